From an optimization exercise on the open Yosys and OpenROAD flow, aimed at small area, a short achievable clock period and few clock cycles; shortcuts taken in it are not production practice. RTL that was checked went through simulation tests only; none was proved equivalent to the original. The runs stand in the order in which they began. Some may have run side by side, so a run need not build on the results above it, and the first need not be the original design. Not every run is shown, and edits may drop behaviour that the tests do not exercise. The RTL of runs 2 to 7, 10 to 12, 14, 18, 20, 21, 23, 24, 26 to 29 and 32 was laid out without a check of its function. The flow treats the clock pin as an ideal source. Dropping or thinning the clock tree relies on that and would not hold on a real chip. Power figures rest on the tool's default switching activity, not on a simulated workload.

$ cat flow/run.sh
#!/bin/bash
# synth_recipe.tcl (not shown) runs the flow's synth.tcl, then flattens the netlist and writes it again
# the make line also repeats each setting of config.mk as NAME=value (left out here)
make -C /OpenROAD-flow-scripts/flow DESIGN_CONFIG=/design/flow/config.mk WORK_HOME=/design/flow/orfs CLKGATE_MAP_FILE= SYNTH_SCRIPT=/design/flow/synth_recipe.tcl finish
$ cat flow/config.mk
export PLATFORM = sky130hd
export DESIGN_NAME = rv_top
export DESIGN_NICKNAME = rv_top
export VERILOG_FILES = /design/flow/design.v
export SDC_FILE = /design/flow/constraint.sdc
export NUM_CORES = 8
export LEC_CHECK = 0
export CAP_MARGIN = 20
export CORE_MARGIN = 2
export CORE_UTILIZATION = 40
export SETUP_SLACK_MARGIN = 0.5
export SLEW_MARGIN = 20
$ cat flow/constraint.sdc
create_clock -name core_clock -period 12.0 [get_ports {clk_i}]
set_input_delay 2.4000 -clock core_clock [delete_from_list [all_inputs] [get_ports {clk_i}]]
set_output_delay 2.4000 -clock core_clock [all_outputs]
set_load 0.01 [all_outputs]
$ cat flow/design.v
package rv_pkg;
    typedef enum logic [3:0] {
        OP_AND = 4'h0,
        OP_OR  = 4'h1,
        OP_ADD = 4'h2,
        OP_SUB = 4'h6,
        OP_SLT = 4'h7,
        OP_NOR = 4'hC,
        OP_NOP = 4'hF
    } alu_operations_e;
endpackage
module rv_alu (
    input  rv_pkg::alu_operations_e alu_ctrl_i, 
    input        [31:0]             operand_a_i,
    input        [31:0]             operand_b_i,
    output logic [31:0]             result_o,
    output logic                    zero_o
);
    assign zero_o = (result_o == 32'b0);
    always @(alu_ctrl_i, operand_a_i, operand_b_i) begin
        case (alu_ctrl_i)
            rv_pkg::OP_AND: result_o = operand_a_i & operand_b_i;
            rv_pkg::OP_OR : result_o = operand_a_i | operand_b_i;
            rv_pkg::OP_ADD: result_o = operand_a_i + operand_b_i;
            rv_pkg::OP_SUB: result_o = operand_a_i - operand_b_i;
            rv_pkg::OP_SLT: result_o = operand_a_i < operand_b_i ? 1:0;
            rv_pkg::OP_NOR: result_o = ~(operand_a_i | operand_b_i);
            default: result_o = 0;
        endcase
    end
endmodule
module counter (
    input               clk_i,
    input               rst_ni,
    input        [31:0] next_addr_i,
    output logic [31:0] addr_o
);
    always @(posedge clk_i) begin
        if ( !rst_ni ) begin
            addr_o <= 32'b0;
        end else begin
            addr_o <= next_addr_i;
        end 
    end
endmodule
module regfile (
    input clk_i,
    input rst_ni,
    input        [ 4:0] rs_addr_a_i,
    output logic [31:0] rs_data_a_o,
    input        [ 4:0] rs_addr_b_i,
    output logic [31:0] rs_data_b_o,
    input        [ 4:0] rd_addr_i,
    input        [31:0] rd_data_i,
    input               rd_we_i
);
    logic [31:0] reg_array [31:0];
    assign rs_data_a_o = reg_array[rs_addr_a_i];
    assign rs_data_b_o = reg_array[rs_addr_b_i];
    assign reg_array[0] = 32'h0;
    for (genvar i = 1; i < 32; i++) begin
        always_ff @(posedge clk_i) begin : regfile_reset
            if ( !rst_ni ) begin
                reg_array[i] <= 32'h0;
            end else if ( rd_we_i && ( rd_addr_i == 5'(i) ) ) begin
                reg_array[i] <= rd_data_i;
            end
        end
    end
endmodule
module rv_ctrl (
    input        [6:0] opcode_i,
    output logic [1:0] alu_op_o,
    output logic       branch_o,
    output logic       alu_src_o,
    output logic       rd_we_o,
    output logic [1:0] alu_dst_o,
    output logic       data_we_o
);
    assign alu_op_o = {opcode_i[4], opcode_i[6]};
    assign branch_o = opcode_i[6];
    assign alu_src_o = ~(opcode_i[6] | (opcode_i[5] & opcode_i[4]));
    assign rd_we_o = (~opcode_i[6]) & ( ~( opcode_i[5] | opcode_i[2] ) | ( opcode_i[5] & opcode_i[4] ) );
    assign alu_dst_o = { opcode_i[2], ~ { opcode_i[6] | opcode_i[5] | opcode_i[4] | opcode_i[2] } };
    assign data_we_o = ( ~opcode_i[6] ) & opcode_i[5] & ( ~opcode_i[4] );
endmodule
module rv_decoder (
    input        [31:0] instr_i,
    output logic [ 4:0] rs_addr_a_o,
    output logic [ 4:0] rs_addr_b_o,
    output logic [ 4:0] rd_addr_o,
    output logic [31:0] rs_imm_b_o,
    output logic [31:0] rd_imm_o,
    output logic        alu_src_o,
    output rv_pkg::alu_operations_e alu_ctrl_o,
    output logic        rd_we_o,
    output logic [31:0] branch_target_o,
    output logic        branch_o,
    output logic [ 1:0] alu_dst_o,
    output logic        data_we_o
);
    assign rd_imm_o = { instr_i[31:12],  
                        12'b0 };         
    assign rs_imm_b_o = { {21{instr_i[31]}},  
                          instr_i[30:25], 
                          data_we_o ? rd_addr_o : rs_addr_b_o };   
    assign branch_target_o = { {20{instr_i[31]}}, 
                                instr_i[7], instr_i[30:25], 
                                instr_i[11:8], 1'b0};
    assign rs_addr_a_o = instr_i[19:15];
    assign rs_addr_b_o = instr_i[24:20];
    assign rd_addr_o   = instr_i[11:7];
    logic [1:0] alu_op;
    logic [3:0] alu_ctrl_d;  
    assign alu_ctrl_d = {instr_i[30], instr_i[14:12]};
    logic [5:0] alu_case;
    assign alu_case = {alu_op, alu_ctrl_d};
    rv_ctrl u_rv_ctrl(
        .opcode_i ( instr_i[6:0] ),
        .alu_op_o (  alu_op      ),
        .branch_o ( branch_o     ),
        .alu_src_o ( alu_src_o   ),
        .rd_we_o  ( rd_we_o      ),
        .alu_dst_o ( alu_dst_o   ),
        .data_we_o ( data_we_o   )
    );
    always @(*) begin
        casex (alu_case)
            6'b00????: alu_ctrl_o = rv_pkg::OP_ADD;
            6'b?1????: alu_ctrl_o = rv_pkg::OP_SUB;
            6'b1?0000: alu_ctrl_o = rv_pkg::OP_ADD;
            6'b1??000: begin
                if (instr_i[5]) begin
                    alu_ctrl_o = rv_pkg::OP_SUB;
                end else begin
                    alu_ctrl_o = rv_pkg::OP_ADD;
                end           
            end
            6'b1?0111: alu_ctrl_o = rv_pkg::OP_AND;
            6'b1?0110: alu_ctrl_o = rv_pkg::OP_OR;
            default:   alu_ctrl_o = rv_pkg::OP_NOP;
        endcase
    end
endmodule
module rv_top (
    input               clk_i,
    input               rst_ni,
    output logic [31:0] addr_o,
    input        [31:0] instr_i,
    input        [31:0] data_i,
    output logic        data_we_o,
    output logic [31:0] data_o,
    output logic [31:0] data_addr_o
);
    rv_pkg::alu_operations_e alu_ctrl;
    logic        alu_zero;
    logic [ 4:0] rs_addr_a;
    logic [31:0] rs_data_a;
    logic [ 4:0] rs_addr_b;
    logic [31:0] rs_data_b;
    logic [ 4:0] rd_addr;
    logic [31:0] rd_data;
    logic        rd_we;
    logic        operand_b_sel;
    logic [31:0] operand_b;
    logic [31:0] rs_imm_b;
    logic [31:0] rd_imm;
    assign operand_b = operand_b_sel ? rs_imm_b : rs_data_b;
    assign data_o = rs_data_b;
    logic [ 1:0] alu_dst;
    logic [31:0] alu_result;
    assign rd_data = alu_dst[1] ? rd_imm : 
                     alu_dst[0] ? data_i : 
                                  alu_result;
    assign data_addr_o = alu_result;
    logic [31:0] next_addr;
    logic        branch_instr;
    logic [31:0] branch_target;
    logic        test_next_addr;
    assign test_next_addr = branch_instr & alu_zero;
    assign next_addr = test_next_addr ? (addr_o + branch_target) : (addr_o + 'h4);
    counter u_counter(
        .clk_i       (     clk_i ),
        .rst_ni      (    rst_ni ),
        .next_addr_i ( next_addr ),
        .addr_o      (    addr_o )
    );
    rv_decoder u_decoder(
        .instr_i     (       instr_i ),
        .rs_addr_a_o (     rs_addr_a ),
        .rs_addr_b_o (     rs_addr_b ),
        .rd_addr_o   (       rd_addr ),
        .rs_imm_b_o  (      rs_imm_b ),
        .rd_imm_o    (        rd_imm ),
        .alu_src_o   ( operand_b_sel ),
        .alu_ctrl_o  (      alu_ctrl ),
        .rd_we_o     (         rd_we ),
        .branch_target_o ( branch_target ),
        .branch_o    (  branch_instr ),
        .alu_dst_o   (       alu_dst ),
        .data_we_o   (     data_we_o )
    );
    rv_alu u_alu (
        .alu_ctrl_i  (   alu_ctrl ),
        .operand_a_i (  rs_data_a ),
        .operand_b_i (  operand_b ),
        .result_o    ( alu_result ),
        .zero_o      (   alu_zero )
    );
    regfile u_regfile(
        .clk_i       (     clk_i ),
        .rst_ni      (    rst_ni ),
        .rs_addr_a_i ( rs_addr_a ),
        .rs_data_a_o ( rs_data_a ),
        .rs_addr_b_i ( rs_addr_b ),
        .rs_data_b_o ( rs_data_b ),
        .rd_addr_i   (   rd_addr ),
        .rd_data_i   (   rd_data ),
        .rd_we_i     (     rd_we )
    );
endmodule
==> results of run 1 <==
-- path summary, 6_finish.rpt --
| kind | start | end | cells past startpoint |
|---|---|---|---|
| worst min register to register | u_regfile.reg_array[22][25]$_SDFFE_PN0P_ | u_regfile.reg_array[22][25]$_SDFFE_PN0P_ | 2 |
| worst max register to register | u_regfile.reg_array[16][1]$_SDFFE_PN0P_ | u_counter.addr_o[23]$_SDFF_PN0_ | 21 |
| worst min-delay path | u_regfile.reg_array[22][25]$_SDFFE_PN0P_ | u_regfile.reg_array[22][25]$_SDFFE_PN0P_ | 2 |
| worst max-delay path | instr_i[15] | data_addr_o[27] | 21 |
-- tightest hold or removal path, cell delays in order (launching register included) --
cell	delay, ps
dfxtp_1	320
nand2_1	60
a21oi_1	50
-- flip-flops by register name, summed over array words and instances, names as in the netlist --
signal,flops
u_regfile.reg_array,992
u_counter.addr_o,31
-- power groups by stage --
stage,registers (mW),logic [mW],clock network [mW]
floorplan,3.50,0.386,0
global placement,3.50,0.724,0
detailed placement,3.50,0.725,0
CTS,3.43,0.729,3.60
global route,3.43,0.792,3.74
finish,3.43,0.780,3.63
-- per-stage QoR --
| step | instances | util, % | hold WS, ps |
|---|---|---|---|
| 2_1_floorplan | 6858 | - | 448 |
| 3_3_place_gp | 8481 | 44.1 | 457 |
| 3_5_place_dp | 8482 | 44.1 | 464 |
| 4_1_cts | 8695 | 47.0 | 472 |
| 5_1_grt | 8734 | 47.4 | 482 |
| 6_report | 8751 | 47.4 | 475 |
-- metal layers --
metal | vias up | track usage, % | routed length, um
met4 | 34 | 28.0 | 26500
met5 | - | 2.88 | 775
met1 | 29300 | 52.8 | 110000
met3 | 1797 | 21.6 | 52300
met2 | 5799 | 57.9 | 117000
li1 | 25400 | - | -
-- layout make-up --
type,count,area (sq um),area share (%)
inverter,112,428,0.679
multi-input combinational,5036,30900,49.0
antenna,17,42.5,0.0675
timing repair buffer,598,5240,8.30
sequential,1023,20500,32.5
clock inverter,49,656,1.04
clock buffer,148,3100,4.92
tap,1768,2210,3.51
-- cell usage after synthesis (all sizes together), types with 12 or more instances --
cell    number
nor2      1147
dfxtp     1023
clkbuf     640
nand2      633
a21oi      617
a22oi      608
a211oi     533
nand3      204
a221oi     156
a22o       147
o21ai      139
ha         127
inv        112
nand4      104
a222oi      65
nor3        54
buf         47
nor4        45
xnor2       36
a21o        29
or3         29
xor2        27
or4         26
a31oi       23
o21a        20
nand2b      18
nor2b       17
and2        16
mux2i       15
o21bai      15
o22ai       13
o211ai      12
-- what timing repair did --
item | 4_1_cts | 5_1_grt
hold buffers | 0 | 0
buffers inserted | 16 | 38
pin swaps | 4 | 15
setup endpoints to repair | 3 | 14
resized for setup | 3 | 21
-- logic make-up after synthesis --
logic type                 after synthesis  share of synthesized area (%)
adders and majority gates              130                           3.09
and+or+nand+nor                       2337                           18.6
AOI/OAI and AO/OA                     2483                           32.8
muxes                                   22                          0.429
other                                    1                        0.00702
buffers and inverters                  799                           5.69
DFF                                   1023                           38.3
xor gates and xnor gates                63                           1.03
==> results by group, run 1 <==
Status
  – Status: finished clean

Layout
  – Commonest non-fill, non-tap cell in the layout: nor2_1
  – Nets: 7074
  – Cell area after layout: 63100 sq um
  – Area growth from synthesis to layout: 18.0%
  – Leading cell types in the layout, fill and taps excluded: nor2_1, dfxtp_1, nand2_1
  – Filler instances: 13000
  – Layout cells sized above 1: 12.0%

Die
  – Initial Util: 40.2%
  – Die area: 137000 sq um
  – Core box area: 133000 sq um
  – Die W: 369 um
  – Die height: 369 um
  – Row cnt: 134
  – IO Pins: 163

Placement
  – Post-DP Area: 58600 sq um
  – Setup WS pre-CTS: 425 ps
  – Final RePlAce weighted congestion: 1.04
  – Port Buffers: 158
  – DP Wirelength: 188 mm

Global route
  – Initial antenna violation count: 19
  – Remaining Overflow, GRT: 0
  – Largest net degree at the start of global routing: 224
  – Total GRT Usage: 42.9%
  – Vias in the first global route: 55100
  – Global-route wire length before repair: 421 mm

STA
  – Final setup TNS: 0 ps
  – Relative slew slack: 8.85%
  – Setup-failing EPs final: 0
  – Hold Fails Final Rpt: 0
  – Setup WS post-layout: 473 ps
  – RSZ-0062 raised after global routing: true
  – Part of the cycle the worst path needs: 96.1%
  – Tmin final: 11530 ps
  – Max-slew violations: 0
  – Slew @ Worst Pin: 1360 ps
  – Skew final: 40.8 ps
  – FMAX: 86.8 MHz

Synthesis
  – Leading area contributor after synthesis: dfxtp_1
  – #FFs+latches synth: 1023
  – Async set-reset flop share out of synthesis: 0%
  – Synth top area share: 38.3%
  – Syn_area_per_cell: 7.79 sq um
  – Synth Instances: 6858
  – Mapped Area: 53400 sq um
  – Synth cell types: 86
  – EDFF count, synth: 0
  – Synth area leaders: dfxtp_1, a22oi_1, nor2_1, a211oi_1, a21oi_1
  – Ys flop type: dfxtp_1
  – Share of the yosys chip area belonging to registers: 38.3%
  – Ys Warns: 5

Power and ir drop
  – Clk pwr share: 46.3%
  – Comb power frac: 10.0%
  – Total power: 7.84 mW
  – Switch share: 27.4%
  – Pwr per Cell Area: 124 nW/um^2
  – Reg power frac: 43.7%
  – Lkg Pwr: 21.9 nW
  – Net Sw Power: 2.15 mW
  – Internal power: 5.69 mW
  – Max IR drop VDD: 0.134 mV

Clock tree
  – CTS root buffer: clkbuf_16
  – CTS tree: built
  – Sink Count: 1023
  – CTS buffer count: 107
  – Worst-case clock buffer depth: 3
  – Reg clk slew, reported paths: 70 ps
  – H-tree depth: 3
  – Clock latency (worst-skew pair): 790 ps

Run
  – Max-Cap Viols: 0

Setup path
  – CP delay by family, top: buffers and inverters
  – Setup crit end kind: output pin
  – Reg2Reg Setup Slack: 5440 ps
  – Crit Path Class: primary input to output pin
  – Crit-path cells: clkdlybuf4s50_1 > nand3b_1 > nor2_4 > buf_4 > a22oi_1 > nand3_1 > nor4_2 > buf_4 > inv_1 > ha_1 > buf_4 > nor4_1 > o21ai_0 > o211a_1 > o221ai_2 > a211oi_2 > o21ai_1 > o211ai_1 > a32oi_1 > inv_1 > clkdlybuf4s50_1
  – Worst Path Max Fanout: 17
  – WP data arrival: 9130 ps
  – Max incr delay on CP: 1160 ps
  – CP Buf/Inv Count: 7
  – Most common cell on crit path: buf_4
  – Slowest-stage cell, CP: nor2_4
  – CP required: 9600 ps
  – CP Launch Type: primary input

Route
  – Router iterations before antenna repair: 13
  – Post-Route WL: 307 mm
  – Avg WL per Cell: 35.1 um
  – DRC Markers: 0
  – Via density: 7.12
  – Vias after detailed routing: 62300
  – Initial DRC Count: 14700
  – Post-route ant nets: 0

Worst hold path
  – Min-delay worst type: flop to flop
Testbench counts, summed over its fixed seeds: cycles 63,104.
==> run 2, diff against run 1 <==
==> flow/design.v (replaced) <==
package rv_pkg;
    typedef enum logic [3:0] {
        OP_AND = 4'h0,
        OP_OR  = 4'h1,
        OP_ADD = 4'h2,
        OP_SUB = 4'h6,
        OP_SLT = 4'h7,
        OP_NOR = 4'hC,
        OP_NOP = 4'hF
    } alu_operations_e;
endpackage
module regfile (
    input               clk_i,
    input        [ 4:0] rs_addr_a_i,
    output logic [31:0] rs_data_a_o,
    input        [ 4:0] rs_addr_b_i,
    output logic [31:0] rs_data_b_o,
    input        [ 4:0] rd_addr_i,
    input        [31:0] rd_data_i,
    input               rd_we_i
);
    logic [31:0] reg_array [31:0];
    assign reg_array[0] = 32'h0;
    for (genvar i = 1; i < 32; i++) begin : g_reg
        always_ff @(posedge clk_i) begin
            if (rd_we_i && (rd_addr_i == 5'(i))) begin
                reg_array[i] <= rd_data_i;
            end
        end
    end
    assign rs_data_a_o = reg_array[rs_addr_a_i];
    assign rs_data_b_o = reg_array[rs_addr_b_i];
endmodule
module rv_top (
    input               clk_i,
    input               rst_ni,
    output logic [31:0] addr_o,
    input        [31:0] instr_i,
    input        [31:0] data_i,
    output logic        data_we_o,
    output logic [31:0] data_o,
    output logic [31:0] data_addr_o
);
    logic [11:1] pc_f;           
    logic        v_d;            
    logic [31:0] ir_d;           
    logic [11:1] tgt_d;          
    logic        v_e;
    logic        wr_e, ld_e, st_e, br_e;
    logic        add_e, sub_e, and_e, or_e, lui_e;
    logic        fa_e, fb_e, fs_e;   
    logic [ 4:0] rd_e;
    logic [31:0] a_e, b_e, s_e;
    logic [11:1] tgt_e;
    logic        wr_m, ld_m, st_m;
    logic [ 4:0] rd_m;
    logic [31:0] res_m, s_m;
    logic        stall_d;        
    logic        redir_e;        
    assign addr_o = {20'b0, pc_f, 1'b0};
    logic        jmp_f;
    logic [11:1] tgt_f;
    assign jmp_f = instr_i[6] & (instr_i[19:15] == instr_i[24:20]);
    assign tgt_f = pc_f + {instr_i[7], instr_i[30:25], instr_i[11:8]};
    always_ff @(posedge clk_i) begin
        if (!rst_ni) begin
            pc_f <= '0;
        end else if (redir_e) begin
            pc_f <= tgt_e;
        end else if (!stall_d) begin
            pc_f <= jmp_f ? tgt_f : pc_f + 11'd2;
        end
    end
    always_ff @(posedge clk_i) begin
        if (!rst_ni) begin
            v_d <= 1'b0;
        end else if (redir_e) begin
            v_d <= 1'b0;
        end else if (!stall_d) begin
            v_d <= 1'b1;
        end
    end
    always_ff @(posedge clk_i) begin
        if (!stall_d) begin
            ir_d  <= instr_i;
            tgt_d <= tgt_f;
        end
    end
    logic [6:0] op_d;
    logic [4:0] rs1_d, rs2_d, rd_d;
    logic [2:0] f3_d;
    assign op_d  = ir_d[6:0];
    assign rd_d  = ir_d[11:7];
    assign f3_d  = ir_d[14:12];
    assign rs1_d = ir_d[19:15];
    assign rs2_d = ir_d[24:20];
    logic is_br_d, is_lui_d, is_alu_d, is_r_d, is_ld_d, is_st_d;
    assign is_br_d  = op_d[6];
    assign is_lui_d = op_d[2];
    assign is_alu_d = op_d[4];                        
    assign is_r_d   = op_d[5] & op_d[4] & ~op_d[2];
    assign is_ld_d  = ~op_d[6] & ~op_d[5] & ~op_d[4];
    assign is_st_d  = ~op_d[6] &  op_d[5] & ~op_d[4];
    logic wr_d, use1_d, use2_d;
    assign wr_d   = (is_alu_d | is_ld_d) & (rd_d != 5'd0);
    assign use1_d = ~is_lui_d;
    assign use2_d = op_d[5] & ~op_d[2];                
    logic        wb_en;
    logic [31:0] wb_data;
    logic [31:0] rf_a, rf_b;
    assign wb_en   = wr_m;
    assign wb_data = ld_m ? data_i : res_m;
    regfile u_regfile (
        .clk_i       ( clk_i   ),
        .rs_addr_a_i ( rs1_d   ),
        .rs_data_a_o ( rf_a    ),
        .rs_addr_b_i ( rs2_d   ),
        .rs_data_b_o ( rf_b    ),
        .rd_addr_i   ( rd_m    ),
        .rd_data_i   ( wb_data ),
        .rd_we_i     ( wb_en   )
    );
    logic [31:0] a_d, b_d;
    assign a_d = (wb_en && rd_m == rs1_d) ? wb_data : rf_a;
    assign b_d = (wb_en && rd_m == rs2_d) ? wb_data : rf_b;
    logic [31:0] imm_d;
    always_comb begin
        if (is_lui_d)      imm_d = {ir_d[31:12], 12'b0};
        else if (is_st_d)  imm_d = {{20{ir_d[31]}}, ir_d[31:25], ir_d[11:7]};
        else               imm_d = {{20{ir_d[31]}}, ir_d[31:20]};
    end
    logic hit1_e, hit2_e;
    assign hit1_e  = v_e & wr_e & (rd_e == rs1_d);
    assign hit2_e  = v_e & wr_e & (rd_e == rs2_d);
    assign stall_d = v_d & ld_e & ((use1_d & hit1_e) | (use2_d & hit2_e));
    logic b30_d, zero3_d;
    assign b30_d   = ir_d[30];
    assign zero3_d = (f3_d == 3'b000);
    always_ff @(posedge clk_i) begin
        if (!rst_ni) begin
            v_e <= 1'b0;
        end else begin
            v_e <= v_d & ~stall_d & ~redir_e;
        end
    end
    always_ff @(posedge clk_i) begin
        wr_e  <= wr_d;
        ld_e  <= is_ld_d;
        st_e  <= is_st_d;
        br_e  <= is_br_d & (rs1_d != rs2_d);
        lui_e <= is_lui_d;
        add_e <= is_ld_d | is_st_d | (is_alu_d & ~is_lui_d & zero3_d);
        sub_e <= is_r_d & zero3_d & b30_d;
        and_e <= is_alu_d & ~is_lui_d & (f3_d == 3'b111) & ~b30_d;
        or_e  <= is_alu_d & ~is_lui_d & (f3_d == 3'b110) & ~b30_d;
        fa_e  <= hit1_e;
        fb_e  <= hit2_e & (is_r_d | is_br_d);
        fs_e  <= hit2_e;
        rd_e  <= rd_d;
        a_e   <= a_d;
        b_e   <= (is_r_d | is_br_d) ? b_d : imm_d;
        s_e   <= b_d;
        tgt_e <= tgt_d;
    end
    logic [31:0] a_x, b_x, s_x, sum_e, res_e;
    assign a_x = fa_e ? res_m : a_e;
    assign b_x = fb_e ? res_m : b_e;
    assign s_x = fs_e ? res_m : s_e;
    assign sum_e = a_x + (b_x ^ {32{sub_e}}) + {31'b0, sub_e};
    always_comb begin
        res_e = 32'b0;
        if (add_e)      res_e = sum_e;
        else if (and_e) res_e = a_x & b_x;
        else if (or_e)  res_e = a_x | b_x;
        else if (lui_e) res_e = b_e;
    end
    assign redir_e = v_e & br_e & (a_x == b_x);
    always_ff @(posedge clk_i) begin
        if (!rst_ni) begin
            wr_m <= 1'b0;
            st_m <= 1'b0;
        end else begin
            wr_m <= v_e & wr_e;
            st_m <= v_e & st_e;
        end
    end
    always_ff @(posedge clk_i) begin
        ld_m  <= ld_e;
        rd_m  <= rd_e;
        res_m <= res_e;
        s_m   <= s_x;
    end
    assign data_we_o   = st_m;
    assign data_addr_o = res_m;
    assign data_o      = s_m;
endmodule
==> results by group, run 2 <==
Status
  – Status: finished clean

Setup path
  – FF-to-FF path depth: 9 (-57%)
  – Worst Path Max Fanout: 22 (+5)
  – CP Launch Type: flop
  – Cell depth of the worst setup path: 9 (-57%)
  – Reg2Reg Setup Slack: 7160 ps (+1720 ps)
  – CP Buf/Inv Count: 1 (-6)
  – CP delay by family, top: simple AND/OR/NAND/NOR gates
  – Setup crit end kind: flop
  – Slowest-stage cell, CP: nor3_1
  – Reg2Reg Launch Point: ir_d[24]$_DFFE_PN_
  – WP data arrival: 5510 ps (-3620 ps)
  – CP required: 12660 ps (+3060 ps)
  – Max incr delay on CP: 1130 ps (-30 ps)
  – Crit Path Class: flop to flop
  – Crit-path cells: nand2b_1 > nor2_4 > buf_4 > a22o_1 > a221oi_1 > nand3_1 > nor3_1 > o22ai_1 > o21a_1
  – Reg2Reg Capture Point: b_e[18]$_DFF_P_

Layout
  – Leading cell types in the layout, fill and taps excluded: edfxtp_1, a22oi_1, a221oi_1
  – Nets: 4376 (-38%)
  – Max reg flops: 992 (unchanged)
  – Layout cells sized above 1: 12.4% (+0.41 points)
  – Area growth from synthesis to layout: 15.7%
  – Commonest non-fill, non-tap cell in the layout: edfxtp_1
  – Layout Utilization: 46.8% (-0.68 points)
  – Filler instances: 11800 (-9.1%)
  – Largest Register: u_regfile.reg_array

Clock tree
  – CTS tree: built
  – CTS buffer count: 134 (+25%)
  – Post-cts resize count: 0 (-3)
  – CTS root buffer: clkbuf_16
  – Clock latency (worst-skew pair): 790 ps (about the same)
  – Post-CTS Setup Inserts: 0 (-16)
  – H-tree depth: 4 (+1)
  – Sink Count: 1241 (+21%)
  – Reg clk slew, reported paths: 60 ps (about the same)
  – Hold Buf Count CTS: 0 (unchanged)
  – Worst-case clock buffer depth: 3 (unchanged)

STA
  – Tmin final: 4840 ps (-6680 ps)
  – Relative slew slack: 4.12% (-4.7 points)
  – Max-slew violations: 0 (unchanged)
  – Part of the cycle the worst path needs: 40.4% (-56 points)
  – Setup-failing EPs final: 0 (unchanged)
  – Slew @ Worst Pin: 1430 ps (+63.3 ps)
  – RSZ-0062 raised after global routing: false
  – Skew final: 26.9 ps (-13.9 ps)
  – Hold Fails Final Rpt: 0 (unchanged)
  – WHS: 336 ps (-139 ps)
  – FMAX: 206 MHz (+140%)
  – Final setup TNS: 0 ps (unchanged)
  – Setup WS post-layout: 7160 ps (+6680 ps)

Global route
  – Remaining Overflow, GRT: 0 (unchanged)
  – Total GRT Usage: 34.3% (-8.6 points)
  – Vias in the first global route: 41600 (-24%)
  – Largest net degree at the start of global routing: 72 (-68%)
  – Global-route wire length before repair: 336 mm (-20%)
  – Initial antenna violation count: 10 (-9)

Synthesis
  – Top cells by count, synth: edfxtp_1, a22oi_1, a221oi_1
  – #FFs+latches synth: 1241 (+21%)
  – Ys Warns: 3 (-2)
  – Mapped Area: 54900 sq um (+2.8%)
  – Synth top area share: 56.4% (+18 points)
  – Synth Instances: 4087 (-40%)
  – Synth cell types: 71 (-17%)
  – Most numerous cell in the Yosys netlist: edfxtp_1
  – Ys flop type: edfxtp_1
  – Share of the yosys chip area belonging to registers: 64.0% (+26 points)
  – Leading area contributor after synthesis: edfxtp_1
  – EDFF count, synth: 1032 (+1032)
  – Synth area leaders: edfxtp_1, dfxtp_1, a22oi_1, a221oi_1, a22o_1
  – Syn_area_per_cell: 13.4 sq um (+73%)
  – Async set-reset flop share out of synthesis: 0% (unchanged)

Die
  – Initial Util: 40.4% (+0.22 points)
  – Die area: 140000 sq um (+2.8%)
  – IO Pins: 163 (unchanged)
  – Die W: 375 um (+1.4%)
  – Row cnt: 135 (+0.75%)
  – Die height: 375 um (+1.4%)
  – Core box area: 136000 sq um (+2.3%)

Placement
  – Final RePlAce weighted congestion: 0.959 (-8.0%)
  – Setup WS pre-CTS: 6770 ps (+6350 ps)
  – DP Wirelength: 138 mm (-27%)
  – Port Buffers: 138 (-13%)

Route
  – Post-Route WL: 249 mm (-19%)
  – Avg WL per Cell: 40.9 um (+17%)
  – Initial DRC Count: 10700 (-27%)
  – DRC Markers: 0 (unchanged)
  – Via density: 7.34 (+3.1%)
  – Router iterations before antenna repair: 16 (+3)
  – Post-route ant nets: 0 (unchanged)
  – Vias after detailed routing: 44700 (-28%)

Worst hold path
  – Hold Startpoint: tgt_d[10]$_DFFE_PN_
  – Worst hold stages: 0 (-2)
  – Hold Path End: tgt_e[10]$_DFF_P_
  – Min-delay worst type: flop to flop

Run
  – Max-Cap Viols: 0 (unchanged)

Power and ir drop
  – Lkg Pwr: 21.2 nW (-3.2%)
  – Pwr per Cell Area: 167 nW/um^2 (+35%)
  – Max IR drop VDD: 0.128 mV (-4.7%)
[run 2: how the worst max path moves through the flow]
stage	from	endpoint	slack (ps)
after floorplan	fa_e$_DFF_P_	res_m[24]$_DFF_P_	7610
after global placement	instr_i[8]	pc_f[9]$_SDFFE_PN0P_	6760
after detailed placement	instr_i[8]	pc_f[9]$_SDFFE_PN0P_	6770
after CTS	fa_e$_DFF_P_	res_m[22]$_DFF_P_	7300
after global routing	fb_e$_DFF_P_	res_m[22]$_DFF_P_	7110
final	ir_d[24]$_DFFE_PN_	b_e[18]$_DFF_P_	7160
[run 2: logic make-up after synthesis]
group           share of synthesized area, %
mux                                     3.75
other cells                          0.00683
fa+ha+maj                               2.47
compound gates                          18.4
simple gates                            6.50
flops                                   64.0
xor+xnor                                1.72
buf+inv                                 3.11
[run 2: per-stage QoR]
stage	cell area, sq um	power, mW	instances
global placement	59100	6.48	5849
finish	63600	10.6	6099
global route	63600	10.9	6092
CTS	63500	10.6	6090
detailed placement	59100	6.50	5849
floorplan	55000	5.89	4107
[run 2: layer usage]
metal,vias to the layer above,global-route usage [%],part of all wire (%)
li1,16900,-,-
met1,21600,41.7,34
met2,4821,48.7,41
met3,1368,16.5,17
met4,22,21.1,8.0
met5,-,1.06,0.24
[run 2: layout make-up]
cell class                 instances  area [sq um]  share of cell area [%]
sequential                      1241         35200                    55.3
multi-input combinational       2436         19000                    29.8
clock inverter                    67           627                   0.986
timing repair buffer             271          2390                    3.76
inverter                         121           454                   0.714
antenna                            8          20.0                  0.0315
tap                             1781          2230                    3.51
clock buffer                     174          3710                    5.84
[run 2: power by group]
group / leakage [nW] / internal [mW] / total (mW) / switching (mW)
logic: 7.86 / 0.433 / 1.36 / 0.926
clock network: 2.10 / 2.39 / 4.16 / 1.77
registers: 11.2 / 5.00 / 5.13 / 0.130
==> run 3, diff against run 2 <==
==> flow/flow/run.sh (new file) <==
#!/bin/bash
set -e
bash standard.sh SETUP_SLACK_MARGIN=8.5 finish > standard.log 2>&1
==> flow/standard.sh (new file) <==
#!/bin/bash
# synth_recipe.tcl (not shown) runs the flow's synth.tcl, then flattens the netlist and writes it again
# the make line also repeats each setting of config.mk as NAME=value (left out here)
make -C /OpenROAD-flow-scripts/flow DESIGN_CONFIG=/design/flow/config.mk WORK_HOME=/design/flow/orfs CLKGATE_MAP_FILE= SYNTH_SCRIPT=/design/flow/synth_recipe.tcl "${@:-finish}"
removed: flow/run.sh
==> results by group, run 3 <==
Die
  – Core box area: 136000 sq um (unchanged)
  – Die area: 140000 sq um (unchanged)
  – Initial Util: 40.4% (unchanged)
  – Die height: 375 um (unchanged)
  – Die W: 375 um (unchanged)
  – Row cnt: 135 (unchanged)
  – IO Pins: 163 (unchanged)

Placement
  – Final RePlAce weighted congestion: 0.974 (+1.6%)
  – DP Wirelength: 141 mm (+2.2%)
  – Post-DP Area: 59300 sq um (+0.29%)
  – Port Buffers: 138 (unchanged)

Synthesis
  – #FFs+latches synth: 1241 (unchanged)
  – Share of the yosys chip area belonging to registers: 64.0% (unchanged)
  – Mapped Area: 54900 sq um (unchanged)
  – Leading area contributor after synthesis: edfxtp_1
  – Syn_area_per_cell: 13.4 sq um (unchanged)
  – Synth cell types: 71 (unchanged)
  – Most numerous cell in the Yosys netlist: edfxtp_1
  – Synth Instances: 4087 (unchanged)
  – Synth area leaders: edfxtp_1, dfxtp_1, a22oi_1, a221oi_1, a22o_1
  – Async set-reset flop share out of synthesis: 0% (unchanged)
  – Ys flop type: edfxtp_1
  – Synth top area share: 56.4% (unchanged)
  – Ys Warns: 3 (unchanged)
  – Top cells by count, synth: edfxtp_1, a22oi_1, a221oi_1
  – EDFF count, synth: 1032 (unchanged)

Global route
  – Initial antenna violation count: 7 (-3)
  – Vias in the first global route: 43200 (+3.7%)
  – Largest net degree at the start of global routing: 72 (unchanged)
  – Total GRT Usage: 35.3% (+1.0 points)
  – Global-route wire length before repair: 345 mm (+2.9%)
  – Remaining Overflow, GRT: 0 (unchanged)

Route
  – Top sig layer: met5
  – Via density: 7.38 (+0.59%)
  – DRC Markers: 0 (unchanged)
  – WL met3: 46.8 mm (+7.4%)
  – Post-Route WL: 259 mm (+3.8%)
  – Router iterations before antenna repair: 10 (-6)
  – Initial DRC Count: 11500 (+7.9%)
  – WL met1: 84.0 mm (+0.11%)
  – Met2 wire len: 105 mm (+4.0%)
  – Avg WL per Cell: 41.3 um (+1.1%)
  – Vias after detailed routing: 46200 (+3.3%)
  – Post-route ant nets: 0 (unchanged)

Worst hold path
  – Hold Startpoint: tgt_d[6]$_DFFE_PN_
  – Worst hold stages: 0 (unchanged)
  – Hold Path End: tgt_e[6]$_DFF_P_
  – Min-delay worst type: flop to flop

Layout
  – Cell area after layout: 66600 sq um (+4.7%)
  – Commonest non-fill, non-tap cell in the layout: edfxtp_1
  – Nets: 4540 (+3.7%)
  – Max reg flops: 992 (unchanged)
  – Largest Register: u_regfile.reg_array
  – Layout cells sized above 1: 22.8% (+10 points)
  – Leading cell types in the layout, fill and taps excluded: edfxtp_1, a22oi_1, a22o_1, a221oi_1, buf_4
  – Area of the multi-input gates: 20100 sq um (+6.0%)
  – Filler instances: 11600 (-1.8%)
  – Area growth from synthesis to layout: 21.1%
  – Reg area: 35400 sq um (+0.52%)

STA
  – RSZ-0062 raised after global routing: true
  – Part of the cycle the worst path needs: 30.9% (-9.5 points)
  – Final setup TNS: 0 ps (unchanged)
  – Relative slew slack: 22.5% (+18 points)
  – Hold Fails Final Rpt: 0 (unchanged)
  – FMAX: 270 MHz (+31%)
  – Tmin final: 3700 ps (-1140 ps)
  – Slew @ Worst Pin: 1160 ps (-265 ps)
  – Setup-failing EPs final: 0 (unchanged)
  – Max-slew violations: 0 (unchanged)
  – Skew final: 27.6 ps (+0.746 ps)

Setup path
  – CP Launch Type: flop
  – Setup crit end kind: flop
  – Worst Path Max Fanout: 6 (-73%)
  – Reg2Reg Setup Slack: 8300 ps (+1140 ps)
  – Reg2Reg Launch Point: fb_e$_DFF_P_
  – Reg2Reg Capture Point: res_m[24]$_DFF_P_
  – FF-to-FF path depth: 14 (+5)
  – WP data arrival: 4400 ps (-1110 ps)
  – CP required: 12700 ps (+40 ps)
  – Crit Path Class: flop to flop

Status
  – Status: finished clean

Power and ir drop
  – Max IR drop VDD: 0.135 mV (+5.8%)
  – Switch share: 27.5% (+0.95 points)
  – Comb power frac: 15.2% (+2.4 points)
  – Clk pwr share: 38.3% (-0.7 points)
  – Lkg Pwr: 22.3 nW (+5.3%)
  – Internal power: 7.96 mW (+1.8%)
  – Pwr per Cell Area: 165 nW/um^2 (-1.4%)
  – Reg power frac: 46.5% (-1.7 points)
  – Net Sw Power: 3.02 mW (+6.9%)

Clock tree
  – Reg clk slew, reported paths: 60 ps (about the same)
  – Clock latency (worst-skew pair): 790 ps (about the same)
  – Worst-case clock buffer depth: 3 (unchanged)
  – CTS root buffer: clkbuf_16
  – CTS buffer count: 132 (-1.5%)
  – CTS tree: built
  – Hold Buf Count CTS: 0 (unchanged)
  – Sink Count: 1241 (unchanged)
  – H-tree depth: 4 (unchanged)

Run
  – Max-Cap Viols: 0 (unchanged)
==> run 3: worst max path at each step <==
stage,startpoint,to,depth (start not counted)
after CTS,fb_e$_DFF_P_,res_m[24]$_DFF_P_,14
after global routing,fb_e$_DFF_P_,res_m[24]$_DFF_P_,14
after global placement,instr_i[22],pc_f[1]$_SDFFE_PN0P_,8
final,fb_e$_DFF_P_,res_m[24]$_DFF_P_,14
after detailed placement,instr_i[22],pc_f[1]$_SDFFE_PN0P_,8
after floorplan,instr_i[8],pc_f[9]$_SDFFE_PN0P_,12
==> run 3: worst max-delay path, cell delays in order (launching register included) <==
cell and delay [ps]:
dfxtp_4 450, buf_6 140, mux2i_4 260, xnor2_2 160, inv_1 90, fa_2 360
nand2b_4 160, a211oi_2 250, a211oi_2 80, or3_4 380, and2_4 170, o31a_1 320
a31o_4 300, or4_4 410, nand3_1 90
==> run 3: kinds of logic (layout without fill, tap and decap cells) <==
kind of cell    count (synthesis)  after routing  share of synthesized area [%]
flops                        1241           1241                           64.0
fa+ha+maj                     108            108                           2.47
mux                           196            196                           3.75
xor+xnor                      108            108                           1.72
buf+inv                       430            796                           3.11
other cells                     1             27                        0.00683
compound gates               1288           1289                           18.4
simple gates                  715            715                           6.50
==> run 3: through the flow <==
stage | power (mW) | std cells | hold slack, ps | worst slack, ps | util, %
global route | 11.2 | 6255 | 345 | 8200 | 48.9
CTS | 10.8 | 6210 | 342 | 8270 | 48.2
detailed placement | 6.51 | 5850 | 328 | 6950 | 43.6
floorplan | 5.90 | 4107 | 323 | 7840 | -
finish | 11.0 | 6261 | 340 | 8300 | 48.9
global placement | 6.50 | 5848 | 323 | 6970 | 43.6
==> run 3: what timing repair did <==
item / CTS / global route
resized for setup: 654 / 136
pin swaps: 61 / 58
endpoints found under the setup margin: 820 / 568
setup buffers: 97 / 38
gates cloned: 24 / 7
==> run 3: layer usage <==
layer	track usage, %	vias up
met5	1.65	-
met2	50.5	5239
met4	22.7	10
met1	42.3	22200
li1	-	17300
met3	17.0	1505
==> run 3: final cells by class <==
class,instances,area share (%)
antenna,6,0.0226
clock buffer,160,5.21
clock inverter,79,1.37
inverter,121,0.829
multi-input combinational,2437,30.2
sequential,1241,53.1
tap,1781,3.35
timing repair buffer,410,5.61
timing repair inverter,26,0.286
==> run 3: power by group through the flow <==
stage                     clock network, mW  registers [mW]  logic (mW)
after global placement                    0            5.22        1.27
after CTS                              4.20            5.10        1.51
after floorplan                           0            5.16       0.741
after detailed placement                  0            5.22        1.29
after global routing                   4.37            5.11        1.73
final                                  4.21            5.10        1.67
==> run 4, diff against run 3 <==
==> flow/run.sh (new file) <==
#!/bin/bash
# synth_recipe.tcl (not shown) runs the flow's synth.tcl, then flattens the netlist and writes it again
# the make line also repeats each setting of config.mk as NAME=value (left out here)
make -C /OpenROAD-flow-scripts/flow DESIGN_CONFIG=/design/flow/config.mk WORK_HOME=/design/flow/orfs CLKGATE_MAP_FILE= SYNTH_SCRIPT=/design/flow/synth_recipe.tcl finish
--- a/flow/config.mk
+++ b/flow/config.mk
@@ -8,5 +8,6 @@
 export CAP_MARGIN = 20
 export CORE_MARGIN = 2
 export CORE_UTILIZATION = 40
+export CTS_BUF_LIST = sky130_fd_sc_hd__clkbuf_4
 export SETUP_SLACK_MARGIN = 0.5
 export SLEW_MARGIN = 20
removed: flow/flow/run.sh
removed: flow/standard.sh
==> results by group, run 4 <==
Clock tree
  – Sink Count: 1241 (unchanged)
  – CTS root buffer: clkbuf_4
  – Reg clk slew, reported paths: 70 ps (about the same)
  – Worst-case clock buffer depth: 4 (+1)
  – CTS buffer count: 336 (+150%)
  – Post-CTS Setup Inserts: 0 (-100%)
  – Clock latency (worst-skew pair): 1300 ps (+510 ps)
  – Hold Buf Count CTS: 0 (unchanged)
  – H-tree depth: 5 (+1)
  – CTS tree: built
  – Post-cts resize count: 0 (-100%)

Placement
  – Final RePlAce weighted congestion: 0.959 (-1.5%)
  – DP Wirelength: 138 mm (-2.2%)
  – Post-DP Area: 59100 sq um (-0.29%)
  – Port Buffers: 138 (unchanged)

Die
  – IO Pins: 163 (unchanged)
  – Row cnt: 135 (unchanged)
  – Die area: 140000 sq um (unchanged)
  – Die height: 375 um (unchanged)
  – Core box area: 136000 sq um (unchanged)
  – Initial Util: 40.4% (unchanged)
  – Die W: 375 um (unchanged)

Layout
  – Max reg flops: 992 (unchanged)
  – Filler instances: 12000 (+3.8%)
  – Commonest non-fill, non-tap cell in the layout: edfxtp_1
  – Largest Register: u_regfile.reg_array
  – Area of the multi-input gates: 19000 sq um (-5.6%)
  – Leading cell types in the layout, fill and taps excluded: edfxtp_1, clkbuf_4, a22oi_1
  – Area growth from synthesis to layout: 15.1%
  – Layout cells sized above 1: 18.0% (-4.8 points)
  – Cell area after layout: 63200 sq um (-5.0%)
  – Nets: 4578 (+0.84%)
  – Reg area: 35200 sq um (-0.52%)

Global route
  – Remaining Overflow, GRT: 0 (unchanged)
  – Vias in the first global route: 43400 (+0.50%)
  – Largest net degree at the start of global routing: 72 (unchanged)
  – Initial antenna violation count: 10 (+3)
  – Total GRT Usage: 34.6% (-0.74 points)
  – Global-route wire length before repair: 340 mm (-1.6%)

Synthesis
  – Synth Instances: 4087 (unchanged)
  – Mapped Area: 54900 sq um (unchanged)
  – XOR/XNOR share of the synthesized area: 1.72% (unchanged)
  – Ys Warns: 3 (unchanged)
  – Largest family of logic cells by synthesized area: compound AO/OA/AOI/OAI gates
  – Most numerous cell in the Yosys netlist: edfxtp_1
  – Synth area leaders: edfxtp_1, dfxtp_1, a22oi_1, a221oi_1, a22o_1
  – Leading area contributor after synthesis: edfxtp_1
  – Mux cell area share after synthesis: 3.75% (unchanged)
  – Async set-reset flop share out of synthesis: 0% (unchanged)
  – Syn_area_per_cell: 13.4 sq um (unchanged)
  – Synth top area share: 56.4% (unchanged)
  – Ys flop type: edfxtp_1
  – Simple-Gate Fraction of Synth Area: 6.50% (unchanged)
  – #FFs+latches synth: 1241 (unchanged)
  – Share of the yosys chip area belonging to registers: 64.0% (unchanged)
  – Compound-Gate Fraction of Synth Area: 18.4% (unchanged)
  – EDFF count, synth: 1032 (unchanged)
  – Top cells by count, synth: edfxtp_1, a22oi_1, a221oi_1
  – Post-Synth Adder-Cell Area: 2.47% (unchanged)
  – Synth cell types: 71 (unchanged)

STA
  – Skew final: 87.0 ps (+59.3 ps)
  – Max-slew violations: 0 (unchanged)
  – FMAX: 203 MHz (-25%)
  – Tmin final: 4920 ps (+1220 ps)
  – Setup-failing EPs final: 0 (unchanged)
  – Slew @ Worst Pin: 1410 ps (+243 ps)
  – Hold Fails Final Rpt: 0 (unchanged)
  – Relative slew slack: 5.59% (-17 points)
  – RSZ-0062 raised after global routing: false
  – Part of the cycle the worst path needs: 41.0% (+10 points)
  – Final setup TNS: 0 ps (unchanged)

Route
  – Via density: 7.13 (-3.3%)
  – Vias after detailed routing: 45900 (-0.71%)
  – Post-route ant nets: 0 (unchanged)
  – Avg WL per Cell: 39.1 um (-5.4%)
  – Initial DRC Count: 10600 (-8.0%)
  – DRC Markers: 0 (unchanged)
  – Router iterations before antenna repair: 13 (+3)
  – Post-Route WL: 251 mm (-2.9%)

Setup path
  – Setup crit end kind: output pin
  – WP data arrival: 2520 ps (-1880 ps)
  – CP Buf/Inv Count: 1 (-1)
  – CP required: 9600 ps (-3100 ps)
  – Worst Path Max Fanout: 5 (-1)
  – Crit Path Class: flop to output pin
  – Slowest-stage cell, CP: clkdlybuf4s50_1
  – Crit-path cells: clkdlybuf4s50_1
  – CP delay by family, top: buffers and inverters
  – CP Launch Type: flop
  – Max incr delay on CP: 640 ps (+190 ps)

Power and ir drop
  – Pwr per Cell Area: 161 nW/um^2 (-2.7%)
  – Max IR drop VDD: 0.106 mV (-21%)
  – Clk pwr share: 36.1% (-2.2 points)
  – Comb power frac: 13.4% (-1.8 points)
  – Net Sw Power: 2.86 mW (-5.4%)
  – Lkg Pwr: 21.5 nW (-3.7%)
  – Total power: 10.2 mW (-7.6%)
  – Switch share: 28.2% (+0.66 points)
  – Internal power: 7.29 mW (-8.4%)
  – Reg power frac: 50.5% (+4.0 points)

Status
  – Status: finished clean

Worst hold path
  – Min-delay worst type: flop to flop

Run
  – Max-Cap Viols: 0 (unchanged)
-- run 4: per-layer routing --
layer / wire length, um / vias to the layer above / part of all wire [%] / global-route usage (%)
li1: - / 17500 / - / -
met1: 84400 / 21900 / 34 / 41.2
met2: 103000 / 5001 / 41 / 49.3
met3: 44300 / 1395 / 18 / 17.9
met4: 19700 / 18 / 7.8 / 20.8
met5: 271 / - / 0.11 / 0.892
-- run 4: final timing paths --
check	slack, ps	startpoint	endpoint	cells past startpoint
worst max-delay path	7080	res_m[31]$_DFF_P_	data_addr_o[31]	1
worst min-delay path	340	tgt_d[4]$_DFFE_PN_	tgt_e[4]$_DFF_P_	0
worst max register to register	7190	ir_d[20]$_DFFE_PN_	b_e[28]$_DFF_P_	10
worst min register to register	340	tgt_d[4]$_DFFE_PN_	tgt_e[4]$_DFF_P_	0
-- run 4: worst reg2reg max path: stages (launching register included) --
cell	delay, ps
edfxtp_1	670
nand2b_1	770
nor2_4	260
buf_4	370
buf_4	390
a22o_1	300
a221oi_1	250
nand4_1	130
nor3_1	940
o22ai_1	400
o21a_1	280
-- run 4: power by group through the flow --
stage	combinational, mW	sequential, mW	clock [mW]
after floorplan	0.733	5.16	0
after global placement	1.27	5.22	0
after detailed placement	1.28	5.22	0
after CTS	1.29	5.12	3.67
after global routing	1.42	5.14	3.92
final	1.36	5.13	3.67
-- run 4: per-stage QoR --
step	setup WS (ps)	util (%)	cells	hold WS (ps)
detailed placement	6770	43.5	5849	327
global route	6990	46.5	6422	348
finish	7080	46.5	6429	342
floorplan	7610	-	4107	323
global placement	6760	43.5	5849	324
CTS	6990	46.4	6418	342
-- run 4: final cells by class --
class / count / area share, %
Sequential cell: 1241 / 55.6
Multi-Input combinational cell: 2436 / 30.0
Clock buffer: 462 / 5.48
Timing Repair Buffer: 271 / 3.78
Tap cell: 1781 / 3.52
Clock inverter: 107 / 0.839
Inverter: 121 / 0.718
Antenna cell: 10 / 0.0396
-- run 4: cell families (layout without fill, tap and decap cells) --
family | after synthesis | after routing
AOI/OAI and AO/OA | 1288 | 1288
xor gates and xnor gates | 108 | 108
adders and majority gates | 108 | 108
buffers and inverters | 430 | 961
DFF | 1241 | 1241
muxes | 196 | 196
other | 1 | 31
and+or+nand+nor | 715 | 715
==> run 5, diff against run 4 <==
--- a/flow/design.v
+++ b/flow/design.v
@@ -62,13 +62,32 @@
     logic [11:1] tgt_f;
     assign jmp_f = instr_i[6] & (instr_i[19:15] == instr_i[24:20]);
     assign tgt_f = pc_f + {instr_i[7], instr_i[30:25], instr_i[11:8]};
+    logic        btb_v;
+    logic [11:1] btb_pc, btb_tgt;
+    logic [11:1] seq_f;
+    logic        hit_f;
+    assign seq_f = pc_f + 11'd2;
+    assign hit_f = btb_v & (seq_f == btb_pc);
+    always_ff @(posedge clk_i) begin
+        if (!rst_ni) begin
+            btb_v <= 1'b0;
+        end else if (jmp_f) begin
+            btb_v <= 1'b1;
+        end
+    end
+    always_ff @(posedge clk_i) begin
+        if (jmp_f) begin
+            btb_pc  <= pc_f;
+            btb_tgt <= tgt_f;
+        end
+    end
     always_ff @(posedge clk_i) begin
         if (!rst_ni) begin
             pc_f <= '0;
         end else if (redir_e) begin
             pc_f <= tgt_e;
         end else if (!stall_d) begin
-            pc_f <= jmp_f ? tgt_f : pc_f + 11'd2;
+            pc_f <= jmp_f ? tgt_f : hit_f ? btb_tgt : seq_f;
         end
     end
     always_ff @(posedge clk_i) begin
==> flow/flow/run.sh (new file) <==
#!/bin/bash
# Layout flow: the standard flow (standard.sh: ORFS synthesis through
# final layout, unchanged constraints), with two settings changed:
#  - repair_timing is asked for a larger setup margin, so it keeps improving
#    paths beyond the 12 ns clock (the SDC and the clock are unchanged);
#  - clock tree synthesis clusters up to 25 flip-flops per leaf buffer and
#    inserts no dummy loads, which makes a smaller tree.
# Each tool's output goes to the ORFS logs under orfs/logs/; the make output
# goes to standard.log in this folder.
set -e
bash standard.sh \
  SETUP_SLACK_MARGIN=8.5 \
  "CTS_ARGS=-sink_clustering_enable -repair_clock_nets -dont_use_dummy_load -buf_list sky130_fd_sc_hd__clkbuf_16 -sink_clustering_size 25 -sink_clustering_max_diameter 100" \
  finish > standard.log 2>&1
==> flow/standard.sh (new file) <==
#!/bin/bash
# synth_recipe.tcl (not shown) runs the flow's synth.tcl, then flattens the netlist and writes it again
# the make line also repeats each setting of config.mk as NAME=value (left out here)
make -C /OpenROAD-flow-scripts/flow DESIGN_CONFIG=/design/flow/config.mk WORK_HOME=/design/flow/orfs CLKGATE_MAP_FILE= SYNTH_SCRIPT=/design/flow/synth_recipe.tcl "${@:-finish}"
--- a/flow/config.mk
+++ b/flow/config.mk
@@ -8,6 +8,5 @@
 export CAP_MARGIN = 20
 export CORE_MARGIN = 2
 export CORE_UTILIZATION = 40
-export CTS_BUF_LIST = sky130_fd_sc_hd__clkbuf_4
 export SETUP_SLACK_MARGIN = 0.5
 export SLEW_MARGIN = 20
removed: flow/run.sh
==> results by group, run 5 <==
Layout
  – Largest Register: u_regfile.reg_array
  – Max reg flops: 992 (unchanged)
  – Area growth from synthesis to layout: 16.1%
  – Commonest non-fill, non-tap cell in the layout: edfxtp_1
  – Cell area after layout: 65000 sq um (+2.7%)
  – Leading cell types in the layout, fill and taps excluded: edfxtp_1, a22oi_1, buf_4
  – Non-Filler Instances: 6232 (-3.1%)
  – Nets: 4524 (-1.2%)
  – Layout cells sized above 1: 21.2% (+3.2 points)

Setup path
  – WP data arrival: 4180 ps (+1660 ps)
  – Setup crit end kind: flop
  – CP delay by family, top: compound AO/OA/AOI/OAI gates
  – Max incr delay on CP: 370 ps (-270 ps)
  – Slowest-stage cell, CP: fa_2
  – CP Launch Type: primary input
  – CP Buf/Inv Count: 3 (+2)
  – Crit-path cells: buf_8 > ha_4 > inv_2 > fa_2 > nor2b_1 > o21ai_1 > nand2b_1 > a21o_1 > nand2_2 > a21oi_4 > a31oi_4 > xnor2_2 > buf_4
  – Crit Path Class: primary input to flop
  – CP required: 12460 ps (+2860 ps)
  – Worst Path Max Fanout: 3 (-2)

Synthesis
  – Async set-reset flop share out of synthesis: 0% (unchanged)
  – #FFs+latches synth: 1264 (+1.9%)
  – Ys flop type: edfxtp_1
  – Mapped Area: 56000 sq um (+1.9%)
  – Most numerous cell in the Yosys netlist: edfxtp_1
  – Synth cell types: 87 (+23%)
  – XOR/XNOR share of the synthesized area: 2.11% (+0.39 points)
  – Top cells by count, synth: edfxtp_1, a22oi_1, a221oi_1, a22o_1, clkbuf_1
  – Compound-Gate Fraction of Synth Area: 18.1% (-0.36 points)
  – Share of the yosys chip area belonging to registers: 64.1% (about the same)
  – Syn_area_per_cell: 13.6 sq um (+1.0%)
  – Synth top area share: 56.6% (+0.16 points)
  – Leading area contributor after synthesis: edfxtp_1
  – Synth area leaders: edfxtp_1, dfxtp_1, a22oi_1, a221oi_1, a22o_1
  – Ys Warns: 3 (unchanged)
  – EDFF count, synth: 1054 (+2.1%)
  – Synth Instances: 4121 (+0.83%)
  – Post-Synth Adder-Cell Area: 2.39% (-0.081 points)
  – Mux cell area share after synthesis: 3.88% (+0.13 points)
  – Simple-Gate Fraction of Synth Area: 6.39% (-0.12 points)
  – Largest family of logic cells by synthesized area: compound AO/OA/AOI/OAI gates

Clock tree
  – CTS buffer count: 57 (-83%)
  – Sink Count: 1264 (+1.9%)
  – Clock latency (worst-skew pair): 740 ps (-560 ps)
  – Worst-case clock buffer depth: 3 (-1)
  – H-tree depth: 2 (-3)
  – Hold Buf Count CTS: 0 (unchanged)
  – Reg clk slew, reported paths: 100 ps (+30 ps)
  – CTS tree: built
  – CTS root buffer: clkbuf_16

Power and ir drop
  – Pwr per Cell Area: 140 nW/um^2 (-13%)
  – Max IR drop VDD: 0.127 mV (+19%)
  – Lkg Pwr: 21.4 nW (-0.12%)

Route
  – Vias after detailed routing: 45300 (-1.2%)
  – Via density: 7.27 (+1.9%)
  – Initial DRC Count: 11100 (+4.6%)
  – Router iterations before antenna repair: 13 (unchanged)
  – DRC Markers: 0 (unchanged)
  – Post-Route WL: 253 mm (+0.82%)
  – Post-route ant nets: 0 (unchanged)
  – Avg WL per Cell: 40.7 um (+4.0%)

Placement
  – Post-DP Area: 60300 sq um (+2.1%)
  – Setup WS pre-CTS: 7060 ps (+288 ps)
  – Final RePlAce weighted congestion: 0.956 (-0.32%)
  – Port Buffers: 138 (unchanged)
  – DP Wirelength: 139 mm (+0.38%)
  – Dpl cells: 5978 (+2.2%)

STA
  – Hold Fails Final Rpt: 0 (unchanged)
  – Relative slew slack: 15.8% (+10 points)
  – Setup WS post-layout: 8280 ps (+1200 ps)
  – Max-slew violations: 0 (unchanged)
  – WHS: 348 ps (+6.45 ps)
  – FMAX: 269 MHz (+32%)
  – Skew final: 67.5 ps (-19.4 ps)
  – Part of the cycle the worst path needs: 31.0% (-10 points)
  – Tmin final: 3720 ps (-1200 ps)
  – Final setup TNS: 0 ps (unchanged)
  – RSZ-0062 raised after global routing: true
  – Setup-failing EPs final: 0 (unchanged)
  – Slew @ Worst Pin: 1260 ps (-143 ps)

Global route
  – Remaining Overflow, GRT: 0 (unchanged)
  – Grt met1 use: 41.6% (+0.37 points)
  – GR met2 Demand/Resource: 50.0% (+0.69 points)
  – GR peak layer: met2
  – Total GRT Usage: 34.0% (-0.61 points)
  – Global-route wire length before repair: 337 mm (-0.73%)
  – Met3 Resource Use GR: 14.4% (-3.5 points)
  – Vias in the first global route: 42000 (-3.3%)
  – Initial antenna violation count: 10 (unchanged)
  – Largest net degree at the start of global routing: 65 (-9.7%)

Die
  – IO Pins: 163 (unchanged)
  – Core box area: 139000 sq um (+2.4%)
  – Die area: 143000 sq um (+1.8%)
  – Initial Util: 40.2% (-0.20 points)
  – Die W: 378 um (+0.91%)
  – Die height: 378 um (+0.91%)
  – Row cnt: 137 (+1.5%)

Status
  – Status: finished clean

Worst hold path
  – Min-delay worst type: flop to flop

Run
  – Max-Cap Viols: 0 (unchanged)
run 5: cell types whose count changed after synthesis, moves of 6 or more:
| cell | previous run | this run |
|---|---|---|
| xnor2_1 | 81 | 91 |
| a22o_1 | 269 | 257 |
| clkbuf_1 | 238 | 230 |
| edfxtp_1 | 1032 | 1054 |
| a21oi_1 | 102 | 94 |
| a21o_1 | 18 | 24 |
| a22oi_1 | 358 | 382 |
| xor2_1 | 27 | 40 |
| nand4_1 | 107 | 98 |
| a221oi_1 | 271 | 257 |
run 5: logic make-up after synthesis:
kind of cell    after synthesis
compound gates             1283
flops                      1264
simple gates                703
buf+inv                     428
mux                         203
xor+xnor                    133
fa+ha+maj                   106
other cells                   1
run 5: worst register-to-register path, cell delays in order, from the launching register on:
cell and delay, ps:
edfxtp_1 430, buf_12 170, or3b_2 610, nor2_4 490, buf_4 710, a22o_1 280, a221oi_1 50, nand4_1 150
nor3_2 90, o22ai_1 480, o21a_1 190
run 5: routing by layer:
layer / up-vias / routed length [um]
met5: - / 444
met4: 18 / 20200
met3: 1351 / 43000
met2: 4886 / 106000
met1: 22000 / 84300
li1: 17100 / -
run 5: final timing paths:
check,cells past startpoint,slack [ps],from,endpoint
setup / recovery,13,8280,instr_i[8],btb_tgt[11]$_DFFE_PP_
hold / removal,0,350,tgt_d[3]$_DFFE_PN_,tgt_e[3]$_DFF_P_
setup reg to reg,10,8360,ir_d[21]$_DFFE_PN_,b_e[26]$_DFF_P_
hold reg to reg,0,350,tgt_d[3]$_DFFE_PN_,tgt_e[3]$_DFF_P_
run 5: final cells by class:
cell class	instances	area, sq um
sequential	1264	36000
fill	12200	74200
timing repair buffer	427	3840
multi-input combinational	2454	20500
tap	1876	2350
inverter	120	559
antenna	5	12.5
timing repair inverter	29	218
clock buffer	57	1430
run 5: power breakdown:
group | internal [mW] | total, mW | switching, mW
Combinational | 0.604 | 1.71 | 1.11
Sequential | 5.09 | 5.18 | 0.0965
Clock | 0.848 | 2.22 | 1.37
Total | 6.54 | 9.11 | 2.58
run 5: stage by stage:
stage,utilization [%],total power [mW]
CTS,45.8,8.88
global route,46.7,9.31
finish,46.7,9.11
floorplan,-,6.02
detailed placement,43.4,6.61
global placement,43.4,6.60
run 5: what timing repair did:
action	in CTS	in global routing
gates cloned	28	10
endpoints found under the setup margin	821	751
endpoints found under the hold margin	0	0
pin swaps	34	46
gates resized for setup	636	164
setup buffers	92	62
==> run 6, diff against run 5 <==
--- a/flow/design.v
+++ b/flow/design.v
@@ -9,6 +9,29 @@
         OP_NOP = 4'hF
     } alu_operations_e;
 endpackage
+module rf_aoi3 (
+    input  a0, b0, a1, b1, a2, b2,
+    output y
+);
+    assign y = ~((a0 & b0) | (a1 & b1) | (a2 & b2));
+endmodule
+module rf_bit (
+    input  [31:1] q,
+    input  [31:1] sel,
+    output        o
+);
+    logic [10:0] n;
+    for (genvar g = 0; g < 10; g++) begin : g_aoi
+        rf_aoi3 u_aoi (
+            .a0 ( q[3*g+1] ), .b0 ( sel[3*g+1] ),
+            .a1 ( q[3*g+2] ), .b1 ( sel[3*g+2] ),
+            .a2 ( q[3*g+3] ), .b2 ( sel[3*g+3] ),
+            .y  ( n[g]     )
+        );
+    end
+    assign n[10] = ~(q[31] & sel[31]);
+    assign o = ~&n;
+endmodule
 module regfile (
     input               clk_i,
     input        [ 4:0] rs_addr_a_i,
@@ -19,8 +42,7 @@
     input        [31:0] rd_data_i,
     input               rd_we_i
 );
-    logic [31:0] reg_array [31:0];
-    assign reg_array[0] = 32'h0;
+    logic [31:0] reg_array [31:1];
     for (genvar i = 1; i < 32; i++) begin : g_reg
         always_ff @(posedge clk_i) begin
             if (rd_we_i && (rd_addr_i == 5'(i))) begin
@@ -28,8 +50,21 @@
             end
         end
     end
-    assign rs_data_a_o = reg_array[rs_addr_a_i];
-    assign rs_data_b_o = reg_array[rs_addr_b_i];
+    logic [31:1] sel_a, sel_b;
+    always_comb begin
+        for (int i = 1; i < 32; i++) begin
+            sel_a[i] = (rs_addr_a_i == 5'(i));
+            sel_b[i] = (rs_addr_b_i == 5'(i));
+        end
+    end
+    for (genvar b = 0; b < 32; b++) begin : g_bit
+        logic [31:1] col;
+        for (genvar i = 1; i < 32; i++) begin : g_col
+            assign col[i] = reg_array[i][b];
+        end
+        rf_bit u_rd_a (.q(col), .sel(sel_a), .o(rs_data_a_o[b]));
+        rf_bit u_rd_b (.q(col), .sel(sel_b), .o(rs_data_b_o[b]));
+    end
 endmodule
 module rv_top (
     input               clk_i,
--- a/flow/config.mk
+++ b/flow/config.mk
@@ -10,3 +10,5 @@
 export CORE_UTILIZATION = 40
 export SETUP_SLACK_MARGIN = 0.5
 export SLEW_MARGIN = 20
+export SYNTH_HIERARCHICAL = 1
+export SYNTH_MINIMUM_KEEP_SIZE = 0
==> results by group, run 6 <==
Status
  – Status: finished clean

STA
  – Setup-failing EPs final: 0 (unchanged)
  – Skew final: 104 ps (+36.9 ps)
  – Slew @ Worst Pin: 1040 ps (-224 ps)
  – Part of the cycle the worst path needs: 33.8% (+2.8 points)
  – Final setup TNS: 0 ps (unchanged)
  – Relative slew slack: 30.7% (+15 points)
  – RSZ-0062 raised after global routing: true
  – Max-slew violations: 0 (unchanged)
  – Tmin final: 4050 ps (+333 ps)
  – WHS: 334 ps (-14.0 ps)
  – Hold Fails Final Rpt: 0 (unchanged)
  – FMAX: 247 MHz (-8.2%)

Layout
  – Largest Register: u_regfile.reg_array
  – Non-Filler Instances: 5878 (-5.7%)
  – Leading cell types in the layout, fill and taps excluded: edfxtp_1, a222oi_1, buf_4
  – Filler instances: 11600 (-4.8%)
  – Nets: 4268 (-5.7%)
  – Layout Utilization: 47.0% (+0.29 points)
  – Area growth from synthesis to layout: 17.0%
  – Layout cells sized above 1: 22.0% (+0.76 points)
  – Commonest non-fill, non-tap cell in the layout: edfxtp_1
  – Max reg flops: 992 (unchanged)

Synthesis
  – Synth Instances: 3665 (-11%)
  – Share of the yosys chip area belonging to registers: 66.1% (+2.1 points)
  – Synth cell types: 91 (+4.6%)
  – Mapped Area: 54200 sq um (-3.1%)
  – Ys Warns: 9 (+6)
  – #FFs+latches synth: 1264 (unchanged)
  – Leading area contributor after synthesis: edfxtp_1
  – EDFF count, synth: 1054 (unchanged)
  – Synth top area share: 58.4% (+1.8 points)
  – Synth area leaders: edfxtp_1, a222oi_1, dfxtp_1, ha_1, mux2i_1
  – Ys flop type: edfxtp_1
  – Most numerous cell in the Yosys netlist: edfxtp_1
  – Async set-reset flop share out of synthesis: 0% (unchanged)
  – Syn_area_per_cell: 14.8 sq um (+8.9%)
  – Top cells by count, synth: edfxtp_1, a222oi_1, nor2_1

Setup path
  – WP data arrival: 4500 ps (+320 ps)
  – Crit Path Class: primary input to flop
  – Setup crit end kind: flop
  – CP Launch Type: primary input
  – Worst Path Max Fanout: 2 (-1)
  – Slowest-stage cell, CP: a2111o_1
  – Max incr delay on CP: 380 ps (about the same)
  – CP required: 12450 ps (about the same)
  – Crit-path cells: buf_8 > ha_4 > fa_2 > a21o_1 > a21oi_2 > o21bai_1 > a2111o_1 > o211ai_1 > o21ai_1 > xnor2_1 > buf_4 > buf_6

Clock tree
  – CTS tree: built
  – Sink Count: 1264 (unchanged)
  – Worst-case clock buffer depth: 3 (unchanged)
  – H-tree depth: 2 (unchanged)
  – Clock latency (worst-skew pair): 770 ps (+30 ps)
  – Hold Buf Count CTS: 0 (unchanged)
  – Reg clk slew, reported paths: 100 ps (about the same)
  – CTS root buffer: clkbuf_16
  – CTS buffer count: 59 (+3.5%)

Route
  – Post-route ant nets: 0 (unchanged)
  – Initial DRC Count: 10200 (-7.8%)
  – Vias after detailed routing: 41000 (-9.7%)
  – DRC Markers: 0 (unchanged)
  – Avg WL per Cell: 37.0 um (-8.9%)
  – Via density: 6.97 (-4.2%)
  – Post-Route WL: 218 mm (-14%)
  – Router iterations before antenna repair: 14 (+1)

Power and ir drop
  – Clk pwr share: 24.1% (-0.3 points)
  – Pwr per Cell Area: 146 nW/um^2 (+3.9%)
  – Reg power frac: 56.3% (-0.6 points)
  – Switch share: 28.6% (+0.37 points)
  – Internal power: 6.59 mW (+0.88%)
  – Total power: 9.24 mW (+1.4%)
  – Comb power frac: 19.6% (+0.8 points)
  – Max IR drop VDD: 0.123 mV (-3.2%)
  – Lkg Pwr: 21.3 nW (-0.49%)
  – Net Sw Power: 2.65 mW (+2.7%)

Die
  – Initial Util: 40.2% (-0.042 points)
  – IO Pins: 163 (unchanged)
  – Die W: 372 um (-1.6%)
  – Die height: 372 um (-1.6%)
  – Die area: 138000 sq um (-3.1%)
  – Core box area: 135000 sq um (-3.0%)
  – Row cnt: 135 (-1.5%)

Global route
  – Remaining Overflow, GRT: 0 (unchanged)
  – Initial antenna violation count: 11 (+1)
  – Vias in the first global route: 38900 (-7.4%)
  – Total GRT Usage: 29.8% (-4.1 points)
  – Global-route wire length before repair: 291 mm (-14%)
  – Largest net degree at the start of global routing: 65 (unchanged)

Run
  – Max-Cap Viols: 0 (unchanged)

Placement
  – Dpl cells: 5610 (-6.2%)
  – Final RePlAce weighted congestion: 0.902 (-5.7%)
  – Port Buffers: 138 (unchanged)
  – DP Wirelength: 118 mm (-15%)

Worst hold path
  – Min-delay worst type: flop to flop
-- run 6: logic make-up (layout without fill, tap and decap cells) --
| logic type | after synthesis | after routing | share of synthesized area [%] |
|---|---|---|---|
| buf+inv | 233 | 642 | 1.82 |
| simple gates | 697 | 698 | 6.37 |
| mux | 219 | 219 | 4.31 |
| other cells | 1 | 23 | 0.00692 |
| xor+xnor | 132 | 132 | 2.23 |
| fa+ha+maj | 106 | 106 | 2.47 |
| flops | 1264 | 1264 | 66.1 |
| compound gates | 1013 | 1013 | 16.6 |
-- run 6: final timing paths --
| check | cells past startpoint | to | slack (ps) | startpoint |
|---|---|---|---|---|
| min | 0 | tgt_e[5]$_DFF_P_ | 330 | tgt_d[5]$_DFFE_PN_ |
| max reg2reg | 13 | b_e[5]$_DFF_P_ | 8450 | ir_d[23]$_DFFE_PN_ |
| min reg2reg | 0 | tgt_e[5]$_DFF_P_ | 330 | tgt_d[5]$_DFFE_PN_ |
| max | 12 | tgt_d[11]$_DFFE_PN_ | 7950 | instr_i[8] |
-- run 6: worst max-delay path, delay by kind of cell --
family	cells	cell delay, ps
adder cells (fa/ha/maj)	2	500
AO/OA/AOI/OAI	6	1090
buffers and inverters	3	360
XOR/XNOR	1	170
-- run 6: cell type report --
cell class | count | area [sq um] | area share [%]
repair inverters | 24 | 175 | 0.276
clock buffers | 59 | 1480 | 2.33
multi-input cells | 2189 | 18800 | 29.6
diodes | 2 | 5.00 | 0.00789
repair buffers | 444 | 4110 | 6.48
flip-flops and latches | 1264 | 36100 | 56.9
well taps | 1781 | 2230 | 3.51
inverters | 115 | 557 | 0.878
-- run 6: power groups by stage --
stage               sequential, mW  clock, mW  combinational [mW]
finish                        5.21       2.22                1.81
global placement              5.33          0                1.38
global route                  5.22       2.38                1.88
floorplan                     5.27          0               0.776
CTS                           5.20       2.23                1.65
detailed placement            5.33          0                1.40
-- run 6: layer usage --
metal  part of all wire [%]  wire, um  vias to the layer above  global-route usage [%]
li1                       -         -                    16600                       -
met4                    5.0     11000                       12                    14.5
met3                     16     34400                      556                    11.5
met5                   0.16       355                        -                    1.54
met1                     36     78300                    20500                    38.7
met2                     43     93700                     3293                    43.5
-- run 6: stage by stage --
step,area (sq um),setup WS [ps]
after floorplan,54400,7520
after global placement,58900,6630
after detailed placement,58900,6580
after CTS,62200,7960
after global routing,63400,7850
final,63400,7950
-- run 6: repair_timing --
action                                  CTS  global route
endpoints found under the setup margin  915           558
cloned                                   26             7
gates resized for setup                 608           154
setup buffers                           119            55
hold endpoints to repair                  0             0
pin swaps                                29            48
-- run 6: modules after synthesis (local to each module, per instance) --
module | flops+latches | cells inside
rf_aoi3 | 0 | 1
rf_bit | 0 | 4
regfile | 992 | 1130
rv_top | 272 | 1639
==> run 7, diff against run 6 <==
--- a/flow/design.v
+++ b/flow/design.v
@@ -140,6 +140,11 @@
             tgt_d <= tgt_f;
         end
     end
+    logic [4:0] ra1_d, ra2_d;
+    always_ff @(posedge clk_i) begin
+        ra1_d <= stall_d ? ir_d[19:15] : instr_i[19:15];
+        ra2_d <= stall_d ? ir_d[24:20] : instr_i[24:20];
+    end
     logic [6:0] op_d;
     logic [4:0] rs1_d, rs2_d, rd_d;
     logic [2:0] f3_d;
@@ -166,9 +171,9 @@
     assign wb_data = ld_m ? data_i : res_m;
     regfile u_regfile (
         .clk_i       ( clk_i   ),
-        .rs_addr_a_i ( rs1_d   ),
+        .rs_addr_a_i ( ra1_d   ),
         .rs_data_a_o ( rf_a    ),
-        .rs_addr_b_i ( rs2_d   ),
+        .rs_addr_b_i ( ra2_d   ),
         .rs_data_b_o ( rf_b    ),
         .rd_addr_i   ( rd_m    ),
         .rd_data_i   ( wb_data ),
==> flow/flow/run.sh (replaced) <==
#!/bin/bash
# Layout flow: the standard flow (standard.sh: ORFS synthesis through
# final layout, unchanged constraints), with these settings changed:
#  - repair_timing is asked for a larger setup margin, so it keeps improving
#    paths beyond the 12 ns clock (the SDC and the clock are unchanged);
#  - clock tree synthesis clusters up to 25 flip-flops per leaf buffer and
#    inserts no dummy loads, which makes a smaller tree;
#  - flow/cts_hook.tcl removes the tree's root buffer, so the clock port
#    drives the four first-level buffers directly.
# Each tool's output goes to the ORFS logs under orfs/logs/; the make output
# goes to standard.log in this folder.
set -e
bash standard.sh \
  SETUP_SLACK_MARGIN=8.7 \
  "CTS_ARGS=-sink_clustering_enable -repair_clock_nets -dont_use_dummy_load -buf_list sky130_fd_sc_hd__clkbuf_16 -sink_clustering_size 25 -sink_clustering_max_diameter 100" \
  PRE_CTS_TCL=$PWD/flow/cts_hook.tcl \
  finish > standard.log 2>&1
==> flow/flow/cts_hook.tcl (new file) <==
rename clock_tree_synthesis orig_clock_tree_synthesis
proc clock_tree_synthesis { args } {
  orig_clock_tree_synthesis {*}$args
  set block [ord::get_db_block]
  set port [$block findBTerm clk_i]
  if { $port == "NULL" } { puts "cts_hook: no clk_i port"; return }
  set pnet [$port getNet]
  set pins [$pnet getITerms]
  if { [llength $pins] != 1 } {
    puts "cts_hook: clk_i drives [llength $pins] pins, tree left as built"
    return
  }
  set root [[lindex $pins 0] getInst]
  set onet ""
  foreach it [$root getITerms] {
    if { [$it isOutputSignal] } { set onet [$it getNet] }
  }
  if { $onet == "" || $onet == "NULL" } { puts "cts_hook: root has no output net"; return }
  set loads {}
  foreach it [$onet getITerms] {
    if { [$it getInst] != $root } { lappend loads $it }
  }
  if { [llength $loads] > 4 || [llength $loads] == 0 || [llength [$onet getBTerms]] > 0 } {
    puts "cts_hook: root [$root getName] drives [llength $loads] pins, tree left as built"
    return
  }
  foreach it $loads {
    puts "cts_hook: [[$it getInst] getName] now driven by clk_i"
    $it disconnect
    $it connect $pnet
  }
  puts "cts_hook: removed root buffer [$root getName] ([[$root getMaster] getName])"
  odb::dbInst_destroy $root
  odb::dbNet_destroy $onet
}
==> results by group, run 7 <==
Status
  – Status: finished clean

Global route
  – Total GRT Usage: 29.9% (+0.11 points)
  – Remaining Overflow, GRT: 0 (unchanged)
  – Initial antenna violation count: 5 (-6)
  – Largest net degree at the start of global routing: 74 (+14%)
  – Vias in the first global route: 39800 (+2.5%)
  – Global-route wire length before repair: 294 mm (+1.2%)

STA
  – Part of the cycle the worst path needs: 33.0% (-0.82 points)
  – Skew final: 83.4 ps (-21.0 ps)
  – Slew @ Worst Pin: 1030 ps (-11.9 ps)
  – Hold Fails Final Rpt: 0 (unchanged)
  – Max-slew violations: 0 (unchanged)
  – RSZ-0062 raised after global routing: true
  – Setup-failing EPs final: 0 (unchanged)
  – Final setup TNS: 0 ps (unchanged)
  – Setup WS post-layout: 8050 ps (+98.0 ps)
  – FMAX: 253 MHz (+2.5%)
  – WHS: 330 ps (-4.24 ps)
  – Tmin final: 3950 ps (-98.0 ps)
  – Relative slew slack: 31.4% (+0.65 points)

Power and ir drop
  – Max IR drop VDD: 0.118 mV (-4.1%)
  – Lkg Pwr: 22.2 nW (+4.1%)
  – Pwr per Cell Area: 145 nW/um^2 (-0.22%)

Synthesis
  – Top cells by count, synth: edfxtp_1, a222oi_1, nor2_1
  – Leading area contributor after synthesis: edfxtp_1
  – Syn_area_per_cell: 14.7 sq um (-0.51%)
  – #FFs+latches synth: 1274 (+0.79%)
  – Synth top area share: 58.3% (-0.13 points)
  – Mapped Area: 54300 sq um (+0.22%)
  – Synth Instances: 3692 (+0.74%)
  – Ys flop type: edfxtp_1
  – Synth area leaders: edfxtp_1, a222oi_1, dfxtp_1, ha_1, mux2i_1
  – Share of the yosys chip area belonging to registers: 66.4% (+0.22 points)
  – Async set-reset flop share out of synthesis: 0% (unchanged)
  – Ys Warns: 9 (unchanged)
  – Synth cell types: 84 (-7.7%)
  – Most numerous cell in the Yosys netlist: edfxtp_1
  – EDFF count, synth: 1054 (unchanged)

Layout
  – Max reg flops: 992 (unchanged)
  – Nets: 4388 (+2.8%)
  – Layout cells sized above 1: 25.8% (+3.8 points)
  – Leading cell types in the layout, fill and taps excluded: edfxtp_1, a222oi_1, buf_4
  – Filler instances: 11600 (-0.65%)
  – Commonest non-fill, non-tap cell in the layout: edfxtp_1
  – Largest Register: u_regfile.reg_array
  – Area growth from synthesis to layout: 20.7%
  – Layout Utilization: 48.5% (+1.5 points)

Placement
  – DP Wirelength: 116 mm (-1.2%)
  – Setup WS pre-CTS: 6840 ps (+264 ps)
  – Port Buffers: 138 (unchanged)
  – Final RePlAce weighted congestion: 0.921 (+2.2%)

Route
  – Post-route ant nets: 0 (unchanged)
  – Avg WL per Cell: 36.4 um (-1.9%)
  – Top sig layer: met5
  – Vias after detailed routing: 42100 (+2.9%)
  – Initial DRC Count: 9710 (-4.9%)
  – WL met3: 36.3 mm (+5.4%)
  – Post-Route WL: 218 mm (+0.13%)
  – WL met1: 78.4 mm (+0.16%)
  – DRC Markers: 0 (unchanged)
  – Router iterations before antenna repair: 15 (+1)
  – Met2 wire len: 91.5 mm (-2.4%)
  – Via density: 7.03 (+0.85%)

Die
  – Core box area: 135000 sq um (+0.13%)
  – Row cnt: 135 (unchanged)
  – IO Pins: 163 (unchanged)
  – Die area: 139000 sq um (+0.22%)
  – Initial Util: 40.2% (about the same)
  – Die W: 373 um (+0.11%)
  – Die height: 373 um (+0.11%)

Setup path
  – Crit Path Class: primary input to flop
  – Reg2Reg Capture Point: res_m[28]$_DFF_P_
  – Worst Setup SP: instr_i[8]
  – Reg2Reg Setup Slack: 8540 ps (+90 ps)
  – CP Launch Type: primary input
  – Worst Setup EP: pc_f[11]$_SDFFE_PN0P_
  – Reg2Reg Launch Point: fa_e$_DFF_P_
  – WP data arrival: 4290 ps (-210 ps)
  – Worst Path Max Fanout: 2 (unchanged)
  – Setup crit end kind: flop
  – CP required: 12330 ps (-120 ps)
  – FF-to-FF path depth: 14 (+1)

Clock tree
  – Clock latency (worst-skew pair): 520 ps (-250 ps)
  – Reg clk slew, reported paths: 100 ps (about the same)
  – Sink Count: 1274 (+0.79%)

Run
  – Max-Cap Viols: 0 (unchanged)

Worst hold path
  – Min-delay worst type: flop to flop
-- run 7: logic make-up (layout without fill, tap and decap cells) --
logic type / Yosys count / in the layout / share of synthesized area [%]
buffers and inverters: 236 / 738 / 1.83
AO/OA/AOI/OAI: 1031 / 1031 / 16.8
multiplexers: 203 / 203 / 3.95
flip-flops: 1274 / 1274 / 66.4
adder cells (fa/ha/maj): 108 / 108 / 2.50
AND/OR/NAND/NOR: 713 / 714 / 6.36
XOR/XNOR: 126 / 126 / 2.15
other: 1 / 22 / 0.00690
-- run 7: report_power, final --
| part | switching [mW] | internal (mW) |
|---|---|---|
| clock network | 1.32 | 0.847 |
| logic | 1.31 | 0.834 |
| registers | 0.106 | 5.12 |
-- run 7: worst max-delay path: stages --
cell	delay, ps
buf_8	110
ha_4	160
fa_2	350
a21o_1	180
a21oi_2	160
o21bai_1	90
a21oi_2	190
o21ai_2	90
a31oi_1	170
xnor2_1	110
a22oi_1	180
a31oi_1	100
-- run 7: per-layer routing --
metal / up-vias / global-route usage [%]
met5: - / 0.909
met4: 6 / 13.6
met3: 630 / 12.7
met2: 3467 / 42.8
met1: 21100 / 39.2
li1: 17000 / -
-- run 7: how the worst min path moves through the flow --
| stage | slack (ps) | cells past startpoint | from | to |
|---|---|---|---|---|
| global placement | 320 | 0 | tgt_d[2]$_DFFE_PN_ | tgt_e[2]$_DFF_P_ |
| detailed placement | 330 | 0 | tgt_d[10]$_DFFE_PN_ | tgt_e[10]$_DFF_P_ |
| global route | 340 | 0 | tgt_d[2]$_DFFE_PN_ | tgt_e[2]$_DFF_P_ |
| CTS | 330 | 0 | tgt_d[2]$_DFFE_PN_ | tgt_e[2]$_DFF_P_ |
| floorplan | 320 | 0 | tgt_d[10]$_DFFE_PN_ | tgt_e[10]$_DFF_P_ |
| finish | 330 | 0 | tgt_d[2]$_DFFE_PN_ | tgt_e[2]$_DFF_P_ |
-- run 7: per-module statistics from Yosys (local to each module, per instance) --
module / cell area, sq um / cells inside / flip-flops and latches
rf_aoi3: 10.0 / 1 / 0
regfile: 30400 / 1130 / 992
rf_bit: 27.5 / 4 / 0
rv_top: 15700 / 1666 / 282
-- run 7: repair_timing --
item,in CTS,in global routing
gates resized for setup,849,198
pin swaps,44,77
cloned,42,9
hold buffers,0,0
setup buffers,195,67
setup endpoints to repair,1208,400
-- run 7: through the flow --
| stage | instance area (sq um) | std cells | power [mW] |
|---|---|---|---|
| after floorplan | 54600 | 3712 | 6.06 |
| after global placement | 59000 | 5626 | 6.69 |
| after detailed placement | 59000 | 5626 | 6.71 |
| after CTS | 64000 | 5920 | 9.30 |
| after global routing | 65600 | 5996 | 9.76 |
| final | 65600 | 5997 | 9.54 |
-- run 7: area by class of cell --
class / count / area (sq um) / share of cell area, %
antenna: 1 / 2.50 / 0.00382
clock buffer: 57 / 1430 / 2.18
inverter: 118 / 576 / 0.878
multi-input combinational: 2203 / 19500 / 29.7
sequential: 1274 / 36300 / 55.3
tap: 1781 / 2230 / 3.40
timing repair buffer: 520 / 5230 / 7.98
timing repair inverter: 43 / 358 / 0.546
==> run 8, diff against run 7 <==
--- a/flow/design.v
+++ b/flow/design.v
@@ -79,7 +79,7 @@
     logic [11:1] pc_f;           
     logic        v_d;            
     logic [31:0] ir_d;           
-    logic [11:1] tgt_d;          
+    logic [11:1] pc_d;           
     logic        v_e;
     logic        wr_e, ld_e, st_e, br_e;
     logic        add_e, sub_e, and_e, or_e, lui_e;
@@ -93,57 +93,45 @@
     logic        stall_d;        
     logic        redir_e;        
     assign addr_o = {20'b0, pc_f, 1'b0};
-    logic        jmp_f;
-    logic [11:1] tgt_f;
-    assign jmp_f = instr_i[6] & (instr_i[19:15] == instr_i[24:20]);
-    assign tgt_f = pc_f + {instr_i[7], instr_i[30:25], instr_i[11:8]};
     logic        btb_v;
     logic [11:1] btb_pc, btb_tgt;
     logic [11:1] seq_f;
     logic        hit_f;
+    logic        jmp_d;          
+    logic [11:1] tgt_d;
     assign seq_f = pc_f + 11'd2;
     assign hit_f = btb_v & (seq_f == btb_pc);
     always_ff @(posedge clk_i) begin
         if (!rst_ni) begin
             btb_v <= 1'b0;
-        end else if (jmp_f) begin
+        end else if (jmp_d) begin
             btb_v <= 1'b1;
         end
     end
     always_ff @(posedge clk_i) begin
-        if (jmp_f) begin
-            btb_pc  <= pc_f;
-            btb_tgt <= tgt_f;
-        end
-    end
-    always_ff @(posedge clk_i) begin
-        if (!rst_ni) begin
-            pc_f <= '0;
-        end else if (redir_e) begin
-            pc_f <= tgt_e;
-        end else if (!stall_d) begin
-            pc_f <= jmp_f ? tgt_f : hit_f ? btb_tgt : seq_f;
-        end
+        if (jmp_d) begin
+            btb_pc  <= pc_d;
+            btb_tgt <= tgt_d;
+        end
+    end
+    always_ff @(posedge clk_i) begin
+        if (!rst_ni)       pc_f <= '0;
+        else if (redir_e)  pc_f <= tgt_e;
+        else if (stall_d)  pc_f <= pc_d;
+        else if (jmp_d)    pc_f <= tgt_d;
+        else if (hit_f)    pc_f <= btb_tgt;
+        else               pc_f <= seq_f;
     end
     always_ff @(posedge clk_i) begin
         if (!rst_ni) begin
             v_d <= 1'b0;
-        end else if (redir_e) begin
-            v_d <= 1'b0;
-        end else if (!stall_d) begin
-            v_d <= 1'b1;
-        end
-    end
-    always_ff @(posedge clk_i) begin
-        if (!stall_d) begin
-            ir_d  <= instr_i;
-            tgt_d <= tgt_f;
-        end
-    end
-    logic [4:0] ra1_d, ra2_d;
-    always_ff @(posedge clk_i) begin
-        ra1_d <= stall_d ? ir_d[19:15] : instr_i[19:15];
-        ra2_d <= stall_d ? ir_d[24:20] : instr_i[24:20];
+        end else begin
+            v_d <= ~redir_e & ~stall_d & ~jmp_d;
+        end
+    end
+    always_ff @(posedge clk_i) begin
+        ir_d <= instr_i;
+        pc_d <= pc_f;
     end
     logic [6:0] op_d;
     logic [4:0] rs1_d, rs2_d, rd_d;
@@ -171,9 +159,9 @@
     assign wb_data = ld_m ? data_i : res_m;
     regfile u_regfile (
         .clk_i       ( clk_i   ),
-        .rs_addr_a_i ( ra1_d   ),
+        .rs_addr_a_i ( rs1_d   ),
         .rs_data_a_o ( rf_a    ),
-        .rs_addr_b_i ( ra2_d   ),
+        .rs_addr_b_i ( rs2_d   ),
         .rs_data_b_o ( rf_b    ),
         .rd_addr_i   ( rd_m    ),
         .rd_data_i   ( wb_data ),
@@ -188,10 +176,14 @@
         else if (is_st_d)  imm_d = {{20{ir_d[31]}}, ir_d[31:25], ir_d[11:7]};
         else               imm_d = {{20{ir_d[31]}}, ir_d[31:20]};
     end
+    logic is_jmp_d;
+    assign is_jmp_d = is_br_d & (rs1_d == rs2_d);
+    assign jmp_d    = v_d & is_jmp_d;
+    assign tgt_d    = pc_d + {ir_d[7], ir_d[30:25], ir_d[11:8]};
     logic hit1_e, hit2_e;
     assign hit1_e  = v_e & wr_e & (rd_e == rs1_d);
     assign hit2_e  = v_e & wr_e & (rd_e == rs2_d);
-    assign stall_d = v_d & ld_e & ((use1_d & hit1_e) | (use2_d & hit2_e));
+    assign stall_d = v_d & ~is_jmp_d & ld_e & ((use1_d & hit1_e) | (use2_d & hit2_e));
     logic b30_d, zero3_d;
     assign b30_d   = ir_d[30];
     assign zero3_d = (f3_d == 3'b000);
@@ -206,7 +198,7 @@
         wr_e  <= wr_d;
         ld_e  <= is_ld_d;
         st_e  <= is_st_d;
-        br_e  <= is_br_d & (rs1_d != rs2_d);
+        br_e  <= is_br_d & ~is_jmp_d;
         lui_e <= is_lui_d;
         add_e <= is_ld_d | is_st_d | (is_alu_d & ~is_lui_d & zero3_d);
         sub_e <= is_r_d & zero3_d & b30_d;
==> results by group, run 8 <==
Power and ir drop
  – Switch share: 28.7% (about the same)
  – Max IR drop VDD: 0.131 mV (+11%)
  – Net Sw Power: 2.71 mW (-1.2%)
  – Lkg Pwr: 21.9 nW (-1.5%)
  – Clk pwr share: 23.0% (+0.2 points)
  – Internal power: 6.72 mW (-1.1%)
  – Comb power frac: 22.3% (-0.2 points)
  – Pwr per Cell Area: 146 nW/um^2 (+0.25%)
  – Reg power frac: 54.7% (about the same)

Route
  – Met2 wire len: 90.0 mm (-1.5%)
  – Via density: 6.88 (-2.1%)
  – Avg WL per Cell: 35.4 um (-2.6%)
  – Post-route ant nets: 0 (unchanged)
  – Vias after detailed routing: 40900 (-3.0%)
  – Initial DRC Count: 9996 (+2.9%)
  – Post-Route WL: 210 mm (-3.5%)
  – Router iterations before antenna repair: 15 (unchanged)
  – Top sig layer: met5
  – WL met1: 78.1 mm (-0.36%)
  – DRC Markers: 0 (unchanged)
  – WL met3: 35.0 mm (-3.6%)

Setup path
  – CP Launch Type: flop
  – FF-to-FF path depth: 14 (unchanged)
  – Slowest-stage cell, CP: dfxtp_4
  – Max incr delay on CP: 450 ps (+100 ps)
  – Reg2Reg Launch Point: fb_e$_DFF_P_
  – Reg2Reg Capture Point: res_m[31]$_DFF_P_
  – Setup crit end kind: flop
  – WP data arrival: 3960 ps (-330 ps)
  – Worst Path Max Fanout: 8 (+6)
  – Reg2Reg Setup Slack: 8420 ps (-120 ps)
  – Crit-path cells: buf_12 > buf_16 > mux2i_4 > xnor2_2 > ha_2 > and2_4 > a22o_1 > or2_4 > a311oi_2 > o2bb2ai_2 > a221oi_2 > o31ai_4 > or4_4 > a41o_1
  – CP required: 12380 ps (+50 ps)
  – Crit Path Class: flop to flop

STA
  – Setup WS post-layout: 8420 ps (+372 ps)
  – Setup-failing EPs final: 0 (unchanged)
  – Tmin final: 3580 ps (-372 ps)
  – Max-slew violations: 0 (unchanged)
  – RSZ-0062 raised after global routing: true
  – FMAX: 279 MHz (+10%)
  – WHS: 363 ps (+32.5 ps)
  – Relative slew slack: 28.2% (-3.2 points)
  – Hold Fails Final Rpt: 0 (unchanged)
  – Skew final: 86.6 ps (+3.21 ps)
  – Final setup TNS: 0 ps (unchanged)
  – Part of the cycle the worst path needs: 29.9% (-3.1 points)
  – Slew @ Worst Pin: 1070 ps (+47.3 ps)

Clock tree
  – Clock latency (worst-skew pair): 530 ps (about the same)
  – Sink Count: 1264 (-0.78%)
  – Reg clk slew, reported paths: 100 ps (about the same)
  – Hold Buf Count CTS: 0 (unchanged)

Synthesis
  – Ys Warns: 9 (unchanged)
  – Synth Instances: 3655 (-1.0%)
  – #FFs+latches synth: 1264 (-0.78%)
  – Most numerous cell in the Yosys netlist: edfxtp_1
  – Share of the yosys chip area belonging to registers: 66.1% (-0.30 points)
  – EDFF count, synth: 1014 (-3.8%)
  – Synth area leaders: edfxtp_1, a222oi_1, dfxtp_1, ha_1, mux2i_1
  – Async set-reset flop share out of synthesis: 0% (unchanged)
  – Top cells by count, synth: edfxtp_1, a222oi_1, nor2_1
  – Synth cell types: 88 (+4.8%)
  – Mapped Area: 53700 sq um (-1.2%)
  – Leading area contributor after synthesis: edfxtp_1
  – Ys flop type: edfxtp_1
  – Synth top area share: 56.7% (-1.5 points)
  – Syn_area_per_cell: 14.7 sq um (-0.22%)

Worst hold path
  – Worst hold stages: 0 (unchanged)
  – Hold Startpoint: ld_e$_DFF_P_
  – Min-delay worst type: flop to flop
  – Hold Path End: ld_m$_DFF_P_

Die
  – Row cnt: 134 (-0.74%)
  – Die W: 370 um (-0.61%)
  – Die area: 137000 sq um (-1.2%)
  – IO Pins: 163 (unchanged)
  – Die height: 370 um (-0.61%)
  – Initial Util: 40.3% (+0.056 points)
  – Core box area: 133000 sq um (-1.4%)

Placement
  – Dpl cells: 5584 (-0.75%)
  – Post-DP Area: 58500 sq um (-0.75%)
  – Setup WS pre-CTS: 7440 ps (+604 ps)
  – DP Wirelength: 119 mm (+2.1%)
  – Final RePlAce weighted congestion: 0.902 (-2.1%)
  – Port Buffers: 138 (unchanged)

Layout
  – Max reg flops: 992 (unchanged)
  – Commonest non-fill, non-tap cell in the layout: edfxtp_1
  – Layout cells sized above 1: 24.3% (-1.5 points)
  – Leading cell types in the layout, fill and taps excluded: edfxtp_1, a222oi_1, buf_4
  – Cell area after layout: 64700 sq um (-1.4%)
  – Non-Filler Instances: 5941 (-0.93%)
  – Nets: 4344 (-1.0%)
  – Largest Register: u_regfile.reg_array
  – Area growth from synthesis to layout: 20.5%

Global route
  – Total GRT Usage: 29.3% (-0.66 points)
  – Remaining Overflow, GRT: 0 (unchanged)
  – Vias in the first global route: 38400 (-3.7%)
  – Largest net degree at the start of global routing: 65 (-12%)
  – Global-route wire length before repair: 287 mm (-2.2%)
  – Initial antenna violation count: 7 (+2)

Run
  – Max-Cap Viols: 0 (unchanged)

Status
  – Status: finished clean
[run 8: cell count changes after synthesis, sizes merged, moves of 9 or more]
cell	change
a21oi	-10
a31o	-11
dfxtp	+30
edfxtp	-40
mux2i	+10
nand2	-24
nor2	+16
nor3	+9
o211ai	-9
[run 8: metal layers]
layer	global-route usage (%)	vias to the layer above
met3	11.1	416
met4	9.65	8
li1	-	16700
met2	43.0	3225
met5	0	-
met1	39.8	20500
[run 8: per-stage QoR]
stage	utilization, %	total power, mW
3_3_place_gp	43.9	6.64
2_1_floorplan	-	6.02
4_1_cts	47.7	9.25
5_1_grt	48.5	9.67
6_report	48.5	9.43
3_5_place_dp	43.9	6.66
[run 8: modules after synthesis, one instance, submodules excluded]
| module | copies in the design | flip-flops and latches | cells inside |
|---|---|---|---|
| rf_aoi3 | 640 | 0 | 1 |
| rf_bit | 64 | 0 | 4 |
| regfile | 1 | 992 | 1130 |
| rv_top | 1 | 272 | 1629 |
[run 8: repair_timing]
item | 4_1_cts | 5_1_grt
buffers inserted | 196 | 57
resized for setup | 746 | 154
pin swaps | 38 | 38
cloned | 41 | 4
setup endpoints to repair | 1185 | 443
[run 8: layout make-up]
type,instances,area (sq um)
Antenna cell,2,5.00
Clock buffer,57,1430
Fill cell,11500,68600
Inverter,115,554
Multi-Input combinational cell,2184,19300
Sequential cell,1264,35700
Tap cell,1768,2210
Timing Repair Buffer,515,5240
Timing Repair inverter,36,263
[run 8: critical path, delay by kind of cell (launching register included)]
family,cells,cell delay [ps]
compound gates,6,1180
xor+xnor,1,130
fa+ha+maj,1,310
buf+inv,2,290
flops,1,450
mux,1,280
simple gates,3,820
[run 8: worst max path at each step]
stage,endpoint,cells after the start,from
5_1_grt,res_m[31]$_DFF_P_,14,fb_e$_DFF_P_
3_3_place_gp,u_regfile.reg_array[14][25]$_DFFE_PP_,3,data_i[25]
2_1_floorplan,res_m[31]$_DFF_P_,16,fb_e$_DFF_P_
4_1_cts,res_m[26]$_DFF_P_,15,fb_e$_DFF_P_
6_report,res_m[31]$_DFF_P_,14,fb_e$_DFF_P_
3_5_place_dp,u_regfile.reg_array[24][25]$_DFFE_PP_,3,data_i[25]
[run 8: logic make-up (layout without fill, tap and decap cells)]
| group | after synthesis | in the layout | share of synthesized area (%) |
|---|---|---|---|
| fa+ha+maj | 108 | 108 | 2.53 |
| other cells | 1 | 23 | 0.00699 |
| compound gates | 1002 | 1002 | 16.6 |
| flops | 1264 | 1264 | 66.1 |
| xor+xnor | 125 | 125 | 2.17 |
| buf+inv | 230 | 723 | 1.84 |
| simple gates | 713 | 716 | 6.51 |
| mux | 212 | 212 | 4.23 |
[run 8: power by group through the flow]
| stage | Combinational (mW) | Clock [mW] | Sequential [mW] |
|---|---|---|---|
| 6_report | 2.10 | 2.17 | 5.16 |
| 5_1_grt | 2.18 | 2.31 | 5.17 |
| 4_1_cts | 1.91 | 2.18 | 5.16 |
| 3_5_place_dp | 1.36 | 0 | 5.29 |
| 3_3_place_gp | 1.35 | 0 | 5.29 |
| 2_1_floorplan | 0.774 | 0 | 5.24 |
Testbench counts for the RTL of run 8, summed over its fixed seeds: cycles 64,215.
==> run 9, diff against run 8 <==
--- a/flow/config.mk
+++ b/flow/config.mk
@@ -10,5 +10,3 @@
 export CORE_UTILIZATION = 40
 export SETUP_SLACK_MARGIN = 0.5
 export SLEW_MARGIN = 20
-export SYNTH_HIERARCHICAL = 1
-export SYNTH_MINIMUM_KEEP_SIZE = 0
==> results by group, run 9 <==
Status
  – Status: finished clean

STA
  – Setup-failing EPs final: 0 (unchanged)
  – Setup WS post-layout: 8570 ps (+152 ps)
  – Hold Fails Final Rpt: 0 (unchanged)
  – Final setup TNS: 0 ps (unchanged)
  – Slew @ Worst Pin: 1210 ps (+139 ps)
  – FMAX: 291 MHz (+4.4%)
  – Tmin final: 3430 ps (-152 ps)
  – Part of the cycle the worst path needs: 28.6% (-1.3 points)
  – Max-slew violations: 0 (unchanged)
  – Relative slew slack: 19.1% (-9.1 points)
  – RSZ-0062 raised after global routing: true
  – Skew final: 74.7 ps (-11.9 ps)

Setup path
  – Crit Path Class: flop to flop
  – CP required: 12340 ps (-40 ps)
  – Reg2Reg Capture Point: a_e[7]$_DFF_P_
  – Worst Setup EP: a_e[7]$_DFF_P_
  – Worst Setup SP: ir_d[16]$_DFF_P_
  – Worst Path Max Fanout: 18 (+10)
  – Reg2Reg Setup Slack: 8570 ps (+150 ps)
  – Reg2Reg Launch Point: ir_d[16]$_DFF_P_
  – CP Launch Type: flop
  – FF-to-FF path depth: 9 (-5)
  – Setup crit end kind: flop
  – WP data arrival: 3770 ps (-190 ps)

Synthesis
  – Leading area contributor after synthesis: edfxtp_1
  – Post-Synth Adder-Cell Area: 2.43% (-0.10 points)
  – Top cells by count, synth: edfxtp_1, a221oi_1, a22o_1
  – Async set-reset flop share out of synthesis: 0% (unchanged)
  – Synth Instances: 4128 (+13%)
  – Synth area leaders: edfxtp_1, dfxtp_1, a221oi_1, a22o_1, ha_1
  – Synth top area share: 54.8% (-2.0 points)
  – Syn_area_per_cell: 13.5 sq um (-8.2%)
  – EDFF count, synth: 1014 (unchanged)
  – Mux cell area share after synthesis: 2.77% (-1.5 points)
  – Compound-Gate Fraction of Synth Area: 19.5% (+2.9 points)
  – Mapped Area: 55600 sq um (+3.6%)
  – Most numerous cell in the Yosys netlist: edfxtp_1
  – Simple-Gate Fraction of Synth Area: 6.38% (-0.13 points)
  – #FFs+latches synth: 1264 (unchanged)
  – Ys Warns: 3 (-6)
  – Synth cell types: 86 (-2.3%)
  – Largest family of logic cells by synthesized area: compound AO/OA/AOI/OAI gates
  – Ys flop type: edfxtp_1
  – XOR/XNOR share of the synthesized area: 1.97% (-0.20 points)
  – Share of the yosys chip area belonging to registers: 63.8% (-2.3 points)

Power and ir drop
  – Clk pwr share: 23.8% (+0.8 points)
  – Switch share: 28.4% (-0.28 points)
  – Lkg Pwr: 21.5 nW (-1.5%)
  – Net Sw Power: 2.60 mW (-4.1%)
  – Comb power frac: 19.9% (-2.4 points)
  – Internal power: 6.54 mW (-2.7%)
  – Pwr per Cell Area: 140 nW/um^2 (-4.0%)
  – Reg power frac: 56.3% (+1.6 points)
  – Max IR drop VDD: 0.115 mV (-13%)

Die
  – Row cnt: 136 (+1.5%)
  – Core box area: 138000 sq um (+3.3%)
  – Initial Util: 40.4% (+0.14 points)
  – IO Pins: 163 (unchanged)
  – Die W: 377 um (+1.8%)
  – Die height: 377 um (+1.8%)
  – Die area: 142000 sq um (+3.6%)

Layout
  – Largest Register: u_regfile.reg_array
  – Nets: 4578 (+5.4%)
  – Cell area after layout: 65200 sq um (+0.89%)
  – Area growth from synthesis to layout: 17.3%
  – Layout cells sized above 1: 21.9% (-2.4 points)
  – Commonest non-fill, non-tap cell in the layout: edfxtp_1
  – Leading cell types in the layout, fill and taps excluded: edfxtp_1, a221oi_1, a22o_1
  – Filler instances: 11900 (+4.3%)
  – Max reg flops: 992 (unchanged)

Placement
  – Setup WS pre-CTS: 7360 ps (-82.9 ps)
  – Final RePlAce weighted congestion: 0.929 (+3.0%)
  – Post-DP Area: 59800 sq um (+2.1%)
  – Port Buffers: 138 (unchanged)
  – DP Wirelength: 136 mm (+15%)

Route
  – Post-Route WL: 263 mm (+25%)
  – Initial DRC Count: 10400 (+4.0%)
  – Router iterations before antenna repair: 14 (-1)
  – Vias after detailed routing: 46200 (+13%)
  – Avg WL per Cell: 42.3 um (+19%)
  – Post-route ant nets: 0 (unchanged)
  – DRC Markers: 0 (unchanged)
  – Via density: 7.45 (+8.3%)

Global route
  – Largest net degree at the start of global routing: 65 (unchanged)
  – Total GRT Usage: 35.5% (+6.3 points)
  – Remaining Overflow, GRT: 0 (unchanged)
  – Initial antenna violation count: 11 (+4)
  – Global-route wire length before repair: 351 mm (+22%)
  – Vias in the first global route: 43000 (+12%)

Worst hold path
  – Min-delay worst type: flop to flop

Clock tree
  – Reg clk slew, reported paths: 110 ps (about the same)
  – Clock latency (worst-skew pair): 530 ps (about the same)
  – Sink Count: 1264 (unchanged)

Run
  – Max-Cap Viols: 0 (unchanged)
-- run 9: critical path: stages (launching register included) --
cell	delay [ps]
dfxtp_2	560
or3b_2	620
nor2_4	110
buf_4	410
buf_4	600
a22o_1	250
a221oi_1	50
nand4_1	160
nor3_1	100
a21oi_2	410
-- run 9: kinds of logic after synthesis --
group,after synthesis
flops,1264
fa+ha+maj,107
buf+inv,439
compound gates,1360
mux,147
xor+xnor,120
simple gates,690
other cells,1
-- run 9: area by class of cell --
type / count / area, sq um / area share [%]
Antenna cell: 7 / 17.5 / 0.0269
Clock buffer: 56 / 1400 / 2.15
Inverter: 124 / 589 / 0.903
Multi-Input combinational cell: 2446 / 20500 / 31.4
Sequential cell: 1264 / 35700 / 54.7
Tap cell: 1794 / 2240 / 3.44
Timing Repair Buffer: 462 / 4430 / 6.80
Timing Repair inverter: 53 / 393 / 0.602
-- run 9: timing repair --
item                        CTS  global route
pin swaps                    31            43
setup endpoints to repair  1203           593
buffers inserted            142            43
gates resized for setup     712           176
cloned                       37            21
hold buffers                  0             0
-- run 9: how the worst min path moves through the flow --
stage / from / end / slack [ps] / depth (start not counted)
floorplan: ld_e$_DFF_P_ / ld_m$_DFF_P_ / 330 / 0
detailed placement: ld_e$_DFF_P_ / ld_m$_DFF_P_ / 340 / 0
global route: ld_e$_DFF_P_ / ld_m$_DFF_P_ / 360 / 0
CTS: ld_e$_DFF_P_ / ld_m$_DFF_P_ / 350 / 0
finish: ld_e$_DFF_P_ / ld_m$_DFF_P_ / 350 / 0
global placement: ld_e$_DFF_P_ / ld_m$_DFF_P_ / 340 / 0
-- run 9: power by group through the flow --
stage          Sequential (mW)  Clock, mW  Combinational (mW)
6_report                  5.14       2.17                1.82
2_1_floorplan             5.21          0               0.720
3_3_place_gp              5.26          0                1.26
5_1_grt                   5.15       2.30                1.89
3_5_place_dp              5.26          0                1.27
4_1_cts                   5.13       2.16                1.60
-- run 9: metrics by stage --
stage	hold WS (ps)	power (mW)	utilization (%)	instances
CTS	353	8.89	46.4	6135
global route	365	9.34	47.4	6199
global placement	336	6.52	43.4	5900
finish	354	9.13	47.4	6206
detailed placement	338	6.53	43.4	5900
floorplan	331	5.93	-	4148
-- run 9: per-layer routing --
layer	share of wire [%]	global-route usage, %	up-vias
met5	0.060	0.240	-
met3	18	15.5	1492
met4	9.0	22.5	10
met2	41	51.5	5223
met1	32	43.2	22200
li1	-	-	17300
==> run 10, diff against run 9 <==
--- a/flow/design.v
+++ b/flow/design.v
@@ -9,6 +9,431 @@
         OP_NOP = 4'hF
     } alu_operations_e;
 endpackage
+module cl_inv   (input a, output y);                 assign y = ~a;                    endmodule
+module cl_nand2 (input a, b, output y);              assign y = ~(a & b);              endmodule
+module cl_nor2  (input a, b, output y);              assign y = ~(a | b);              endmodule
+module cl_xor2  (input a, b, output y);              assign y = a ^ b;                 endmodule
+module cl_xnor2 (input a, b, output y);              assign y = ~(a ^ b);              endmodule
+module cl_aoi21 (input a1, a2, b1, output y);        assign y = ~((a1 & a2) | b1);     endmodule
+module cl_oai21 (input a1, a2, b1, output y);        assign y = ~((a1 | a2) & b1);     endmodule
+module cl_mux2  (input a, b, s, output y);           assign y = s ? b : a;             endmodule
+module rv_add32c (
+    input  [31:0] a_i,
+    input  [31:0] b_i,
+    input         cin_i,
+    output [31:0] s_o
+);
+    wire w1, w2, w3, w4, w5, w6, w7, w8, w9, w10, w11, w12, w13, w14, w15, w16, w17, w18, w19, w20, w21, w22, w23, w24, w25, w26, w27, w28, w29, w30, w31, w32, w33, w34, w35, w36, w37, w38, w39, w40, w41, w42, w43, w44, w45, w46, w47, w48, w49, w50, w51, w52, w53, w54, w55, w56, w57, w58, w59, w60, w61, w62, w63, w64, w65, w66, w67, w68, w69, w70, w71, w72, w73, w74, w75, w76, w77, w78, w79, w80, w81, w82, w83, w84, w85, w86, w87, w88, w89, w90, w91, w92, w93, w94, w95, w96, w97, w98, w99, w100, w101, w102, w103, w104, w105, w106, w107, w108, w109, w110, w111, w112, w113, w114, w115, w116, w117, w118, w119, w120, w121, w122, w123, w124, w125, w126, w127, w128, w129, w130, w131, w132, w133, w134, w135, w136, w137, w138, w139, w140, w141, w142, w143, w144, w145, w146, w147, w148, w149, w150, w151, w152, w153, w154, w155, w156, w157, w158, w159, w160, w161, w162, w163, w164, w165, w166, w167, w168, w169, w170, w171, w172, w173, w174, w175, w176, w177, w178, w179, w180, w181, w182, w183, w184, w185, w186, w187, w188, w189, w190, w191, w192, w193, w194, w195, w196, w197, w198, w199, w200, w201, w202, w203, w204, w205, w206, w207, w208, w209, w210, w211, w212, w213, w214, w215, w216, w217, w218, w219, w220, w221, w222, w223, w224, w225, w226, w227, w228, w229, w230, w231, w232, w233, w234, w235, w236, w237, w238, w239, w240, w241, w242, w243, w244, w245, w246, w247, w248, w249, w250, w251, w252, w253, w254, w255, w256, w257, w258, w259, w260, w261, w262, w263, w264, w265, w266, w267, w268, w269, w270, w271, w272, w273, w274, w275, w276, w277, w278, w279, w280, w281, w282, w283, w284, w285, w286;
+    cl_inv u1 (.a(cin_i), .y(w1));
+    cl_nand2 u2 (.a(a_i[0]), .b(b_i[0]), .y(w2));
+    cl_nor2 u3 (.a(a_i[0]), .b(b_i[0]), .y(w3));
+    cl_xor2 u4 (.a(a_i[0]), .b(b_i[0]), .y(w4));
+    cl_nand2 u5 (.a(a_i[1]), .b(b_i[1]), .y(w5));
+    cl_nor2 u6 (.a(a_i[1]), .b(b_i[1]), .y(w6));
+    cl_xor2 u7 (.a(a_i[1]), .b(b_i[1]), .y(w7));
+    cl_nand2 u8 (.a(a_i[2]), .b(b_i[2]), .y(w8));
+    cl_nor2 u9 (.a(a_i[2]), .b(b_i[2]), .y(w9));
+    cl_xor2 u10 (.a(a_i[2]), .b(b_i[2]), .y(w10));
+    cl_nand2 u11 (.a(a_i[3]), .b(b_i[3]), .y(w11));
+    cl_nor2 u12 (.a(a_i[3]), .b(b_i[3]), .y(w12));
+    cl_xor2 u13 (.a(a_i[3]), .b(b_i[3]), .y(w13));
+    cl_nand2 u14 (.a(a_i[4]), .b(b_i[4]), .y(w14));
+    cl_nor2 u15 (.a(a_i[4]), .b(b_i[4]), .y(w15));
+    cl_xor2 u16 (.a(a_i[4]), .b(b_i[4]), .y(w16));
+    cl_nand2 u17 (.a(a_i[5]), .b(b_i[5]), .y(w17));
+    cl_nor2 u18 (.a(a_i[5]), .b(b_i[5]), .y(w18));
+    cl_xor2 u19 (.a(a_i[5]), .b(b_i[5]), .y(w19));
+    cl_nand2 u20 (.a(a_i[6]), .b(b_i[6]), .y(w20));
+    cl_nor2 u21 (.a(a_i[6]), .b(b_i[6]), .y(w21));
+    cl_xor2 u22 (.a(a_i[6]), .b(b_i[6]), .y(w22));
+    cl_nand2 u23 (.a(a_i[7]), .b(b_i[7]), .y(w23));
+    cl_nor2 u24 (.a(a_i[7]), .b(b_i[7]), .y(w24));
+    cl_xor2 u25 (.a(a_i[7]), .b(b_i[7]), .y(w25));
+    cl_nand2 u26 (.a(a_i[8]), .b(b_i[8]), .y(w26));
+    cl_nor2 u27 (.a(a_i[8]), .b(b_i[8]), .y(w27));
+    cl_xor2 u28 (.a(a_i[8]), .b(b_i[8]), .y(w28));
+    cl_nand2 u29 (.a(a_i[9]), .b(b_i[9]), .y(w29));
+    cl_nor2 u30 (.a(a_i[9]), .b(b_i[9]), .y(w30));
+    cl_xor2 u31 (.a(a_i[9]), .b(b_i[9]), .y(w31));
+    cl_nand2 u32 (.a(a_i[10]), .b(b_i[10]), .y(w32));
+    cl_nor2 u33 (.a(a_i[10]), .b(b_i[10]), .y(w33));
+    cl_xor2 u34 (.a(a_i[10]), .b(b_i[10]), .y(w34));
+    cl_nand2 u35 (.a(a_i[11]), .b(b_i[11]), .y(w35));
+    cl_nor2 u36 (.a(a_i[11]), .b(b_i[11]), .y(w36));
+    cl_xor2 u37 (.a(a_i[11]), .b(b_i[11]), .y(w37));
+    cl_nand2 u38 (.a(a_i[12]), .b(b_i[12]), .y(w38));
+    cl_nor2 u39 (.a(a_i[12]), .b(b_i[12]), .y(w39));
+    cl_xor2 u40 (.a(a_i[12]), .b(b_i[12]), .y(w40));
+    cl_nand2 u41 (.a(a_i[13]), .b(b_i[13]), .y(w41));
+    cl_nor2 u42 (.a(a_i[13]), .b(b_i[13]), .y(w42));
+    cl_xor2 u43 (.a(a_i[13]), .b(b_i[13]), .y(w43));
+    cl_nand2 u44 (.a(a_i[14]), .b(b_i[14]), .y(w44));
+    cl_nor2 u45 (.a(a_i[14]), .b(b_i[14]), .y(w45));
+    cl_xor2 u46 (.a(a_i[14]), .b(b_i[14]), .y(w46));
+    cl_nand2 u47 (.a(a_i[15]), .b(b_i[15]), .y(w47));
+    cl_nor2 u48 (.a(a_i[15]), .b(b_i[15]), .y(w48));
+    cl_xor2 u49 (.a(a_i[15]), .b(b_i[15]), .y(w49));
+    cl_nand2 u50 (.a(a_i[16]), .b(b_i[16]), .y(w50));
+    cl_nor2 u51 (.a(a_i[16]), .b(b_i[16]), .y(w51));
+    cl_xor2 u52 (.a(a_i[16]), .b(b_i[16]), .y(w52));
+    cl_nand2 u53 (.a(a_i[17]), .b(b_i[17]), .y(w53));
+    cl_nor2 u54 (.a(a_i[17]), .b(b_i[17]), .y(w54));
+    cl_xor2 u55 (.a(a_i[17]), .b(b_i[17]), .y(w55));
+    cl_nand2 u56 (.a(a_i[18]), .b(b_i[18]), .y(w56));
+    cl_nor2 u57 (.a(a_i[18]), .b(b_i[18]), .y(w57));
+    cl_xor2 u58 (.a(a_i[18]), .b(b_i[18]), .y(w58));
+    cl_nand2 u59 (.a(a_i[19]), .b(b_i[19]), .y(w59));
+    cl_nor2 u60 (.a(a_i[19]), .b(b_i[19]), .y(w60));
+    cl_xor2 u61 (.a(a_i[19]), .b(b_i[19]), .y(w61));
+    cl_nand2 u62 (.a(a_i[20]), .b(b_i[20]), .y(w62));
+    cl_nor2 u63 (.a(a_i[20]), .b(b_i[20]), .y(w63));
+    cl_xor2 u64 (.a(a_i[20]), .b(b_i[20]), .y(w64));
+    cl_nand2 u65 (.a(a_i[21]), .b(b_i[21]), .y(w65));
+    cl_nor2 u66 (.a(a_i[21]), .b(b_i[21]), .y(w66));
+    cl_xor2 u67 (.a(a_i[21]), .b(b_i[21]), .y(w67));
+    cl_nand2 u68 (.a(a_i[22]), .b(b_i[22]), .y(w68));
+    cl_nor2 u69 (.a(a_i[22]), .b(b_i[22]), .y(w69));
+    cl_xor2 u70 (.a(a_i[22]), .b(b_i[22]), .y(w70));
+    cl_nand2 u71 (.a(a_i[23]), .b(b_i[23]), .y(w71));
+    cl_nor2 u72 (.a(a_i[23]), .b(b_i[23]), .y(w72));
+    cl_xor2 u73 (.a(a_i[23]), .b(b_i[23]), .y(w73));
+    cl_nand2 u74 (.a(a_i[24]), .b(b_i[24]), .y(w74));
+    cl_nor2 u75 (.a(a_i[24]), .b(b_i[24]), .y(w75));
+    cl_xor2 u76 (.a(a_i[24]), .b(b_i[24]), .y(w76));
+    cl_nand2 u77 (.a(a_i[25]), .b(b_i[25]), .y(w77));
+    cl_nor2 u78 (.a(a_i[25]), .b(b_i[25]), .y(w78));
+    cl_xor2 u79 (.a(a_i[25]), .b(b_i[25]), .y(w79));
+    cl_nand2 u80 (.a(a_i[26]), .b(b_i[26]), .y(w80));
+    cl_nor2 u81 (.a(a_i[26]), .b(b_i[26]), .y(w81));
+    cl_xor2 u82 (.a(a_i[26]), .b(b_i[26]), .y(w82));
+    cl_nand2 u83 (.a(a_i[27]), .b(b_i[27]), .y(w83));
+    cl_nor2 u84 (.a(a_i[27]), .b(b_i[27]), .y(w84));
+    cl_xor2 u85 (.a(a_i[27]), .b(b_i[27]), .y(w85));
+    cl_nand2 u86 (.a(a_i[28]), .b(b_i[28]), .y(w86));
+    cl_nor2 u87 (.a(a_i[28]), .b(b_i[28]), .y(w87));
+    cl_xor2 u88 (.a(a_i[28]), .b(b_i[28]), .y(w88));
+    cl_nand2 u89 (.a(a_i[29]), .b(b_i[29]), .y(w89));
+    cl_nor2 u90 (.a(a_i[29]), .b(b_i[29]), .y(w90));
+    cl_xor2 u91 (.a(a_i[29]), .b(b_i[29]), .y(w91));
+    cl_nand2 u92 (.a(a_i[30]), .b(b_i[30]), .y(w92));
+    cl_nor2 u93 (.a(a_i[30]), .b(b_i[30]), .y(w93));
+    cl_xor2 u94 (.a(a_i[30]), .b(b_i[30]), .y(w94));
+    cl_nand2 u95 (.a(a_i[31]), .b(b_i[31]), .y(w95));
+    cl_nor2 u96 (.a(a_i[31]), .b(b_i[31]), .y(w96));
+    cl_xor2 u97 (.a(a_i[31]), .b(b_i[31]), .y(w97));
+    cl_oai21 u98 (.a1(w3), .a2(w1), .b1(w2), .y(w98));
+    cl_oai21 u99 (.a1(w9), .a2(w5), .b1(w8), .y(w99));
+    cl_nor2 u100 (.a(w9), .b(w6), .y(w100));
+    cl_oai21 u101 (.a1(w15), .a2(w11), .b1(w14), .y(w101));
+    cl_nor2 u102 (.a(w15), .b(w12), .y(w102));
+    cl_oai21 u103 (.a1(w21), .a2(w17), .b1(w20), .y(w103));
+    cl_nor2 u104 (.a(w21), .b(w18), .y(w104));
+    cl_oai21 u105 (.a1(w27), .a2(w23), .b1(w26), .y(w105));
+    cl_nor2 u106 (.a(w27), .b(w24), .y(w106));
+    cl_oai21 u107 (.a1(w33), .a2(w29), .b1(w32), .y(w107));
+    cl_nor2 u108 (.a(w33), .b(w30), .y(w108));
+    cl_oai21 u109 (.a1(w39), .a2(w35), .b1(w38), .y(w109));
+    cl_nor2 u110 (.a(w39), .b(w36), .y(w110));
+    cl_oai21 u111 (.a1(w45), .a2(w41), .b1(w44), .y(w111));
+    cl_nor2 u112 (.a(w45), .b(w42), .y(w112));
+    cl_oai21 u113 (.a1(w51), .a2(w47), .b1(w50), .y(w113));
+    cl_nor2 u114 (.a(w51), .b(w48), .y(w114));
+    cl_oai21 u115 (.a1(w57), .a2(w53), .b1(w56), .y(w115));
+    cl_nor2 u116 (.a(w57), .b(w54), .y(w116));
+    cl_oai21 u117 (.a1(w63), .a2(w59), .b1(w62), .y(w117));
+    cl_nor2 u118 (.a(w63), .b(w60), .y(w118));
+    cl_oai21 u119 (.a1(w69), .a2(w65), .b1(w68), .y(w119));
+    cl_nor2 u120 (.a(w69), .b(w66), .y(w120));
+    cl_oai21 u121 (.a1(w75), .a2(w71), .b1(w74), .y(w121));
+    cl_nor2 u122 (.a(w75), .b(w72), .y(w122));
+    cl_oai21 u123 (.a1(w81), .a2(w77), .b1(w80), .y(w123));
+    cl_nor2 u124 (.a(w81), .b(w78), .y(w124));
+    cl_oai21 u125 (.a1(w87), .a2(w83), .b1(w86), .y(w125));
+    cl_nor2 u126 (.a(w87), .b(w84), .y(w126));
+    cl_oai21 u127 (.a1(w93), .a2(w89), .b1(w92), .y(w127));
+    cl_nor2 u128 (.a(w93), .b(w90), .y(w128));
+    cl_inv u129 (.a(w98), .y(w129));
+    cl_oai21 u130 (.a1(w6), .a2(w129), .b1(w5), .y(w130));
+    cl_aoi21 u131 (.a1(w100), .a2(w98), .b1(w99), .y(w131));
+    cl_inv u132 (.a(w101), .y(w132));
+    cl_inv u133 (.a(w102), .y(w133));
+    cl_oai21 u134 (.a1(w18), .a2(w132), .b1(w17), .y(w134));
+    cl_nor2 u135 (.a(w18), .b(w133), .y(w135));
+    cl_aoi21 u136 (.a1(w104), .a2(w101), .b1(w103), .y(w136));
+    cl_nand2 u137 (.a(w104), .b(w102), .y(w137));
+    cl_inv u138 (.a(w105), .y(w138));
+    cl_inv u139 (.a(w106), .y(w139));
+    cl_oai21 u140 (.a1(w30), .a2(w138), .b1(w29), .y(w140));
+    cl_nor2 u141 (.a(w30), .b(w139), .y(w141));
+    cl_aoi21 u142 (.a1(w108), .a2(w105), .b1(w107), .y(w142));
+    cl_nand2 u143 (.a(w108), .b(w106), .y(w143));
+    cl_inv u144 (.a(w109), .y(w144));
+    cl_inv u145 (.a(w110), .y(w145));
+    cl_oai21 u146 (.a1(w42), .a2(w144), .b1(w41), .y(w146));
+    cl_nor2 u147 (.a(w42), .b(w145), .y(w147));
+    cl_aoi21 u148 (.a1(w112), .a2(w109), .b1(w111), .y(w148));
+    cl_nand2 u149 (.a(w112), .b(w110), .y(w149));
+    cl_inv u150 (.a(w113), .y(w150));
+    cl_inv u151 (.a(w114), .y(w151));
+    cl_oai21 u152 (.a1(w54), .a2(w150), .b1(w53), .y(w152));
+    cl_nor2 u153 (.a(w54), .b(w151), .y(w153));
+    cl_aoi21 u154 (.a1(w116), .a2(w113), .b1(w115), .y(w154));
+    cl_nand2 u155 (.a(w116), .b(w114), .y(w155));
+    cl_inv u156 (.a(w117), .y(w156));
+    cl_inv u157 (.a(w118), .y(w157));
+    cl_oai21 u158 (.a1(w66), .a2(w156), .b1(w65), .y(w158));
+    cl_nor2 u159 (.a(w66), .b(w157), .y(w159));
+    cl_aoi21 u160 (.a1(w120), .a2(w117), .b1(w119), .y(w160));
+    cl_nand2 u161 (.a(w120), .b(w118), .y(w161));
+    cl_inv u162 (.a(w121), .y(w162));
+    cl_inv u163 (.a(w122), .y(w163));
+    cl_oai21 u164 (.a1(w78), .a2(w162), .b1(w77), .y(w164));
+    cl_nor2 u165 (.a(w78), .b(w163), .y(w165));
+    cl_aoi21 u166 (.a1(w124), .a2(w121), .b1(w123), .y(w166));
+    cl_nand2 u167 (.a(w124), .b(w122), .y(w167));
+    cl_inv u168 (.a(w125), .y(w168));
+    cl_inv u169 (.a(w126), .y(w169));
+    cl_oai21 u170 (.a1(w90), .a2(w168), .b1(w89), .y(w170));
+    cl_nor2 u171 (.a(w90), .b(w169), .y(w171));
+    cl_aoi21 u172 (.a1(w128), .a2(w125), .b1(w127), .y(w172));
+    cl_nand2 u173 (.a(w128), .b(w126), .y(w173));
+    cl_oai21 u174 (.a1(w12), .a2(w131), .b1(w11), .y(w174));
+    cl_inv u175 (.a(w131), .y(w175));
+    cl_aoi21 u176 (.a1(w102), .a2(w175), .b1(w101), .y(w176));
+    cl_aoi21 u177 (.a1(w135), .a2(w175), .b1(w134), .y(w177));
+    cl_oai21 u178 (.a1(w137), .a2(w131), .b1(w136), .y(w178));
+    cl_oai21 u179 (.a1(w36), .a2(w142), .b1(w35), .y(w179));
+    cl_nor2 u180 (.a(w36), .b(w143), .y(w180));
+    cl_inv u181 (.a(w142), .y(w181));
+    cl_inv u182 (.a(w143), .y(w182));
+    cl_aoi21 u183 (.a1(w110), .a2(w181), .b1(w109), .y(w183));
+    cl_nand2 u184 (.a(w110), .b(w182), .y(w184));
+    cl_aoi21 u185 (.a1(w147), .a2(w181), .b1(w146), .y(w185));
+    cl_nand2 u186 (.a(w147), .b(w182), .y(w186));
+    cl_oai21 u187 (.a1(w149), .a2(w142), .b1(w148), .y(w187));
+    cl_nor2 u188 (.a(w149), .b(w143), .y(w188));
+    cl_oai21 u189 (.a1(w60), .a2(w154), .b1(w59), .y(w189));
+    cl_nor2 u190 (.a(w60), .b(w155), .y(w190));
+    cl_inv u191 (.a(w154), .y(w191));
+    cl_inv u192 (.a(w155), .y(w192));
+    cl_aoi21 u193 (.a1(w118), .a2(w191), .b1(w117), .y(w193));
+    cl_nand2 u194 (.a(w118), .b(w192), .y(w194));
+    cl_aoi21 u195 (.a1(w159), .a2(w191), .b1(w158), .y(w195));
+    cl_nand2 u196 (.a(w159), .b(w192), .y(w196));
+    cl_oai21 u197 (.a1(w161), .a2(w154), .b1(w160), .y(w197));
+    cl_nor2 u198 (.a(w161), .b(w155), .y(w198));
+    cl_oai21 u199 (.a1(w84), .a2(w166), .b1(w83), .y(w199));
+    cl_nor2 u200 (.a(w84), .b(w167), .y(w200));
+    cl_inv u201 (.a(w166), .y(w201));
+    cl_inv u202 (.a(w167), .y(w202));
+    cl_aoi21 u203 (.a1(w126), .a2(w201), .b1(w125), .y(w203));
+    cl_nand2 u204 (.a(w126), .b(w202), .y(w204));
+    cl_aoi21 u205 (.a1(w171), .a2(w201), .b1(w170), .y(w205));
+    cl_nand2 u206 (.a(w171), .b(w202), .y(w206));
+    cl_oai21 u207 (.a1(w173), .a2(w166), .b1(w172), .y(w207));
+    cl_nor2 u208 (.a(w173), .b(w167), .y(w208));
+    cl_inv u209 (.a(w178), .y(w209));
+    cl_oai21 u210 (.a1(w24), .a2(w209), .b1(w23), .y(w210));
+    cl_aoi21 u211 (.a1(w106), .a2(w178), .b1(w105), .y(w211));
+    cl_aoi21 u212 (.a1(w141), .a2(w178), .b1(w140), .y(w212));
+    cl_oai21 u213 (.a1(w143), .a2(w209), .b1(w142), .y(w213));
+    cl_aoi21 u214 (.a1(w180), .a2(w178), .b1(w179), .y(w214));
+    cl_oai21 u215 (.a1(w184), .a2(w209), .b1(w183), .y(w215));
+    cl_oai21 u216 (.a1(w186), .a2(w209), .b1(w185), .y(w216));
+    cl_aoi21 u217 (.a1(w188), .a2(w178), .b1(w187), .y(w217));
+    cl_inv u218 (.a(w197), .y(w218));
+    cl_inv u219 (.a(w198), .y(w219));
+    cl_oai21 u220 (.a1(w72), .a2(w218), .b1(w71), .y(w220));
+    cl_nor2 u221 (.a(w72), .b(w219), .y(w221));
+    cl_aoi21 u222 (.a1(w122), .a2(w197), .b1(w121), .y(w222));
+    cl_nand2 u223 (.a(w122), .b(w198), .y(w223));
+    cl_aoi21 u224 (.a1(w165), .a2(w197), .b1(w164), .y(w224));
+    cl_nand2 u225 (.a(w165), .b(w198), .y(w225));
+    cl_oai21 u226 (.a1(w167), .a2(w218), .b1(w166), .y(w226));
+    cl_nor2 u227 (.a(w167), .b(w219), .y(w227));
+    cl_aoi21 u228 (.a1(w200), .a2(w197), .b1(w199), .y(w228));
+    cl_nand2 u229 (.a(w200), .b(w198), .y(w229));
+    cl_oai21 u230 (.a1(w204), .a2(w218), .b1(w203), .y(w230));
+    cl_nor2 u231 (.a(w204), .b(w219), .y(w231));
+    cl_oai21 u232 (.a1(w206), .a2(w218), .b1(w205), .y(w232));
+    cl_nor2 u233 (.a(w206), .b(w219), .y(w233));
+    cl_aoi21 u234 (.a1(w208), .a2(w197), .b1(w207), .y(w234));
+    cl_nand2 u235 (.a(w208), .b(w198), .y(w235));
+    cl_oai21 u236 (.a1(w48), .a2(w217), .b1(w47), .y(w236));
+    cl_inv u237 (.a(w217), .y(w237));
+    cl_aoi21 u238 (.a1(w114), .a2(w237), .b1(w113), .y(w238));
+    cl_aoi21 u239 (.a1(w153), .a2(w237), .b1(w152), .y(w239));
+    cl_oai21 u240 (.a1(w155), .a2(w217), .b1(w154), .y(w240));
+    cl_aoi21 u241 (.a1(w190), .a2(w237), .b1(w189), .y(w241));
+    cl_oai21 u242 (.a1(w194), .a2(w217), .b1(w193), .y(w242));
+    cl_oai21 u243 (.a1(w196), .a2(w217), .b1(w195), .y(w243));
+    cl_aoi21 u244 (.a1(w198), .a2(w237), .b1(w197), .y(w244));
+    cl_aoi21 u245 (.a1(w221), .a2(w237), .b1(w220), .y(w245));
+    cl_oai21 u246 (.a1(w223), .a2(w217), .b1(w222), .y(w246));
+    cl_oai21 u247 (.a1(w225), .a2(w217), .b1(w224), .y(w247));
+    cl_aoi21 u248 (.a1(w227), .a2(w237), .b1(w226), .y(w248));
+    cl_oai21 u249 (.a1(w229), .a2(w217), .b1(w228), .y(w249));
+    cl_aoi21 u250 (.a1(w231), .a2(w237), .b1(w230), .y(w250));
+    cl_aoi21 u251 (.a1(w233), .a2(w237), .b1(w232), .y(w251));
+    cl_oai21 u252 (.a1(w235), .a2(w217), .b1(w234), .y(w252));
+    cl_inv u253 (.a(w252), .y(w253));
+    cl_oai21 u254 (.a1(w96), .a2(w253), .b1(w95), .y(w254));
+    cl_xnor2 u255 (.a(w4), .b(w1), .y(w255));
+    cl_xor2 u256 (.a(w7), .b(w98), .y(w256));
+    cl_xor2 u257 (.a(w10), .b(w130), .y(w257));
+    cl_xnor2 u258 (.a(w13), .b(w131), .y(w258));
+    cl_xor2 u259 (.a(w16), .b(w174), .y(w259));
+    cl_xnor2 u260 (.a(w19), .b(w176), .y(w260));
+    cl_xnor2 u261 (.a(w22), .b(w177), .y(w261));
+    cl_xor2 u262 (.a(w25), .b(w178), .y(w262));
+    cl_xor2 u263 (.a(w28), .b(w210), .y(w263));
+    cl_xnor2 u264 (.a(w31), .b(w211), .y(w264));
+    cl_xnor2 u265 (.a(w34), .b(w212), .y(w265));
+    cl_xor2 u266 (.a(w37), .b(w213), .y(w266));
+    cl_xnor2 u267 (.a(w40), .b(w214), .y(w267));
+    cl_xor2 u268 (.a(w43), .b(w215), .y(w268));
+    cl_xor2 u269 (.a(w46), .b(w216), .y(w269));
+    cl_xnor2 u270 (.a(w49), .b(w217), .y(w270));
+    cl_xor2 u271 (.a(w52), .b(w236), .y(w271));
+    cl_xnor2 u272 (.a(w55), .b(w238), .y(w272));
+    cl_xnor2 u273 (.a(w58), .b(w239), .y(w273));
+    cl_xor2 u274 (.a(w61), .b(w240), .y(w274));
+    cl_xnor2 u275 (.a(w64), .b(w241), .y(w275));
+    cl_xor2 u276 (.a(w67), .b(w242), .y(w276));
+    cl_xor2 u277 (.a(w70), .b(w243), .y(w277));
+    cl_xnor2 u278 (.a(w73), .b(w244), .y(w278));
+    cl_xnor2 u279 (.a(w76), .b(w245), .y(w279));
+    cl_xor2 u280 (.a(w79), .b(w246), .y(w280));
+    cl_xor2 u281 (.a(w82), .b(w247), .y(w281));
+    cl_xnor2 u282 (.a(w85), .b(w248), .y(w282));
+    cl_xor2 u283 (.a(w88), .b(w249), .y(w283));
+    cl_xnor2 u284 (.a(w91), .b(w250), .y(w284));
+    cl_xnor2 u285 (.a(w94), .b(w251), .y(w285));
+    cl_xor2 u286 (.a(w97), .b(w252), .y(w286));
+    assign s_o[0] = w255;
+    assign s_o[1] = w256;
+    assign s_o[2] = w257;
+    assign s_o[3] = w258;
+    assign s_o[4] = w259;
+    assign s_o[5] = w260;
+    assign s_o[6] = w261;
+    assign s_o[7] = w262;
+    assign s_o[8] = w263;
+    assign s_o[9] = w264;
+    assign s_o[10] = w265;
+    assign s_o[11] = w266;
+    assign s_o[12] = w267;
+    assign s_o[13] = w268;
+    assign s_o[14] = w269;
+    assign s_o[15] = w270;
+    assign s_o[16] = w271;
+    assign s_o[17] = w272;
+    assign s_o[18] = w273;
+    assign s_o[19] = w274;
+    assign s_o[20] = w275;
+    assign s_o[21] = w276;
+    assign s_o[22] = w277;
+    assign s_o[23] = w278;
+    assign s_o[24] = w279;
+    assign s_o[25] = w280;
+    assign s_o[26] = w281;
+    assign s_o[27] = w282;
+    assign s_o[28] = w283;
+    assign s_o[29] = w284;
+    assign s_o[30] = w285;
+    assign s_o[31] = w286;
+endmodule
+module rv_add11 (
+    input  [10:0] a_i,
+    input  [10:0] b_i,
+    output [10:0] s_o
+);
+    wire w1, w2, w3, w4, w5, w6, w7, w8, w9, w10, w11, w12, w13, w14, w15, w16, w17, w18, w19, w20, w21, w22, w23, w24, w25, w26, w27, w28, w29, w30, w31, w32, w33, w34, w35, w36, w37, w38, w39, w40, w41, w42, w43, w44, w45, w46, w47, w48, w49, w50, w51, w52, w53, w54, w55, w56, w57, w58, w59, w60, w61, w62, w63, w64, w65, w66, w67, w68, w69, w70, w71, w72, w73;
+    cl_nand2 u1 (.a(a_i[0]), .b(b_i[0]), .y(w1));
+    cl_xor2 u2 (.a(a_i[0]), .b(b_i[0]), .y(w2));
+    cl_nand2 u3 (.a(a_i[1]), .b(b_i[1]), .y(w3));
+    cl_nor2 u4 (.a(a_i[1]), .b(b_i[1]), .y(w4));
+    cl_xor2 u5 (.a(a_i[1]), .b(b_i[1]), .y(w5));
+    cl_nand2 u6 (.a(a_i[2]), .b(b_i[2]), .y(w6));
+    cl_nor2 u7 (.a(a_i[2]), .b(b_i[2]), .y(w7));
+    cl_xor2 u8 (.a(a_i[2]), .b(b_i[2]), .y(w8));
+    cl_nand2 u9 (.a(a_i[3]), .b(b_i[3]), .y(w9));
+    cl_nor2 u10 (.a(a_i[3]), .b(b_i[3]), .y(w10));
+    cl_xor2 u11 (.a(a_i[3]), .b(b_i[3]), .y(w11));
+    cl_nand2 u12 (.a(a_i[4]), .b(b_i[4]), .y(w12));
+    cl_nor2 u13 (.a(a_i[4]), .b(b_i[4]), .y(w13));
+    cl_xor2 u14 (.a(a_i[4]), .b(b_i[4]), .y(w14));
+    cl_nand2 u15 (.a(a_i[5]), .b(b_i[5]), .y(w15));
+    cl_nor2 u16 (.a(a_i[5]), .b(b_i[5]), .y(w16));
+    cl_xor2 u17 (.a(a_i[5]), .b(b_i[5]), .y(w17));
+    cl_nand2 u18 (.a(a_i[6]), .b(b_i[6]), .y(w18));
+    cl_nor2 u19 (.a(a_i[6]), .b(b_i[6]), .y(w19));
+    cl_xor2 u20 (.a(a_i[6]), .b(b_i[6]), .y(w20));
+    cl_nand2 u21 (.a(a_i[7]), .b(b_i[7]), .y(w21));
+    cl_nor2 u22 (.a(a_i[7]), .b(b_i[7]), .y(w22));
+    cl_xor2 u23 (.a(a_i[7]), .b(b_i[7]), .y(w23));
+    cl_nand2 u24 (.a(a_i[8]), .b(b_i[8]), .y(w24));
+    cl_nor2 u25 (.a(a_i[8]), .b(b_i[8]), .y(w25));
+    cl_xor2 u26 (.a(a_i[8]), .b(b_i[8]), .y(w26));
+    cl_nand2 u27 (.a(a_i[9]), .b(b_i[9]), .y(w27));
+    cl_nor2 u28 (.a(a_i[9]), .b(b_i[9]), .y(w28));
+    cl_xor2 u29 (.a(a_i[9]), .b(b_i[9]), .y(w29));
+    cl_nand2 u30 (.a(a_i[10]), .b(b_i[10]), .y(w30));
+    cl_nor2 u31 (.a(a_i[10]), .b(b_i[10]), .y(w31));
+    cl_xor2 u32 (.a(a_i[10]), .b(b_i[10]), .y(w32));
+    cl_oai21 u33 (.a1(w4), .a2(w1), .b1(w3), .y(w33));
+    cl_oai21 u34 (.a1(w10), .a2(w6), .b1(w9), .y(w34));
+    cl_nor2 u35 (.a(w10), .b(w7), .y(w35));
+    cl_oai21 u36 (.a1(w16), .a2(w12), .b1(w15), .y(w36));
+    cl_nor2 u37 (.a(w16), .b(w13), .y(w37));
+    cl_oai21 u38 (.a1(w22), .a2(w18), .b1(w21), .y(w38));
+    cl_nor2 u39 (.a(w22), .b(w19), .y(w39));
+    cl_oai21 u40 (.a1(w28), .a2(w24), .b1(w27), .y(w40));
+    cl_nor2 u41 (.a(w28), .b(w25), .y(w41));
+    cl_inv u42 (.a(w33), .y(w42));
+    cl_oai21 u43 (.a1(w7), .a2(w42), .b1(w6), .y(w43));
+    cl_aoi21 u44 (.a1(w35), .a2(w33), .b1(w34), .y(w44));
+    cl_inv u45 (.a(w36), .y(w45));
+    cl_inv u46 (.a(w37), .y(w46));
+    cl_oai21 u47 (.a1(w19), .a2(w45), .b1(w18), .y(w47));
+    cl_nor2 u48 (.a(w19), .b(w46), .y(w48));
+    cl_aoi21 u49 (.a1(w39), .a2(w36), .b1(w38), .y(w49));
+    cl_nand2 u50 (.a(w39), .b(w37), .y(w50));
+    cl_inv u51 (.a(w40), .y(w51));
+    cl_inv u52 (.a(w41), .y(w52));
+    cl_oai21 u53 (.a1(w31), .a2(w51), .b1(w30), .y(w53));
+    cl_nor2 u54 (.a(w31), .b(w52), .y(w54));
+    cl_oai21 u55 (.a1(w13), .a2(w44), .b1(w12), .y(w55));
+    cl_inv u56 (.a(w44), .y(w56));
+    cl_aoi21 u57 (.a1(w37), .a2(w56), .b1(w36), .y(w57));
+    cl_aoi21 u58 (.a1(w48), .a2(w56), .b1(w47), .y(w58));
+    cl_oai21 u59 (.a1(w50), .a2(w44), .b1(w49), .y(w59));
+    cl_inv u60 (.a(w59), .y(w60));
+    cl_oai21 u61 (.a1(w25), .a2(w60), .b1(w24), .y(w61));
+    cl_aoi21 u62 (.a1(w41), .a2(w59), .b1(w40), .y(w62));
+    cl_aoi21 u63 (.a1(w54), .a2(w59), .b1(w53), .y(w63));
+    cl_xnor2 u64 (.a(w5), .b(w1), .y(w64));
+    cl_xor2 u65 (.a(w8), .b(w33), .y(w65));
+    cl_xor2 u66 (.a(w11), .b(w43), .y(w66));
+    cl_xnor2 u67 (.a(w14), .b(w44), .y(w67));
+    cl_xor2 u68 (.a(w17), .b(w55), .y(w68));
+    cl_xnor2 u69 (.a(w20), .b(w57), .y(w69));
+    cl_xnor2 u70 (.a(w23), .b(w58), .y(w70));
+    cl_xor2 u71 (.a(w26), .b(w59), .y(w71));
+    cl_xor2 u72 (.a(w29), .b(w61), .y(w72));
+    cl_xnor2 u73 (.a(w32), .b(w62), .y(w73));
+    assign s_o[0] = w2;
+    assign s_o[1] = w64;
+    assign s_o[2] = w65;
+    assign s_o[3] = w66;
+    assign s_o[4] = w67;
+    assign s_o[5] = w68;
+    assign s_o[6] = w69;
+    assign s_o[7] = w70;
+    assign s_o[8] = w71;
+    assign s_o[9] = w72;
+    assign s_o[10] = w73;
+endmodule
 module rf_aoi3 (
     input  a0, b0, a1, b1, a2, b2,
     output y
@@ -93,40 +518,59 @@
     logic        stall_d;        
     logic        redir_e;        
     assign addr_o = {20'b0, pc_f, 1'b0};
+    logic        jmp_f;
+    logic [11:1] tgt_f;
+    assign jmp_f = instr_i[6] & (instr_i[19:15] == instr_i[24:20]);
+    rv_add11 u_tgt_f (
+        .a_i ( pc_f ),
+        .b_i ( {instr_i[7], instr_i[30:25], instr_i[11:8]} ),
+        .s_o ( tgt_f )
+    );
     logic        btb_v;
     logic [11:1] btb_pc, btb_tgt;
     logic [11:1] seq_f;
     logic        hit_f;
-    logic        jmp_d;          
+    logic        jmp_d;
     logic [11:1] tgt_d;
     assign seq_f = pc_f + 11'd2;
     assign hit_f = btb_v & (seq_f == btb_pc);
     always_ff @(posedge clk_i) begin
         if (!rst_ni) begin
             btb_v <= 1'b0;
-        end else if (jmp_d) begin
+        end else if (v_d && jmp_d) begin
             btb_v <= 1'b1;
         end
     end
     always_ff @(posedge clk_i) begin
-        if (jmp_d) begin
+        if (v_d && jmp_d) begin
             btb_pc  <= pc_d;
             btb_tgt <= tgt_d;
         end
     end
+    logic [11:1] early_f;
+    logic        late_f;
+    always_comb begin
+        if (!rst_ni)       early_f = '0;
+        else if (redir_e)  early_f = tgt_e;
+        else if (stall_d)  early_f = pc_d;
+        else if (hit_f)    early_f = btb_tgt;
+        else               early_f = seq_f;
+    end
+    assign late_f = rst_ni & ~redir_e & ~stall_d;
+    logic        take_f;
+    logic [11:1] next_f;
+    assign take_f = late_f & jmp_f;
+    for (genvar i = 1; i < 12; i++) begin : g_next_f
+        cl_mux2 u_mux (.a(early_f[i]), .b(tgt_f[i]), .s(take_f), .y(next_f[i]));
+    end
     always_ff @(posedge clk_i) begin
-        if (!rst_ni)       pc_f <= '0;
-        else if (redir_e)  pc_f <= tgt_e;
-        else if (stall_d)  pc_f <= pc_d;
-        else if (jmp_d)    pc_f <= tgt_d;
-        else if (hit_f)    pc_f <= btb_tgt;
-        else               pc_f <= seq_f;
+        pc_f <= next_f;
     end
     always_ff @(posedge clk_i) begin
         if (!rst_ni) begin
             v_d <= 1'b0;
         end else begin
-            v_d <= ~redir_e & ~stall_d & ~jmp_d;
+            v_d <= ~redir_e & ~stall_d;
         end
     end
     always_ff @(posedge clk_i) begin
@@ -176,14 +620,12 @@
         else if (is_st_d)  imm_d = {{20{ir_d[31]}}, ir_d[31:25], ir_d[11:7]};
         else               imm_d = {{20{ir_d[31]}}, ir_d[31:20]};
     end
-    logic is_jmp_d;
-    assign is_jmp_d = is_br_d & (rs1_d == rs2_d);
-    assign jmp_d    = v_d & is_jmp_d;
-    assign tgt_d    = pc_d + {ir_d[7], ir_d[30:25], ir_d[11:8]};
+    assign jmp_d = is_br_d & (rs1_d == rs2_d);
+    assign tgt_d = pc_d + {ir_d[7], ir_d[30:25], ir_d[11:8]};
     logic hit1_e, hit2_e;
     assign hit1_e  = v_e & wr_e & (rd_e == rs1_d);
     assign hit2_e  = v_e & wr_e & (rd_e == rs2_d);
-    assign stall_d = v_d & ~is_jmp_d & ld_e & ((use1_d & hit1_e) | (use2_d & hit2_e));
+    assign stall_d = v_d & ~jmp_d & ld_e & ((use1_d & hit1_e) | (use2_d & hit2_e));
     logic b30_d, zero3_d;
     assign b30_d   = ir_d[30];
     assign zero3_d = (f3_d == 3'b000);
@@ -198,7 +640,7 @@
         wr_e  <= wr_d;
         ld_e  <= is_ld_d;
         st_e  <= is_st_d;
-        br_e  <= is_br_d & ~is_jmp_d;
+        br_e  <= is_br_d & ~jmp_d;
         lui_e <= is_lui_d;
         add_e <= is_ld_d | is_st_d | (is_alu_d & ~is_lui_d & zero3_d);
         sub_e <= is_r_d & zero3_d & b30_d;
@@ -217,7 +659,12 @@
     assign a_x = fa_e ? res_m : a_e;
     assign b_x = fb_e ? res_m : b_e;
     assign s_x = fs_e ? res_m : s_e;
-    assign sum_e = a_x + (b_x ^ {32{sub_e}}) + {31'b0, sub_e};
+    rv_add32c u_add (
+        .a_i   ( a_x ),
+        .b_i   ( b_x ^ {32{sub_e}} ),
+        .cin_i ( sub_e ),
+        .s_o   ( sum_e )
+    );
     always_comb begin
         res_e = 32'b0;
         if (add_e)      res_e = sum_e;
--- a/flow/config.mk
+++ b/flow/config.mk
@@ -10,3 +10,5 @@
 export CORE_UTILIZATION = 40
 export SETUP_SLACK_MARGIN = 0.5
 export SLEW_MARGIN = 20
+export SYNTH_HIERARCHICAL = 1
+export SYNTH_MINIMUM_KEEP_SIZE = 0
==> results by group, run 10 <==
Setup path
  – Reg2Reg Launch Point: fb_e$_DFF_P_
  – CP Buf/Inv Count: 2 (unchanged)
  – CP delay by family, top: simple AND/OR/NAND/NOR gates
  – Reg2Reg Capture Point: pc_f[3]$_DFF_P_
  – Cell depth of the worst setup path: 7 (-2)
  – WP data arrival: 3890 ps (+120 ps)
  – Slowest-stage cell, CP: nor4_4
  – Crit-path cells: buf_6 > xor2_1 > nor4_4 > nand3_2 > nor2_4 > buf_12 > mux2_4
  – Worst Path Max Fanout: 6 (-12)
  – CP required: 12330 ps (about the same)
  – Setup crit end kind: flop
  – FF-to-FF path depth: 12 (+3)
  – Max incr delay on CP: 360 ps (-260 ps)
  – Crit Path Class: primary input to flop
  – Reg2Reg Setup Slack: 8550 ps (-20 ps)
  – Worst Setup EP: pc_f[3]$_DFF_P_
  – Worst Setup SP: instr_i[16]
  – CP Launch Type: primary input

Power and ir drop
  – Pwr per Cell Area: 146 nW/um^2 (+4.1%)
  – Lkg Pwr: 21.2 nW (-1.4%)
  – Max IR drop VDD: 0.0994 mV (-13%)
  – Total power: 9.20 mW (+0.76%)

Die
  – Die area: 138000 sq um (-2.7%)
  – IO Pins: 163 (unchanged)
  – Die height: 372 um (-1.4%)
  – Row cnt: 134 (-1.5%)
  – Initial Util: 40.4% (about the same)
  – Core box area: 134000 sq um (-2.8%)
  – Die W: 372 um (-1.4%)

Global route
  – Initial antenna violation count: 11 (unchanged)
  – Global-route wire length before repair: 282 mm (-20%)
  – Remaining Overflow, GRT: 0 (unchanged)
  – Largest net degree at the start of global routing: 65 (unchanged)
  – Total GRT Usage: 28.6% (-6.9 points)
  – Vias in the first global route: 39000 (-9.3%)

Route
  – Initial DRC Count: 9976 (-4.0%)
  – DRC Markers: 0 (unchanged)
  – Via density: 6.87 (-7.8%)
  – Post-route ant nets: 0 (unchanged)
  – Router iterations before antenna repair: 14 (unchanged)
  – Avg WL per Cell: 34.9 um (-18%)
  – Vias after detailed routing: 40900 (-12%)
  – Post-Route WL: 208 mm (-21%)

Synthesis
  – Top cells by count, synth: edfxtp_1, a222oi_1, nor2_1
  – Leading area contributor after synthesis: edfxtp_1
  – EDFF count, synth: 1014 (unchanged)
  – Synth area leaders: edfxtp_1, a222oi_1, dfxtp_1, nor2_1, mux2i_1
  – Mapped Area: 54100 sq um (-2.8%)
  – Syn_area_per_cell: 14.2 sq um (+5.7%)
  – #FFs+latches synth: 1264 (unchanged)
  – Ys Warns: 9 (+6)
  – Async set-reset flop share out of synthesis: 0% (unchanged)
  – Ys flop type: edfxtp_1
  – Share of the yosys chip area belonging to registers: 65.6% (+1.8 points)
  – Most numerous cell in the Yosys netlist: edfxtp_1
  – Synth top area share: 56.3% (+1.6 points)
  – Synth cell types: 70 (-19%)
  – Synth Instances: 3798 (-8.0%)

Placement
  – Port Buffers: 138 (unchanged)
  – DP Wirelength: 116 mm (-15%)
  – Final RePlAce weighted congestion: 0.935 (+0.64%)

Status
  – Status: finished clean

Layout
  – Filler instances: 11700 (-2.1%)
  – Nets: 4327 (-5.5%)
  – Max reg flops: 992 (unchanged)
  – Layout cells sized above 1: 22.6% (+0.73 points)
  – Largest Register: u_regfile.reg_array
  – Commonest non-fill, non-tap cell in the layout: edfxtp_1
  – Area growth from synthesis to layout: 16.7%
  – # diodes: 0 (-7)
  – Leading cell types in the layout, fill and taps excluded: edfxtp_1, a222oi_1, buf_4

STA
  – Setup-failing EPs final: 0 (unchanged)
  – FMAX: 281 MHz (-3.5%)
  – Final setup TNS: 0 ps (unchanged)
  – Slew @ Worst Pin: 987 ps (-227 ps)
  – Part of the cycle the worst path needs: 29.6% (+1.0 points)
  – Skew final: 92.2 ps (+17.5 ps)
  – Relative slew slack: 34.2% (+15 points)
  – Hold Fails Final Rpt: 0 (unchanged)
  – Tmin final: 3560 ps (+125 ps)
  – RSZ-0062 raised after global routing: true
  – Max-slew violations: 0 (unchanged)

Run
  – Max-Cap Viols: 0 (unchanged)

Worst hold path
  – Worst hold stages: 0 (unchanged)
  – Min-delay worst type: flop to flop

Clock tree
  – Sink Count: 1264 (unchanged)
  – Reg clk slew, reported paths: 100 ps (about the same)
  – Hold Buf Count CTS: 0 (unchanged)
  – Clock latency (worst-skew pair): 510 ps (-20 ps)
==> run 10: changes by cell type in the layout (fill, tap and decap cells not counted), sizes merged, moves of 50 or more <==
| cell | delta |
|---|---|
| a222oi | +576 |
| a22o | -449 |
| xor2 | +60 |
| a2111o | +64 |
| nor2 | +150 |
| nor3 | -65 |
| mux2 | +50 |
| nand2 | +73 |
| a221oi | -450 |
==> run 10: metrics by stage <==
step                hold WS, ps  instance area (sq um)  setup slack [ps]  utilization, %  instances
floorplan                   331                  54200              8290               -       3818
global placement            339                  58300              7190            43.6       5688
detailed placement          339                  58300              7170            43.6       5688
CTS                         354                  62200              8300            46.5       5905
global route                370                  63100              8410            47.2       5951
finish                      354                  63100              8440            47.2       5951
==> run 10: cells by family (layout without fill, tap and decap cells) <==
family                     Yosys count  after routing  synth area share, %
DFF                               1264           1264                 65.6
AOI/OAI and AO/OA                 1020           1020                 16.6
and+or+nand+nor                    766            766                 6.61
buffers and inverters              296            661                 2.62
muxes                              203            203                 4.04
xor gates and xnor gates           171            171                 2.77
adders and majority gates           77             77                 1.79
other                                1             21              0.00693
==> run 10: per-module statistics from Yosys, one instance, submodules excluded, a selection <==
module     area, sq um  copies in the design  cells inside
cl_nand2          3.75                    59             1
rv_add32c          240                     1            32
cl_inv            3.75                    32             1
regfile          30400                     1          1130
rf_aoi3           10.0                   640             1
cl_nor2           3.75                    77             1
rv_top           13000                     1          1370
cl_xor2           8.76                    64             1
rf_bit            27.5                    64             4
cl_xnor2          8.76                    21             1
==> run 10: layout make-up <==
| cell class | count | area (sq um) | area share [%] |
|---|---|---|---|
| clock buffers | 56 | 1400 | 2.22 |
| inverters | 143 | 661 | 1.05 |
| multi-input cells | 2258 | 18700 | 29.6 |
| flip-flops and latches | 1264 | 35700 | 56.5 |
| well taps | 1768 | 2210 | 3.50 |
| repair buffers | 423 | 4190 | 6.64 |
| repair inverters | 39 | 290 | 0.460 |
==> run 10: worst min path at each step <==
stage	start	endpoint	slack, ps
final	ld_e$_DFF_P_	ld_m$_DFF_P_	350
after global placement	ld_e$_DFF_P_	ld_m$_DFF_P_	340
after global routing	ld_e$_DFF_P_	ld_m$_DFF_P_	370
after CTS	ld_e$_DFF_P_	ld_m$_DFF_P_	350
after detailed placement	ld_e$_DFF_P_	ld_m$_DFF_P_	340
after floorplan	ld_e$_DFF_P_	ld_m$_DFF_P_	330
==> run 10: per-layer routing <==
metal	vias up	part of all wire, %	GRT usage [%]
li1	16700	-	-
met1	20400	36	37.5
met2	3229	43	43.0
met3	549	15	9.16
met4	8	5.2	13.5
met5	-	0.023	0
==> run 10: what timing repair did <==
action	4_1_cts	5_1_grt
pin swaps	20	24
cloned	34	10
setup buffers	127	36
resized for setup	716	136
endpoints found under the setup margin	1188	398
==> run 10: where the power goes <==
group          leakage, nW  internal [mW]  total [mW]  switching (mW)
combinational         9.21          0.690        1.89            1.20
clock                0.690          0.834        2.15            1.32
sequential            11.3           5.07        5.17          0.0974
==> run 11, diff against run 10 <==
--- a/flow/design.v
+++ b/flow/design.v
@@ -440,46 +440,60 @@
 );
     assign y = ~((a0 & b0) | (a1 & b1) | (a2 & b2));
 endmodule
-module rf_bit (
-    input  [31:1] q,
-    input  [31:1] sel,
-    output        o
+module rf_bit #(
+    parameter int N = 33
+) (
+    input  [N-1:0] q,
+    input  [N-1:0] sel,
+    output         o
 );
-    logic [10:0] n;
-    for (genvar g = 0; g < 10; g++) begin : g_aoi
+    localparam int G = (N + 2) / 3;
+    logic [3*G-1:0] qq, ss;
+    logic [G-1:0]   n;
+    assign qq = {{(3*G-N){1'b0}}, q};
+    assign ss = {{(3*G-N){1'b0}}, sel};
+    for (genvar g = 0; g < G; g++) begin : g_aoi
         rf_aoi3 u_aoi (
-            .a0 ( q[3*g+1] ), .b0 ( sel[3*g+1] ),
-            .a1 ( q[3*g+2] ), .b1 ( sel[3*g+2] ),
-            .a2 ( q[3*g+3] ), .b2 ( sel[3*g+3] ),
-            .y  ( n[g]     )
+            .a0 ( qq[3*g]   ), .b0 ( ss[3*g]   ),
+            .a1 ( qq[3*g+1] ), .b1 ( ss[3*g+1] ),
+            .a2 ( qq[3*g+2] ), .b2 ( ss[3*g+2] ),
+            .y  ( n[g]      )
         );
     end
-    assign n[10] = ~(q[31] & sel[31]);
     assign o = ~&n;
 endmodule
-module regfile (
+module regfile #(
+    parameter int NA = 2,
+    parameter int NB = 3
+) (
     input               clk_i,
-    input        [ 4:0] rs_addr_a_i,
-    output logic [31:0] rs_data_a_o,
-    input        [ 4:0] rs_addr_b_i,
-    output logic [31:0] rs_data_b_o,
-    input        [ 4:0] rd_addr_i,
-    input        [31:0] rd_data_i,
-    input               rd_we_i
+    input        [ 4:0] ra_a_i,
+    input               mask_a_i,
+    input        [NA-1:0]      xa_en_i,
+    input        [NA-1:0][31:0] xa_i,
+    output logic [31:0] rd_a_o,
+    input        [ 4:0] ra_b_i,
+    input               mask_b_i,
+    input        [NB-1:0]      xb_en_i,
+    input        [NB-1:0][31:0] xb_i,
+    output logic [31:0] rd_b_o,
+    input        [ 4:0] wa_i,
+    input        [31:0] wd_i,
+    input               we_i
 );
     logic [31:0] reg_array [31:1];
     for (genvar i = 1; i < 32; i++) begin : g_reg
         always_ff @(posedge clk_i) begin
-            if (rd_we_i && (rd_addr_i == 5'(i))) begin
-                reg_array[i] <= rd_data_i;
+            if (we_i && (wa_i == 5'(i))) begin
+                reg_array[i] <= wd_i;
             end
         end
     end
     logic [31:1] sel_a, sel_b;
     always_comb begin
         for (int i = 1; i < 32; i++) begin
-            sel_a[i] = (rs_addr_a_i == 5'(i));
-            sel_b[i] = (rs_addr_b_i == 5'(i));
+            sel_a[i] = (ra_a_i == 5'(i)) & ~mask_a_i;
+            sel_b[i] = (ra_b_i == 5'(i)) & ~mask_b_i;
         end
     end
     for (genvar b = 0; b < 32; b++) begin : g_bit
@@ -487,8 +501,24 @@
         for (genvar i = 1; i < 32; i++) begin : g_col
             assign col[i] = reg_array[i][b];
         end
-        rf_bit u_rd_a (.q(col), .sel(sel_a), .o(rs_data_a_o[b]));
-        rf_bit u_rd_b (.q(col), .sel(sel_b), .o(rs_data_b_o[b]));
+        logic [NA-1:0] xa_b;
+        logic [NB-1:0] xb_b;
+        for (genvar j = 0; j < NA; j++) begin : g_xa
+            assign xa_b[j] = xa_i[j][b];
+        end
+        for (genvar j = 0; j < NB; j++) begin : g_xb
+            assign xb_b[j] = xb_i[j][b];
+        end
+        rf_bit #(.N(31 + NA)) u_rd_a (
+            .q   ( {col, xa_b}      ),
+            .sel ( {sel_a, xa_en_i} ),
+            .o   ( rd_a_o[b]        )
+        );
+        rf_bit #(.N(31 + NB)) u_rd_b (
+            .q   ( {col, xb_b}      ),
+            .sel ( {sel_b, xb_en_i} ),
+            .o   ( rd_b_o[b]        )
+        );
     end
 endmodule
 module rv_top (
@@ -505,12 +535,16 @@
     logic        v_d;            
     logic [31:0] ir_d;           
     logic [11:1] pc_d;           
+    logic        byp_a_d;        
+    logic        byp_b_d;        
+    logic        imm_d;          
     logic        v_e;
     logic        wr_e, ld_e, st_e, br_e;
     logic        add_e, sub_e, and_e, or_e, lui_e;
-    logic        fa_e, fb_e, fs_e;   
+    logic        fa_e, fb_e;     
     logic [ 4:0] rd_e;
-    logic [31:0] a_e, b_e, s_e;
+    logic [31:0] a_e, b_e;       
+    logic [11:0] simm_e;         
     logic [11:1] tgt_e;
     logic        wr_m, ld_m, st_m;
     logic [ 4:0] rd_m;
@@ -574,8 +608,11 @@
         end
     end
     always_ff @(posedge clk_i) begin
-        ir_d <= instr_i;
-        pc_d <= pc_f;
+        ir_d    <= instr_i;
+        pc_d    <= pc_f;
+        byp_a_d <= v_e & wr_e & (rd_e == instr_i[19:15]);
+        byp_b_d <= v_e & wr_e & (rd_e == instr_i[24:20]);
+        imm_d   <= ~instr_i[5] | instr_i[2];              
     end
     logic [6:0] op_d;
     logic [4:0] rs1_d, rs2_d, rd_d;
@@ -596,30 +633,27 @@
     assign wr_d   = (is_alu_d | is_ld_d) & (rd_d != 5'd0);
     assign use1_d = ~is_lui_d;
     assign use2_d = op_d[5] & ~op_d[2];                
-    logic        wb_en;
+    logic [31:0] immb_d;
+    assign immb_d = is_lui_d ? {ir_d[31:12], 12'b0} : {{20{ir_d[31]}}, ir_d[31:20]};
     logic [31:0] wb_data;
-    logic [31:0] rf_a, rf_b;
-    assign wb_en   = wr_m;
+    logic [31:0] a_d, b_d;
     assign wb_data = ld_m ? data_i : res_m;
-    regfile u_regfile (
-        .clk_i       ( clk_i   ),
-        .rs_addr_a_i ( rs1_d   ),
-        .rs_data_a_o ( rf_a    ),
-        .rs_addr_b_i ( rs2_d   ),
-        .rs_data_b_o ( rf_b    ),
-        .rd_addr_i   ( rd_m    ),
-        .rd_data_i   ( wb_data ),
-        .rd_we_i     ( wb_en   )
+    regfile #(.NA(2), .NB(3)) u_regfile (
+        .clk_i    ( clk_i                ),
+        .ra_a_i   ( rs1_d                ),
+        .mask_a_i ( byp_a_d              ),
+        .xa_en_i  ( {byp_a_d & ld_m, byp_a_d & ~ld_m} ),
+        .xa_i     ( {data_i, res_m}      ),
+        .rd_a_o   ( a_d                  ),
+        .ra_b_i   ( rs2_d                ),
+        .mask_b_i ( byp_b_d | imm_d      ),
+        .xb_en_i  ( {byp_b_d & ~imm_d & ld_m, byp_b_d & ~imm_d & ~ld_m, imm_d} ),
+        .xb_i     ( {data_i, res_m, immb_d} ),
+        .rd_b_o   ( b_d                  ),
+        .wa_i     ( rd_m                 ),
+        .wd_i     ( wb_data              ),
+        .we_i     ( wr_m                 )
     );
-    logic [31:0] a_d, b_d;
-    assign a_d = (wb_en && rd_m == rs1_d) ? wb_data : rf_a;
-    assign b_d = (wb_en && rd_m == rs2_d) ? wb_data : rf_b;
-    logic [31:0] imm_d;
-    always_comb begin
-        if (is_lui_d)      imm_d = {ir_d[31:12], 12'b0};
-        else if (is_st_d)  imm_d = {{20{ir_d[31]}}, ir_d[31:25], ir_d[11:7]};
-        else               imm_d = {{20{ir_d[31]}}, ir_d[31:20]};
-    end
     assign jmp_d = is_br_d & (rs1_d == rs2_d);
     assign tgt_d = pc_d + {ir_d[7], ir_d[30:25], ir_d[11:8]};
     logic hit1_e, hit2_e;
@@ -637,31 +671,30 @@
         end
     end
     always_ff @(posedge clk_i) begin
-        wr_e  <= wr_d;
-        ld_e  <= is_ld_d;
-        st_e  <= is_st_d;
-        br_e  <= is_br_d & ~jmp_d;
-        lui_e <= is_lui_d;
-        add_e <= is_ld_d | is_st_d | (is_alu_d & ~is_lui_d & zero3_d);
-        sub_e <= is_r_d & zero3_d & b30_d;
-        and_e <= is_alu_d & ~is_lui_d & (f3_d == 3'b111) & ~b30_d;
-        or_e  <= is_alu_d & ~is_lui_d & (f3_d == 3'b110) & ~b30_d;
-        fa_e  <= hit1_e;
-        fb_e  <= hit2_e & (is_r_d | is_br_d);
-        fs_e  <= hit2_e;
-        rd_e  <= rd_d;
-        a_e   <= a_d;
-        b_e   <= (is_r_d | is_br_d) ? b_d : imm_d;
-        s_e   <= b_d;
-        tgt_e <= tgt_d;
+        wr_e   <= wr_d;
+        ld_e   <= is_ld_d;
+        st_e   <= is_st_d;
+        br_e   <= is_br_d & ~jmp_d;
+        lui_e  <= is_lui_d;
+        add_e  <= is_ld_d | is_st_d | (is_alu_d & ~is_lui_d & zero3_d);
+        sub_e  <= is_r_d & zero3_d & b30_d;
+        and_e  <= is_alu_d & ~is_lui_d & (f3_d == 3'b111) & ~b30_d;
+        or_e   <= is_alu_d & ~is_lui_d & (f3_d == 3'b110) & ~b30_d;
+        fa_e   <= hit1_e;
+        fb_e   <= hit2_e & use2_d;
+        rd_e   <= rd_d;
+        a_e    <= a_d;
+        b_e    <= b_d;
+        simm_e <= {ir_d[31:25], ir_d[11:7]};
+        tgt_e  <= tgt_d;
     end
-    logic [31:0] a_x, b_x, s_x, sum_e, res_e;
+    logic [31:0] a_x, b_x, o_x, sum_e, res_e;
     assign a_x = fa_e ? res_m : a_e;
     assign b_x = fb_e ? res_m : b_e;
-    assign s_x = fs_e ? res_m : s_e;
+    assign o_x = st_e ? {{20{simm_e[11]}}, simm_e} : b_x ^ {32{sub_e}};
     rv_add32c u_add (
-        .a_i   ( a_x ),
-        .b_i   ( b_x ^ {32{sub_e}} ),
+        .a_i   ( a_x   ),
+        .b_i   ( o_x   ),
         .cin_i ( sub_e ),
         .s_o   ( sum_e )
     );
@@ -686,7 +719,7 @@
         ld_m  <= ld_e;
         rd_m  <= rd_e;
         res_m <= res_e;
-        s_m   <= s_x;
+        s_m   <= b_x;
     end
     assign data_we_o   = st_m;
     assign data_addr_o = res_m;
==> results by group, run 11 <==
STA
  – Setup-failing EPs final: 0 (unchanged)
  – Skew final: 91.7 ps (-0.414 ps)
  – Hold Fails Final Rpt: 0 (unchanged)
  – FMAX: 285 MHz (+1.2%)
  – RSZ-0062 raised after global routing: true
  – Slew @ Worst Pin: 1110 ps (+126 ps)
  – Part of the cycle the worst path needs: 29.3% (-0.35 points)
  – WHS: 396 ps (+41.6 ps)
  – Relative slew slack: 25.6% (-8.6 points)
  – Max-slew violations: 0 (unchanged)
  – Final setup TNS: 0 ps (unchanged)
  – Tmin final: 3510 ps (-41.7 ps)

Route
  – Via density: 7.33 (+6.8%)
  – Initial DRC Count: 13700 (+37%)
  – Post-route ant nets: 0 (unchanged)
  – Post-Route WL: 238 mm (+14%)
  – Avg WL per Cell: 40.5 um (+16%)
  – Vias after detailed routing: 43000 (+5.3%)
  – DRC Markers: 0 (unchanged)
  – Router iterations before antenna repair: 22 (+8)

Clock tree
  – Reg clk slew, reported paths: 110 ps (about the same)
  – Sink Count: 1241 (-1.8%)
  – Clock latency (worst-skew pair): 520 ps (about the same)

Global route
  – Largest net degree at the start of global routing: 65 (unchanged)
  – Remaining Overflow, GRT: 0 (unchanged)
  – Vias in the first global route: 39800 (+2.1%)
  – Global-route wire length before repair: 314 mm (+12%)
  – Initial antenna violation count: 11 (unchanged)
  – Total GRT Usage: 33.3% (+4.7 points)

Placement
  – Final RePlAce weighted congestion: 0.960 (+2.7%)
  – DP Wirelength: 136 mm (+17%)
  – Post-DP Area: 58200 sq um (-0.14%)
  – Port Buffers: 138 (unchanged)

Setup path
  – Max incr delay on CP: 700 ps (+340 ps)
  – Reg2Reg Launch Point: ir_d[15]$_DFF_P_
  – Reg2Reg Setup Slack: 8510 ps (-40 ps)
  – CP required: 12370 ps (+40 ps)
  – Reg2Reg Capture Point: a_e[12]$_DFF_P_
  – WP data arrival: 3890 ps (about the same)
  – Setup crit end kind: flop
  – FF-to-FF path depth: 6 (-6)
  – Slowest-stage cell, CP: a222oi_1
  – Crit-path cells: buf_12 > a222oi_1 > nand4_1 > or3_4
  – Crit Path Class: primary input to flop
  – CP Launch Type: primary input
  – Worst Path Max Fanout: 3 (-3)

Layout
  – Commonest non-fill, non-tap cell in the layout: edfxtp_1
  – Leading cell types in the layout, fill and taps excluded: edfxtp_1, a222oi_1, buf_4
  – Layout Utilization: 46.5% (-0.65 points)
  – Nets: 4255 (-1.7%)
  – Largest Register: u_regfile.reg_array
  – Max reg flops: 992 (unchanged)
  – Layout cells sized above 1: 18.8% (-3.8 points)
  – Area growth from synthesis to layout: 15.2%
  – Cell area after layout: 61400 sq um (-2.7%)

Synthesis
  – Ys flop type: edfxtp_1
  – Synth Instances: 3711 (-2.3%)
  – Share of the yosys chip area belonging to registers: 65.6% (about the same)
  – Async set-reset flop share out of synthesis: 0% (unchanged)
  – Synth top area share: 57.1% (+0.80 points)
  – Syn_area_per_cell: 14.4 sq um (+0.92%)
  – Top cells by count, synth: edfxtp_1, a222oi_1, dfxtp_1
  – Synth cell types: 61 (-13%)
  – Synth area leaders: edfxtp_1, a222oi_1, dfxtp_1, nand4_1, xor2_1
  – Leading area contributor after synthesis: edfxtp_1
  – Most numerous cell in the Yosys netlist: edfxtp_1
  – EDFF count, synth: 1014 (unchanged)
  – Mapped Area: 53300 sq um (-1.4%)
  – #FFs+latches synth: 1241 (-1.8%)
  – Ys Warns: 9 (unchanged)

Run
  – Max-Cap Viols: 0 (unchanged)

Power and ir drop
  – Pwr per Cell Area: 140 nW/um^2 (-4.0%)
  – Max IR drop VDD: 0.122 mV (+23%)
  – Lkg Pwr: 20.7 nW (-2.6%)
  – Total power: 8.59 mW (-6.6%)

Die
  – Die W: 369 um (-0.69%)
  – Die height: 369 um (-0.69%)
  – Initial Util: 40.4% (about the same)
  – Core box area: 132000 sq um (-1.4%)
  – IO Pins: 163 (unchanged)
  – Row cnt: 133 (-0.75%)
  – Die area: 136000 sq um (-1.4%)

Worst hold path
  – Hold Startpoint: ld_e$_DFF_P_
  – Worst hold stages: 0 (unchanged)
  – Min-delay worst type: flop to flop
  – Hold Path End: ld_m$_DFF_P_

Status
  – Status: finished clean
## run 11: area by class of cell
class | instances | area (sq um)
Multi-Input combinational cell | 2339 | 18900
Timing Repair Buffer | 365 | 3360
Inverter | 111 | 420
Tap cell | 1755 | 2200
Antenna cell | 1 | 2.50
Clock buffer | 55 | 1380
Sequential cell | 1241 | 35200
Fill cell | 11500 | 70600
## run 11: logic make-up after synthesis
family,share of synthesized area (%)
other,0.232
and+or+nand+nor,7.81
buffers and inverters,2.25
xor gates and xnor gates,2.79
AOI/OAI and AO/OA,16.4
adders and majority gates,1.80
DFF,65.6
muxes,3.07
## run 11: worst max-delay path by stage
stage                            startpoint  cells past startpoint                to  slack, ps
after floorplan                 instr_i[15]                      5  pc_f[10]$_DFF_P_       8290
after global placement          instr_i[15]                      6   pc_f[1]$_DFF_P_       7460
after detailed placement       fa_e$_DFF_P_                     10   pc_f[2]$_DFF_P_       7480
after CTS                 res_m[14]$_DFF_P_                      1   data_addr_o[14]       8550
after global routing           fa_e$_DFF_P_                     12   pc_f[7]$_DFF_P_       8510
final                            data_i[30]                      4   b_e[30]$_DFF_P_       8490
## run 11: through the flow
step / setup WS, ps / cells
after floorplan: 8290 / 3827
after global placement: 7460 / 5697
after detailed placement: 7480 / 5698
after CTS: 8550 / 5848
after global routing: 8510 / 5866
final: 8490 / 5867
## run 11: power by group
| part | total (mW) | internal (mW) | switching, mW | leakage, nW |
|---|---|---|---|---|
| registers | 5.12 | 4.97 | 0.148 | 11.1 |
| clock network | 2.12 | 0.819 | 1.31 | 0.678 |
| logic | 1.35 | 0.452 | 0.902 | 8.90 |
| total | 8.59 | 6.24 | 2.36 | 20.7 |
## run 11: timing repair
item / CTS / global route
pin swaps: 77 / 47
gates cloned: 4 / 2
hold buffers: 0 / 0
gates resized for setup: 679 / 104
endpoints found under the hold margin: 0 / 0
setup buffers: 91 / 16
endpoints found under the setup margin: 850 / 142
## run 11: layer usage
layer  part of all wire, %  global-route usage (%)  up-vias
li1                      -                       -    16600
met1                    34                    41.3    20900
met5                 0.085                   0.890        -
met4                   6.2                    15.9       14
met3                    19                    17.6      911
met2                    40                    47.2     4596
## run 11: critical path, delay by kind of cell
family	cells	cell delay [ps]
buf+inv	1	120
compound gates	1	700
simple gates	2	670
## run 11: per-module statistics from Yosys, one instance, submodules excluded, a selection
module | times used | cell area, sq um | flip-flops and latches
rv_add11 | 1 | 82.6 | 0
cl_mux2 | 11 | 15.0 | 0
rf_aoi3 | 736 | 10.0 | 0
cl_aoi21 | 37 | 8.76 | 0
cl_xnor2 | 21 | 8.76 | 0
cl_xor2 | 64 | 8.76 | 0
## Run 12: large edit since run 11, in outline
flow/design.v: 727 -> 778 lines; modules unchanged: 9
  rv_add32c: edited, 326 -> 347 lines, shown in part
  rv_add11: edited, 91 -> 96 lines, not shown
  rf_aoi2: new, 6 lines
  rf_bit: edited, 22 -> 25 lines
  regfile: edited, 59 -> 59 lines, not shown
  rv_top: edited, 204 -> 220 lines, not shown
==> module rv_add32c as of run 12, first 6 of 347 lines <==
module rv_add32c (
    input  [31:0] a_i,
    input  [31:0] b_i,
    input         cin_i,
    output [31:0] s_o
);
==> module rf_aoi2 as of run 12 <==
module rf_aoi2 (
    input  a0, b0, a1, b1,
    output y
);
    assign y = ~((a0 & b0) | (a1 & b1));
endmodule
==> module rf_bit as of run 12 <==
module rf_bit #(
    parameter int N = 33
) (
    input  [N-1:0] q,
    input  [N-1:0] sel,
    output         o
);
    localparam int G = N / 3;            
    localparam int R = N % 3;            
    logic [G + (R > 0) - 1:0] n;
    for (genvar g = 0; g < G; g++) begin : g_aoi
        rf_aoi3 u_aoi (
            .a0 ( q[3*g]   ), .b0 ( sel[3*g]   ),
            .a1 ( q[3*g+1] ), .b1 ( sel[3*g+1] ),
            .a2 ( q[3*g+2] ), .b2 ( sel[3*g+2] ),
            .y  ( n[g]     )
        );
    end
    if (R == 2) begin : g_r2
        rf_aoi2 u_aoi (.a0(q[3*G]), .b0(sel[3*G]), .a1(q[3*G+1]), .b1(sel[3*G+1]), .y(n[G]));
    end else if (R == 1) begin : g_r1
        assign n[G] = ~(q[3*G] & sel[3*G]);
    end
    assign o = ~&n;
endmodule
==> results by group, run 12 <==
Status
  – Status: finished clean

Die
  – Row cnt: 135 (+1.5%)
  – IO Pins: 163 (unchanged)
  – Initial Util: 40.2% (-0.24 points)
  – Die area: 139000 sq um (+1.8%)
  – Die W: 372 um (+0.88%)
  – Die height: 372 um (+0.88%)
  – Core box area: 135000 sq um (+2.4%)

Synthesis
  – Mux cell area share after synthesis: 3.01% (-0.061 points)
  – #FFs+latches synth: 1297 (+4.5%)
  – Ys flop type: edfxtp_1
  – Synth Instances: 3718 (+0.19%)
  – Leading area contributor after synthesis: edfxtp_1
  – EDFF count, synth: 1014 (unchanged)
  – Compound-Gate Fraction of Synth Area: 16.3% (-0.10 points)
  – Syn_area_per_cell: 14.6 sq um (+1.6%)
  – XOR/XNOR share of the synthesized area: 2.80% (+0.0038 points)
  – Synth cell types: 63 (+3.3%)
  – Largest family of logic cells by synthesized area: compound AO/OA/AOI/OAI gates
  – Async set-reset flop share out of synthesis: 0% (unchanged)
  – Most numerous cell in the Yosys netlist: edfxtp_1
  – Synth top area share: 56.1% (-1.0 points)
  – Simple-Gate Fraction of Synth Area: 7.21% (-0.60 points)
  – Top cells by count, synth: edfxtp_1, a222oi_1, dfxtp_1
  – Post-Synth Adder-Cell Area: 1.78% (-0.013 points)
  – Share of the yosys chip area belonging to registers: 66.5% (+0.91 points)
  – Ys Warns: 9 (unchanged)
  – Synth area leaders: edfxtp_1, a222oi_1, dfxtp_1, xor2_1, ha_1
  – Mapped Area: 54300 sq um (+1.8%)

Setup path
  – CP Buf/Inv Count: 4 (+3)
  – Worst Path Max Fanout: 10 (+7)
  – Crit Path Class: flop to flop
  – Cell depth of the worst setup path: 13 (+9)
  – CP Launch Type: flop
  – Crit-path cells: buf_12 > buf_12 > buf_16 > mux2i_4 > ha_1 > nor4_4 > nand2_2 > or4_4 > nor2b_4 > nand2_2 > nor2_4 > buf_12 > mux2_4
  – CP delay by family, top: simple AND/OR/NAND/NOR gates
  – Setup crit end kind: flop
  – Worst Setup SP: fb_e$_DFF_P_
  – Max incr delay on CP: 590 ps (-110 ps)
  – Reg2Reg Launch Point: fb_e$_DFF_P_
  – FF-to-FF path depth: 13 (+7)
  – WP data arrival: 4030 ps (+140 ps)
  – CP required: 12370 ps (about the same)
  – Most common cell on crit path: buf_12
  – Slowest-stage cell, CP: or4_4

Placement
  – Final RePlAce weighted congestion: 0.951 (-0.98%)
  – Port Buffers: 138 (unchanged)
  – DP Wirelength: 139 mm (+2.6%)
  – Setup WS pre-CTS: 6180 ps (-1300 ps)

Global route
  – Total GRT Usage: 33.7% (+0.42 points)
  – Vias in the first global route: 40300 (+1.3%)
  – Initial antenna violation count: 17 (+6)
  – Largest net degree at the start of global routing: 65 (unchanged)
  – Remaining Overflow, GRT: 0 (unchanged)
  – Global-route wire length before repair: 320 mm (+1.8%)

STA
  – FMAX: 273 MHz (-3.9%)
  – Part of the cycle the worst path needs: 30.5% (+1.2 points)
  – Skew final: 83.5 ps (-8.23 ps)
  – RSZ-0062 raised after global routing: true
  – Relative slew slack: 20.6% (-5.0 points)
  – Final setup TNS: 0 ps (unchanged)
  – Tmin final: 3660 ps (+144 ps)
  – Setup WS post-layout: 8340 ps (-144 ps)
  – Slew @ Worst Pin: 1180 ps (+69.7 ps)
  – Hold Fails Final Rpt: 0 (unchanged)
  – Max-slew violations: 0 (unchanged)
  – Setup-failing EPs final: 0 (unchanged)

Route
  – Router iterations before antenna repair: 17 (-23%)
  – Avg WL per Cell: 42.2 um (+4.2%)
  – Post-Route WL: 244 mm (+2.5%)
  – DRC Markers: 0 (unchanged)
  – Vias after detailed routing: 42700 (-0.72%)
  – Via density: 7.40 (+0.88%)
  – Post-route ant nets: 0 (unchanged)
  – Initial DRC Count: 12700 (-7.2%)

Run
  – Max-Cap Viols: 0 (unchanged)

Layout
  – Area growth from synthesis to layout: 13.4%
  – Area of the multi-input gates: 18200 sq um (-3.7%)
  – Nets: 4132 (-2.9%)
  – Commonest non-fill, non-tap cell in the layout: edfxtp_1
  – Filler instances: 11900 (+3.0%)
  – Layout cells sized above 1: 18.2% (-0.60 points)
  – Leading cell types in the layout, fill and taps excluded: edfxtp_1, a222oi_1, dfxtp_1
  – Max reg flops: 992 (unchanged)
  – Largest Register: u_regfile.reg_array
  – Reg area: 36200 sq um (+2.9%)

Worst hold path
  – Worst hold stages: 0 (unchanged)
  – Hold Startpoint: ir_d[11]$_DFF_P_
  – Min-delay worst type: flop to flop

Power and ir drop
  – Lkg Pwr: 21.0 nW (+1.5%)
  – Pwr per Cell Area: 145 nW/um^2 (+3.8%)
  – Max IR drop VDD: 0.117 mV (-4.0%)

Clock tree
  – Clock latency (worst-skew pair): 520 ps (about the same)
  – Sink Count: 1297 (+4.5%)
  – Reg clk slew, reported paths: 100 ps (about the same)
[run 12: per-module statistics from Yosys (local to each module, per instance), a selection]
module	flops+latches	times used	cells inside	cell area [sq um]
rv_add11	0	1	11	82.6
cl_oai21	0	57	1	5.00
cl_inv	0	55	1	3.75
rf_aoi3	0	704	1	10.0
cl_xnor2	0	16	1	8.76
rv_add32c	0	1	32	240
rv_top	305	1	1233	12600
cl_xor2	0	69	1	8.76
cl_aoi21	0	38	1	8.76
cl_nand2	0	65	1	3.75
cl_mux2	0	11	1	15.0
cl_nor2	0	71	1	3.75
[run 12: cells by family (layout without fill, tap and decap cells)]
group           Yosys count  in the layout
buf+inv                 270            518
compound gates          982            982
xor+xnor                170            170
simple gates            772            774
other cells               1             26
fa+ha+maj                77             77
flops                  1297           1297
mux                     149            149
[run 12: worst reg2reg max path: cells and delay by family (launching register included)]
family | cells | cell delay, ps
AND/OR/NAND/NOR | 6 | 1620
buffers and inverters | 4 | 600
multiplexers | 2 | 570
flip-flops | 1 | 450
adder cells (fa/ha/maj) | 1 | 290
[run 12: repair_timing]
item / in CTS / in global routing
pin swaps: 40 / 48
setup buffers: 47 / 23
endpoints found under the setup margin: 847 / 140
resized for setup: 613 / 123
hold buffers: 0 / 0
cloned: 4 / 2
[run 12: final cells by class]
cell class	count	area share (%)
multi-input cells	2173	29.5
diodes	5	0.0203
flip-flops and latches	1297	58.8
repair buffers	324	4.80
clock buffers	59	2.40
well taps	1781	3.62
inverters	135	0.823
[run 12: power by group]
part           switching [mW]  internal, mW  total, mW
Clock                    1.38         0.876       2.25
Combinational           0.869         0.473       1.34
Sequential              0.160          5.19       5.35
Total                    2.41          6.54       8.94
[run 12: path summary, 6_finish.rpt]
path	to	slack [ps]
setup / recovery	pc_f[11]$_DFF_P_	8340
hold / removal	simm_e[4]$_DFF_P_	360
setup reg to reg	pc_f[11]$_DFF_P_	8340
hold reg to reg	simm_e[4]$_DFF_P_	360
[run 12: stage by stage]
stage	instance area [sq um]	hold slack, ps	total power [mW]	std cells	utilization [%]
finish	61600	364	8.94	5774	45.6
global route	61600	372	9.15	5770	45.6
CTS	60900	364	8.76	5744	45.1
detailed placement	58400	350	6.56	5634	43.3
global placement	58400	352	6.55	5633	43.2
floorplan	54400	329	6.08	3738	-
[run 12: routing by layer]
metal	track usage (%)	routed length, um	vias to the layer above
met5	1.15	205	-
met2	49.5	102000	4538
met3	13.9	40700	1153
met1	40.1	79200	20600
li1	-	-	16400
met4	23.3	21700	12
==> run 13, diff against run 12 <==
--- a/flow/design.v
+++ b/flow/design.v
@@ -23,7 +23,7 @@
     input         cin_i,
     output [31:0] s_o
 );
-    wire w1, w2, w3, w4, w5, w6, w7, w8, w9, w10, w11, w12, w13, w14, w15, w16, w17, w18, w19, w20, w21, w22, w23, w24, w25, w26, w27, w28, w29, w30, w31, w32, w33, w34, w35, w36, w37, w38, w39, w40, w41, w42, w43, w44, w45, w46, w47, w48, w49, w50, w51, w52, w53, w54, w55, w56, w57, w58, w59, w60, w61, w62, w63, w64, w65, w66, w67, w68, w69, w70, w71, w72, w73, w74, w75, w76, w77, w78, w79, w80, w81, w82, w83, w84, w85, w86, w87, w88, w89, w90, w91, w92, w93, w94, w95, w96, w97, w98, w99, w100, w101, w102, w103, w104, w105, w106, w107, w108, w109, w110, w111, w112, w113, w114, w115, w116, w117, w118, w119, w120, w121, w122, w123, w124, w125, w126, w127, w128, w129, w130, w131, w132, w133, w134, w135, w136, w137, w138, w139, w140, w141, w142, w143, w144, w145, w146, w147, w148, w149, w150, w151, w152, w153, w154, w155, w156, w157, w158, w159, w160, w161, w162, w163, w164, w165, w166, w167, w168, w169, w170, w171, w172, w173, w174, w175, w176, w177, w178, w179, w180, w181, w182, w183, w184, w185, w186, w187, w188, w189, w190, w191, w192, w193, w194, w195, w196, w197, w198, w199, w200, w201, w202, w203, w204, w205, w206, w207, w208, w209, w210, w211, w212, w213, w214, w215, w216, w217, w218, w219, w220, w221, w222, w223, w224, w225, w226, w227, w228, w229, w230, w231, w232, w233, w234, w235, w236, w237, w238, w239, w240, w241, w242, w243, w244, w245, w246, w247, w248, w249, w250, w251, w252, w253, w254, w255, w256, w257, w258, w259, w260, w261, w262, w263, w264, w265, w266, w267, w268, w269, w270, w271, w272, w273, w274, w275, w276, w277, w278, w279, w280, w281, w282, w283, w284, w285, w286, w287, w288, w289, w290, w291, w292, w293, w294, w295, w296, w297, w298, w299, w300, w301, w302, w303, w304, w305, w306, w307;
+    wire w1, w2, w3, w4, w5, w6, w7, w8, w9, w10, w11, w12, w13, w14, w15, w16, w17, w18, w19, w20, w21, w22, w23, w24, w25, w26, w27, w28, w29, w30, w31, w32, w33, w34, w35, w36, w37, w38, w39, w40, w41, w42, w43, w44, w45, w46, w47, w48, w49, w50, w51, w52, w53, w54, w55, w56, w57, w58, w59, w60, w61, w62, w63, w64, w65, w66, w67, w68, w69, w70, w71, w72, w73, w74, w75, w76, w77, w78, w79, w80, w81, w82, w83, w84, w85, w86, w87, w88, w89, w90, w91, w92, w93, w94, w95, w96, w97, w98, w99, w100, w101, w102, w103, w104, w105, w106, w107, w108, w109, w110, w111, w112, w113, w114, w115, w116, w117, w118, w119, w120, w121, w122, w123, w124, w125, w126, w127, w128, w129, w130, w131, w132, w133, w134, w135, w136, w137, w138, w139, w140, w141, w142, w143, w144, w145, w146, w147, w148, w149, w150, w151, w152, w153, w154, w155, w156, w157, w158, w159, w160, w161, w162, w163, w164, w165, w166, w167, w168, w169, w170, w171, w172, w173, w174, w175, w176, w177, w178, w179, w180, w181, w182, w183, w184, w185, w186, w187, w188, w189, w190, w191, w192, w193, w194, w195, w196, w197, w198, w199, w200, w201, w202, w203, w204, w205, w206, w207, w208, w209, w210, w211, w212, w213, w214, w215, w216, w217, w218, w219, w220, w221, w222, w223, w224, w225, w226, w227, w228, w229, w230, w231, w232, w233, w234, w235, w236, w237, w238, w239, w240, w241, w242, w243, w244, w245, w246, w247, w248, w249, w250, w251, w252, w253, w254, w255, w256, w257, w258, w259, w260, w261, w262, w263, w264, w265, w266, w267, w268, w269, w270, w271, w272, w273, w274, w275, w276, w277, w278, w279, w280, w281, w282, w283, w284, w285, w286;
     cl_inv u1 (.a(cin_i), .y(w1));
     cl_nand2 u2 (.a(a_i[0]), .b(b_i[0]), .y(w2));
     cl_nor2 u3 (.a(a_i[0]), .b(b_i[0]), .y(w3));
@@ -152,224 +152,203 @@
     cl_nor2 u126 (.a(w87), .b(w84), .y(w126));
     cl_oai21 u127 (.a1(w93), .a2(w89), .b1(w92), .y(w127));
     cl_nor2 u128 (.a(w93), .b(w90), .y(w128));
-    cl_inv u129 (.a(w5), .y(w129));
-    cl_inv u130 (.a(w6), .y(w130));
-    cl_aoi21 u131 (.a1(w130), .a2(w98), .b1(w129), .y(w131));
-    cl_aoi21 u132 (.a1(w100), .a2(w98), .b1(w99), .y(w132));
-    cl_inv u133 (.a(w17), .y(w133));
-    cl_inv u134 (.a(w18), .y(w134));
-    cl_aoi21 u135 (.a1(w134), .a2(w101), .b1(w133), .y(w135));
-    cl_nand2 u136 (.a(w134), .b(w102), .y(w136));
-    cl_aoi21 u137 (.a1(w104), .a2(w101), .b1(w103), .y(w137));
-    cl_nand2 u138 (.a(w104), .b(w102), .y(w138));
-    cl_inv u139 (.a(w29), .y(w139));
-    cl_inv u140 (.a(w30), .y(w140));
-    cl_aoi21 u141 (.a1(w140), .a2(w105), .b1(w139), .y(w141));
-    cl_nand2 u142 (.a(w140), .b(w106), .y(w142));
-    cl_aoi21 u143 (.a1(w108), .a2(w105), .b1(w107), .y(w143));
-    cl_nand2 u144 (.a(w108), .b(w106), .y(w144));
-    cl_inv u145 (.a(w41), .y(w145));
-    cl_inv u146 (.a(w42), .y(w146));
-    cl_aoi21 u147 (.a1(w146), .a2(w109), .b1(w145), .y(w147));
-    cl_nand2 u148 (.a(w146), .b(w110), .y(w148));
-    cl_aoi21 u149 (.a1(w112), .a2(w109), .b1(w111), .y(w149));
-    cl_nand2 u150 (.a(w112), .b(w110), .y(w150));
-    cl_inv u151 (.a(w53), .y(w151));
-    cl_inv u152 (.a(w54), .y(w152));
-    cl_aoi21 u153 (.a1(w152), .a2(w113), .b1(w151), .y(w153));
-    cl_nand2 u154 (.a(w152), .b(w114), .y(w154));
-    cl_aoi21 u155 (.a1(w116), .a2(w113), .b1(w115), .y(w155));
-    cl_nand2 u156 (.a(w116), .b(w114), .y(w156));
-    cl_inv u157 (.a(w65), .y(w157));
-    cl_inv u158 (.a(w66), .y(w158));
-    cl_aoi21 u159 (.a1(w158), .a2(w117), .b1(w157), .y(w159));
-    cl_nand2 u160 (.a(w158), .b(w118), .y(w160));
-    cl_aoi21 u161 (.a1(w120), .a2(w117), .b1(w119), .y(w161));
-    cl_nand2 u162 (.a(w120), .b(w118), .y(w162));
-    cl_inv u163 (.a(w77), .y(w163));
-    cl_inv u164 (.a(w78), .y(w164));
-    cl_aoi21 u165 (.a1(w164), .a2(w121), .b1(w163), .y(w165));
-    cl_nand2 u166 (.a(w164), .b(w122), .y(w166));
-    cl_aoi21 u167 (.a1(w124), .a2(w121), .b1(w123), .y(w167));
-    cl_nand2 u168 (.a(w124), .b(w122), .y(w168));
-    cl_inv u169 (.a(w89), .y(w169));
-    cl_inv u170 (.a(w90), .y(w170));
-    cl_aoi21 u171 (.a1(w170), .a2(w125), .b1(w169), .y(w171));
-    cl_nand2 u172 (.a(w170), .b(w126), .y(w172));
-    cl_aoi21 u173 (.a1(w128), .a2(w125), .b1(w127), .y(w173));
-    cl_nand2 u174 (.a(w128), .b(w126), .y(w174));
-    cl_oai21 u175 (.a1(w12), .a2(w132), .b1(w11), .y(w175));
-    cl_inv u176 (.a(w101), .y(w176));
-    cl_inv u177 (.a(w102), .y(w177));
-    cl_oai21 u178 (.a1(w177), .a2(w132), .b1(w176), .y(w178));
-    cl_oai21 u179 (.a1(w136), .a2(w132), .b1(w135), .y(w179));
-    cl_oai21 u180 (.a1(w138), .a2(w132), .b1(w137), .y(w180));
-    cl_oai21 u181 (.a1(w36), .a2(w143), .b1(w35), .y(w181));
-    cl_nor2 u182 (.a(w36), .b(w144), .y(w182));
-    cl_inv u183 (.a(w109), .y(w183));
-    cl_inv u184 (.a(w110), .y(w184));
-    cl_oai21 u185 (.a1(w184), .a2(w143), .b1(w183), .y(w185));
-    cl_nor2 u186 (.a(w184), .b(w144), .y(w186));
-    cl_oai21 u187 (.a1(w148), .a2(w143), .b1(w147), .y(w187));
-    cl_nor2 u188 (.a(w148), .b(w144), .y(w188));
-    cl_oai21 u189 (.a1(w150), .a2(w143), .b1(w149), .y(w189));
-    cl_nor2 u190 (.a(w150), .b(w144), .y(w190));
-    cl_oai21 u191 (.a1(w60), .a2(w155), .b1(w59), .y(w191));
-    cl_nor2 u192 (.a(w60), .b(w156), .y(w192));
-    cl_inv u193 (.a(w117), .y(w193));
-    cl_inv u194 (.a(w118), .y(w194));
-    cl_oai21 u195 (.a1(w194), .a2(w155), .b1(w193), .y(w195));
-    cl_nor2 u196 (.a(w194), .b(w156), .y(w196));
-    cl_oai21 u197 (.a1(w160), .a2(w155), .b1(w159), .y(w197));
-    cl_nor2 u198 (.a(w160), .b(w156), .y(w198));
-    cl_oai21 u199 (.a1(w162), .a2(w155), .b1(w161), .y(w199));
-    cl_nor2 u200 (.a(w162), .b(w156), .y(w200));
-    cl_oai21 u201 (.a1(w84), .a2(w167), .b1(w83), .y(w201));
-    cl_nor2 u202 (.a(w84), .b(w168), .y(w202));
-    cl_inv u203 (.a(w125), .y(w203));
-    cl_inv u204 (.a(w126), .y(w204));
-    cl_oai21 u205 (.a1(w204), .a2(w167), .b1(w203), .y(w205));
-    cl_nor2 u206 (.a(w204), .b(w168), .y(w206));
-    cl_oai21 u207 (.a1(w172), .a2(w167), .b1(w171), .y(w207));
-    cl_nor2 u208 (.a(w172), .b(w168), .y(w208));
-    cl_oai21 u209 (.a1(w174), .a2(w167), .b1(w173), .y(w209));
-    cl_nor2 u210 (.a(w174), .b(w168), .y(w210));
-    cl_inv u211 (.a(w23), .y(w211));
-    cl_inv u212 (.a(w24), .y(w212));
-    cl_aoi21 u213 (.a1(w212), .a2(w180), .b1(w211), .y(w213));
-    cl_aoi21 u214 (.a1(w106), .a2(w180), .b1(w105), .y(w214));
-    cl_inv u215 (.a(w141), .y(w215));
-    cl_inv u216 (.a(w142), .y(w216));
-    cl_aoi21 u217 (.a1(w216), .a2(w180), .b1(w215), .y(w217));
-    cl_inv u218 (.a(w143), .y(w218));
-    cl_inv u219 (.a(w144), .y(w219));
-    cl_aoi21 u220 (.a1(w219), .a2(w180), .b1(w218), .y(w220));
-    cl_aoi21 u221 (.a1(w182), .a2(w180), .b1(w181), .y(w221));
-    cl_aoi21 u222 (.a1(w186), .a2(w180), .b1(w185), .y(w222));
-    cl_aoi21 u223 (.a1(w188), .a2(w180), .b1(w187), .y(w223));
-    cl_aoi21 u224 (.a1(w190), .a2(w180), .b1(w189), .y(w224));
-    cl_inv u225 (.a(w71), .y(w225));
-    cl_inv u226 (.a(w72), .y(w226));
-    cl_aoi21 u227 (.a1(w226), .a2(w199), .b1(w225), .y(w227));
-    cl_nand2 u228 (.a(w226), .b(w200), .y(w228));
-    cl_aoi21 u229 (.a1(w122), .a2(w199), .b1(w121), .y(w229));
-    cl_nand2 u230 (.a(w122), .b(w200), .y(w230));
-    cl_inv u231 (.a(w165), .y(w231));
-    cl_inv u232 (.a(w166), .y(w232));
-    cl_aoi21 u233 (.a1(w232), .a2(w199), .b1(w231), .y(w233));
-    cl_nand2 u234 (.a(w232), .b(w200), .y(w234));
-    cl_inv u235 (.a(w167), .y(w235));
-    cl_inv u236 (.a(w168), .y(w236));
-    cl_aoi21 u237 (.a1(w236), .a2(w199), .b1(w235), .y(w237));
-    cl_nand2 u238 (.a(w236), .b(w200), .y(w238));
-    cl_aoi21 u239 (.a1(w202), .a2(w199), .b1(w201), .y(w239));
-    cl_nand2 u240 (.a(w202), .b(w200), .y(w240));
-    cl_aoi21 u241 (.a1(w206), .a2(w199), .b1(w205), .y(w241));
-    cl_nand2 u242 (.a(w206), .b(w200), .y(w242));
-    cl_aoi21 u243 (.a1(w208), .a2(w199), .b1(w207), .y(w243));
-    cl_nand2 u244 (.a(w208), .b(w200), .y(w244));
-    cl_aoi21 u245 (.a1(w210), .a2(w199), .b1(w209), .y(w245));
-    cl_nand2 u246 (.a(w210), .b(w200), .y(w246));
-    cl_oai21 u247 (.a1(w48), .a2(w224), .b1(w47), .y(w247));
-    cl_inv u248 (.a(w113), .y(w248));
-    cl_inv u249 (.a(w114), .y(w249));
-    cl_oai21 u250 (.a1(w249), .a2(w224), .b1(w248), .y(w250));
-    cl_oai21 u251 (.a1(w154), .a2(w224), .b1(w153), .y(w251));
-    cl_oai21 u252 (.a1(w156), .a2(w224), .b1(w155), .y(w252));
-    cl_inv u253 (.a(w191), .y(w253));
-    cl_inv u254 (.a(w192), .y(w254));
-    cl_oai21 u255 (.a1(w254), .a2(w224), .b1(w253), .y(w255));
-    cl_inv u256 (.a(w195), .y(w256));
-    cl_inv u257 (.a(w196), .y(w257));
-    cl_oai21 u258 (.a1(w257), .a2(w224), .b1(w256), .y(w258));
-    cl_inv u259 (.a(w197), .y(w259));
-    cl_inv u260 (.a(w198), .y(w260));
-    cl_oai21 u261 (.a1(w260), .a2(w224), .b1(w259), .y(w261));
-    cl_inv u262 (.a(w199), .y(w262));
-    cl_inv u263 (.a(w200), .y(w263));
-    cl_oai21 u264 (.a1(w263), .a2(w224), .b1(w262), .y(w264));
-    cl_oai21 u265 (.a1(w228), .a2(w224), .b1(w227), .y(w265));
-    cl_oai21 u266 (.a1(w230), .a2(w224), .b1(w229), .y(w266));
-    cl_oai21 u267 (.a1(w234), .a2(w224), .b1(w233), .y(w267));
-    cl_oai21 u268 (.a1(w238), .a2(w224), .b1(w237), .y(w268));
-    cl_oai21 u269 (.a1(w240), .a2(w224), .b1(w239), .y(w269));
-    cl_oai21 u270 (.a1(w242), .a2(w224), .b1(w241), .y(w270));
-    cl_oai21 u271 (.a1(w244), .a2(w224), .b1(w243), .y(w271));
-    cl_oai21 u272 (.a1(w246), .a2(w224), .b1(w245), .y(w272));
-    cl_inv u273 (.a(w95), .y(w273));
-    cl_inv u274 (.a(w96), .y(w274));
-    cl_aoi21 u275 (.a1(w274), .a2(w272), .b1(w273), .y(w275));
-    cl_xnor2 u276 (.a(w4), .b(w1), .y(w276));
-    cl_xor2 u277 (.a(w7), .b(w98), .y(w277));
-    cl_xnor2 u278 (.a(w10), .b(w131), .y(w278));
-    cl_xnor2 u279 (.a(w13), .b(w132), .y(w279));
-    cl_xor2 u280 (.a(w16), .b(w175), .y(w280));
-    cl_xor2 u281 (.a(w19), .b(w178), .y(w281));
-    cl_xor2 u282 (.a(w22), .b(w179), .y(w282));
-    cl_xor2 u283 (.a(w25), .b(w180), .y(w283));
-    cl_xnor2 u284 (.a(w28), .b(w213), .y(w284));
-    cl_xnor2 u285 (.a(w31), .b(w214), .y(w285));
-    cl_xnor2 u286 (.a(w34), .b(w217), .y(w286));
-    cl_xnor2 u287 (.a(w37), .b(w220), .y(w287));
-    cl_xnor2 u288 (.a(w40), .b(w221), .y(w288));
-    cl_xnor2 u289 (.a(w43), .b(w222), .y(w289));
-    cl_xnor2 u290 (.a(w46), .b(w223), .y(w290));
-    cl_xnor2 u291 (.a(w49), .b(w224), .y(w291));
-    cl_xor2 u292 (.a(w52), .b(w247), .y(w292));
-    cl_xor2 u293 (.a(w55), .b(w250), .y(w293));
-    cl_xor2 u294 (.a(w58), .b(w251), .y(w294));
-    cl_xor2 u295 (.a(w61), .b(w252), .y(w295));
-    cl_xor2 u296 (.a(w64), .b(w255), .y(w296));
-    cl_xor2 u297 (.a(w67), .b(w258), .y(w297));
-    cl_xor2 u298 (.a(w70), .b(w261), .y(w298));
-    cl_xor2 u299 (.a(w73), .b(w264), .y(w299));
-    cl_xor2 u300 (.a(w76), .b(w265), .y(w300));
-    cl_xor2 u301 (.a(w79), .b(w266), .y(w301));
-    cl_xor2 u302 (.a(w82), .b(w267), .y(w302));
-    cl_xor2 u303 (.a(w85), .b(w268), .y(w303));
-    cl_xor2 u304 (.a(w88), .b(w269), .y(w304));
-    cl_xor2 u305 (.a(w91), .b(w270), .y(w305));
-    cl_xor2 u306 (.a(w94), .b(w271), .y(w306));
-    cl_xor2 u307 (.a(w97), .b(w272), .y(w307));
-    assign s_o[0] = w276;
-    assign s_o[1] = w277;
-    assign s_o[2] = w278;
-    assign s_o[3] = w279;
-    assign s_o[4] = w280;
-    assign s_o[5] = w281;
-    assign s_o[6] = w282;
-    assign s_o[7] = w283;
-    assign s_o[8] = w284;
-    assign s_o[9] = w285;
-    assign s_o[10] = w286;
-    assign s_o[11] = w287;
-    assign s_o[12] = w288;
-    assign s_o[13] = w289;
-    assign s_o[14] = w290;
-    assign s_o[15] = w291;
-    assign s_o[16] = w292;
-    assign s_o[17] = w293;
-    assign s_o[18] = w294;
-    assign s_o[19] = w295;
-    assign s_o[20] = w296;
-    assign s_o[21] = w297;
-    assign s_o[22] = w298;
-    assign s_o[23] = w299;
-    assign s_o[24] = w300;
-    assign s_o[25] = w301;
-    assign s_o[26] = w302;
-    assign s_o[27] = w303;
-    assign s_o[28] = w304;
-    assign s_o[29] = w305;
-    assign s_o[30] = w306;
-    assign s_o[31] = w307;
+    cl_inv u129 (.a(w98), .y(w129));
+    cl_oai21 u130 (.a1(w6), .a2(w129), .b1(w5), .y(w130));
+    cl_aoi21 u131 (.a1(w100), .a2(w98), .b1(w99), .y(w131));
+    cl_inv u132 (.a(w101), .y(w132));
+    cl_inv u133 (.a(w102), .y(w133));
+    cl_oai21 u134 (.a1(w18), .a2(w132), .b1(w17), .y(w134));
+    cl_nor2 u135 (.a(w18), .b(w133), .y(w135));
+    cl_aoi21 u136 (.a1(w104), .a2(w101), .b1(w103), .y(w136));
+    cl_nand2 u137 (.a(w104), .b(w102), .y(w137));
+    cl_inv u138 (.a(w105), .y(w138));
+    cl_inv u139 (.a(w106), .y(w139));
+    cl_oai21 u140 (.a1(w30), .a2(w138), .b1(w29), .y(w140));
+    cl_nor2 u141 (.a(w30), .b(w139), .y(w141));
+    cl_aoi21 u142 (.a1(w108), .a2(w105), .b1(w107), .y(w142));
+    cl_nand2 u143 (.a(w108), .b(w106), .y(w143));
+    cl_inv u144 (.a(w109), .y(w144));
+    cl_inv u145 (.a(w110), .y(w145));
+    cl_oai21 u146 (.a1(w42), .a2(w144), .b1(w41), .y(w146));
+    cl_nor2 u147 (.a(w42), .b(w145), .y(w147));
+    cl_aoi21 u148 (.a1(w112), .a2(w109), .b1(w111), .y(w148));
+    cl_nand2 u149 (.a(w112), .b(w110), .y(w149));
+    cl_inv u150 (.a(w113), .y(w150));
+    cl_inv u151 (.a(w114), .y(w151));
+    cl_oai21 u152 (.a1(w54), .a2(w150), .b1(w53), .y(w152));
+    cl_nor2 u153 (.a(w54), .b(w151), .y(w153));
+    cl_aoi21 u154 (.a1(w116), .a2(w113), .b1(w115), .y(w154));
+    cl_nand2 u155 (.a(w116), .b(w114), .y(w155));
+    cl_inv u156 (.a(w117), .y(w156));
+    cl_inv u157 (.a(w118), .y(w157));
+    cl_oai21 u158 (.a1(w66), .a2(w156), .b1(w65), .y(w158));
+    cl_nor2 u159 (.a(w66), .b(w157), .y(w159));
+    cl_aoi21 u160 (.a1(w120), .a2(w117), .b1(w119), .y(w160));
+    cl_nand2 u161 (.a(w120), .b(w118), .y(w161));
+    cl_inv u162 (.a(w121), .y(w162));
+    cl_inv u163 (.a(w122), .y(w163));
+    cl_oai21 u164 (.a1(w78), .a2(w162), .b1(w77), .y(w164));
+    cl_nor2 u165 (.a(w78), .b(w163), .y(w165));
+    cl_aoi21 u166 (.a1(w124), .a2(w121), .b1(w123), .y(w166));
+    cl_nand2 u167 (.a(w124), .b(w122), .y(w167));
+    cl_inv u168 (.a(w125), .y(w168));
+    cl_inv u169 (.a(w126), .y(w169));
+    cl_oai21 u170 (.a1(w90), .a2(w168), .b1(w89), .y(w170));
+    cl_nor2 u171 (.a(w90), .b(w169), .y(w171));
+    cl_aoi21 u172 (.a1(w128), .a2(w125), .b1(w127), .y(w172));
+    cl_nand2 u173 (.a(w128), .b(w126), .y(w173));
+    cl_oai21 u174 (.a1(w12), .a2(w131), .b1(w11), .y(w174));
+    cl_inv u175 (.a(w131), .y(w175));
+    cl_aoi21 u176 (.a1(w102), .a2(w175), .b1(w101), .y(w176));
+    cl_aoi21 u177 (.a1(w135), .a2(w175), .b1(w134), .y(w177));
+    cl_oai21 u178 (.a1(w137), .a2(w131), .b1(w136), .y(w178));
+    cl_oai21 u179 (.a1(w36), .a2(w142), .b1(w35), .y(w179));
+    cl_nor2 u180 (.a(w36), .b(w143), .y(w180));
+    cl_inv u181 (.a(w142), .y(w181));
+    cl_inv u182 (.a(w143), .y(w182));
+    cl_aoi21 u183 (.a1(w110), .a2(w181), .b1(w109), .y(w183));
+    cl_nand2 u184 (.a(w110), .b(w182), .y(w184));
+    cl_aoi21 u185 (.a1(w147), .a2(w181), .b1(w146), .y(w185));
+    cl_nand2 u186 (.a(w147), .b(w182), .y(w186));
+    cl_oai21 u187 (.a1(w149), .a2(w142), .b1(w148), .y(w187));
+    cl_nor2 u188 (.a(w149), .b(w143), .y(w188));
+    cl_oai21 u189 (.a1(w60), .a2(w154), .b1(w59), .y(w189));
+    cl_nor2 u190 (.a(w60), .b(w155), .y(w190));
+    cl_inv u191 (.a(w154), .y(w191));
+    cl_inv u192 (.a(w155), .y(w192));
+    cl_aoi21 u193 (.a1(w118), .a2(w191), .b1(w117), .y(w193));
+    cl_nand2 u194 (.a(w118), .b(w192), .y(w194));
+    cl_aoi21 u195 (.a1(w159), .a2(w191), .b1(w158), .y(w195));
+    cl_nand2 u196 (.a(w159), .b(w192), .y(w196));
+    cl_oai21 u197 (.a1(w161), .a2(w154), .b1(w160), .y(w197));
+    cl_nor2 u198 (.a(w161), .b(w155), .y(w198));
+    cl_oai21 u199 (.a1(w84), .a2(w166), .b1(w83), .y(w199));
+    cl_nor2 u200 (.a(w84), .b(w167), .y(w200));
+    cl_inv u201 (.a(w166), .y(w201));
+    cl_inv u202 (.a(w167), .y(w202));
+    cl_aoi21 u203 (.a1(w126), .a2(w201), .b1(w125), .y(w203));
+    cl_nand2 u204 (.a(w126), .b(w202), .y(w204));
+    cl_aoi21 u205 (.a1(w171), .a2(w201), .b1(w170), .y(w205));
+    cl_nand2 u206 (.a(w171), .b(w202), .y(w206));
+    cl_oai21 u207 (.a1(w173), .a2(w166), .b1(w172), .y(w207));
+    cl_nor2 u208 (.a(w173), .b(w167), .y(w208));
+    cl_inv u209 (.a(w178), .y(w209));
+    cl_oai21 u210 (.a1(w24), .a2(w209), .b1(w23), .y(w210));
+    cl_aoi21 u211 (.a1(w106), .a2(w178), .b1(w105), .y(w211));
+    cl_aoi21 u212 (.a1(w141), .a2(w178), .b1(w140), .y(w212));
+    cl_oai21 u213 (.a1(w143), .a2(w209), .b1(w142), .y(w213));
+    cl_aoi21 u214 (.a1(w180), .a2(w178), .b1(w179), .y(w214));
+    cl_oai21 u215 (.a1(w184), .a2(w209), .b1(w183), .y(w215));
+    cl_oai21 u216 (.a1(w186), .a2(w209), .b1(w185), .y(w216));
+    cl_aoi21 u217 (.a1(w188), .a2(w178), .b1(w187), .y(w217));
+    cl_inv u218 (.a(w197), .y(w218));
+    cl_inv u219 (.a(w198), .y(w219));
+    cl_oai21 u220 (.a1(w72), .a2(w218), .b1(w71), .y(w220));
+    cl_nor2 u221 (.a(w72), .b(w219), .y(w221));
+    cl_aoi21 u222 (.a1(w122), .a2(w197), .b1(w121), .y(w222));
+    cl_nand2 u223 (.a(w122), .b(w198), .y(w223));
+    cl_aoi21 u224 (.a1(w165), .a2(w197), .b1(w164), .y(w224));
+    cl_nand2 u225 (.a(w165), .b(w198), .y(w225));
+    cl_oai21 u226 (.a1(w167), .a2(w218), .b1(w166), .y(w226));
+    cl_nor2 u227 (.a(w167), .b(w219), .y(w227));
+    cl_aoi21 u228 (.a1(w200), .a2(w197), .b1(w199), .y(w228));
+    cl_nand2 u229 (.a(w200), .b(w198), .y(w229));
+    cl_oai21 u230 (.a1(w204), .a2(w218), .b1(w203), .y(w230));
+    cl_nor2 u231 (.a(w204), .b(w219), .y(w231));
+    cl_oai21 u232 (.a1(w206), .a2(w218), .b1(w205), .y(w232));
+    cl_nor2 u233 (.a(w206), .b(w219), .y(w233));
+    cl_aoi21 u234 (.a1(w208), .a2(w197), .b1(w207), .y(w234));
+    cl_nand2 u235 (.a(w208), .b(w198), .y(w235));
+    cl_oai21 u236 (.a1(w48), .a2(w217), .b1(w47), .y(w236));
+    cl_inv u237 (.a(w217), .y(w237));
+    cl_aoi21 u238 (.a1(w114), .a2(w237), .b1(w113), .y(w238));
+    cl_aoi21 u239 (.a1(w153), .a2(w237), .b1(w152), .y(w239));
+    cl_oai21 u240 (.a1(w155), .a2(w217), .b1(w154), .y(w240));
+    cl_aoi21 u241 (.a1(w190), .a2(w237), .b1(w189), .y(w241));
+    cl_oai21 u242 (.a1(w194), .a2(w217), .b1(w193), .y(w242));
+    cl_oai21 u243 (.a1(w196), .a2(w217), .b1(w195), .y(w243));
+    cl_aoi21 u244 (.a1(w198), .a2(w237), .b1(w197), .y(w244));
+    cl_aoi21 u245 (.a1(w221), .a2(w237), .b1(w220), .y(w245));
+    cl_oai21 u246 (.a1(w223), .a2(w217), .b1(w222), .y(w246));
+    cl_oai21 u247 (.a1(w225), .a2(w217), .b1(w224), .y(w247));
+    cl_aoi21 u248 (.a1(w227), .a2(w237), .b1(w226), .y(w248));
+    cl_oai21 u249 (.a1(w229), .a2(w217), .b1(w228), .y(w249));
+    cl_aoi21 u250 (.a1(w231), .a2(w237), .b1(w230), .y(w250));
+    cl_aoi21 u251 (.a1(w233), .a2(w237), .b1(w232), .y(w251));
+    cl_oai21 u252 (.a1(w235), .a2(w217), .b1(w234), .y(w252));
+    cl_inv u253 (.a(w252), .y(w253));
+    cl_oai21 u254 (.a1(w96), .a2(w253), .b1(w95), .y(w254));
+    cl_xnor2 u255 (.a(w4), .b(w1), .y(w255));
+    cl_xor2 u256 (.a(w7), .b(w98), .y(w256));
+    cl_xor2 u257 (.a(w10), .b(w130), .y(w257));
+    cl_xnor2 u258 (.a(w13), .b(w131), .y(w258));
+    cl_xor2 u259 (.a(w16), .b(w174), .y(w259));
+    cl_xnor2 u260 (.a(w19), .b(w176), .y(w260));
+    cl_xnor2 u261 (.a(w22), .b(w177), .y(w261));
+    cl_xor2 u262 (.a(w25), .b(w178), .y(w262));
+    cl_xor2 u263 (.a(w28), .b(w210), .y(w263));
+    cl_xnor2 u264 (.a(w31), .b(w211), .y(w264));
+    cl_xnor2 u265 (.a(w34), .b(w212), .y(w265));
+    cl_xor2 u266 (.a(w37), .b(w213), .y(w266));
+    cl_xnor2 u267 (.a(w40), .b(w214), .y(w267));
+    cl_xor2 u268 (.a(w43), .b(w215), .y(w268));
+    cl_xor2 u269 (.a(w46), .b(w216), .y(w269));
+    cl_xnor2 u270 (.a(w49), .b(w217), .y(w270));
+    cl_xor2 u271 (.a(w52), .b(w236), .y(w271));
+    cl_xnor2 u272 (.a(w55), .b(w238), .y(w272));
+    cl_xnor2 u273 (.a(w58), .b(w239), .y(w273));
+    cl_xor2 u274 (.a(w61), .b(w240), .y(w274));
+    cl_xnor2 u275 (.a(w64), .b(w241), .y(w275));
+    cl_xor2 u276 (.a(w67), .b(w242), .y(w276));
+    cl_xor2 u277 (.a(w70), .b(w243), .y(w277));
+    cl_xnor2 u278 (.a(w73), .b(w244), .y(w278));
+    cl_xnor2 u279 (.a(w76), .b(w245), .y(w279));
+    cl_xor2 u280 (.a(w79), .b(w246), .y(w280));
+    cl_xor2 u281 (.a(w82), .b(w247), .y(w281));
+    cl_xnor2 u282 (.a(w85), .b(w248), .y(w282));
+    cl_xor2 u283 (.a(w88), .b(w249), .y(w283));
+    cl_xnor2 u284 (.a(w91), .b(w250), .y(w284));
+    cl_xnor2 u285 (.a(w94), .b(w251), .y(w285));
+    cl_xor2 u286 (.a(w97), .b(w252), .y(w286));
+    assign s_o[0] = w255;
+    assign s_o[1] = w256;
+    assign s_o[2] = w257;
+    assign s_o[3] = w258;
+    assign s_o[4] = w259;
+    assign s_o[5] = w260;
+    assign s_o[6] = w261;
+    assign s_o[7] = w262;
+    assign s_o[8] = w263;
+    assign s_o[9] = w264;
+    assign s_o[10] = w265;
+    assign s_o[11] = w266;
+    assign s_o[12] = w267;
+    assign s_o[13] = w268;
+    assign s_o[14] = w269;
+    assign s_o[15] = w270;
+    assign s_o[16] = w271;
+    assign s_o[17] = w272;
+    assign s_o[18] = w273;
+    assign s_o[19] = w274;
+    assign s_o[20] = w275;
+    assign s_o[21] = w276;
+    assign s_o[22] = w277;
+    assign s_o[23] = w278;
+    assign s_o[24] = w279;
+    assign s_o[25] = w280;
+    assign s_o[26] = w281;
+    assign s_o[27] = w282;
+    assign s_o[28] = w283;
+    assign s_o[29] = w284;
+    assign s_o[30] = w285;
+    assign s_o[31] = w286;
 endmodule
 module rv_add11 (
     input  [10:0] a_i,
     input  [10:0] b_i,
     output [10:0] s_o
 );
-    wire w1, w2, w3, w4, w5, w6, w7, w8, w9, w10, w11, w12, w13, w14, w15, w16, w17, w18, w19, w20, w21, w22, w23, w24, w25, w26, w27, w28, w29, w30, w31, w32, w33, w34, w35, w36, w37, w38, w39, w40, w41, w42, w43, w44, w45, w46, w47, w48, w49, w50, w51, w52, w53, w54, w55, w56, w57, w58, w59, w60, w61, w62, w63, w64, w65, w66, w67, w68, w69, w70, w71, w72, w73, w74, w75, w76, w77, w78;
+    wire w1, w2, w3, w4, w5, w6, w7, w8, w9, w10, w11, w12, w13, w14, w15, w16, w17, w18, w19, w20, w21, w22, w23, w24, w25, w26, w27, w28, w29, w30, w31, w32, w33, w34, w35, w36, w37, w38, w39, w40, w41, w42, w43, w44, w45, w46, w47, w48, w49, w50, w51, w52, w53, w54, w55, w56, w57, w58, w59, w60, w61, w62, w63, w64, w65, w66, w67, w68, w69, w70, w71, w72, w73;
     cl_nand2 u1 (.a(a_i[0]), .b(b_i[0]), .y(w1));
     cl_xor2 u2 (.a(a_i[0]), .b(b_i[0]), .y(w2));
     cl_nand2 u3 (.a(a_i[1]), .b(b_i[1]), .y(w3));
@@ -411,54 +390,49 @@
     cl_nor2 u39 (.a(w22), .b(w19), .y(w39));
     cl_oai21 u40 (.a1(w28), .a2(w24), .b1(w27), .y(w40));
     cl_nor2 u41 (.a(w28), .b(w25), .y(w41));
-    cl_inv u42 (.a(w6), .y(w42));
-    cl_inv u43 (.a(w7), .y(w43));
-    cl_aoi21 u44 (.a1(w43), .a2(w33), .b1(w42), .y(w44));
-    cl_aoi21 u45 (.a1(w35), .a2(w33), .b1(w34), .y(w45));
-    cl_inv u46 (.a(w18), .y(w46));
-    cl_inv u47 (.a(w19), .y(w47));
-    cl_aoi21 u48 (.a1(w47), .a2(w36), .b1(w46), .y(w48));
-    cl_nand2 u49 (.a(w47), .b(w37), .y(w49));
-    cl_aoi21 u50 (.a1(w39), .a2(w36), .b1(w38), .y(w50));
-    cl_nand2 u51 (.a(w39), .b(w37), .y(w51));
-    cl_inv u52 (.a(w30), .y(w52));
-    cl_inv u53 (.a(w31), .y(w53));
-    cl_aoi21 u54 (.a1(w53), .a2(w40), .b1(w52), .y(w54));
-    cl_nand2 u55 (.a(w53), .b(w41), .y(w55));
-    cl_oai21 u56 (.a1(w13), .a2(w45), .b1(w12), .y(w56));
-    cl_inv u57 (.a(w36), .y(w57));
-    cl_inv u58 (.a(w37), .y(w58));
-    cl_oai21 u59 (.a1(w58), .a2(w45), .b1(w57), .y(w59));
-    cl_oai21 u60 (.a1(w49), .a2(w45), .b1(w48), .y(w60));
-    cl_oai21 u61 (.a1(w51), .a2(w45), .b1(w50), .y(w61));
-    cl_inv u62 (.a(w24), .y(w62));
-    cl_inv u63 (.a(w25), .y(w63));
-    cl_aoi21 u64 (.a1(w63), .a2(w61), .b1(w62), .y(w64));
-    cl_aoi21 u65 (.a1(w41), .a2(w61), .b1(w40), .y(w65));
-    cl_inv u66 (.a(w54), .y(w66));
-    cl_inv u67 (.a(w55), .y(w67));
-    cl_aoi21 u68 (.a1(w67), .a2(w61), .b1(w66), .y(w68));
-    cl_xnor2 u69 (.a(w5), .b(w1), .y(w69));
-    cl_xor2 u70 (.a(w8), .b(w33), .y(w70));
-    cl_xnor2 u71 (.a(w11), .b(w44), .y(w71));
-    cl_xnor2 u72 (.a(w14), .b(w45), .y(w72));
-    cl_xor2 u73 (.a(w17), .b(w56), .y(w73));
-    cl_xor2 u74 (.a(w20), .b(w59), .y(w74));
-    cl_xor2 u75 (.a(w23), .b(w60), .y(w75));
-    cl_xor2 u76 (.a(w26), .b(w61), .y(w76));
-    cl_xnor2 u77 (.a(w29), .b(w64), .y(w77));
-    cl_xnor2 u78 (.a(w32), .b(w65), .y(w78));
+    cl_inv u42 (.a(w33), .y(w42));
+    cl_oai21 u43 (.a1(w7), .a2(w42), .b1(w6), .y(w43));
+    cl_aoi21 u44 (.a1(w35), .a2(w33), .b1(w34), .y(w44));
+    cl_inv u45 (.a(w36), .y(w45));
+    cl_inv u46 (.a(w37), .y(w46));
+    cl_oai21 u47 (.a1(w19), .a2(w45), .b1(w18), .y(w47));
+    cl_nor2 u48 (.a(w19), .b(w46), .y(w48));
+    cl_aoi21 u49 (.a1(w39), .a2(w36), .b1(w38), .y(w49));
+    cl_nand2 u50 (.a(w39), .b(w37), .y(w50));
+    cl_inv u51 (.a(w40), .y(w51));
+    cl_inv u52 (.a(w41), .y(w52));
+    cl_oai21 u53 (.a1(w31), .a2(w51), .b1(w30), .y(w53));
+    cl_nor2 u54 (.a(w31), .b(w52), .y(w54));
+    cl_oai21 u55 (.a1(w13), .a2(w44), .b1(w12), .y(w55));
+    cl_inv u56 (.a(w44), .y(w56));
+    cl_aoi21 u57 (.a1(w37), .a2(w56), .b1(w36), .y(w57));
+    cl_aoi21 u58 (.a1(w48), .a2(w56), .b1(w47), .y(w58));
+    cl_oai21 u59 (.a1(w50), .a2(w44), .b1(w49), .y(w59));
+    cl_inv u60 (.a(w59), .y(w60));
+    cl_oai21 u61 (.a1(w25), .a2(w60), .b1(w24), .y(w61));
+    cl_aoi21 u62 (.a1(w41), .a2(w59), .b1(w40), .y(w62));
+    cl_aoi21 u63 (.a1(w54), .a2(w59), .b1(w53), .y(w63));
+    cl_xnor2 u64 (.a(w5), .b(w1), .y(w64));
+    cl_xor2 u65 (.a(w8), .b(w33), .y(w65));
+    cl_xor2 u66 (.a(w11), .b(w43), .y(w66));
+    cl_xnor2 u67 (.a(w14), .b(w44), .y(w67));
+    cl_xor2 u68 (.a(w17), .b(w55), .y(w68));
+    cl_xnor2 u69 (.a(w20), .b(w57), .y(w69));
+    cl_xnor2 u70 (.a(w23), .b(w58), .y(w70));
+    cl_xor2 u71 (.a(w26), .b(w59), .y(w71));
+    cl_xor2 u72 (.a(w29), .b(w61), .y(w72));
+    cl_xnor2 u73 (.a(w32), .b(w62), .y(w73));
     assign s_o[0] = w2;
-    assign s_o[1] = w69;
-    assign s_o[2] = w70;
-    assign s_o[3] = w71;
-    assign s_o[4] = w72;
-    assign s_o[5] = w73;
-    assign s_o[6] = w74;
-    assign s_o[7] = w75;
-    assign s_o[8] = w76;
-    assign s_o[9] = w77;
-    assign s_o[10] = w78;
+    assign s_o[1] = w64;
+    assign s_o[2] = w65;
+    assign s_o[3] = w66;
+    assign s_o[4] = w67;
+    assign s_o[5] = w68;
+    assign s_o[6] = w69;
+    assign s_o[7] = w70;
+    assign s_o[8] = w71;
+    assign s_o[9] = w72;
+    assign s_o[10] = w73;
 endmodule
 module rf_aoi3 (
     input  a0, b0, a1, b1, a2, b2,
@@ -466,12 +440,6 @@
 );
     assign y = ~((a0 & b0) | (a1 & b1) | (a2 & b2));
 endmodule
-module rf_aoi2 (
-    input  a0, b0, a1, b1,
-    output y
-);
-    assign y = ~((a0 & b0) | (a1 & b1));
-endmodule
 module rf_bit #(
     parameter int N = 33
 ) (
@@ -479,22 +447,19 @@
     input  [N-1:0] sel,
     output         o
 );
-    localparam int G = N / 3;            
-    localparam int R = N % 3;            
-    logic [G + (R > 0) - 1:0] n;
+    localparam int G = (N + 2) / 3;
+    logic [3*G-1:0] qq, ss;
+    logic [G-1:0]   n;
+    assign qq = {{(3*G-N){1'b0}}, q};
+    assign ss = {{(3*G-N){1'b0}}, sel};
     for (genvar g = 0; g < G; g++) begin : g_aoi
         rf_aoi3 u_aoi (
-            .a0 ( q[3*g]   ), .b0 ( sel[3*g]   ),
-            .a1 ( q[3*g+1] ), .b1 ( sel[3*g+1] ),
-            .a2 ( q[3*g+2] ), .b2 ( sel[3*g+2] ),
-            .y  ( n[g]     )
+            .a0 ( qq[3*g]   ), .b0 ( ss[3*g]   ),
+            .a1 ( qq[3*g+1] ), .b1 ( ss[3*g+1] ),
+            .a2 ( qq[3*g+2] ), .b2 ( ss[3*g+2] ),
+            .y  ( n[g]      )
         );
     end
-    if (R == 2) begin : g_r2
-        rf_aoi2 u_aoi (.a0(q[3*G]), .b0(sel[3*G]), .a1(q[3*G+1]), .b1(sel[3*G+1]), .y(n[G]));
-    end else if (R == 1) begin : g_r1
-        assign n[G] = ~(q[3*G] & sel[3*G]);
-    end
     assign o = ~&n;
 endmodule
 module regfile #(
@@ -584,7 +549,6 @@
     logic        wr_m, ld_m, st_m;
     logic [ 4:0] rd_m;
     logic [31:0] res_m, s_m;
-    logic [31:0] addr_m;         
     logic        stall_d;        
     logic        redir_e;        
     assign addr_o = {20'b0, pc_f, 1'b0};
@@ -768,11 +732,10 @@
     always_ff @(posedge clk_i) begin
         ld_m  <= ld_e;
         rd_m  <= rd_e;
-        res_m  <= res_e;
-        addr_m <= sum_e;
-        s_m    <= b_x;
+        res_m <= res_e;
+        s_m   <= b_x;
     end
     assign data_we_o   = st_m;
-    assign data_addr_o = addr_m;
+    assign data_addr_o = res_m;
     assign data_o      = s_m;
 endmodule
==> results by group, run 13 <==
Die
  – Core box area: 134000 sq um (-1.1%)
  – Die W: 371 um (-0.37%)
  – Die area: 138000 sq um (-0.75%)
  – Initial Util: 40.3% (+0.14 points)
  – Die height: 371 um (-0.37%)
  – Row cnt: 134 (-0.74%)
  – IO Pins: 163 (unchanged)

Setup path
  – CP required: 9600 ps (-2770 ps)
  – Setup crit end kind: output pin
  – CP Launch Type: flop
  – Slowest-stage cell, CP: dfxtp_4
  – WP data arrival: 1130 ps (-2900 ps)
  – Reg2Reg Setup Slack: 8580 ps (+240 ps)
  – Worst Path Max Fanout: 2 (-8)
  – Crit-path cells: buf_6
  – Max incr delay on CP: 480 ps (-110 ps)
  – CP Buf/Inv Count: 1 (-3)
  – CP delay by family, top: flip-flops
  – Crit Path Class: flop to output pin

Status
  – Status: finished clean

Placement
  – Port Buffers: 138 (unchanged)
  – Final RePlAce weighted congestion: 0.916 (-3.6%)
  – DP Wirelength: 131 mm (-6.0%)

STA
  – Relative slew slack: 21.0% (+0.43 points)
  – Hold Fails Final Rpt: 0 (unchanged)
  – RSZ-0062 raised after global routing: true
  – FMAX: 284 MHz (+3.7%)
  – Final setup TNS: 0 ps (unchanged)
  – Setup-failing EPs final: 0 (unchanged)
  – Part of the cycle the worst path needs: 29.4% (-1.1 points)
  – Slew @ Worst Pin: 1180 ps (-0.772 ps)
  – Skew final: 57.9 ps (-25.6 ps)
  – Tmin final: 3530 ps (-132 ps)
  – Max-slew violations: 0 (unchanged)

Power and ir drop
  – Pwr per Cell Area: 141 nW/um^2 (-2.7%)
  – Switch share: 27.1% (+0.14 points)
  – Reg power frac: 59.7% (about the same)
  – Max IR drop VDD: 0.122 mV (+3.7%)
  – Clk pwr share: 24.8% (-0.4 points)
  – Lkg Pwr: 20.8 nW (-0.93%)
  – Comb power frac: 15.6% (+0.6 points)
  – Internal power: 6.35 mW (-2.8%)
  – Net Sw Power: 2.36 mW (-2.1%)

Layout
  – Leading cell types in the layout, fill and taps excluded: edfxtp_1, a222oi_1, nand2_1
  – Max reg flops: 992 (unchanged)
  – Area growth from synthesis to layout: 14.4%
  – Commonest non-fill, non-tap cell in the layout: edfxtp_1
  – Largest Register: u_regfile.reg_array
  – Nets: 4251 (+2.9%)
  – Layout cells sized above 1: 18.8% (+0.62 points)
  – Layout Utilization: 46.1% (+0.55 points)

Synthesis
  – Ys Warns: 9 (unchanged)
  – Syn_area_per_cell: 14.5 sq um (-1.0%)
  – Synth cell types: 62 (-1.6%)
  – Synth area leaders: edfxtp_1, a222oi_1, dfxtp_1, nand4_1, xor2_1
  – Synth top area share: 56.5% (+0.43 points)
  – Leading area contributor after synthesis: edfxtp_1
  – Async set-reset flop share out of synthesis: 0% (unchanged)
  – Most numerous cell in the Yosys netlist: edfxtp_1
  – Share of the yosys chip area belonging to registers: 65.9% (-0.68 points)
  – EDFF count, synth: 1014 (unchanged)
  – Synth Instances: 3727 (+0.24%)
  – #FFs+latches synth: 1265 (-2.5%)
  – Ys flop type: edfxtp_1
  – Mapped Area: 53900 sq um (-0.76%)
  – Top cells by count, synth: edfxtp_1, a222oi_1, dfxtp_1

Global route
  – Initial antenna violation count: 15 (-2)
  – Remaining Overflow, GRT: 0 (unchanged)
  – Total GRT Usage: 32.0% (-1.7 points)
  – Global-route wire length before repair: 307 mm (-4.1%)
  – Vias in the first global route: 39700 (-1.5%)
  – Largest net degree at the start of global routing: 65 (unchanged)

Route
  – Post-Route WL: 229 mm (-6.0%)
  – Via density: 7.16 (-3.2%)
  – Post-route ant nets: 0 (unchanged)
  – DRC Markers: 0 (unchanged)
  – Initial DRC Count: 11900 (-6.0%)
  – Avg WL per Cell: 39.0 um (-7.7%)
  – Router iterations before antenna repair: 12 (-5)
  – Vias after detailed routing: 42100 (-1.5%)

Clock tree
  – Sink Count: 1265 (-2.5%)
  – Reg clk slew, reported paths: 100 ps (about the same)
  – Hold Buf Count CTS: 0 (unchanged)
  – Clock latency (worst-skew pair): 510 ps (about the same)

Run
  – Max-Cap Viols: 0 (unchanged)

Worst hold path
  – Min-delay worst type: flop to flop
[run 13: cell count changes in the layout (fill, tap and decap cells not counted), moves of 32 or more]
cell,previous run,this run
a2111o_1,32,0
a222oi_1,704,736
conb_1,21,149
dfxtp_1,222,176
dfxtp_4,12,46
nand3_1,72,39
nand4_1,137,169
[run 13: metal layers]
metal  track usage [%]  up-vias  share of wire [%]
met1              39.1    20500                 34
met3              10.5      941                 15
li1                  -    16600                  -
met2              49.2     4009                 44
met4              19.3        6                7.4
met5                 0        -              0.018
[run 13: through the flow]
| stage | setup WS [ps] | total power [mW] | hold slack [ps] | cells | instance area, sq um |
|---|---|---|---|---|---|
| 4_1_cts | 8480 | 8.59 | 352 | 5855 | 61200 |
| 3_5_place_dp | 7300 | 6.39 | 342 | 5725 | 58300 |
| 2_1_floorplan | 8150 | 5.97 | 329 | 3843 | 54400 |
| 5_1_grt | 8450 | 8.93 | 361 | 5875 | 61600 |
| 6_report | 8470 | 8.71 | 351 | 5879 | 61600 |
| 3_3_place_gp | 7280 | 6.37 | 337 | 5725 | 58300 |
[run 13: kinds of logic (layout without fill, tap and decap cells)]
kind of cell / after synthesis / after routing / share of synthesized area (%)
AOI/OAI and AO/OA: 982 / 982 / 16.4
adders and majority gates: 77 / 77 / 1.80
xor gates and xnor gates: 170 / 170 / 2.82
other: 33 / 153 / 0.230
buffers and inverters: 247 / 511 / 2.19
muxes: 149 / 149 / 3.03
and+or+nand+nor: 804 / 804 / 7.71
DFF: 1265 / 1265 / 65.9
[run 13: worst paths after layout]
check,startpoint,endpoint,cells after the start
worst max-delay path,res_m[26]$_DFF_P_,data_addr_o[26],1
worst min-delay path,ld_e$_DFF_P_,ld_m$_DFF_P_,0
worst max register to register,fb_e$_DFF_P_,pc_f[1]$_DFF_P_,14
worst min register to register,ld_e$_DFF_P_,ld_m$_DFF_P_,0
[run 13: timing repair]
| action | 4_1_cts | 5_1_grt |
|---|---|---|
| pin swaps | 51 | 41 |
| gates resized for setup | 711 | 103 |
| setup endpoints to repair | 815 | 123 |
| setup buffers | 68 | 18 |
| gates cloned | 6 | 2 |
[run 13: final cells by class]
class / instances / area [sq um]
tap: 1768 / 2210
fill: 11700 / 72000
multi-input combinational: 2331 / 18700
sequential: 1265 / 35700
clock buffer: 56 / 1400
antenna: 4 / 10.0
inverter: 112 / 424
timing repair buffer: 343 / 3160
[run 13: worst register-to-register path: cells and delay by family, from the launching register on]
| family | cells | cell delay [ps] |
|---|---|---|
| AOI/OAI and AO/OA | 1 | 70 |
| adders and majority gates | 1 | 240 |
| and+or+nand+nor | 5 | 1360 |
| muxes | 2 | 560 |
| buffers and inverters | 5 | 700 |
| DFF | 1 | 390 |
[run 13: power by group through the flow]
stage | clock, mW | sequential [mW] | combinational, mW
after floorplan | 0 | 5.21 | 0.758
final | 2.16 | 5.20 | 1.36
after global routing | 2.29 | 5.20 | 1.44
after CTS | 2.15 | 5.18 | 1.26
after global placement | 0 | 5.31 | 1.06
after detailed placement | 0 | 5.31 | 1.08
[run 13: per-module statistics from Yosys (local to each module, per instance), a selection]
module | cell area, sq um | copies in the design
rv_add11 | 82.6 | 1
cl_oai21 | 5.00 | 58
rv_add32c | 240 | 1
cl_aoi21 | 8.76 | 37
cl_xor2 | 8.76 | 64
cl_nor2 | 3.75 | 77
rv_top | 11900 | 1
cl_inv | 3.75 | 32
cl_nand2 | 3.75 | 59
cl_mux2 | 15.0 | 11
cl_xnor2 | 8.76 | 21
rf_aoi3 | 10.0 | 736
Testbench counts for the RTL of run 13, summed over its fixed seeds: cycles 62,844.
==> run 14: too many edits to list; what changed since run 13 <==
flow/design.v: 741 -> 785 lines; modules unchanged: 10
  rv_add32c: edited, 326 -> 347 lines, shown in part
  rv_add11: edited, 91 -> 96 lines, not shown
  rf_aoi2: new, 6 lines
  rf_bit: edited, 22 -> 25 lines
  rv_top: edited, 218 -> 227 lines, not shown
==> module rv_add32c as of run 14, first 6 of 347 lines <==
module rv_add32c (
    input  [31:0] a_i,
    input  [31:0] b_i,
    input         cin_i,
    output [31:0] s_o
);
==> module rf_aoi2 as of run 14 <==
module rf_aoi2 (
    input  a0, b0, a1, b1,
    output y
);
    assign y = ~((a0 & b0) | (a1 & b1));
endmodule
==> module rf_bit as of run 14 <==
module rf_bit #(
    parameter int N = 33
) (
    input  [N-1:0] q,
    input  [N-1:0] sel,
    output         o
);
    localparam int G = N / 3;            
    localparam int R = N % 3;            
    logic [G + (R > 0) - 1:0] n;
    for (genvar g = 0; g < G; g++) begin : g_aoi
        rf_aoi3 u_aoi (
            .a0 ( q[3*g]   ), .b0 ( sel[3*g]   ),
            .a1 ( q[3*g+1] ), .b1 ( sel[3*g+1] ),
            .a2 ( q[3*g+2] ), .b2 ( sel[3*g+2] ),
            .y  ( n[g]     )
        );
    end
    if (R == 2) begin : g_r2
        rf_aoi2 u_aoi (.a0(q[3*G]), .b0(sel[3*G]), .a1(q[3*G+1]), .b1(sel[3*G+1]), .y(n[G]));
    end else if (R == 1) begin : g_r1
        assign n[G] = ~(q[3*G] & sel[3*G]);
    end
    assign o = ~&n;
endmodule
==> results by group, run 14 <==
Layout
  – Leading cell types in the layout, fill and taps excluded: edfxtp_1, a222oi_1, dfxtp_1
  – Commonest non-fill, non-tap cell in the layout: edfxtp_1
  – Layout Utilization: 45.5% (-0.64 points)
  – Layout cells sized above 1: 19.0% (+0.23 points)
  – Area growth from synthesis to layout: 12.9%
  – Filler instances: 11900 (+1.8%)
  – Largest Register: u_regfile.reg_array
  – Non-Filler Instances: 5789 (-1.5%)
  – Max reg flops: 992 (unchanged)
  – Nets: 4139 (-2.6%)

Clock tree
  – Sink Count: 1297 (+2.5%)
  – Clock latency (worst-skew pair): 530 ps (+20 ps)
  – Reg clk slew, reported paths: 90 ps (about the same)

Route
  – WL met3: 44.5 mm (+30%)
  – Avg WL per Cell: 40.7 um (+4.6%)
  – WL met1: 81.5 mm (+4.5%)
  – Router iterations before antenna repair: 12 (unchanged)
  – Post-route ant nets: 0 (unchanged)
  – Via density: 7.36 (+2.8%)
  – Initial DRC Count: 13800 (+16%)
  – Met2 wire len: 95.7 mm (-4.2%)
  – Vias after detailed routing: 42600 (+1.2%)
  – Post-Route WL: 236 mm (+3.0%)
  – DRC Markers: 0 (unchanged)
  – Top sig layer: met5

Setup path
  – Slowest-stage cell, CP: dfxtp_4
  – Max incr delay on CP: 390 ps (-90 ps)
  – Worst Setup EP: pc_f[8]$_DFF_P_
  – CP Launch Type: flop
  – Worst Setup SP: fb_e$_DFF_P_
  – FF-to-FF path depth: 22 (+8)
  – Setup crit end kind: flop
  – Crit Path Class: flop to flop
  – Reg2Reg Launch Point: fb_e$_DFF_P_
  – Reg2Reg Setup Slack: 7600 ps (-980 ps)
  – Worst Path Max Fanout: 9 (+7)
  – Crit-path cells: buf_12 > buf_16 > mux2i_4 > xor2_1 > o21ai_2 > nand2_1 > o21ai_2 > a21oi_4 > o21ai_4 > a21oi_4 > buf_12 > buf_4 > o21ai_1 > xor2_1 > nor4_2 > nand4_1 > nor2_1 > and2_4 > buf_4 > nor3_4 > and4_4 > mux2_4
  – Reg2Reg Capture Point: pc_f[8]$_DFF_P_
  – WP data arrival: 4770 ps (+3640 ps)
  – CP required: 12370 ps (+2770 ps)

Synthesis
  – Compound-Gate Fraction of Synth Area: 16.3% (-0.12 points)
  – Mapped Area: 54500 sq um (+1.2%)
  – Ys flop type: edfxtp_1
  – Synth top area share: 55.9% (-0.65 points)
  – Largest family of logic cells by synthesized area: compound AO/OA/AOI/OAI gates
  – Simple-Gate Fraction of Synth Area: 7.21% (-0.50 points)
  – Leading area contributor after synthesis: edfxtp_1
  – Mux cell area share after synthesis: 3.31% (+0.28 points)
  – Syn_area_per_cell: 14.6 sq um (+1.0%)
  – #FFs+latches synth: 1297 (+2.5%)
  – Top cells by count, synth: edfxtp_1, a222oi_1, dfxtp_1
  – EDFF count, synth: 1014 (unchanged)
  – Synth area leaders: edfxtp_1, a222oi_1, dfxtp_1, xor2_1, ha_1
  – Most numerous cell in the Yosys netlist: edfxtp_1
  – Ys Warns: 9 (unchanged)
  – Synth cell types: 61 (-1.6%)
  – XOR/XNOR share of the synthesized area: 2.88% (+0.060 points)
  – Async set-reset flop share out of synthesis: 0% (unchanged)
  – Share of the yosys chip area belonging to registers: 66.3% (+0.42 points)
  – Synth Instances: 3731 (+0.11%)
  – Post-Synth Adder-Cell Area: 1.76% (-0.039 points)

STA
  – FMAX: 227 MHz (-20%)
  – Final setup TNS: 0 ps (unchanged)
  – Hold Fails Final Rpt: 0 (unchanged)
  – Relative slew slack: 24.3% (+3.3 points)
  – Slew @ Worst Pin: 1130 ps (-47.2 ps)
  – Tmin final: 4400 ps (+872 ps)
  – Part of the cycle the worst path needs: 36.7% (+7.3 points)
  – RSZ-0062 raised after global routing: true
  – Max-slew violations: 0 (unchanged)
  – WHS: 372 ps (+21.1 ps)
  – Skew final: 64.8 ps (+6.94 ps)
  – Setup-failing EPs final: 0 (unchanged)

Placement
  – Dpl cells: 5647 (-1.4%)
  – Port Buffers: 138 (unchanged)
  – Final RePlAce weighted congestion: 0.948 (+3.4%)
  – DP Wirelength: 137 mm (+4.9%)

Power and ir drop
  – Pwr per Cell Area: 146 nW/um^2 (+3.4%)
  – Lkg Pwr: 20.9 nW (+0.69%)
  – Total power: 8.99 mW (+3.2%)
  – Max IR drop VDD: 0.119 mV (-2.1%)

Global route
  – Total GRT Usage: 32.2% (+0.28 points)
  – Vias in the first global route: 39800 (+0.29%)
  – Largest net degree at the start of global routing: 65 (unchanged)
  – Initial antenna violation count: 12 (-3)
  – Remaining Overflow, GRT: 0 (unchanged)
  – Global-route wire length before repair: 314 mm (+2.5%)

Worst hold path
  – Min-delay worst type: flop to flop

Die
  – Die W: 373 um (+0.57%)
  – Core box area: 135000 sq um (+1.3%)
  – IO Pins: 163 (unchanged)
  – Initial Util: 40.3% (about the same)
  – Die area: 139000 sq um (+1.1%)
  – Row cnt: 135 (+0.75%)
  – Die height: 373 um (+0.57%)

Status
  – Status: finished clean

Run
  – Max-Cap Viols: 0 (unchanged)
==> run 14: worst min-delay path by stage <==
| stage | startpoint | end | slack, ps | depth (start not counted) |
|---|---|---|---|---|
| final | ld_e$_DFF_P_ | ld_m$_DFF_P_ | 370 | 0 |
| after global routing | ld_e$_DFF_P_ | ld_m$_DFF_P_ | 380 | 0 |
| after CTS | ld_e$_DFF_P_ | ld_m$_DFF_P_ | 370 | 0 |
| after detailed placement | ld_e$_DFF_P_ | ld_m$_DFF_P_ | 350 | 0 |
| after global placement | ld_e$_DFF_P_ | ld_m$_DFF_P_ | 360 | 0 |
| after floorplan | simm_e[0]$_DFF_P_ | rd_m[0]$_DFF_P_ | 330 | 0 |
==> run 14: area by class of cell <==
class                      count  area, sq um  area share, %
sequential                  1297        36200           58.9
antenna                       13         32.5         0.0529
timing repair buffer         317         2720           4.41
tap                         1781         2230           3.62
inverter                     136          510          0.830
clock buffer                  58         1450           2.36
multi-input combinational   2187        18400           29.8
==> run 14: worst max-delay path: cells and delay by family, from the launching register on <==
kind / cells / cell delay, ps
compound gates: 6 / 960
simple gates: 7 / 1190
xor+xnor: 2 / 440
mux: 2 / 570
buf+inv: 5 / 700
flops: 1 / 390
==> run 14: cells by family (layout without fill, tap and decap cells) <==
kind of cell,Yosys count,in the layout
other cells,1,34
fa+ha+maj,76,76
compound gates,974,974
flops,1297,1297
buf+inv,268,511
mux,161,161
xor+xnor,171,171
simple gates,783,784
==> run 14: power by group <==
part / internal [mW] / total (mW) / switching (mW)
sequential: 5.19 / 5.42 / 0.230
combinational: 0.476 / 1.35 / 0.871
clock: 0.862 / 2.22 / 1.36
total: 6.53 / 8.99 / 2.46
==> run 14: Yosys stat by module, one instance, submodules excluded, excerpt <==
module,flip-flops and latches,cell area [sq um]
rv_add32c,0,240
rv_add11,0,82.6
cl_inv,0,3.75
cl_mux2,0,15.0
rv_top,305,12600
cl_aoi21,0,8.76
rf_aoi3,0,10.0
cl_oai21,0,5.00
==> run 14: per-stage QoR <==
| step | instance area [sq um] | worst slack, ps |
|---|---|---|
| floorplan | 54800 | 8130 |
| global route | 61500 | 7500 |
| global placement | 58700 | 6120 |
| detailed placement | 58700 | 6100 |
| CTS | 61000 | 7650 |
| finish | 61500 | 7600 |
==> run 14: layer usage <==
layer,GRT usage (%),vias up
li1,-,16500
met1,41.2,20800
met2,45.5,4460
met3,15.6,887
met4,15.5,12
met5,1.12,-
==> run 14: what timing repair did <==
item | 4_1_cts | 5_1_grt
resized for setup | 554 | 141
hold buffers | 0 | 0
pin swaps | 54 | 42
setup buffers | 46 | 22
endpoints found under the setup margin | 875 | 123
cloned | 2 | 1
==> run 15, diff against run 14 <==
--- a/flow/design.v
+++ b/flow/design.v
@@ -17,6 +17,9 @@
 module cl_aoi21 (input a1, a2, b1, output y);        assign y = ~((a1 & a2) | b1);     endmodule
 module cl_oai21 (input a1, a2, b1, output y);        assign y = ~((a1 | a2) & b1);     endmodule
 module cl_mux2  (input a, b, s, output y);           assign y = s ? b : a;             endmodule
+module cl_nand3 (input a, b, c, output y);           assign y = ~(a & b & c);          endmodule
+module cl_nor3  (input a, b, c, output y);           assign y = ~(a | b | c);          endmodule
+module cl_dff   (input clk, d, output logic q);      always_ff @(posedge clk) q <= d;  endmodule
 module rv_add32c (
     input  [31:0] a_i,
     input  [31:0] b_i,
@@ -460,6 +463,77 @@
     assign s_o[9] = w77;
     assign s_o[10] = w78;
 endmodule
+module rv_neq32 (
+    input  [31:0] a_i,
+    input  [31:0] b_i,
+    output neq_o
+);
+    wire w1, w2, w3, w4, w5, w6, w7, w8, w9, w10, w11, w12, w13, w14, w15, w16, w17, w18, w19, w20, w21, w22, w23, w24, w25, w26, w27, w28, w29, w30, w31, w32, w33, w34, w35, w36, w37, w38, w39, w40, w41, w42, w43, w44, w45, w46, w47, w48, w49, w50, w51, w52, w53, w54, w55, w56, w57, w58, w59, w60, w61, w62, w63;
+    cl_xnor2 u1 (.a(a_i[0]), .b(b_i[0]), .y(w1));
+    cl_xnor2 u2 (.a(a_i[1]), .b(b_i[1]), .y(w2));
+    cl_xnor2 u3 (.a(a_i[2]), .b(b_i[2]), .y(w3));
+    cl_xnor2 u4 (.a(a_i[3]), .b(b_i[3]), .y(w4));
+    cl_xnor2 u5 (.a(a_i[4]), .b(b_i[4]), .y(w5));
+    cl_xnor2 u6 (.a(a_i[5]), .b(b_i[5]), .y(w6));
+    cl_xnor2 u7 (.a(a_i[6]), .b(b_i[6]), .y(w7));
+    cl_xnor2 u8 (.a(a_i[7]), .b(b_i[7]), .y(w8));
+    cl_xnor2 u9 (.a(a_i[8]), .b(b_i[8]), .y(w9));
+    cl_xnor2 u10 (.a(a_i[9]), .b(b_i[9]), .y(w10));
+    cl_xnor2 u11 (.a(a_i[10]), .b(b_i[10]), .y(w11));
+    cl_xnor2 u12 (.a(a_i[11]), .b(b_i[11]), .y(w12));
+    cl_xnor2 u13 (.a(a_i[12]), .b(b_i[12]), .y(w13));
+    cl_xnor2 u14 (.a(a_i[13]), .b(b_i[13]), .y(w14));
+    cl_xnor2 u15 (.a(a_i[14]), .b(b_i[14]), .y(w15));
+    cl_xnor2 u16 (.a(a_i[15]), .b(b_i[15]), .y(w16));
+    cl_xnor2 u17 (.a(a_i[16]), .b(b_i[16]), .y(w17));
+    cl_xnor2 u18 (.a(a_i[17]), .b(b_i[17]), .y(w18));
+    cl_xnor2 u19 (.a(a_i[18]), .b(b_i[18]), .y(w19));
+    cl_xnor2 u20 (.a(a_i[19]), .b(b_i[19]), .y(w20));
+    cl_xnor2 u21 (.a(a_i[20]), .b(b_i[20]), .y(w21));
+    cl_xnor2 u22 (.a(a_i[21]), .b(b_i[21]), .y(w22));
+    cl_xnor2 u23 (.a(a_i[22]), .b(b_i[22]), .y(w23));
+    cl_xnor2 u24 (.a(a_i[23]), .b(b_i[23]), .y(w24));
+    cl_xnor2 u25 (.a(a_i[24]), .b(b_i[24]), .y(w25));
+    cl_xnor2 u26 (.a(a_i[25]), .b(b_i[25]), .y(w26));
+    cl_xnor2 u27 (.a(a_i[26]), .b(b_i[26]), .y(w27));
+    cl_xnor2 u28 (.a(a_i[27]), .b(b_i[27]), .y(w28));
+    cl_xnor2 u29 (.a(a_i[28]), .b(b_i[28]), .y(w29));
+    cl_xnor2 u30 (.a(a_i[29]), .b(b_i[29]), .y(w30));
+    cl_xnor2 u31 (.a(a_i[30]), .b(b_i[30]), .y(w31));
+    cl_xnor2 u32 (.a(a_i[31]), .b(b_i[31]), .y(w32));
+    cl_nand2 u33 (.a(w1), .b(w2), .y(w33));
+    cl_nand2 u34 (.a(w3), .b(w4), .y(w34));
+    cl_nand2 u35 (.a(w5), .b(w6), .y(w35));
+    cl_nand2 u36 (.a(w7), .b(w8), .y(w36));
+    cl_nand2 u37 (.a(w9), .b(w10), .y(w37));
+    cl_nand2 u38 (.a(w11), .b(w12), .y(w38));
+    cl_nand2 u39 (.a(w13), .b(w14), .y(w39));
+    cl_nand2 u40 (.a(w15), .b(w16), .y(w40));
+    cl_nand2 u41 (.a(w17), .b(w18), .y(w41));
+    cl_nand2 u42 (.a(w19), .b(w20), .y(w42));
+    cl_nand2 u43 (.a(w21), .b(w22), .y(w43));
+    cl_nand2 u44 (.a(w23), .b(w24), .y(w44));
+    cl_nand2 u45 (.a(w25), .b(w26), .y(w45));
+    cl_nand2 u46 (.a(w27), .b(w28), .y(w46));
+    cl_nand2 u47 (.a(w29), .b(w30), .y(w47));
+    cl_nand2 u48 (.a(w31), .b(w32), .y(w48));
+    cl_nor2 u49 (.a(w33), .b(w34), .y(w49));
+    cl_nor2 u50 (.a(w35), .b(w36), .y(w50));
+    cl_nor2 u51 (.a(w37), .b(w38), .y(w51));
+    cl_nor2 u52 (.a(w39), .b(w40), .y(w52));
+    cl_nor2 u53 (.a(w41), .b(w42), .y(w53));
+    cl_nor2 u54 (.a(w43), .b(w44), .y(w54));
+    cl_nor2 u55 (.a(w45), .b(w46), .y(w55));
+    cl_nor2 u56 (.a(w47), .b(w48), .y(w56));
+    cl_nand2 u57 (.a(w49), .b(w50), .y(w57));
+    cl_nand2 u58 (.a(w51), .b(w52), .y(w58));
+    cl_nand2 u59 (.a(w53), .b(w54), .y(w59));
+    cl_nand2 u60 (.a(w55), .b(w56), .y(w60));
+    cl_nor2 u61 (.a(w57), .b(w58), .y(w61));
+    cl_nor2 u62 (.a(w59), .b(w60), .y(w62));
+    cl_nand2 u63 (.a(w61), .b(w62), .y(w63));
+    assign neq_o = w63;
+endmodule
 module rf_aoi3 (
     input  a0, b0, a1, b1, a2, b2,
     output y
@@ -576,7 +650,7 @@
     logic        v_e;
     logic        wr_e, ld_e, st_e, br_e;
     logic        add_e, sub_e, and_e, or_e, lui_e;
-    logic        fa_e, fb_e;     
+    logic [3:0]  fa_e, fb_e;     
     logic [ 4:0] rd_e;
     logic [31:0] a_e, b_e;       
     logic [11:0] simm_e;         
@@ -586,12 +660,9 @@
     logic [31:0] res_m, s_m;
     logic [31:0] addr_m;         
     logic        stall_d;        
-    logic        redir_d;        
     logic        redir_e;        
     assign addr_o = {20'b0, pc_f, 1'b0};
-    logic        jmp_f;
     logic [11:1] tgt_f;
-    assign jmp_f = instr_i[6] & (instr_i[19:15] == instr_i[24:20]);
     rv_add11 u_tgt_f (
         .a_i ( pc_f ),
         .b_i ( {instr_i[7], instr_i[30:25], instr_i[11:8]} ),
@@ -618,22 +689,30 @@
             btb_tgt <= tgt_d;
         end
     end
-    logic [11:1] early_f, mid_f;
-    logic        late_f;
+    logic [11:1] e2_f, e1_f, e0_f, next_f;
     always_comb begin
-        if (!rst_ni)       early_f = '0;
-        else if (redir_e)  early_f = tgt_e;
-        else if (stall_d)  early_f = pc_d;
-        else if (hit_f)    early_f = btb_tgt;
-        else               early_f = seq_f;
-    end
-    assign late_f = rst_ni & ~redir_e & ~stall_d;
-    logic        take_f;
-    logic [11:1] next_f;
-    assign take_f = late_f & ~redir_d & jmp_f;
+        if (stall_d)      e2_f = pc_d;
+        else if (hit_f)   e2_f = btb_tgt;
+        else              e2_f = seq_f;
+    end
+    for (genvar i = 1; i < 12; i++) begin : g_red_f
+        cl_mux2 u_mux (.a(e2_f[i]), .b(tgt_e[i]), .s(redir_e), .y(e1_f[i]));
+    end
+    assign e0_f = e1_f & {11{rst_ni}};
+    logic [4:0] x_f;
+    logic       n0_f, n1_f, nlate_f;
+    logic [2:0] take_f;
+    for (genvar k = 0; k < 5; k++) begin : g_x_f
+        cl_xnor2 u_x (.a(instr_i[15+k]), .b(instr_i[20+k]), .y(x_f[k]));
+    end
+    cl_nand3 u_n0_f (.a(x_f[0]), .b(x_f[1]), .c(x_f[2]),    .y(n0_f));
+    cl_nand3 u_n1_f (.a(x_f[3]), .b(x_f[4]), .c(instr_i[6]), .y(n1_f));
+    assign nlate_f = ~rst_ni | redir_e | stall_d;
+    for (genvar j = 0; j < 3; j++) begin : g_take_f
+        cl_nor3 u_take (.a(n0_f), .b(n1_f), .c(nlate_f), .y(take_f[j]));
+    end
     for (genvar i = 1; i < 12; i++) begin : g_next_f
-        cl_mux2 u_mid (.a(early_f[i]), .b(tgt_d[i]), .s(redir_d), .y(mid_f[i]));
-        cl_mux2 u_mux (.a(mid_f[i]), .b(tgt_f[i]), .s(take_f), .y(next_f[i]));
+        cl_mux2 u_mux (.a(e0_f[i]), .b(tgt_f[i]), .s(take_f[(i-1)/4]), .y(next_f[i]));
     end
     always_ff @(posedge clk_i) begin
         pc_f <= next_f;
@@ -642,7 +721,7 @@
         if (!rst_ni) begin
             v_d <= 1'b0;
         end else begin
-            v_d <= ~redir_e & ~stall_d & ~redir_d;
+            v_d <= ~redir_e & ~stall_d;
         end
     end
     logic       byp_a_f, byp_b_f, imm_f;
@@ -712,10 +791,6 @@
     assign hit1_e  = v_e & wr_e & (rd_e == rs1_d);
     assign hit2_e  = v_e & wr_e & (rd_e == rs2_d);
     assign stall_d = v_d & ~jmp_d & ld_e & ((use1_d & hit1_e) | (use2_d & hit2_e));
-    logic early_d, sumz_e;
-    assign early_d = v_d & is_br_d & ~jmp_d & add_e & ~ld_e &
-                     (((rs2_d == 5'd0) & hit1_e) | ((rs1_d == 5'd0) & hit2_e));
-    assign redir_d = early_d & sumz_e;
     logic b30_d, zero3_d;
     assign b30_d   = ir_d[30];
     assign zero3_d = (f3_d == 3'b000);
@@ -730,23 +805,27 @@
         wr_e   <= wr_d;
         ld_e   <= is_ld_d;
         st_e   <= is_st_d;
-        br_e   <= is_br_d & ~jmp_d & ~early_d;
+        br_e   <= is_br_d & ~jmp_d;
         lui_e  <= is_lui_d;
         add_e  <= is_ld_d | is_st_d | (is_alu_d & ~is_lui_d & zero3_d);
         sub_e  <= is_r_d & zero3_d & b30_d;
         and_e  <= is_alu_d & ~is_lui_d & (f3_d == 3'b111) & ~b30_d;
         or_e   <= is_alu_d & ~is_lui_d & (f3_d == 3'b110) & ~b30_d;
-        fa_e   <= hit1_e;
-        fb_e   <= hit2_e & use2_d;
         rd_e   <= rd_d;
         a_e    <= a_d;
         b_e    <= b_d;
         simm_e <= {ir_d[31:25], ir_d[11:7]};
         tgt_e  <= tgt_d;
     end
+    for (genvar j = 0; j < 4; j++) begin : g_fwd
+        cl_dff u_fa (.clk(clk_i), .d(hit1_e),          .q(fa_e[j]));
+        cl_dff u_fb (.clk(clk_i), .d(hit2_e & use2_d), .q(fb_e[j]));
+    end
     logic [31:0] a_x, b_x, o_x, sum_e, res_e;
-    assign a_x = fa_e ? res_m : a_e;
-    assign b_x = fb_e ? res_m : b_e;
+    for (genvar i = 0; i < 32; i++) begin : g_opnd
+        assign a_x[i] = fa_e[i/8] ? res_m[i] : a_e[i];
+        assign b_x[i] = fb_e[i/8] ? res_m[i] : b_e[i];
+    end
     assign o_x = st_e ? {{20{simm_e[11]}}, simm_e} : b_x ^ {32{sub_e}};
     rv_add32c u_add (
         .a_i   ( a_x   ),
@@ -761,8 +840,9 @@
         else if (or_e)  res_e = a_x | b_x;
         else if (lui_e) res_e = b_e;
     end
-    assign redir_e = v_e & br_e & (a_x == b_x);
-    assign sumz_e  = (sum_e == 32'b0);
+    logic neq_e;
+    rv_neq32 u_neq (.a_i(a_x), .b_i(b_x), .neq_o(neq_e));
+    assign redir_e = v_e & br_e & ~neq_e;
     always_ff @(posedge clk_i) begin
         if (!rst_ni) begin
             wr_m <= 1'b0;
--- a/flow/config.mk
+++ b/flow/config.mk
@@ -7,7 +7,7 @@
 export LEC_CHECK = 0
 export CAP_MARGIN = 20
 export CORE_MARGIN = 2
-export CORE_UTILIZATION = 40
+export CORE_UTILIZATION = 30
 export SETUP_SLACK_MARGIN = 0.5
 export SLEW_MARGIN = 20
 export SYNTH_HIERARCHICAL = 1
==> results by group, run 15 <==
Status
  – Status: finished clean

Power and ir drop
  – Max IR drop VDD: 0.119 mV (-0.15%)
  – Reg power frac: 61.2% (+0.9 points)
  – Clk pwr share: 25.1% (+0.4 points)
  – Net Sw Power: 2.39 mW (-3.1%)
  – Pwr per Cell Area: 145 nW/um^2 (-1.1%)
  – Switch share: 26.9% (-0.56 points)
  – Lkg Pwr: 20.5 nW (-2.0%)
  – Internal power: 6.50 mW (-0.38%)
  – Comb power frac: 13.7% (-1.3 points)

Route
  – Avg WL per Cell: 38.3 um (-6.1%)
  – Vias after detailed routing: 42500 (-0.12%)
  – Router iterations before antenna repair: 15 (+3)
  – Via density: 6.76 (-8.1%)
  – DRC Markers: 0 (unchanged)
  – Post-Route WL: 241 mm (+2.0%)
  – Post-route ant nets: 0 (unchanged)
  – Initial DRC Count: 13200 (-3.9%)

Layout
  – Area of the multi-input gates: 17600 sq um (-4.1%)
  – Layout cells sized above 1: 18.5% (-0.51 points)
  – Commonest non-fill, non-tap cell in the layout: edfxtp_1
  – Reg area: 36400 sq um (+0.49%)
  – Non-Filler Instances: 6289 (+8.6%)
  – Largest Register: u_regfile.reg_array
  – Leading cell types in the layout, fill and taps excluded: edfxtp_1, a222oi_1, dfxtp_1
  – Max reg flops: 992 (unchanged)
  – Filler instances: 17100 (+44%)
  – Area growth from synthesis to layout: 14.1%
  – Nets: 3997 (-3.4%)

Setup path
  – Max incr delay on CP: 380 ps (about the same)
  – Reg2Reg Launch Point: pc_f[3]$_DFF_P_
  – FF-to-FF path depth: 13 (-41%)
  – CP delay by family, top: flip-flops
  – Reg2Reg Setup Slack: 8680 ps (+1080 ps)
  – CP Buf/Inv Count: 1 (-4)
  – WP data arrival: 990 ps (-3780 ps)
  – Worst Setup SP: s_m[11]$_DFF_P_
  – Worst Path Max Fanout: 1 (-8)
  – Crit Path Class: flop to output pin
  – Crit-path cells: buf_6
  – Worst Setup EP: data_o[11]
  – CP required: 9600 ps (-2770 ps)
  – Cell depth of the worst setup path: 1 (-95%)
  – CP Launch Type: flop
  – Reg2Reg Capture Point: pc_f[11]$_DFF_P_
  – Slowest-stage cell, CP: dfxtp_2
  – Setup crit end kind: output pin

Global route
  – Initial antenna violation count: 19 (+7)
  – Total GRT Usage: 24.7% (-7.5 points)
  – Largest net degree at the start of global routing: 65 (unchanged)
  – Remaining Overflow, GRT: 0 (unchanged)
  – Global-route wire length before repair: 318 mm (+1.2%)
  – Vias in the first global route: 39500 (-0.69%)

STA
  – Max-slew violations: 0 (unchanged)
  – Relative slew slack: 24.5% (+0.18 points)
  – Slew @ Worst Pin: 1130 ps (-2.74 ps)
  – FMAX: 295 MHz (+30%)
  – Setup-failing EPs final: 0 (unchanged)
  – Skew final: 94.5 ps (+29.7 ps)
  – Tmin final: 3390 ps (-1010 ps)
  – Part of the cycle the worst path needs: 28.3% (-8.4 points)
  – Hold Fails Final Rpt: 0 (unchanged)
  – Final setup TNS: 0 ps (unchanged)
  – RSZ-0062 raised after global routing: true

Synthesis
  – Synth top area share: 56.5% (+0.60 points)
  – Syn_area_per_cell: 14.7 sq um (+0.64%)
  – Synth area leaders: edfxtp_1, a222oi_1, dfxtp_1, xor2_1, nand4_1
  – Synth cell types: 69 (+13%)
  – Ys Warns: 10 (+1)
  – Leading area contributor after synthesis: edfxtp_1
  – Most numerous cell in the Yosys netlist: edfxtp_1
  – Ys flop type: edfxtp_1
  – Mapped Area: 53900 sq um (-1.1%)
  – Share of the yosys chip area belonging to registers: 67.2% (+0.93 points)
  – Async set-reset flop share out of synthesis: 0% (unchanged)
  – #FFs+latches synth: 1303 (+0.46%)
  – Synth Instances: 3668 (-1.7%)
  – EDFF count, synth: 1014 (unchanged)
  – Top cells by count, synth: edfxtp_1, a222oi_1, dfxtp_1

Clock tree
  – Hold Buf Count CTS: 0 (unchanged)
  – Reg clk slew, reported paths: 110 ps (+20 ps)
  – Clock latency (worst-skew pair): 550 ps (+20 ps)
  – Sink Count: 1303 (+0.46%)

Die
  – Row cnt: 155 (+15%)
  – Initial Util: 30.2% (-10 points)
  – Die W: 428 um (+15%)
  – IO Pins: 163 (unchanged)
  – Die height: 428 um (+15%)
  – Die area: 183000 sq um (+32%)
  – Core box area: 178000 sq um (+32%)

Placement
  – Port Buffers: 138 (unchanged)
  – DP Wirelength: 129 mm (-6.1%)
  – Final RePlAce weighted congestion: 0.903 (-4.7%)
  – Dpl cells: 6167 (+9.2%)

Run
  – Max-Cap Viols: 0 (unchanged)

Worst hold path
  – Hold Startpoint: ld_e$_DFF_P_
  – Min-delay worst type: flop to flop
-- run 15: cell count changes after synthesis, moves of 24 or more --
cell,previous run,this run
mux2_2,64,32
o31ai_1,1,32
xnor2_1,38,78
a21oi_1,46,70
o21ai_0,71,35
o21a_1,2,34
ha_1,75,11
-- run 15: layer usage --
| metal | vias to the layer above | GRT usage, % | share of wire, % |
|---|---|---|---|
| met5 | - | 0.104 | 0.14 |
| met4 | 16 | 16.3 | 8.1 |
| met3 | 1172 | 10.8 | 17 |
| met2 | 4499 | 37.3 | 43 |
| met1 | 20600 | 28.6 | 32 |
| li1 | 16200 | - | - |
-- run 15: through the flow --
stage	power [mW]	utilization [%]	hold WS, ps	area, sq um	setup WS, ps
floorplan	6.11	-	329	54100	8390
global placement	6.60	33.0	336	58900	7180
detailed placement	6.62	33.0	342	58900	7160
CTS	8.79	34.1	352	60900	8540
global route	9.10	34.4	366	61500	8600
finish	8.89	34.5	354	61500	8610
-- run 15: power by group through the flow --
stage	clock network (mW)	logic [mW]	registers (mW)
floorplan	0	0.711	5.40
global placement	0	1.11	5.49
detailed placement	0	1.14	5.49
CTS	2.23	1.15	5.41
global route	2.37	1.29	5.44
finish	2.23	1.22	5.44
-- run 15: worst min path at each step --
stage                                  to  slack (ps)  cells past startpoint
after floorplan           rd_m[0]$_DFF_P_         330                      0
after global placement       ld_m$_DFF_P_         340                      0
after detailed placement     ld_m$_DFF_P_         340                      0
after CTS                    ld_m$_DFF_P_         350                      0
after global routing         ld_m$_DFF_P_         370                      0
final                        ld_m$_DFF_P_         350                      0
-- run 15: area by class of cell --
cell class | instances | area share (%)
Multi-Input combinational cell | 2135 | 28.6
Clock buffer | 58 | 2.36
Timing Repair Buffer | 295 | 4.17
Antenna cell | 17 | 0.0692
Inverter | 126 | 0.769
Sequential cell | 1303 | 59.2
Tap cell | 2355 | 4.79
-- run 15: repair_timing --
action                     4_1_cts  5_1_grt
pin swaps                       54       61
setup endpoints to repair      705      132
setup buffers                   28       19
hold endpoints to repair         0        0
resized for setup              664      125
-- run 15: modules after synthesis, one instance, submodules excluded, a selection --
module     flip-flops and latches  cells  times used  area (sq um)
cl_nand3                        0      1           2          5.00
rv_top                        303   1091           1         11400
cl_nor3                         0      1           3          10.0
rv_add32c                       0     32           1           240
cl_aoi21                        0      1          38          8.76
cl_inv                          0      1          55          3.75
cl_xor2                         0      1          69          8.76
rf_aoi3                         0      1         704          10.0
cl_nand2                        0      1          86          3.75
cl_oai21                        0      1          57          5.00
rv_add11                        0     11           1          82.6
-- run 15: kinds of logic after synthesis --
family | after synthesis | share of synthesized area, %
muxes | 127 | 2.66
DFF | 1303 | 67.2
other | 1 | 0.00696
buffers and inverters | 250 | 2.20
and+or+nand+nor | 744 | 7.06
xor gates and xnor gates | 202 | 3.31
adders and majority gates | 12 | 0.292
AOI/OAI and AO/OA | 1029 | 17.3
Testbench counts for the RTL of run 15, summed over its fixed seeds: cycles 62,844.
==> run 16, diff against run 15 <==
--- a/flow/config.mk
+++ b/flow/config.mk
@@ -7,7 +7,7 @@
 export LEC_CHECK = 0
 export CAP_MARGIN = 20
 export CORE_MARGIN = 2
-export CORE_UTILIZATION = 30
+export CORE_UTILIZATION = 40
 export SETUP_SLACK_MARGIN = 0.5
 export SLEW_MARGIN = 20
 export SYNTH_HIERARCHICAL = 1
==> results by group, run 16 <==
Clock tree
  – Sink Count: 1303 (unchanged)
  – Reg clk slew, reported paths: 110 ps (about the same)
  – Hold Buf Count CTS: 0 (unchanged)
  – Clock latency (worst-skew pair): 550 ps (about the same)

Setup path
  – Worst Setup SP: data_i[14]
  – FF-to-FF path depth: 13 (unchanged)
  – CP Launch Type: primary input
  – CP required: 12310 ps (+2710 ps)
  – Reg2Reg Launch Point: pc_f[2]$_DFF_P_
  – Worst Path Max Fanout: 3 (+2)
  – Setup crit end kind: flop
  – Slowest-stage cell, CP: a222oi_1
  – WP data arrival: 3720 ps (+2730 ps)
  – Crit Path Class: primary input to flop
  – Reg2Reg Setup Slack: 8730 ps (+50 ps)
  – Max incr delay on CP: 440 ps (+60 ps)
  – Crit-path cells: clkdlybuf4s15_2 > a222oi_1 > nand4_1 > a2111o_1

Power and ir drop
  – Lkg Pwr: 20.5 nW (-0.19%)
  – Pwr per Cell Area: 145 nW/um^2 (+0.48%)
  – Max IR drop VDD: 0.127 mV (+6.9%)

Status
  – Status: finished clean

Synthesis
  – Most numerous cell in the Yosys netlist: edfxtp_1
  – Synth Instances: 3668 (unchanged)
  – Synth top area share: 56.5% (unchanged)
  – Ys Warns: 10 (unchanged)
  – Syn_area_per_cell: 14.7 sq um (unchanged)
  – Synth cell types: 69 (unchanged)
  – Async set-reset flop share out of synthesis: 0% (unchanged)
  – #FFs+latches synth: 1303 (unchanged)
  – Mapped Area: 53900 sq um (unchanged)
  – Ys flop type: edfxtp_1
  – Leading area contributor after synthesis: edfxtp_1
  – EDFF count, synth: 1014 (unchanged)
  – Share of the yosys chip area belonging to registers: 67.2% (unchanged)
  – Top cells by count, synth: edfxtp_1, a222oi_1, dfxtp_1
  – Synth area leaders: edfxtp_1, a222oi_1, dfxtp_1, xor2_1, nand4_1

Layout
  – Non-Filler Instances: 5691 (-9.5%)
  – Area growth from synthesis to layout: 12.5%
  – Leading cell types in the layout, fill and taps excluded: edfxtp_1, a222oi_1, dfxtp_1
  – Layout cells sized above 1: 18.2% (-0.29 points)
  – Largest Register: u_regfile.reg_array
  – Commonest non-fill, non-tap cell in the layout: edfxtp_1
  – Max reg flops: 992 (unchanged)
  – Nets: 3994 (-0.075%)
  – Layout Utilization: 45.4% (+11 points)

Die
  – Die area: 138000 sq um (-25%)
  – Row cnt: 134 (-14%)
  – Die W: 371 um (-13%)
  – Initial Util: 40.3% (+10 points)
  – IO Pins: 163 (unchanged)
  – Core box area: 134000 sq um (-25%)
  – Die height: 371 um (-13%)

Worst hold path
  – Min-delay worst type: flop to flop
  – Hold Startpoint: ld_e$_DFF_P_
  – Worst hold stages: 0 (unchanged)

STA
  – Final setup TNS: 0 ps (unchanged)
  – RSZ-0062 raised after global routing: true
  – FMAX: 293 MHz (-0.55%)
  – Hold Fails Final Rpt: 0 (unchanged)
  – Setup-failing EPs final: 0 (unchanged)
  – Relative slew slack: 30.1% (+5.6 points)
  – Slew @ Worst Pin: 1050 ps (-86.1 ps)
  – Part of the cycle the worst path needs: 28.4% (+0.15 points)
  – Max-slew violations: 0 (unchanged)
  – Skew final: 95.1 ps (+0.590 ps)
  – Tmin final: 3410 ps (+18.6 ps)

Global route
  – Vias in the first global route: 38900 (-1.7%)
  – Total GRT Usage: 32.5% (+7.7 points)
  – Initial antenna violation count: 8 (-11)
  – Global-route wire length before repair: 309 mm (-2.8%)
  – Largest net degree at the start of global routing: 65 (unchanged)
  – Remaining Overflow, GRT: 0 (unchanged)

Route
  – Vias after detailed routing: 42700 (+0.32%)
  – Router iterations before antenna repair: 15 (unchanged)
  – Avg WL per Cell: 41.2 um (+7.6%)
  – Post-Route WL: 234 mm (-2.7%)
  – Post-route ant nets: 0 (unchanged)
  – Via density: 7.50 (+11%)
  – Initial DRC Count: 13600 (+2.8%)
  – DRC Markers: 0 (unchanged)

Placement
  – Dpl cells: 5576 (-9.6%)
  – Port Buffers: 138 (unchanged)
  – DP Wirelength: 129 mm (-0.26%)
  – Final RePlAce weighted congestion: 0.920 (+1.8%)

Run
  – Max-Cap Viols: 0 (unchanged)
==> run 16: power breakdown <==
group | leakage (nW) | switching (mW) | total [mW] | internal [mW]
Sequential | 11.7 | 0.211 | 5.42 | 5.21
Combinational | 8.09 | 0.778 | 1.19 | 0.408
Clock | 0.702 | 1.35 | 2.20 | 0.847
Total | 20.5 | 2.34 | 8.81 | 6.47
==> run 16: final cells by class <==
type | instances | area, sq um
fill | 11700 | 73000
sequential | 1303 | 36400
multi-input combinational | 2136 | 17600
timing repair buffer | 292 | 2490
tap | 1768 | 2210
clock buffer | 57 | 1430
inverter | 126 | 473
antenna | 9 | 22.5
==> run 16: worst paths after layout <==
path / to
worst max-delay path: b_e[14]$_DFF_P_
worst min register to register: ld_m$_DFF_P_
worst min-delay path: ld_m$_DFF_P_
worst max register to register: pc_f[11]$_DFF_P_
==> run 16: Yosys stat by module, one instance, submodules excluded, excerpt <==
module	cell area [sq um]	flip-flops and latches
rv_add32c	240	0
cl_dff	20.0	1
cl_aoi21	8.76	0
cl_oai21	5.00	0
cl_nand3	5.00	0
cl_nand2	3.75	0
cl_nor2	3.75	0
==> run 16: critical path: cells and delay by family <==
kind                   cells  cell delay (ps)
AO/OA/AOI/OAI              2              880
buffers and inverters      1              280
AND/OR/NAND/NOR            1              160
==> run 16: routing by layer <==
metal	share of wire (%)	global-route usage, %	vias to the layer above
met5	0.23	1.40	-
met4	6.2	15.2	22
met3	19	16.5	896
met2	40	45.5	4665
met1	34	41.3	20800
li1	-	-	16300
==> run 16: per-stage QoR <==
| step | cell area (sq um) | hold WS [ps] | power (mW) | setup slack [ps] |
|---|---|---|---|---|
| floorplan | 54100 | 329 | 6.11 | 8390 |
| global placement | 58100 | 352 | 6.57 | 7500 |
| detailed placement | 58100 | 344 | 6.58 | 7480 |
| CTS | 60000 | 360 | 8.69 | 8610 |
| global route | 60600 | 373 | 9.01 | 8620 |
| finish | 60600 | 358 | 8.81 | 8590 |
==> run 16: kinds of logic after synthesis <==
| kind of cell | after synthesis | synth area share [%] |
|---|---|---|
| xor gates and xnor gates | 202 | 3.31 |
| adders and majority gates | 12 | 0.292 |
| AOI/OAI and AO/OA | 1029 | 17.3 |
| and+or+nand+nor | 744 | 7.06 |
| muxes | 127 | 2.66 |
| other | 1 | 0.00696 |
| buffers and inverters | 250 | 2.20 |
| DFF | 1303 | 67.2 |
==> run 16: timing repair <==
action / in CTS / in global routing
hold endpoints to repair: 0 / 0
pin swaps: 57 / 51
gates resized for setup: 613 / 135
setup endpoints to repair: 704 / 129
setup buffers: 29 / 19
gates cloned: 0 / 1
==> run 17, diff against run 16 <==
--- a/flow/flow/run.sh
+++ b/flow/flow/run.sh
@@ -6,7 +6,9 @@
 #  - clock tree synthesis clusters up to 25 flip-flops per leaf buffer and
 #    inserts no dummy loads, which makes a smaller tree;
 #  - flow/cts_hook.tcl removes the tree's root buffer, so the clock port
-#    drives the four first-level buffers directly.
+#    drives the four first-level buffers directly;
+#  - the input and output ports are buffered with buf_4 cells (the standard flow's flow
+#    picks a delay cell for them).
 # Each tool's output goes to the ORFS logs under orfs/logs/; the make output
 # goes to standard.log in this folder.
 set -e
@@ -14,4 +16,5 @@
   SETUP_SLACK_MARGIN=8.7 \
   "CTS_ARGS=-sink_clustering_enable -repair_clock_nets -dont_use_dummy_load -buf_list sky130_fd_sc_hd__clkbuf_16 -sink_clustering_size 25 -sink_clustering_max_diameter 100" \
   PRE_CTS_TCL=$PWD/flow/cts_hook.tcl \
+  "BUFFER_PORTS_ARGS=-buffer_cell sky130_fd_sc_hd__buf_4" \
   finish > standard.log 2>&1
==> results by group, run 17 <==
Status
  – Status: finished clean

Synthesis
  – Mux cell area share after synthesis: 2.66% (unchanged)
  – Most numerous cell in the Yosys netlist: edfxtp_1
  – Mapped Area: 53900 sq um (unchanged)
  – Synth cell types: 69 (unchanged)
  – Top cells by count, synth: edfxtp_1, a222oi_1, dfxtp_1
  – Syn_area_per_cell: 14.7 sq um (unchanged)
  – Ys flop type: edfxtp_1
  – Largest family of logic cells by synthesized area: compound AO/OA/AOI/OAI gates
  – Simple-Gate Fraction of Synth Area: 7.06% (unchanged)
  – XOR/XNOR share of the synthesized area: 3.31% (unchanged)
  – Synth area leaders: edfxtp_1, a222oi_1, dfxtp_1, xor2_1, nand4_1
  – Post-Synth Adder-Cell Area: 0.292% (unchanged)
  – Async set-reset flop share out of synthesis: 0% (unchanged)
  – #FFs+latches synth: 1303 (unchanged)
  – Ys Warns: 10 (unchanged)
  – Leading area contributor after synthesis: edfxtp_1
  – EDFF count, synth: 1014 (unchanged)
  – Share of the yosys chip area belonging to registers: 67.2% (unchanged)
  – Compound-Gate Fraction of Synth Area: 17.3% (unchanged)
  – Synth Instances: 3668 (unchanged)
  – Synth top area share: 56.5% (unchanged)

Layout
  – Filler instances: 11800 (+0.96%)
  – Cell area after layout: 60500 sq um (-0.21%)
  – Max reg flops: 992 (unchanged)
  – Area growth from synthesis to layout: 12.2%
  – Leading cell types in the layout, fill and taps excluded: edfxtp_1, a222oi_1, buf_4
  – Layout cells sized above 1: 18.8% (+0.54 points)
  – Largest Register: u_regfile.reg_array
  – Non-Filler Instances: 5680 (-0.19%)
  – Layout Utilization: 45.3% (-0.094 points)
  – Commonest non-fill, non-tap cell in the layout: edfxtp_1
  – Nets: 3977 (-0.43%)

Clock tree
  – Hold Buf Count CTS: 0 (unchanged)
  – Clock latency (worst-skew pair): 520 ps (-30 ps)
  – Reg clk slew, reported paths: 100 ps (about the same)
  – Sink Count: 1303 (unchanged)

Global route
  – Remaining Overflow, GRT: 0 (unchanged)
  – Vias in the first global route: 39200 (+0.99%)
  – Global-route wire length before repair: 310 mm (+0.22%)
  – Largest net degree at the start of global routing: 65 (unchanged)
  – Initial antenna violation count: 14 (+6)
  – Total GRT Usage: 32.6% (+0.18 points)

Setup path
  – CP Launch Type: flop
  – Setup crit end kind: output pin
  – Worst Setup SP: pc_f[3]$_DFF_P_
  – Crit-path cells: buf_6
  – Worst Path Max Fanout: 5 (+2)
  – WP data arrival: 1000 ps (-2720 ps)
  – CP required: 9600 ps (-2710 ps)
  – Crit Path Class: flop to output pin
  – CP delay by family, top: flip-flops
  – Max incr delay on CP: 410 ps (-30 ps)
  – Slowest-stage cell, CP: dfxtp_4
  – Reg2Reg Launch Point: pc_f[3]$_DFF_P_
  – CP Buf/Inv Count: 1 (unchanged)

Placement
  – DP Wirelength: 132 mm (+2.9%)
  – Post-DP Area: 57800 sq um (-0.59%)
  – Setup WS pre-CTS: 7730 ps (+253 ps)
  – Dpl cells: 5576 (unchanged)
  – Final RePlAce weighted congestion: 0.941 (+2.3%)
  – Port Buffers: 138 (unchanged)

STA
  – Setup WS post-layout: 8600 ps (+5.95 ps)
  – Final setup TNS: 0 ps (unchanged)
  – Hold Fails Final Rpt: 0 (unchanged)
  – Setup-failing EPs final: 0 (unchanged)
  – Tmin final: 3400 ps (-5.95 ps)
  – Part of the cycle the worst path needs: 28.4% (-0.050 points)
  – FMAX: 294 MHz (+0.17%)
  – RSZ-0062 raised after global routing: true
  – Max-slew violations: 0 (unchanged)
  – Skew final: 65.6 ps (-29.5 ps)
  – Slew @ Worst Pin: 1060 ps (+11.6 ps)
  – Relative slew slack: 29.3% (-0.77 points)

Die
  – IO Pins: 163 (unchanged)
  – Initial Util: 40.3% (unchanged)
  – Die W: 371 um (unchanged)
  – Die height: 371 um (unchanged)
  – Row cnt: 134 (unchanged)
  – Core box area: 134000 sq um (unchanged)
  – Die area: 138000 sq um (unchanged)

Route
  – Via density: 7.44 (-0.80%)
  – Avg WL per Cell: 41.3 um (+0.41%)
  – Router iterations before antenna repair: 20 (+5)
  – Post-Route WL: 235 mm (+0.21%)
  – Vias after detailed routing: 42200 (-0.99%)
  – Post-route ant nets: 0 (unchanged)
  – DRC Markers: 0 (unchanged)
  – Initial DRC Count: 12900 (-5.3%)

Run
  – Max-Cap Viols: 0 (unchanged)

Worst hold path
  – Hold Startpoint: ir_d[11]$_DFF_P_
  – Min-delay worst type: flop to flop

Power and ir drop
  – Net Sw Power: 2.34 mW (about the same)
  – Internal power: 6.50 mW (+0.47%)
  – Comb power frac: 13.6% (about the same)
  – Lkg Pwr: 20.4 nW (-0.56%)
  – Max IR drop VDD: 0.119 mV (-6.3%)
  – Pwr per Cell Area: 146 nW/um^2 (+0.56%)
  – Clk pwr share: 24.9% (about the same)
  – Switch share: 26.5% (-0.087 points)
  – Reg power frac: 61.5% (about the same)
==> run 17: cell counts after synthesis <==
Identical to the previous run, type by type.
==> run 17: logic make-up (layout without fill, tap and decap cells) <==
family,Yosys count,after routing
flops,1303,1303
fa+ha+maj,12,12
buf+inv,250,458
simple gates,744,744
compound gates,1029,1030
xor+xnor,202,202
other cells,1,36
mux,127,127
==> run 17: timing repair <==
action | in CTS | in global routing
buffers inserted | 21 | 10
gates cloned | 0 | 1
pin swaps | 8 | 25
endpoints found under the setup margin | 130 | 125
gates resized for setup | 200 | 118
endpoints found under the hold margin | 0 | 0
==> run 17: path summary, 6_finish.rpt <==
| kind | slack [ps] | endpoint | cells after the start |
|---|---|---|---|
| setup / recovery | 8600 | addr_o[3] | 1 |
| hold / removal | 380 | simm_e[4]$_DFF_P_ | 0 |
| setup reg to reg | 8770 | pc_f[1]$_DFF_P_ | 12 |
| hold reg to reg | 380 | simm_e[4]$_DFF_P_ | 0 |
==> run 17: worst register-to-register path: stages (launching register included) <==
cell and delay (ps):
dfxtp_4 390, ha_4 250, xnor2_2 140, nand4_1 180
nor4_2 310, nand4_1 170, a2111oi_4 250, buf_4 210
mux2_4 300, mux2_4 260, mux2_4 270, and2_4 150
mux2_4 250
==> run 17: metrics by stage <==
stage	total power [mW]	hold slack (ps)
floorplan	6.11	329
global placement	6.54	348
detailed placement	6.55	354
CTS	8.73	373
global route	9.05	383
finish	8.84	382
==> run 17: power by group through the flow <==
stage | Sequential (mW) | Combinational (mW) | Clock (mW)
5_1_grt | 5.44 | 1.28 | 2.33
4_1_cts | 5.40 | 1.14 | 2.19
3_3_place_gp | 5.48 | 1.06 | 0
3_5_place_dp | 5.48 | 1.07 | 0
6_report | 5.43 | 1.20 | 2.20
2_1_floorplan | 5.40 | 0.711 | 0
==> run 17: area by class of cell <==
cell class | count | area (sq um) | share of cell area (%)
sequential | 1303 | 36400 | 60.2
inverter | 126 | 473 | 0.782
antenna | 15 | 37.5 | 0.0620
timing repair buffer | 275 | 2410 | 3.99
multi-input combinational | 2136 | 17500 | 29.0
clock buffer | 57 | 1430 | 2.36
tap | 1768 | 2210 | 3.66
==> run 17: metal layers <==
metal  GRT usage [%]  wire length, um  vias up
met5           0.210              153        -
met4            18.0            16400       16
met3            16.5            43100     1019
met2            46.3            96000     4378
met1            40.1            79100    20600
li1                -                -    16200
==> run 17: Yosys stat by module (local to each module, per instance), excerpt <==
module / copies in the design / cells / area, sq um
rv_add32c: 1 / 32 / 240
rf_aoi3: 704 / 1 / 10.0
cl_nor2: 81 / 1 / 3.75
cl_oai21: 57 / 1 / 5.00
rv_add11: 1 / 11 / 82.6
cl_xnor2: 53 / 1 / 8.76
cl_inv: 55 / 1 / 3.75
cl_nor3: 3 / 1 / 10.0
==> run 18, diff against run 17 <==
--- a/flow/design.v
+++ b/flow/design.v
@@ -24,9 +24,10 @@
     input  [31:0] a_i,
     input  [31:0] b_i,
     input         cin_i,
-    output [31:0] s_o
+    output [31:0] s_o,
+    output nz_o
 );
-    wire w1, w2, w3, w4, w5, w6, w7, w8, w9, w10, w11, w12, w13, w14, w15, w16, w17, w18, w19, w20, w21, w22, w23, w24, w25, w26, w27, w28, w29, w30, w31, w32, w33, w34, w35, w36, w37, w38, w39, w40, w41, w42, w43, w44, w45, w46, w47, w48, w49, w50, w51, w52, w53, w54, w55, w56, w57, w58, w59, w60, w61, w62, w63, w64, w65, w66, w67, w68, w69, w70, w71, w72, w73, w74, w75, w76, w77, w78, w79, w80, w81, w82, w83, w84, w85, w86, w87, w88, w89, w90, w91, w92, w93, w94, w95, w96, w97, w98, w99, w100, w101, w102, w103, w104, w105, w106, w107, w108, w109, w110, w111, w112, w113, w114, w115, w116, w117, w118, w119, w120, w121, w122, w123, w124, w125, w126, w127, w128, w129, w130, w131, w132, w133, w134, w135, w136, w137, w138, w139, w140, w141, w142, w143, w144, w145, w146, w147, w148, w149, w150, w151, w152, w153, w154, w155, w156, w157, w158, w159, w160, w161, w162, w163, w164, w165, w166, w167, w168, w169, w170, w171, w172, w173, w174, w175, w176, w177, w178, w179, w180, w181, w182, w183, w184, w185, w186, w187, w188, w189, w190, w191, w192, w193, w194, w195, w196, w197, w198, w199, w200, w201, w202, w203, w204, w205, w206, w207, w208, w209, w210, w211, w212, w213, w214, w215, w216, w217, w218, w219, w220, w221, w222, w223, w224, w225, w226, w227, w228, w229, w230, w231, w232, w233, w234, w235, w236, w237, w238, w239, w240, w241, w242, w243, w244, w245, w246, w247, w248, w249, w250, w251, w252, w253, w254, w255, w256, w257, w258, w259, w260, w261, w262, w263, w264, w265, w266, w267, w268, w269, w270, w271, w272, w273, w274, w275, w276, w277, w278, w279, w280, w281, w282, w283, w284, w285, w286, w287, w288, w289, w290, w291, w292, w293, w294, w295, w296, w297, w298, w299, w300, w301, w302, w303, w304, w305, w306, w307;
+    wire w1, w2, w3, w4, w5, w6, w7, w8, w9, w10, w11, w12, w13, w14, w15, w16, w17, w18, w19, w20, w21, w22, w23, w24, w25, w26, w27, w28, w29, w30, w31, w32, w33, w34, w35, w36, w37, w38, w39, w40, w41, w42, w43, w44, w45, w46, w47, w48, w49, w50, w51, w52, w53, w54, w55, w56, w57, w58, w59, w60, w61, w62, w63, w64, w65, w66, w67, w68, w69, w70, w71, w72, w73, w74, w75, w76, w77, w78, w79, w80, w81, w82, w83, w84, w85, w86, w87, w88, w89, w90, w91, w92, w93, w94, w95, w96, w97, w98, w99, w100, w101, w102, w103, w104, w105, w106, w107, w108, w109, w110, w111, w112, w113, w114, w115, w116, w117, w118, w119, w120, w121, w122, w123, w124, w125, w126, w127, w128, w129, w130, w131, w132, w133, w134, w135, w136, w137, w138, w139, w140, w141, w142, w143, w144, w145, w146, w147, w148, w149, w150, w151, w152, w153, w154, w155, w156, w157, w158, w159, w160, w161, w162, w163, w164, w165, w166, w167, w168, w169, w170, w171, w172, w173, w174, w175, w176, w177, w178, w179, w180, w181, w182, w183, w184, w185, w186, w187, w188, w189, w190, w191, w192, w193, w194, w195, w196, w197, w198, w199, w200, w201, w202, w203, w204, w205, w206, w207, w208, w209, w210, w211, w212, w213, w214, w215, w216, w217, w218, w219, w220, w221, w222, w223, w224, w225, w226, w227, w228, w229, w230, w231, w232, w233, w234, w235, w236, w237, w238, w239, w240, w241, w242, w243, w244, w245, w246, w247, w248, w249, w250, w251, w252, w253, w254, w255, w256, w257, w258, w259, w260, w261, w262, w263, w264, w265, w266, w267, w268, w269, w270, w271, w272, w273, w274, w275, w276, w277, w278, w279, w280, w281, w282, w283, w284, w285, w286, w287, w288, w289, w290, w291, w292, w293, w294, w295, w296, w297, w298, w299, w300, w301, w302, w303, w304, w305, w306, w307, w308, w309, w310, w311, w312, w313, w314, w315, w316, w317, w318, w319, w320, w321, w322, w323, w324, w325, w326, w327, w328, w329, w330, w331, w332, w333, w334, w335, w336, w337, w338, w339, w340, w341, w342, w343, w344, w345, w346, w347, w348, w349, w350, w351, w352, w353, w354, w355, w356, w357, w358, w359, w360, w361, w362, w363, w364, w365, w366, w367, w368, w369, w370;
     cl_inv u1 (.a(cin_i), .y(w1));
     cl_nand2 u2 (.a(a_i[0]), .b(b_i[0]), .y(w2));
     cl_nor2 u3 (.a(a_i[0]), .b(b_i[0]), .y(w3));
@@ -334,6 +335,69 @@
     cl_xor2 u305 (.a(w91), .b(w270), .y(w305));
     cl_xor2 u306 (.a(w94), .b(w271), .y(w306));
     cl_xor2 u307 (.a(w97), .b(w272), .y(w307));
+    cl_xnor2 u308 (.a(w4), .b(cin_i), .y(w308));
+    cl_xor2 u309 (.a(w7), .b(w3), .y(w309));
+    cl_xor2 u310 (.a(w10), .b(w6), .y(w310));
+    cl_xor2 u311 (.a(w13), .b(w9), .y(w311));
+    cl_xor2 u312 (.a(w16), .b(w12), .y(w312));
+    cl_xor2 u313 (.a(w19), .b(w15), .y(w313));
+    cl_xor2 u314 (.a(w22), .b(w18), .y(w314));
+    cl_xor2 u315 (.a(w25), .b(w21), .y(w315));
+    cl_xor2 u316 (.a(w28), .b(w24), .y(w316));
+    cl_xor2 u317 (.a(w31), .b(w27), .y(w317));
+    cl_xor2 u318 (.a(w34), .b(w30), .y(w318));
+    cl_xor2 u319 (.a(w37), .b(w33), .y(w319));
+    cl_xor2 u320 (.a(w40), .b(w36), .y(w320));
+    cl_xor2 u321 (.a(w43), .b(w39), .y(w321));
+    cl_xor2 u322 (.a(w46), .b(w42), .y(w322));
+    cl_xor2 u323 (.a(w49), .b(w45), .y(w323));
+    cl_xor2 u324 (.a(w52), .b(w48), .y(w324));
+    cl_xor2 u325 (.a(w55), .b(w51), .y(w325));
+    cl_xor2 u326 (.a(w58), .b(w54), .y(w326));
+    cl_xor2 u327 (.a(w61), .b(w57), .y(w327));
+    cl_xor2 u328 (.a(w64), .b(w60), .y(w328));
+    cl_xor2 u329 (.a(w67), .b(w63), .y(w329));
+    cl_xor2 u330 (.a(w70), .b(w66), .y(w330));
+    cl_xor2 u331 (.a(w73), .b(w69), .y(w331));
+    cl_xor2 u332 (.a(w76), .b(w72), .y(w332));
+    cl_xor2 u333 (.a(w79), .b(w75), .y(w333));
+    cl_xor2 u334 (.a(w82), .b(w78), .y(w334));
+    cl_xor2 u335 (.a(w85), .b(w81), .y(w335));
+    cl_xor2 u336 (.a(w88), .b(w84), .y(w336));
+    cl_xor2 u337 (.a(w91), .b(w87), .y(w337));
+    cl_xor2 u338 (.a(w94), .b(w90), .y(w338));
+    cl_xor2 u339 (.a(w97), .b(w93), .y(w339));
+    cl_nand2 u340 (.a(w308), .b(w309), .y(w340));
+    cl_nand2 u341 (.a(w310), .b(w311), .y(w341));
+    cl_nand2 u342 (.a(w312), .b(w313), .y(w342));
+    cl_nand2 u343 (.a(w314), .b(w315), .y(w343));
+    cl_nand2 u344 (.a(w316), .b(w317), .y(w344));
+    cl_nand2 u345 (.a(w318), .b(w319), .y(w345));
+    cl_nand2 u346 (.a(w320), .b(w321), .y(w346));
+    cl_nand2 u347 (.a(w322), .b(w323), .y(w347));
+    cl_nand2 u348 (.a(w324), .b(w325), .y(w348));
+    cl_nand2 u349 (.a(w326), .b(w327), .y(w349));
+    cl_nand2 u350 (.a(w328), .b(w329), .y(w350));
+    cl_nand2 u351 (.a(w330), .b(w331), .y(w351));
+    cl_nand2 u352 (.a(w332), .b(w333), .y(w352));
+    cl_nand2 u353 (.a(w334), .b(w335), .y(w353));
+    cl_nand2 u354 (.a(w336), .b(w337), .y(w354));
+    cl_nand2 u355 (.a(w338), .b(w339), .y(w355));
+    cl_nor2 u356 (.a(w340), .b(w341), .y(w356));
+    cl_nor2 u357 (.a(w342), .b(w343), .y(w357));
+    cl_nor2 u358 (.a(w344), .b(w345), .y(w358));
+    cl_nor2 u359 (.a(w346), .b(w347), .y(w359));
+    cl_nor2 u360 (.a(w348), .b(w349), .y(w360));
+    cl_nor2 u361 (.a(w350), .b(w351), .y(w361));
+    cl_nor2 u362 (.a(w352), .b(w353), .y(w362));
+    cl_nor2 u363 (.a(w354), .b(w355), .y(w363));
+    cl_nand2 u364 (.a(w356), .b(w357), .y(w364));
+    cl_nand2 u365 (.a(w358), .b(w359), .y(w365));
+    cl_nand2 u366 (.a(w360), .b(w361), .y(w366));
+    cl_nand2 u367 (.a(w362), .b(w363), .y(w367));
+    cl_nor2 u368 (.a(w364), .b(w365), .y(w368));
+    cl_nor2 u369 (.a(w366), .b(w367), .y(w369));
+    cl_nand2 u370 (.a(w368), .b(w369), .y(w370));
     assign s_o[0] = w276;
     assign s_o[1] = w277;
     assign s_o[2] = w278;
@@ -366,6 +430,7 @@
     assign s_o[29] = w305;
     assign s_o[30] = w306;
     assign s_o[31] = w307;
+    assign nz_o = w370;
 endmodule
 module rv_add11 (
     input  [10:0] a_i,
@@ -660,6 +725,7 @@
     logic [31:0] res_m, s_m;
     logic [31:0] addr_m;         
     logic        stall_d;        
+    logic        redir_d;        
     logic        redir_e;        
     assign addr_o = {20'b0, pc_f, 1'b0};
     logic [11:1] tgt_f;
@@ -689,7 +755,7 @@
             btb_tgt <= tgt_d;
         end
     end
-    logic [11:1] e2_f, e1_f, e0_f, next_f;
+    logic [11:1] e2_f, e1_f, e1d_f, e0_f, next_f;
     always_comb begin
         if (stall_d)      e2_f = pc_d;
         else if (hit_f)   e2_f = btb_tgt;
@@ -698,7 +764,10 @@
     for (genvar i = 1; i < 12; i++) begin : g_red_f
         cl_mux2 u_mux (.a(e2_f[i]), .b(tgt_e[i]), .s(redir_e), .y(e1_f[i]));
     end
-    assign e0_f = e1_f & {11{rst_ni}};
+    for (genvar i = 1; i < 12; i++) begin : g_redd_f
+        cl_mux2 u_mux (.a(e1_f[i]), .b(tgt_d[i]), .s(redir_d), .y(e1d_f[i]));
+    end
+    assign e0_f = e1d_f & {11{rst_ni}};
     logic [4:0] x_f;
     logic       n0_f, n1_f, nlate_f;
     logic [2:0] take_f;
@@ -707,7 +776,7 @@
     end
     cl_nand3 u_n0_f (.a(x_f[0]), .b(x_f[1]), .c(x_f[2]),    .y(n0_f));
     cl_nand3 u_n1_f (.a(x_f[3]), .b(x_f[4]), .c(instr_i[6]), .y(n1_f));
-    assign nlate_f = ~rst_ni | redir_e | stall_d;
+    assign nlate_f = ~rst_ni | redir_e | stall_d | redir_d;
     for (genvar j = 0; j < 3; j++) begin : g_take_f
         cl_nor3 u_take (.a(n0_f), .b(n1_f), .c(nlate_f), .y(take_f[j]));
     end
@@ -721,7 +790,7 @@
         if (!rst_ni) begin
             v_d <= 1'b0;
         end else begin
-            v_d <= ~redir_e & ~stall_d;
+            v_d <= ~redir_e & ~stall_d & ~redir_d;
         end
     end
     logic       byp_a_f, byp_b_f, imm_f;
@@ -791,6 +860,10 @@
     assign hit1_e  = v_e & wr_e & (rd_e == rs1_d);
     assign hit2_e  = v_e & wr_e & (rd_e == rs2_d);
     assign stall_d = v_d & ~jmp_d & ld_e & ((use1_d & hit1_e) | (use2_d & hit2_e));
+    logic early_d, nz_e;
+    assign early_d = v_d & is_br_d & ~jmp_d & add_e & ~ld_e &
+                     (((rs2_d == 5'd0) & hit1_e) | ((rs1_d == 5'd0) & hit2_e));
+    assign redir_d = early_d & ~nz_e;
     logic b30_d, zero3_d;
     assign b30_d   = ir_d[30];
     assign zero3_d = (f3_d == 3'b000);
@@ -805,7 +878,7 @@
         wr_e   <= wr_d;
         ld_e   <= is_ld_d;
         st_e   <= is_st_d;
-        br_e   <= is_br_d & ~jmp_d;
+        br_e   <= is_br_d & ~jmp_d & ~early_d;
         lui_e  <= is_lui_d;
         add_e  <= is_ld_d | is_st_d | (is_alu_d & ~is_lui_d & zero3_d);
         sub_e  <= is_r_d & zero3_d & b30_d;
@@ -831,7 +904,8 @@
         .a_i   ( a_x   ),
         .b_i   ( o_x   ),
         .cin_i ( sub_e ),
-        .s_o   ( sum_e )
+        .s_o   ( sum_e ),
+        .nz_o  ( nz_e  )
     );
     always_comb begin
         res_e = 32'b0;
--- a/flow/config.mk
+++ b/flow/config.mk
@@ -7,7 +7,7 @@
 export LEC_CHECK = 0
 export CAP_MARGIN = 20
 export CORE_MARGIN = 2
-export CORE_UTILIZATION = 40
+export CORE_UTILIZATION = 30
 export SETUP_SLACK_MARGIN = 0.5
 export SLEW_MARGIN = 20
 export SYNTH_HIERARCHICAL = 1
==> results by group, run 18 <==
Synthesis
  – Top cells by count, synth: edfxtp_1, a222oi_1, dfxtp_1
  – Mapped Area: 54500 sq um (+1.1%)
  – Async set-reset flop share out of synthesis: 0% (unchanged)
  – EDFF count, synth: 1014 (unchanged)
  – Most numerous cell in the Yosys netlist: edfxtp_1
  – Share of the yosys chip area belonging to registers: 66.5% (-0.74 points)
  – Synth top area share: 55.9% (-0.62 points)
  – Synth area leaders: edfxtp_1, a222oi_1, dfxtp_1, xor2_1, nand4_1
  – Ys flop type: edfxtp_1
  – Ys Warns: 10 (unchanged)
  – Synth Instances: 3750 (+2.2%)
  – #FFs+latches synth: 1303 (unchanged)
  – Syn_area_per_cell: 14.5 sq um (-1.1%)
  – Leading area contributor after synthesis: edfxtp_1
  – Synth cell types: 65 (-5.8%)

Die
  – Row cnt: 156 (+16%)
  – Die W: 430 um (+16%)
  – IO Pins: 163 (unchanged)
  – Die area: 185000 sq um (+34%)
  – Die height: 430 um (+16%)
  – Core box area: 181000 sq um (+35%)
  – Initial Util: 30.2% (-10 points)

Setup path
  – CP delay by family, top: flip-flops
  – Slowest-stage cell, CP: dfxtp_4
  – WP data arrival: 1010 ps (about the same)
  – Max incr delay on CP: 400 ps (about the same)
  – Reg2Reg Launch Point: g_fwd[3].u_fb.q$_DFF_P_
  – CP Buf/Inv Count: 1 (unchanged)
  – Reg2Reg Capture Point: pc_f[8]$_DFF_P_
  – CP Launch Type: flop
  – Worst Path Max Fanout: 1 (-4)
  – FF-to-FF path depth: 16 (+4)
  – Crit Path Class: flop to output pin
  – Setup crit end kind: output pin
  – Crit-path cells: buf_6
  – Reg2Reg Setup Slack: 8630 ps (-140 ps)
  – CP required: 9600 ps (about the same)

STA
  – Relative slew slack: 25.2% (-4.1 points)
  – Part of the cycle the worst path needs: 28.4% (+0.087 points)
  – Final setup TNS: 0 ps (unchanged)
  – Hold Fails Final Rpt: 0 (unchanged)
  – Max-slew violations: 0 (unchanged)
  – Tmin final: 3410 ps (+10.4 ps)
  – FMAX: 293 MHz (-0.30%)
  – RSZ-0062 raised after global routing: true
  – Skew final: 118 ps (+52.4 ps)
  – Slew @ Worst Pin: 1120 ps (+61.1 ps)
  – Setup-failing EPs final: 0 (unchanged)

Placement
  – Final RePlAce weighted congestion: 0.911 (-3.2%)
  – Dpl cells: 6261 (+12%)
  – Port Buffers: 138 (unchanged)
  – DP Wirelength: 133 mm (+0.50%)
  – Post-DP Area: 59200 sq um (+2.5%)

Power and ir drop
  – Clk pwr share: 24.8% (about the same)
  – Internal power: 6.59 mW (+1.5%)
  – Max IR drop VDD: 0.129 mV (+8.1%)
  – Net Sw Power: 2.45 mW (+4.5%)
  – Pwr per Cell Area: 145 nW/um^2 (-1.0%)
  – Total power: 9.04 mW (+2.3%)
  – Lkg Pwr: 20.9 nW (+2.5%)
  – Comb power frac: 14.8% (+1.2 points)
  – Switch share: 27.1% (+0.56 points)
  – Reg power frac: 60.3% (-1.2 points)

Layout
  – Non-Filler Instances: 6398 (+13%)
  – Max reg flops: 992 (unchanged)
  – Area growth from synthesis to layout: 14.7%
  – Commonest non-fill, non-tap cell in the layout: edfxtp_1
  – Cell area after layout: 62500 sq um (+3.3%)
  – Largest Register: u_regfile.reg_array
  – Layout cells sized above 1: 20.0% (+1.2 points)
  – Nets: 4101 (+3.1%)
  – Layout Utilization: 34.6% (-11 points)
  – Leading cell types in the layout, fill and taps excluded: edfxtp_1, a222oi_1, buf_4

Clock tree
  – Sink Count: 1303 (unchanged)
  – Clock latency (worst-skew pair): 550 ps (+30 ps)
  – Hold Buf Count CTS: 0 (unchanged)
  – Reg clk slew, reported paths: 100 ps (about the same)

Global route
  – Largest net degree at the start of global routing: 65 (unchanged)
  – Initial antenna violation count: 17 (+3)
  – Global-route wire length before repair: 312 mm (+0.63%)
  – Vias in the first global route: 39800 (+1.5%)
  – Remaining Overflow, GRT: 0 (unchanged)
  – Total GRT Usage: 23.8% (-8.9 points)

Route
  – DRC Markers: 0 (unchanged)
  – Via density: 6.51 (-12%)
  – Vias after detailed routing: 41600 (-1.4%)
  – Avg WL per Cell: 36.1 um (-13%)
  – Initial DRC Count: 10900 (-15%)
  – Post-Route WL: 231 mm (-1.5%)
  – Post-route ant nets: 0 (unchanged)
  – Router iterations before antenna repair: 15 (-25%)

Worst hold path
  – Min-delay worst type: flop to flop
  – Hold Startpoint: ld_e$_DFF_P_
  – Hold Path End: ld_m$_DFF_P_
  – Worst hold stages: 0 (unchanged)

Run
  – Max-Cap Viols: 0 (unchanged)

Status
  – Status: finished clean
## run 18: changes by cell type in the layout (fill, tap and decap cells not counted), sizes merged, moves of 5 or more
| cell | before | now |
|---|---|---|
| buf | 275 | 316 |
| nand2 | 180 | 211 |
| and3 | 9 | 4 |
| o21ai | 92 | 102 |
| nand3 | 82 | 73 |
| mux2i | 67 | 73 |
| xor2 | 123 | 154 |
| mux2 | 60 | 65 |
| o221a | 6 | 0 |
| xnor2 | 78 | 83 |
| diode | 15 | 7 |
| nor2 | 147 | 156 |
## run 18: worst max-delay path by stage
stage                                  startpoint                to  slack, ps  depth (start not counted)
after floorplan                        instr_i[9]  pc_f[10]$_DFF_P_       8390                          8
after global placement    g_fwd[3].u_fb.q$_DFF_P_   pc_f[8]$_DFF_P_       7410                         14
after detailed placement  g_fwd[3].u_fb.q$_DFF_P_   pc_f[8]$_DFF_P_       7470                         13
after CTS                         s_m[16]$_DFF_P_        data_o[16]       8580                          1
after global routing      g_fwd[3].u_fb.q$_DFF_P_   pc_f[8]$_DFF_P_       8420                         16
final                          addr_m[16]$_DFF_P_   data_addr_o[16]       8590                          1
## run 18: what timing repair did
action | 4_1_cts | 5_1_grt
buffers inserted | 61 | 10
setup endpoints to repair | 125 | 113
pin swaps | 32 | 20
gates resized for setup | 325 | 43
## run 18: through the flow
stage          setup slack [ps]  hold slack, ps
6_report                   8590             375
5_1_grt                    8420             393
3_3_place_gp               7410             361
4_1_cts                    8580             371
2_1_floorplan              8390             329
3_5_place_dp               7470             361
## run 18: power groups by stage
| stage | registers [mW] | logic, mW | clock network [mW] |
|---|---|---|---|
| floorplan | 5.40 | 0.777 | 0 |
| global placement | 5.50 | 1.15 | 0 |
| detailed placement | 5.50 | 1.17 | 0 |
| CTS | 5.44 | 1.29 | 2.25 |
| global route | 5.46 | 1.43 | 2.39 |
| finish | 5.46 | 1.34 | 2.24 |
## run 18: cells by family after synthesis
family / Yosys count / synth area share, %
muxes: 138 / 2.91
adders and majority gates: 12 / 0.289
DFF: 1303 / 66.5
buffers and inverters: 249 / 2.18
and+or+nand+nor: 776 / 7.20
other: 1 / 0.00688
xor gates and xnor gates: 238 / 3.86
AOI/OAI and AO/OA: 1033 / 17.1
## run 18: per-module statistics from Yosys (local to each module, per instance), excerpt
module | area [sq um] | cells | copies in the design | flip-flops and latches
cl_nor2 | 3.75 | 1 | 91 | 0
cl_xnor2 | 8.76 | 1 | 54 | 0
cl_nand2 | 3.75 | 1 | 107 | 0
cl_nand3 | 5.00 | 1 | 2 | 0
cl_aoi21 | 8.76 | 1 | 38 | 0
rv_add32c | 240 | 32 | 1 | 0
cl_inv | 3.75 | 1 | 55 | 0
## run 18: final cells by class
cell class,count,area (sq um)
Antenna cell,7,17.5
Clock buffer,59,1480
Multi-Input combinational cell,2218,18300
Sequential cell,1303,36500
Fill cell,17300,118000
Timing Repair Buffer,316,2870
Tap cell,2370,2970
Inverter,125,469
## run 18: routing by layer
layer / vias up / wire length, um / part of all wire (%) / global-route usage [%]
li1: 16500 / - / - / -
met1: 20400 / 77300 / 33 / 27.7
met2: 3773 / 103000 / 44 / 37.3
met3: 917 / 32900 / 14 / 7.86
met4: 14 / 18100 / 7.8 / 15.7
met5: - / 139 / 0.060 / 0.390
==> run 19, diff against run 18 <==
==> flow/design.v: back to that of run 15 <==
--- a/flow/flow/run.sh
+++ b/flow/flow/run.sh
@@ -13,7 +13,7 @@
 # goes to standard.log in this folder.
 set -e
 bash standard.sh \
-  SETUP_SLACK_MARGIN=8.7 \
+  SETUP_SLACK_MARGIN=8.6 \
   "CTS_ARGS=-sink_clustering_enable -repair_clock_nets -dont_use_dummy_load -buf_list sky130_fd_sc_hd__clkbuf_16 -sink_clustering_size 25 -sink_clustering_max_diameter 100" \
   PRE_CTS_TCL=$PWD/flow/cts_hook.tcl \
   "BUFFER_PORTS_ARGS=-buffer_cell sky130_fd_sc_hd__buf_4" \
==> results by group, run 19 <==
Setup path
  – Setup crit end kind: output pin
  – Crit-path cells: buf_6 > buf_6
  – Cell depth of the worst setup path: 2 (+1)
  – CP Buf/Inv Count: 2 (+1)
  – Max incr delay on CP: 380 ps (-20 ps)
  – CP Launch Type: flop
  – CP required: 9600 ps (about the same)
  – Worst Path Max Fanout: 5 (+4)
  – CP delay by family, top: flip-flops
  – Crit Path Class: flop to output pin
  – Slowest-stage cell, CP: dfxtp_4
  – WP data arrival: 1080 ps (+70 ps)
  – Most common cell on crit path: buf_6
  – FF-to-FF path depth: 9 (-7)

Route
  – Initial DRC Count: 13100 (+20%)
  – Avg WL per Cell: 38.3 um (+5.8%)
  – Via density: 6.77 (+4.0%)
  – Post-route ant nets: 0 (unchanged)
  – Router iterations before antenna repair: 17 (+2)
  – Vias after detailed routing: 42500 (+2.0%)
  – DRC Markers: 0 (unchanged)
  – Post-Route WL: 240 mm (+3.7%)

Global route
  – Global-route wire length before repair: 317 mm (+1.8%)
  – GR met2 Demand/Resource: 35.3% (-2.0 points)
  – Total GRT Usage: 24.7% (+0.99 points)
  – Remaining Overflow, GRT: 0 (unchanged)
  – Initial antenna violation count: 17 (unchanged)
  – Vias in the first global route: 39400 (-1.1%)
  – GR peak layer: met2
  – Met3 Resource Use GR: 11.9% (+4.0 points)
  – Largest net degree at the start of global routing: 65 (unchanged)
  – Grt met1 use: 29.8% (+2.1 points)

Layout
  – Nets: 3980 (-3.0%)
  – Commonest non-fill, non-tap cell in the layout: edfxtp_1
  – Largest Register: u_regfile.reg_array
  – Leading cell types in the layout, fill and taps excluded: edfxtp_1, a222oi_1, buf_4
  – Filler instances: 17200 (-0.85%)
  – Max reg flops: 992 (unchanged)
  – Non-Filler Instances: 6271 (-2.0%)
  – Area growth from synthesis to layout: 12.6%
  – Layout cells sized above 1: 16.9% (-3.1 points)

Synthesis
  – Synth top area share: 56.5% (+0.62 points)
  – Top cells by count, synth: edfxtp_1, a222oi_1, dfxtp_1
  – Syn_area_per_cell: 14.7 sq um (+1.1%)
  – Synth area leaders: edfxtp_1, a222oi_1, dfxtp_1, xor2_1, nand4_1
  – Leading area contributor after synthesis: edfxtp_1
  – Synth cell types: 69 (+6.2%)
  – Most numerous cell in the Yosys netlist: edfxtp_1
  – Share of the yosys chip area belonging to registers: 67.2% (+0.74 points)
  – Async set-reset flop share out of synthesis: 0% (unchanged)
  – Mapped Area: 53900 sq um (-1.1%)
  – Ys Warns: 10 (unchanged)
  – #FFs+latches synth: 1303 (unchanged)
  – Synth Instances: 3668 (-2.2%)
  – Ys flop type: edfxtp_1
  – EDFF count, synth: 1014 (unchanged)

STA
  – Part of the cycle the worst path needs: 29.0% (+0.56 points)
  – Slew @ Worst Pin: 1240 ps (+117 ps)
  – Max-slew violations: 0 (unchanged)
  – RSZ-0062 raised after global routing: true
  – Skew final: 151 ps (+33.5 ps)
  – Hold Fails Final Rpt: 0 (unchanged)
  – Relative slew slack: 17.4% (-7.8 points)
  – FMAX: 287 MHz (-1.9%)
  – Setup-failing EPs final: 0 (unchanged)
  – Final setup TNS: 0 ps (unchanged)
  – Tmin final: 3480 ps (+67.2 ps)

Clock tree
  – Hold Buf Count CTS: 0 (unchanged)
  – Sink Count: 1303 (unchanged)
  – Clock latency (worst-skew pair): 580 ps (+30 ps)
  – Reg clk slew, reported paths: 100 ps (about the same)

Die
  – Die height: 428 um (-0.55%)
  – IO Pins: 163 (unchanged)
  – Initial Util: 30.2% (+0.056 points)
  – Die W: 428 um (-0.55%)
  – Die area: 183000 sq um (-1.1%)
  – Core box area: 178000 sq um (-1.3%)
  – Row cnt: 155 (-0.64%)

Power and ir drop
  – Max IR drop VDD: 0.139 mV (+8.2%)
  – Pwr per Cell Area: 145 nW/um^2 (+0.35%)
  – Lkg Pwr: 20.2 nW (-2.9%)

Placement
  – DP Wirelength: 128 mm (-3.6%)
  – Port Buffers: 138 (unchanged)
  – Dpl cells: 6167 (-1.5%)
  – Final RePlAce weighted congestion: 0.911 (about the same)

Status
  – Status: finished clean

Run
  – Max-Cap Viols: 0 (unchanged)

Worst hold path
  – Min-delay worst type: flop to flop
  – Worst hold stages: 0 (unchanged)
-- run 19: cell types whose count changed after synthesis, sizes merged, moves of 4 or more --
cell	delta
xnor2	-5
mux2i	-6
mux2	-5
nor3	-4
nand3	+9
o221a	+6
and3	+5
nand2	-31
nor2	-9
o21ai	-10
xor2	-31
-- run 19: kinds of logic (layout without fill, tap and decap cells) --
| family | count (synthesis) | count (layout) | share of synthesized area (%) |
|---|---|---|---|
| other | 1 | 37 | 0.00696 |
| buffers and inverters | 250 | 462 | 2.20 |
| AOI/OAI and AO/OA | 1029 | 1029 | 17.3 |
| DFF | 1303 | 1303 | 67.2 |
| adders and majority gates | 12 | 12 | 0.292 |
| muxes | 127 | 127 | 2.66 |
| and+or+nand+nor | 744 | 744 | 7.06 |
| xor gates and xnor gates | 202 | 202 | 3.31 |
-- run 19: area by class of cell --
type | instances | area [sq um] | area share [%]
inverters | 126 | 473 | 0.779
repair buffers | 278 | 2150 | 3.55
well taps | 2355 | 2950 | 4.85
diodes | 16 | 40.0 | 0.0660
clock buffers | 58 | 1450 | 2.39
multi-input cells | 2135 | 17300 | 28.5
flip-flops and latches | 1303 | 36300 | 59.9
-- run 19: worst register-to-register path, stage by stage, from the launching register on --
cell	delay, ps
dfxtp_1	690
xor2_1	160
nor4_1	610
nand3_1	260
a221o_1	350
buf_4	220
mux2_1	330
mux2_4	260
and2_1	150
mux2_4	250
-- run 19: metrics by stage --
stage	worst slack (ps)	total power, mW	hold WS (ps)	area, sq um	utilization (%)
global placement	7800	6.56	363	58500	32.8
global route	8480	9.02	391	60700	34.0
floorplan	8390	6.11	329	54100	-
detailed placement	7810	6.58	365	58500	32.8
CTS	8580	8.72	383	60300	33.8
finish	8520	8.81	381	60700	34.0
-- run 19: Yosys stat by module, one instance, submodules excluded, a selection --
module	times used	cells	cell area [sq um]
cl_xnor2	53	1	8.76
cl_inv	55	1	3.75
rv_add32c	1	32	240
cl_dff	8	1	20.0
rv_top	1	1091	11400
rf_aoi3	704	1	10.0
cl_nand3	2	1	5.00
cl_xor2	69	1	8.76
cl_nand2	86	1	3.75
cl_mux2	22	1	15.0
cl_oai21	57	1	5.00
rv_add11	1	11	82.6
cl_nor3	3	1	10.0
cl_aoi21	38	1	8.76
-- run 19: what timing repair did --
action	CTS	global route
pin swaps	8	6
endpoints found under the setup margin	63	58
buffers inserted	22	6
resized for setup	69	69
-- run 19: path summary, 6_finish.rpt --
| check | slack [ps] | start | endpoint |
|---|---|---|---|
| setup / recovery | 8520 | pc_f[3]$_DFF_P_ | addr_o[3] |
| hold / removal | 380 | ld_e$_DFF_P_ | ld_m$_DFF_P_ |
| setup reg to reg | 8620 | simm_e[2]$_DFF_P_ | pc_f[1]$_DFF_P_ |
| hold reg to reg | 380 | ld_e$_DFF_P_ | ld_m$_DFF_P_ |
-- run 19: report_power, final --
| part | switching (mW) | leakage, nW | internal [mW] | total, mW |
|---|---|---|---|---|
| Sequential | 0.210 | 11.7 | 5.21 | 5.42 |
| Combinational | 0.774 | 7.85 | 0.380 | 1.15 |
| Clock | 1.37 | 0.715 | 0.862 | 2.24 |
-- run 19: metal layers --
layer | routed length [um] | up-vias | part of all wire (%)
met1 | 80200 | 20600 | 33
met3 | 42200 | 1085 | 18
li1 | - | 16200 | -
met4 | 19000 | 20 | 7.9
met2 | 98100 | 4559 | 41
met5 | 521 | - | 0.22
Testbench counts for the RTL of run 19, summed over its fixed seeds: cycles 62,844.
==> run 20, diff against run 19 <==
--- a/flow/design.v
+++ b/flow/design.v
@@ -646,6 +646,7 @@
     logic [11:1] pc_d;           
     logic        byp_a_d;        
     logic        byp_b_d;        
+    logic        ldu_d;          
     logic        imm_d;          
     logic        v_e;
     logic        wr_e, ld_e, st_e, br_e;
@@ -730,12 +731,17 @@
     assign byp_a_f = v_e & wr_e & (rd_e == instr_i[19:15]);
     assign byp_b_f = v_e & wr_e & (rd_e == instr_i[24:20]);
     assign imm_f   = ~instr_i[5] | instr_i[2];            
+    logic ldu_f;
+    assign ldu_f = v_d & is_ld_d & wr_d &
+                   ((~instr_i[2] & (rd_d == instr_i[19:15])) |               
+                    (instr_i[5] & ~instr_i[2] & (rd_d == instr_i[24:20])));   
     always_ff @(posedge clk_i) begin
         ir_d    <= instr_i;
         pc_d    <= pc_f;
         byp_a_d <= byp_a_f;
         byp_b_d <= byp_b_f;
         imm_d   <= imm_f;
+        ldu_d   <= ldu_f;
         for (int i = 0; i < 4; i++) begin
             lo_a_d[i] <= (instr_i[16:15] == 2'(i));
             lo_b_d[i] <= (instr_i[21:20] == 2'(i));
@@ -790,7 +796,7 @@
     logic hit1_e, hit2_e;
     assign hit1_e  = v_e & wr_e & (rd_e == rs1_d);
     assign hit2_e  = v_e & wr_e & (rd_e == rs2_d);
-    assign stall_d = v_d & ~jmp_d & ld_e & ((use1_d & hit1_e) | (use2_d & hit2_e));
+    assign stall_d = v_d & ~jmp_d & ldu_d;
     logic b30_d, zero3_d;
     assign b30_d   = ir_d[30];
     assign zero3_d = (f3_d == 3'b000);
--- a/flow/flow/run.sh
+++ b/flow/flow/run.sh
@@ -13,7 +13,7 @@
 # goes to standard.log in this folder.
 set -e
 bash standard.sh \
-  SETUP_SLACK_MARGIN=8.6 \
+  SETUP_SLACK_MARGIN=8.7 \
   "CTS_ARGS=-sink_clustering_enable -repair_clock_nets -dont_use_dummy_load -buf_list sky130_fd_sc_hd__clkbuf_16 -sink_clustering_size 25 -sink_clustering_max_diameter 100" \
   PRE_CTS_TCL=$PWD/flow/cts_hook.tcl \
   "BUFFER_PORTS_ARGS=-buffer_cell sky130_fd_sc_hd__buf_4" \
==> results by group, run 20 <==
STA
  – Max-slew violations: 0 (unchanged)
  – Skew final: 66.2 ps (-85.2 ps)
  – Slew @ Worst Pin: 1210 ps (-28.3 ps)
  – FMAX: 294 MHz (+2.2%)
  – Tmin final: 3410 ps (-75.6 ps)
  – Setup-failing EPs final: 0 (unchanged)
  – RSZ-0062 raised after global routing: true
  – Final setup TNS: 0 ps (unchanged)
  – Relative slew slack: 19.3% (+1.9 points)
  – Part of the cycle the worst path needs: 28.4% (-0.63 points)
  – Hold Fails Final Rpt: 0 (unchanged)
  – Setup WS post-layout: 8590 ps (+75.6 ps)

Setup path
  – CP Launch Type: flop
  – CP required: 9600 ps (about the same)
  – FF-to-FF path depth: 14 (+5)
  – CP Buf/Inv Count: 1 (-1)
  – Slowest-stage cell, CP: dfxtp_4
  – Cell depth of the worst setup path: 1 (-1)
  – WP data arrival: 1010 ps (-70 ps)
  – Max incr delay on CP: 400 ps (+20 ps)
  – Crit-path cells: buf_6
  – CP delay by family, top: flip-flops
  – Reg2Reg Capture Point: pc_f[5]$_DFF_P_
  – Reg2Reg Setup Slack: 8670 ps (+50 ps)
  – Crit Path Class: flop to output pin
  – Setup crit end kind: output pin
  – Reg2Reg Launch Point: g_fwd[2].u_fa.q$_DFF_P_
  – Worst Path Max Fanout: 1 (-4)

Die
  – Row cnt: 155 (unchanged)
  – Core box area: 179000 sq um (+0.22%)
  – Die area: 184000 sq um (+0.38%)
  – IO Pins: 163 (unchanged)
  – Die height: 429 um (+0.19%)
  – Initial Util: 30.3% (+0.049 points)
  – Die W: 429 um (+0.19%)

Layout
  – Area growth from synthesis to layout: 13.7%
  – Leading cell types in the layout, fill and taps excluded: edfxtp_1, a222oi_1, dfxtp_1
  – Nets: 4011 (+0.78%)
  – Filler instances: 17200 (+0.099%)
  – Commonest non-fill, non-tap cell in the layout: edfxtp_1
  – Max reg flops: 992 (unchanged)
  – Layout cells sized above 1: 18.6% (+1.7 points)
  – Largest Register: u_regfile.reg_array
  – Non-Filler Instances: 6295 (+0.38%)

Worst hold path
  – Worst hold stages: 0 (unchanged)
  – Min-delay worst type: flop to flop
  – Hold Startpoint: ld_e$_DFF_P_
  – Hold Path End: ld_m$_DFF_P_

Placement
  – Setup WS pre-CTS: 7680 ps (-132 ps)
  – DP Wirelength: 130 mm (+1.1%)
  – Dpl cells: 6196 (+0.47%)
  – Port Buffers: 138 (unchanged)
  – Final RePlAce weighted congestion: 0.948 (+4.0%)

Synthesis
  – Ys Warns: 10 (unchanged)
  – Synth area leaders: edfxtp_1, a222oi_1, dfxtp_1, xor2_1, nand4_1
  – Synth Instances: 3705 (+1.0%)
  – Leading area contributor after synthesis: edfxtp_1
  – Synth cell types: 65 (-5.8%)
  – Synth top area share: 56.3% (-0.21 points)
  – #FFs+latches synth: 1304 (+0.077%)
  – Async set-reset flop share out of synthesis: 0% (unchanged)
  – Most numerous cell in the Yosys netlist: edfxtp_1
  – EDFF count, synth: 1014 (unchanged)
  – Mapped Area: 54100 sq um (+0.38%)
  – Top cells by count, synth: edfxtp_1, a222oi_1, dfxtp_1
  – Share of the yosys chip area belonging to registers: 67.0% (-0.22 points)
  – Syn_area_per_cell: 14.6 sq um (-0.62%)
  – Ys flop type: edfxtp_1

Route
  – Initial DRC Count: 13400 (+2.4%)
  – Post-route ant nets: 0 (unchanged)
  – DRC Markers: 0 (unchanged)
  – Router iterations before antenna repair: 17 (unchanged)
  – Post-Route WL: 245 mm (+2.0%)
  – Avg WL per Cell: 38.9 um (+1.6%)
  – Vias after detailed routing: 42800 (+0.78%)
  – Via density: 6.80 (+0.40%)

Run
  – Max-Cap Viols: 0 (unchanged)

Clock tree
  – Sink Count: 1304 (+0.077%)
  – Clock latency (worst-skew pair): 520 ps (-60 ps)
  – Reg clk slew, reported paths: 100 ps (about the same)

Power and ir drop
  – Net Sw Power: 2.37 mW (+0.56%)
  – Lkg Pwr: 20.5 nW (+1.1%)
  – Max IR drop VDD: 0.134 mV (-3.7%)
  – Reg power frac: 60.6% (-0.9 points)
  – Internal power: 6.54 mW (+1.4%)
  – Switch share: 26.6% (-0.16 points)
  – Comb power frac: 14.3% (+1.2 points)
  – Pwr per Cell Area: 145 nW/um^2 (-0.17%)
  – Clk pwr share: 25.1% (-0.3 points)
  – Total power: 8.91 mW (+1.2%)

Global route
  – Initial antenna violation count: 26 (+9)
  – Global-route wire length before repair: 323 mm (+1.8%)
  – Vias in the first global route: 40000 (+1.5%)
  – Total GRT Usage: 25.1% (+0.38 points)
  – Largest net degree at the start of global routing: 47 (-28%)
  – Remaining Overflow, GRT: 0 (unchanged)

Status
  – Status: finished clean
run 20: cell types whose count changed in the layout (fill, tap and decap cells not counted), moves of 13 or more:
cell / delta
buf_4: -84
nor2_1: +15
dfxtp_2: +35
buf_6: +76
dfxtp_1: -38
nand2_1: +13
mux2i_1: -14
run 20: cell families (layout without fill, tap and decap cells):
group / Yosys count / count (layout) / synth area share [%]
flip-flops: 1304 / 1304 / 67.0
XOR/XNOR: 213 / 213 / 3.51
AO/OA/AOI/OAI: 1027 / 1027 / 17.2
multiplexers: 119 / 119 / 2.48
AND/OR/NAND/NOR: 774 / 774 / 7.28
other: 1 / 30 / 0.00693
buffers and inverters: 255 / 461 / 2.26
adder cells (fa/ha/maj): 12 / 12 / 0.291
run 20: modules after synthesis, one instance, submodules excluded, excerpt:
module,copies in the design,flip-flops and latches
cl_aoi21,38,0
cl_mux2,22,0
cl_nand2,86,0
cl_nand3,2,0
cl_oai21,57,0
cl_xnor2,53,0
cl_xor2,69,0
rf_aoi3,704,0
rv_add11,1,0
rv_add32c,1,0
rv_top,1,304
run 20: metrics by stage:
stage	cell area [sq um]	util (%)	hold WS [ps]
3_5_place_dp	58700	32.8	314
2_1_floorplan	54300	-	310
5_1_grt	61500	34.4	345
3_3_place_gp	58700	32.8	314
4_1_cts	61000	34.1	334
6_report	61500	34.4	336
run 20: worst max-delay path by stage:
stage,from,to
finish,addr_m[19]$_DFF_P_,data_addr_o[19]
floorplan,instr_i[9],pc_f[10]$_DFF_P_
detailed placement,g_fwd[2].u_fb.q$_DFF_P_,res_m[23]$_DFF_P_
global placement,g_fwd[2].u_fb.q$_DFF_P_,res_m[23]$_DFF_P_
CTS,addr_m[19]$_DFF_P_,data_addr_o[19]
global route,addr_m[19]$_DFF_P_,data_addr_o[19]
run 20: power groups by stage:
stage | Clock (mW) | Sequential (mW) | Combinational (mW)
after floorplan | 0 | 5.41 | 0.719
after global placement | 0 | 5.46 | 1.10
after detailed placement | 0 | 5.46 | 1.12
after CTS | 2.23 | 5.38 | 1.20
after global routing | 2.37 | 5.41 | 1.33
final | 2.24 | 5.40 | 1.27
run 20: cell type report:
cell class | count | area [sq um] | share of cell area [%]
inverters | 126 | 475 | 0.773
repair buffers | 276 | 2490 | 4.05
multi-input cells | 2166 | 17700 | 28.7
clock buffers | 59 | 1480 | 2.40
diodes | 9 | 22.5 | 0.0366
flip-flops and latches | 1304 | 36400 | 59.2
well taps | 2355 | 2950 | 4.79
run 20: timing repair:
action                                  4_1_cts  5_1_grt
buffers inserted                             21        8
hold buffers                                  0        0
pin swaps                                     9       13
resized for setup                           200      103
gates cloned                                  0        1
endpoints found under the setup margin      130      120
run 20: metal layers:
layer / wire (um) / global-route usage (%) / vias to the layer above
met5: 371 / 0.677 / -
met4: 19700 / 16.3 / 28
met2: 100000 / 36.2 / 4693
met3: 45600 / 12.4 / 1069
met1: 78700 / 29.5 / 20700
li1: - / - / 16300
==> run 21, diff against run 20 <==
--- a/flow/design.v
+++ b/flow/design.v
@@ -534,6 +534,51 @@
     cl_nand2 u63 (.a(w61), .b(w62), .y(w63));
     assign neq_o = w63;
 endmodule
+module rv_isone32 (
+    input  [31:0] a_i,
+    output one_o
+);
+    wire w1, w2, w3, w4, w5, w6, w7, w8, w9, w10, w11, w12, w13, w14, w15, w16, w17, w18, w19, w20, w21, w22, w23, w24, w25, w26, w27, w28, w29, w30, w31, w32, w33, w34, w35, w36, w37, w38;
+    cl_inv u1 (.a(a_i[0]), .y(w1));
+    cl_nor2 u2 (.a(a_i[1]), .b(a_i[2]), .y(w2));
+    cl_nor2 u3 (.a(a_i[3]), .b(a_i[4]), .y(w3));
+    cl_nor2 u4 (.a(a_i[5]), .b(a_i[6]), .y(w4));
+    cl_nor2 u5 (.a(a_i[7]), .b(a_i[8]), .y(w5));
+    cl_nor2 u6 (.a(a_i[9]), .b(a_i[10]), .y(w6));
+    cl_nor2 u7 (.a(a_i[11]), .b(a_i[12]), .y(w7));
+    cl_nor2 u8 (.a(a_i[13]), .b(a_i[14]), .y(w8));
+    cl_nor2 u9 (.a(a_i[15]), .b(a_i[16]), .y(w9));
+    cl_nor2 u10 (.a(a_i[17]), .b(a_i[18]), .y(w10));
+    cl_nor2 u11 (.a(a_i[19]), .b(a_i[20]), .y(w11));
+    cl_nor2 u12 (.a(a_i[21]), .b(a_i[22]), .y(w12));
+    cl_nor2 u13 (.a(a_i[23]), .b(a_i[24]), .y(w13));
+    cl_nor2 u14 (.a(a_i[25]), .b(a_i[26]), .y(w14));
+    cl_nor2 u15 (.a(a_i[27]), .b(a_i[28]), .y(w15));
+    cl_nor2 u16 (.a(a_i[29]), .b(a_i[30]), .y(w16));
+    cl_inv u17 (.a(a_i[31]), .y(w17));
+    cl_nand2 u18 (.a(w2), .b(w3), .y(w18));
+    cl_nand2 u19 (.a(w4), .b(w5), .y(w19));
+    cl_nand2 u20 (.a(w6), .b(w7), .y(w20));
+    cl_nand2 u21 (.a(w8), .b(w9), .y(w21));
+    cl_nand2 u22 (.a(w10), .b(w11), .y(w22));
+    cl_nand2 u23 (.a(w12), .b(w13), .y(w23));
+    cl_nand2 u24 (.a(w14), .b(w15), .y(w24));
+    cl_nand2 u25 (.a(w16), .b(w17), .y(w25));
+    cl_inv u26 (.a(a_i[0]), .y(w26));
+    cl_nor2 u27 (.a(w18), .b(w19), .y(w27));
+    cl_nor2 u28 (.a(w20), .b(w21), .y(w28));
+    cl_nor2 u29 (.a(w22), .b(w23), .y(w29));
+    cl_nor2 u30 (.a(w24), .b(w25), .y(w30));
+    cl_inv u31 (.a(w26), .y(w31));
+    cl_nand2 u32 (.a(w27), .b(w28), .y(w32));
+    cl_nand2 u33 (.a(w29), .b(w30), .y(w33));
+    cl_inv u34 (.a(w31), .y(w34));
+    cl_nor2 u35 (.a(w32), .b(w33), .y(w35));
+    cl_inv u36 (.a(w34), .y(w36));
+    cl_nand2 u37 (.a(w35), .b(w36), .y(w37));
+    cl_inv u38 (.a(w37), .y(w38));
+    assign one_o = w38;
+endmodule
 module rf_aoi3 (
     input  a0, b0, a1, b1, a2, b2,
     output y
@@ -651,6 +696,7 @@
     logic        v_e;
     logic        wr_e, ld_e, st_e, br_e;
     logic        add_e, sub_e, and_e, or_e, lui_e;
+    logic        dec_e;          
     logic [3:0]  fa_e, fb_e;     
     logic [ 4:0] rd_e;
     logic [31:0] a_e, b_e;       
@@ -661,6 +707,7 @@
     logic [31:0] res_m, s_m;
     logic [31:0] addr_m;         
     logic        stall_d;        
+    logic        redir_d;        
     logic        redir_e;        
     assign addr_o = {20'b0, pc_f, 1'b0};
     logic [11:1] tgt_f;
@@ -690,7 +737,7 @@
             btb_tgt <= tgt_d;
         end
     end
-    logic [11:1] e2_f, e1_f, e0_f, next_f;
+    logic [11:1] e2_f, e1_f, e1d_f, e0_f, next_f;
     always_comb begin
         if (stall_d)      e2_f = pc_d;
         else if (hit_f)   e2_f = btb_tgt;
@@ -699,7 +746,10 @@
     for (genvar i = 1; i < 12; i++) begin : g_red_f
         cl_mux2 u_mux (.a(e2_f[i]), .b(tgt_e[i]), .s(redir_e), .y(e1_f[i]));
     end
-    assign e0_f = e1_f & {11{rst_ni}};
+    for (genvar i = 1; i < 12; i++) begin : g_redd_f
+        cl_mux2 u_mux (.a(e1_f[i]), .b(tgt_d[i]), .s(redir_d), .y(e1d_f[i]));
+    end
+    assign e0_f = e1d_f & {11{rst_ni}};
     logic [4:0] x_f;
     logic       n0_f, n1_f, nlate_f;
     logic [2:0] take_f;
@@ -708,7 +758,7 @@
     end
     cl_nand3 u_n0_f (.a(x_f[0]), .b(x_f[1]), .c(x_f[2]),    .y(n0_f));
     cl_nand3 u_n1_f (.a(x_f[3]), .b(x_f[4]), .c(instr_i[6]), .y(n1_f));
-    assign nlate_f = ~rst_ni | redir_e | stall_d;
+    assign nlate_f = ~rst_ni | redir_e | stall_d | redir_d;
     for (genvar j = 0; j < 3; j++) begin : g_take_f
         cl_nor3 u_take (.a(n0_f), .b(n1_f), .c(nlate_f), .y(take_f[j]));
     end
@@ -722,7 +772,7 @@
         if (!rst_ni) begin
             v_d <= 1'b0;
         end else begin
-            v_d <= ~redir_e & ~stall_d;
+            v_d <= ~redir_e & ~stall_d & ~redir_d;
         end
     end
     logic       byp_a_f, byp_b_f, imm_f;
@@ -797,6 +847,10 @@
     assign hit1_e  = v_e & wr_e & (rd_e == rs1_d);
     assign hit2_e  = v_e & wr_e & (rd_e == rs2_d);
     assign stall_d = v_d & ~jmp_d & ldu_d;
+    logic early_d, one_e;
+    assign early_d = v_d & is_br_d & ~jmp_d & dec_e &
+                     (((rs2_d == 5'd0) & hit1_e) | ((rs1_d == 5'd0) & hit2_e));
+    assign redir_d = early_d & one_e;
     logic b30_d, zero3_d;
     assign b30_d   = ir_d[30];
     assign zero3_d = (f3_d == 3'b000);
@@ -811,7 +865,8 @@
         wr_e   <= wr_d;
         ld_e   <= is_ld_d;
         st_e   <= is_st_d;
-        br_e   <= is_br_d & ~jmp_d;
+        br_e   <= is_br_d & ~jmp_d & ~early_d;
+        dec_e  <= is_alu_d & ~op_d[5] & ~is_lui_d & zero3_d & (ir_d[31:20] == 12'hfff);
         lui_e  <= is_lui_d;
         add_e  <= is_ld_d | is_st_d | (is_alu_d & ~is_lui_d & zero3_d);
         sub_e  <= is_r_d & zero3_d & b30_d;
@@ -848,6 +903,7 @@
     end
     logic neq_e;
     rv_neq32 u_neq (.a_i(a_x), .b_i(b_x), .neq_o(neq_e));
+    rv_isone32 u_one (.a_i(a_x), .one_o(one_e));
     assign redir_e = v_e & br_e & ~neq_e;
     always_ff @(posedge clk_i) begin
         if (!rst_ni) begin
==> flow/flow/run.sh (replaced) <==
#!/bin/bash
# Layout flow: the standard flow (standard.sh: ORFS synthesis through
# final layout, unchanged constraints), with these settings changed:
#  - repair_timing is asked for a larger setup margin, so it keeps improving
#    paths beyond the 12 ns clock (the SDC and the clock are unchanged);
#  - clock tree synthesis clusters up to 25 flip-flops per leaf buffer and
#    inserts no dummy loads, which makes a smaller tree, from buf_12 cells;
#  - flow/cts_hook.tcl removes the tree's root buffer, so the clock port
#    drives the four first-level buffers directly;
#  - the input and output ports are buffered with buf_4 cells (the standard flow's flow
#    picks a delay cell for them).
# Each tool's output goes to the ORFS logs under orfs/logs/; the make output
# goes to standard.log in this folder.
set -e
bash standard.sh \
  SETUP_SLACK_MARGIN=8.7 \
  "CTS_ARGS=-sink_clustering_enable -repair_clock_nets -dont_use_dummy_load -buf_list sky130_fd_sc_hd__buf_12 -sink_clustering_size 25 -sink_clustering_max_diameter 100" \
  PRE_CTS_TCL=$PWD/flow/cts_hook.tcl \
  "BUFFER_PORTS_ARGS=-buffer_cell sky130_fd_sc_hd__buf_4" \
  finish > standard.log 2>&1
==> results by group, run 21 <==
Status
  – Status: finished clean

Route
  – Post-Route WL: 241 mm (-1.6%)
  – Router iterations before antenna repair: 15 (-2)
  – Via density: 6.71 (-1.3%)
  – Initial DRC Count: 12700 (-5.7%)
  – DRC Markers: 0 (unchanged)
  – Post-route ant nets: 0 (unchanged)
  – Vias after detailed routing: 42800 (+0.065%)
  – Avg WL per Cell: 37.7 um (-3.0%)

Power and ir drop
  – Pwr per Cell Area: 143 nW/um^2 (-0.99%)
  – Lkg Pwr: 20.5 nW (-0.10%)
  – Total power: 8.83 mW (-0.92%)
  – Max IR drop VDD: 0.142 mV (+5.9%)

STA
  – Relative slew slack: 28.8% (+9.4 points)
  – Setup-failing EPs final: 0 (unchanged)
  – FMAX: 296 MHz (+0.81%)
  – Hold Fails Final Rpt: 0 (unchanged)
  – Setup WS post-layout: 8620 ps (+27.3 ps)
  – RSZ-0062 raised after global routing: true
  – Skew final: 76.2 ps (+10.1 ps)
  – Part of the cycle the worst path needs: 28.1% (-0.23 points)
  – Final setup TNS: 0 ps (unchanged)
  – Tmin final: 3380 ps (-27.3 ps)
  – Slew @ Worst Pin: 1070 ps (-141 ps)
  – Max-slew violations: 0 (unchanged)

Setup path
  – WP data arrival: 980 ps (-30 ps)
  – Max incr delay on CP: 380 ps (-20 ps)
  – Setup crit end kind: output pin
  – CP required: 9600 ps (about the same)
  – Slowest-stage cell, CP: dfxtp_4
  – CP Buf/Inv Count: 1 (unchanged)
  – CP Launch Type: flop
  – Worst Path Max Fanout: 2 (+1)
  – Crit Path Class: flop to output pin
  – CP delay by family, top: flip-flops
  – Crit-path cells: buf_6
  – Reg2Reg Setup Slack: 8760 ps (+90 ps)

Synthesis
  – Most numerous cell in the Yosys netlist: edfxtp_1
  – Ys flop type: edfxtp_1
  – Simple-Gate Fraction of Synth Area: 7.48% (+0.21 points)
  – Post-Synth Adder-Cell Area: 0.289% (-0.0021 points)
  – Synth cell types: 66 (+1.5%)
  – Async set-reset flop share out of synthesis: 0% (unchanged)
  – XOR/XNOR share of the synthesized area: 3.52% (about the same)
  – #FFs+latches synth: 1305 (+0.077%)
  – Top cells by count, synth: edfxtp_1, a222oi_1, dfxtp_1
  – Ys Warns: 10 (unchanged)
  – Syn_area_per_cell: 14.4 sq um (-1.1%)
  – EDFF count, synth: 1014 (unchanged)
  – Synth Instances: 3774 (+1.9%)
  – Mapped Area: 54500 sq um (+0.73%)
  – Synth area leaders: edfxtp_1, a222oi_1, dfxtp_1, xor2_1, nand4_1
  – Leading area contributor after synthesis: edfxtp_1
  – Compound-Gate Fraction of Synth Area: 17.1% (-0.064 points)
  – Synth top area share: 55.9% (-0.41 points)
  – Share of the yosys chip area belonging to registers: 66.5% (-0.45 points)
  – Largest family of logic cells by synthesized area: compound AO/OA/AOI/OAI gates
  – Mux cell area share after synthesis: 2.75% (+0.27 points)

Die
  – Core box area: 181000 sq um (+1.1%)
  – IO Pins: 163 (unchanged)
  – Die W: 430 um (+0.36%)
  – Die area: 185000 sq um (+0.72%)
  – Row cnt: 156 (+0.65%)
  – Die height: 430 um (+0.36%)
  – Initial Util: 30.2% (-0.11 points)

Worst hold path
  – Min-delay worst type: flop to flop

Layout
  – Layout Utilization: 34.1% (-0.35 points)
  – Layout cells sized above 1: 18.4% (-0.25 points)
  – Nets: 4087 (+1.9%)
  – Max reg flops: 992 (unchanged)
  – Area growth from synthesis to layout: 12.9%
  – Area of the multi-input gates: 18000 sq um (+1.9%)
  – Non-Filler Instances: 6384 (+1.4%)
  – Reg area: 36400 sq um (unchanged)
  – Largest Register: u_regfile.reg_array
  – Filler instances: 17500 (+1.5%)
  – Leading cell types in the layout, fill and taps excluded: edfxtp_1, a222oi_1, buf_4
  – Commonest non-fill, non-tap cell in the layout: edfxtp_1

Global route
  – Global-route wire length before repair: 321 mm (-0.67%)
  – Remaining Overflow, GRT: 0 (unchanged)
  – Initial antenna violation count: 20 (-23%)
  – Vias in the first global route: 40300 (+0.76%)
  – Largest net degree at the start of global routing: 65 (+38%)
  – Total GRT Usage: 24.7% (-0.41 points)

Placement
  – Final RePlAce weighted congestion: 0.931 (-1.8%)
  – Port Buffers: 138 (unchanged)
  – Dpl cells: 6281 (+1.4%)
  – Setup WS pre-CTS: 7650 ps (-26.8 ps)
  – DP Wirelength: 134 mm (+3.3%)

Clock tree
  – Sink Count: 1305 (+0.077%)
  – Reg clk slew, reported paths: 100 ps (about the same)
  – Clock latency (worst-skew pair): 510 ps (about the same)

Run
  – Max-Cap Viols: 0 (unchanged)
run 21: cells by family (layout without fill, tap and decap cells):
| family | Yosys count | after routing |
|---|---|---|
| buf+inv | 265 | 478 |
| mux | 129 | 129 |
| fa+ha+maj | 12 | 12 |
| simple gates | 808 | 808 |
| compound gates | 1040 | 1040 |
| other cells | 1 | 28 |
| xor+xnor | 214 | 214 |
| flops | 1305 | 1305 |
run 21: Yosys stat by module (local to each module, per instance), a selection:
module,copies in the design,cells
cl_mux2,33,1
cl_xor2,69,1
cl_nor3,3,1
rv_add32c,1,32
cl_aoi21,38,1
rf_aoi3,704,1
cl_xnor2,53,1
run 21: power breakdown:
part | total (mW) | internal [mW] | switching [mW]
clock network | 2.15 | 0.750 | 1.40
registers | 5.44 | 5.22 | 0.222
logic | 1.24 | 0.427 | 0.811
total | 8.83 | 6.40 | 2.43
run 21: stage by stage:
step,hold WS [ps],cell area (sq um)
after floorplan,310,54700
after global placement,313,59100
after detailed placement,330,59100
after CTS,345,61000
after global routing,361,61500
final,343,61600
run 21: path summary, 6_finish.rpt:
path | startpoint | endpoint | cells past startpoint
max | pc_f[10]$_DFF_P_ | addr_o[10] | 1
min | ld_e$_DFF_P_ | ld_m$_DFF_P_ | 0
min reg2reg | ld_e$_DFF_P_ | ld_m$_DFF_P_ | 0
max reg2reg | ir_d[2]$_DFF_P_ | b_e[23]$_DFF_P_ | 7
run 21: timing repair:
item	4_1_cts	5_1_grt
resized for setup	168	105
buffers inserted	24	14
endpoints found under the setup margin	106	99
hold buffers	0	0
pin swaps	14	21
run 21: area by class of cell:
class                      instances  area share, %
multi-input combinational       2224           29.3
timing repair buffer             286           3.99
inverter                         134          0.823
clock buffer                      58           1.89
antenna                            7         0.0285
sequential                      1305           59.2
tap                             2370           4.82
run 21: layer usage:
metal / up-vias / share of wire, % / GRT usage (%)
met5: - / 0.23 / 0.885
met4: 30 / 7.7 / 14.7
met3: 1051 / 18 / 11.5
met2: 4335 / 42 / 36.2
met1: 20900 / 33 / 29.5
li1: 16500 / - / -
run 21: worst register-to-register path: stages (launching register included):
cell and delay [ps]:
dfxtp_1 330, buf_4 600, nand2b_1 220, buf_4 460
nand2_1 370, a222oi_1 440, nand4_1 150, a2111o_1 490
==> run 22, diff against run 21 <==
==> flow/design.v: back to that of run 15 <==
==> results by group, run 22 <==
Placement
  – Dpl cells: 6163 (-1.9%)
  – DP Wirelength: 131 mm (-2.1%)
  – Final RePlAce weighted congestion: 0.916 (-1.6%)
  – Port Buffers: 138 (unchanged)
  – Setup WS pre-CTS: 7700 ps (+45.0 ps)
  – Post-DP Area: 58500 sq um (-1.1%)

Global route
  – Initial antenna violation count: 19 (-5.0%)
  – Total GRT Usage: 24.8% (+0.066 points)
  – Vias in the first global route: 39800 (-1.2%)
  – Largest net degree at the start of global routing: 65 (unchanged)
  – Global-route wire length before repair: 320 mm (-0.43%)
  – Remaining Overflow, GRT: 0 (unchanged)

Die
  – Row cnt: 155 (-0.64%)
  – Die area: 183000 sq um (-1.1%)
  – Die height: 428 um (-0.55%)
  – Die W: 428 um (-0.55%)
  – IO Pins: 163 (unchanged)
  – Initial Util: 30.2% (+0.057 points)
  – Core box area: 178000 sq um (-1.3%)

Setup path
  – Worst Path Max Fanout: 6 (+4)
  – Slowest-stage cell, CP: dfxtp_4
  – CP delay by family, top: flip-flops
  – CP Buf/Inv Count: 1 (unchanged)
  – Setup crit end kind: output pin
  – Max incr delay on CP: 410 ps (+30 ps)
  – CP Launch Type: flop
  – Crit-path cells: buf_6
  – WP data arrival: 970 ps (about the same)
  – CP required: 9600 ps (about the same)
  – Crit Path Class: flop to output pin

Route
  – Vias after detailed routing: 42200 (-1.5%)
  – Post-route ant nets: 0 (unchanged)
  – Router iterations before antenna repair: 12 (-3)
  – Post-Route WL: 240 mm (-0.45%)
  – Avg WL per Cell: 38.2 um (+1.3%)
  – Via density: 6.72 (+0.22%)
  – Initial DRC Count: 12200 (-3.8%)
  – DRC Markers: 0 (unchanged)

Clock tree
  – Reg clk slew, reported paths: 110 ps (about the same)
  – Clock latency (worst-skew pair): 510 ps (about the same)
  – Sink Count: 1303 (-0.15%)
  – Hold Buf Count CTS: 0 (unchanged)

STA
  – FMAX: 297 MHz (+0.32%)
  – Tmin final: 3370 ps (-10.9 ps)
  – RSZ-0062 raised after global routing: true
  – Skew final: 98.5 ps (+22.3 ps)
  – WHS: 370 ps (+26.9 ps)
  – Max-slew violations: 0 (unchanged)
  – Hold Fails Final Rpt: 0 (unchanged)
  – Final setup TNS: 0 ps (unchanged)
  – Slew @ Worst Pin: 1130 ps (+59.9 ps)
  – Setup-failing EPs final: 0 (unchanged)
  – Relative slew slack: 24.8% (-4.0 points)
  – Setup WS post-layout: 8630 ps (+10.9 ps)
  – Part of the cycle the worst path needs: 28.1% (-0.091 points)

Layout
  – Nets: 3991 (-2.3%)
  – Leading cell types in the layout, fill and taps excluded: edfxtp_1, a222oi_1, buf_4
  – Cell area after layout: 61100 sq um (-0.77%)
  – Area growth from synthesis to layout: 13.3%
  – Commonest non-fill, non-tap cell in the layout: edfxtp_1
  – Non-Filler Instances: 6276 (-1.7%)
  – Layout Utilization: 34.2% (+0.18 points)
  – Largest Register: u_regfile.reg_array
  – Max reg flops: 992 (unchanged)
  – Area of the multi-input gates: 17600 sq um (-2.6%)
  – Reg area: 36400 sq um (about the same)
  – Layout cells sized above 1: 18.8% (+0.43 points)
  – Filler instances: 17100 (-1.8%)

Synthesis
  – Leading area contributor after synthesis: edfxtp_1
  – Async set-reset flop share out of synthesis: 0% (unchanged)
  – Top cells by count, synth: edfxtp_1, a222oi_1, dfxtp_1
  – Mapped Area: 53900 sq um (-1.1%)
  – Synth Instances: 3668 (-2.8%)
  – Ys Warns: 10 (unchanged)
  – EDFF count, synth: 1014 (unchanged)
  – Synth area leaders: edfxtp_1, a222oi_1, dfxtp_1, xor2_1, nand4_1
  – Synth cell types: 69 (+4.5%)
  – Synth top area share: 56.5% (+0.62 points)
  – Most numerous cell in the Yosys netlist: edfxtp_1
  – Syn_area_per_cell: 14.7 sq um (+1.8%)
  – Share of the yosys chip area belonging to registers: 67.2% (+0.66 points)
  – #FFs+latches synth: 1303 (-0.15%)
  – Ys flop type: edfxtp_1

Worst hold path
  – Min-delay worst type: flop to flop

Status
  – Status: finished clean

Power and ir drop
  – Lkg Pwr: 20.3 nW (-0.74%)
  – Max IR drop VDD: 0.115 mV (-19%)
  – Pwr per Cell Area: 144 nW/um^2 (+0.59%)
  – Total power: 8.81 mW (-0.18%)

Run
  – Max-Cap Viols: 0 (unchanged)
-- run 22: cell types whose count changed after synthesis, moves of 8 or more --
cell and delta:
a31oi_1 -9, inv_1 -8, mux2_4 -11, nand2_1 -25
nor2_1 -29, nor4_1 -8, o31ai_1 -10
-- run 22: Yosys stat by module, one instance, submodules excluded, a selection --
module	cells	flip-flops and latches	times used	area [sq um]
rv_add11	11	0	1	82.6
cl_dff	1	1	8	20.0
cl_xor2	1	0	69	8.76
cl_xnor2	1	0	53	8.76
cl_nand3	1	0	2	5.00
cl_nand2	1	0	86	3.75
-- run 22: power breakdown --
part | switching, mW | total, mW | internal [mW]
combinational | 0.786 | 1.21 | 0.422
clock | 1.39 | 2.16 | 0.763
sequential | 0.231 | 5.45 | 5.22
-- run 22: cell type report --
type | instances | share of cell area [%]
flip-flops and latches | 1303 | 59.6
multi-input cells | 2135 | 28.7
repair buffers | 288 | 4.09
clock buffers | 59 | 1.93
well taps | 2355 | 4.82
diodes | 10 | 0.0410
inverters | 126 | 0.774
-- run 22: timing repair --
action / CTS / global route
gates resized for setup: 206 / 88
setup buffers: 20 / 24
pin swaps: 8 / 20
setup endpoints to repair: 102 / 92
-- run 22: cells by family after synthesis --
kind of cell / share of synthesized area, %
flops: 67.2
compound gates: 17.3
simple gates: 7.06
buf+inv: 2.20
xor+xnor: 3.31
mux: 2.66
fa+ha+maj: 0.292
other cells: 0.00696
-- run 22: final timing paths --
path	startpoint	end	slack, ps	cells after the start
worst max register to register	pc_f[3]$_DFF_P_	pc_f[1]$_DFF_P_	8700	12
worst min register to register	ir_d[8]$_DFF_P_	simm_e[1]$_DFF_P_	370	0
worst max-delay path	pc_f[3]$_DFF_P_	addr_o[3]	8630	1
worst min-delay path	ir_d[8]$_DFF_P_	simm_e[1]$_DFF_P_	370	0
-- run 22: metal layers --
metal,vias to the layer above,part of all wire [%],GRT usage (%)
li1,16200,-,-
met1,20400,33,29.2
met5,-,0.28,0.651
met4,28,8.1,16.1
met2,4398,43,37.1
met3,1126,16,10.3
Testbench counts for the RTL of run 22, summed over its fixed seeds: cycles 62,844.
==> run 23, diff against run 22 <==
--- a/flow/design.v
+++ b/flow/design.v
@@ -19,6 +19,8 @@
 module cl_mux2  (input a, b, s, output y);           assign y = s ? b : a;             endmodule
 module cl_nand3 (input a, b, c, output y);           assign y = ~(a & b & c);          endmodule
 module cl_nor3  (input a, b, c, output y);           assign y = ~(a | b | c);          endmodule
+module cl_nand4 (input a, b, c, d, output y);        assign y = ~(a & b & c & d);      endmodule
+module cl_ao2111 (input a1, a2, b, c, d, output y);  assign y = (a1 & a2) | b | c | d; endmodule
 module cl_dff   (input clk, d, output logic q);      always_ff @(posedge clk) q <= d;  endmodule
 module rv_add32c (
     input  [31:0] a_i,
@@ -551,11 +553,13 @@
 ) (
     input  [N-1:0] q,
     input  [N-1:0] sel,
+    input          lq,
+    input          ls,
     output         o
 );
     localparam int G = N / 3;            
     localparam int R = N % 3;            
-    logic [G + (R > 0) - 1:0] n;
+    logic [10:0] n;
     for (genvar g = 0; g < G; g++) begin : g_aoi
         rf_aoi3 u_aoi (
             .a0 ( q[3*g]   ), .b0 ( sel[3*g]   ),
@@ -566,25 +570,31 @@
     end
     if (R == 2) begin : g_r2
         rf_aoi2 u_aoi (.a0(q[3*G]), .b0(sel[3*G]), .a1(q[3*G+1]), .b1(sel[3*G+1]), .y(n[G]));
-    end else if (R == 1) begin : g_r1
-        assign n[G] = ~(q[3*G] & sel[3*G]);
     end
-    assign o = ~&n;
+    logic [2:0] m;
+    cl_nand4 u_m0 (.a(n[0]), .b(n[1]), .c(n[2]),  .d(n[3]), .y(m[0]));
+    cl_nand4 u_m1 (.a(n[4]), .b(n[5]), .c(n[6]),  .d(n[7]), .y(m[1]));
+    cl_nand3 u_m2 (.a(n[8]), .b(n[9]), .c(n[10]),           .y(m[2]));
+    cl_ao2111 u_o (.a1(lq), .a2(ls), .b(m[0]), .c(m[1]), .d(m[2]), .y(o));
 endmodule
 module regfile #(
-    parameter int NA = 2,
-    parameter int NB = 3
+    parameter int NA = 1,
+    parameter int NB = 2
 ) (
     input               clk_i,
     input        [ 3:0] lo_a_i,
     input        [ 7:0] hi_a_i,
     input        [NA-1:0]      xa_en_i,
     input        [NA-1:0][31:0] xa_i,
+    input               la_en_i,         
+    input        [31:0] la_i,
     output logic [31:0] rd_a_o,
     input        [ 3:0] lo_b_i,
     input        [ 7:0] hi_b_i,
     input        [NB-1:0]      xb_en_i,
     input        [NB-1:0][31:0] xb_i,
+    input               lb_en_i,
+    input        [31:0] lb_i,
     output logic [31:0] rd_b_o,
     input        [ 4:0] wa_i,
     input        [31:0] wd_i,
@@ -621,11 +631,15 @@
         rf_bit #(.N(31 + NA)) u_rd_a (
             .q   ( {col, xa_b}      ),
             .sel ( {sel_a, xa_en_i} ),
+            .lq  ( la_i[b]          ),
+            .ls  ( la_en_i          ),
             .o   ( rd_a_o[b]        )
         );
         rf_bit #(.N(31 + NB)) u_rd_b (
             .q   ( {col, xb_b}      ),
             .sel ( {sel_b, xb_en_i} ),
+            .lq  ( lb_i[b]          ),
+            .ls  ( lb_en_i          ),
             .o   ( rd_b_o[b]        )
         );
     end
@@ -646,6 +660,7 @@
     logic [11:1] pc_d;           
     logic        byp_a_d;        
     logic        byp_b_d;        
+    logic        ldu_d;          
     logic        imm_d;          
     logic        v_e;
     logic        wr_e, ld_e, st_e, br_e;
@@ -661,7 +676,8 @@
     logic [31:0] addr_m;         
     logic        stall_d;        
     logic        redir_e;        
-    assign addr_o = {20'b0, pc_f, 1'b0};
+    logic [11:1] pc_o;
+    assign addr_o = {20'b0, pc_o, 1'b0};
     logic [11:1] tgt_f;
     rv_add11 u_tgt_f (
         .a_i ( pc_f ),
@@ -717,6 +733,9 @@
     always_ff @(posedge clk_i) begin
         pc_f <= next_f;
     end
+    for (genvar i = 1; i < 12; i++) begin : g_pc_o
+        cl_dff u_ff (.clk(clk_i), .d(next_f[i]), .q(pc_o[i]));
+    end
     always_ff @(posedge clk_i) begin
         if (!rst_ni) begin
             v_d <= 1'b0;
@@ -730,12 +749,17 @@
     assign byp_a_f = v_e & wr_e & (rd_e == instr_i[19:15]);
     assign byp_b_f = v_e & wr_e & (rd_e == instr_i[24:20]);
     assign imm_f   = ~instr_i[5] | instr_i[2];            
+    logic ldu_f;
+    assign ldu_f = v_d & is_ld_d & wr_d &
+                   ((~instr_i[2] & (rd_d == instr_i[19:15])) |               
+                    (instr_i[5] & ~instr_i[2] & (rd_d == instr_i[24:20])));   
     always_ff @(posedge clk_i) begin
         ir_d    <= instr_i;
         pc_d    <= pc_f;
         byp_a_d <= byp_a_f;
         byp_b_d <= byp_b_f;
         imm_d   <= imm_f;
+        ldu_d   <= ldu_f;
         for (int i = 0; i < 4; i++) begin
             lo_a_d[i] <= (instr_i[16:15] == 2'(i));
             lo_b_d[i] <= (instr_i[21:20] == 2'(i));
@@ -769,17 +793,21 @@
     logic [31:0] wb_data;
     logic [31:0] a_d, b_d;
     assign wb_data = ld_m ? data_i : res_m;
-    regfile #(.NA(2), .NB(3)) u_regfile (
+    regfile #(.NA(1), .NB(2)) u_regfile (
         .clk_i    ( clk_i                ),
         .lo_a_i   ( lo_a_d               ),
         .hi_a_i   ( hi_a_d               ),
-        .xa_en_i  ( {byp_a_d & ld_m, byp_a_d & ~ld_m} ),
-        .xa_i     ( {data_i, res_m}      ),
+        .xa_en_i  ( byp_a_d & ~ld_m      ),
+        .xa_i     ( res_m                ),
+        .la_en_i  ( byp_a_d & ld_m       ),
+        .la_i     ( data_i               ),
         .rd_a_o   ( a_d                  ),
         .lo_b_i   ( lo_b_d               ),
         .hi_b_i   ( hi_b_d               ),
-        .xb_en_i  ( {byp_b_d & ~imm_d & ld_m, byp_b_d & ~imm_d & ~ld_m, imm_d} ),
-        .xb_i     ( {data_i, res_m, immb_d} ),
+        .xb_en_i  ( {byp_b_d & ~imm_d & ~ld_m, imm_d} ),
+        .xb_i     ( {res_m, immb_d}      ),
+        .lb_en_i  ( byp_b_d & ~imm_d & ld_m ),
+        .lb_i     ( data_i               ),
         .rd_b_o   ( b_d                  ),
         .wa_i     ( rd_m                 ),
         .wd_i     ( wb_data              ),
@@ -790,7 +818,7 @@
     logic hit1_e, hit2_e;
     assign hit1_e  = v_e & wr_e & (rd_e == rs1_d);
     assign hit2_e  = v_e & wr_e & (rd_e == rs2_d);
-    assign stall_d = v_d & ~jmp_d & ld_e & ((use1_d & hit1_e) | (use2_d & hit2_e));
+    assign stall_d = v_d & ~jmp_d & ldu_d;
     logic b30_d, zero3_d;
     assign b30_d   = ir_d[30];
     assign zero3_d = (f3_d == 3'b000);
--- a/flow/flow/run.sh
+++ b/flow/flow/run.sh
@@ -8,7 +8,9 @@
 #  - flow/cts_hook.tcl removes the tree's root buffer, so the clock port
 #    drives the four first-level buffers directly;
 #  - the input and output ports are buffered with buf_4 cells (the standard flow's flow
-#    picks a delay cell for them).
+#    picks a delay cell for them);
+#  - flow/place_hook.tcl moves each flip-flop that only drives an output
+#    port's buffer next to that buffer after global placement.
 # Each tool's output goes to the ORFS logs under orfs/logs/; the make output
 # goes to standard.log in this folder.
 set -e
@@ -16,5 +18,6 @@
   SETUP_SLACK_MARGIN=8.7 \
   "CTS_ARGS=-sink_clustering_enable -repair_clock_nets -dont_use_dummy_load -buf_list sky130_fd_sc_hd__buf_12 -sink_clustering_size 25 -sink_clustering_max_diameter 100" \
   PRE_CTS_TCL=$PWD/flow/cts_hook.tcl \
+  POST_GLOBAL_PLACE_TCL=$PWD/flow/place_hook.tcl \
   "BUFFER_PORTS_ARGS=-buffer_cell sky130_fd_sc_hd__buf_4" \
   finish > standard.log 2>&1
==> flow/flow/place_hook.tcl (new file) <==
# Sourced by ORFS's global_place.tcl after global placement
# (POST_GLOBAL_PLACE_TCL). For each output port driven by a buffer whose
# input comes straight from a flip-flop that drives nothing else, move the
# flip-flop next to the buffer, so that the flip-flop-to-port path has a
# short wire. Detailed placement legalizes the moved cells afterwards.
set block [ord::get_db_block]
set moved 0
foreach bterm [$block getBTerms] {
  if { [$bterm getIoType] != "OUTPUT" } { continue }
  set net [$bterm getNet]
  if { $net == "NULL" } { continue }
  set buf ""
  foreach it [$net getITerms] {
    if { [$it isOutputSignal] } { set buf [$it getInst] }
  }
  if { $buf == "" } { continue }
  # the buffer's input net and its driver
  set in_net ""
  foreach it [$buf getITerms] {
    if { [$it isInputSignal] } { set in_net [$it getNet] }
  }
  if { $in_net == "" || $in_net == "NULL" } { continue }
  set its [$in_net getITerms]
  if { [llength $its] != 2 } { continue }
  set ff ""
  foreach it $its {
    if { [$it isOutputSignal] } { set ff [$it getInst] }
  }
  if { $ff == "" } { continue }
  if { ![string match "*df*" [[$ff getMaster] getName]] } { continue }
  set loc [$buf getLocation]
  $ff setLocation [lindex $loc 0] [lindex $loc 1]
  incr moved
}
puts "place_hook: moved $moved output flip-flops next to their port buffers"
==> results by group, run 23 <==
Placement
  – Dpl cells: 6232 (+1.1%)
  – Setup WS pre-CTS: 7630 ps (-63.4 ps)
  – Post-DP Area: 59200 sq um (+1.2%)
  – DP Wirelength: 130 mm (-1.2%)
  – Port Buffers: 138 (unchanged)

Die
  – Die height: 431 um (+0.61%)
  – Die W: 431 um (+0.61%)
  – Core box area: 181000 sq um (+1.3%)
  – Initial Util: 30.2% (about the same)
  – Row cnt: 156 (+0.65%)
  – Die area: 185000 sq um (+1.2%)
  – IO Pins: 163 (unchanged)

Route
  – Post-route ant nets: 0 (unchanged)
  – Post-Route WL: 216 mm (-9.9%)
  – DRC Markers: 0 (unchanged)
  – Initial DRC Count: 10200 (-17%)
  – Avg WL per Cell: 34.0 um (-11%)
  – Vias after detailed routing: 40700 (-3.6%)
  – Via density: 6.41 (-4.6%)
  – Router iterations before antenna repair: 22 (+10)

Global route
  – GR peak layer: met2
  – Global-route wire length before repair: 293 mm (-8.2%)
  – GR met2 Demand/Resource: 34.7% (-2.4 points)
  – Initial antenna violation count: 15 (-4)
  – Total GRT Usage: 22.3% (-2.5 points)
  – Remaining Overflow, GRT: 0 (unchanged)
  – Largest net degree at the start of global routing: 65 (unchanged)
  – Met3 Resource Use GR: 6.38% (-3.9 points)
  – Vias in the first global route: 38700 (-2.9%)
  – Grt met1 use: 27.1% (-2.0 points)

Synthesis
  – #FFs+latches synth: 1315 (+0.92%)
  – Mapped Area: 54600 sq um (+1.2%)
  – Top cells by count, synth: edfxtp_1, a222oi_1, dfxtp_1
  – Synth top area share: 55.8% (-0.69 points)
  – EDFF count, synth: 1014 (unchanged)
  – Ys flop type: edfxtp_1
  – Synth area leaders: edfxtp_1, a222oi_1, dfxtp_1, xor2_1, nand4_1
  – Synth cell types: 66 (-4.3%)
  – Leading area contributor after synthesis: edfxtp_1
  – Async set-reset flop share out of synthesis: 0% (unchanged)
  – Ys Warns: 10 (unchanged)
  – Syn_area_per_cell: 14.7 sq um (about the same)
  – Most numerous cell in the Yosys netlist: edfxtp_1
  – Share of the yosys chip area belonging to registers: 66.8% (-0.38 points)
  – Synth Instances: 3716 (+1.3%)

Layout
  – Area growth from synthesis to layout: 13.8%
  – Max reg flops: 992 (unchanged)
  – Layout Utilization: 34.4% (+0.14 points)
  – Leading cell types in the layout, fill and taps excluded: edfxtp_1, a222oi_1, dfxtp_1
  – Filler instances: 17300 (+0.72%)
  – Non-Filler Instances: 6344 (+1.1%)
  – Commonest non-fill, non-tap cell in the layout: edfxtp_1
  – Largest Register: u_regfile.reg_array
  – Cell area after layout: 62100 sq um (+1.7%)
  – Nets: 4046 (+1.4%)
  – Layout cells sized above 1: 19.0% (+0.22 points)

Setup path
  – CP Launch Type: flop
  – Slowest-stage cell, CP: dfxtp_2
  – Max incr delay on CP: 330 ps (-80 ps)
  – Cell depth of the worst setup path: 1 (unchanged)
  – CP required: 9600 ps (about the same)
  – Crit Path Class: flop to output pin
  – FF-to-FF path depth: 16 (+4)
  – CP delay by family, top: flip-flops
  – CP Buf/Inv Count: 1 (unchanged)
  – Crit-path cells: buf_6
  – Worst Path Max Fanout: 1 (-5)
  – Setup crit end kind: output pin
  – WP data arrival: 1090 ps (+120 ps)

Power and ir drop
  – Lkg Pwr: 20.6 nW (+1.6%)
  – Pwr per Cell Area: 145 nW/um^2 (+0.78%)
  – Total power: 9.03 mW (+2.5%)
  – Max IR drop VDD: 0.110 mV (-4.5%)

Clock tree
  – CTS tree: built
  – Clock latency (worst-skew pair): 660 ps (+150 ps)
  – CTS buffer count: 67
  – Reg clk slew, reported paths: 100 ps (about the same)
  – Sink Count: 1315 (+0.92%)

Run
  – Max-Cap Viols: 0 (unchanged)

STA
  – FMAX: 287 MHz (-3.4%)
  – Max-slew violations: 0 (unchanged)
  – Setup-failing EPs final: 0 (unchanged)
  – Slew @ Worst Pin: 1300 ps (+172 ps)
  – Relative slew slack: 13.5% (-11 points)
  – Final setup TNS: 0 ps (unchanged)
  – Tmin final: 3490 ps (+120 ps)
  – Setup WS post-layout: 8510 ps (-120 ps)
  – WHS: 328 ps (-42.0 ps)
  – Part of the cycle the worst path needs: 29.1% (+1.0 points)
  – Hold Fails Final Rpt: 0 (unchanged)
  – RSZ-0062 raised after global routing: true
  – Skew final: 91.5 ps (-7.04 ps)

Worst hold path
  – Min-delay worst type: flop to flop
  – Worst hold stages: 0 (unchanged)

Status
  – Status: finished clean
run 23: cell types whose count changed after synthesis, sizes merged, moves of 6 or more:
cell | previous run | this run
o221a | 6 | 0
mux2 | 60 | 54
a222oi | 704 | 672
a2111o | 32 | 64
xnor2 | 78 | 88
nor3 | 19 | 25
nand2 | 180 | 192
nor2 | 147 | 168
dfxtp | 289 | 301
a211oi | 2 | 10
or3 | 34 | 3
a22oi | 0 | 32
run 23: per-layer routing:
layer / wire, um / share of wire (%)
met5: 69 / 0.032
met4: 15400 / 7.2
met3: 29000 / 13
met2: 95600 / 44
met1: 75800 / 35
run 23: modules after synthesis (local to each module, per instance), excerpt:
module,cells inside,cell area (sq um)
rv_top,1128,11600
rf_aoi2,1,12.5
cl_nor3,1,10.0
rf_aoi3,1,10.0
cl_mux2,1,15.0
cl_inv,1,3.75
rv_add32c,32,240
rv_add11,11,82.6
cl_xnor2,1,8.76
cl_nand2,1,3.75
run 23: worst paths after layout:
path,startpoint,end,slack [ps]
setup reg to reg,g_fwd[0].u_fb.q$_DFF_P_,g_pc_o[3].u_ff.q$_DFF_P_,8740
hold reg to reg,ld_e$_DFF_P_,ld_m$_DFF_P_,330
hold / removal,ld_e$_DFF_P_,ld_m$_DFF_P_,330
setup / recovery,addr_m[7]$_DFF_P_,data_addr_o[7],8510
run 23: power by group:
group | leakage, nW | switching, mW | internal, mW | total (mW)
Sequential | 11.8 | 0.170 | 5.26 | 5.43
Combinational | 8.22 | 0.837 | 0.458 | 1.29
Clock | 0.630 | 1.44 | 0.872 | 2.31
run 23: what timing repair did:
| action | 4_1_cts | 5_1_grt |
|---|---|---|
| gates cloned | 1 | 1 |
| buffers inserted | 7 | 28 |
| hold buffers | 0 | 0 |
| gates resized for setup | 229 | 106 |
| pin swaps | 6 | 13 |
| setup endpoints to repair | 148 | 122 |
run 23: kinds of logic (layout without fill, tap and decap cells):
logic type / Yosys count / count (layout) / synth area share, %
other: 1 / 29 / 0.00687
xor gates and xnor gates: 213 / 213 / 3.48
muxes: 119 / 119 / 2.46
and+or+nand+nor: 742 / 743 / 6.85
DFF: 1315 / 1315 / 66.8
buffers and inverters: 255 / 484 / 2.24
AOI/OAI and AO/OA: 1059 / 1059 / 17.9
adders and majority gates: 12 / 12 / 0.289
run 23: final cells by class:
type	count	area (sq um)	share of cell area (%)
antenna	8	20.0	0.0322
clock buffer	67	1340	2.16
inverter	126	475	0.765
multi-input combinational	2167	18100	29.1
sequential	1315	36600	58.9
tap	2370	2970	4.77
timing repair buffer	291	2620	4.21
==> run 24, diff against run 23 <==
--- a/flow/design.v
+++ b/flow/design.v
@@ -536,6 +536,51 @@
     cl_nand2 u63 (.a(w61), .b(w62), .y(w63));
     assign neq_o = w63;
 endmodule
+module rv_isone32 (
+    input  [31:0] a_i,
+    output one_o
+);
+    wire w1, w2, w3, w4, w5, w6, w7, w8, w9, w10, w11, w12, w13, w14, w15, w16, w17, w18, w19, w20, w21, w22, w23, w24, w25, w26, w27, w28, w29, w30, w31, w32, w33, w34, w35, w36, w37, w38;
+    cl_inv u1 (.a(a_i[0]), .y(w1));
+    cl_nor2 u2 (.a(a_i[1]), .b(a_i[2]), .y(w2));
+    cl_nor2 u3 (.a(a_i[3]), .b(a_i[4]), .y(w3));
+    cl_nor2 u4 (.a(a_i[5]), .b(a_i[6]), .y(w4));
+    cl_nor2 u5 (.a(a_i[7]), .b(a_i[8]), .y(w5));
+    cl_nor2 u6 (.a(a_i[9]), .b(a_i[10]), .y(w6));
+    cl_nor2 u7 (.a(a_i[11]), .b(a_i[12]), .y(w7));
+    cl_nor2 u8 (.a(a_i[13]), .b(a_i[14]), .y(w8));
+    cl_nor2 u9 (.a(a_i[15]), .b(a_i[16]), .y(w9));
+    cl_nor2 u10 (.a(a_i[17]), .b(a_i[18]), .y(w10));
+    cl_nor2 u11 (.a(a_i[19]), .b(a_i[20]), .y(w11));
+    cl_nor2 u12 (.a(a_i[21]), .b(a_i[22]), .y(w12));
+    cl_nor2 u13 (.a(a_i[23]), .b(a_i[24]), .y(w13));
+    cl_nor2 u14 (.a(a_i[25]), .b(a_i[26]), .y(w14));
+    cl_nor2 u15 (.a(a_i[27]), .b(a_i[28]), .y(w15));
+    cl_nor2 u16 (.a(a_i[29]), .b(a_i[30]), .y(w16));
+    cl_inv u17 (.a(a_i[31]), .y(w17));
+    cl_nand2 u18 (.a(w2), .b(w3), .y(w18));
+    cl_nand2 u19 (.a(w4), .b(w5), .y(w19));
+    cl_nand2 u20 (.a(w6), .b(w7), .y(w20));
+    cl_nand2 u21 (.a(w8), .b(w9), .y(w21));
+    cl_nand2 u22 (.a(w10), .b(w11), .y(w22));
+    cl_nand2 u23 (.a(w12), .b(w13), .y(w23));
+    cl_nand2 u24 (.a(w14), .b(w15), .y(w24));
+    cl_nand2 u25 (.a(w16), .b(w17), .y(w25));
+    cl_inv u26 (.a(a_i[0]), .y(w26));
+    cl_nor2 u27 (.a(w18), .b(w19), .y(w27));
+    cl_nor2 u28 (.a(w20), .b(w21), .y(w28));
+    cl_nor2 u29 (.a(w22), .b(w23), .y(w29));
+    cl_nor2 u30 (.a(w24), .b(w25), .y(w30));
+    cl_inv u31 (.a(w26), .y(w31));
+    cl_nand2 u32 (.a(w27), .b(w28), .y(w32));
+    cl_nand2 u33 (.a(w29), .b(w30), .y(w33));
+    cl_inv u34 (.a(w31), .y(w34));
+    cl_nor2 u35 (.a(w32), .b(w33), .y(w35));
+    cl_inv u36 (.a(w34), .y(w36));
+    cl_nand2 u37 (.a(w35), .b(w36), .y(w37));
+    cl_inv u38 (.a(w37), .y(w38));
+    assign one_o = w38;
+endmodule
 module rf_aoi3 (
     input  a0, b0, a1, b1, a2, b2,
     output y
@@ -665,6 +710,7 @@
     logic        v_e;
     logic        wr_e, ld_e, st_e, br_e;
     logic        add_e, sub_e, and_e, or_e, lui_e;
+    logic        dec_e;          
     logic [3:0]  fa_e, fb_e;     
     logic [ 4:0] rd_e;
     logic [31:0] a_e, b_e;       
@@ -675,6 +721,7 @@
     logic [31:0] res_m, s_m;
     logic [31:0] addr_m;         
     logic        stall_d;        
+    logic        redir_d;        
     logic        redir_e;        
     logic [11:1] pc_o;
     assign addr_o = {20'b0, pc_o, 1'b0};
@@ -705,7 +752,7 @@
             btb_tgt <= tgt_d;
         end
     end
-    logic [11:1] e2_f, e1_f, e0_f, next_f;
+    logic [11:1] e2_f, e1_f, e1d_f, e0_f, next_f;
     always_comb begin
         if (stall_d)      e2_f = pc_d;
         else if (hit_f)   e2_f = btb_tgt;
@@ -714,7 +761,10 @@
     for (genvar i = 1; i < 12; i++) begin : g_red_f
         cl_mux2 u_mux (.a(e2_f[i]), .b(tgt_e[i]), .s(redir_e), .y(e1_f[i]));
     end
-    assign e0_f = e1_f & {11{rst_ni}};
+    for (genvar i = 1; i < 12; i++) begin : g_redd_f
+        cl_mux2 u_mux (.a(e1_f[i]), .b(tgt_d[i]), .s(redir_d), .y(e1d_f[i]));
+    end
+    assign e0_f = e1d_f & {11{rst_ni}};
     logic [4:0] x_f;
     logic       n0_f, n1_f, nlate_f;
     logic [2:0] take_f;
@@ -723,7 +773,7 @@
     end
     cl_nand3 u_n0_f (.a(x_f[0]), .b(x_f[1]), .c(x_f[2]),    .y(n0_f));
     cl_nand3 u_n1_f (.a(x_f[3]), .b(x_f[4]), .c(instr_i[6]), .y(n1_f));
-    assign nlate_f = ~rst_ni | redir_e | stall_d;
+    assign nlate_f = ~rst_ni | redir_e | stall_d | redir_d;
     for (genvar j = 0; j < 3; j++) begin : g_take_f
         cl_nor3 u_take (.a(n0_f), .b(n1_f), .c(nlate_f), .y(take_f[j]));
     end
@@ -740,7 +790,7 @@
         if (!rst_ni) begin
             v_d <= 1'b0;
         end else begin
-            v_d <= ~redir_e & ~stall_d;
+            v_d <= ~redir_e & ~stall_d & ~redir_d;
         end
     end
     logic       byp_a_f, byp_b_f, imm_f;
@@ -819,6 +869,10 @@
     assign hit1_e  = v_e & wr_e & (rd_e == rs1_d);
     assign hit2_e  = v_e & wr_e & (rd_e == rs2_d);
     assign stall_d = v_d & ~jmp_d & ldu_d;
+    logic early_d, one_e;
+    assign early_d = v_d & is_br_d & ~jmp_d & dec_e &
+                     (((rs2_d == 5'd0) & hit1_e) | ((rs1_d == 5'd0) & hit2_e));
+    assign redir_d = early_d & one_e;
     logic b30_d, zero3_d;
     assign b30_d   = ir_d[30];
     assign zero3_d = (f3_d == 3'b000);
@@ -833,7 +887,8 @@
         wr_e   <= wr_d;
         ld_e   <= is_ld_d;
         st_e   <= is_st_d;
-        br_e   <= is_br_d & ~jmp_d;
+        br_e   <= is_br_d & ~jmp_d & ~early_d;
+        dec_e  <= is_alu_d & ~op_d[5] & ~is_lui_d & zero3_d & (ir_d[31:20] == 12'hfff);
         lui_e  <= is_lui_d;
         add_e  <= is_ld_d | is_st_d | (is_alu_d & ~is_lui_d & zero3_d);
         sub_e  <= is_r_d & zero3_d & b30_d;
@@ -870,6 +925,7 @@
     end
     logic neq_e;
     rv_neq32 u_neq (.a_i(a_x), .b_i(b_x), .neq_o(neq_e));
+    rv_isone32 u_one (.a_i(a_x), .one_o(one_e));
     assign redir_e = v_e & br_e & ~neq_e;
     always_ff @(posedge clk_i) begin
         if (!rst_ni) begin
==> results by group, run 24 <==
Worst hold path
  – Min-delay worst type: flop to flop
  – Hold Startpoint: ld_e$_DFF_P_
  – Worst hold stages: 0 (unchanged)
  – Hold Path End: ld_m$_DFF_P_

Layout
  – Leading cell types in the layout, fill and taps excluded: edfxtp_1, a222oi_1, buf_4
  – Nets: 4134 (+2.2%)
  – Max reg flops: 992 (unchanged)
  – Area of the multi-input gates: 18700 sq um (+3.4%)
  – Reg area: 36600 sq um (about the same)
  – Layout cells sized above 1: 21.3% (+2.3 points)
  – Area growth from synthesis to layout: 14.8%
  – Largest Register: u_regfile.reg_array
  – Commonest non-fill, non-tap cell in the layout: edfxtp_1
  – Filler instances: 17500 (+1.1%)
  – Non-Filler Instances: 6447 (+1.6%)

Setup path
  – Reg2Reg Capture Point: g_pc_o[11].u_ff.q$_DFF_P_
  – CP required: 12330 ps (+2730 ps)
  – Worst Path Max Fanout: 6 (+5)
  – Crit Path Class: flop to flop
  – WP data arrival: 3710 ps (+2620 ps)
  – Reg2Reg Launch Point: g_fwd[3].u_fa.q$_DFF_P_
  – Setup crit end kind: flop
  – FF-to-FF path depth: 15 (-1)
  – CP Launch Type: flop
  – Reg2Reg Setup Slack: 8620 ps (-120 ps)

Clock tree
  – Clock latency (worst-skew pair): 500 ps (-160 ps)
  – Sink Count: 1316 (+0.076%)
  – Reg clk slew, reported paths: 110 ps (about the same)

STA
  – FMAX: 296 MHz (+3.0%)
  – Hold Fails Final Rpt: 0 (unchanged)
  – Final setup TNS: 0 ps (unchanged)
  – Relative slew slack: 15.5% (+1.9 points)
  – Setup-failing EPs final: 0 (unchanged)
  – Setup WS post-layout: 8620 ps (+103 ps)
  – Tmin final: 3380 ps (-103 ps)
  – Skew final: 87.3 ps (-4.22 ps)
  – Max-slew violations: 0 (unchanged)
  – Slew @ Worst Pin: 1260 ps (-36.0 ps)
  – RSZ-0062 raised after global routing: true
  – Part of the cycle the worst path needs: 28.2% (-0.86 points)

Power and ir drop
  – Internal power: 6.54 mW (-0.77%)
  – Comb power frac: 15.5% (+1.2 points)
  – Max IR drop VDD: 0.131 mV (+19%)
  – Lkg Pwr: 21.0 nW (+1.8%)
  – Reg power frac: 60.4% (+0.3 points)
  – Net Sw Power: 2.46 mW (+0.54%)
  – Pwr per Cell Area: 143 nW/um^2 (-1.9%)
  – Clk pwr share: 24.0% (-1.5 points)
  – Switch share: 27.3% (+0.26 points)
  – Total power: 9.00 mW (-0.42%)

Global route
  – Vias in the first global route: 39800 (+3.0%)
  – Global-route wire length before repair: 304 mm (+3.5%)
  – Initial antenna violation count: 26 (+11)
  – Total GRT Usage: 22.9% (+0.69 points)
  – Largest net degree at the start of global routing: 65 (unchanged)
  – Remaining Overflow, GRT: 0 (unchanged)

Synthesis
  – Synth area leaders: edfxtp_1, a222oi_1, dfxtp_1, xor2_1, nand4_1
  – Leading area contributor after synthesis: edfxtp_1
  – Most numerous cell in the Yosys netlist: edfxtp_1
  – EDFF count, synth: 1014 (unchanged)
  – Ys Warns: 10 (unchanged)
  – Syn_area_per_cell: 14.5 sq um (-1.1%)
  – Mapped Area: 55000 sq um (+0.72%)
  – Synth top area share: 55.4% (-0.40 points)
  – #FFs+latches synth: 1316 (+0.076%)
  – Top cells by count, synth: edfxtp_1, a222oi_1, dfxtp_1
  – Share of the yosys chip area belonging to registers: 66.4% (-0.44 points)
  – Synth cell types: 67 (+1.5%)
  – Ys flop type: edfxtp_1
  – Async set-reset flop share out of synthesis: 0% (unchanged)
  – Synth Instances: 3785 (+1.9%)

Die
  – Die height: 432 um (+0.36%)
  – Row cnt: 157 (+0.64%)
  – Core box area: 182000 sq um (+0.97%)
  – IO Pins: 163 (unchanged)
  – Initial Util: 30.1% (-0.074 points)
  – Die area: 187000 sq um (+0.71%)
  – Die W: 432 um (+0.36%)

Route
  – Vias after detailed routing: 41800 (+2.7%)
  – Post-route ant nets: 0 (unchanged)
  – Router iterations before antenna repair: 14 (-36%)
  – DRC Markers: 0 (unchanged)
  – Initial DRC Count: 11100 (+9.3%)
  – Via density: 6.48 (+1.0%)
  – Avg WL per Cell: 35.0 um (+2.9%)
  – Post-Route WL: 226 mm (+4.6%)

Placement
  – DP Wirelength: 133 mm (+2.9%)
  – Setup WS pre-CTS: 7240 ps (-391 ps)
  – Port Buffers: 138 (unchanged)
  – Dpl cells: 6306 (+1.2%)

Run
  – Max-Cap Viols: 0 (unchanged)

Status
  – Status: finished clean
## run 24: cell count changes after synthesis, moves of 9 or more
cell and change:
a211oi_2 -9, nor4_1 +10, a31oi_1 +9, nor2_1 +9, o31ai_1 +10, mux2_4 +11, nand2_1 +12, nand4_1 +9
## run 24: cell type report
| class | instances | share of cell area [%] |
|---|---|---|
| repair buffers | 321 | 4.80 |
| diodes | 8 | 0.0317 |
| well taps | 2385 | 4.73 |
| inverters | 134 | 0.807 |
| clock buffers | 59 | 1.87 |
| flip-flops and latches | 1316 | 58.1 |
| multi-input cells | 2224 | 29.7 |
## run 24: cell families (layout without fill, tap and decap cells)
family          count (synthesis)  after routing  synth area share (%)
other cells                     1             29               0.00682
mux                           129            129                  2.72
flops                        1316           1316                  66.4
simple gates                  776            776                  7.06
compound gates               1072           1072                  17.8
fa+ha+maj                      12             12                 0.287
buf+inv                       265            514                  2.27
xor+xnor                      214            214                  3.49
## run 24: through the flow
step	utilization (%)	hold slack (ps)	instance area, sq um
finish	34.6	331	63100
global route	34.6	338	63100
CTS	33.9	332	61800
detailed placement	32.6	315	59600
global placement	32.6	315	59600
floorplan	-	310	55200
## run 24: worst max-delay path, cell delays in order, from the launching register on
cell     delay, ps
dfxtp_4        410
buf_12         140
mux2i_4        260
inv_2          100
xnor2_2        160
nand2_1         80
nor2_2         150
nand2_2        110
nor2_4         270
nand2_4        150
nor2_4         200
buf_12         160
mux2_4         300
mux2_4         290
and2_4         140
mux2_4         270
## run 24: how the worst max path moves through the flow
stage	end	cells past startpoint	startpoint
after floorplan	g_pc_o[10].u_ff.q$_DFF_P_	8	instr_i[9]
after global placement	g_pc_o[11].u_ff.q$_DFF_P_	13	g_fwd[3].u_fb.q$_DFF_P_
after detailed placement	g_pc_o[11].u_ff.q$_DFF_P_	13	g_fwd[3].u_fb.q$_DFF_P_
after CTS	data_o[22]	1	s_m[22]$_DFF_P_
after global routing	g_pc_o[10].u_ff.q$_DFF_P_	15	g_fwd[3].u_fa.q$_DFF_P_
final	g_pc_o[11].u_ff.q$_DFF_P_	15	g_fwd[3].u_fa.q$_DFF_P_
## run 24: power groups by stage
| stage | sequential (mW) | combinational [mW] | clock [mW] |
|---|---|---|---|
| 6_report | 5.44 | 1.40 | 2.16 |
| 5_1_grt | 5.45 | 1.47 | 2.31 |
| 4_1_cts | 5.41 | 1.25 | 2.18 |
| 3_5_place_dp | 5.48 | 1.17 | 0 |
| 3_3_place_gp | 5.49 | 1.14 | 0 |
| 2_1_floorplan | 5.45 | 0.741 | 0 |
## run 24: metal layers
| metal | part of all wire [%] | global-route usage (%) | routed length, um | vias up |
|---|---|---|---|---|
| met2 | 44 | 35.5 | 99400 | 3772 |
| met3 | 14 | 8.22 | 32300 | 977 |
| met5 | 0.086 | 0 | 193 | - |
| met4 | 8.0 | 15.7 | 18100 | 18 |
| met1 | 34 | 26.6 | 75800 | 20300 |
| li1 | - | - | - | 16700 |
## run 24: modules after synthesis (local to each module, per instance), excerpt
module / flops+latches / cells inside / copies in the design
cl_ao2111: 0 / 1 / 64
cl_aoi21: 0 / 1 / 38
cl_mux2: 0 / 1 / 33
cl_nand3: 0 / 1 / 66
cl_nor2: 0 / 1 / 101
cl_nor3: 0 / 1 / 3
rf_aoi3: 0 / 1 / 672
rv_add11: 0 / 11 / 1
## run 24: timing repair
action	in CTS	in global routing
buffers inserted	18	52
pin swaps	8	36
hold buffers	0	0
cloned	0	4
endpoints found under the setup margin	146	129
resized for setup	250	163
==> run 25, diff against run 24 <==
--- a/flow/design.v
+++ b/flow/design.v
@@ -536,51 +536,6 @@
     cl_nand2 u63 (.a(w61), .b(w62), .y(w63));
     assign neq_o = w63;
 endmodule
-module rv_isone32 (
-    input  [31:0] a_i,
-    output one_o
-);
-    wire w1, w2, w3, w4, w5, w6, w7, w8, w9, w10, w11, w12, w13, w14, w15, w16, w17, w18, w19, w20, w21, w22, w23, w24, w25, w26, w27, w28, w29, w30, w31, w32, w33, w34, w35, w36, w37, w38;
-    cl_inv u1 (.a(a_i[0]), .y(w1));
-    cl_nor2 u2 (.a(a_i[1]), .b(a_i[2]), .y(w2));
-    cl_nor2 u3 (.a(a_i[3]), .b(a_i[4]), .y(w3));
-    cl_nor2 u4 (.a(a_i[5]), .b(a_i[6]), .y(w4));
-    cl_nor2 u5 (.a(a_i[7]), .b(a_i[8]), .y(w5));
-    cl_nor2 u6 (.a(a_i[9]), .b(a_i[10]), .y(w6));
-    cl_nor2 u7 (.a(a_i[11]), .b(a_i[12]), .y(w7));
-    cl_nor2 u8 (.a(a_i[13]), .b(a_i[14]), .y(w8));
-    cl_nor2 u9 (.a(a_i[15]), .b(a_i[16]), .y(w9));
-    cl_nor2 u10 (.a(a_i[17]), .b(a_i[18]), .y(w10));
-    cl_nor2 u11 (.a(a_i[19]), .b(a_i[20]), .y(w11));
-    cl_nor2 u12 (.a(a_i[21]), .b(a_i[22]), .y(w12));
-    cl_nor2 u13 (.a(a_i[23]), .b(a_i[24]), .y(w13));
-    cl_nor2 u14 (.a(a_i[25]), .b(a_i[26]), .y(w14));
-    cl_nor2 u15 (.a(a_i[27]), .b(a_i[28]), .y(w15));
-    cl_nor2 u16 (.a(a_i[29]), .b(a_i[30]), .y(w16));
-    cl_inv u17 (.a(a_i[31]), .y(w17));
-    cl_nand2 u18 (.a(w2), .b(w3), .y(w18));
-    cl_nand2 u19 (.a(w4), .b(w5), .y(w19));
-    cl_nand2 u20 (.a(w6), .b(w7), .y(w20));
-    cl_nand2 u21 (.a(w8), .b(w9), .y(w21));
-    cl_nand2 u22 (.a(w10), .b(w11), .y(w22));
-    cl_nand2 u23 (.a(w12), .b(w13), .y(w23));
-    cl_nand2 u24 (.a(w14), .b(w15), .y(w24));
-    cl_nand2 u25 (.a(w16), .b(w17), .y(w25));
-    cl_inv u26 (.a(a_i[0]), .y(w26));
-    cl_nor2 u27 (.a(w18), .b(w19), .y(w27));
-    cl_nor2 u28 (.a(w20), .b(w21), .y(w28));
-    cl_nor2 u29 (.a(w22), .b(w23), .y(w29));
-    cl_nor2 u30 (.a(w24), .b(w25), .y(w30));
-    cl_inv u31 (.a(w26), .y(w31));
-    cl_nand2 u32 (.a(w27), .b(w28), .y(w32));
-    cl_nand2 u33 (.a(w29), .b(w30), .y(w33));
-    cl_inv u34 (.a(w31), .y(w34));
-    cl_nor2 u35 (.a(w32), .b(w33), .y(w35));
-    cl_inv u36 (.a(w34), .y(w36));
-    cl_nand2 u37 (.a(w35), .b(w36), .y(w37));
-    cl_inv u38 (.a(w37), .y(w38));
-    assign one_o = w38;
-endmodule
 module rf_aoi3 (
     input  a0, b0, a1, b1, a2, b2,
     output y
@@ -705,12 +660,10 @@
     logic [11:1] pc_d;           
     logic        byp_a_d;        
     logic        byp_b_d;        
-    logic        ldu_d;          
     logic        imm_d;          
     logic        v_e;
     logic        wr_e, ld_e, st_e, br_e;
     logic        add_e, sub_e, and_e, or_e, lui_e;
-    logic        dec_e;          
     logic [3:0]  fa_e, fb_e;     
     logic [ 4:0] rd_e;
     logic [31:0] a_e, b_e;       
@@ -721,10 +674,8 @@
     logic [31:0] res_m, s_m;
     logic [31:0] addr_m;         
     logic        stall_d;        
-    logic        redir_d;        
     logic        redir_e;        
-    logic [11:1] pc_o;
-    assign addr_o = {20'b0, pc_o, 1'b0};
+    assign addr_o = {20'b0, pc_f, 1'b0};
     logic [11:1] tgt_f;
     rv_add11 u_tgt_f (
         .a_i ( pc_f ),
@@ -752,7 +703,7 @@
             btb_tgt <= tgt_d;
         end
     end
-    logic [11:1] e2_f, e1_f, e1d_f, e0_f, next_f;
+    logic [11:1] e2_f, e1_f, e0_f, next_f;
     always_comb begin
         if (stall_d)      e2_f = pc_d;
         else if (hit_f)   e2_f = btb_tgt;
@@ -761,10 +712,7 @@
     for (genvar i = 1; i < 12; i++) begin : g_red_f
         cl_mux2 u_mux (.a(e2_f[i]), .b(tgt_e[i]), .s(redir_e), .y(e1_f[i]));
     end
-    for (genvar i = 1; i < 12; i++) begin : g_redd_f
-        cl_mux2 u_mux (.a(e1_f[i]), .b(tgt_d[i]), .s(redir_d), .y(e1d_f[i]));
-    end
-    assign e0_f = e1d_f & {11{rst_ni}};
+    assign e0_f = e1_f & {11{rst_ni}};
     logic [4:0] x_f;
     logic       n0_f, n1_f, nlate_f;
     logic [2:0] take_f;
@@ -773,7 +721,7 @@
     end
     cl_nand3 u_n0_f (.a(x_f[0]), .b(x_f[1]), .c(x_f[2]),    .y(n0_f));
     cl_nand3 u_n1_f (.a(x_f[3]), .b(x_f[4]), .c(instr_i[6]), .y(n1_f));
-    assign nlate_f = ~rst_ni | redir_e | stall_d | redir_d;
+    assign nlate_f = ~rst_ni | redir_e | stall_d;
     for (genvar j = 0; j < 3; j++) begin : g_take_f
         cl_nor3 u_take (.a(n0_f), .b(n1_f), .c(nlate_f), .y(take_f[j]));
     end
@@ -783,14 +731,11 @@
     always_ff @(posedge clk_i) begin
         pc_f <= next_f;
     end
-    for (genvar i = 1; i < 12; i++) begin : g_pc_o
-        cl_dff u_ff (.clk(clk_i), .d(next_f[i]), .q(pc_o[i]));
-    end
     always_ff @(posedge clk_i) begin
         if (!rst_ni) begin
             v_d <= 1'b0;
         end else begin
-            v_d <= ~redir_e & ~stall_d & ~redir_d;
+            v_d <= ~redir_e & ~stall_d;
         end
     end
     logic       byp_a_f, byp_b_f, imm_f;
@@ -799,17 +744,12 @@
     assign byp_a_f = v_e & wr_e & (rd_e == instr_i[19:15]);
     assign byp_b_f = v_e & wr_e & (rd_e == instr_i[24:20]);
     assign imm_f   = ~instr_i[5] | instr_i[2];            
-    logic ldu_f;
-    assign ldu_f = v_d & is_ld_d & wr_d &
-                   ((~instr_i[2] & (rd_d == instr_i[19:15])) |               
-                    (instr_i[5] & ~instr_i[2] & (rd_d == instr_i[24:20])));   
     always_ff @(posedge clk_i) begin
         ir_d    <= instr_i;
         pc_d    <= pc_f;
         byp_a_d <= byp_a_f;
         byp_b_d <= byp_b_f;
         imm_d   <= imm_f;
-        ldu_d   <= ldu_f;
         for (int i = 0; i < 4; i++) begin
             lo_a_d[i] <= (instr_i[16:15] == 2'(i));
             lo_b_d[i] <= (instr_i[21:20] == 2'(i));
@@ -868,11 +808,7 @@
     logic hit1_e, hit2_e;
     assign hit1_e  = v_e & wr_e & (rd_e == rs1_d);
     assign hit2_e  = v_e & wr_e & (rd_e == rs2_d);
-    assign stall_d = v_d & ~jmp_d & ldu_d;
-    logic early_d, one_e;
-    assign early_d = v_d & is_br_d & ~jmp_d & dec_e &
-                     (((rs2_d == 5'd0) & hit1_e) | ((rs1_d == 5'd0) & hit2_e));
-    assign redir_d = early_d & one_e;
+    assign stall_d = v_d & ~jmp_d & ld_e & ((use1_d & hit1_e) | (use2_d & hit2_e));
     logic b30_d, zero3_d;
     assign b30_d   = ir_d[30];
     assign zero3_d = (f3_d == 3'b000);
@@ -887,8 +823,7 @@
         wr_e   <= wr_d;
         ld_e   <= is_ld_d;
         st_e   <= is_st_d;
-        br_e   <= is_br_d & ~jmp_d & ~early_d;
-        dec_e  <= is_alu_d & ~op_d[5] & ~is_lui_d & zero3_d & (ir_d[31:20] == 12'hfff);
+        br_e   <= is_br_d & ~jmp_d;
         lui_e  <= is_lui_d;
         add_e  <= is_ld_d | is_st_d | (is_alu_d & ~is_lui_d & zero3_d);
         sub_e  <= is_r_d & zero3_d & b30_d;
@@ -925,7 +860,6 @@
     end
     logic neq_e;
     rv_neq32 u_neq (.a_i(a_x), .b_i(b_x), .neq_o(neq_e));
-    rv_isone32 u_one (.a_i(a_x), .one_o(one_e));
     assign redir_e = v_e & br_e & ~neq_e;
     always_ff @(posedge clk_i) begin
         if (!rst_ni) begin
--- a/flow/flow/run.sh
+++ b/flow/flow/run.sh
@@ -8,9 +8,7 @@
 #  - flow/cts_hook.tcl removes the tree's root buffer, so the clock port
 #    drives the four first-level buffers directly;
 #  - the input and output ports are buffered with buf_4 cells (the standard flow's flow
-#    picks a delay cell for them);
-#  - flow/place_hook.tcl moves each flip-flop that only drives an output
-#    port's buffer next to that buffer after global placement.
+#    picks a delay cell for them).
 # Each tool's output goes to the ORFS logs under orfs/logs/; the make output
 # goes to standard.log in this folder.
 set -e
@@ -18,6 +16,5 @@
   SETUP_SLACK_MARGIN=8.7 \
   "CTS_ARGS=-sink_clustering_enable -repair_clock_nets -dont_use_dummy_load -buf_list sky130_fd_sc_hd__buf_12 -sink_clustering_size 25 -sink_clustering_max_diameter 100" \
   PRE_CTS_TCL=$PWD/flow/cts_hook.tcl \
-  POST_GLOBAL_PLACE_TCL=$PWD/flow/place_hook.tcl \
   "BUFFER_PORTS_ARGS=-buffer_cell sky130_fd_sc_hd__buf_4" \
   finish > standard.log 2>&1
removed: flow/flow/place_hook.tcl
==> results by group, run 25 <==
STA
  – Hold Fails Final Rpt: 0 (unchanged)
  – Skew final: 66.7 ps (-20.6 ps)
  – Max-slew violations: 0 (unchanged)
  – Slew @ Worst Pin: 1030 ps (-234 ps)
  – Setup-failing EPs final: 0 (unchanged)
  – RSZ-0062 raised after global routing: true
  – Part of the cycle the worst path needs: 27.9% (-0.30 points)
  – Final setup TNS: 0 ps (unchanged)
  – FMAX: 299 MHz (+1.1%)
  – Tmin final: 3350 ps (-35.6 ps)
  – Relative slew slack: 31.4% (+16 points)

Layout
  – Largest Register: u_regfile.reg_array
  – Max reg flops: 992 (unchanged)
  – Commonest non-fill, non-tap cell in the layout: edfxtp_1
  – Leading cell types in the layout, fill and taps excluded: edfxtp_1, a222oi_1, dfxtp_1
  – Area growth from synthesis to layout: 12.7%
  – Layout cells sized above 1: 17.4% (-3.9 points)
  – Nets: 3978 (-3.8%)

Synthesis
  – Ys Warns: 10 (unchanged)
  – Leading area contributor after synthesis: edfxtp_1
  – Syn_area_per_cell: 14.8 sq um (+1.7%)
  – EDFF count, synth: 1014 (unchanged)
  – Most numerous cell in the Yosys netlist: edfxtp_1
  – Synth cell types: 70 (+4.5%)
  – Synth Instances: 3668 (-3.1%)
  – Synth top area share: 56.2% (+0.84 points)
  – Share of the yosys chip area belonging to registers: 66.9% (+0.52 points)
  – Ys flop type: edfxtp_1
  – #FFs+latches synth: 1303 (-0.99%)
  – Top cells by count, synth: edfxtp_1, a222oi_1, dfxtp_1
  – Mapped Area: 54200 sq um (-1.5%)
  – Async set-reset flop share out of synthesis: 0% (unchanged)
  – Synth area leaders: edfxtp_1, a222oi_1, dfxtp_1, xor2_1, nand4_1

Global route
  – Vias in the first global route: 36800 (-7.6%)
  – Global-route wire length before repair: 264 mm (-13%)
  – Largest net degree at the start of global routing: 65 (unchanged)
  – Remaining Overflow, GRT: 0 (unchanged)
  – Total GRT Usage: 19.3% (-3.6 points)
  – Initial antenna violation count: 7 (-73%)

Setup path
  – WP data arrival: 950 ps (-2760 ps)
  – CP Launch Type: flop
  – CP Buf/Inv Count: 1 (-2)
  – Crit Path Class: flop to output pin
  – CP required: 9600 ps (-2730 ps)
  – Slowest-stage cell, CP: dfxtp_4
  – Max incr delay on CP: 370 ps (-40 ps)
  – CP delay by family, top: flip-flops
  – Crit-path cells: buf_6
  – Setup crit end kind: output pin
  – Worst Path Max Fanout: 2 (-4)

Run
  – Max-Cap Viols: 0 (unchanged)

Route
  – Router iterations before antenna repair: 13 (-1)
  – Initial DRC Count: 8522 (-23%)
  – Post-route ant nets: 0 (unchanged)
  – Via density: 6.13 (-5.4%)
  – Avg WL per Cell: 30.1 um (-14%)
  – DRC Markers: 0 (unchanged)
  – Vias after detailed routing: 38300 (-8.2%)
  – Post-Route WL: 188 mm (-17%)

Die
  – Row cnt: 155 (-1.3%)
  – Die height: 429 um (-0.74%)
  – IO Pins: 163 (unchanged)
  – Core box area: 179000 sq um (-2.0%)
  – Initial Util: 30.3% (+0.16 points)
  – Die area: 184000 sq um (-1.5%)
  – Die W: 429 um (-0.74%)

Clock tree
  – Hold Buf Count CTS: 0 (unchanged)
  – Clock latency (worst-skew pair): 460 ps (-40 ps)
  – Sink Count: 1303 (-0.99%)
  – Reg clk slew, reported paths: 110 ps (about the same)

Placement
  – DP Wirelength: 122 mm (-8.2%)
  – Final RePlAce weighted congestion: 0.919
  – Port Buffers: 138 (unchanged)

Worst hold path
  – Min-delay worst type: flop to flop

Power and ir drop
  – Pwr per Cell Area: 143 nW/um^2 (+0.22%)
  – Lkg Pwr: 20.2 nW (-3.7%)
  – Max IR drop VDD: 0.127 mV (-3.3%)
  – Total power: 8.72 mW (-3.0%)

Status
  – Status: finished clean
-- run 25: final timing paths --
check	start	end	slack [ps]	depth (start not counted)
setup / recovery	pc_f[5]$_DFF_P_	addr_o[5]	8650	1
hold / removal	ld_e$_DFF_P_	ld_m$_DFF_P_	360	0
setup reg to reg	ir_d[21]$_DFF_P_	pc_f[7]$_DFF_P_	8820	9
hold reg to reg	ld_e$_DFF_P_	ld_m$_DFF_P_	360	0
-- run 25: what timing repair did --
item	in CTS	in global routing
setup endpoints to repair	126	128
resized for setup	214	69
setup buffers	21	12
endpoints found under the hold margin	0	0
gates cloned	1	2
pin swaps	20	19
-- run 25: logic make-up after synthesis --
| group | after synthesis | synth area share [%] |
|---|---|---|
| DFF | 1303 | 66.9 |
| adders and majority gates | 12 | 0.291 |
| other | 1 | 0.00692 |
| buffers and inverters | 250 | 2.19 |
| muxes | 127 | 2.65 |
| AOI/OAI and AO/OA | 1061 | 18.0 |
| xor gates and xnor gates | 202 | 3.29 |
| and+or+nand+nor | 712 | 6.66 |
-- run 25: per-stage QoR --
step / worst slack, ps / cell area, sq um / cells / util [%] / hold WS [ps]
2_1_floorplan: 8390 / 54300 / 3688 / - / 329
3_3_place_gp: 7780 / 58600 / 6159 / 32.8 / 338
3_5_place_dp: 7790 / 58600 / 6159 / 32.8 / 339
4_1_cts: 8630 / 60600 / 6239 / 33.9 / 356
5_1_grt: 8630 / 61000 / 6253 / 34.1 / 368
6_report: 8650 / 61100 / 6254 / 34.1 / 355
-- run 25: area by class of cell --
cell class / instances / area [sq um]
inverter: 126 / 473
clock buffer: 58 / 1160
tap: 2355 / 2950
multi-input combinational: 2138 / 17700
sequential: 1303 / 36400
antenna: 1 / 2.50
timing repair buffer: 273 / 2390
fill: 17200 / 118000
-- run 25: per-layer routing --
layer / global-route usage (%) / vias up / share of wire [%]
li1: - / 16200 / -
met1: 24.2 / 19000 / 36
met2: 32.0 / 2705 / 47
met3: 4.61 / 380 / 12
met4: 7.77 / 4 / 4.6
met5: 0.182 / - / 0.025
-- run 25: per-module statistics from Yosys, one instance, submodules excluded, a selection --
module     cells  times used  cell area [sq um]  flops+latches
rv_add11      11           1               82.6              0
cl_dff         1           8               20.0              1
cl_nand3       1          66               5.00              0
rf_aoi2        1          32               12.5              0
rv_add32c     32           1                240              0
cl_nor3        1           3               10.0              0
rf_aoi3        1         672               10.0              0
cl_ao2111      1          64               11.3              0
cl_nor2        1          81               3.75              0
cl_inv         1          55               3.75              0
rv_top      1091           1              11400            303
cl_mux2        1          22               15.0              0
cl_oai21       1          57               5.00              0
cl_nand4       1         128               6.26              0
cl_xor2        1          69               8.76              0
cl_aoi21       1          38               8.76              0
-- run 25: report_power, final --
part	switching [mW]	leakage [nW]	internal [mW]	total [mW]
registers	0.155	11.7	5.22	5.37
clock network	1.36	0.545	0.750	2.11
logic	0.816	8.00	0.431	1.25
Testbench counts for the RTL of run 25, summed over its fixed seeds: cycles 62,844.
==> run 26, diff against run 25 <==
==> flow/design.v: back to that of run 24 <==
==> results by group, run 26 <==
Route
  – Avg WL per Cell: 34.8 um (+16%)
  – Post-Route WL: 224 mm (+19%)
  – Post-route ant nets: 0 (unchanged)
  – Router iterations before antenna repair: 13 (unchanged)
  – Vias after detailed routing: 41700 (+8.9%)
  – Initial DRC Count: 10900 (+28%)
  – Via density: 6.48 (+5.8%)
  – DRC Markers: 0 (unchanged)

Synthesis
  – Share of the yosys chip area belonging to registers: 66.4% (-0.52 points)
  – Ys flop type: edfxtp_1
  – Synth Instances: 3785 (+3.2%)
  – Most numerous cell in the Yosys netlist: edfxtp_1
  – Leading area contributor after synthesis: edfxtp_1
  – Mapped Area: 55000 sq um (+1.5%)
  – Syn_area_per_cell: 14.5 sq um (-1.6%)
  – Synth area leaders: edfxtp_1, a222oi_1, dfxtp_1, xor2_1, nand4_1
  – #FFs+latches synth: 1316 (+1.0%)
  – Synth top area share: 55.4% (-0.84 points)
  – EDFF count, synth: 1014 (unchanged)
  – Ys Warns: 10 (unchanged)
  – Async set-reset flop share out of synthesis: 0% (unchanged)
  – Synth cell types: 67 (-4.3%)
  – Top cells by count, synth: edfxtp_1, a222oi_1, dfxtp_1

Setup path
  – CP delay by family, top: flip-flops
  – Slowest-stage cell, CP: dfxtp_4
  – Max incr delay on CP: 420 ps (+50 ps)
  – CP required: 9600 ps (about the same)
  – Worst Path Max Fanout: 1 (-1)
  – CP Buf/Inv Count: 1 (unchanged)
  – Crit Path Class: flop to output pin
  – WP data arrival: 1020 ps (+70 ps)
  – Crit-path cells: buf_6
  – CP Launch Type: flop
  – Setup crit end kind: output pin

STA
  – RSZ-0062 raised after global routing: true
  – FMAX: 292 MHz (-2.2%)
  – Final setup TNS: 0 ps (unchanged)
  – Tmin final: 3420 ps (+76.3 ps)
  – Setup-failing EPs final: 0 (unchanged)
  – Part of the cycle the worst path needs: 28.5% (+0.64 points)
  – Skew final: 132 ps (+65.5 ps)
  – Relative slew slack: 26.0% (-5.3 points)
  – Max-slew violations: 0 (unchanged)
  – Hold Fails Final Rpt: 0 (unchanged)
  – Slew @ Worst Pin: 1110 ps (+82.6 ps)
  – WHS: 404 ps (+49.1 ps)

Power and ir drop
  – Lkg Pwr: 20.9 nW (+3.1%)
  – Max IR drop VDD: 0.129 mV (+2.0%)
  – Pwr per Cell Area: 142 nW/um^2 (-0.37%)

Global route
  – Vias in the first global route: 40300 (+9.5%)
  – Global-route wire length before repair: 304 mm (+16%)
  – Total GRT Usage: 23.0% (+3.7 points)
  – Initial antenna violation count: 23 (+16)
  – Largest net degree at the start of global routing: 65 (unchanged)
  – Remaining Overflow, GRT: 0 (unchanged)

Clock tree
  – Sink Count: 1316 (+1.0%)
  – Clock latency (worst-skew pair): 510 ps (+50 ps)
  – Reg clk slew, reported paths: 110 ps (about the same)

Die
  – Core box area: 182000 sq um (+2.1%)
  – IO Pins: 163 (unchanged)
  – Die height: 432 um (+0.75%)
  – Die area: 187000 sq um (+1.5%)
  – Die W: 432 um (+0.75%)
  – Row cnt: 157 (+1.3%)
  – Initial Util: 30.1% (-0.16 points)

Status
  – Status: finished clean

Run
  – Max-Cap Viols: 0 (unchanged)

Layout
  – Layout cells sized above 1: 21.0% (+3.6 points)
  – Filler instances: 17500 (+2.0%)
  – Leading cell types in the layout, fill and taps excluded: edfxtp_1, a222oi_1, buf_4
  – Max reg flops: 992 (unchanged)
  – Layout Utilization: 34.4% (+0.29 points)
  – Commonest non-fill, non-tap cell in the layout: edfxtp_1
  – Non-Filler Instances: 6435 (+2.9%)
  – Largest Register: u_regfile.reg_array
  – Nets: 4113 (+3.4%)
  – Cell area after layout: 62800 sq um (+2.9%)
  – Area growth from synthesis to layout: 14.3%

Placement
  – Dpl cells: 6306 (+2.4%)
  – DP Wirelength: 134 mm (+9.2%)
  – Port Buffers: 138 (unchanged)
  – Final RePlAce weighted congestion: 0.961 (+4.5%)
  – Post-DP Area: 59600 sq um (+1.7%)

Worst hold path
  – Min-delay worst type: flop to flop
==> run 26: changes by cell type after synthesis, moves of 7 or more <==
cell and delta:
nand2_1 +25, nor2_1 +29, nand3_1 -7, nor4_1 +8, a31oi_1 +9, inv_1 +8
nand4_1 +7, mux2_4 +11, dfxtp_1 +13, o31ai_1 +10
==> run 26: layout make-up <==
| class | count | area (sq um) | area share [%] |
|---|---|---|---|
| antenna | 17 | 42.5 | 0.0677 |
| clock buffer | 60 | 1200 | 1.91 |
| inverter | 134 | 509 | 0.810 |
| multi-input combinational | 2224 | 18700 | 29.8 |
| sequential | 1316 | 36700 | 58.3 |
| tap | 2385 | 2980 | 4.75 |
| timing repair buffer | 299 | 2740 | 4.36 |
==> run 26: final timing paths <==
check | end | slack [ps] | cells after the start | startpoint
max | data_o[1] | 8580 | 1 | s_m[1]$_DFF_P_
min | ld_m$_DFF_P_ | 400 | 0 | ld_e$_DFF_P_
max reg2reg | g_pc_o[11].u_ff.q$_DFF_P_ | 8660 | 15 | g_fwd[1].u_fb.q$_DFF_P_
min reg2reg | ld_m$_DFF_P_ | 400 | 0 | ld_e$_DFF_P_
==> run 26: stage by stage <==
step	total power [mW]	setup slack (ps)
after global routing	9.19	8560
after CTS	8.87	8550
final	8.95	8580
after floorplan	6.19	8390
after detailed placement	6.65	7240
after global placement	6.63	7280
==> run 26: cells by family (layout without fill, tap and decap cells) <==
| kind of cell | after synthesis | after routing | share of synthesized area (%) |
|---|---|---|---|
| AO/OA/AOI/OAI | 1072 | 1072 | 17.8 |
| XOR/XNOR | 214 | 214 | 3.49 |
| adder cells (fa/ha/maj) | 12 | 12 | 0.287 |
| buffers and inverters | 265 | 493 | 2.27 |
| flip-flops | 1316 | 1316 | 66.4 |
| multiplexers | 129 | 129 | 2.72 |
| other | 1 | 38 | 0.00682 |
| AND/OR/NAND/NOR | 776 | 776 | 7.06 |
==> run 26: power by group <==
group / switching (mW) / leakage (nW) / internal (mW)
sequential: 0.187 / 11.8 / 5.26
combinational: 0.846 / 8.50 / 0.476
clock: 1.40 / 0.564 / 0.775
==> run 26: worst register-to-register path, delay by kind of cell, from the launching register on <==
family / cells / cell delay [ps]
flip-flops: 1 / 400
multiplexers: 4 / 1150
buffers and inverters: 3 / 440
XOR/XNOR: 1 / 200
AND/OR/NAND/NOR: 7 / 990
==> run 26: layer usage <==
metal / part of all wire, % / vias up / GRT usage [%] / routed length (um)
met3: 14 / 966 / 8.49 / 31700
met2: 44 / 3712 / 35.6 / 99200
li1: - / 16600 / - / -
met5: 0.11 / - / 0.572 / 253
met4: 8.1 / 18 / 16.3 / 18200
met1: 33 / 20400 / 26.3 / 74700
==> run 26: modules after synthesis, one instance, submodules excluded, a selection <==
module,copies in the design,cells inside,flip-flops and latches
cl_mux2,33,1,0
cl_ao2111,64,1,0
cl_nand2,97,1,0
cl_dff,19,1,1
rv_add11,1,11,0
cl_nand4,128,1,0
cl_xnor2,53,1,0
rv_top,1,1149,305
==> run 26: timing repair <==
| item | 4_1_cts | 5_1_grt |
|---|---|---|
| gates resized for setup | 283 | 128 |
| setup endpoints to repair | 141 | 119 |
| pin swaps | 12 | 31 |
| hold buffers | 0 | 0 |
| hold endpoints to repair | 0 | 0 |
| buffers inserted | 24 | 28 |
==> run 27, diff against run 26 <==
--- a/flow/design.v
+++ b/flow/design.v
@@ -705,7 +705,6 @@
     logic [11:1] pc_d;           
     logic        byp_a_d;        
     logic        byp_b_d;        
-    logic        ldu_d;          
     logic        imm_d;          
     logic        v_e;
     logic        wr_e, ld_e, st_e, br_e;
@@ -720,7 +719,6 @@
     logic [ 4:0] rd_m;
     logic [31:0] res_m, s_m;
     logic [31:0] addr_m;         
-    logic        stall_d;        
     logic        redir_d;        
     logic        redir_e;        
     logic [11:1] pc_o;
@@ -752,12 +750,8 @@
             btb_tgt <= tgt_d;
         end
     end
-    logic [11:1] e2_f, e1_f, e1d_f, e0_f, next_f;
-    always_comb begin
-        if (stall_d)      e2_f = pc_d;
-        else if (hit_f)   e2_f = btb_tgt;
-        else              e2_f = seq_f;
-    end
+    logic [11:1] e2_f, e1_f, e1d_f, e0_f, h_f, next_f;
+    assign e2_f = hit_f ? btb_tgt : seq_f;
     for (genvar i = 1; i < 12; i++) begin : g_red_f
         cl_mux2 u_mux (.a(e2_f[i]), .b(tgt_e[i]), .s(redir_e), .y(e1_f[i]));
     end
@@ -773,12 +767,14 @@
     end
     cl_nand3 u_n0_f (.a(x_f[0]), .b(x_f[1]), .c(x_f[2]),    .y(n0_f));
     cl_nand3 u_n1_f (.a(x_f[3]), .b(x_f[4]), .c(instr_i[6]), .y(n1_f));
-    assign nlate_f = ~rst_ni | redir_e | stall_d | redir_d;
+    assign nlate_f = ~rst_ni | redir_e | redir_d;
     for (genvar j = 0; j < 3; j++) begin : g_take_f
         cl_nor3 u_take (.a(n0_f), .b(n1_f), .c(nlate_f), .y(take_f[j]));
     end
+    logic hold_f;
     for (genvar i = 1; i < 12; i++) begin : g_next_f
-        cl_mux2 u_mux (.a(e0_f[i]), .b(tgt_f[i]), .s(take_f[(i-1)/4]), .y(next_f[i]));
+        cl_mux2 u_hold (.a(e0_f[i]), .b(pc_o[i]), .s(hold_f), .y(h_f[i]));
+        cl_mux2 u_mux (.a(h_f[i]), .b(tgt_f[i]), .s(take_f[(i-1)/4]), .y(next_f[i]));
     end
     always_ff @(posedge clk_i) begin
         pc_f <= next_f;
@@ -790,7 +786,7 @@
         if (!rst_ni) begin
             v_d <= 1'b0;
         end else begin
-            v_d <= ~redir_e & ~stall_d & ~redir_d;
+            v_d <= ~redir_e & ~redir_d & ~hold_f;
         end
     end
     logic       byp_a_f, byp_b_f, imm_f;
@@ -800,16 +796,16 @@
     assign byp_b_f = v_e & wr_e & (rd_e == instr_i[24:20]);
     assign imm_f   = ~instr_i[5] | instr_i[2];            
     logic ldu_f;
-    assign ldu_f = v_d & is_ld_d & wr_d &
+    assign ldu_f = v_d & is_ld_d & wr_d & ~(~n0_f & ~n1_f) &                  
                    ((~instr_i[2] & (rd_d == instr_i[19:15])) |               
                     (instr_i[5] & ~instr_i[2] & (rd_d == instr_i[24:20])));   
+    assign hold_f = ldu_f & ~nlate_f;
     always_ff @(posedge clk_i) begin
         ir_d    <= instr_i;
         pc_d    <= pc_f;
         byp_a_d <= byp_a_f;
         byp_b_d <= byp_b_f;
         imm_d   <= imm_f;
-        ldu_d   <= ldu_f;
         for (int i = 0; i < 4; i++) begin
             lo_a_d[i] <= (instr_i[16:15] == 2'(i));
             lo_b_d[i] <= (instr_i[21:20] == 2'(i));
@@ -868,7 +864,6 @@
     logic hit1_e, hit2_e;
     assign hit1_e  = v_e & wr_e & (rd_e == rs1_d);
     assign hit2_e  = v_e & wr_e & (rd_e == rs2_d);
-    assign stall_d = v_d & ~jmp_d & ldu_d;
     logic early_d, one_e;
     assign early_d = v_d & is_br_d & ~jmp_d & dec_e &
                      (((rs2_d == 5'd0) & hit1_e) | ((rs1_d == 5'd0) & hit2_e));
@@ -880,7 +875,7 @@
         if (!rst_ni) begin
             v_e <= 1'b0;
         end else begin
-            v_e <= v_d & ~stall_d & ~redir_e;
+            v_e <= v_d & ~redir_e;
         end
     end
     always_ff @(posedge clk_i) begin
==> results by group, run 27 <==
Power and ir drop
  – Switch share: 26.7% (-0.41 points)
  – Reg power frac: 61.4% (+0.5 points)
  – Comb power frac: 14.7% (about the same)
  – Max IR drop VDD: 0.127 mV (-1.3%)
  – Total power: 8.83 mW (-1.3%)
  – Pwr per Cell Area: 143 nW/um^2 (+0.12%)
  – Internal power: 6.47 mW (-0.74%)
  – Lkg Pwr: 20.6 nW (-1.3%)
  – Net Sw Power: 2.36 mW (-2.8%)
  – Clk pwr share: 23.9% (-0.4 points)

Clock tree
  – Sink Count: 1315 (-0.076%)
  – Hold Buf Count CTS: 0 (unchanged)
  – Reg clk slew, reported paths: 100 ps (about the same)
  – Clock latency (worst-skew pair): 450 ps (-60 ps)

Setup path
  – Crit Path Class: primary input to flop
  – Reg2Reg Launch Point: pc_f[2]$_DFF_P_
  – Worst Path Max Fanout: 6 (+5)
  – Setup crit end kind: flop
  – Worst Setup EP: pc_f[9]$_DFF_P_
  – CP Launch Type: primary input
  – CP required: 12340 ps (+2740 ps)
  – Worst Setup SP: instr_i[15]
  – Reg2Reg Setup Slack: 8190 ps (-470 ps)
  – WP data arrival: 4280 ps (+3260 ps)
  – FF-to-FF path depth: 12 (-3)
  – Reg2Reg Capture Point: g_pc_o[8].u_ff.q$_DFF_P_

Route
  – Router iterations before antenna repair: 15 (+2)
  – Avg WL per Cell: 30.1 um (-13%)
  – Post-Route WL: 192 mm (-14%)
  – Post-route ant nets: 0 (unchanged)
  – Vias after detailed routing: 38700 (-7.2%)
  – Initial DRC Count: 9048 (-17%)
  – DRC Markers: 0 (unchanged)
  – Via density: 6.08 (-6.3%)

Synthesis
  – Most numerous cell in the Yosys netlist: edfxtp_1
  – #FFs+latches synth: 1315 (-0.076%)
  – Synth cell types: 68 (+1.5%)
  – EDFF count, synth: 1014 (unchanged)
  – Share of the yosys chip area belonging to registers: 66.4% (about the same)
  – Ys flop type: edfxtp_1
  – Synth Instances: 3748 (-0.98%)
  – Synth top area share: 55.4% (about the same)
  – Synth area leaders: edfxtp_1, a222oi_1, dfxtp_1, xor2_1, nand4_1
  – Leading area contributor after synthesis: edfxtp_1
  – Top cells by count, synth: edfxtp_1, a222oi_1, dfxtp_1
  – Mapped Area: 55000 sq um (about the same)
  – Async set-reset flop share out of synthesis: 0% (unchanged)
  – Syn_area_per_cell: 14.7 sq um (+0.96%)
  – Ys Warns: 10 (unchanged)

Layout
  – Largest Register: u_regfile.reg_array
  – Commonest non-fill, non-tap cell in the layout: edfxtp_1
  – Area growth from synthesis to layout: 12.7%
  – Max reg flops: 992 (unchanged)
  – Nets: 4062 (-1.2%)
  – Layout cells sized above 1: 17.9% (-3.0 points)
  – Non-Filler Instances: 6369 (-1.0%)
  – Leading cell types in the layout, fill and taps excluded: edfxtp_1, a222oi_1, dfxtp_1
  – Filler instances: 17500 (-0.18%)

STA
  – Setup-failing EPs final: 0 (unchanged)
  – Slew @ Worst Pin: 1020 ps (-93.5 ps)
  – Max-slew violations: 0 (unchanged)
  – FMAX: 254 MHz (-13%)
  – Final setup TNS: 0 ps (unchanged)
  – Hold Fails Final Rpt: 0 (unchanged)
  – Setup WS post-layout: 8060 ps (-513 ps)
  – Relative slew slack: 32.1% (+6.1 points)
  – Part of the cycle the worst path needs: 32.8% (+4.3 points)
  – RSZ-0062 raised after global routing: true
  – Skew final: 69.5 ps (-62.7 ps)
  – Tmin final: 3940 ps (+513 ps)

Die
  – Initial Util: 30.1% (about the same)
  – Row cnt: 157 (unchanged)
  – IO Pins: 163 (unchanged)
  – Core box area: 182000 sq um (unchanged)
  – Die height: 432 um (about the same)
  – Die W: 432 um (about the same)
  – Die area: 187000 sq um (about the same)

Placement
  – Final RePlAce weighted congestion: 0.900 (-6.3%)
  – Dpl cells: 6268 (-0.60%)
  – Setup WS pre-CTS: 7120 ps (-117 ps)
  – Port Buffers: 138 (unchanged)
  – DP Wirelength: 125 mm (-6.2%)

Global route
  – Total GRT Usage: 19.6% (-3.5 points)
  – Remaining Overflow, GRT: 0 (unchanged)
  – Vias in the first global route: 36700 (-8.9%)
  – Initial antenna violation count: 7 (-70%)
  – Global-route wire length before repair: 269 mm (-12%)
  – Largest net degree at the start of global routing: 65 (unchanged)

Run
  – Max-Cap Viols: 0 (unchanged)

Worst hold path
  – Min-delay worst type: flop to flop

Status
  – Status: finished clean
run 27: cell type report:
type | instances | area, sq um | share of cell area (%)
inverters | 135 | 510 | 0.824
flip-flops and latches | 1315 | 36600 | 59.1
repair buffers | 284 | 2600 | 4.20
diodes | 2 | 5.00 | 0.00808
clock buffers | 58 | 1160 | 1.87
well taps | 2385 | 2980 | 4.82
multi-input cells | 2190 | 18100 | 29.1
run 27: metal layers:
layer / wire length (um) / part of all wire, % / GRT usage (%)
met1: 71400 / 37 / 24.7
met3: 22300 / 12 / 4.98
met5: 0 / 0 / 0
met4: 6910 / 3.6 / 6.27
met2: 91300 / 48 / 32.7
run 27: power by group through the flow:
stage	combinational (mW)	sequential (mW)	clock (mW)
floorplan	0.736	5.45	0
global placement	1.14	5.47	0
detailed placement	1.16	5.48	0
CTS	1.25	5.41	2.15
global route	1.38	5.44	2.29
finish	1.29	5.42	2.11
run 27: worst min-delay path by stage:
stage                       from      endpoint  slack [ps]  cells past startpoint
finish              ld_e$_DFF_P_  ld_m$_DFF_P_         340                      0
global route        ld_e$_DFF_P_  ld_m$_DFF_P_         360                      0
CTS                 ld_e$_DFF_P_  ld_m$_DFF_P_         340                      0
detailed placement  ld_e$_DFF_P_  ld_m$_DFF_P_         320                      0
global placement    ld_e$_DFF_P_  ld_m$_DFF_P_         320                      0
floorplan           ld_e$_DFF_P_  ld_m$_DFF_P_         310                      0
run 27: timing repair:
action,in CTS,in global routing
buffers inserted,29,10
resized for setup,245,65
gates cloned,1,0
pin swaps,9,5
endpoints found under the setup margin,142,127
run 27: logic make-up after synthesis:
| kind of cell | Yosys count | share of synthesized area, % |
|---|---|---|
| AOI/OAI and AO/OA | 1055 | 17.6 |
| xor gates and xnor gates | 216 | 3.44 |
| adders and majority gates | 12 | 0.287 |
| buffers and inverters | 263 | 2.31 |
| DFF | 1315 | 66.4 |
| muxes | 152 | 3.32 |
| other | 1 | 0.00682 |
| and+or+nand+nor | 734 | 6.64 |
run 27: through the flow:
| stage | utilization [%] | hold WS (ps) | instance area, sq um |
|---|---|---|---|
| floorplan | - | 310 | 55100 |
| global placement | 32.5 | 319 | 59300 |
| detailed placement | 32.5 | 321 | 59300 |
| CTS | 33.8 | 342 | 61600 |
| global route | 33.9 | 364 | 61900 |
| finish | 33.9 | 341 | 61900 |
run 27: Yosys stat by module, one instance, submodules excluded, excerpt:
module / area [sq um] / times used / flip-flops and latches / cells inside
cl_nor3: 10.0 / 3 / 0 / 1
cl_inv: 3.75 / 61 / 0 / 1
cl_nor2: 3.75 / 101 / 0 / 1
cl_xor2: 8.76 / 69 / 0 / 1
cl_dff: 20.0 / 19 / 1 / 1
cl_oai21: 5.00 / 57 / 0 / 1
cl_aoi21: 8.76 / 38 / 0 / 1
rv_top: 11500 / 1 / 304 / 1101
rf_aoi3: 10.0 / 672 / 0 / 1
rf_aoi2: 12.5 / 32 / 0 / 1
cl_nand4: 6.26 / 128 / 0 / 1
rv_add32c: 240 / 1 / 0 / 32
cl_ao2111: 11.3 / 64 / 0 / 1
cl_mux2: 15.0 / 44 / 0 / 1
cl_nand2: 3.75 / 97 / 0 / 1
run 27: critical path: stages:
cell	delay [ps]
buf_12	120
xnor2_4	140
nand4_1	110
or3_4	390
o31ai_4	80
and3b_4	300
buf_12	150
mux2_4	300
mux2_4	280
==> run 28, diff against run 27 <==
--- a/flow/config.mk
+++ b/flow/config.mk
@@ -7,7 +7,7 @@
 export LEC_CHECK = 0
 export CAP_MARGIN = 20
 export CORE_MARGIN = 2
-export CORE_UTILIZATION = 30
+export CORE_UTILIZATION = 40
 export SETUP_SLACK_MARGIN = 0.5
 export SLEW_MARGIN = 20
 export SYNTH_HIERARCHICAL = 1
==> results by group, run 28 <==
Status
  – Status: finished clean

STA
  – Setup WS post-layout: 8110 ps (+46.5 ps)
  – Skew final: 72.6 ps (+3.09 ps)
  – RSZ-0062 raised after global routing: true
  – Part of the cycle the worst path needs: 32.4% (-0.39 points)
  – Relative slew slack: 28.9% (-3.2 points)
  – Final setup TNS: 0 ps (unchanged)
  – FMAX: 257 MHz (+1.2%)
  – Tmin final: 3890 ps (-46.5 ps)
  – Hold Fails Final Rpt: 0 (unchanged)
  – WHS: 330 ps (-10.3 ps)
  – Setup-failing EPs final: 0 (unchanged)
  – Slew @ Worst Pin: 1070 ps (+51.0 ps)
  – Max-slew violations: 0 (unchanged)

Global route
  – Vias in the first global route: 36800 (+0.29%)
  – Remaining Overflow, GRT: 0 (unchanged)
  – Total GRT Usage: 25.2% (+5.7 points)
  – Initial antenna violation count: 6 (-1)
  – Largest net degree at the start of global routing: 65 (unchanged)
  – Global-route wire length before repair: 261 mm (-2.9%)

Clock tree
  – Reg clk slew, reported paths: 100 ps (about the same)
  – Sink Count: 1315 (unchanged)
  – Clock latency (worst-skew pair): 490 ps (+40 ps)

Layout
  – Layout Utilization: 44.3% (+10 points)
  – Layout cells sized above 1: 17.2% (-0.69 points)
  – Largest Register: u_regfile.reg_array
  – Cell area after layout: 60700 sq um (-1.9%)
  – Non-Filler Instances: 5756 (-9.6%)
  – Nets: 4041 (-0.52%)
  – Max reg flops: 992 (unchanged)
  – Commonest non-fill, non-tap cell in the layout: edfxtp_1
  – Filler instances: 12200 (-30%)
  – Leading cell types in the layout, fill and taps excluded: edfxtp_1, a222oi_1, dfxtp_1
  – Area growth from synthesis to layout: 10.5%

Route
  – Met2 wire len: 86.1 mm (-5.8%)
  – Post-route ant nets: 0 (unchanged)
  – Avg WL per Cell: 32.2 um (+6.8%)
  – Initial DRC Count: 8639 (-4.5%)
  – Vias after detailed routing: 38400 (-0.71%)
  – DRC Markers: 0 (unchanged)
  – Via density: 6.68 (+9.9%)
  – Post-Route WL: 185 mm (-3.5%)
  – WL met3: 24.3 mm (+9.2%)
  – Top sig layer: met5
  – WL met1: 68.7 mm (-3.8%)
  – Router iterations before antenna repair: 13 (-2)

Die
  – Die area: 140000 sq um (-25%)
  – IO Pins: 163 (unchanged)
  – Die height: 375 um (-13%)
  – Die W: 375 um (-13%)
  – Core box area: 137000 sq um (-25%)
  – Row cnt: 136 (-13%)
  – Initial Util: 40.1% (+10 points)

Worst hold path
  – Min-delay worst type: flop to flop

Placement
  – Setup WS pre-CTS: 7090 ps (-32.0 ps)
  – Post-DP Area: 58600 sq um (-1.2%)
  – Final RePlAce weighted congestion: 0.949 (+5.4%)
  – DP Wirelength: 119 mm (-4.8%)
  – Dpl cells: 5681 (-9.4%)
  – Port Buffers: 138 (unchanged)

Setup path
  – WP data arrival: 4220 ps (-60 ps)
  – CP required: 12330 ps (about the same)
  – CP Launch Type: primary input
  – Crit Path Class: primary input to flop
  – Worst Path Max Fanout: 6 (unchanged)
  – Setup crit end kind: flop

Synthesis
  – EDFF count, synth: 1014 (unchanged)
  – Share of the yosys chip area belonging to registers: 66.4% (unchanged)
  – Most numerous cell in the Yosys netlist: edfxtp_1
  – Mapped Area: 55000 sq um (unchanged)
  – Synth area leaders: edfxtp_1, a222oi_1, dfxtp_1, xor2_1, nand4_1
  – Leading area contributor after synthesis: edfxtp_1
  – Syn_area_per_cell: 14.7 sq um (unchanged)
  – Async set-reset flop share out of synthesis: 0% (unchanged)
  – Ys Warns: 10 (unchanged)
  – Synth top area share: 55.4% (unchanged)
  – #FFs+latches synth: 1315 (unchanged)
  – Synth Instances: 3748 (unchanged)
  – Ys flop type: edfxtp_1
  – Synth cell types: 68 (unchanged)
  – Top cells by count, synth: edfxtp_1, a222oi_1, dfxtp_1

Run
  – Max-Cap Viols: 0 (unchanged)

Power and ir drop
  – Pwr per Cell Area: 144 nW/um^2 (+0.80%)
  – Max IR drop VDD: 0.130 mV (+1.7%)
  – Lkg Pwr: 20.4 nW (-0.69%)
  – Total power: 8.73 mW (-1.2%)
==> run 28: final timing paths <==
kind | from | endpoint | slack, ps | depth (start not counted)
worst min register to register | ld_e$_DFF_P_ | ld_m$_DFF_P_ | 330 | 0
worst min-delay path | ld_e$_DFF_P_ | ld_m$_DFF_P_ | 330 | 0
worst max-delay path | instr_i[17] | pc_f[5]$_DFF_P_ | 8110 | 9
worst max register to register | g_fwd[2].u_fb.q$_DFF_P_ | g_pc_o[10].u_ff.q$_DFF_P_ | 8180 | 16
==> run 28: layout make-up <==
| class | count | area, sq um | share of cell area [%] |
|---|---|---|---|
| well taps | 1794 | 2240 | 3.70 |
| clock buffers | 57 | 1140 | 1.88 |
| inverters | 135 | 510 | 0.840 |
| flip-flops and latches | 1315 | 36600 | 60.3 |
| repair buffers | 264 | 2370 | 3.89 |
| multi-input cells | 2190 | 17900 | 29.4 |
| diodes | 1 | 2.50 | 0.00412 |
==> run 28: timing repair <==
| item | in CTS | in global routing |
|---|---|---|
| gates resized for setup | 200 | 69 |
| pin swaps | 7 | 2 |
| setup endpoints to repair | 125 | 120 |
| cloned | 1 | 0 |
| hold buffers | 0 | 0 |
| setup buffers | 11 | 5 |
==> run 28: where the power goes <==
part / switching (mW) / internal (mW)
combinational: 0.798 / 0.429
sequential: 0.146 / 5.26
clock: 1.36 / 0.738
==> run 28: Yosys stat by module (local to each module, per instance), excerpt <==
module / area [sq um] / copies in the design / flip-flops and latches / cells inside
cl_aoi21: 8.76 / 38 / 0 / 1
cl_nand2: 3.75 / 97 / 0 / 1
cl_xor2: 8.76 / 69 / 0 / 1
rf_aoi2: 12.5 / 32 / 0 / 1
rf_aoi3: 10.0 / 672 / 0 / 1
rv_add11: 82.6 / 1 / 0 / 11
==> run 28: kinds of logic (layout without fill, tap and decap cells) <==
family                     Yosys count  after routing  share of synthesized area (%)
DFF                               1315           1315                           66.4
AOI/OAI and AO/OA                 1055           1055                           17.6
and+or+nand+nor                    734            734                           6.64
buffers and inverters              263            456                           2.31
xor gates and xnor gates           216            216                           3.44
muxes                              152            152                           3.32
adders and majority gates           12             12                          0.287
other                                1             22                        0.00682
==> run 28: per-layer routing <==
metal	vias to the layer above	global-route usage [%]
met5	-	0
met4	8	7.94
met3	348	7.33
met2	2585	41.1
met1	19100	32.4
li1	16400	-
==> run 28: critical path: stages <==
cell and delay [ps]:
buf_12 110, xnor2_2 110, nand4_1 110, or3_4 390, o31ai_4 70, and3b_4 300, buf_12 160, mux2_4 300
mux2_4 280
==> run 29, diff against run 28 <==
--- a/flow/design.v
+++ b/flow/design.v
@@ -536,51 +536,6 @@
     cl_nand2 u63 (.a(w61), .b(w62), .y(w63));
     assign neq_o = w63;
 endmodule
-module rv_isone32 (
-    input  [31:0] a_i,
-    output one_o
-);
-    wire w1, w2, w3, w4, w5, w6, w7, w8, w9, w10, w11, w12, w13, w14, w15, w16, w17, w18, w19, w20, w21, w22, w23, w24, w25, w26, w27, w28, w29, w30, w31, w32, w33, w34, w35, w36, w37, w38;
-    cl_inv u1 (.a(a_i[0]), .y(w1));
-    cl_nor2 u2 (.a(a_i[1]), .b(a_i[2]), .y(w2));
-    cl_nor2 u3 (.a(a_i[3]), .b(a_i[4]), .y(w3));
-    cl_nor2 u4 (.a(a_i[5]), .b(a_i[6]), .y(w4));
-    cl_nor2 u5 (.a(a_i[7]), .b(a_i[8]), .y(w5));
-    cl_nor2 u6 (.a(a_i[9]), .b(a_i[10]), .y(w6));
-    cl_nor2 u7 (.a(a_i[11]), .b(a_i[12]), .y(w7));
-    cl_nor2 u8 (.a(a_i[13]), .b(a_i[14]), .y(w8));
-    cl_nor2 u9 (.a(a_i[15]), .b(a_i[16]), .y(w9));
-    cl_nor2 u10 (.a(a_i[17]), .b(a_i[18]), .y(w10));
-    cl_nor2 u11 (.a(a_i[19]), .b(a_i[20]), .y(w11));
-    cl_nor2 u12 (.a(a_i[21]), .b(a_i[22]), .y(w12));
-    cl_nor2 u13 (.a(a_i[23]), .b(a_i[24]), .y(w13));
-    cl_nor2 u14 (.a(a_i[25]), .b(a_i[26]), .y(w14));
-    cl_nor2 u15 (.a(a_i[27]), .b(a_i[28]), .y(w15));
-    cl_nor2 u16 (.a(a_i[29]), .b(a_i[30]), .y(w16));
-    cl_inv u17 (.a(a_i[31]), .y(w17));
-    cl_nand2 u18 (.a(w2), .b(w3), .y(w18));
-    cl_nand2 u19 (.a(w4), .b(w5), .y(w19));
-    cl_nand2 u20 (.a(w6), .b(w7), .y(w20));
-    cl_nand2 u21 (.a(w8), .b(w9), .y(w21));
-    cl_nand2 u22 (.a(w10), .b(w11), .y(w22));
-    cl_nand2 u23 (.a(w12), .b(w13), .y(w23));
-    cl_nand2 u24 (.a(w14), .b(w15), .y(w24));
-    cl_nand2 u25 (.a(w16), .b(w17), .y(w25));
-    cl_inv u26 (.a(a_i[0]), .y(w26));
-    cl_nor2 u27 (.a(w18), .b(w19), .y(w27));
-    cl_nor2 u28 (.a(w20), .b(w21), .y(w28));
-    cl_nor2 u29 (.a(w22), .b(w23), .y(w29));
-    cl_nor2 u30 (.a(w24), .b(w25), .y(w30));
-    cl_inv u31 (.a(w26), .y(w31));
-    cl_nand2 u32 (.a(w27), .b(w28), .y(w32));
-    cl_nand2 u33 (.a(w29), .b(w30), .y(w33));
-    cl_inv u34 (.a(w31), .y(w34));
-    cl_nor2 u35 (.a(w32), .b(w33), .y(w35));
-    cl_inv u36 (.a(w34), .y(w36));
-    cl_nand2 u37 (.a(w35), .b(w36), .y(w37));
-    cl_inv u38 (.a(w37), .y(w38));
-    assign one_o = w38;
-endmodule
 module rf_aoi3 (
     input  a0, b0, a1, b1, a2, b2,
     output y
@@ -709,7 +664,6 @@
     logic        v_e;
     logic        wr_e, ld_e, st_e, br_e;
     logic        add_e, sub_e, and_e, or_e, lui_e;
-    logic        dec_e;          
     logic [3:0]  fa_e, fb_e;     
     logic [ 4:0] rd_e;
     logic [31:0] a_e, b_e;       
@@ -719,7 +673,6 @@
     logic [ 4:0] rd_m;
     logic [31:0] res_m, s_m;
     logic [31:0] addr_m;         
-    logic        redir_d;        
     logic        redir_e;        
     logic [11:1] pc_o;
     assign addr_o = {20'b0, pc_o, 1'b0};
@@ -750,15 +703,12 @@
             btb_tgt <= tgt_d;
         end
     end
-    logic [11:1] e2_f, e1_f, e1d_f, e0_f, h_f, next_f;
+    logic [11:1] e2_f, e1_f, e0_f, h_f, next_f;
     assign e2_f = hit_f ? btb_tgt : seq_f;
     for (genvar i = 1; i < 12; i++) begin : g_red_f
         cl_mux2 u_mux (.a(e2_f[i]), .b(tgt_e[i]), .s(redir_e), .y(e1_f[i]));
     end
-    for (genvar i = 1; i < 12; i++) begin : g_redd_f
-        cl_mux2 u_mux (.a(e1_f[i]), .b(tgt_d[i]), .s(redir_d), .y(e1d_f[i]));
-    end
-    assign e0_f = e1d_f & {11{rst_ni}};
+    assign e0_f = e1_f & {11{rst_ni}};
     logic [4:0] x_f;
     logic       n0_f, n1_f, nlate_f;
     logic [2:0] take_f;
@@ -767,7 +717,7 @@
     end
     cl_nand3 u_n0_f (.a(x_f[0]), .b(x_f[1]), .c(x_f[2]),    .y(n0_f));
     cl_nand3 u_n1_f (.a(x_f[3]), .b(x_f[4]), .c(instr_i[6]), .y(n1_f));
-    assign nlate_f = ~rst_ni | redir_e | redir_d;
+    assign nlate_f = ~rst_ni | redir_e;
     for (genvar j = 0; j < 3; j++) begin : g_take_f
         cl_nor3 u_take (.a(n0_f), .b(n1_f), .c(nlate_f), .y(take_f[j]));
     end
@@ -786,7 +736,7 @@
         if (!rst_ni) begin
             v_d <= 1'b0;
         end else begin
-            v_d <= ~redir_e & ~redir_d & ~hold_f;
+            v_d <= ~redir_e & ~hold_f;
         end
     end
     logic       byp_a_f, byp_b_f, imm_f;
@@ -864,10 +814,6 @@
     logic hit1_e, hit2_e;
     assign hit1_e  = v_e & wr_e & (rd_e == rs1_d);
     assign hit2_e  = v_e & wr_e & (rd_e == rs2_d);
-    logic early_d, one_e;
-    assign early_d = v_d & is_br_d & ~jmp_d & dec_e &
-                     (((rs2_d == 5'd0) & hit1_e) | ((rs1_d == 5'd0) & hit2_e));
-    assign redir_d = early_d & one_e;
     logic b30_d, zero3_d;
     assign b30_d   = ir_d[30];
     assign zero3_d = (f3_d == 3'b000);
@@ -882,8 +828,7 @@
         wr_e   <= wr_d;
         ld_e   <= is_ld_d;
         st_e   <= is_st_d;
-        br_e   <= is_br_d & ~jmp_d & ~early_d;
-        dec_e  <= is_alu_d & ~op_d[5] & ~is_lui_d & zero3_d & (ir_d[31:20] == 12'hfff);
+        br_e   <= is_br_d & ~jmp_d;
         lui_e  <= is_lui_d;
         add_e  <= is_ld_d | is_st_d | (is_alu_d & ~is_lui_d & zero3_d);
         sub_e  <= is_r_d & zero3_d & b30_d;
@@ -920,7 +865,6 @@
     end
     logic neq_e;
     rv_neq32 u_neq (.a_i(a_x), .b_i(b_x), .neq_o(neq_e));
-    rv_isone32 u_one (.a_i(a_x), .one_o(one_e));
     assign redir_e = v_e & br_e & ~neq_e;
     always_ff @(posedge clk_i) begin
         if (!rst_ni) begin
--- a/flow/config.mk
+++ b/flow/config.mk
@@ -7,7 +7,7 @@
 export LEC_CHECK = 0
 export CAP_MARGIN = 20
 export CORE_MARGIN = 2
-export CORE_UTILIZATION = 40
+export CORE_UTILIZATION = 30
 export SETUP_SLACK_MARGIN = 0.5
 export SLEW_MARGIN = 20
 export SYNTH_HIERARCHICAL = 1
==> results by group, run 29 <==
Die
  – Core box area: 181000 sq um (+32%)
  – Die area: 185000 sq um (+32%)
  – Die height: 430 um (+15%)
  – Die W: 430 um (+15%)
  – Row cnt: 156 (+15%)
  – Initial Util: 30.2% (-9.9 points)
  – IO Pins: 163 (unchanged)

STA
  – Setup-failing EPs final: 0 (unchanged)
  – Skew final: 101 ps (+28.6 ps)
  – FMAX: 242 MHz (-5.8%)
  – WHS: 331 ps (+1.09 ps)
  – Tmin final: 4130 ps (+238 ps)
  – Relative slew slack: 23.8% (-5.0 points)
  – Part of the cycle the worst path needs: 34.4% (+2.0 points)
  – Hold Fails Final Rpt: 0 (unchanged)
  – Setup WS post-layout: 7870 ps (-238 ps)
  – Slew @ Worst Pin: 1140 ps (+75.6 ps)
  – RSZ-0062 raised after global routing: true
  – Max-slew violations: 0 (unchanged)
  – Final setup TNS: 0 ps (unchanged)

Layout
  – Max reg flops: 992 (unchanged)
  – Filler instances: 17500 (+43%)
  – Commonest non-fill, non-tap cell in the layout: edfxtp_1
  – Area growth from synthesis to layout: 12.3%
  – # diodes: 0 (-1)
  – Layout cells sized above 1: 17.1% (-0.10 points)
  – Nets: 3994 (-1.2%)
  – Leading cell types in the layout, fill and taps excluded: edfxtp_1, a222oi_1, dfxtp_1
  – Largest Register: u_regfile.reg_array
  – Non-Filler Instances: 6284 (+9.2%)
  – Cell area after layout: 61200 sq um (+0.79%)

Synthesis
  – XOR/XNOR share of the synthesized area: 3.45% (+0.010 points)
  – Synth cell types: 63 (-7.4%)
  – Mux cell area share after synthesis: 3.08% (-0.24 points)
  – #FFs+latches synth: 1314 (-0.076%)
  – Simple-Gate Fraction of Synth Area: 6.44% (-0.20 points)
  – Share of the yosys chip area belonging to registers: 66.8% (+0.47 points)
  – Post-Synth Adder-Cell Area: 0.289% (+0.0022 points)
  – Ys Warns: 10 (unchanged)
  – Leading area contributor after synthesis: edfxtp_1
  – Mapped Area: 54500 sq um (-0.76%)
  – Syn_area_per_cell: 14.8 sq um (+0.88%)
  – EDFF count, synth: 1014 (unchanged)
  – Top cells by count, synth: edfxtp_1, a222oi_1, dfxtp_1
  – Async set-reset flop share out of synthesis: 0% (unchanged)
  – Compound-Gate Fraction of Synth Area: 17.7% (+0.078 points)
  – Synth area leaders: edfxtp_1, a222oi_1, dfxtp_1, xor2_1, xnor2_1
  – Largest family of logic cells by synthesized area: compound AO/OA/AOI/OAI gates
  – Synth Instances: 3687 (-1.6%)
  – Most numerous cell in the Yosys netlist: edfxtp_1
  – Ys flop type: edfxtp_1
  – Synth top area share: 55.8% (+0.43 points)

Status
  – Status: finished clean

Global route
  – Largest net degree at the start of global routing: 65 (unchanged)
  – Total GRT Usage: 19.6% (-5.6 points)
  – Vias in the first global route: 36400 (-1.2%)
  – Global-route wire length before repair: 268 mm (+2.6%)
  – Remaining Overflow, GRT: 0 (unchanged)
  – Initial antenna violation count: 7 (+1)

Setup path
  – CP Launch Type: primary input
  – Slowest-stage cell, CP: or3_4
  – CP required: 12350 ps (+20 ps)
  – Max incr delay on CP: 400 ps (about the same)
  – Reg2Reg Launch Point: g_fwd[3].u_fb.q$_DFF_P_
  – Setup crit end kind: flop
  – CP Buf/Inv Count: 3 (+1)
  – CP delay by family, top: multiplexers
  – Cell depth of the worst setup path: 9 (unchanged)
  – Reg2Reg Capture Point: g_pc_o[1].u_ff.q$_DFF_P_
  – Worst Path Max Fanout: 5 (-1)
  – Crit Path Class: primary input to flop
  – WP data arrival: 4480 ps (+260 ps)
  – Reg2Reg Setup Slack: 8070 ps (-110 ps)
  – FF-to-FF path depth: 14 (-2)
  – Worst Setup SP: instr_i[23]
  – Crit-path cells: buf_12 > xnor2_2 > nand4_1 > or3_4 > a2111oi_4 > buf_4 > buf_8 > mux2_4 > mux2_4
  – Most common cell on crit path: mux2_4
  – Worst Setup EP: g_pc_o[6].u_ff.q$_DFF_P_

Clock tree
  – Sink Count: 1314 (-0.076%)
  – Hold Buf Count CTS: 0 (unchanged)
  – Reg clk slew, reported paths: 100 ps (about the same)
  – Clock latency (worst-skew pair): 460 ps (-30 ps)

Placement
  – Post-DP Area: 59000 sq um (+0.69%)
  – Dpl cells: 6197 (+9.1%)
  – Port Buffers: 138 (unchanged)
  – Final RePlAce weighted congestion: 0.913 (-3.8%)
  – Setup WS pre-CTS: 7320 ps (+226 ps)
  – DP Wirelength: 123 mm (+2.8%)

Route
  – Initial DRC Count: 9348 (+8.2%)
  – DRC Markers: 0 (unchanged)
  – Vias after detailed routing: 38200 (-0.60%)
  – Via density: 6.08 (-9.0%)
  – Router iterations before antenna repair: 14 (+1)
  – Post-route ant nets: 0 (unchanged)
  – Post-Route WL: 191 mm (+3.2%)
  – Avg WL per Cell: 30.4 um (-5.5%)

Worst hold path
  – Min-delay worst type: flop to flop

Power and ir drop
  – Lkg Pwr: 20.3 nW (-0.79%)
  – Pwr per Cell Area: 144 nW/um^2 (about the same)
  – Max IR drop VDD: 0.124 mV (-4.3%)

Run
  – Max-Cap Viols: 0 (unchanged)
run 29: changes by cell type in the layout (fill, tap and decap cells not counted), sizes merged, moves of 3 or more:
cell / delta
nand2: -12
o211ai: +3
mux2: -10
xor2: -3
nor2: -22
nor2b: +4
nand3: -3
inv: -9
o21ai: +5
buf: +10
run 29: power by group:
part	switching (mW)	internal (mW)
Combinational	0.824	0.439
Clock	1.37	0.751
Sequential	0.147	5.26
Total	2.35	6.45
run 29: kinds of logic after synthesis:
group,count (synthesis)
compound gates,1056
simple gates,695
mux,143
xor+xnor,215
fa+ha+maj,12
flops,1314
other cells,1
buf+inv,251
run 29: layout make-up:
class,count,area [sq um],share of cell area [%]
repair buffers,274,2470,4.04
clock buffers,58,1160,1.90
flip-flops and latches,1314,36600,59.7
well taps,2370,2970,4.84
multi-input cells,2143,17600,28.7
inverters,125,469,0.766
run 29: Yosys stat by module (local to each module, per instance), excerpt:
| module | flip-flops and latches | cells inside | copies in the design |
|---|---|---|---|
| rv_top | 303 | 1088 | 1 |
| cl_aoi21 | 0 | 1 | 38 |
| rv_add32c | 0 | 32 | 1 |
| cl_nand4 | 0 | 1 | 128 |
| cl_xnor2 | 0 | 1 | 53 |
| rf_aoi3 | 0 | 1 | 672 |
| cl_nor2 | 0 | 1 | 81 |
| cl_nand2 | 0 | 1 | 86 |
| rf_aoi2 | 0 | 1 | 32 |
| cl_xor2 | 0 | 1 | 69 |
| cl_nand3 | 0 | 1 | 66 |
| cl_oai21 | 0 | 1 | 57 |
run 29: worst register-to-register path: cells and delay by family (launching register included):
family | cells | cell delay [ps]
AND/OR/NAND/NOR | 7 | 1400
multiplexers | 4 | 1260
flip-flops | 1 | 530
buffers and inverters | 2 | 420
XOR/XNOR | 1 | 190
run 29: stage by stage:
step / util, % / power (mW)
final: 33.9 / 8.79
after global routing: 33.9 / 9.06
after floorplan: - / 6.17
after CTS: 33.7 / 8.78
after detailed placement: 32.7 / 6.61
after global placement: 32.7 / 6.59
run 29: repair_timing:
item                                    4_1_cts  5_1_grt
setup buffers                                16       11
pin swaps                                    11        9
endpoints found under the setup margin      139      131
resized for setup                           199       64
gates cloned                                  2        0
run 29: how the worst min path moves through the flow:
stage,startpoint,to,slack [ps],cells after the start
4_1_cts,ld_e$_DFF_P_,ld_m$_DFF_P_,330,0
3_3_place_gp,ld_e$_DFF_P_,ld_m$_DFF_P_,320,0
6_report,ld_e$_DFF_P_,ld_m$_DFF_P_,330,0
2_1_floorplan,ld_e$_DFF_P_,ld_m$_DFF_P_,310,0
5_1_grt,ld_e$_DFF_P_,ld_m$_DFF_P_,340,0
3_5_place_dp,ld_e$_DFF_P_,ld_m$_DFF_P_,310,0
run 29: layer usage:
metal  routed length, um  vias to the layer above  global-route usage (%)
li1                    -                    16200                       -
met3               23300                      284                    4.51
met5                   0                        -                       0
met1               71300                    19200                    25.3
met4                6960                        0                    6.45
met2               89500                     2536                    32.4
==> run 30, diff against run 29 <==
==> flow/design.v: back to that of run 25 <==
--- a/flow/config.mk
+++ b/flow/config.mk
@@ -12,3 +12,4 @@
 export SLEW_MARGIN = 20
 export SYNTH_HIERARCHICAL = 1
 export SYNTH_MINIMUM_KEEP_SIZE = 0
+export TNS_END_PERCENT = 30
==> results by group, run 30 <==
Setup path
  – Crit Path Class: flop to output pin
  – Reg2Reg Launch Point: pc_f[2]$_DFF_P_
  – Reg2Reg Setup Slack: 8630 ps (+560 ps)
  – Crit-path cells: buf_4
  – Slowest-stage cell, CP: dfxtp_1
  – CP delay by family, top: flip-flops
  – FF-to-FF path depth: 12 (-2)
  – Setup crit end kind: output pin
  – WP data arrival: 1040 ps (-3440 ps)
  – Worst Path Max Fanout: 1 (-4)
  – CP required: 9600 ps (-2750 ps)
  – Max incr delay on CP: 420 ps (+20 ps)
  – Reg2Reg Capture Point: pc_f[1]$_DFF_P_
  – CP Buf/Inv Count: 1 (-2)
  – CP Launch Type: flop

Placement
  – Setup WS pre-CTS: 7760 ps (+437 ps)
  – Dpl cells: 6163 (-0.55%)
  – Post-DP Area: 58600 sq um (-0.70%)
  – Final RePlAce weighted congestion: 0.931 (+1.9%)
  – DP Wirelength: 123 mm (+0.37%)
  – Port Buffers: 138 (unchanged)

Layout
  – Non-Filler Instances: 6273 (-0.18%)
  – Cell area after layout: 60800 sq um (-0.74%)
  – Layout cells sized above 1: 16.2% (-0.96 points)
  – Nets: 3998 (+0.10%)
  – # diodes: 0 (unchanged)
  – Largest Register: u_regfile.reg_array
  – Commonest non-fill, non-tap cell in the layout: edfxtp_1
  – Layout Utilization: 34.0% (+0.11 points)
  – Leading cell types in the layout, fill and taps excluded: edfxtp_1, a222oi_1, buf_4
  – Max reg flops: 992 (unchanged)
  – Area growth from synthesis to layout: 12.2% (about the same)

Synthesis
  – Mapped Area: 54200 sq um (-0.70%)
  – Synth cell types: 70 (+11%)
  – Share of the yosys chip area belonging to registers: 66.9% (about the same)
  – Syn_area_per_cell: 14.8 sq um (-0.19%)
  – Ys Warns: 10 (unchanged)
  – Most numerous cell in the Yosys netlist: edfxtp_1
  – Mux cell area share after synthesis: 2.65% (-0.43 points)
  – #FFs+latches synth: 1303 (-0.84%)
  – Largest family of logic cells by synthesized area: compound AO/OA/AOI/OAI gates
  – EDFF count, synth: 1014 (unchanged)
  – Simple-Gate Fraction of Synth Area: 6.66% (+0.22 points)
  – Synth top area share: 56.2% (+0.39 points)
  – Ys flop type: edfxtp_1
  – Synth Instances: 3668 (-0.52%)
  – XOR/XNOR share of the synthesized area: 3.29% (-0.16 points)
  – Async set-reset flop share out of synthesis: 0% (unchanged)
  – Synth area leaders: edfxtp_1, a222oi_1, dfxtp_1, xor2_1, nand4_1
  – Top cells by count, synth: edfxtp_1, a222oi_1, dfxtp_1
  – Compound-Gate Fraction of Synth Area: 18.0% (+0.30 points)
  – Leading area contributor after synthesis: edfxtp_1
  – Post-Synth Adder-Cell Area: 0.291% (+0.0020 points)

STA
  – Slew @ Worst Pin: 1100 ps (-46.1 ps)
  – Setup-failing EPs final: 0 (unchanged)
  – WHS: 361 ps (+29.5 ps)
  – Hold Fails Final Rpt: 0 (unchanged)
  – FMAX: 291 MHz (+20%)
  – Final setup TNS: 0 ps (unchanged)
  – Relative slew slack: 26.7% (+2.9 points)
  – Max-slew violations: 0 (unchanged)
  – RSZ-0062 raised after global routing: true
  – Skew final: 50.1 ps (-51.2 ps)
  – Tmin final: 3440 ps (-688 ps)
  – Part of the cycle the worst path needs: 28.7% (-5.7 points)
  – Setup WS post-layout: 8560 ps (+688 ps)

Worst hold path
  – Hold Startpoint: ld_e$_DFF_P_
  – Min-delay worst type: flop to flop
  – Worst hold stages: 0 (unchanged)
  – Hold Path End: ld_m$_DFF_P_

Route
  – Post-Route WL: 190 mm (-0.86%)
  – Vias after detailed routing: 38500 (+0.75%)
  – Avg WL per Cell: 30.2 um (-0.69%)
  – DRC Markers: 0 (unchanged)
  – Router iterations before antenna repair: 14 (unchanged)
  – Post-route ant nets: 0 (unchanged)
  – Initial DRC Count: 8372 (-10%)
  – Via density: 6.14 (+0.93%)

Die
  – Row cnt: 155 (-0.64%)
  – Die W: 429 um (-0.35%)
  – Die height: 429 um (-0.35%)
  – Die area: 184000 sq um (-0.70%)
  – Core box area: 179000 sq um (-1.1%)
  – IO Pins: 163 (unchanged)
  – Initial Util: 30.3% (+0.11 points)

Global route
  – Total GRT Usage: 19.4% (-0.17 points)
  – Largest net degree at the start of global routing: 49 (-25%)
  – Global-route wire length before repair: 265 mm (-1.2%)
  – Vias in the first global route: 36600 (+0.54%)
  – Remaining Overflow, GRT: 0 (unchanged)
  – Initial antenna violation count: 9 (+2)

Power and ir drop
  – Lkg Pwr: 20.2 nW (-0.19%)
  – Max IR drop VDD: 0.122 mV (-1.8%)
  – Pwr per Cell Area: 142 nW/um^2 (-0.82%)
  – Total power: 8.66 mW (-1.5%)

Clock tree
  – Sink Count: 1303 (-0.84%)
  – Clock latency (worst-skew pair): 460 ps (about the same)
  – Reg clk slew, reported paths: 100 ps (about the same)

Run
  – Max-Cap Viols: 0 (unchanged)

Status
  – Status: finished clean
[run 30: cell count changes in the layout (fill, tap and decap cells not counted), sizes merged, moves of 6 or more]
cell	previous run	this run
o221a	0	6
buf	331	352
xnor2	98	78
mux2	75	60
xor2	117	123
nor2	140	147
nand3	71	82
nand2	189	180
dfxtp	300	289
[run 30: where the power goes]
part	total, mW	internal (mW)	switching (mW)
logic	1.20	0.397	0.800
registers	5.36	5.20	0.151
clock network	2.10	0.750	1.36
total	8.66	6.35	2.31
[run 30: logic make-up (layout without fill, tap and decap cells)]
group / count (synthesis) / count (layout)
AOI/OAI and AO/OA: 1061 / 1062
DFF: 1303 / 1303
other: 1 / 21
muxes: 127 / 127
buffers and inverters: 250 / 479
and+or+nand+nor: 712 / 712
xor gates and xnor gates: 202 / 202
adders and majority gates: 12 / 12
[run 30: timing repair]
item,in CTS,in global routing
gates cloned,1,0
pin swaps,8,10
buffers inserted,11,40
gates resized for setup,79,75
endpoints found under the setup margin,124,128
hold buffers,0,0
[run 30: per-module statistics from Yosys, one instance, submodules excluded, a selection]
module,cells,times used,cell area (sq um)
rv_top,1091,1,11400
cl_oai21,1,57,5.00
rf_aoi3,1,672,10.0
cl_mux2,1,22,15.0
cl_nand3,1,66,5.00
cl_xnor2,1,53,8.76
cl_nand4,1,128,6.26
cl_inv,1,55,3.75
cl_nor3,1,3,10.0
rv_add32c,32,1,240
[run 30: how the worst max path moves through the flow]
stage	to	from	depth (start not counted)	slack, ps
2_1_floorplan	pc_f[10]$_DFF_P_	instr_i[9]	8	8390
3_3_place_gp	pc_f[9]$_DFF_P_	instr_i[23]	5	7790
3_5_place_dp	res_m[28]$_DFF_P_	st_e$_DFF_P_	12	7760
4_1_cts	addr_o[4]	pc_f[4]$_DFF_P_	1	8510
5_1_grt	pc_f[1]$_DFF_P_	pc_f[3]$_DFF_P_	12	8480
6_report	data_addr_o[26]	addr_m[26]$_DFF_P_	1	8560
[run 30: area by class of cell]
type	instances	area, sq um
clock buffers	58	1160
multi-input cells	2136	17500
inverters	126	473
flip-flops and latches	1303	36300
well taps	2355	2950
repair buffers	295	2330
fillers	17200	118000
[run 30: routing by layer]
layer / global-route usage (%) / vias to the layer above / part of all wire (%)
li1: - / 16200 / -
met1: 24.1 / 19200 / 36
met2: 32.6 / 2646 / 48
met3: 4.46 / 406 / 12
met4: 7.52 / 4 / 4.4
met5: 0 / - / 0.012
Testbench counts for the RTL of run 30, summed over its fixed seeds: cycles 62,844.
==> run 31, diff against run 30 <==
--- a/flow/flow/run.sh
+++ b/flow/flow/run.sh
@@ -13,7 +13,7 @@
 # goes to standard.log in this folder.
 set -e
 bash standard.sh \
-  SETUP_SLACK_MARGIN=8.7 \
+  SETUP_SLACK_MARGIN=8.8 \
   "CTS_ARGS=-sink_clustering_enable -repair_clock_nets -dont_use_dummy_load -buf_list sky130_fd_sc_hd__buf_12 -sink_clustering_size 25 -sink_clustering_max_diameter 100" \
   PRE_CTS_TCL=$PWD/flow/cts_hook.tcl \
   "BUFFER_PORTS_ARGS=-buffer_cell sky130_fd_sc_hd__buf_4" \
--- a/flow/config.mk
+++ b/flow/config.mk
@@ -12,4 +12,3 @@
 export SLEW_MARGIN = 20
 export SYNTH_HIERARCHICAL = 1
 export SYNTH_MINIMUM_KEEP_SIZE = 0
-export TNS_END_PERCENT = 30
==> results by group, run 31 <==
Setup path
  – WP data arrival: 980 ps (-60 ps)
  – CP Buf/Inv Count: 1 (unchanged)
  – Worst Path Max Fanout: 6 (+5)
  – CP required: 9600 ps (about the same)
  – Slowest-stage cell, CP: dfxtp_4
  – CP delay by family, top: flip-flops
  – CP Launch Type: flop
  – Max incr delay on CP: 420 ps (about the same)
  – Crit-path cells: buf_6
  – Setup crit end kind: output pin
  – Crit Path Class: flop to output pin

Synthesis
  – Most numerous cell in the Yosys netlist: edfxtp_1
  – Syn_area_per_cell: 14.8 sq um (unchanged)
  – Top cells by count, synth: edfxtp_1, a222oi_1, dfxtp_1
  – Share of the yosys chip area belonging to registers: 66.9% (unchanged)
  – Synth top area share: 56.2% (unchanged)
  – Ys Warns: 10 (unchanged)
  – EDFF count, synth: 1014 (unchanged)
  – Synth cell types: 70 (unchanged)
  – Synth Instances: 3668 (unchanged)
  – Ys flop type: edfxtp_1
  – Synth area leaders: edfxtp_1, a222oi_1, dfxtp_1, xor2_1, nand4_1
  – Async set-reset flop share out of synthesis: 0% (unchanged)
  – #FFs+latches synth: 1303 (unchanged)
  – Leading area contributor after synthesis: edfxtp_1
  – Mapped Area: 54200 sq um (unchanged)

Die
  – Die W: 429 um (unchanged)
  – Die area: 184000 sq um (unchanged)
  – Row cnt: 155 (unchanged)
  – Initial Util: 30.3% (unchanged)
  – Die height: 429 um (unchanged)
  – IO Pins: 163 (unchanged)
  – Core box area: 179000 sq um (unchanged)

STA
  – Tmin final: 3380 ps (-57.6 ps)
  – Setup WS post-layout: 8620 ps (+57.6 ps)
  – Setup-failing EPs final: 0 (unchanged)
  – Part of the cycle the worst path needs: 28.2% (-0.48 points)
  – Max-slew violations: 0 (unchanged)
  – Slew @ Worst Pin: 1060 ps (-38.6 ps)
  – Relative slew slack: 29.5% (+2.7 points)
  – RSZ-0062 raised after global routing: true
  – Hold Fails Final Rpt: 0 (unchanged)
  – FMAX: 296 MHz (+1.7%)
  – Skew final: 55.5 ps (+5.44 ps)
  – Final setup TNS: 0 ps (unchanged)

Layout
  – Layout cells sized above 1: 17.9% (+1.7 points)
  – Nets: 3982 (-0.40%)
  – Cell area after layout: 61300 sq um (+0.89%)
  – Commonest non-fill, non-tap cell in the layout: edfxtp_1
  – Leading cell types in the layout, fill and taps excluded: edfxtp_1, a222oi_1, dfxtp_1
  – Max reg flops: 992 (unchanged)
  – Area growth from synthesis to layout: 13.2%
  – Largest Register: u_regfile.reg_array

Global route
  – Vias in the first global route: 37000 (+1.1%)
  – Global-route wire length before repair: 257 mm (-3.0%)
  – Initial antenna violation count: 6 (-3)
  – Largest net degree at the start of global routing: 65 (+33%)
  – Remaining Overflow, GRT: 0 (unchanged)
  – Total GRT Usage: 18.6% (-0.77 points)

Route
  – Post-Route WL: 181 mm (-4.3%)
  – Via density: 6.06 (-1.2%)
  – Router iterations before antenna repair: 17 (+3)
  – Avg WL per Cell: 29.0 um (-4.1%)
  – Post-route ant nets: 0 (unchanged)
  – Initial DRC Count: 7425 (-11%)
  – Vias after detailed routing: 38000 (-1.4%)
  – DRC Markers: 0 (unchanged)

Power and ir drop
  – Net Sw Power: 2.31 mW (+0.28%)
  – Comb power frac: 14.3% (+0.5 points)
  – Pwr per Cell Area: 142 nW/um^2 (-0.29%)
  – Internal power: 6.40 mW (+0.71%)
  – Clk pwr share: 23.9% (-0.4 points)
  – Lkg Pwr: 20.3 nW (+0.26%)
  – Switch share: 26.5% (-0.083 points)
  – Max IR drop VDD: 0.112 mV (-7.9%)
  – Reg power frac: 61.8% (about the same)

Run
  – Max-Cap Viols: 0 (unchanged)

Placement
  – Port Buffers: 138 (unchanged)
  – Setup WS pre-CTS: 7680 ps (-70.1 ps)
  – Post-DP Area: 58700 sq um (about the same)
  – DP Wirelength: 123 mm (+0.26%)
  – Final RePlAce weighted congestion: 0.922 (-0.97%)

Clock tree
  – Sink Count: 1303 (unchanged)
  – Clock latency (worst-skew pair): 480 ps (+20 ps)
  – Reg clk slew, reported paths: 110 ps (about the same)

Status
  – Status: finished clean

Worst hold path
  – Min-delay worst type: flop to flop
==> run 31: what timing repair did <==
action                                  in CTS  in global routing
endpoints found under the setup margin     130                115
hold endpoints to repair                     0                  0
gates resized for setup                    247                 89
setup buffers                               23                 23
pin swaps                                   14                 30
hold buffers                                 0                  0
cloned                                       1                  0
==> run 31: logic make-up after synthesis <==
| group | after synthesis | share of synthesized area [%] |
|---|---|---|
| adders and majority gates | 12 | 0.291 |
| buffers and inverters | 250 | 2.19 |
| AOI/OAI and AO/OA | 1061 | 18.0 |
| and+or+nand+nor | 712 | 6.66 |
| muxes | 127 | 2.65 |
| DFF | 1303 | 66.9 |
| other | 1 | 0.00692 |
| xor gates and xnor gates | 202 | 3.29 |
==> run 31: worst paths after layout <==
path                                 startpoint              end  slack [ps]  cells past startpoint
worst max register to register  pc_f[6]$_DFF_P_  pc_f[3]$_DFF_P_        8780                     12
worst min-delay path               ld_e$_DFF_P_     ld_m$_DFF_P_         370                      0
worst max-delay path            pc_f[2]$_DFF_P_        addr_o[2]        8620                      1
worst min register to register     ld_e$_DFF_P_     ld_m$_DFF_P_         370                      0
==> run 31: area by class of cell <==
cell class	instances	area, sq um
repair buffers	280	2560
multi-input cells	2136	17800
fillers	17100	117000
flip-flops and latches	1303	36400
inverters	126	488
clock buffers	57	1140
well taps	2355	2950
diodes	4	10.0
==> run 31: Yosys stat by module, one instance, submodules excluded, excerpt <==
module,flip-flops and latches,copies in the design
cl_oai21,0,57
cl_ao2111,0,64
cl_nand2,0,86
cl_xnor2,0,53
cl_dff,1,8
cl_xor2,0,69
rf_aoi3,0,672
cl_nor3,0,3
cl_nor2,0,81
cl_mux2,0,22
cl_aoi21,0,38
cl_inv,0,55
cl_nand4,0,128
rv_add11,0,1
==> run 31: worst register-to-register path, stage by stage (launching register included) <==
cell	delay (ps)
dfxtp_4	370
buf_4	200
and4_4	280
nand3_4	90
mux2i_2	240
nand3_2	120
a2111oi_4	310
buf_4	210
mux2_1	320
mux2_1	300
mux2_4	270
and2_1	150
mux2_4	260
==> run 31: per-layer routing <==
layer  global-route usage [%]  up-vias  wire length [um]
li1                         -    16200                 -
met1                     22.7    18900             66700
met2                     31.9     2419             87500
met3                     3.57      457             18400
met4                     8.17        4              8760
met5                        0        -                27
==> run 31: stage by stage <==
step / total power [mW] / hold WS [ps] / instances / util, %
floorplan: 6.12 / 329 / 3688 / -
global placement: 6.54 / 349 / 6153 / 32.8
detailed placement: 6.57 / 344 / 6153 / 32.8
CTS: 8.68 / 365 / 6234 / 34.0
global route: 8.98 / 376 / 6259 / 34.3
finish: 8.71 / 369 / 6261 / 34.3
==> run 31: power groups by stage <==
stage	clock (mW)	sequential (mW)	combinational (mW)
after floorplan	0	5.40	0.721
after global placement	0	5.44	1.09
after detailed placement	0	5.44	1.12
after CTS	2.11	5.37	1.20
after global routing	2.25	5.39	1.33
final	2.08	5.38	1.24
==> run 32, diff against run 31 <==
--- a/flow/design.v
+++ b/flow/design.v
@@ -536,6 +536,51 @@
     cl_nand2 u63 (.a(w61), .b(w62), .y(w63));
     assign neq_o = w63;
 endmodule
+module rv_isone32 (
+    input  [31:0] a_i,
+    output one_o
+);
+    wire w1, w2, w3, w4, w5, w6, w7, w8, w9, w10, w11, w12, w13, w14, w15, w16, w17, w18, w19, w20, w21, w22, w23, w24, w25, w26, w27, w28, w29, w30, w31, w32, w33, w34, w35, w36, w37, w38;
+    cl_inv u1 (.a(a_i[0]), .y(w1));
+    cl_nor2 u2 (.a(a_i[1]), .b(a_i[2]), .y(w2));
+    cl_nor2 u3 (.a(a_i[3]), .b(a_i[4]), .y(w3));
+    cl_nor2 u4 (.a(a_i[5]), .b(a_i[6]), .y(w4));
+    cl_nor2 u5 (.a(a_i[7]), .b(a_i[8]), .y(w5));
+    cl_nor2 u6 (.a(a_i[9]), .b(a_i[10]), .y(w6));
+    cl_nor2 u7 (.a(a_i[11]), .b(a_i[12]), .y(w7));
+    cl_nor2 u8 (.a(a_i[13]), .b(a_i[14]), .y(w8));
+    cl_nor2 u9 (.a(a_i[15]), .b(a_i[16]), .y(w9));
+    cl_nor2 u10 (.a(a_i[17]), .b(a_i[18]), .y(w10));
+    cl_nor2 u11 (.a(a_i[19]), .b(a_i[20]), .y(w11));
+    cl_nor2 u12 (.a(a_i[21]), .b(a_i[22]), .y(w12));
+    cl_nor2 u13 (.a(a_i[23]), .b(a_i[24]), .y(w13));
+    cl_nor2 u14 (.a(a_i[25]), .b(a_i[26]), .y(w14));
+    cl_nor2 u15 (.a(a_i[27]), .b(a_i[28]), .y(w15));
+    cl_nor2 u16 (.a(a_i[29]), .b(a_i[30]), .y(w16));
+    cl_inv u17 (.a(a_i[31]), .y(w17));
+    cl_nand2 u18 (.a(w2), .b(w3), .y(w18));
+    cl_nand2 u19 (.a(w4), .b(w5), .y(w19));
+    cl_nand2 u20 (.a(w6), .b(w7), .y(w20));
+    cl_nand2 u21 (.a(w8), .b(w9), .y(w21));
+    cl_nand2 u22 (.a(w10), .b(w11), .y(w22));
+    cl_nand2 u23 (.a(w12), .b(w13), .y(w23));
+    cl_nand2 u24 (.a(w14), .b(w15), .y(w24));
+    cl_nand2 u25 (.a(w16), .b(w17), .y(w25));
+    cl_inv u26 (.a(a_i[0]), .y(w26));
+    cl_nor2 u27 (.a(w18), .b(w19), .y(w27));
+    cl_nor2 u28 (.a(w20), .b(w21), .y(w28));
+    cl_nor2 u29 (.a(w22), .b(w23), .y(w29));
+    cl_nor2 u30 (.a(w24), .b(w25), .y(w30));
+    cl_inv u31 (.a(w26), .y(w31));
+    cl_nand2 u32 (.a(w27), .b(w28), .y(w32));
+    cl_nand2 u33 (.a(w29), .b(w30), .y(w33));
+    cl_inv u34 (.a(w31), .y(w34));
+    cl_nor2 u35 (.a(w32), .b(w33), .y(w35));
+    cl_inv u36 (.a(w34), .y(w36));
+    cl_nand2 u37 (.a(w35), .b(w36), .y(w37));
+    cl_inv u38 (.a(w37), .y(w38));
+    assign one_o = w38;
+endmodule
 module rf_aoi3 (
     input  a0, b0, a1, b1, a2, b2,
     output y
@@ -664,6 +709,7 @@
     logic        v_e;
     logic        wr_e, ld_e, st_e, br_e;
     logic        add_e, sub_e, and_e, or_e, lui_e;
+    logic        dec_e;          
     logic [3:0]  fa_e, fb_e;     
     logic [ 4:0] rd_e;
     logic [31:0] a_e, b_e;       
@@ -674,6 +720,7 @@
     logic [31:0] res_m, s_m;
     logic [31:0] addr_m;         
     logic        stall_d;        
+    logic        redir_d;        
     logic        redir_e;        
     assign addr_o = {20'b0, pc_f, 1'b0};
     logic [11:1] tgt_f;
@@ -703,7 +750,7 @@
             btb_tgt <= tgt_d;
         end
     end
-    logic [11:1] e2_f, e1_f, e0_f, next_f;
+    logic [11:1] e2_f, e1_f, e1d_f, e0_f, next_f;
     always_comb begin
         if (stall_d)      e2_f = pc_d;
         else if (hit_f)   e2_f = btb_tgt;
@@ -712,7 +759,10 @@
     for (genvar i = 1; i < 12; i++) begin : g_red_f
         cl_mux2 u_mux (.a(e2_f[i]), .b(tgt_e[i]), .s(redir_e), .y(e1_f[i]));
     end
-    assign e0_f = e1_f & {11{rst_ni}};
+    for (genvar i = 1; i < 12; i++) begin : g_redd_f
+        cl_mux2 u_mux (.a(e1_f[i]), .b(tgt_d[i]), .s(redir_d), .y(e1d_f[i]));
+    end
+    assign e0_f = e1d_f & {11{rst_ni}};
     logic [4:0] x_f;
     logic       n0_f, n1_f, nlate_f;
     logic [2:0] take_f;
@@ -721,7 +771,7 @@
     end
     cl_nand3 u_n0_f (.a(x_f[0]), .b(x_f[1]), .c(x_f[2]),    .y(n0_f));
     cl_nand3 u_n1_f (.a(x_f[3]), .b(x_f[4]), .c(instr_i[6]), .y(n1_f));
-    assign nlate_f = ~rst_ni | redir_e | stall_d;
+    assign nlate_f = ~rst_ni | redir_e | stall_d | redir_d;
     for (genvar j = 0; j < 3; j++) begin : g_take_f
         cl_nor3 u_take (.a(n0_f), .b(n1_f), .c(nlate_f), .y(take_f[j]));
     end
@@ -735,7 +785,7 @@
         if (!rst_ni) begin
             v_d <= 1'b0;
         end else begin
-            v_d <= ~redir_e & ~stall_d;
+            v_d <= ~redir_e & ~stall_d & ~redir_d;
         end
     end
     logic       byp_a_f, byp_b_f, imm_f;
@@ -809,6 +859,10 @@
     assign hit1_e  = v_e & wr_e & (rd_e == rs1_d);
     assign hit2_e  = v_e & wr_e & (rd_e == rs2_d);
     assign stall_d = v_d & ~jmp_d & ld_e & ((use1_d & hit1_e) | (use2_d & hit2_e));
+    logic early_d, one_e;
+    assign early_d = v_d & is_br_d & ~jmp_d & dec_e &
+                     (((rs2_d == 5'd0) & hit1_e) | ((rs1_d == 5'd0) & hit2_e));
+    assign redir_d = early_d & one_e;
     logic b30_d, zero3_d;
     assign b30_d   = ir_d[30];
     assign zero3_d = (f3_d == 3'b000);
@@ -823,7 +877,8 @@
         wr_e   <= wr_d;
         ld_e   <= is_ld_d;
         st_e   <= is_st_d;
-        br_e   <= is_br_d & ~jmp_d;
+        br_e   <= is_br_d & ~jmp_d & ~early_d;
+        dec_e  <= is_alu_d & ~op_d[5] & ~is_lui_d & zero3_d & (ir_d[31:20] == 12'hfff);
         lui_e  <= is_lui_d;
         add_e  <= is_ld_d | is_st_d | (is_alu_d & ~is_lui_d & zero3_d);
         sub_e  <= is_r_d & zero3_d & b30_d;
@@ -860,6 +915,10 @@
     end
     logic neq_e;
     rv_neq32 u_neq (.a_i(a_x), .b_i(b_x), .neq_o(neq_e));
+    logic one_ae, one_rm;
+    rv_isone32 u_one_a (.a_i(a_e),   .one_o(one_ae));
+    rv_isone32 u_one_r (.a_i(res_m), .one_o(one_rm));
+    assign one_e = fa_e[0] ? one_rm : one_ae;
     assign redir_e = v_e & br_e & ~neq_e;
     always_ff @(posedge clk_i) begin
         if (!rst_ni) begin
--- a/flow/flow/run.sh
+++ b/flow/flow/run.sh
@@ -13,7 +13,7 @@
 # goes to standard.log in this folder.
 set -e
 bash standard.sh \
-  SETUP_SLACK_MARGIN=8.8 \
+  SETUP_SLACK_MARGIN=8.7 \
   "CTS_ARGS=-sink_clustering_enable -repair_clock_nets -dont_use_dummy_load -buf_list sky130_fd_sc_hd__buf_12 -sink_clustering_size 25 -sink_clustering_max_diameter 100" \
   PRE_CTS_TCL=$PWD/flow/cts_hook.tcl \
   "BUFFER_PORTS_ARGS=-buffer_cell sky130_fd_sc_hd__buf_4" \
==> results by group, run 32 <==
Setup path
  – Worst Path Max Fanout: 1 (-5)
  – Crit-path cells: buf_6
  – CP required: 9600 ps (about the same)
  – CP delay by family, top: flip-flops
  – Slowest-stage cell, CP: dfxtp_4
  – CP Buf/Inv Count: 1 (unchanged)
  – Max incr delay on CP: 390 ps (-30 ps)
  – Setup crit end kind: output pin
  – Worst Setup SP: s_m[26]$_DFF_P_
  – Reg2Reg Launch Point: pc_f[2]$_DFF_P_
  – WP data arrival: 960 ps (-20 ps)
  – CP Launch Type: flop
  – Crit Path Class: flop to output pin

Synthesis
  – Async set-reset flop share out of synthesis: 0% (unchanged)
  – Synth area leaders: edfxtp_1, a222oi_1, dfxtp_1, xor2_1, nand4_1
  – EDFF count, synth: 1014 (unchanged)
  – Synth top area share: 55.7% (-0.55 points)
  – Leading area contributor after synthesis: edfxtp_1
  – Synth cell types: 68 (-2.9%)
  – Most numerous cell in the Yosys netlist: edfxtp_1
  – Ys flop type: edfxtp_1
  – Top cells by count, synth: edfxtp_1, a222oi_1, dfxtp_1
  – Synth Instances: 3769 (+2.8%)
  – Ys Warns: 10 (unchanged)
  – #FFs+latches synth: 1304 (+0.077%)
  – Syn_area_per_cell: 14.5 sq um (-1.7%)
  – Share of the yosys chip area belonging to registers: 66.3% (-0.62 points)
  – Mapped Area: 54700 sq um (+0.99%)

Global route
  – Remaining Overflow, GRT: 0 (unchanged)
  – Largest net degree at the start of global routing: 65 (unchanged)
  – Vias in the first global route: 37100 (+0.27%)
  – Initial antenna violation count: 2 (-4)
  – Global-route wire length before repair: 271 mm (+5.4%)
  – Total GRT Usage: 19.8% (+1.1 points)

Die
  – Initial Util: 30.2% (-0.059 points)
  – Row cnt: 156 (+0.65%)
  – Core box area: 181000 sq um (+1.2%)
  – Die height: 431 um (+0.49%)
  – IO Pins: 163 (unchanged)
  – Die area: 186000 sq um (+0.98%)
  – Die W: 431 um (+0.49%)

Layout
  – Layout cells sized above 1: 18.2% (+0.33 points)
  – Max reg flops: 992 (unchanged)
  – Area growth from synthesis to layout: 13.2% (about the same)
  – Commonest non-fill, non-tap cell in the layout: edfxtp_1
  – Largest Register: u_regfile.reg_array
  – Nets: 4092 (+2.8%)
  – Leading cell types in the layout, fill and taps excluded: edfxtp_1, a222oi_1, nand2_1

Placement
  – DP Wirelength: 125 mm (+0.97%)
  – Port Buffers: 138 (unchanged)
  – Final RePlAce weighted congestion: 0.898 (-2.5%)

Clock tree
  – Sink Count: 1304 (+0.077%)
  – Hold Buf Count CTS: 0 (unchanged)
  – Clock latency (worst-skew pair): 520 ps (+40 ps)
  – Reg clk slew, reported paths: 100 ps (about the same)

Route
  – Vias after detailed routing: 39100 (+3.1%)
  – Post-route ant nets: 0 (unchanged)
  – Avg WL per Cell: 30.5 um (+5.3%)
  – Initial DRC Count: 9068 (+22%)
  – Post-Route WL: 195 mm (+7.4%)
  – DRC Markers: 0 (unchanged)
  – Via density: 6.13 (+1.1%)
  – Router iterations before antenna repair: 13 (-4)

Power and ir drop
  – Max IR drop VDD: 0.155 mV (+38%)
  – Lkg Pwr: 20.6 nW (+1.3%)
  – Pwr per Cell Area: 142 nW/um^2 (about the same)

STA
  – Max-slew violations: 0 (unchanged)
  – WHS: 358 ps (-10.9 ps)
  – Hold Fails Final Rpt: 0 (unchanged)
  – FMAX: 297 MHz (+0.58%)
  – Relative slew slack: 22.7% (-6.8 points)
  – RSZ-0062 raised after global routing: true
  – Tmin final: 3360 ps (-19.4 ps)
  – Skew final: 85.3 ps (+29.8 ps)
  – Setup-failing EPs final: 0 (unchanged)
  – Part of the cycle the worst path needs: 28.0% (-0.16 points)
  – Slew @ Worst Pin: 1160 ps (+102 ps)
  – Final setup TNS: 0 ps (unchanged)

Worst hold path
  – Min-delay worst type: flop to flop
  – Hold Startpoint: ld_e$_DFF_P_

Run
  – Max-Cap Viols: 0 (unchanged)

Status
  – Status: finished clean
## run 32: changes by cell type after synthesis, moves of 3 or more
cell,previous run,this run
xnor2_1,78,82
and3_1,9,3
mux2_4,22,33
o221a_2,6,0
nand3_1,80,73
nor3_1,16,20
clkbuf_1,51,54
buf_1,7,3
mux2i_1,66,74
nor2_1,147,186
nand2_1,179,212
mux2_1,6,0
o21ai_1,57,65
inv_1,126,138
## run 32: cells by family (layout without fill, tap and decap cells)
kind of cell | count (synthesis) | count (layout) | share of synthesized area (%)
adder cells (fa/ha/maj) | 12 | 12 | 0.288
AO/OA/AOI/OAI | 1065 | 1065 | 17.8
buffers and inverters | 264 | 486 | 2.28
multiplexers | 139 | 139 | 2.92
XOR/XNOR | 206 | 206 | 3.34
AND/OR/NAND/NOR | 778 | 779 | 7.06
other | 1 | 25 | 0.00686
flip-flops | 1304 | 1304 | 66.3
## run 32: Yosys stat by module (local to each module, per instance), excerpt
module     cells inside  cell area (sq um)  times used  flops+latches
cl_ao2111             1               11.3          64              0
cl_aoi21              1               8.76          38              0
cl_mux2               1               15.0          33              0
cl_nand3              1               5.00          66              0
cl_xor2               1               8.76          69              0
rv_add11             11               82.6           1              0
rv_top             1107              11500           1            304
## run 32: stage by stage
| stage | power [mW] | instances | instance area, sq um | utilization, % | worst slack, ps |
|---|---|---|---|---|---|
| after detailed placement | 6.62 | 6276 | 59200 | 32.7 | 7300 |
| final | 8.80 | 6386 | 61900 | 34.2 | 8640 |
| after global routing | 9.07 | 6382 | 61900 | 34.2 | 8610 |
| after global placement | 6.60 | 6276 | 59200 | 32.7 | 7310 |
| after floorplan | 6.16 | 3789 | 54900 | - | 8390 |
| after CTS | 8.78 | 6361 | 61300 | 33.9 | 8610 |
## run 32: area by class of cell
| class | instances | area [sq um] |
|---|---|---|
| flip-flops and latches | 1304 | 36400 |
| inverters | 139 | 522 |
| repair buffers | 289 | 2620 |
| clock buffers | 58 | 1160 |
| multi-input cells | 2222 | 18200 |
| fillers | 17200 | 119000 |
| diodes | 4 | 10.0 |
| well taps | 2370 | 2970 |
## run 32: timing repair
item,4_1_cts,5_1_grt
pin swaps,11,23
resized for setup,227,101
cloned,0,2
setup buffers,27,18
setup endpoints to repair,128,105
## run 32: per-layer routing
| layer | up-vias | GRT usage, % | routed length, um |
|---|---|---|---|
| met1 | 19400 | 25.2 | 71700 |
| met4 | 2 | 8.04 | 8860 |
| li1 | 16500 | - | - |
| met5 | - | 0.260 | 66 |
| met2 | 2835 | 31.8 | 89300 |
| met3 | 402 | 5.12 | 24900 |
## run 32: path summary, 6_finish.rpt
check	end	slack, ps	cells after the start
worst min register to register	ld_m$_DFF_P_	360	0
worst max-delay path	data_o[26]	8640	1
worst max register to register	pc_f[10]$_DFF_P_	8730	14
worst min-delay path	ld_m$_DFF_P_	360	0
## run 32: where the power goes
part	internal, mW	switching, mW	total [mW]
registers	5.22	0.171	5.39
clock network	0.750	1.37	2.12
logic	0.451	0.840	1.29
total	6.42	2.38	8.80
==> run 33, diff against run 32 <==
--- a/flow/design.v
+++ b/flow/design.v
@@ -750,19 +750,17 @@
             btb_tgt <= tgt_d;
         end
     end
-    logic [11:1] e2_f, e1_f, e1d_f, e0_f, next_f;
+    logic [11:1] e2_f, e1_f, e0_f, next_f;
     always_comb begin
-        if (stall_d)      e2_f = pc_d;
+        if (redir_d)      e2_f = tgt_d;
+        else if (stall_d) e2_f = pc_d;
         else if (hit_f)   e2_f = btb_tgt;
         else              e2_f = seq_f;
     end
     for (genvar i = 1; i < 12; i++) begin : g_red_f
         cl_mux2 u_mux (.a(e2_f[i]), .b(tgt_e[i]), .s(redir_e), .y(e1_f[i]));
     end
-    for (genvar i = 1; i < 12; i++) begin : g_redd_f
-        cl_mux2 u_mux (.a(e1_f[i]), .b(tgt_d[i]), .s(redir_d), .y(e1d_f[i]));
-    end
-    assign e0_f = e1d_f & {11{rst_ni}};
+    assign e0_f = e1_f & {11{rst_ni}};
     logic [4:0] x_f;
     logic       n0_f, n1_f, nlate_f;
     logic [2:0] take_f;
@@ -860,7 +858,7 @@
     assign hit2_e  = v_e & wr_e & (rd_e == rs2_d);
     assign stall_d = v_d & ~jmp_d & ld_e & ((use1_d & hit1_e) | (use2_d & hit2_e));
     logic early_d, one_e;
-    assign early_d = v_d & is_br_d & ~jmp_d & dec_e &
+    assign early_d = v_d & is_br_d & ~jmp_d & dec_e & ~fa_e[0] &
                      (((rs2_d == 5'd0) & hit1_e) | ((rs1_d == 5'd0) & hit2_e));
     assign redir_d = early_d & one_e;
     logic b30_d, zero3_d;
@@ -915,10 +913,7 @@
     end
     logic neq_e;
     rv_neq32 u_neq (.a_i(a_x), .b_i(b_x), .neq_o(neq_e));
-    logic one_ae, one_rm;
-    rv_isone32 u_one_a (.a_i(a_e),   .one_o(one_ae));
-    rv_isone32 u_one_r (.a_i(res_m), .one_o(one_rm));
-    assign one_e = fa_e[0] ? one_rm : one_ae;
+    rv_isone32 u_one (.a_i(a_e), .one_o(one_e));
     assign redir_e = v_e & br_e & ~neq_e;
     always_ff @(posedge clk_i) begin
         if (!rst_ni) begin
==> results by group, run 33 <==
Layout
  – Filler instances: 17300 (+0.42%)
  – Cell area after layout: 61400 sq um (-0.81%)
  – Max reg flops: 992 (unchanged)
  – Leading cell types in the layout, fill and taps excluded: edfxtp_1, a222oi_1, dfxtp_1
  – Nets: 4041 (-1.2%)
  – Commonest non-fill, non-tap cell in the layout: edfxtp_1
  – Layout cells sized above 1: 17.3% (-0.90 points)
  – Non-Filler Instances: 6333 (-0.83%)
  – Area growth from synthesis to layout: 12.9%
  – Largest Register: u_regfile.reg_array

Power and ir drop
  – Clk pwr share: 24.1% (about the same)
  – Comb power frac: 14.5% (-0.2 points)
  – Reg power frac: 61.4% (about the same)
  – Net Sw Power: 2.35 mW (-1.1%)
  – Pwr per Cell Area: 143 nW/um^2 (+0.38%)
  – Max IR drop VDD: 0.115 mV (-25%)
  – Internal power: 6.41 mW (-0.17%)
  – Lkg Pwr: 20.4 nW (-0.64%)
  – Switch share: 26.8% (-0.19 points)

Die
  – Die W: 430 um (-0.23%)
  – IO Pins: 163 (unchanged)
  – Die area: 185000 sq um (-0.47%)
  – Row cnt: 156 (unchanged)
  – Initial Util: 30.1% (-0.078 points)
  – Core box area: 181000 sq um (-0.22%)
  – Die height: 430 um (-0.23%)

STA
  – Setup-failing EPs final: 0 (unchanged)
  – Hold Fails Final Rpt: 0 (unchanged)
  – Part of the cycle the worst path needs: 28.1% (about the same)
  – Skew final: 53.0 ps (-32.3 ps)
  – Relative slew slack: 25.7% (+3.1 points)
  – Tmin final: 3370 ps (+3.00 ps)
  – Slew @ Worst Pin: 1110 ps (-45.9 ps)
  – RSZ-0062 raised after global routing: true
  – Max-slew violations: 0 (unchanged)
  – Final setup TNS: 0 ps (unchanged)
  – FMAX: 297 MHz (about the same)

Synthesis
  – Synth cell types: 62 (-8.8%)
  – Synth area leaders: edfxtp_1, a222oi_1, dfxtp_1, xor2_1, nand4_1
  – Share of the yosys chip area belonging to registers: 66.6% (+0.32 points)
  – Top cells by count, synth: edfxtp_1, a222oi_1, dfxtp_1
  – Ys flop type: edfxtp_1
  – Syn_area_per_cell: 14.6 sq um (+0.57%)
  – #FFs+latches synth: 1304 (unchanged)
  – Synth Instances: 3730 (-1.0%)
  – Mapped Area: 54400 sq um (-0.47%)
  – Synth top area share: 55.9% (+0.26 points)
  – Async set-reset flop share out of synthesis: 0% (unchanged)
  – Leading area contributor after synthesis: edfxtp_1
  – Ys Warns: 10 (unchanged)
  – Most numerous cell in the Yosys netlist: edfxtp_1
  – EDFF count, synth: 1014 (unchanged)

Route
  – Via density: 6.14 (+0.24%)
  – Post-route ant nets: 0 (unchanged)
  – Initial DRC Count: 8411 (-7.2%)
  – DRC Markers: 0 (unchanged)
  – Post-Route WL: 192 mm (-1.2%)
  – Router iterations before antenna repair: 16 (+3)
  – Vias after detailed routing: 38900 (-0.59%)
  – Avg WL per Cell: 30.4 um (-0.35%)

Run
  – Max-Cap Viols: 0 (unchanged)

Global route
  – Initial antenna violation count: 8 (+6)
  – Remaining Overflow, GRT: 0 (unchanged)
  – Total GRT Usage: 19.7% (-0.069 points)
  – Vias in the first global route: 37300 (+0.58%)
  – Largest net degree at the start of global routing: 65 (unchanged)
  – Global-route wire length before repair: 269 mm (-0.46%)

Placement
  – Port Buffers: 138 (unchanged)
  – Final RePlAce weighted congestion: 0.926 (+3.0%)
  – Post-DP Area: 58900 sq um (-0.47%)
  – DP Wirelength: 125 mm (about the same)
  – Dpl cells: 6237 (-0.62%)

Setup path
  – Max incr delay on CP: 380 ps (about the same)
  – CP required: 9600 ps (about the same)
  – Slowest-stage cell, CP: dfxtp_4
  – CP Buf/Inv Count: 1 (unchanged)
  – Crit Path Class: flop to output pin
  – Setup crit end kind: output pin
  – Reg2Reg Setup Slack: 8720 ps (about the same)
  – CP Launch Type: flop
  – Crit-path cells: buf_6
  – Worst Path Max Fanout: 1 (unchanged)
  – CP delay by family, top: flip-flops
  – WP data arrival: 970 ps (about the same)

Worst hold path
  – Min-delay worst type: flop to flop

Clock tree
  – Clock latency (worst-skew pair): 470 ps (-50 ps)
  – Reg clk slew, reported paths: 100 ps (about the same)
  – Sink Count: 1304 (unchanged)

Status
  – Status: finished clean
-- run 33: power by group through the flow --
stage          Sequential [mW]  Clock [mW]  Combinational, mW
2_1_floorplan             5.41           0              0.727
3_3_place_gp              5.44           0               1.12
3_5_place_dp              5.44           0               1.15
4_1_cts                   5.37        2.15               1.21
5_1_grt                   5.39        2.27               1.36
6_report                  5.38        2.11               1.27
-- run 33: layer usage --
layer	part of all wire, %	global-route usage [%]
met5	0.0047	0
met4	4.4	8.20
met3	12	4.84
met2	46	31.9
met1	37	25.1
-- run 33: area by class of cell --
cell class | instances | area (sq um) | area share (%)
Antenna cell | 2 | 5.00 | 0.00815
Clock buffer | 58 | 1160 | 1.89
Inverter | 136 | 513 | 0.835
Multi-Input combinational cell | 2186 | 17900 | 29.2
Sequential cell | 1304 | 36400 | 59.3
Tap cell | 2370 | 2970 | 4.83
Timing Repair Buffer | 277 | 2470 | 4.02
-- run 33: per-stage QoR --
stage / hold slack, ps / setup WS, ps / power, mW / util [%]
after floorplan: 329 / 8390 / 6.14 / -
after detailed placement: 338 / 7960 / 6.59 / 32.6
after global placement: 339 / 7950 / 6.56 / 32.6
final: 358 / 8630 / 8.76 / 34.0
after global routing: 369 / 8610 / 9.03 / 34.0
after CTS: 356 / 8620 / 8.72 / 33.8
-- run 33: per-module statistics from Yosys, one instance, submodules excluded, excerpt --
module | flip-flops and latches | copies in the design | area [sq um]
cl_aoi21 | 0 | 38 | 8.76
cl_nand2 | 0 | 97 | 3.75
cl_nand4 | 0 | 128 | 6.26
cl_nor2 | 0 | 101 | 3.75
cl_nor3 | 0 | 3 | 10.0
cl_xnor2 | 0 | 53 | 8.76
rf_aoi3 | 0 | 672 | 10.0
rv_add11 | 0 | 1 | 82.6
rv_add32c | 0 | 1 | 240
-- run 33: path summary, 6_finish.rpt --
path,depth (start not counted),from,end
setup / recovery,1,addr_m[29]$_DFF_P_,data_addr_o[29]
setup reg to reg,17,g_fwd[2].u_fb.q$_DFF_P_,pc_f[4]$_DFF_P_
hold reg to reg,0,ld_e$_DFF_P_,ld_m$_DFF_P_
hold / removal,0,ld_e$_DFF_P_,ld_m$_DFF_P_
-- run 33: logic make-up after synthesis --
kind of cell	count (synthesis)	share of synthesized area, %
flip-flops	1304	66.6
multiplexers	130	2.68
XOR/XNOR	210	3.42
AND/OR/NAND/NOR	743	6.82
adder cells (fa/ha/maj)	12	0.290
other	1	0.00689
buffers and inverters	260	2.26
AO/OA/AOI/OAI	1070	17.9
-- run 33: repair_timing --
item                                    in CTS  in global routing
pin swaps                                    7                  9
resized for setup                          211                 85
hold buffers                                 0                  0
endpoints found under the setup margin     118                107
setup buffers                               26                 10
Testbench counts for the RTL of run 33, summed over its fixed seeds: cycles 61,847.
==> run 34, diff against run 33 <==
--- a/flow/config.mk
+++ b/flow/config.mk
@@ -7,7 +7,7 @@
 export LEC_CHECK = 0
 export CAP_MARGIN = 20
 export CORE_MARGIN = 2
-export CORE_UTILIZATION = 30
+export CORE_UTILIZATION = 40
 export SETUP_SLACK_MARGIN = 0.5
 export SLEW_MARGIN = 20
 export SYNTH_HIERARCHICAL = 1
==> results by group, run 34 <==
Setup path
  – CP Buf/Inv Count: 1 (unchanged)
  – Reg2Reg Capture Point: pc_f[11]$_DFF_P_
  – Worst Setup EP: data_addr_o[15]
  – Cell depth of the worst setup path: 1 (unchanged)
  – Setup crit end kind: output pin
  – CP required: 9600 ps (about the same)
  – Max incr delay on CP: 380 ps (about the same)
  – Worst Path Max Fanout: 1 (unchanged)
  – Crit Path Class: flop to output pin
  – Crit-path cells: buf_6
  – FF-to-FF path depth: 12 (-5)
  – CP Launch Type: flop
  – Reg2Reg Setup Slack: 8840 ps (+120 ps)
  – Reg2Reg Launch Point: ir_d[8]$_DFF_P_
  – Worst Setup SP: addr_m[15]$_DFF_P_
  – WP data arrival: 970 ps (about the same)
  – CP delay by family, top: flip-flops
  – Slowest-stage cell, CP: dfxtp_4

Global route
  – Initial antenna violation count: 6 (-2)
  – Met3 Resource Use GR: 7.48% (+2.6 points)
  – Remaining Overflow, GRT: 0 (unchanged)
  – Vias in the first global route: 36800 (-1.3%)
  – Largest net degree at the start of global routing: 65 (unchanged)
  – Global-route wire length before repair: 261 mm (-3.1%)
  – GR met2 Demand/Resource: 40.8% (+8.9 points)
  – Total GRT Usage: 25.3% (+5.6 points)
  – Grt met1 use: 32.0% (+7.0 points)
  – GR peak layer: met2

Synthesis
  – Most numerous cell in the Yosys netlist: edfxtp_1
  – Leading area contributor after synthesis: edfxtp_1
  – Async set-reset flop share out of synthesis: 0% (unchanged)
  – #FFs+latches synth: 1304 (unchanged)
  – Share of the yosys chip area belonging to registers: 66.6% (unchanged)
  – Synth area leaders: edfxtp_1, a222oi_1, dfxtp_1, xor2_1, nand4_1
  – Syn_area_per_cell: 14.6 sq um (unchanged)
  – Ys flop type: edfxtp_1
  – Synth top area share: 55.9% (unchanged)
  – EDFF count, synth: 1014 (unchanged)
  – Synth cell types: 62 (unchanged)
  – Mapped Area: 54400 sq um (unchanged)
  – Ys Warns: 10 (unchanged)
  – Top cells by count, synth: edfxtp_1, a222oi_1, dfxtp_1
  – Synth Instances: 3730 (unchanged)

Layout
  – Largest Register: u_regfile.reg_array
  – Leading cell types in the layout, fill and taps excluded: edfxtp_1, a222oi_1, dfxtp_1
  – Commonest non-fill, non-tap cell in the layout: edfxtp_1
  – Area growth from synthesis to layout: 11.0%
  – Filler instances: 11900 (-31%)
  – Layout cells sized above 1: 16.9% (-0.39 points)
  – Nets: 4038 (-0.074%)
  – Max reg flops: 992 (unchanged)
  – # diodes: 0 (-2)

Placement
  – Port Buffers: 138 (unchanged)
  – Final RePlAce weighted congestion: 0.957 (+3.4%)
  – DP Wirelength: 118 mm (-5.3%)
  – Setup WS pre-CTS: 7810 ps (-149 ps)

Run
  – Max-Cap Viols: 0 (unchanged)

Route
  – Vias after detailed routing: 38300 (-1.5%)
  – Avg WL per Cell: 32.1 um (+5.8%)
  – Via density: 6.67 (+8.7%)
  – Initial DRC Count: 7644 (-9.1%)
  – Router iterations before antenna repair: 14 (-2)
  – DRC Markers: 0 (unchanged)
  – Post-route ant nets: 0 (unchanged)
  – Post-Route WL: 184 mm (-4.2%)

Clock tree
  – Reg clk slew, reported paths: 100 ps (about the same)
  – Clock latency (worst-skew pair): 500 ps (+30 ps)
  – Sink Count: 1304 (unchanged)
  – Hold Buf Count CTS: 0 (unchanged)

STA
  – Setup-failing EPs final: 0 (unchanged)
  – Final setup TNS: 0 ps (unchanged)
  – Slew @ Worst Pin: 1120 ps (+6.74 ps)
  – RSZ-0062 raised after global routing: true
  – Max-slew violations: 0 (unchanged)
  – Tmin final: 3370 ps (+1.61 ps)
  – Part of the cycle the worst path needs: 28.1% (about the same)
  – Skew final: 81.8 ps (+28.8 ps)
  – Relative slew slack: 25.3% (-0.45 points)
  – WHS: 372 ps (+14.0 ps)
  – Hold Fails Final Rpt: 0 (unchanged)
  – Setup WS post-layout: 8630 ps (-1.61 ps)
  – FMAX: 297 MHz (about the same)

Die
  – Die height: 373 um (-13%)
  – IO Pins: 163 (unchanged)
  – Row cnt: 135 (-13%)
  – Core box area: 135000 sq um (-25%)
  – Initial Util: 40.2% (+10 points)
  – Die W: 373 um (-13%)
  – Die area: 139000 sq um (-25%)

Power and ir drop
  – Max IR drop VDD: 0.131 mV (+14%)
  – Pwr per Cell Area: 143 nW/um^2 (+0.55%)
  – Lkg Pwr: 20.3 nW (-0.42%)

Worst hold path
  – Min-delay worst type: flop to flop

Status
  – Status: finished clean
## run 34: how the worst min path moves through the flow
| stage | from | to | cells after the start |
|---|---|---|---|
| after floorplan | ir_d[2]$_DFF_P_ | lui_e$_DFF_P_ | 0 |
| after global routing | ld_e$_DFF_P_ | ld_m$_DFF_P_ | 0 |
| after global placement | ld_e$_DFF_P_ | ld_m$_DFF_P_ | 0 |
| after CTS | ld_e$_DFF_P_ | ld_m$_DFF_P_ | 0 |
| final | ld_e$_DFF_P_ | ld_m$_DFF_P_ | 0 |
| after detailed placement | ld_e$_DFF_P_ | ld_m$_DFF_P_ | 0 |
## run 34: logic make-up after synthesis
| group | count (synthesis) | share of synthesized area (%) |
|---|---|---|
| other cells | 1 | 0.00689 |
| compound gates | 1070 | 17.9 |
| buf+inv | 260 | 2.26 |
| simple gates | 743 | 6.82 |
| mux | 130 | 2.68 |
| xor+xnor | 210 | 3.42 |
| fa+ha+maj | 12 | 0.290 |
| flops | 1304 | 66.6 |
## run 34: Yosys stat by module (local to each module, per instance), excerpt
module,flops+latches,area [sq um],cells
cl_ao2111,0,11.3,1
cl_aoi21,0,8.76,1
cl_inv,0,3.75,1
cl_mux2,0,15.0,1
cl_nand2,0,3.75,1
cl_nand3,0,5.00,1
cl_nand4,0,6.26,1
cl_nor2,0,3.75,1
cl_nor3,0,10.0,1
cl_xnor2,0,8.76,1
rf_aoi2,0,12.5,1
rf_aoi3,0,10.0,1
rv_add11,0,82.6,11
rv_add32c,0,240,32
rv_top,304,11600,1116
## run 34: timing repair
action,in CTS,in global routing
setup endpoints to repair,104,95
gates cloned,0,1
pin swaps,11,13
resized for setup,164,95
endpoints found under the hold margin,0,0
buffers inserted,22,8
## run 34: metrics by stage
stage,instance area [sq um],util [%],power [mW],instances
CTS,60000,44.3,8.64,5730
global route,60400,44.6,8.94,5739
global placement,58200,43.0,6.53,5651
finish,60400,44.6,8.66,5739
floorplan,54600,-,6.14,3750
detailed placement,58200,43.0,6.55,5651
## run 34: final cells by class
class | instances | area [sq um] | area share [%]
Sequential cell | 1304 | 36400 | 60.3
Multi-Input combinational cell | 2187 | 17700 | 29.4
Inverter | 136 | 513 | 0.849
Clock buffer | 57 | 1140 | 1.89
Timing Repair Buffer | 274 | 2360 | 3.92
Tap cell | 1781 | 2230 | 3.69
## run 34: metal layers
layer,part of all wire [%],vias to the layer above
li1,-,16400
met1,37,19000
met2,46,2594
met3,13,365
met4,3.8,8
met5,0.025,-
## run 34: report_power, final
part           switching (mW)  total (mW)  internal, mW  leakage (nW)
clock network            1.34        2.08         0.738         0.536
registers               0.148        5.37          5.22          11.7
logic                   0.791        1.21         0.424          8.12
==> run 35, diff against run 34 <==
--- a/flow/config.mk
+++ b/flow/config.mk
@@ -7,7 +7,7 @@
 export LEC_CHECK = 0
 export CAP_MARGIN = 20
 export CORE_MARGIN = 2
-export CORE_UTILIZATION = 40
+export CORE_UTILIZATION = 35
 export SETUP_SLACK_MARGIN = 0.5
 export SLEW_MARGIN = 20
 export SYNTH_HIERARCHICAL = 1
==> results by group, run 35 <==
STA
  – RSZ-0062 raised after global routing: true
  – Relative slew slack: 25.3% (about the same)
  – Hold Fails Final Rpt: 0 (unchanged)
  – Slew @ Worst Pin: 1120 ps (+0.00566 ps)
  – WHS: 362 ps (-9.94 ps)
  – Skew final: 42.1 ps (-39.6 ps)
  – Part of the cycle the worst path needs: 28.1% (+0.062 points)
  – FMAX: 296 MHz (-0.22%)
  – Tmin final: 3380 ps (+7.50 ps)
  – Setup WS post-layout: 8620 ps (-7.50 ps)
  – Setup-failing EPs final: 0 (unchanged)
  – Final setup TNS: 0 ps (unchanged)
  – Max-slew violations: 0 (unchanged)

Status
  – Status: finished clean

Layout
  – Filler instances: 14300 (+20%)
  – Max reg flops: 992 (unchanged)
  – Commonest non-fill, non-tap cell in the layout: edfxtp_1
  – Largest Register: u_regfile.reg_array
  – Layout Utilization: 39.5% (-5.1 points)
  – Area growth from synthesis to layout: 11.9%
  – Nets: 4042 (+0.099%)
  – Layout cells sized above 1: 17.3% (+0.44 points)
  – Leading cell types in the layout, fill and taps excluded: edfxtp_1, a222oi_1, dfxtp_1

Power and ir drop
  – Reg power frac: 61.6% (-0.4 points)
  – Lkg Pwr: 20.4 nW (+0.31%)
  – Max IR drop VDD: 0.105 mV (-20%)
  – Internal power: 6.40 mW (+0.33%)
  – Pwr per Cell Area: 143 nW/um^2 (-0.10%)
  – Clk pwr share: 24.0% (about the same)
  – Total power: 8.73 mW (+0.75%)
  – Switch share: 26.7% (+0.31 points)
  – Net Sw Power: 2.33 mW (+1.9%)
  – Comb power frac: 14.5% (+0.5 points)

Setup path
  – Crit Path Class: flop to output pin
  – CP delay by family, top: flip-flops
  – Slowest-stage cell, CP: dfxtp_4
  – Worst Path Max Fanout: 1 (unchanged)
  – Max incr delay on CP: 380 ps (about the same)
  – CP required: 9600 ps (about the same)
  – CP Buf/Inv Count: 1 (unchanged)
  – Setup crit end kind: output pin
  – CP Launch Type: flop
  – WP data arrival: 980 ps (about the same)
  – Crit-path cells: buf_6

Synthesis
  – Ys flop type: edfxtp_1
  – Synth area leaders: edfxtp_1, a222oi_1, dfxtp_1, xor2_1, nand4_1
  – Async set-reset flop share out of synthesis: 0% (unchanged)
  – Ys Warns: 10 (unchanged)
  – Share of the yosys chip area belonging to registers: 66.6% (unchanged)
  – Most numerous cell in the Yosys netlist: edfxtp_1
  – Synth Instances: 3730 (unchanged)
  – Synth top area share: 55.9% (unchanged)
  – Syn_area_per_cell: 14.6 sq um (unchanged)
  – #FFs+latches synth: 1304 (unchanged)
  – EDFF count, synth: 1014 (unchanged)
  – Leading area contributor after synthesis: edfxtp_1
  – Synth cell types: 62 (unchanged)
  – Mapped Area: 54400 sq um (unchanged)
  – Top cells by count, synth: edfxtp_1, a222oi_1, dfxtp_1

Run
  – Max-Cap Viols: 0 (unchanged)

Placement
  – Final RePlAce weighted congestion: 0.906 (-5.3%)
  – Setup WS pre-CTS: 7460 ps (-347 ps)
  – Port Buffers: 138 (unchanged)
  – DP Wirelength: 120 mm (+1.5%)

Global route
  – Global-route wire length before repair: 264 mm (+1.3%)
  – Total GRT Usage: 22.8% (-2.6 points)
  – Vias in the first global route: 36800 (+0.071%)
  – Largest net degree at the start of global routing: 65 (unchanged)
  – Initial antenna violation count: 11 (+5)
  – Remaining Overflow, GRT: 0 (unchanged)

Die
  – Die area: 159000 sq um (+14%)
  – Die W: 398 um (+6.8%)
  – Row cnt: 144 (+6.7%)
  – Core box area: 154000 sq um (+14%)
  – Initial Util: 35.3% (-4.9 points)
  – IO Pins: 163 (unchanged)
  – Die height: 398 um (+6.8%)

Route
  – Post-Route WL: 189 mm (+2.4%)
  – Vias after detailed routing: 38600 (+0.86%)
  – Post-route ant nets: 0 (unchanged)
  – Via density: 6.43 (-3.7%)
  – DRC Markers: 0 (unchanged)
  – Initial DRC Count: 8223 (+7.6%)
  – Router iterations before antenna repair: 21 (+7)
  – Avg WL per Cell: 31.4 um (-2.2%)

Worst hold path
  – Min-delay worst type: flop to flop

Clock tree
  – Hold Buf Count CTS: 0 (unchanged)
  – Sink Count: 1304 (unchanged)
  – Reg clk slew, reported paths: 120 ps (+20 ps)
  – Clock latency (worst-skew pair): 470 ps (-30 ps)
## run 35: cell count changes in the layout (fill, tap and decap cells not counted), sizes merged
cell and delta:
a21oi +1, buf +4, or4 -1, diode +5
## run 35: layout make-up
class	instances	area (sq um)	share of cell area, %
Antenna cell	5	12.5	0.0205
Timing Repair Buffer	278	2460	4.03
Inverter	136	513	0.842
Sequential cell	1304	36400	59.8
Clock buffer	57	1140	1.87
Tap cell	2044	2560	4.20
Multi-Input combinational cell	2187	17800	29.2
## run 35: power by group through the flow
stage | sequential [mW] | combinational, mW | clock (mW)
after CTS | 5.36 | 1.21 | 2.12
final | 5.37 | 1.26 | 2.09
after global placement | 5.43 | 1.11 | 0
after detailed placement | 5.44 | 1.13 | 0
after global routing | 5.39 | 1.35 | 2.26
after floorplan | 5.41 | 0.727 | 0
## run 35: per-module statistics from Yosys, one instance, submodules excluded, a selection
module | copies in the design | flip-flops and latches | cell area [sq um]
cl_ao2111 | 64 | 0 | 11.3
cl_nand2 | 97 | 0 | 3.75
cl_nor2 | 101 | 0 | 3.75
cl_nand4 | 128 | 0 | 6.26
cl_oai21 | 57 | 0 | 5.00
rv_add11 | 1 | 0 | 82.6
rf_aoi3 | 672 | 0 | 10.0
rv_top | 1 | 304 | 11600
cl_mux2 | 22 | 0 | 15.0
cl_dff | 8 | 1 | 20.0
rf_aoi2 | 32 | 0 | 12.5
cl_inv | 61 | 0 | 3.75
cl_nor3 | 3 | 0 | 10.0
cl_aoi21 | 38 | 0 | 8.76
## run 35: final timing paths
kind / cells after the start / slack, ps / from / end
min reg2reg: 0 / 360 / ld_e$_DFF_P_ / ld_m$_DFF_P_
max: 1 / 8620 / addr_m[27]$_DFF_P_ / data_addr_o[27]
min: 0 / 360 / ld_e$_DFF_P_ / ld_m$_DFF_P_
max reg2reg: 15 / 8770 / g_fwd[0].u_fb.q$_DFF_P_ / res_m[25]$_DFF_P_
## run 35: what timing repair did
| action | in CTS | in global routing |
|---|---|---|
| pin swaps | 7 | 12 |
| gates cloned | 1 | 0 |
| gates resized for setup | 197 | 97 |
| endpoints found under the setup margin | 115 | 126 |
| setup buffers | 23 | 11 |
## run 35: logic make-up (layout without fill, tap and decap cells)
group / count (synthesis) / in the layout / share of synthesized area, %
other: 1 / 26 / 0.00689
AO/OA/AOI/OAI: 1070 / 1071 / 17.9
XOR/XNOR: 210 / 210 / 3.42
multiplexers: 130 / 130 / 2.68
flip-flops: 1304 / 1304 / 66.6
adder cells (fa/ha/maj): 12 / 12 / 0.290
AND/OR/NAND/NOR: 743 / 743 / 6.82
buffers and inverters: 260 / 471 / 2.26
## run 35: through the flow
stage	cells	cell area, sq um
after floorplan	3750	54600
after global placement	5914	58500
after detailed placement	5914	58500
after CTS	5995	60500
after global routing	6006	60900
final	6011	60900
## run 35: layer usage
layer	up-vias	global-route usage (%)	share of wire, %
li1	16400	-	-
met1	19200	29.5	37
met2	2681	36.7	46
met3	393	6.01	13
met4	10	7.87	3.8
met5	-	1.45	0.19

## what the ideal ports hide
The results above use ideal ports. As a check the final layouts listed here were re-extracted and re-timed, cells and wires unchanged. Step 1: set_driving_cell puts a clkbuf_16 on clk_i and a buf_2 on each other input, an assumption about the parent block. Step 2 times the ports against the registers' clock, not the clock port: input delays grow and output delays shrink by t, the midpoint of the rising clock arrivals with the driver on. Slacks: no drivers / after step 1 / after step 2; pairs: no drivers / after step 1.
| run | t, ns | setup slack, ns | slew at the worst register clock pin (ns) | pins driven straight from the clock port |
|---|---|---|---|---|
| run 1 | 0.849 | 0.473 / 0.438 / 0.438 | 0.08 / 0.08 | 1 |
| run 2 | 0.856 | 7.156 / 7.156 / 6.759 | 0.07 / 0.07 | 1 |
| run 3 | 0.855 | 8.296 / 8.244 / 7.523 | 0.07 / 0.07 | 1 |
| run 4 | 1.329 | 7.076 / 7.007 / 6.747 | 0.09 / 0.09 | 1 |
| run 5 | 0.785 | 8.280 / 8.263 / 7.519 | 0.11 / 0.11 | 1 |
| run 6 | 0.805 | 7.947 / 7.991 / 7.186 | 0.12 / 0.12 | 1 |
| run 7 | 0.641 | 8.045 / 7.962 / 7.527 | 0.11 / 0.11 | 4 |
| run 8 | 0.648 | 8.417 / 8.417 / 8.106 | 0.11 / 0.11 | 4 |
| run 9 | 0.662 | 8.569 / 8.424 / 8.115 | 0.11 / 0.11 | 4 |
| run 10 | 0.621 | 8.445 / 8.435 / 7.950 | 0.11 / 0.11 | 4 |
| run 11 | 0.639 | 8.486 / 8.362 / 7.961 | 0.11 / 0.11 | 4 |
| run 12 | 0.640 | 8.342 / 8.343 / 7.954 | 0.11 / 0.11 | 4 |
| run 13 | 0.642 | 8.474 / 8.309 / 8.026 | 0.11 / 0.11 | 4 |
| run 14 | 0.645 | 7.602 / 7.602 / 7.360 | 0.11 / 0.11 | 4 |
| run 15 | 0.668 | 8.609 / 8.440 / 8.135 | 0.11 / 0.11 | 4 |
| run 16 | 0.657 | 8.591 / 8.479 / 8.056 | 0.11 / 0.11 | 4 |
| run 17 | 0.656 | 8.597 / 8.431 / 8.163 | 0.11 / 0.11 | 4 |
| run 18 | 0.658 | 8.586 / 8.424 / 8.119 | 0.11 / 0.11 | 4 |
| run 19 | 0.670 | 8.519 / 8.350 / 7.961 | 0.11 / 0.11 | 4 |
| run 20 | 0.656 | 8.595 / 8.424 / 8.102 | 0.11 / 0.11 | 4 |
| run 21 | 0.629 | 8.622 / 8.463 / 8.116 | 0.11 / 0.11 | 4 |
| run 22 | 0.628 | 8.633 / 8.469 / 8.158 | 0.12 / 0.12 | 4 |
| run 23 | 0.706 | 8.513 / 8.426 / 8.086 | 0.11 / 0.11 | 1 |
| run 24 | 0.597 | 8.616 / 8.502 / 8.190 | 0.12 / 0.12 | 4 |
| run 25 | 0.567 | 8.652 / 8.510 / 8.285 | 0.11 / 0.11 | 4 |
| run 26 | 0.606 | 8.575 / 8.409 / 8.217 | 0.11 / 0.11 | 4 |
| run 27 | 0.584 | 8.062 / 8.152 / 7.568 | 0.11 / 0.11 | 4 |
| run 28 | 0.607 | 8.109 / 8.183 / 7.605 | 0.11 / 0.11 | 4 |
| run 29 | 0.569 | 7.871 / 7.968 / 7.400 | 0.11 / 0.11 | 4 |
| run 30 | 0.585 | 8.558 / 8.415 / 8.164 | 0.11 / 0.11 | 4 |
| run 31 | 0.599 | 8.616 / 8.465 / 8.252 | 0.11 / 0.11 | 4 |
| run 32 | 0.614 | 8.635 / 8.483 / 8.215 | 0.11 / 0.11 | 4 |
| run 33 | 0.595 | 8.632 / 8.489 / 8.195 | 0.11 / 0.11 | 4 |
| run 34 | 0.599 | 8.631 / 8.487 / 8.248 | 0.11 / 0.11 | 4 |
| run 35 | 0.597 | 8.623 / 8.477 / 8.217 | 0.12 / 0.12 | 4 |
After both steps setup and hold are still met in every run listed. The setup slack of run 3, which loses most, moves by -0.052 ns with the drivers and by -0.773 ns with both steps.
